Source: an optimization exercise on an open RTL-to-GDS flow (aim: small area, a short achievable clock period and few clock cycles per item). Production flows keep margins and buffers that such runs may drop. RTL that was checked went through simulation tests only; none was proved equivalent to the original. Order is by start time. A run may have started before the one above it ended, and the first run may already hold edits. Not every run is shown, and edits may drop behaviour that the tests do not exercise. For runs 1 to 8, 21, 24, 31, 32, 34, 36, 37, 44, 45, 50, 51 and 54, only the layout was checked, not whether the RTL still works. Power and IR drop assume default switching activity.

<file path="design/flow/run.sh">
#!/bin/bash
# synth_recipe.tcl (not shown) runs the flow's synth.tcl, then flattens the netlist and writes it again
# the make line also repeats each setting of config.mk as NAME=value (left out here)
make -C /OpenROAD-flow-scripts/flow DESIGN_CONFIG=/design/flow/config.mk WORK_HOME=/design/flow/orfs CLKGATE_MAP_FILE= SYNTH_SCRIPT=/design/flow/synth_recipe.tcl finish
</file>
<file path="design/flow/config.mk">
export PLATFORM = sky130hd
export DESIGN_NAME = iterativeDivision
export DESIGN_NICKNAME = iterativeDivision
export VERILOG_FILES = /design/flow/design.v
export SDC_FILE = /design/flow/constraint.sdc
export NUM_CORES = 4
export LEC_CHECK = 0
export CAP_MARGIN = 20
export CORE_MARGIN = 2
export CORE_UTILIZATION = 40
export SLEW_MARGIN = 20
</file>
<file path="design/flow/constraint.sdc">
create_clock -name core_clock -period 8.0 [get_ports {i_clk}]
set_input_delay 1.6000 -clock core_clock [delete_from_list [all_inputs] [get_ports {i_clk}]]
set_output_delay 1.6000 -clock core_clock [all_outputs]
set_load 0.01 [all_outputs]
</file>
<file path="design/flow/design.v">
`default_nettype none
module iterativeDivision
  #(parameter int unsigned DATA_W = 32)
  ( input  var logic i_clk
  , input  var logic i_rst  
  , input  var logic [DATA_W-1:0] i_dividend
  , input  var logic [DATA_W-1:0] i_divisor
  , input  var logic i_start  
  , output var logic [DATA_W-1:0] o_quotient
  , output var logic [DATA_W-1:0] o_remainder
  , output var logic o_finish  
  );
  logic [5:0] counter_q;
  always_ff @(posedge i_clk)
    if (i_rst)
      counter_q <= 6'd63;
    else if (i_start)
      counter_q <= '0;
    else if (counter_q != 6'd63)
      counter_q <= counter_q + 1'b1;
    else
      counter_q <= counter_q;
  logic doProcess_d, doProcess_q;
  always_ff @(posedge i_clk)
    if (i_rst)
      doProcess_q <= '0;
    else
      doProcess_q <= doProcess_d;
  always_comb
    if (i_start)
      doProcess_d = '1;
    else if (counter_q == 6'd31)
      doProcess_d = '0;
    else
      doProcess_d = doProcess_q;
  logic finalShift;
  always_ff @(posedge i_clk)
    if (i_rst)
      finalShift <= '0;
    else
      finalShift <= doProcess_q;
  always_comb
    if (counter_q == 6'd33)
      o_finish = '1;
    else
      o_finish = '0;
  logic [DATA_W-1:0] divisor_q;
  always_ff @(posedge i_clk)
    if (i_start)
      divisor_q <= i_divisor;
    else
      divisor_q <= divisor_q;
  logic [(2*DATA_W):0] dividendRemainder_q, dividendRemainder_d;
  always_ff @(posedge i_clk)
    if (i_start)
      dividendRemainder_q <= {{(DATA_W+1){1'b0}}, i_dividend};
    else
      dividendRemainder_q <= dividendRemainder_d;
  logic [DATA_W:0] opA, opB;
  always_comb
    opA = dividendRemainder_q[(2*DATA_W):DATA_W];
  always_comb
    opB = {1'b0, divisor_q};
  logic shiftIn;
  always_comb
    if ((opA > opB) || (opA == opB))
      shiftIn = '1;
    else
      shiftIn = '0;
  logic [DATA_W:0] partialRemainder;
  always_comb
    partialRemainder = opA - opB;
  logic [DATA_W-1:0] quotient_d, quotient_q;
  always_ff @(posedge i_clk)
    if (i_start)
      quotient_q <= '0;
    else
      quotient_q <= quotient_d;
  always_comb
    if ((doProcess_q || finalShift) && shiftIn)
      quotient_d = {quotient_q[DATA_W-2:0], 1'b1};
    else if ((doProcess_q || finalShift) && !shiftIn)
      quotient_d = quotient_q << 1;
    else
      quotient_d = quotient_q;
  always_comb
    o_quotient = quotient_q;
  always_comb
    if (doProcess_q && !shiftIn)
      dividendRemainder_d = dividendRemainder_q << 1;
    else if (doProcess_q && shiftIn)
      dividendRemainder_d = {partialRemainder, dividendRemainder_q
                             [DATA_W-1:0]} << 1;
    else if (finalShift && shiftIn)
      dividendRemainder_d = {partialRemainder, dividendRemainder_q
                             [DATA_W-1:0]};
    else
      dividendRemainder_d = dividendRemainder_q;
  always_comb
    o_remainder = dividendRemainder_q[(2*DATA_W)-1:DATA_W];
endmodule
`resetall
</file>
==> flow_summary.ini, run 1 <==
[logic_synthesis]
avgSynthCellArea_um2 = 9.49
netlist_instances = 871
syn_area_um2 = 8260
ys_seq_area_frac = 0.409
yosys_warnings = 1
synth_ff_type = dfxtp_1
syn-num-nets = 973
yosys_register_bits = 137
synth.distinct_cells = 77
synth_edf_count = 64
synthArstFlopShare = 0

[sta]
fmax_mhz = 272
max_slew_margin = 0.328
hold_violations = 0
fin_crit_ns = 3.68
tightest_slew_ns = 1.01
layout_worst_path_cycle_share = 0.460
timing.final.ws_setup_ns = 4.32
holdWs_ns = 0.449
slew_viol_final = 0
finalSetupTns_ns = 0
rsz0062_at_grt = no
setup_viol = 0
skew_ns = 0.00886

[run_status]
outcome = timing/DRC/antenna clean

[critical_path]
worstSetupPathType = reg2reg
required_ns = 8.34
start_kind = register
cp.arrival_ns = 4.02
rr_worst_depth = 10
crit_fanout = 32
worstSetupEndpointType = register

[die]
core_um2 = 20200
row_count = 52
die_h_um = 148
fp.dieW_um = 148
die_area_um2 = 21800
ioPinCount = 132
initial_core_util = 0.408

[global_route]
grt_pass1_wl_um = 31500
grt_max_degree = 60
antenna_found_initial = 0
grt_pass1_vias = 6003
gr-total-overflow = 0
grt.total_usage = 0.181

[clock_network]
cts_buffers = 17
clk_pin_slew_ns = 0.07
clkLatencyLatePin_ns = 0.43
cts_hold_buf = 0
htreeDepth = 4
cts_setup_buffers = 0
cts_max_path_buffers = 2
root_buffer = clkbuf_16
cts_tree = yes
cts_resized = 0
clock-sinks = 137

[routing]
wl_per_cell_um = 16.2
drtAntennaViolNets = 0
routed_wl_um = 19500
vias = 6315
viasPerCell = 5.27
initialDrtViolationCount = 373
drc = 0
drt-pass1-iter-count = 5

[power]
leakage_nw = 3.70
ir_drop_v = 0.000129
powerDensity_nw_per_um2 = 210

[cells_and_area]
num-nets-final = 1018
antenna_cells = 0
syn2layout_area_growth_pct = 18.6
fillers = 1921
mostFrequentLayoutCells = 138 x nand2_1, 130 x clkdlybuf4s50_1, 72 x dfxtp_1
layout_commonest_cell = nand2_1
drive_above_1_share = 0.101

[min_path]
min_path_cells = 2
hp-class = reg2reg

[job]
maxCapViolations = 0

[placed_design]
gp_congestion = 0.864
port-buffer-count = 131
dpl.hpwl_um = 13300
post-place-ws_ns = 4.30
## Yosys cell counts (all sizes together) (25+ instances only)
master	n	area, µm²
xnor2	25	219
dfxtp	73	1460
a311oi	26	357
edfxtp	64	1920
nor2	38	158
a22o	32	280
a21oi	65	337
o21ai	32	164
inv	42	158
nand2	141	542
buf	87	648
ha	34	425
## worst paths after layout
check	slack, ns	end	from
hold reg to reg	0.45	quotient_q[31]	quotient_q[31]
setup / recovery	4.32	dividendRemainder_q[63]	dividendRemainder_q[42]
setup reg to reg	4.32	dividendRemainder_q[63]	dividendRemainder_q[42]
hold / removal	0.45	quotient_q[31]	quotient_q[31]
## where the power goes
group	internal, W	switching (W)	total [W]
Clock	0.000435	0.000357	0.000792
Sequential	0.000786	0.0000295	0.000815
Combinational	0.000197	0.000253	0.000449
## flip-flops by register name, summed over array words and instances, names as in the netlist
name / flops
quotient_q: 32
divisor_q: 32
finalShift: 1
doProcess_q: 1
counter_q: 6
dividendRemainder_q: 65
## metrics by stage
stage / utilization / cell area, µm² / std cells / total power (W)
after global routing: 0.484 / 9800 / 1199 / 0.00216
final: 0.484 / 9800 / 1199 / 0.00206
after floorplan: - / 8260 / 871 / 0.00116
after detailed placement: 0.454 / 9180 / 1166 / 0.00128
after global placement: 0.453 / 9170 / 1166 / 0.00128
after CTS: 0.483 / 9770 / 1198 / 0.00208
## area by class of cell
class                           count  area, µm²  area share
Inverter                           43        161      0.0165
Clock buffer                       18        450      0.0460
Multi-Input combinational cell    580       3950       0.403
Timing Repair Buffer              137       1370       0.140
Clock inverter                     14        143      0.0146
Sequential cell                   137       3380       0.345
Tap cell                          270        338      0.0345
## critical path, cell delays in order (launching register included)
cell      delay (ns)
dfxtp_1         0.34
ha_1            0.39
a21oi_2         0.21
o21ai_1         0.13
or3_1           0.40
o211ai_2        0.28
nand2_4         0.10
a21boi_4        0.81
nor2_2          0.28
a311o_1         0.41
a311oi_2        0.24
## per-layer routing
metal  up-vias  track usage  part of all wire
met1      3003        0.250              0.48
li1       3164            -                 -
met3        14       0.0367             0.041
met4         0       0.0514             0.011
met5         -            0                 0
met2       134        0.287              0.46
## kinds of logic (layout without fill, tap and decap cells)
| kind of cell | after synthesis | in the layout | share of synthesized area |
|---|---|---|---|
| AO/OA/AOI/OAI | 247 | 247 | 0.232 |
| XOR/XNOR | 31 | 31 | 0.0329 |
| adder cells (fa/ha/maj) | 35 | 35 | 0.0539 |
| buffers and inverters | 154 | 212 | 0.114 |
| flip-flops | 137 | 137 | 0.409 |
| multiplexers | 11 | 11 | 0.0142 |
| AND/OR/NAND/NOR | 256 | 256 | 0.144 |
==> run 2, diff against run 1 <==
==> design/flow/design.v (replaced) <==
`default_nettype none
module iterativeDivision
  #(parameter int unsigned DATA_W = 32)
  ( input  var logic i_clk
  , input  var logic i_rst  
  , input  var logic [DATA_W-1:0] i_dividend
  , input  var logic [DATA_W-1:0] i_divisor
  , input  var logic i_start  
  , output var logic [DATA_W-1:0] o_quotient
  , output var logic [DATA_W-1:0] o_remainder
  , output var logic o_finish  
  );
  function automatic logic [5:0] clz32(input logic [31:0] x);
    logic [5:0] n;
    n = 6'd32;
    for (int i = 0; i < 32; i++)
      if (x[i]) n = 31 - i;
    clz32 = n;
  endfunction
  logic [5:0] zA, zB;
  logic [5:0] shAmt;
  logic       divZero, quotZero;
  always_comb begin
    zA       = clz32(i_dividend);
    zB       = clz32(i_divisor);
    shAmt    = zB - zA;
    divZero  = (i_divisor == '0);
    quotZero = (zB < zA);  
  end
  logic       busy_q, iter_q;
  logic [3:0] count_q;
  always_ff @(posedge i_clk)
    if (i_rst) begin
      busy_q <= '0;
      iter_q <= '0;
    end else if (i_start) begin
      busy_q <= '1;
      iter_q <= !(divZero || quotZero);
    end else begin
      busy_q <= busy_q && iter_q;
      iter_q <= iter_q && (count_q != '0);
    end
  always_ff @(posedge i_clk)
    if (i_start)
      count_q <= shAmt[4:1];
    else
      count_q <= count_q - 1'b1;
  always_comb
    o_finish = busy_q && !iter_q;
  logic [DATA_W:0]   div_q;
  logic [DATA_W-1:0] rem_q, quo_q;
  logic [DATA_W:0]   t1, t2, div2;
  logic [DATA_W-1:0] rem1, rem2;
  logic              q1, q2;
  always_comb begin
    t1   = {1'b0, rem_q} - div_q;
    q1   = !t1[DATA_W] && !div_q[DATA_W];
    rem1 = q1 ? t1[DATA_W-1:0] : rem_q;
    div2 = div_q >> 1;
    t2   = {1'b0, rem1} - div2;
    q2   = !t2[DATA_W];
    rem2 = q2 ? t2[DATA_W-1:0] : rem1;
  end
  always_ff @(posedge i_clk)
    if (i_start) begin
      div_q <= {1'b0, i_divisor} << {shAmt[4:1], 1'b1};
      rem_q <= i_dividend;
      quo_q <= {DATA_W{divZero}};
    end else begin
      div_q <= div_q >> 2;
      rem_q <= rem2;
      quo_q <= {quo_q[DATA_W-3:0], q1, q2};
    end
  always_comb begin
    o_quotient  = quo_q;
    o_remainder = rem_q;
  end
endmodule
`resetall
==> flow_summary.ini, run 2 <==
[critical_path]
critPathSlowestCell = a41o_2
worstSetupPathType = reg2reg
start_kind = register
worstSetupEndpointType = register
crit_fanout = 39
required_ns = 8.24
cp.arrival_ns = 7.50
slowest_delay_ns = 0.87

[logic_synthesis]
ys_seq_area_frac = 0.229
yosys_register_bits = 103
yosys_warnings = 1
netlist_instances = 1141
syn_area_um2 = 9020
yosys.area.top_type = dfxtp_1
avgSynthCellArea_um2 = 7.91
synth_edf_count = 0
ys_top_cells_by_count = 109 x inv_1, 103 x dfxtp_1, 99 x o21ai_0
syn-num-nets = 1281
yosysMostFrequentCell = inv_1
synth_ff_type = dfxtp_1
yosys-top-cells-area = dfxtp_1 23%, ha_1 9.7%, o21ai_0 5.5%
synthArstFlopShare = 0
synth_top_area_frac = 0.229
synth.distinct_cells = 69

[cells_and_area]
top_register = div_q
antenna_cells = 0
seqCellArea_um2 = 2060
drive_above_1_share = 0.0789
fillers = 2091
syn2layout_area_growth_pct = 20.7
mostFrequentLayoutCells = 130 x clkdlybuf4s50_1, 109 x inv_1, 103 x dfxtp_1
largest_register_ffs = 33
multi_input_area_um2 = 6370
num-nets-final = 1390
instances_no_fill = 1535
layout_commonest_cell = clkdlybuf4s50_1
largestRegisters = div_q (33), quo_q (32), rem_q (32)

[run_status]
outcome = timing/DRC/antenna clean

[die]
die_area_um2 = 23800
core_um2 = 22000
ioPinCount = 132
fp.dieW_um = 154
die_h_um = 154
initial_core_util = 0.411
row_count = 54

[global_route]
grt_pass1_wl_um = 43800
antenna_found_initial = 0
grt_max_degree = 57
gr-total-overflow = 0
grt.total_usage = 0.229
grt_pass1_vias = 8314

[clock_network]
root_buffer = clkbuf_16
clkLatencyLatePin_ns = 0.36
cts_max_path_buffers = 2
clock-sinks = 103
clk_pin_slew_ns = 0.08
cts_setup_buffers = 0
cts_tree = yes
cts_resized = 0
cts_hold_buf = 0
htreeDepth = 3
cts_buffers = 9

[placed_design]
dpl.hpwl_um = 21500
place_inst = 1519
gp_congestion = 0.902
port-buffer-count = 131

[routing]
drtAntennaViolNets = 0
routed_wl_um = 27300
vias = 8692
wl_per_cell_um = 17.8
viasPerCell = 5.66
drt-pass1-iter-count = 5
drc = 0
initialDrtViolationCount = 573

[sta]
tightest_slew_ns = 1.00
holdWs_ns = 0.450
hold_violations = 0
finalSetupTns_ns = 0
skew_ns = 0.0131
setup_viol = 0
fmax_mhz = 138
max_slew_margin = 0.331
layout_worst_path_cycle_share = 0.907
fin_crit_ns = 7.26
rsz0062_at_grt = no
slew_viol_final = 0

[min_path]
hp-class = reg2reg

[job]
maxCapViolations = 0
[run 2: cell types whose count changed in the layout (fill, tap and decap cells not counted), sizes merged, moves of 25 or more]
cell    delta
nor2      +51
mux2      +27
dfxtp     +30
nand2     -59
edfxtp    -64
inv       +60
a22o      -32
mux2i     +43
o22ai     +25
ha        +36
a21oi     +35
o21ai     +75
[run 2: metrics by stage]
| step | instance area [µm²] | setup slack (ns) | utilization |
|---|---|---|---|
| 2_1_floorplan | 9020 | 2.46 | - |
| 3_3_place_gp | 10600 | 0.991 | 0.482 |
| 3_5_place_dp | 10600 | 0.862 | 0.482 |
| 4_1_cts | 10900 | 0.794 | 0.496 |
| 5_1_grt | 10900 | 0.120 | 0.496 |
| 6_report | 10900 | 0.743 | 0.496 |
[run 2: kinds of logic after synthesis]
family          after synthesis  synth area share
flops                       103             0.229
compound gates              372             0.263
simple gates                286             0.146
mux                          95             0.134
xor+xnor                     59            0.0573
buf+inv                     153            0.0677
fa+ha+maj                    73             0.104
[run 2: cell type report]
type                            count  area share
Tap cell                          280      0.0322
Inverter                          110      0.0379
Timing Repair Buffer              141       0.127
Clock inverter                      7     0.00839
Clock buffer                        9      0.0207
Sequential cell                   103       0.189
Multi-Input combinational cell    885       0.585
[run 2: worst paths after layout]
path              startpoint   endpoint  slack (ns)  depth (start not counted)
setup reg to reg    rem_q[0]  rem_q[11]        0.74                         28
setup / recovery    rem_q[0]  rem_q[11]        0.74                         28
hold / removal     quo_q[18]  quo_q[20]        0.45                          2
hold reg to reg    quo_q[18]  quo_q[20]        0.45                          2
[run 2: critical path: cells and delay by family, from the launching register on]
family                     cells  cell delay [ns]
AOI/OAI and AO/OA             17             4.54
adders and majority gates      4             1.07
buffers and inverters          5             0.76
DFF                            1             0.37
and+or+nand+nor                2             0.35
[run 2: routing by layer]
metal,global-route usage,share of wire,vias to the layer above
li1,-,-,4338
met1,0.322,0.48,4081
met2,0.372,0.45,251
met3,0.0325,0.054,22
met4,0.0547,0.015,0
met5,0,0,-
Power of run 2 is not shown: the default activity estimate is doubtful for this run.
==> run 3, diff against run 2 <==
--- a/design/flow/config.mk
+++ b/design/flow/config.mk
@@ -10,2 +10,3 @@
 export CORE_UTILIZATION = 40
+export SETUP_SLACK_MARGIN = 4.0
 export SLEW_MARGIN = 20
==> flow_summary.ini, run 3 <==
[run_status]
outcome = timing/DRC/antenna clean

[global_route]
grt_pass1_wl_um = 49800
grt_max_degree = 59
grt.total_usage = 0.265
grt_pass1_vias = 9117
gr-total-overflow = 0
antenna_found_initial = 0

[sta]
max_slew_margin = 0.480
slew_viol_final = 0
tightest_slew_ns = 0.780
fmax_mhz = 186
hold_violations = 0
fin_crit_ns = 5.38
finalSetupTns_ns = 0
layout_worst_path_cycle_share = 0.672
rsz0062_at_grt = yes
setup_viol = 0
skew_ns = 0.0113

[clock_network]
clkLatencyLatePin_ns = 0.37
cts_max_path_buffers = 2
clk_pin_slew_ns = 0.08
clock-sinks = 103
cts_hold_buf = 0
cts_tree = yes
htreeDepth = 3
root_buffer = clkbuf_16
cts_buffers = 9

[routing]
wl_met2_um = 14800
routed_wl_um = 33000
vias = 9480
drc = 0
initialDrtViolationCount = 689
drtAntennaViolNets = 0
wl_met3_um = 2360
drt-met1-wl_um = 14300
drt-pass1-iter-count = 5
wl_per_cell_um = 20.1
highest_layer = met4
viasPerCell = 5.79

[logic_synthesis]
synth_edf_count = 0
avgSynthCellArea_um2 = 7.91
synthArstFlopShare = 0
yosys-top-cells-area = dfxtp_1 23%, ha_1 9.7%, o21ai_0 5.5%
yosys.area.top_type = dfxtp_1
syn-num-nets = 1281
yosys_warnings = 1
ys_seq_area_frac = 0.229
synth_ff_type = dfxtp_1
synth_top_area_frac = 0.229
ys_top_cells_by_count = 109 x inv_1, 103 x dfxtp_1, 99 x o21ai_0
synth.distinct_cells = 69
netlist_instances = 1141
yosys_register_bits = 103
syn_area_um2 = 9020
yosysMostFrequentCell = inv_1

[critical_path]
worstSetupPathType = reg2reg
critPathMostFrequentCell = buf_12
worstSetupEndpointType = register
path_delay_family = compound AO/OA/AOI/OAI gates
slowest_delay_ns = 0.38
start_kind = register
crit_start = div_q[21]
path_buf_inv = 5
crit_fanout = 7
r2r_start = div_q[21]
cp.arrival_ns = 5.64
critPathSlowestCell = a2111oi_4
required_ns = 8.26

[die]
fp.dieW_um = 154
row_count = 54
die_area_um2 = 23800
initial_core_util = 0.411
ioPinCount = 132
core_um2 = 22000
die_h_um = 154

[cells_and_area]
antenna_cells = 0
fillers = 1833
layout_commonest_cell = dfxtp_1
largestRegisters = div_q (33), quo_q (32), rem_q (32)
syn2layout_area_growth_pct = 49.4
multi_input_area_um2 = 7970
seqCellArea_um2 = 2070
num-nets-final = 1492
top_register = div_q
largest_register_ffs = 33
mostFrequentLayoutCells = 100 x dfxtp_1, 99 x clkdlybuf4s50_1, 95 x inv_1
drive_above_1_share = 0.307

[min_path]
hp-class = reg2reg
min_from = quo_q[24]

[placed_design]
port-buffer-count = 131
dpl.hpwl_um = 21800
gp_congestion = 0.972

[job]
maxCapViolations = 0
run 3: worst paths after layout:
path | cells after the start | slack [ns] | end
worst min register to register | 2 | 0.45 | quo_q[26]
worst min-delay path | 2 | 0.45 | quo_q[26]
worst max-delay path | 25 | 2.62 | rem_q[18]
worst max register to register | 25 | 2.62 | rem_q[18]
run 3: final cells by class:
cell class,instances,area share
flip-flops and latches,103,0.153
inverters,110,0.0310
clock buffers,9,0.0167
clock inverters,7,0.00622
repair buffers,236,0.176
well taps,280,0.0260
multi-input cells,892,0.591
run 3: stage by stage:
stage / std cells / util / cell area [µm²] / hold WS (ns) / setup slack, ns
2_1_floorplan: 1141 / - / 9410 / 0.438 / 3.04
3_3_place_gp: 1516 / 0.493 / 10800 / 0.436 / 1.48
3_5_place_dp: 1516 / 0.493 / 10800 / 0.441 / 1.46
4_1_cts: 1615 / 0.576 / 12700 / 0.452 / 2.59
5_1_grt: 1637 / 0.614 / 13500 / 0.459 / 2.44
6_report: 1637 / 0.614 / 13500 / 0.450 / 2.62
run 3: cells by family after synthesis:
kind of cell | after synthesis | share of synthesized area
AOI/OAI and AO/OA | 372 | 0.263
DFF | 103 | 0.229
buffers and inverters | 153 | 0.0677
adders and majority gates | 73 | 0.104
xor gates and xnor gates | 59 | 0.0573
and+or+nand+nor | 286 | 0.146
muxes | 95 | 0.134
run 3: tightest hold or removal path, cell delays in order (launching register included):
cell and delay (ns):
dfxtp_1 0.31, inv_1 0.04, o21ai_0 0.05
run 3: per-layer routing:
layer	up-vias	GRT usage
met3	85	0.0488
li1	4569	-
met1	4480	0.352
met2	346	0.427
met4	0	0.107
met5	-	0
run 3: timing repair:
item	in CTS	in global routing
endpoints found under the setup margin	73	77
cloned	9	2
gates resized for setup	213	154
pin swaps	59	62
buffers inserted	74	20
hold endpoints to repair	0	0
Power of run 3 is left out: the tool's default activity adds up to more than one toggle a clock period on the data nets, which glitch-free logic cannot reach.
==> run 4, diff against run 3 <==
--- a/design/flow/design.v
+++ b/design/flow/design.v
@@ -50,14 +50,30 @@
   logic [DATA_W:0]   div_q;
-  logic [DATA_W-1:0] rem_q, quo_q;
-  logic [DATA_W:0]   t1, t2, div2;
-  logic [DATA_W-1:0] rem1, rem2;
-  logic              q1, q2;
+  logic [DATA_W-1:0] rem_q, quo_q, rem2;
+  localparam int unsigned W = DATA_W + 3;
+  logic [W-1:0] rX, dX, d2X, s3, c3;
+  logic [W:0]   t1, t2, t3;
+  logic         ge1, ge2, ge3, q1, q2;
   always_comb begin
-    t1   = {1'b0, rem_q} - div_q;
-    q1   = !t1[DATA_W] && !div_q[DATA_W];
-    rem1 = q1 ? t1[DATA_W-1:0] : rem_q;
-    div2 = div_q >> 1;
-    t2   = {1'b0, rem1} - div2;
-    q2   = !t2[DATA_W];
-    rem2 = q2 ? t2[DATA_W-1:0] : rem1;
+    rX  = W'(rem_q);
+    d2X = W'(div_q);
+    dX  = W'(div_q[DATA_W:1]);
+    s3  = rX ^ ~d2X ^ ~dX;
+    c3  = {(rX[W-2:0] & ~d2X[W-2:0]) | (rX[W-2:0] & ~dX[W-2:0])
+           | (~d2X[W-2:0] & ~dX[W-2:0]), 1'b1};
+    t1  = {rX, 1'b1} + {~dX, 1'b1};
+    t2  = {rX, 1'b1} + {~d2X, 1'b1};
+    t3  = {s3, 1'b1} + {c3, 1'b1};
+    ge1 = !t1[W];
+    ge2 = !t2[W];
+    ge3 = !t3[W];
+    q1  = ge2;
+    q2  = ge3 || (ge1 && !ge2);
+    if (ge3)
+      rem2 = t3[DATA_W:1];
+    else if (ge2)
+      rem2 = t2[DATA_W:1];
+    else if (ge1)
+      rem2 = t1[DATA_W:1];
+    else
+      rem2 = rem_q;
   end
--- a/design/flow/config.mk
+++ b/design/flow/config.mk
@@ -10,3 +10,2 @@
 export CORE_UTILIZATION = 40
-export SETUP_SLACK_MARGIN = 4.0
 export SLEW_MARGIN = 20
==> flow_summary.ini, run 4 <==
[run_status]
outcome = timing/DRC/antenna clean

[cells_and_area]
clock_cell_area_share = 0.0226
num-nets-final = 1709
clock_buffers = 9
dominant_cells = multi-input gates
fillers = 2858
mostFrequentLayoutCells = 130 x clkdlybuf4s50_1, 124 x o21ai_0, 116 x a21oi_1, 116 x nand2_1, 105 x inv_1
top_register = div_q
multi_input_comb_cells = 1142
buffers = 141
seq_cells = 103
layout_commonest_cell = clkdlybuf4s50_1
drive_above_1_share = 0.0417
multi_input_area_um2 = 8400
largestRegisters = div_q (33), quo_q (32), rem_q (32)
seqAreaFraction = 0.179
seqCellArea_um2 = 2380
largest_register_ffs = 33
antenna_cells = 0
area_share_nonclk_buffers = 0.104
syn2layout_area_growth_pct = 17.3
nNonClkInverters = 108
multi_input_area_share = 0.629

[critical_path]
path_delay_family = compound AO/OA/AOI/OAI gates
ff2ff_setup_slack_ns = 3.01
start_kind = primary input
worstSetupPathType = in2reg
crit_fanout = 14
rr_worst_depth = 13
worstSetupEndpointType = register
r2r-end = rem_q[4]
worstPathCellList = clkdlybuf4s50_1 > nor2_1 > o31ai_1 > a211oi_1 > nor3_1 > nor3_1 > o31a_1 > o31ai_1 > a211oi_1 > nor3_1 > o31ai_1 > fa_1 > a21o_1 > a21oi_1 > xnor2_1 > buf_4 > nor2_1 > buf_4 > nand2_1 > mux2_2 > o21ai_0
slowest_delay_ns = 0.55
cp.arrival_ns = 6.38
path_buf_inv = 3
critPathSlowestCell = nor2_1
required_ns = 8.29
r2r_start = rem_q[1]

[clock_network]
clk_pin_slew_ns = 0.08
root_buffer = clkbuf_16
cts_buffers = 9
cts_tree = yes
cts_hold_buf = 0
clkLatencyLatePin_ns = 0.38
cts_max_path_buffers = 2
clock-sinks = 103
htreeDepth = 3
cts_setup_buffers = 0
cts_resized = 0

[global_route]
grt.total_usage = 0.242
grt_pass1_vias = 10500
gr-total-overflow = 0
grt_max_degree = 88
antenna_found_initial = 0
grt_pass1_wl_um = 58100

[logic_synthesis]
synth.distinct_cells = 78
syn-num-nets = 1607
yosysMostFrequentCell = o21ai_0
yosys-top-cells-area = dfxtp_1 12%, ha_1 11%, edfxtp_1 8.4%
synth_ff_type = dfxtp_1
yosys_register_bits = 103
avgSynthCellArea_um2 = 8.11
yosys_warnings = 1
syn_area_um2 = 11400
synth_top_area_frac = 0.125
ys_top_cells_by_count = 124 x o21ai_0, 116 x a21oi_1, 116 x nand2_1
ys_seq_area_frac = 0.209
synth_edf_count = 32
netlist_instances = 1403
synthArstFlopShare = 0
yosys.area.top_type = dfxtp_1

[sta]
tightest_slew_ns = 1.01
fmax_mhz = 164
hold_violations = 0
layout_worst_path_cycle_share = 0.761
finalSetupTns_ns = 0
setup_viol = 0
fin_crit_ns = 6.09
max_slew_margin = 0.312
rsz0062_at_grt = no
slew_viol_final = 0
skew_ns = 0.0137

[min_path]
hp-class = reg2reg
min_from = quo_q[26]
hold_path_end = quo_q[28]
min_path_cells = 2

[die]
die_h_um = 173
initial_core_util = 0.407
row_count = 61
core_um2 = 27900
taps = 378
fp.dieW_um = 173
ioPinCount = 132
die_area_um2 = 29800

[routing]
vias = 11000
drtAntennaViolNets = 0
drc = 0
drt-pass1-iter-count = 5
viasPerCell = 5.84
initialDrtViolationCount = 769
routed_wl_um = 36400
wl_per_cell_um = 19.3

[placed_design]
gp_congestion = 0.955
dpl.hpwl_um = 28800
port-buffer-count = 131

[job]
maxCapViolations = 0
## run 4: changes by cell type in the layout (fill, tap and decap cells not counted), sizes merged, moves of 21 or more
cell / before / now
o21ai: 107 / 131
dfxtp: 103 / 71
ha: 70 / 101
clkdlybuf4s50: 99 / 130
a21o: 24 / 47
edfxtp: 0 / 32
mux2: 33 / 12
buf: 112 / 11
fa: 3 / 36
nand2: 83 / 116
## run 4: stage by stage
stage | hold slack [ns] | instances | utilization | area, µm² | worst slack, ns
floorplan | 0.430 | 1403 | - | 11400 | 2.66
global route | 0.473 | 1888 | 0.478 | 13300 | 1.52
finish | 0.453 | 1888 | 0.478 | 13300 | 1.91
detailed placement | 0.444 | 1872 | 0.467 | 13000 | 1.62
global placement | 0.438 | 1872 | 0.467 | 13000 | 1.66
CTS | 0.456 | 1888 | 0.478 | 13300 | 1.98
## run 4: cell families (layout without fill, tap and decap cells)
logic type,Yosys count,after routing,synth area share
XOR/XNOR,73,73,0.0569
AND/OR/NAND/NOR,356,356,0.146
buffers and inverters,158,265,0.0549
multiplexers,74,74,0.0704
AO/OA/AOI/OAI,502,502,0.288
adder cells (fa/ha/maj),137,137,0.174
flip-flops,103,103,0.209
## run 4: worst reg2reg max path, delay by kind of cell (launching register included)
| kind | cells | cell delay [ns] |
|---|---|---|
| buffers and inverters | 2 | 0.67 |
| and+or+nand+nor | 5 | 1.40 |
| AOI/OAI and AO/OA | 4 | 1.23 |
| DFF | 1 | 0.54 |
| adders and majority gates | 2 | 0.82 |
## run 4: worst max path at each step
stage	start	to	cells past startpoint	slack [ns]
floorplan	i_divisor[0]	div_q[27]	17	2.66
global placement	i_dividend[0]	div_q[28]	18	1.66
detailed placement	i_dividend[0]	div_q[28]	18	1.62
CTS	i_dividend[0]	div_q[28]	18	1.98
global route	i_dividend[0]	div_q[12]	21	1.52
finish	i_dividend[0]	div_q[20]	21	1.91
## run 4: metal layers
layer  wire (µm)  part of all wire  global-route usage  vias up
met3        2220             0.061              0.0451       46
met4         688             0.019              0.0583        0
met2       16000              0.44               0.377      358
li1            -                 -                   -     5375
met1       17500              0.48               0.345     5242
met5           0                 0                   0        -
Power of run 4 is not shown: the default activity estimate is doubtful for this run.
==> run 5, diff against run 4 <==
--- a/design/flow/design.v
+++ b/design/flow/design.v
@@ -13,10 +13,30 @@
   function automatic logic [5:0] clz32(input logic [31:0] x);
-    logic [5:0] n;
-    n = 6'd32;
-    for (int i = 0; i < 32; i++)
-      if (x[i]) n = 31 - i;
-    clz32 = n;
+    logic [15:0] z1; logic [15:0] c1;       
+    logic [7:0]  z2; logic [15:0] c2;       
+    logic [3:0]  z3; logic [11:0] c3;       
+    logic [1:0]  z4; logic [7:0]  c4;       
+    logic        z5; logic [4:0]  c5;
+    for (int i = 0; i < 16; i++) begin
+      z1[i] = !(x[2*i+1] || x[2*i]);
+      c1[i] = !x[2*i+1];
+    end
+    for (int i = 0; i < 8; i++) begin
+      z2[i]         = z1[2*i+1] && z1[2*i];
+      c2[2*i+:2]    = z1[2*i+1] ? {1'b1, c1[2*i]} : {1'b0, c1[2*i+1]};
+    end
+    for (int i = 0; i < 4; i++) begin
+      z3[i]         = z2[2*i+1] && z2[2*i];
+      c3[3*i+:3]    = z2[2*i+1] ? {1'b1, c2[4*i+:2]} : {1'b0, c2[4*i+2+:2]};
+    end
+    for (int i = 0; i < 2; i++) begin
+      z4[i]         = z3[2*i+1] && z3[2*i];
+      c4[4*i+:4]    = z3[2*i+1] ? {1'b1, c3[6*i+:3]} : {1'b0, c3[6*i+3+:3]};
+    end
+    z5 = z4[1] && z4[0];
+    c5 = z4[1] ? {1'b1, c4[3:0]} : {1'b0, c4[7:4]};
+    clz32 = {z5, z5 ? 5'd0 : c5};
   endfunction
   logic [5:0] zA, zB;
-  logic [5:0] shAmt;
+  logic [6:0] shDiff;
+  logic [4:0] shAmt;
   logic       divZero, quotZero;
@@ -25,5 +45,6 @@
     zB       = clz32(i_divisor);
-    shAmt    = zB - zA;
-    divZero  = (i_divisor == '0);
-    quotZero = (zB < zA);  
+    shDiff   = {1'b0, zB} - {1'b0, zA};
+    shAmt    = shDiff[4:0];
+    divZero  = zB[5];
+    quotZero = shDiff[6];  
   end
--- a/design/flow/config.mk
+++ b/design/flow/config.mk
@@ -10,2 +10,3 @@
 export CORE_UTILIZATION = 40
+export SETUP_SLACK_MARGIN = 4.0
 export SLEW_MARGIN = 20
==> flow_summary.ini, run 5 <==
[run_status]
outcome = timing/DRC/antenna clean

[logic_synthesis]
synth_edf_count = 32
ys_seq_area_frac = 0.198
synthArstFlopShare = 0
yosys_register_bits = 103
netlist_instances = 1517
yosys.area.top_type = dfxtp_1
synth_ff_type = dfxtp_1
ys_top_cells_by_count = 128 x a21oi_1, 123 x inv_1, 108 x nand2_1
syn-num-nets = 1721
syn_area_um2 = 12000
avgSynthCellArea_um2 = 7.93
yosys-top-cells-area = dfxtp_1 12%, ha_1 11%, edfxtp_1 8.0%
yosysMostFrequentCell = a21oi_1
yosys_warnings = 1
synth.distinct_cells = 82
synth_top_area_frac = 0.118

[routing]
drtAntennaViolNets = 0
highest_layer = met5
drt-pass1-iter-count = 5
initialDrtViolationCount = 962
drt-met1-wl_um = 20200
wl_met2_um = 20800
wl_met3_um = 2970
drc = 0
vias = 12800
wl_per_cell_um = 21.5
routed_wl_um = 45500
viasPerCell = 6.05

[clock_network]
cts_buffers = 9
cts_max_path_buffers = 2
clkLatencyLatePin_ns = 0.36
clk_pin_slew_ns = 0.09
htreeDepth = 3
clock-sinks = 103
root_buffer = clkbuf_16
cts_hold_buf = 0
cts_tree = yes

[critical_path]
r2r-end = rem_q[27]
worstSetupPathType = in2reg
critPathSlowestCell = fa_2
path_buf_inv = 4
path_delay_family = simple AND/OR/NAND/NOR gates
worstPathCellList = clkbuf_2 > nor4_4 > buf_4 > nand2_1 > nor3_2 > o221a_2 > o311ai_4 > or2_4 > fa_2 > xor2_4 > buf_12 > buf_4 > mux2i_4 > nand2_1 > nand2_2 > a31oi_2 > a41oi_2 > o22ai_1
required_ns = 8.21
worstSetupEndpointType = register
r2r_start = div_q[15]
crit_fanout = 7
ff2ff_setup_slack_ns = 3.98
rr_worst_depth = 12
cp.arrival_ns = 5.09
start_kind = primary input
slowest_delay_ns = 0.47

[cells_and_area]
antenna_cells = 0
largestRegisters = div_q (33), quo_q (32), rem_q (32)
num-nets-final = 1922
largest_register_ffs = 33
fin_area_um2 = 15700
top_register = div_q
layout_commonest_cell = a21oi_1
mostFrequentLayoutCells = 122 x a21oi_1, 108 x inv_1, 106 x buf_4
final_core_util = 0.531
syn2layout_area_growth_pct = 30.9
drive_above_1_share = 0.189

[sta]
finalSetupTns_ns = 0
fmax_mhz = 205
hold_violations = 0
tightest_slew_ns = 0.897
setup_viol = 0
max_slew_margin = 0.400
rsz0062_at_grt = yes
layout_worst_path_cycle_share = 0.609
timing.final.ws_setup_ns = 3.12
skew_ns = 0.0206
slew_viol_final = 0
fin_crit_ns = 4.88

[global_route]
antenna_found_initial = 1
grt.total_usage = 0.277
gr-total-overflow = 0
grt_pass1_vias = 11800
grt_pass1_wl_um = 67500
grt_max_degree = 61

[placed_design]
gp_congestion = 0.996
post-place-ws_ns = 1.66
dpl.hpwl_um = 33000
dpl-instance-area_um2 = 13700
port-buffer-count = 131

[min_path]
min_path_cells = 2
min_from = quo_q[27]
hp-class = reg2reg
hold_path_end = quo_q[29]

[die]
ioPinCount = 132
die_h_um = 177
initial_core_util = 0.406
core_um2 = 29600
row_count = 63
fp.dieW_um = 177
die_area_um2 = 31500

[job]
maxCapViolations = 0
## run 5: worst max-delay path by stage
stage,from,endpoint,slack (ns),cells after the start
after floorplan,i_dividend[18],div_q[29],3.16,15
after global placement,i_dividend[31],div_q[6],1.76,16
after CTS,i_dividend[20],div_q[29],3.14,16
after global routing,i_dividend[28],div_q[27],3.02,17
after detailed placement,i_dividend[31],div_q[5],1.66,16
final,i_dividend[28],div_q[16],3.12,18
## run 5: final cells by class
class	instances	area, µm²
fillers	2765	13900
multi-input cells	1230	9830
flip-flops and latches	103	2380
repair buffers	250	2240
well taps	390	488
inverters	124	482
clock buffers	9	225
clock inverters	7	86.3
## run 5: what timing repair did
action                                  in CTS  in global routing
setup buffers                               73                 31
endpoints found under the setup margin     133                123
pin swaps                                   45                 29
gates cloned                                 6                  2
gates resized for setup                    229                 71
## run 5: stage by stage
step                cells  hold slack [ns]
detailed placement   1985            0.442
global route         2113            0.483
floorplan            1517            0.436
global placement     1985            0.442
finish               2113            0.450
CTS                  2080            0.457
## run 5: kinds of logic after synthesis
family,after synthesis,synth area share
AO/OA/AOI/OAI,524,0.289
XOR/XNOR,64,0.0466
adder cells (fa/ha/maj),137,0.165
buffers and inverters,190,0.0615
flip-flops,103,0.198
multiplexers,76,0.0649
AND/OR/NAND/NOR,423,0.175
## run 5: per-layer routing
layer  vias up  global-route usage
met4         2              0.0960
met2       530               0.441
li1       6070                   -
met1      6110               0.388
met3        76              0.0306
met5         -                   0
## run 5: worst reg2reg max path: cells and delay by family (launching register included)
| kind | cells | cell delay (ns) |
|---|---|---|
| AND/OR/NAND/NOR | 3 | 0.92 |
| AO/OA/AOI/OAI | 5 | 1.21 |
| flip-flops | 1 | 0.31 |
| adder cells (fa/ha/maj) | 2 | 0.88 |
| buffers and inverters | 2 | 0.45 |
Power of run 5 is not shown: the default activity estimate is doubtful for this run.
==> run 6, diff against run 5 <==
--- a/design/flow/config.mk
+++ b/design/flow/config.mk
@@ -10,3 +10,2 @@
 export CORE_UTILIZATION = 40
-export SETUP_SLACK_MARGIN = 4.0
 export SLEW_MARGIN = 20
==> flow_summary.ini, run 6 <==
[run_status]
outcome = timing/DRC/antenna clean

[clock_network]
root_buffer = clkbuf_16
cts_resized = 0
cts_buffers = 9
cts_tree = yes
htreeDepth = 3
clkLatencyLatePin_ns = 0.36
clock-sinks = 103
cts_setup_buffers = 0
cts_hold_buf = 0
clk_pin_slew_ns = 0.08
cts_max_path_buffers = 2

[sta]
fmax_mhz = 159
setup_viol = 0
max_slew_margin = 0.281
finalSetupTns_ns = 0
hold_violations = 0
timing.final.ws_setup_ns = 1.72
holdWs_ns = 0.450
fin_crit_ns = 6.28
skew_ns = 0.0125
layout_worst_path_cycle_share = 0.785
slew_viol_final = 0
tightest_slew_ns = 1.08
rsz0062_at_grt = no

[routing]
viasPerCell = 6.00
initialDrtViolationCount = 944
vias = 12000
wl_per_cell_um = 20.7
drc = 0
routed_wl_um = 41500
drtAntennaViolNets = 0
drt-pass1-iter-count = 5

[die]
fp.dieW_um = 177
row_count = 63
core_um2 = 29600
ioPinCount = 132
die_h_um = 177
die_area_um2 = 31500
initial_core_util = 0.406

[logic_synthesis]
syn-num-nets = 1721
netlist_instances = 1517
synth_top_area_frac = 0.118
yosys_register_bits = 103
ys_seq_area_frac = 0.198
synth_ff_type = dfxtp_1
avgSynthCellArea_um2 = 7.93
yosys_warnings = 1
synth.distinct_cells = 82
synth_edf_count = 32
yosys.area.top_type = dfxtp_1
yosys-top-cells-area = dfxtp_1 12%, ha_1 11%, edfxtp_1 8.0%
syn_area_um2 = 12000
yosysMostFrequentCell = a21oi_1
synthArstFlopShare = 0
ys_top_cells_by_count = 128 x a21oi_1, 123 x inv_1, 108 x nand2_1

[critical_path]
cp.arrival_ns = 6.58
required_ns = 8.30
crit_fanout = 25
worstSetupPathType = in2reg
worstSetupEndpointType = register
start_kind = primary input

[cells_and_area]
largestRegisters = div_q (33), quo_q (32), rem_q (32)
drive_above_1_share = 0.0458
num-nets-final = 1813
largest_register_ffs = 33
syn2layout_area_growth_pct = 16.5
fillers = 2996
fin_area_um2 = 14000
top_register = div_q
mostFrequentLayoutCells = 130 x clkdlybuf4s50_1, 128 x a21oi_1, 123 x inv_1
layout_commonest_cell = clkdlybuf4s50_1

[min_path]
hp-class = reg2reg

[global_route]
grt_pass1_wl_um = 63500
grt.total_usage = 0.260
grt_pass1_vias = 11400
antenna_found_initial = 0
grt_max_degree = 51
gr-total-overflow = 0

[job]
maxCapViolations = 0

[placed_design]
dpl.hpwl_um = 33200
post-place-ws_ns = 1.35
gp_congestion = 0.969
dpl-instance-area_um2 = 13700
port-buffer-count = 131
## run 6: worst paths after layout
path | start | endpoint | slack, ns | cells after the start
max | i_dividend[27] | div_q[30] | 1.72 | 13
min | quo_q[28] | quo_q[30] | 0.45 | 2
max reg2reg | rem_q[7] | rem_q[3] | 3.02 | 11
min reg2reg | quo_q[28] | quo_q[30] | 0.45 | 2
## run 6: logic make-up (layout without fill, tap and decap cells)
logic type / count (synthesis) / after routing / synth area share
XOR/XNOR: 64 / 64 / 0.0466
buffers and inverters: 190 / 287 / 0.0615
AO/OA/AOI/OAI: 524 / 524 / 0.289
AND/OR/NAND/NOR: 423 / 423 / 0.175
adder cells (fa/ha/maj): 137 / 137 / 0.165
multiplexers: 76 / 76 / 0.0649
other: 0 / 1 / 0
flip-flops: 103 / 103 / 0.198
## run 6: layout make-up
type / instances / area [µm²] / area share
Multi-Input combinational cell: 1224 / 8930 / 0.638
Tap cell: 390 / 488 / 0.0348
Sequential cell: 103 / 2380 / 0.170
Inverter: 124 / 465 / 0.0332
Clock inverter: 6 / 58.8 / 0.00420
Antenna cell: 1 / 2.50 / 0.000179
Timing Repair Buffer: 147 / 1430 / 0.102
Clock buffer: 10 / 250 / 0.0179
## run 6: critical path, stage by stage
cell and delay, ns:
clkdlybuf4s50_1 0.46, nor4_1 0.76, and2_1 0.31, o211ai_4 0.11
a2111oi_4 0.31, o311ai_1 0.18, or2_2 0.33, fa_1 1.21
inv_2 0.41, mux2i_1 0.39, mux2i_1 0.13, or2_1 0.22
a31oi_1 0.15
## run 6: through the flow
| stage | std cells | utilization |
|---|---|---|
| floorplan | 1517 | - |
| global placement | 1988 | 0.462 |
| detailed placement | 1988 | 0.462 |
| CTS | 2004 | 0.472 |
| global route | 2004 | 0.472 |
| finish | 2005 | 0.473 |
## run 6: per-layer routing
layer	up-vias	track usage	routed length, µm
met1	5713	0.368	18700
met5	-	0	0
li1	5818	-	-
met4	0	0.0697	952
met3	55	0.0296	2910
met2	449	0.419	18900
Power of run 6 is not shown: the default activity estimate is doubtful for this run.
==> run 7, diff against run 6 <==
==> design/flow/design.v (replaced) <==
`default_nettype none
module iterativeDivision
  #(parameter int unsigned DATA_W = 32)
  ( input  var logic i_clk
  , input  var logic i_rst  
  , input  var logic [DATA_W-1:0] i_dividend
  , input  var logic [DATA_W-1:0] i_divisor
  , input  var logic i_start  
  , output var logic [DATA_W-1:0] o_quotient
  , output var logic [DATA_W-1:0] o_remainder
  , output var logic o_finish  
  );
  function automatic logic [5:0] clz32(input logic [31:0] x);
    logic [15:0] z1; logic [15:0] c1;       
    logic [7:0]  z2; logic [15:0] c2;       
    logic [3:0]  z3; logic [11:0] c3;       
    logic [1:0]  z4; logic [7:0]  c4;       
    logic        z5; logic [4:0]  c5;
    for (int i = 0; i < 16; i++) begin
      z1[i] = !(x[2*i+1] || x[2*i]);
      c1[i] = !x[2*i+1];
    end
    for (int i = 0; i < 8; i++) begin
      z2[i]         = z1[2*i+1] && z1[2*i];
      c2[2*i+:2]    = z1[2*i+1] ? {1'b1, c1[2*i]} : {1'b0, c1[2*i+1]};
    end
    for (int i = 0; i < 4; i++) begin
      z3[i]         = z2[2*i+1] && z2[2*i];
      c3[3*i+:3]    = z2[2*i+1] ? {1'b1, c2[4*i+:2]} : {1'b0, c2[4*i+2+:2]};
    end
    for (int i = 0; i < 2; i++) begin
      z4[i]         = z3[2*i+1] && z3[2*i];
      c4[4*i+:4]    = z3[2*i+1] ? {1'b1, c3[6*i+:3]} : {1'b0, c3[6*i+3+:3]};
    end
    z5 = z4[1] && z4[0];
    c5 = z4[1] ? {1'b1, c4[3:0]} : {1'b0, c4[7:4]};
    clz32 = {z5, z5 ? 5'd0 : c5};
  endfunction
  logic [5:0] zA_q, zB_q;
  always_ff @(posedge i_clk)
    if (i_start) begin
      zA_q <= clz32(i_dividend);
      zB_q <= clz32(i_divisor);
    end
  logic [6:0] shDiff;
  logic [4:0] shAmt;
  logic       quotZero;
  always_comb begin
    shDiff   = {1'b0, zB_q} - {1'b0, zA_q};
    shAmt    = shDiff[4:0];
    quotZero = shDiff[6] || zB_q[5];
  end
  logic       busy_q, align_q, step_q;
  logic [4:0] count_q;
  always_ff @(posedge i_clk)
    if (i_rst) begin
      busy_q  <= '0;
      align_q <= '0;
      step_q  <= '0;
    end else if (i_start) begin
      busy_q  <= '1;
      align_q <= '1;
      step_q  <= '0;
    end else if (align_q) begin
      busy_q  <= !quotZero;
      align_q <= '0;
      step_q  <= !quotZero;
    end else begin
      busy_q  <= busy_q && step_q;
      step_q  <= step_q && (count_q != '0);
    end
  always_ff @(posedge i_clk)
    if (align_q)
      count_q <= shAmt;
    else
      count_q <= count_q - 1'b1;
  always_comb
    o_finish = busy_q && (align_q ? quotZero : !step_q);
  logic [DATA_W-1:0] div_q, rem_q, quo_q;
  logic [DATA_W:0]   diff;
  logic              qBit;
  always_comb begin
    diff = {1'b0, rem_q} - {1'b0, div_q};
    qBit = !diff[DATA_W];
  end
  always_ff @(posedge i_clk)
    if (i_start)
      div_q <= i_divisor;
    else if (align_q)
      div_q <= div_q << shAmt;
    else
      div_q <= div_q >> 1;
  always_ff @(posedge i_clk)
    if (i_start)
      rem_q <= i_dividend;
    else if (step_q && qBit)
      rem_q <= diff[DATA_W-1:0];
  always_ff @(posedge i_clk)
    if (i_start)
      quo_q <= {DATA_W{i_divisor == '0}};
    else if (step_q)
      quo_q <= {quo_q[DATA_W-2:0], qBit};
  always_comb begin
    o_quotient  = quo_q;
    o_remainder = rem_q;
  end
endmodule
`resetall
--- a/design/flow/config.mk
+++ b/design/flow/config.mk
@@ -10,2 +10,3 @@
 export CORE_UTILIZATION = 40
+export SETUP_SLACK_MARGIN = 5.0
 export SLEW_MARGIN = 20
==> flow_summary.ini, run 7 <==
[cells_and_area]
final_core_util = 0.561
fin_area_um2 = 12200
syn2layout_area_growth_pct = 38.5
antenna_cells = 0
drive_above_1_share = 0.196
num-nets-final = 1268
mostFrequentLayoutCells = 108 x nand2_1, 98 x inv_1, 78 x edfxtp_1
layout_commonest_cell = nand2_1
largestRegisters = div_q (32), quo_q (32), rem_q (32)

[clock_network]
clk_pin_slew_ns = 0.06
htreeDepth = 4
root_buffer = clkbuf_16
clock-sinks = 116
cts_hold_buf = 0
cts_buffers = 17
clkLatencyLatePin_ns = 0.43
cts_max_path_buffers = 2
cts_tree = yes

[routing]
drc = 0
vias = 8520
drtAntennaViolNets = 0
initialDrtViolationCount = 967
wl_per_cell_um = 20.7
drt-pass1-iter-count = 5
viasPerCell = 5.87
routed_wl_um = 30100

[sta]
finalSetupTns_ns = 0
fmax_mhz = 250
holdWs_ns = 0.498
hold_violations = 0
slew_viol_final = 0
setup_viol = 0
rsz0062_at_grt = yes
layout_worst_path_cycle_share = 0.500
fin_crit_ns = 4.00
max_slew_margin = 0.388
tightest_slew_ns = 0.914
skew_ns = 0.0114

[placed_design]
gp_congestion = 0.977
dpl-instance-area_um2 = 10300
port-buffer-count = 131
dpl.hpwl_um = 21100

[logic_synthesis]
synth_ff_type = edfxtp_1
synth_edf_count = 78
synthArstFlopShare = 0
synth_top_family_by_area = compound AO/OA/AOI/OAI gates
synth-compound-area-share = 0.212
syn-num-nets = 1118
synth_adder_area_share = 0.0615
avgSynthCellArea_um2 = 8.71
netlist_instances = 1009
yosys_register_bits = 116
yosys.area.top_type = edfxtp_1
ys_top_cells_by_count = 114 x nand2_1, 99 x inv_1, 78 x edfxtp_1
yosys_warnings = 1
synth_top_area_frac = 0.267
synthMuxAreaShare = 0.126
synthSimpleGateAreaFrac = 0.144
yosys-top-cells-area = edfxtp_1 27%, dfxtp_1 8.7%, mux2i_1 6.6%
yosysMostFrequentCell = nand2_1
synth.distinct_cells = 65
syn_area_um2 = 8780
synth-xor-area-share = 0.0308
ys_seq_area_frac = 0.353

[die]
core_um2 = 21700
ioPinCount = 132
die_area_um2 = 23200
fp.dieW_um = 152
die_h_um = 152
row_count = 54
initial_core_util = 0.405

[global_route]
grt_pass1_vias = 8116
antenna_found_initial = 0
grt_pass1_wl_um = 46300
grt_max_degree = 95
gr-total-overflow = 0
grt.total_usage = 0.256

[power]
ir_drop_v = 0.000133
p_total_w = 0.00324
powerDensity_nw_per_um2 = 267
leakage_nw = 5.09

[critical_path]
cp.arrival_ns = 2.40
crit_fanout = 2
worstSetupPathType = reg2out
required_ns = 6.40
worstSetupEndpointType = primary output
start_kind = register

[job]
maxCapViolations = 0

[min_path]
hp-class = reg2reg

[run_status]
outcome = timing/DRC/antenna clean
run 7: cell count changes after synthesis, moves of 33 or more:
cell / previous run / this run
o21ai_0: 102 / 69
ha_1: 101 / 40
dfxtp_1: 71 / 38
a21oi_1: 128 / 75
edfxtp_1: 32 / 78
fa_1: 36 / 2
run 7: worst paths after layout:
| check | start | endpoint | slack (ns) | cells past startpoint |
|---|---|---|---|---|
| worst max-delay path | zA_q[0] | o_finish | 4.00 | 10 |
| worst min-delay path | count_q[0] | count_q[0] | 0.50 | 1 |
| worst max register to register | zA_q[0] | div_q[28] | 4.87 | 13 |
| worst min register to register | count_q[0] | count_q[0] | 0.50 | 1 |
run 7: area by class of cell:
| class | instances | area [µm²] |
|---|---|---|
| fillers | 1917 | 9520 |
| clock inverters | 13 | 206 |
| clock buffers | 19 | 433 |
| well taps | 280 | 350 |
| repair buffers | 182 | 1890 |
| inverters | 101 | 384 |
| multi-input cells | 741 | 5800 |
| flip-flops and latches | 116 | 3100 |
run 7: critical path, cell delays in order, from the launching register on:
cell      delay, ns
edfxtp_1       0.37
ha_1           0.21
inv_2          0.08
fa_2           0.21
a21o_1         0.13
a21oi_2        0.06
o21bai_1       0.15
a21oi_2        0.08
or3_4          0.37
and3b_1        0.19
buf_2          0.14
run 7: per-stage QoR:
step	cells	setup slack, ns
after floorplan	1009	4.59
after global placement	1372	3.51
after detailed placement	1372	3.44
after CTS	1443	4.00
after global routing	1452	3.88
final	1452	4.00
run 7: repair_timing:
item,CTS,global route
cloned,8,0
buffers inserted,31,9
resized for setup,154,85
pin swaps,33,34
setup endpoints to repair,136,130
run 7: where the power goes:
| group | leakage [nW] | switching [W] | total, W | internal (W) |
|---|---|---|---|---|
| registers | 1.09 | 0.0000898 | 0.000850 | 0.000760 |
| clock network | 0.307 | 0.000293 | 0.000845 | 0.000552 |
| logic | 3.69 | 0.000842 | 0.00155 | 0.000706 |
| total | 5.09 | 0.00123 | 0.00324 | 0.00202 |
run 7: metal layers:
metal  vias up  share of wire  track usage
met5         -              0            0
met4         0          0.030       0.0846
met3        64          0.067       0.0481
met2       333           0.46        0.400
met1      4119           0.44        0.359
li1       4004              -            -
==> run 8, diff against run 7 <==
--- a/design/flow/config.mk
+++ b/design/flow/config.mk
@@ -10,3 +10,2 @@
 export CORE_UTILIZATION = 40
-export SETUP_SLACK_MARGIN = 5.0
 export SLEW_MARGIN = 20
==> flow_summary.ini, run 8 <==
[sta]
rsz0062_at_grt = no
hold_violations = 0
setup_viol = 0
slew_viol_final = 0
finalSetupTns_ns = 0
fmax_mhz = 218
layout_worst_path_cycle_share = 0.574
skew_ns = 0.0106
holdWs_ns = 0.474
max_slew_margin = 0.305
tightest_slew_ns = 1.04
fin_crit_ns = 4.59

[power]
ir_drop_v = 0.000164
leakage_nw = 4.42
powerDensity_nw_per_um2 = 272
p_total_w = 0.00296

[clock_network]
cts_setup_buffers = 0
cts_buffers = 17
cts_hold_buf = 0
cts_tree = yes
htreeDepth = 4
cts_resized = 0
cts_max_path_buffers = 2
clock-sinks = 116
clkLatencyLatePin_ns = 0.43
root_buffer = clkbuf_16
clk_pin_slew_ns = 0.06

[global_route]
grt.total_usage = 0.237
grt_max_degree = 105
gr-total-overflow = 0
grt_pass1_wl_um = 43000
antenna_found_initial = 0
grt_pass1_vias = 7561

[cells_and_area]
num-nets-final = 1221
fillers = 2081
fin_area_um2 = 10900
syn2layout_area_growth_pct = 23.9
mostFrequentLayoutCells = 130 x clkdlybuf4s50_1, 114 x nand2_1, 99 x inv_1
antenna_cells = 0
layout_commonest_cell = clkdlybuf4s50_1
largestRegisters = div_q (32), quo_q (32), rem_q (32)
multi_input_area_um2 = 5070
drive_above_1_share = 0.0667
instances_no_fill = 1405
seqCellArea_um2 = 3100

[critical_path]
r2r_start = zB_q[0]
rr_worst_depth = 10
cp.arrival_ns = 2.99
crit_fanout = 3
required_ns = 6.40
worstSetupEndpointType = primary output
crit_start = zB_q[0]
start_kind = register
ff2ff_setup_slack_ns = 4.31
r2r-end = div_q[18]
worstSetupPathType = reg2out
endpoint = o_finish

[logic_synthesis]
ys_top_cells_by_count = 114 x nand2_1, 99 x inv_1, 78 x edfxtp_1
syn-num-nets = 1118
netlist_instances = 1009
synth_top_area_frac = 0.267
yosys-top-cells-area = edfxtp_1 27%, dfxtp_1 8.7%, mux2i_1 6.6%
yosysMostFrequentCell = nand2_1
yosys_warnings = 1
synth_edf_count = 78
avgSynthCellArea_um2 = 8.71
synth.distinct_cells = 65
yosys_register_bits = 116
yosys.area.top_type = edfxtp_1
syn_area_um2 = 8780
synth_ff_type = edfxtp_1
synthArstFlopShare = 0
ys_seq_area_frac = 0.353

[die]
core_um2 = 21700
initial_core_util = 0.405
fp.dieW_um = 152
ioPinCount = 132
die_area_um2 = 23200
die_h_um = 152
row_count = 54

[routing]
viasPerCell = 5.75
routed_wl_um = 27800
wl_per_cell_um = 19.8
drt-pass1-iter-count = 7
initialDrtViolationCount = 840
vias = 8081
drtAntennaViolNets = 0
drc = 0

[placed_design]
dpl-instance-area_um2 = 10300
dpl.hpwl_um = 21000
place_inst = 1373
gp_congestion = 0.920
port-buffer-count = 131

[run_status]
outcome = timing/DRC/antenna clean

[job]
maxCapViolations = 0

[min_path]
hp-class = reg2reg
==> run 8: cell counts after synthesis <==
Identical to the previous run, type by type.
==> run 8: stage by stage <==
step / util / worst slack, ns
after floorplan: - / 3.49
after global placement: 0.474 / 3.37
after detailed placement: 0.474 / 3.28
after CTS: 0.502 / 3.37
after global routing: 0.502 / 3.22
final: 0.502 / 3.41
==> run 8: layout make-up <==
class | count | share of cell area
multi-input combinational | 736 | 0.466
timing repair buffer | 140 | 0.126
sequential | 116 | 0.285
inverter | 101 | 0.0348
clock inverter | 15 | 0.0164
tap | 280 | 0.0322
clock buffer | 17 | 0.0391
==> run 8: logic make-up (layout without fill, tap and decap cells) <==
group | count (synthesis) | count (layout) | share of synthesized area
flops | 116 | 116 | 0.353
buf+inv | 157 | 273 | 0.0722
fa+ha+maj | 42 | 42 | 0.0615
simple gates | 278 | 278 | 0.144
xor+xnor | 30 | 30 | 0.0308
compound gates | 302 | 302 | 0.212
mux | 84 | 84 | 0.126
==> run 8: worst min-delay path by stage <==
stage	cells past startpoint	startpoint	end
final	1	count_q[0]	count_q[0]
after global routing	1	count_q[0]	count_q[0]
after CTS	1	count_q[0]	count_q[0]
after detailed placement	1	count_q[0]	count_q[0]
after global placement	1	count_q[0]	count_q[0]
after floorplan	1	count_q[0]	count_q[0]
==> run 8: routing by layer <==
layer / part of all wire / track usage / wire, µm
met5: 0 / 0 / 0
met4: 0.025 / 0.0859 / 684
met3: 0.063 / 0.0361 / 1740
met2: 0.45 / 0.354 / 12500
met1: 0.46 / 0.348 / 12900
==> run 8: where the power goes <==
group	leakage (nW)	switching, W	internal (W)
Sequential	1.09	0.0000842	0.000761
Clock	0.300	0.000307	0.000492
Combinational	3.03	0.000739	0.000577
==> run 8: worst max-delay path: stages (launching register included) <==
cell             delay, ns
edfxtp_1              0.36
inv_1                 0.06
ha_1                  0.13
inv_1                 0.06
fa_2                  0.39
a21o_1                0.19
a21oi_1               0.26
o21bai_1              0.12
a21oi_1               0.15
or3_1                 0.16
and3b_1               0.16
clkdlybuf4s50_1       0.53
==> run 9, diff against run 8 <==
--- a/design/flow/design.v
+++ b/design/flow/design.v
@@ -38,18 +38,20 @@
   endfunction
-  logic [5:0] zA_q, zB_q;
+  logic divZero_q;
+  logic [5:0] zA, zB;
+  logic [6:0] shDiff_q;
+  always_comb begin
+    zA = clz32(i_dividend);
+    zB = clz32(i_divisor);
+  end
   always_ff @(posedge i_clk)
-    if (i_start) begin
-      zA_q <= clz32(i_dividend);
-      zB_q <= clz32(i_divisor);
-    end
-  logic [6:0] shDiff;
-  logic [4:0] shAmt;
+    if (i_start)
+      shDiff_q <= {1'b0, zB} - {1'b0, zA};
+  logic [3:0] shAmt;
   logic       quotZero;
   always_comb begin
-    shDiff   = {1'b0, zB_q} - {1'b0, zA_q};
-    shAmt    = shDiff[4:0];
-    quotZero = shDiff[6] || zB_q[5];
+    shAmt    = shDiff_q[4:1];
+    quotZero = shDiff_q[6] || divZero_q;
   end
   logic       busy_q, align_q, step_q;
-  logic [4:0] count_q;
+  logic [3:0] count_q;
   always_ff @(posedge i_clk)
@@ -78,8 +80,31 @@
     o_finish = busy_q && (align_q ? quotZero : !step_q);
-  logic [DATA_W-1:0] div_q, rem_q, quo_q;
-  logic [DATA_W:0]   diff;
-  logic              qBit;
+  logic [DATA_W:0]   div_q;
+  logic [DATA_W-1:0] rem_q, quo_q, remNext;
+  localparam int unsigned W = DATA_W + 3;
+  logic [W-1:0] rX, dX, d2X, s3, c3;
+  logic [W:0]   t1, t2, t3;
+  logic         ge1, ge2, ge3, q1, q2;
   always_comb begin
-    diff = {1'b0, rem_q} - {1'b0, div_q};
-    qBit = !diff[DATA_W];
+    rX  = W'(rem_q);
+    d2X = W'(div_q);
+    dX  = W'(div_q[DATA_W:1]);
+    s3  = rX ^ ~d2X ^ ~dX;
+    c3  = {(rX[W-2:0] & ~d2X[W-2:0]) | (rX[W-2:0] & ~dX[W-2:0])
+           | (~d2X[W-2:0] & ~dX[W-2:0]), 1'b1};
+    t1  = {rX, 1'b1} + {~dX, 1'b1};
+    t2  = {rX, 1'b1} + {~d2X, 1'b1};
+    t3  = {s3, 1'b1} + {c3, 1'b1};
+    ge1 = !t1[W];
+    ge2 = !t2[W];
+    ge3 = !t3[W];
+    q1  = ge2;
+    q2  = ge3 || (ge1 && !ge2);
+    if (ge3)
+      remNext = t3[DATA_W:1];
+    else if (ge2)
+      remNext = t2[DATA_W:1];
+    else if (ge1)
+      remNext = t1[DATA_W:1];
+    else
+      remNext = rem_q;
   end
@@ -87,7 +112,10 @@
     if (i_start)
-      div_q <= i_divisor;
+      divZero_q <= (i_divisor == '0);
+  always_ff @(posedge i_clk)
+    if (i_start)
+      div_q <= {1'b0, i_divisor};
     else if (align_q)
-      div_q <= div_q << shAmt;
+      div_q <= {div_q[DATA_W-1:0], 1'b0} << {shAmt, 1'b0};
     else
-      div_q <= div_q >> 1;
+      div_q <= div_q >> 2;
   always_ff @(posedge i_clk)
@@ -95,4 +123,4 @@
       rem_q <= i_dividend;
-    else if (step_q && qBit)
-      rem_q <= diff[DATA_W-1:0];
+    else if (step_q)
+      rem_q <= remNext;
   always_ff @(posedge i_clk)
@@ -101,3 +129,3 @@
     else if (step_q)
-      quo_q <= {quo_q[DATA_W-2:0], qBit};
+      quo_q <= {quo_q[DATA_W-3:0], q1, q2};
   always_comb begin
--- a/design/flow/config.mk
+++ b/design/flow/config.mk
@@ -10,2 +10,3 @@
 export CORE_UTILIZATION = 40
+export SETUP_SLACK_MARGIN = 3.0
 export SLEW_MARGIN = 20
==> flow_summary.ini, run 9 <==
[logic_synthesis]
yosys_register_bits = 110
syn-num-nets = 1742
synth-compound-area-share = 0.273
yosys_warnings = 1
synth_adder_area_share = 0.160
synthArstFlopShare = 0
yosys-top-cells-area = edfxtp_1 17%, ha_1 10%, dfxtp_1 6.5%
synthMuxAreaShare = 0.0531
ys_top_cells_by_count = 152 x a21oi_1, 152 x nand2_1, 137 x o21ai_0
synthSimpleGateAreaFrac = 0.160
synth-xor-area-share = 0.0573
synth_top_area_frac = 0.170
yosys.area.top_type = edfxtp_1
netlist_instances = 1538
synth.distinct_cells = 77
ys_seq_area_frac = 0.235
synth_top_family_by_area = compound AO/OA/AOI/OAI gates
avgSynthCellArea_um2 = 8.05
syn_area_um2 = 12400
synth_edf_count = 70
synth_ff_type = edfxtp_1

[routing]
viasPerCell = 5.98
drt-pass1-iter-count = 7
vias = 12100
routed_wl_um = 42600
wl_per_cell_um = 21.1
drtAntennaViolNets = 0
drc = 0
initialDrtViolationCount = 1073

[sta]
tightest_slew_ns = 0.857
setup_viol = 0
fmax_mhz = 211
slew_viol_final = 0
fin_crit_ns = 4.74
rsz0062_at_grt = no
hold_violations = 0
max_slew_margin = 0.429
skew_ns = 0.0183
finalSetupTns_ns = 0
layout_worst_path_cycle_share = 0.592

[global_route]
grt_max_degree = 65
grt.total_usage = 0.258
antenna_found_initial = 0
grt_pass1_wl_um = 66400
gr-total-overflow = 0
grt_pass1_vias = 11700

[die]
core_um2 = 30500
fp.dieW_um = 180
initial_core_util = 0.406
die_area_um2 = 32400
die_h_um = 180
row_count = 64
ioPinCount = 132

[critical_path]
ff2ff_setup_slack_ns = 3.31
critPathSlowestCell = or4_1
crit_start = i_dividend[14]
worstSetupEndpointType = register
worstSetupPathType = in2reg
crit_fanout = 5
worstPathCellList = clkdlybuf4s50_1 > or4_1 > nand2b_1 > nor2_1 > nor2_1 > a22oi_1 > inv_1 > fa_1 > inv_1 > a21o_1 > a21oi_1 > o21bai_1 > a21oi_1
slowest_delay_ns = 0.57
cp.arrival_ns = 4.86
r2r_start = rem_q[1]
start_kind = primary input
required_ns = 8.12

[clock_network]
cts_tree = yes
cts_max_path_buffers = 2
cts_hold_buf = 0
root_buffer = clkbuf_16
clk_pin_slew_ns = 0.08
cts_buffers = 9
clock-sinks = 110
htreeDepth = 3
cts_setup_buffers = 0
clkLatencyLatePin_ns = 0.38

[cells_and_area]
top_register = div_q
largest_register_ffs = 33
num-nets-final = 1827
drive_above_1_share = 0.0381
largestRegisters = div_q (33), quo_q (32), rem_q (32)
syn2layout_area_growth_pct = 15.5
instances_no_fill = 2024
mostFrequentLayoutCells = 152 x a21oi_1, 152 x nand2_1, 137 x o21ai_0
antenna_cells = 0

[power]
powerDensity_nw_per_um2 = 447
p_total_w = 0.00638
leakage_nw = 5.90
ir_drop_v = 0.000283

[min_path]
hp-class = reg2reg
min_from = count_q[0]

[run_status]
outcome = timing/DRC/antenna clean

[job]
maxCapViolations = 0

[placed_design]
gp_congestion = 0.962
dpl.hpwl_um = 33500
place_inst = 2008
port-buffer-count = 131
[run 9: cell count changes after synthesis, sizes merged, moves of 13 or more]
cell / previous run / this run
xnor2: 12 / 45
a21o: 21 / 51
xor2: 18 / 36
a21oi: 75 / 152
mux2i: 58 / 33
inv: 99 / 125
nand2: 114 / 152
o211ai: 7 / 21
nand2b: 5 / 18
ha: 40 / 101
nor2: 65 / 111
fa: 2 / 36
clkbuf: 38 / 54
o21ai: 98 / 146
[run 9: area by class of cell]
class / count / area, µm²
timing repair buffer: 141 / 1390
sequential: 110 / 2900
multi-input combinational: 1233 / 8730
fill: 3109 / 16200
clock inverter: 7 / 66.3
clock buffer: 9 / 225
inverter: 128 / 480
tap: 396 / 495
[run 9: where the power goes]
group	leakage, nW	internal (W)	total, W	switching, W
logic	4.73	0.00206	0.00488	0.00283
clock network	0.143	0.000221	0.000479	0.000258
registers	1.03	0.000803	0.00102	0.000217
[run 9: cell families after synthesis]
family                     Yosys count
and+or+nand+nor                    428
xor gates and xnor gates            81
muxes                               52
adders and majority gates          137
DFF                                110
buffers and inverters              195
AOI/OAI and AO/OA                  535
[run 9: path summary, 6_finish.rpt]
check,to,cells after the start
worst max-delay path,shDiff_q[6],13
worst min-delay path,count_q[0],1
worst max register to register,rem_q[14],14
worst min register to register,count_q[0],1
[run 9: critical path: cells and delay by family]
family / cells / cell delay, ns
AO/OA/AOI/OAI: 5 / 0.74
AND/OR/NAND/NOR: 4 / 1.42
buffers and inverters: 3 / 0.65
adder cells (fa/ha/maj): 1 / 0.44
[run 9: stage by stage]
| stage | hold slack [ns] | util | setup WS (ns) | cell area [µm²] |
|---|---|---|---|---|
| floorplan | 0.439 | - | 3.53 | 12400 |
| global placement | 0.464 | 0.458 | 3.05 | 14000 |
| detailed placement | 0.469 | 0.458 | 2.97 | 14000 |
| CTS | 0.481 | 0.468 | 3.12 | 14300 |
| global route | 0.509 | 0.468 | 3.01 | 14300 |
| finish | 0.479 | 0.468 | 3.26 | 14300 |
[run 9: timing repair]
item | 4_1_cts | 5_1_grt
endpoints found under the setup margin | 2 | 33
pin swaps | 0 | 0
gates resized for setup | 1 | 3
[run 9: metal layers]
metal,wire (µm),GRT usage,vias to the layer above,share of wire
met2,20200,0.430,463,0.47
li1,-,-,5788,-
met3,2920,0.0432,50,0.068
met4,693,0.0556,0,0.016
met1,18800,0.352,5797,0.44
met5,0,0,-,0
Testbench counts for the RTL of run 9, summed over its fixed seeds: cycles 13,991, items 3,200.
==> run 10, diff against run 9 <==
--- a/design/flow/config.mk
+++ b/design/flow/config.mk
@@ -10,3 +10,3 @@
 export CORE_UTILIZATION = 40
-export SETUP_SLACK_MARGIN = 3.0
+export SETUP_SLACK_MARGIN = 4.5
 export SLEW_MARGIN = 20
==> flow_summary.ini, run 10 <==
[routing]
initialDrtViolationCount = 1221
viasPerCell = 6.07
drtAntennaViolNets = 0
drt-pass1-iter-count = 6
routed_wl_um = 48200
drc = 0
vias = 13100
wl_per_cell_um = 22.4

[die]
row_count = 64
die_h_um = 180
initial_core_util = 0.406
ioPinCount = 132
die_area_um2 = 32400
fp.dieW_um = 180
core_um2 = 30500

[critical_path]
worstSetupPathType = reg2reg
worstSetupEndpointType = register
required_ns = 8.08
start_kind = register
cp.arrival_ns = 3.97
crit_fanout = 16

[clock_network]
clock-sinks = 110
cts_hold_buf = 0
root_buffer = clkbuf_16
clkLatencyLatePin_ns = 0.37
cts_buffers = 9
cts_tree = yes
cts_max_path_buffers = 2
clk_pin_slew_ns = 0.09
htreeDepth = 3

[sta]
rsz0062_at_grt = yes
tightest_slew_ns = 0.891
finalSetupTns_ns = 0
max_slew_margin = 0.406
hold_violations = 0
setup_viol = 0
layout_worst_path_cycle_share = 0.486
fin_crit_ns = 3.89
skew_ns = 0.0132
holdWs_ns = 0.485
fmax_mhz = 257
slew_viol_final = 0

[placed_design]
gp_congestion = 0.962
port-buffer-count = 131
dpl.hpwl_um = 33600

[global_route]
grt_use_met1 = 0.382
grt_use_met3 = 0.0454
grt_pass1_vias = 12600
gr-total-overflow = 0
busiest_layer = met2
grt_max_degree = 72
grt.total_usage = 0.286
antenna_found_initial = 1
use_met2 = 0.469
grt_pass1_wl_um = 73100

[cells_and_area]
fillers = 2695
largestRegisters = div_q (33), quo_q (32), rem_q (32)
top_register = div_q
mostFrequentLayoutCells = 149 x nand2_1, 131 x a21oi_1, 108 x o21ai_0
layout_commonest_cell = nand2_1
syn2layout_area_growth_pct = 37.0
drive_above_1_share = 0.233
num-nets-final = 1957
antenna_cells = 0
largest_register_ffs = 33

[logic_synthesis]
yosys.area.top_type = edfxtp_1
synth_edf_count = 70
yosys_register_bits = 110
synth_ff_type = edfxtp_1
syn-num-nets = 1742
yosys_warnings = 1
ys_top_cells_by_count = 152 x a21oi_1, 152 x nand2_1, 137 x o21ai_0
netlist_instances = 1538
synth_top_area_frac = 0.170
ys_seq_area_frac = 0.235
syn_area_um2 = 12400
yosys-top-cells-area = edfxtp_1 17%, ha_1 10%, dfxtp_1 6.5%
avgSynthCellArea_um2 = 8.05
synth.distinct_cells = 77
synthArstFlopShare = 0

[min_path]
hp-class = reg2reg

[job]
maxCapViolations = 0

[run_status]
outcome = timing/DRC/antenna clean
[run 10: kinds of logic after synthesis]
family | Yosys count | share of synthesized area
and+or+nand+nor | 428 | 0.160
DFF | 110 | 0.235
xor gates and xnor gates | 81 | 0.0573
AOI/OAI and AO/OA | 535 | 0.273
muxes | 52 | 0.0531
adders and majority gates | 137 | 0.160
buffers and inverters | 195 | 0.0616
[run 10: cell type report]
cell class	count	area (µm²)	share of cell area
multi-input cells	1234	9980	0.589
flip-flops and latches	110	2930	0.173
repair buffers	270	2740	0.161
inverters	128	509	0.0300
well taps	396	495	0.0292
clock buffers	9	225	0.0133
clock inverters	7	83.8	0.00494
[run 10: layer usage]
metal / vias up / wire length [µm]
li1: 6071 / -
met1: 6314 / 20600
met2: 572 / 22500
met3: 109 / 3290
met4: 0 / 1840
met5: - / 0
[run 10: repair_timing]
action,in CTS,in global routing
endpoints found under the setup margin,106,79
pin swaps,81,52
cloned,12,0
resized for setup,299,110
setup buffers,92,25
[run 10: final timing paths]
kind | from | endpoint | slack [ns] | cells after the start
max reg2reg | div_q[9] | rem_q[20] | 4.11 | 15
min | count_q[0] | count_q[0] | 0.49 | 1
min reg2reg | count_q[0] | count_q[0] | 0.49 | 1
max | div_q[9] | rem_q[20] | 4.11 | 15
[run 10: per-stage QoR]
step / setup WS (ns) / area (µm²) / std cells / utilization
after floorplan: 4.17 / 12600 / 1538 / -
after global placement: 3.02 / 14200 / 2009 / 0.465
after detailed placement: 2.98 / 14200 / 2009 / 0.465
after CTS: 4.19 / 16500 / 2129 / 0.540
after global routing: 4.00 / 17000 / 2154 / 0.556
final: 4.11 / 17000 / 2154 / 0.556
[run 10: critical path: stages (launching register included)]
cell	delay (ns)
dfxtp_4	0.39
inv_8	0.05
fa_1	0.52
ha_4	0.32
o21ai_2	0.05
o21bai_1	0.21
o211ai_1	0.23
o31ai_2	0.34
nand3_1	0.18
o21ba_4	0.23
o32a_4	0.24
buf_12	0.14
and2_4	0.16
buf_4	0.14
a31oi_4	0.18
buf_12	0.19
Power of run 10 is not shown: the default activity estimate is doubtful for this run.
==> run 11, diff against run 10 <==
--- a/design/flow/config.mk
+++ b/design/flow/config.mk
@@ -7,2 +7,3 @@
 export LEC_CHECK = 0
+export ABC_AREA = 1
 export CAP_MARGIN = 20
==> flow_summary.ini, run 11 <==
[clock_network]
cts_buffers = 9
cts_tree = yes
root_buffer = clkbuf_16
clock-sinks = 110
htreeDepth = 3
cts_max_path_buffers = 2
clk_pin_slew_ns = 0.09
clkLatencyLatePin_ns = 0.38

[logic_synthesis]
ys_top_cells_by_count = 801 x nand2_1, 350 x inv_1, 218 x nor2_1
syn_area_um2 = 14100
yosys-top-cells-area = nand2_1 21%, edfxtp_1 15%, inv_1 9.3%
syn-num-nets = 2521
synthArstFlopShare = 0
avgSynthCellArea_um2 = 6.09
ys_seq_area_frac = 0.206
synth.distinct_cells = 54
yosys_register_bits = 110
synth_edf_count = 70
yosys_warnings = 1
synth_top_area_frac = 0.213
yosys.area.top_type = nand2_1
netlist_instances = 2317
synth_ff_type = edfxtp_1
yosysMostFrequentCell = nand2_1

[sta]
hold_violations = 0
finalSetupTns_ns = 0
fin_crit_ns = 3.57
timing.final.ws_setup_ns = 4.43
slew_viol_final = 0
layout_worst_path_cycle_share = 0.447
max_slew_margin = 0.281
fmax_mhz = 280
rsz0062_at_grt = yes
skew_ns = 0.0144
tightest_slew_ns = 1.08
setup_viol = 0

[min_path]
hp-class = reg2reg

[die]
row_count = 68
fp.dieW_um = 192
die_area_um2 = 36800
ioPinCount = 132
core_um2 = 34600
die_h_um = 192
initial_core_util = 0.407

[cells_and_area]
largest_register_ffs = 33
mostFrequentLayoutCells = 778 x nand2_1, 312 x inv_1, 188 x nor2_1
drive_above_1_share = 0.134
fillers = 3676
syn2layout_area_growth_pct = 26.5
fin_area_um2 = 17800
instances_no_fill = 2991
seqCellArea_um2 = 2910
num-nets-final = 2735
top_register = div_q
multi_input_area_um2 = 10400
antenna_cells = 0
layout_commonest_cell = nand2_1
largestRegisters = div_q (33), quo_q (32), rem_q (32)

[global_route]
grt_use_met3 = 0.0384
gr-total-overflow = 0
grt_pass1_vias = 15300
busiest_layer = met2
grt_max_degree = 74
use_met2 = 0.533
grt_use_met1 = 0.404
antenna_found_initial = 0
grt.total_usage = 0.319
grt_pass1_wl_um = 87400

[routing]
vias = 16300
drt-pass1-iter-count = 5
initialDrtViolationCount = 1415
viasPerCell = 5.46
drc = 0
drtAntennaViolNets = 0
wl_per_cell_um = 20.3
routed_wl_um = 60700

[critical_path]
critPathMostFrequentCell = nand2_1
path_delay_family = simple AND/OR/NAND/NOR gates
path_buf_inv = 3
cp.arrival_ns = 3.72
crit_fanout = 3
start_kind = primary input
critPathSlowestCell = dlygate4sd2_1
required_ns = 8.15
worstSetupEndpointType = register
slowest_delay_ns = 0.29
worstSetupPathType = in2reg
ff2ff_setup_slack_ns = 4.54
worstPathCellList = dlygate4sd2_1 > nor2_4 > buf_4 > o21ai_0 > a21oi_1 > o21ai_2 > or2_4 > buf_4 > ha_1 > nand2_1 > o21bai_4 > nand2_1 > nand2_1 > nand2_1

[placed_design]
gp_congestion = 0.966
port-buffer-count = 131
dpl.hpwl_um = 47600
place_inst = 2861
dpl-instance-area_um2 = 15800
post-place-ws_ns = 3.50

[run_status]
outcome = timing/DRC/antenna clean

[job]
maxCapViolations = 0
-- run 11: cells by family after synthesis --
| group | share of synthesized area |
|---|---|
| AND/OR/NAND/NOR | 0.368 |
| XOR/XNOR | 0.0298 |
| AO/OA/AOI/OAI | 0.140 |
| multiplexers | 0.00355 |
| flip-flops | 0.206 |
| adder cells (fa/ha/maj) | 0.141 |
| buffers and inverters | 0.113 |
-- run 11: final timing paths --
kind,startpoint,endpoint,cells after the start
hold reg to reg,count_q[0],count_q[0],1
hold / removal,count_q[0],count_q[0],1
setup / recovery,i_dividend[18],shDiff_q[3],14
setup reg to reg,div_q[11],rem_q[21],15
-- run 11: cell type report --
type	instances	share of cell area
Sequential cell	110	0.163
Tap cell	455	0.0319
Timing Repair Buffer	251	0.126
Inverter	354	0.0793
Clock inverter	7	0.00498
Clock buffer	9	0.0126
Multi-Input combinational cell	1805	0.582
-- run 11: what timing repair did --
action,in CTS,in global routing
pin swaps,60,32
hold buffers,0,0
gates cloned,1,6
resized for setup,145,136
buffers inserted,40,67
setup endpoints to repair,100,100
-- run 11: per-layer routing --
layer / part of all wire / up-vias
met4: 0.055 / 0
met2: 0.47 / 675
met3: 0.073 / 134
li1: - / 7917
met5: 0 / -
met1: 0.40 / 7606
-- run 11: stage by stage --
stage	hold WS, ns	utilization
2_1_floorplan	0.435	-
3_3_place_gp	0.462	0.457
3_5_place_dp	0.475	0.457
4_1_cts	0.487	0.481
5_1_grt	0.536	0.515
6_report	0.477	0.515
-- run 11: worst reg2reg max path, cell delays in order, from the launching register on --
cell	delay, ns
dfxtp_2	0.37
clkinvlp_4	0.16
buf_4	0.18
fa_1	0.49
ha_4	0.31
nand2_1	0.12
nor2_4	0.14
nand2_1	0.15
a21oi_2	0.20
o21ai_4	0.12
nand2_1	0.12
nor2_4	0.06
buf_4	0.16
a31oi_4	0.26
buf_12	0.18
clkbuf_16	0.18
Power of run 11 is not shown: the default activity estimate is doubtful for this run.
==> run 12, diff against run 11 <==
--- a/design/flow/design.v
+++ b/design/flow/design.v
@@ -49,3 +49,3 @@
   logic [3:0] shAmt;
-  logic       quotZero;
+  logic       quotZero, alignDone;
   always_comb begin
@@ -53,2 +53,3 @@
     quotZero = shDiff_q[6] || divZero_q;
+    alignDone = (shDiff_q[5:1] == '0);
   end
@@ -68,3 +69,3 @@
       align_q <= '0;
-      step_q  <= !quotZero;
+      step_q  <= !quotZero && !alignDone;
     end else begin
@@ -82,2 +83,5 @@
   logic [DATA_W-1:0] rem_q, quo_q, remNext;
+  logic              doStep;
+  always_comb
+    doStep = step_q || (align_q && alignDone && !quotZero);
   localparam int unsigned W = DATA_W + 3;
@@ -115,5 +119,5 @@
     if (i_start)
-      div_q <= {1'b0, i_divisor};
+      div_q <= {i_divisor, 1'b0};
     else if (align_q)
-      div_q <= {div_q[DATA_W-1:0], 1'b0} << {shAmt, 1'b0};
+      div_q <= div_q << {shAmt, 1'b0};
     else
@@ -123,3 +127,3 @@
       rem_q <= i_dividend;
-    else if (step_q)
+    else if (doStep)
       rem_q <= remNext;
@@ -128,3 +132,3 @@
       quo_q <= {DATA_W{i_divisor == '0}};
-    else if (step_q)
+    else if (doStep)
       quo_q <= {quo_q[DATA_W-3:0], q1, q2};
--- a/design/flow/config.mk
+++ b/design/flow/config.mk
@@ -11,3 +11,3 @@
 export CORE_UTILIZATION = 40
-export SETUP_SLACK_MARGIN = 4.5
+export SETUP_SLACK_MARGIN = 5.0
 export SLEW_MARGIN = 20
==> flow_summary.ini, run 12 <==
[sta]
skew_ns = 0.0169
rsz0062_at_grt = yes
timing.final.ws_setup_ns = 4.41
tightest_slew_ns = 0.825
slew_viol_final = 0
hold_violations = 0
fin_crit_ns = 3.59
layout_worst_path_cycle_share = 0.449
max_slew_margin = 0.444
setup_viol = 0
finalSetupTns_ns = 0
fmax_mhz = 278

[cells_and_area]
num-nets-final = 2833
syn2layout_area_growth_pct = 33.8
top_register = div_q
largest_register_ffs = 33
mostFrequentLayoutCells = 771 x nand2_1, 310 x inv_1, 171 x nor2_1
largestRegisters = div_q (33), quo_q (32), rem_q (32)
layout_commonest_cell = nand2_1
fillers = 3550
drive_above_1_share = 0.197
final_core_util = 0.543
antenna_cells = 0

[logic_synthesis]
synth_ff_type = edfxtp_1
yosys-top-cells-area = nand2_1 21%, edfxtp_1 16%, inv_1 9.3%
syn_area_um2 = 14400
synth_top_area_frac = 0.213
synthSimpleGateAreaFrac = 0.367
synth_adder_area_share = 0.138
netlist_instances = 2364
avgSynthCellArea_um2 = 6.09
yosys_register_bits = 111
synth.distinct_cells = 59
syn-num-nets = 2568
synth-compound-area-share = 0.138
yosysMostFrequentCell = nand2_1
ys_top_cells_by_count = 818 x nand2_1, 357 x inv_1, 203 x nor2_1
yosys.area.top_type = nand2_1
synthMuxAreaShare = 0.00417
synthArstFlopShare = 0
synth-xor-area-share = 0.0304
ys_seq_area_frac = 0.206
synth_edf_count = 75
synth_top_family_by_area = simple AND/OR/NAND/NOR gates
yosys_warnings = 1

[clock_network]
cts_hold_buf = 0
cts_setup_buffers = 128
cts_buffers = 9
root_buffer = clkbuf_16
cts_tree = yes
cts_max_path_buffers = 2
clk_pin_slew_ns = 0.09
cts_resized = 339
clkLatencyLatePin_ns = 0.38
htreeDepth = 3
clock-sinks = 111

[routing]
wl_per_cell_um = 20.5
viasPerCell = 5.52
initialDrtViolationCount = 1669
drtAntennaViolNets = 0
vias = 17100
drc = 0
drt-pass1-iter-count = 6
routed_wl_um = 63500

[min_path]
hold_path_end = count_q[0]
min_from = count_q[0]
hp-class = reg2reg
min_path_cells = 1

[power]
ir_drop_v = 0.000162
seqPwrFrac = 0.130
power_switching_w = 0.00367
netSwitchingFraction = 0.548
p_int_w = 0.00302
powerDensity_nw_per_um2 = 347
leakage_nw = 9.53
pwr-share-comb = 0.799
clkPwrFrac = 0.071

[die]
die_area_um2 = 37500
die_h_um = 194
row_count = 69
core_um2 = 35500
ioPinCount = 132
fp.dieW_um = 194
initial_core_util = 0.406

[job]
maxCapViolations = 0

[critical_path]
critPathSlowestCell = clkdlybuf4s50_1
cp.arrival_ns = 3.74
required_ns = 8.15
worstSetupPathType = in2reg
crit_fanout = 4
rr_worst_depth = 16
r2r-end = rem_q[28]
worstSetupEndpointType = register
critPathMostFrequentCell = nor2_1
start_kind = primary input
slowest_delay_ns = 0.46
r2r_start = div_q[26]
worstPathCellList = clkdlybuf4s50_1 > nor2_1 > nand3_1 > nor2_4 > inv_2 > nor2_4 > o211ai_1 > nand2_1 > inv_2 > fa_2 > o21ai_2 > a21oi_1 > nor2_1 > nor2_1
ff2ff_setup_slack_ns = 4.78

[run_status]
outcome = timing/DRC/antenna clean

[global_route]
gr-total-overflow = 0
grt_pass1_vias = 16600
grt_pass1_wl_um = 94900
antenna_found_initial = 0
grt_max_degree = 84
grt.total_usage = 0.328

[placed_design]
post-place-ws_ns = 3.53
dpl.hpwl_um = 47600
gp_congestion = 1.00
port-buffer-count = 131
==> run 12: per-stage QoR <==
| step | hold WS, ns | instances | power [W] | instance area (µm²) |
|---|---|---|---|---|
| 2_1_floorplan | 0.411 | 2364 | 0.00378 | 14500 |
| 3_3_place_gp | 0.430 | 2909 | 0.00495 | 16100 |
| 3_5_place_dp | 0.431 | 2909 | 0.00497 | 16100 |
| 4_1_cts | 0.447 | 3062 | 0.00626 | 18500 |
| 5_1_grt | 0.455 | 3095 | 0.00721 | 19300 |
| 6_report | 0.449 | 3095 | 0.00669 | 19300 |
==> run 12: power groups by stage <==
stage	sequential, W	clock (W)	combinational (W)
5_1_grt	0.000885	0.000497	0.00583
2_1_floorplan	0.000908	0	0.00287
3_5_place_dp	0.000952	0	0.00402
3_3_place_gp	0.000952	0	0.00400
4_1_cts	0.000866	0.000481	0.00491
6_report	0.000870	0.000477	0.00534
==> run 12: worst max-delay path by stage <==
| stage | from | end | slack, ns | cells after the start |
|---|---|---|---|---|
| after floorplan | i_divisor[27] | shDiff_q[6] | 4.30 | 16 |
| after global placement | i_divisor[27] | shDiff_q[5] | 3.52 | 17 |
| after detailed placement | i_dividend[31] | shDiff_q[5] | 3.53 | 15 |
| after CTS | i_divisor[26] | shDiff_q[6] | 4.37 | 17 |
| after global routing | i_divisor[26] | shDiff_q[6] | 4.28 | 17 |
| final | i_divisor[19] | shDiff_q[6] | 4.41 | 14 |
==> run 12: routing by layer <==
metal  wire (µm)  vias up  share of wire  global-route usage
met3        3910      152          0.062              0.0376
met5           0        -              0                   0
met1       26200     8090           0.41               0.413
met2       30200      669           0.48               0.553
li1            -     8179              -                   -
met4        3230        0          0.051               0.168
==> run 12: final cells by class <==
class	instances	area, µm²	share of cell area
Clock buffer	9	225	0.0117
Inverter	368	1460	0.0755
Timing Repair Buffer	299	2730	0.142
Multi-Input combinational cell	1838	11200	0.580
Clock inverter	7	75.1	0.00390
Sequential cell	111	3010	0.156
Timing Repair inverter	2	17.5	0.000909
Tap cell	461	577	0.0299
==> run 12: worst max-delay path, delay by kind of cell <==
family	cells	cell delay, ns
simple gates	7	0.87
fa+ha+maj	1	0.39
compound gates	3	0.31
buf+inv	3	0.60
Testbench counts for the RTL of run 12, summed over its fixed seeds: cycles 13,806, items 3,200.
==> run 13, diff against run 12 <==
==> design/flow/flow/run.sh (new file) <==
#!/bin/bash
# Standard layout, with the port buffers made from the smallest buffer cell
# (repair may still resize them). make's output goes to flow_make.log; each
# ORFS step writes its own log under orfs/logs/.
set -euo pipefail
export BUFFER_PORTS_ARGS="-buffer_cell sky130_fd_sc_hd__buf_1"
bash standard.sh finish > flow_make.log 2>&1
==> design/flow/standard.sh (new file) <==
#!/bin/bash
# synth_recipe.tcl (not shown) runs the flow's synth.tcl, then flattens the netlist and writes it again
# the make line also repeats each setting of config.mk as NAME=value (left out here)
make -C /OpenROAD-flow-scripts/flow DESIGN_CONFIG=/design/flow/config.mk WORK_HOME=/design/flow/orfs CLKGATE_MAP_FILE= SYNTH_SCRIPT=/design/flow/synth_recipe.tcl "${@:-finish}"
removed: design/flow/run.sh
==> flow_summary.ini, run 13 <==
[run_status]
outcome = timing/DRC/antenna clean

[logic_synthesis]
synth_edf_count = 75
syn-num-nets = 2568
ys_seq_area_frac = 0.206
yosysMostFrequentCell = nand2_1
ys_top_cells_by_count = 818 x nand2_1, 357 x inv_1, 203 x nor2_1
synthArstFlopShare = 0
synth_ff_type = edfxtp_1
syn_area_um2 = 14400
synth_top_area_frac = 0.213
yosys-top-cells-area = nand2_1 21%, edfxtp_1 16%, inv_1 9.3%
avgSynthCellArea_um2 = 6.09
netlist_instances = 2364
synth.distinct_cells = 59
yosys_warnings = 1
yosys.area.top_type = nand2_1
yosys_register_bits = 111

[sta]
setup_viol = 0
skew_ns = 0.0155
slew_viol_final = 0
max_slew_margin = 0.423
tightest_slew_ns = 0.857
layout_worst_path_cycle_share = 0.465
fin_crit_ns = 3.72
fmax_mhz = 269
holdWs_ns = 0.474
finalSetupTns_ns = 0
hold_violations = 0
rsz0062_at_grt = yes

[cells_and_area]
largest_register_ffs = 33
fin_area_um2 = 17800
antenna_cells = 0
syn2layout_area_growth_pct = 23.6
top_register = div_q
layout_commonest_cell = nand2_1
drive_above_1_share = 0.162
largestRegisters = div_q (33), quo_q (32), rem_q (32)
num-nets-final = 2779
mostFrequentLayoutCells = 781 x nand2_1, 315 x inv_1, 185 x nor2_1

[power]
ir_drop_v = 0.000182
leakage_nw = 8.71
powerDensity_nw_per_um2 = 369

[die]
die_h_um = 194
die_area_um2 = 37500
ioPinCount = 132
initial_core_util = 0.406
row_count = 69
core_um2 = 35500
fp.dieW_um = 194

[critical_path]
critPathSlowestCell = or2_2
path_buf_inv = 2
worstPathCellList = buf_1 > or2_2 > nor3_2 > nand2_2 > nor2_4 > buf_6 > o211ai_1 > a21oi_1 > ha_1 > a21oi_2 > nor2_1 > a211oi_2 > nand2_1 > nand2_1 > nand2_1
slowest_delay_ns = 0.34
crit_fanout = 4
cp.arrival_ns = 3.86
path_delay_family = simple AND/OR/NAND/NOR gates
worstSetupPathType = in2reg
required_ns = 8.14
critPathMostFrequentCell = nand2_1
worstSetupEndpointType = register
start_kind = primary input

[routing]
initialDrtViolationCount = 1772
drc = 0
vias = 16800
drtAntennaViolNets = 0
drt-pass1-iter-count = 6
wl_per_cell_um = 20.2
viasPerCell = 5.54
routed_wl_um = 61500

[clock_network]
htreeDepth = 3
root_buffer = clkbuf_16
cts_buffers = 9
clk_pin_slew_ns = 0.08
cts_hold_buf = 0
cts_tree = yes
cts_max_path_buffers = 2
clkLatencyLatePin_ns = 0.38
clock-sinks = 111

[global_route]
grt_max_degree = 84
gr-total-overflow = 0
grt_pass1_vias = 16000
grt.total_usage = 0.315
grt_pass1_wl_um = 91000
antenna_found_initial = 0

[min_path]
hp-class = reg2reg

[placed_design]
port-buffer-count = 131
dpl-instance-area_um2 = 15300
gp_congestion = 1.04
dpl.hpwl_um = 46700

[job]
maxCapViolations = 0
[run 13: changes by cell type in the layout (fill, tap and decap cells not counted), sizes merged]
cell	previous run	this run
buf	172	244
clkdlybuf4s50	59	0
dlygate4sd2	59	0
dlymetal6s2s	7	0
clkinv	8	4
clkbuf	11	14
bufinv	0	1
inv	365	366
nand2	832	831
nor2	216	215
[run 13: per-layer routing]
layer	track usage	up-vias	part of all wire
met3	0.0381	154	0.080
met5	0	-	0
li1	-	8036	-
met4	0.145	0	0.052
met2	0.519	824	0.46
met1	0.413	7824	0.41
[run 13: logic make-up after synthesis]
kind of cell / count (synthesis) / synth area share
simple gates: 1277 / 0.367
buf+inv: 424 / 0.116
compound gates: 359 / 0.138
fa+ha+maj: 137 / 0.138
flops: 111 / 0.206
xor+xnor: 50 / 0.0304
mux: 6 / 0.00417
[run 13: power breakdown]
group / switching (W) / leakage (nW) / internal [W]
Sequential: 0.000102 / 1.05 / 0.000765
Clock: 0.000242 / 0.146 / 0.000249
Combinational: 0.00329 / 7.51 / 0.00193
[run 13: stage by stage]
step / instances / setup WS, ns / power (W) / util
after global routing: 3041 / 4.11 / 0.00705 / 0.502
after CTS: 3007 / 4.20 / 0.00610 / 0.480
after global placement: 2907 / 3.74 / 0.00491 / 0.431
after floorplan: 2364 / 4.30 / 0.00378 / -
final: 3041 / 4.28 / 0.00658 / 0.502
after detailed placement: 2907 / 3.65 / 0.00491 / 0.431
[run 13: worst paths after layout]
path / from / end / slack (ns) / cells after the start
min reg2reg: count_q[0] / count_q[0] / 0.47 / 1
max reg2reg: div_q[10] / rem_q[5] / 4.91 / 14
max: i_divisor[23] / shDiff_q[5] / 4.28 / 15
min: count_q[0] / count_q[0] / 0.47 / 1
[run 13: layout make-up]
cell class                      count  area (µm²)
Timing Repair inverter              1        8.76
Fill cell                        3537       17700
Sequential cell                   111        3010
Clock buffer                       10         229
Inverter                          368        1460
Timing Repair Buffer              248        1570
Clock inverter                      6        75.1
Tap cell                          461         577
Multi-Input combinational cell   1836       10900
[run 13: repair_timing]
item / CTS / global route
cloned: 7 / 4
pin swaps: 36 / 67
buffers inserted: 77 / 30
gates resized for setup: 184 / 131
endpoints found under the setup margin: 103 / 111
==> run 14, diff against run 13 <==
==> design/flow/run.sh (new file) <==
#!/bin/bash
# synth_recipe.tcl (not shown) runs the flow's synth.tcl, then flattens the netlist and writes it again
# the make line also repeats each setting of config.mk as NAME=value (left out here)
make -C /OpenROAD-flow-scripts/flow DESIGN_CONFIG=/design/flow/config.mk WORK_HOME=/design/flow/orfs CLKGATE_MAP_FILE= SYNTH_SCRIPT=/design/flow/synth_recipe.tcl finish
--- a/design/flow/config.mk
+++ b/design/flow/config.mk
@@ -11,3 +11,3 @@
 export CORE_UTILIZATION = 40
-export SETUP_SLACK_MARGIN = 5.0
+export SETUP_SLACK_MARGIN = 4.5
 export SLEW_MARGIN = 20
removed: design/flow/flow/run.sh
removed: design/flow/standard.sh
==> flow_summary.ini, run 14 <==
[run_status]
outcome = timing/DRC/antenna clean

[clock_network]
cts_hold_buf = 0
clock-sinks = 111
cts_tree = yes
root_buffer = clkbuf_16
cts_buffers = 9
cts_max_path_buffers = 2
htreeDepth = 3
clk_pin_slew_ns = 0.08
clkLatencyLatePin_ns = 0.38

[global_route]
antenna_found_initial = 1
gr-total-overflow = 0
grt_use_met3 = 0.0344
grt_pass1_vias = 15700
use_met2 = 0.516
grt_use_met1 = 0.402
grt.total_usage = 0.311
grt_max_degree = 82
grt_pass1_wl_um = 89400
busiest_layer = met2

[sta]
hold_violations = 0
fmax_mhz = 274
skew_ns = 0.0127
max_slew_margin = 0.391
rsz0062_at_grt = yes
slew_viol_final = 0
fin_crit_ns = 3.65
tightest_slew_ns = 0.914
timing.final.ws_setup_ns = 4.35
finalSetupTns_ns = 0
setup_viol = 0
layout_worst_path_cycle_share = 0.457
holdWs_ns = 0.452

[min_path]
hp-class = reg2reg
hold_path_end = count_q[0]
min_path_cells = 1
min_from = count_q[0]

[cells_and_area]
multi_input_area_um2 = 10200
syn2layout_area_growth_pct = 20.9
num-nets-final = 2726
top_register = div_q
largestRegisters = div_q (33), quo_q (32), rem_q (32)
fillers = 3749
largest_register_ffs = 33
layout_commonest_cell = nand2_1
mostFrequentLayoutCells = 805 x nand2_1, 321 x inv_1, 183 x nor2_1
seqCellArea_um2 = 2980
drive_above_1_share = 0.0977

[critical_path]
worstSetupEndpointType = register
ff2ff_setup_slack_ns = 4.56
r2r_start = div_q[32]
start_kind = primary input
r2r-end = rem_q[12]
slowest_delay_ns = 0.44
worstPathCellList = clkdlybuf4s50_1 > nor2_2 > nand2_4 > nor2_4 > buf_6 > o22a_1 > o21ai_1 > nand2_2 > inv_1 > fa_2 > buf_4 > buf_6 > xnor2_1
rr_worst_depth = 13
crit_fanout = 4
crit_start = i_dividend[28]
required_ns = 8.13
worstSetupPathType = in2reg
cp.arrival_ns = 3.78
critPathSlowestCell = clkdlybuf4s50_1
critPathMostFrequentCell = buf_6

[logic_synthesis]
synthArstFlopShare = 0
syn_area_um2 = 14400
synth.distinct_cells = 59
yosys.area.top_type = nand2_1
yosys-top-cells-area = nand2_1 21%, edfxtp_1 16%, inv_1 9.3%
ys_seq_area_frac = 0.206
synth_top_area_frac = 0.213
yosys_warnings = 1
yosys_register_bits = 111
yosysMostFrequentCell = nand2_1
avgSynthCellArea_um2 = 6.09
netlist_instances = 2364
synth_edf_count = 75
synth_ff_type = edfxtp_1
syn-num-nets = 2568
ys_top_cells_by_count = 818 x nand2_1, 357 x inv_1, 203 x nor2_1

[power]
ir_drop_v = 0.000130
powerDensity_nw_per_um2 = 328
p_total_w = 0.00570
leakage_nw = 8.85

[routing]
drtAntennaViolNets = 0
initialDrtViolationCount = 1480
wl_per_cell_um = 19.9
drt-pass1-iter-count = 6
vias = 16200
drc = 0
viasPerCell = 5.43
routed_wl_um = 59600

[die]
core_um2 = 35500
row_count = 69
die_h_um = 194
initial_core_util = 0.406
fp.dieW_um = 194
ioPinCount = 132
die_area_um2 = 37500

[placed_design]
dpl.hpwl_um = 48400
port-buffer-count = 131
post-place-ws_ns = 3.50
gp_congestion = 1.03

[job]
maxCapViolations = 0
[run 14: cell counts after synthesis]
Identical to the previous run, type by type.
[run 14: timing repair]
| action | in CTS | in global routing |
|---|---|---|
| setup endpoints to repair | 101 | 87 |
| setup buffers | 36 | 23 |
| gates resized for setup | 89 | 107 |
| cloned | 2 | 0 |
| pin swaps | 33 | 40 |
[run 14: worst max path at each step]
stage / end / slack [ns] / cells after the start
after global routing: shDiff_q[5] / 4.22 / 15
after floorplan: shDiff_q[6] / 4.30 / 16
after detailed placement: shDiff_q[6] / 3.50 / 17
final: shDiff_q[2] / 4.35 / 13
after CTS: shDiff_q[6] / 4.30 / 17
after global placement: shDiff_q[5] / 3.58 / 15
[run 14: where the power goes]
part           internal [W]  switching (W)
Clock              0.000224       0.000249
Sequential         0.000764       0.000163
Combinational       0.00149        0.00281
Total               0.00248        0.00323
[run 14: layout make-up]
cell class / count / area share
well taps: 461 / 0.0331
clock inverters: 7 / 0.00417
inverters: 368 / 0.0818
flip-flops and latches: 111 / 0.171
repair buffers: 201 / 0.111
multi-input cells: 1831 / 0.586
clock buffers: 9 / 0.0129
diodes: 1 / 0.000144
[run 14: cells by family (layout without fill, tap and decap cells)]
kind of cell	after synthesis	count (layout)	synth area share
buf+inv	424	585	0.116
mux	6	6	0.00417
other cells	0	1	0
simple gates	1277	1278	0.367
xor+xnor	50	50	0.0304
fa+ha+maj	137	137	0.138
flops	111	111	0.206
compound gates	359	360	0.138
[run 14: stage by stage]
stage / utilization / cells / cell area (µm²)
after floorplan: - / 2364 / 14500
after global placement: 0.454 / 2910 / 16100
after detailed placement: 0.455 / 2911 / 16100
after CTS: 0.477 / 2965 / 16900
after global routing: 0.490 / 2988 / 17400
final: 0.490 / 2989 / 17400
[run 14: worst max-delay path, delay by kind of cell]
| kind | cells | cell delay (ns) |
|---|---|---|
| compound gates | 2 | 0.32 |
| buf+inv | 5 | 0.86 |
| xor+xnor | 1 | 0.13 |
| fa+ha+maj | 1 | 0.35 |
| simple gates | 4 | 0.51 |
[run 14: layer usage]
layer | vias up | share of wire | wire length (µm)
met4 | 0 | 0.052 | 3120
met2 | 587 | 0.46 | 27300
met5 | - | 0 | 0
li1 | 7925 | - | -
met1 | 7592 | 0.43 | 25800
met3 | 133 | 0.055 | 3270
==> run 15, diff against run 14 <==
--- a/design/flow/config.mk
+++ b/design/flow/config.mk
@@ -11,3 +11,3 @@
 export CORE_UTILIZATION = 40
-export SETUP_SLACK_MARGIN = 4.5
+export SETUP_SLACK_MARGIN = 4.0
 export SLEW_MARGIN = 20
==> flow_summary.ini, run 15 <==
[clock_network]
cts_tree = yes
htreeDepth = 3
clk_pin_slew_ns = 0.09
root_buffer = clkbuf_16
cts_buffers = 9
cts_max_path_buffers = 2
clkLatencyLatePin_ns = 0.39
clock-sinks = 111

[routing]
routed_wl_um = 59000
drc = 0
initialDrtViolationCount = 1314
wl_met2_um = 27700
viasPerCell = 5.42
drt-met1-wl_um = 25100
drt-pass1-iter-count = 6
wl_per_cell_um = 20.0
vias = 16000
highest_layer = met4
wl_met3_um = 3170
drtAntennaViolNets = 0

[logic_synthesis]
ys_seq_area_frac = 0.206
syn-num-nets = 2568
synth.distinct_cells = 59
yosysMostFrequentCell = nand2_1
ys_top_cells_by_count = 818 x nand2_1, 357 x inv_1, 203 x nor2_1
avgSynthCellArea_um2 = 6.09
yosys_warnings = 1
yosys.area.top_type = nand2_1
synth_edf_count = 75
yosys_register_bits = 111
synthArstFlopShare = 0
syn_area_um2 = 14400
synth_ff_type = edfxtp_1
synth_top_area_frac = 0.213
netlist_instances = 2364
yosys-top-cells-area = nand2_1 21%, edfxtp_1 16%, inv_1 9.3%

[cells_and_area]
layout_commonest_cell = nand2_1
top_register = div_q
fillers = 3859
mostFrequentLayoutCells = 815 x nand2_1, 355 x inv_1, 196 x nor2_1
largest_register_ffs = 33
antenna_cells = 0
num-nets-final = 2686
largestRegisters = div_q (33), quo_q (32), rem_q (32)
fin_area_um2 = 16800
syn2layout_area_growth_pct = 16.4
drive_above_1_share = 0.0503

[sta]
finalSetupTns_ns = 0
holdWs_ns = 0.451
skew_ns = 0.0170
setup_viol = 0
layout_worst_path_cycle_share = 0.484
fin_crit_ns = 3.88
slew_viol_final = 0
tightest_slew_ns = 0.892
hold_violations = 0
max_slew_margin = 0.405
fmax_mhz = 258
rsz0062_at_grt = yes

[die]
core_um2 = 35500
die_area_um2 = 37500
die_h_um = 194
initial_core_util = 0.406
row_count = 69
ioPinCount = 132
fp.dieW_um = 194

[critical_path]
worstSetupPathType = reg2reg
path_buf_inv = 3
start_kind = register
slowest_delay_ns = 0.51
worstPathCellList = inv_1 > fa_1 > ha_1 > a21oi_1 > o21ai_1 > a21oi_2 > nor2_1 > nor2_2 > nand3_4 > nand2_1 > inv_1 > nand2_1 > nand2_1 > inv_1 > nand2_1
critPathMostFrequentCell = nand2_1
crit_fanout = 16
worstSetupEndpointType = register
critPathSlowestCell = fa_1
path_delay_family = simple AND/OR/NAND/NOR gates
required_ns = 8.13
cp.arrival_ns = 4.01

[global_route]
grt.total_usage = 0.309
gr-total-overflow = 0
antenna_found_initial = 0
grt_max_degree = 74
grt_pass1_wl_um = 88300
grt_pass1_vias = 15600

[placed_design]
port-buffer-count = 131
gp_congestion = 1.02
dpl.hpwl_um = 48300
dpl-instance-area_um2 = 16100

[power]
ir_drop_v = 0.000141
clkPwrFrac = 0.086
netSwitchingFraction = 0.566
leakage_nw = 8.49
pwr-share-comb = 0.746
seqPwrFrac = 0.168
p_total_w = 0.00562
powerDensity_nw_per_um2 = 335
power_switching_w = 0.00318
p_int_w = 0.00244

[run_status]
outcome = timing/DRC/antenna clean

[min_path]
hp-class = reg2reg

[job]
maxCapViolations = 0
[run 15: cell counts after synthesis]
No cell type changed its count.
[run 15: worst paths after layout]
check | from | to | slack (ns) | cells after the start
max | div_q[22] | rem_q[18] | 4.12 | 15
min | count_q[0] | count_q[0] | 0.45 | 1
min reg2reg | count_q[0] | count_q[0] | 0.45 | 1
max reg2reg | div_q[22] | rem_q[18] | 4.12 | 15
[run 15: layout make-up]
class,count,area (µm²),share of cell area
multi-input cells,1832,9950,0.593
flip-flops and latches,111,2970,0.177
repair buffers,160,1580,0.0941
inverters,368,1380,0.0825
well taps,461,577,0.0344
clock buffers,9,225,0.0134
clock inverters,7,81.3,0.00485
[run 15: per-layer routing]
metal,vias up,GRT usage
li1,7849,-
met1,7433,0.393
met2,571,0.529
met3,116,0.0244
met4,0,0.150
met5,-,0
[run 15: power by group through the flow]
stage	logic, W	clock network (W)	registers (W)
finish	0.00419	0.000481	0.000945
CTS	0.00409	0.000490	0.000943
floorplan	0.00286	0	0.000908
global route	0.00466	0.000503	0.000961
global placement	0.00400	0	0.000953
detailed placement	0.00402	0	0.000956
[run 15: kinds of logic (layout without fill, tap and decap cells)]
family                   Yosys count  in the layout  share of synthesized area
multiplexers                       6              6                    0.00417
AND/OR/NAND/NOR                 1277           1279                      0.367
XOR/XNOR                          50             50                     0.0304
adder cells (fa/ha/maj)          137            137                      0.138
AO/OA/AOI/OAI                    359            360                      0.138
flip-flops                       111            111                      0.206
buffers and inverters            424            544                      0.116
[run 15: repair_timing]
| action | 4_1_cts | 5_1_grt |
|---|---|---|
| pin swaps | 5 | 17 |
| hold buffers | 0 | 0 |
| setup buffers | 12 | 8 |
| cloned | 2 | 1 |
| gates resized for setup | 8 | 38 |
| setup endpoints to repair | 42 | 80 |
[run 15: per-stage QoR]
stage / worst slack [ns] / std cells / util
final: 4.12 / 2948 / 0.473
after global routing: 3.96 / 2948 / 0.473
after CTS: 3.93 / 2939 / 0.466
after detailed placement: 3.22 / 2909 / 0.453
after global placement: 3.28 / 2909 / 0.453
after floorplan: 4.10 / 2364 / -
==> run 16, diff against run 15 <==
--- a/design/flow/config.mk
+++ b/design/flow/config.mk
@@ -10,4 +10,4 @@
 export CORE_MARGIN = 2
-export CORE_UTILIZATION = 40
-export SETUP_SLACK_MARGIN = 4.0
+export CORE_UTILIZATION = 55
+export SETUP_SLACK_MARGIN = 4.5
 export SLEW_MARGIN = 20
==> flow_summary.ini, run 16 <==
[die]
die_area_um2 = 27500
ioPinCount = 132
row_count = 59
die_h_um = 166
fp.dieW_um = 166
core_um2 = 25900
initial_core_util = 0.556

[logic_synthesis]
syn-num-nets = 2568
syn_area_um2 = 14400
netlist_instances = 2364
synth-compound-area-share = 0.138
yosys.area.top_type = nand2_1
synth_top_family_by_area = simple AND/OR/NAND/NOR gates
synthSimpleGateAreaFrac = 0.367
synth_edf_count = 75
yosys_register_bits = 111
synth_top_area_frac = 0.213
synth_ff_type = edfxtp_1
synthMuxAreaShare = 0.00417
avgSynthCellArea_um2 = 6.09
yosys_warnings = 1
yosysMostFrequentCell = nand2_1
synth-xor-area-share = 0.0304
ys_top_cells_by_count = 818 x nand2_1, 357 x inv_1, 203 x nor2_1
synthArstFlopShare = 0
ys_seq_area_frac = 0.206
yosys-top-cells-area = nand2_1 21%, edfxtp_1 16%, inv_1 9.3%
synth_adder_area_share = 0.138
synth.distinct_cells = 59

[sta]
rsz0062_at_grt = yes
setup_viol = 0
tightest_slew_ns = 0.974
layout_worst_path_cycle_share = 0.473
skew_ns = 0.0115
finalSetupTns_ns = 0
fmax_mhz = 264
fin_crit_ns = 3.79
max_slew_margin = 0.351
hold_violations = 0
slew_viol_final = 0

[clock_network]
cts_hold_buf = 0
htreeDepth = 3
clk_pin_slew_ns = 0.09
cts_max_path_buffers = 2
cts_buffers = 9
clkLatencyLatePin_ns = 0.38
cts_tree = yes
root_buffer = clkbuf_16
clock-sinks = 111

[cells_and_area]
drive_above_1_share = 0.119
largest_register_ffs = 33
fin_area_um2 = 17600
top_register = div_q
num-nets-final = 2743
syn2layout_area_growth_pct = 22.1
layout_commonest_cell = nand2_1
largestRegisters = div_q (33), quo_q (32), rem_q (32)
mostFrequentLayoutCells = 797 x nand2_1, 313 x inv_1, 180 x nor2_1
fillers = 2250

[global_route]
gr-total-overflow = 0
antenna_found_initial = 1
grt_pass1_wl_um = 86700
grt_pass1_vias = 16300
grt.total_usage = 0.404
grt_max_degree = 82

[routing]
vias = 17000
initialDrtViolationCount = 1897
drtAntennaViolNets = 0
wl_per_cell_um = 20.4
routed_wl_um = 58700
drt-pass1-iter-count = 6
viasPerCell = 5.91
drc = 0

[critical_path]
worstSetupEndpointType = register
worstSetupPathType = in2reg
start_kind = primary input
cp.arrival_ns = 3.93
required_ns = 8.14
crit_fanout = 4

[placed_design]
dpl-instance-area_um2 = 16000
dpl.hpwl_um = 45100
gp_congestion = 1.05
port-buffer-count = 131

[power]
p_total_w = 0.00595
leakage_nw = 8.88
powerDensity_nw_per_um2 = 338
ir_drop_v = 0.000187

[min_path]
hp-class = reg2reg

[job]
maxCapViolations = 0

[run_status]
outcome = timing/DRC/antenna clean
[run 16: changes by cell type in the layout (fill, tap and decap cells not counted), moves of 12 or more]
cell,previous run,this run
inv_1,355,313
nand2_1,815,797
dlygate4sd2_1,0,17
nand2_2,11,24
nor2_1,196,180
buf_4,26,76
inv_2,10,37
dlymetal6s2s_1,4,16
clkdlybuf4s50_1,126,92
[run 16: metal layers]
layer  vias to the layer above  track usage  routed length [µm]  part of all wire
li1                       7970            -                   -                 -
met1                      7788        0.479               21300              0.36
met2                      1008        0.700               27800              0.47
met3                       259       0.0596                5510             0.094
met4                         0        0.230                4090             0.070
met5                         -            0                   0                 0
[run 16: cell type report]
type	instances	area, µm²	area share
Antenna cell	1	2.50	0.000142
Clock buffer	9	225	0.0128
Clock inverter	7	87.6	0.00498
Inverter	368	1440	0.0818
Multi-Input combinational cell	1830	10300	0.588
Sequential cell	111	2990	0.170
Tap cell	335	419	0.0238
Timing Repair Buffer	219	2090	0.119
[run 16: timing repair]
action,CTS,global route
pin swaps,45,44
setup buffers,37,40
gates cloned,1,2
setup endpoints to repair,95,67
hold endpoints to repair,0,0
resized for setup,102,147
[run 16: worst max-delay path, stage by stage]
cell	delay [ns]
clkdlybuf4s50_1	0.46
nor2_1	0.20
nand2_2	0.10
inv_2	0.09
nand3_4	0.10
inv_4	0.09
o21ai_0	0.08
o211ai_1	0.10
nand2_1	0.10
nand3_2	0.12
inv_1	0.08
fa_2	0.37
o21ai_2	0.16
a21oi_1	0.10
nor2_1	0.12
nor2_1	0.06
[run 16: report_power, final]
part	internal, W	leakage, nW	total [W]	switching (W)
Clock	0.000231	0.155	0.000512	0.000282
Combinational	0.00158	7.67	0.00450	0.00292
Sequential	0.000765	1.05	0.000934	0.000169
[run 16: worst paths after layout]
check / startpoint / end / slack [ns] / cells past startpoint
setup / recovery: i_dividend[12] / shDiff_q[6] / 4.21 / 16
hold / removal: count_q[0] / count_q[0] / 0.48 / 1
setup reg to reg: div_q[19] / quo_q[0] / 4.56 / 13
hold reg to reg: count_q[0] / count_q[0] / 0.48 / 1
[run 16: per-stage QoR]
step,setup WS (ns),cells,util,hold WS (ns)
floorplan,4.30,2364,-,0.411
global placement,3.50,2783,0.616,0.429
detailed placement,3.46,2783,0.616,0.463
CTS,4.27,2837,0.648,0.475
global route,4.19,2880,0.679,0.506
finish,4.21,2880,0.679,0.480
==> run 17, diff against run 16 <==
==> design/flow/flow/run.sh (new file) <==
#!/bin/bash
# Standard layout, with the port buffers made from the smallest buffer cell
# (repair may still resize them). make's output goes to flow_make.log; each
# ORFS step writes its own log under orfs/logs/.
set -euo pipefail
export BUFFER_PORTS_ARGS="-buffer_cell sky130_fd_sc_hd__buf_1"
bash standard.sh finish > flow_make.log 2>&1
==> design/flow/standard.sh (new file) <==
#!/bin/bash
# synth_recipe.tcl (not shown) runs the flow's synth.tcl, then flattens the netlist and writes it again
# the make line also repeats each setting of config.mk as NAME=value (left out here)
make -C /OpenROAD-flow-scripts/flow DESIGN_CONFIG=/design/flow/config.mk WORK_HOME=/design/flow/orfs CLKGATE_MAP_FILE= SYNTH_SCRIPT=/design/flow/synth_recipe.tcl "${@:-finish}"
--- a/design/flow/config.mk
+++ b/design/flow/config.mk
@@ -7,6 +7,6 @@
 export LEC_CHECK = 0
-export ABC_AREA = 1
+export ABC_CLOCK_PERIOD_IN_PS = 3000
 export CAP_MARGIN = 20
 export CORE_MARGIN = 2
-export CORE_UTILIZATION = 55
+export CORE_UTILIZATION = 40
 export SETUP_SLACK_MARGIN = 4.5
removed: design/flow/run.sh
==> flow_summary.ini, run 17 <==
[global_route]
grt_pass1_vias = 12100
grt.total_usage = 0.269
gr-total-overflow = 0
grt_max_degree = 53
grt_pass1_wl_um = 69300
antenna_found_initial = 0

[logic_synthesis]
synth-xor-area-share = 0.0530
syn-num-nets = 1777
synth_top_area_frac = 0.179
ys_top_cells_by_count = 163 x o21ai_0, 146 x a21oi_1, 145 x nand2_1
yosys_warnings = 1
syn_area_um2 = 12600
yosys.area.top_type = edfxtp_1
netlist_instances = 1573
synth.distinct_cells = 80
synthArstFlopShare = 0
synth_adder_area_share = 0.158
synth_ff_type = edfxtp_1
synthSimpleGateAreaFrac = 0.159
avgSynthCellArea_um2 = 7.98
yosysMostFrequentCell = o21ai_0
synth-compound-area-share = 0.294
synth_top_family_by_area = compound AO/OA/AOI/OAI gates
synthMuxAreaShare = 0.0377
yosys_register_bits = 111
yosys-top-cells-area = edfxtp_1 18%, ha_1 10%, o21ai_0 6.5%
synth_edf_count = 75
ys_seq_area_frac = 0.237

[clock_network]
clk_pin_slew_ns = 0.08
htreeDepth = 3
clock-sinks = 111
cts_max_path_buffers = 2
cts_buffers = 9
cts_tree = yes
root_buffer = clkbuf_16
clkLatencyLatePin_ns = 0.39

[sta]
slew_viol_final = 0
rsz0062_at_grt = yes
tightest_slew_ns = 0.774
setup_viol = 0
fin_crit_ns = 3.73
finalSetupTns_ns = 0
skew_ns = 0.0144
hold_violations = 0
max_slew_margin = 0.482
layout_worst_path_cycle_share = 0.466
fmax_mhz = 268

[routing]
viasPerCell = 6.11
drt-pass1-iter-count = 6
routed_wl_um = 46500
initialDrtViolationCount = 1172
drc = 0
drtAntennaViolNets = 0
wl_per_cell_um = 21.6
vias = 13100

[critical_path]
worstSetupEndpointType = register
path_buf_inv = 1
worstSetupPathType = in2reg
path_delay_family = simple AND/OR/NAND/NOR gates
crit_fanout = 4
worstPathCellList = buf_1 > nor4_4 > nand3_2 > o41ai_4 > nand4_1 > ha_1 > o21ai_2 > a21oi_2 > mux2i_1 > nand2_1
ff2ff_setup_slack_ns = 4.28
slowest_delay_ns = 0.41
start_kind = primary input
critPathSlowestCell = o41ai_4
required_ns = 8.13
cp.arrival_ns = 3.86

[cells_and_area]
mostFrequentLayoutCells = 144 x o21ai_0, 133 x nand2_1, 126 x a21oi_1
largestRegisters = div_q (33), quo_q (32), rem_q (32)
top_register = div_q
drive_above_1_share = 0.199
largest_register_ffs = 33
layout_commonest_cell = o21ai_0
antenna_cells = 0
syn2layout_area_growth_pct = 26.7
num-nets-final = 1953

[run_status]
outcome = timing/DRC/antenna clean

[die]
row_count = 64
die_area_um2 = 32800
die_h_um = 181
core_um2 = 30700
ioPinCount = 132
initial_core_util = 0.408
fp.dieW_um = 181

[placed_design]
dpl.hpwl_um = 34000
port-buffer-count = 131
gp_congestion = 0.963

[min_path]
hp-class = reg2reg

[job]
maxCapViolations = 0
==> run 17: cell types whose count changed in the layout (fill, tap and decap cells not counted), moves of 18 or more <==
cell,delta
nand2_1,-664
clkdlybuf4s50_1,-92
inv_2,-18
buf_1,+123
a21oi_1,-21
o21ai_0,+40
xnor2_1,+28
inv_1,-208
mux2i_1,+30
nor2_1,-76
nand3_1,-123
nand2b_1,+18
a21o_1,+58
==> run 17: cells by family after synthesis <==
group / Yosys count
AO/OA/AOI/OAI: 577
flip-flops: 111
adder cells (fa/ha/maj): 137
XOR/XNOR: 76
buffers and inverters: 197
multiplexers: 46
AND/OR/NAND/NOR: 429
==> run 17: final cells by class <==
| type | count | area [µm²] |
|---|---|---|
| flip-flops and latches | 111 | 3000 |
| inverters | 128 | 494 |
| clock buffers | 9 | 225 |
| repair buffers | 232 | 1570 |
| fillers | 2979 | 14800 |
| well taps | 396 | 495 |
| clock inverters | 7 | 98.8 |
| multi-input cells | 1267 | 10000 |
==> run 17: worst paths after layout <==
check | endpoint | startpoint | cells past startpoint
setup / recovery | shDiff_q[5] | i_dividend[22] | 10
hold / removal | count_q[0] | count_q[0] | 1
setup reg to reg | rem_q[31] | div_q[4] | 15
hold reg to reg | count_q[0] | count_q[0] | 1
==> run 17: per-layer routing <==
layer	up-vias	track usage	wire, µm
met5	-	0	0
met1	6230	0.363	19700
met3	104	0.0456	3760
li1	6143	-	-
met2	652	0.438	21400
met4	0	0.0875	1620
==> run 17: stage by stage <==
step / hold slack [ns] / utilization / instances / cell area [µm²] / worst slack, ns
global placement: 0.462 / 0.437 / 2042 / 13400 / 3.01
floorplan: 0.439 / - / 1573 / 12700 / 4.09
finish: 0.476 / 0.517 / 2150 / 15900 / 4.27
global route: 0.505 / 0.517 / 2150 / 15900 / 4.12
detailed placement: 0.469 / 0.438 / 2043 / 13500 / 3.11
CTS: 0.482 / 0.490 / 2113 / 15100 / 4.13
==> run 17: what timing repair did <==
item | 4_1_cts | 5_1_grt
gates cloned | 5 | 0
hold buffers | 0 | 0
setup buffers | 49 | 37
setup endpoints to repair | 103 | 107
pin swaps | 63 | 65
resized for setup | 187 | 121
Power of run 17 is not shown: the default activity estimate is doubtful for this run.
==> run 18, diff against run 17 <==
--- a/design/flow/config.mk
+++ b/design/flow/config.mk
@@ -7,3 +7,3 @@
 export LEC_CHECK = 0
-export ABC_CLOCK_PERIOD_IN_PS = 3000
+export ABC_AREA = 1
 export CAP_MARGIN = 20
==> flow_summary.ini, run 18 <==
[run_status]
outcome = timing/DRC/antenna clean

[min_path]
hp-class = reg2reg

[cells_and_area]
num-nets-final = 2710
final_core_util = 0.459
mostFrequentLayoutCells = 810 x nand2_1, 323 x inv_1, 193 x nor2_1
largest_register_ffs = 33
multi_input_area_um2 = 10000
drive_above_1_share = 0.0812
syn2layout_area_growth_pct = 13.0
largestRegisters = div_q (33), quo_q (32), rem_q (32)
fillers = 3865
layout_commonest_cell = nand2_1
instances_no_fill = 2973
seqCellArea_um2 = 2980
fin_area_um2 = 16300
top_register = div_q

[clock_network]
clk_pin_slew_ns = 0.09
cts_max_path_buffers = 2
htreeDepth = 3
cts_hold_buf = 0
cts_buffers = 9
clkLatencyLatePin_ns = 0.38
clock-sinks = 111
root_buffer = clkbuf_16
cts_tree = yes

[critical_path]
path_delay_family = compound AO/OA/AOI/OAI gates
endpoint = shDiff_q[4]
worstPathCellList = buf_1 > nor2_1 > nand2_1 > o21ai_0 > o22a_1 > o21ai_1 > nand2_1 > inv_1 > fa_2 > o21ai_2 > buf_4 > xor2_1
worstSetupPathType = in2reg
crit_start = i_dividend[23]
cp.arrival_ns = 3.77
slowest_delay_ns = 0.41
required_ns = 8.22
rr_worst_depth = 15
critPathSlowestCell = fa_2
critPathMostFrequentCell = nand2_1
crit_fanout = 4
worstSetupEndpointType = register
path_buf_inv = 3
ff2ff_setup_slack_ns = 4.60
cp_num_cells = 12
start_kind = primary input
r2r-end = rem_q[29]
r2r_start = rem_q[8]

[global_route]
gr-total-overflow = 0
antenna_found_initial = 1
grt_max_degree = 82
grt_pass1_wl_um = 87600
grt.total_usage = 0.306
grt_pass1_vias = 15500

[sta]
fin_crit_ns = 3.55
setup_viol = 0
max_slew_margin = 0.340
layout_worst_path_cycle_share = 0.443
hold_violations = 0
fmax_mhz = 282
timing.final.ws_setup_ns = 4.45
slew_viol_final = 0
rsz0062_at_grt = yes
skew_ns = 0.0195
finalSetupTns_ns = 0
tightest_slew_ns = 0.983

[routing]
viasPerCell = 5.44
drc = 0
drt-pass1-iter-count = 8
vias = 16200
drtAntennaViolNets = 0
routed_wl_um = 58600
wl_per_cell_um = 19.7
initialDrtViolationCount = 1451

[die]
fp.dieW_um = 194
die_h_um = 194
ioPinCount = 132
initial_core_util = 0.406
row_count = 69
die_area_um2 = 37500
core_um2 = 35500

[power]
leakage_nw = 8.18
powerDensity_nw_per_um2 = 348
ir_drop_v = 0.000203

[logic_synthesis]
ys_top_cells_by_count = 818 x nand2_1, 357 x inv_1, 203 x nor2_1
syn-num-nets = 2568
netlist_instances = 2364
syn_area_um2 = 14400
yosysMostFrequentCell = nand2_1
yosys-top-cells-area = nand2_1 21%, edfxtp_1 16%, inv_1 9.3%
yosys_warnings = 1
yosys_register_bits = 111
yosys.area.top_type = nand2_1
synthArstFlopShare = 0
ys_seq_area_frac = 0.206
avgSynthCellArea_um2 = 6.09
synth_edf_count = 75
synth_top_area_frac = 0.213
synth.distinct_cells = 59
synth_ff_type = edfxtp_1

[job]
maxCapViolations = 0

[placed_design]
dpl.hpwl_um = 47600
gp_congestion = 1.08
port-buffer-count = 131
dpl-instance-area_um2 = 15300
place_inst = 2907
post-place-ws_ns = 3.75
run 18: cell families (layout without fill, tap and decap cells):
family,after synthesis,count (layout),synth area share
AND/OR/NAND/NOR,1277,1279,0.367
buffers and inverters,424,568,0.116
AO/OA/AOI/OAI,359,360,0.138
adder cells (fa/ha/maj),137,137,0.138
flip-flops,111,111,0.206
XOR/XNOR,50,50,0.0304
multiplexers,6,6,0.00417
other,0,1,0
run 18: how the worst min path moves through the flow:
stage                     cells past startpoint  startpoint         end  slack [ns]
after floorplan                               1  count_q[0]  count_q[0]        0.41
after global placement                        1  count_q[0]  count_q[0]        0.43
after detailed placement                      1  count_q[0]  count_q[0]        0.43
after CTS                                     1  count_q[0]  count_q[0]        0.45
after global routing                          1  count_q[0]  count_q[0]        0.46
final                                         1  count_q[0]  count_q[0]        0.44
run 18: what timing repair did:
item,4_1_cts,5_1_grt
gates cloned,3,0
resized for setup,37,65
hold endpoints to repair,0,0
pin swaps,20,13
buffers inserted,21,25
endpoints found under the setup margin,72,71
run 18: power breakdown:
part	switching, W	leakage [nW]	total (W)	internal (W)
combinational	0.00285	6.98	0.00428	0.00143
sequential	0.000148	1.05	0.000912	0.000764
clock	0.000246	0.147	0.000467	0.000221
total	0.00325	8.18	0.00566	0.00241
run 18: final cells by class:
class / count / area share
clock inverters: 7 / 0.00446
diodes: 1 / 0.000154
inverters: 368 / 0.0865
well taps: 461 / 0.0354
flip-flops and latches: 111 / 0.183
repair buffers: 184 / 0.0591
multi-input cells: 1832 / 0.617
clock buffers: 9 / 0.0138
run 18: through the flow:
| step | total power, W | hold WS (ns) |
|---|---|---|
| after floorplan | 0.00377 | 0.411 |
| after global placement | 0.00491 | 0.433 |
| after detailed placement | 0.00489 | 0.433 |
| after CTS | 0.00548 | 0.447 |
| after global routing | 0.00614 | 0.463 |
| final | 0.00566 | 0.445 |
run 18: per-layer routing:
layer	vias up	wire length [µm]	GRT usage
met4	0	2880	0.148
met2	657	26600	0.499
met3	122	4010	0.0407
met5	-	0	0
li1	7902	-	-
met1	7497	25100	0.400
==> run 19, diff against run 18 <==
==> design/flow/run.sh (new file) <==
#!/bin/bash
# synth_recipe.tcl (not shown) runs the flow's synth.tcl, then flattens the netlist and writes it again
# the make line also repeats each setting of config.mk as NAME=value (left out here)
make -C /OpenROAD-flow-scripts/flow DESIGN_CONFIG=/design/flow/config.mk WORK_HOME=/design/flow/orfs CLKGATE_MAP_FILE= SYNTH_SCRIPT=/design/flow/synth_recipe.tcl finish
--- a/design/flow/config.mk
+++ b/design/flow/config.mk
@@ -10,3 +10,4 @@
 export CORE_MARGIN = 2
-export CORE_UTILIZATION = 40
+export CORE_UTILIZATION = 55
+export PLACE_DENSITY = 0.7
 export SETUP_SLACK_MARGIN = 4.5
removed: design/flow/flow/run.sh
removed: design/flow/standard.sh
==> flow_summary.ini, run 19 <==
[cells_and_area]
largest_register_ffs = 33
syn2layout_area_growth_pct = 21.3
drive_above_1_share = 0.105
num-nets-final = 2744
fin_area_um2 = 17500
top_register = div_q
mostFrequentLayoutCells = 802 x nand2_1, 326 x inv_1, 184 x nor2_1
antenna_cells = 0
fillers = 2421
largestRegisters = div_q (33), quo_q (32), rem_q (32)
multi_input_area_um2 = 10300
seqCellArea_um2 = 2980
layout_commonest_cell = nand2_1

[critical_path]
required_ns = 8.14
cp.arrival_ns = 3.73
crit_fanout = 4
crit_start = i_dividend[27]
worstSetupEndpointType = register
start_kind = primary input
r2r_start = rem_q[17]
worstSetupPathType = in2reg

[sta]
tightest_slew_ns = 0.906
skew_ns = 0.0202
hold_violations = 0
fin_crit_ns = 3.59
max_slew_margin = 0.393
finalSetupTns_ns = 0
slew_viol_final = 0
fmax_mhz = 279
layout_worst_path_cycle_share = 0.448
setup_viol = 0
rsz0062_at_grt = yes

[clock_network]
cts_hold_buf = 0
cts_setup_buffers = 54
cts_max_path_buffers = 2
cts_buffers = 9
clk_pin_slew_ns = 0.08
clock-sinks = 111
htreeDepth = 3
root_buffer = clkbuf_16
cts_resized = 119
clkLatencyLatePin_ns = 0.38
cts_tree = yes

[routing]
routed_wl_um = 55800
drc = 0
drt-pass1-iter-count = 6
drtAntennaViolNets = 0
vias = 16800
viasPerCell = 5.85
initialDrtViolationCount = 1746
wl_per_cell_um = 19.4

[die]
ioPinCount = 132
row_count = 59
die_area_um2 = 27500
fp.dieW_um = 166
die_h_um = 166
initial_core_util = 0.556
core_um2 = 25900

[global_route]
grt.total_usage = 0.395
antenna_found_initial = 0
grt_pass1_vias = 16300
grt_max_degree = 60
grt_pass1_wl_um = 85000
gr-total-overflow = 0

[placed_design]
gp_congestion = 1.03
port-buffer-count = 131
dpl.hpwl_um = 43200
dpl-instance-area_um2 = 16000

[logic_synthesis]
ys_top_cells_by_count = 818 x nand2_1, 357 x inv_1, 203 x nor2_1
yosys_register_bits = 111
ys_seq_area_frac = 0.206
yosys-top-cells-area = nand2_1 21%, edfxtp_1 16%, inv_1 9.3%
synth_ff_type = edfxtp_1
syn-num-nets = 2568
syn_area_um2 = 14400
yosys.area.top_type = nand2_1
synth_edf_count = 75
synthArstFlopShare = 0
avgSynthCellArea_um2 = 6.09
synth.distinct_cells = 59
yosysMostFrequentCell = nand2_1
synth_top_area_frac = 0.213
netlist_instances = 2364
yosys_warnings = 1

[min_path]
hp-class = reg2reg
min_from = count_q[0]

[power]
leakage_nw = 8.91
ir_drop_v = 0.000165
powerDensity_nw_per_um2 = 332

[run_status]
outcome = timing/DRC/antenna clean

[job]
maxCapViolations = 0
## run 19: worst max-delay path, stage by stage
cell	delay (ns)
dlygate4sd2_1	0.27
nor2_2	0.19
nand2_2	0.09
nor2_4	0.21
inv_2	0.08
nor2_4	0.19
nand2_4	0.10
buf_12	0.14
ha_2	0.39
nand2_2	0.07
buf_4	0.13
nor2_1	0.08
nand2_1	0.07
nand3_1	0.07
nand2_1	0.05
## run 19: metrics by stage
| stage | worst slack, ns | utilization | power (W) | instances | hold WS [ns] |
|---|---|---|---|---|---|
| 2_1_floorplan | 4.30 | - | 0.00377 | 2364 | 0.411 |
| 3_5_place_dp | 3.38 | 0.616 | 0.00494 | 2782 | 0.439 |
| 5_1_grt | 4.28 | 0.674 | 0.00626 | 2880 | 0.468 |
| 3_3_place_gp | 3.42 | 0.616 | 0.00488 | 2782 | 0.430 |
| 6_report | 4.41 | 0.674 | 0.00580 | 2880 | 0.460 |
| 4_1_cts | 4.30 | 0.657 | 0.00554 | 2855 | 0.452 |
## run 19: per-layer routing
metal,part of all wire,track usage
met1,0.38,0.471
met2,0.47,0.683
met3,0.087,0.0565
met4,0.066,0.221
met5,0,0
## run 19: final cells by class
type | instances | area share
clock buffers | 9 | 0.0129
clock inverters | 7 | 0.00509
inverters | 368 | 0.0810
multi-input cells | 1832 | 0.589
flip-flops and latches | 111 | 0.170
well taps | 335 | 0.0240
repair buffers | 218 | 0.118
## run 19: logic make-up after synthesis
kind of cell / Yosys count / synth area share
fa+ha+maj: 137 / 0.138
buf+inv: 424 / 0.116
mux: 6 / 0.00417
flops: 111 / 0.206
xor+xnor: 50 / 0.0304
compound gates: 359 / 0.138
simple gates: 1277 / 0.367
## run 19: worst paths after layout
| check | end | slack [ns] | cells past startpoint |
|---|---|---|---|
| min | count_q[0] | 0.46 | 1 |
| min reg2reg | count_q[0] | 0.46 | 1 |
| max reg2reg | rem_q[25] | 4.60 | 13 |
| max | shDiff_q[5] | 4.41 | 15 |
## run 19: report_power, final
group / internal [W] / leakage (nW) / switching [W]
Clock: 0.000228 / 0.153 / 0.000262
Combinational: 0.00153 / 7.71 / 0.00285
Sequential: 0.000764 / 1.05 / 0.000166
Total: 0.00252 / 8.91 / 0.00327
==> run 20, diff against run 19 <==
==> design/flow/flow/run.sh (new file) <==
#!/bin/bash
# Standard layout, with the port buffers made from the smallest buffer cell
# (repair may still resize them). make's output goes to flow_make.log; each
# ORFS step writes its own log under orfs/logs/.
set -euo pipefail
export BUFFER_PORTS_ARGS="-buffer_cell sky130_fd_sc_hd__buf_1"
bash standard.sh finish > flow_make.log 2>&1
==> design/flow/standard.sh (new file) <==
#!/bin/bash
# synth_recipe.tcl (not shown) runs the flow's synth.tcl, then flattens the netlist and writes it again
# the make line also repeats each setting of config.mk as NAME=value (left out here)
make -C /OpenROAD-flow-scripts/flow DESIGN_CONFIG=/design/flow/config.mk WORK_HOME=/design/flow/orfs CLKGATE_MAP_FILE= SYNTH_SCRIPT=/design/flow/synth_recipe.tcl "${@:-finish}"
--- a/design/flow/config.mk
+++ b/design/flow/config.mk
@@ -7,7 +7,6 @@
 export LEC_CHECK = 0
-export ABC_AREA = 1
+export ABC_CLOCK_PERIOD_IN_PS = 2000
 export CAP_MARGIN = 20
 export CORE_MARGIN = 2
-export CORE_UTILIZATION = 55
-export PLACE_DENSITY = 0.7
+export CORE_UTILIZATION = 40
 export SETUP_SLACK_MARGIN = 4.5
removed: design/flow/run.sh
==> flow_summary.ini, run 20 <==
[run_status]
outcome = timing/DRC/antenna clean

[clock_network]
cts_max_path_buffers = 2
clkLatencyLatePin_ns = 0.39
cts_buffers = 9
cts_hold_buf = 0
clk_pin_slew_ns = 0.08
clock-sinks = 111
cts_resized = 187
root_buffer = clkbuf_16
cts_setup_buffers = 49
cts_tree = yes
htreeDepth = 3

[routing]
drt-pass1-iter-count = 6
drt-met1-wl_um = 19700
highest_layer = met4
routed_wl_um = 46500
wl_met3_um = 3760
vias = 13100
viasPerCell = 6.11
initialDrtViolationCount = 1172
wl_met2_um = 21400
drtAntennaViolNets = 0
wl_per_cell_um = 21.6
drc = 0

[logic_synthesis]
synth_ff_type = edfxtp_1
synthArstFlopShare = 0
syn-num-nets = 1777
yosys_register_bits = 111
yosysMostFrequentCell = o21ai_0
synth_edf_count = 75
netlist_instances = 1573
yosys_warnings = 1
synth_top_area_frac = 0.179
yosys-top-cells-area = edfxtp_1 18%, ha_1 10%, o21ai_0 6.5%
ys_top_cells_by_count = 163 x o21ai_0, 146 x a21oi_1, 145 x nand2_1
ys_seq_area_frac = 0.237
avgSynthCellArea_um2 = 7.98
syn_area_um2 = 12600
synth.distinct_cells = 80
yosys.area.top_type = edfxtp_1

[die]
fp.dieW_um = 181
core_um2 = 30700
die_area_um2 = 32800
die_h_um = 181
row_count = 64
ioPinCount = 132
initial_core_util = 0.408

[min_path]
min_from = count_q[0]
hold_path_end = count_q[0]
hp-class = reg2reg
min_path_cells = 1

[job]
maxCapViolations = 0

[critical_path]
cp.arrival_ns = 3.86
worstSetupEndpointType = register
crit_fanout = 4
required_ns = 8.13
r2r-end = rem_q[31]
r2r_start = div_q[4]
worstSetupPathType = in2reg
rr_worst_depth = 15
ff2ff_setup_slack_ns = 4.28
start_kind = primary input

[sta]
layout_worst_path_cycle_share = 0.466
skew_ns = 0.0144
slew_viol_final = 0
setup_viol = 0
fmax_mhz = 268
rsz0062_at_grt = yes
fin_crit_ns = 3.73
max_slew_margin = 0.482
holdWs_ns = 0.476
finalSetupTns_ns = 0
hold_violations = 0
tightest_slew_ns = 0.774

[cells_and_area]
top_register = div_q
fillers = 2979
largestRegisters = div_q (33), quo_q (32), rem_q (32)
antenna_cells = 0
largest_register_ffs = 33
syn2layout_area_growth_pct = 26.7
mostFrequentLayoutCells = 144 x o21ai_0, 133 x nand2_1, 126 x a21oi_1
num-nets-final = 1953
layout_commonest_cell = o21ai_0
final_core_util = 0.517
drive_above_1_share = 0.199

[global_route]
gr-total-overflow = 0
grt_max_degree = 53
antenna_found_initial = 0
grt.total_usage = 0.269
grt_pass1_vias = 12100
grt_pass1_wl_um = 69300

[placed_design]
dpl.hpwl_um = 34000
port-buffer-count = 131
gp_congestion = 0.963
run 20: changes by cell type after synthesis, moves of 30 or more:
| cell | before | now |
|---|---|---|
| mux2i_1 | 6 | 39 |
| a21o_1 | 3 | 61 |
| xnor2_1 | 15 | 45 |
| o21ai_0 | 116 | 163 |
| nand3_1 | 156 | 26 |
| inv_1 | 357 | 127 |
| nor2_1 | 203 | 116 |
| nand2_1 | 818 | 145 |
run 20: through the flow:
| stage | instances | setup WS [ns] | area, µm² |
|---|---|---|---|
| after global placement | 2042 | 3.01 | 13400 |
| after detailed placement | 2043 | 3.11 | 13500 |
| after CTS | 2113 | 4.13 | 15100 |
| after global routing | 2150 | 4.12 | 15900 |
| final | 2150 | 4.27 | 15900 |
| after floorplan | 1573 | 4.09 | 12700 |
run 20: area by class of cell:
class / count / area [µm²] / share of cell area
inverters: 128 / 494 / 0.0311
clock buffers: 9 / 225 / 0.0142
well taps: 396 / 495 / 0.0312
clock inverters: 7 / 98.8 / 0.00622
repair buffers: 232 / 1570 / 0.0989
multi-input cells: 1267 / 10000 / 0.630
flip-flops and latches: 111 / 3000 / 0.189
run 20: routing by layer:
metal / vias to the layer above / track usage
li1: 6143 / -
met1: 6230 / 0.363
met2: 652 / 0.438
met3: 104 / 0.0456
met4: 0 / 0.0875
met5: - / 0
run 20: cells by family (layout without fill, tap and decap cells):
logic type      after synthesis  after routing  synth area share
fa+ha+maj                   137            137             0.158
flops                       111            111             0.237
mux                          46             46            0.0377
compound gates              577            577             0.294
simple gates                429            431             0.159
xor+xnor                     76             76            0.0530
buf+inv                     197            376            0.0620
run 20: critical path, stage by stage:
cell and delay [ns]:
buf_1 0.16, nor4_4 0.30, nand3_2 0.22, o41ai_4 0.41
nand4_1 0.26, ha_1 0.38, o21ai_2 0.07, a21oi_2 0.19
mux2i_1 0.21, nand2_1 0.06
run 20: worst max path at each step:
stage | startpoint | end | depth (start not counted)
2_1_floorplan | i_divisor[15] | shDiff_q[5] | 11
3_3_place_gp | div_q[9] | rem_q[2] | 13
3_5_place_dp | div_q[3] | rem_q[1] | 14
4_1_cts | i_dividend[2] | shDiff_q[5] | 14
5_1_grt | rem_q[6] | rem_q[31] | 12
6_report | i_dividend[22] | shDiff_q[5] | 10
Power of run 20 is not shown: the default activity estimate is doubtful for this run.
==> run 21, diff against run 20 <==
--- a/design/flow/design.v
+++ b/design/flow/design.v
@@ -38,12 +38,17 @@
   endfunction
-  logic divZero_q;
-  logic [5:0] zA, zB;
-  logic [6:0] shDiff_q;
+  logic [5:0] zA_q, zB_q;
+  logic       quotZero_q;
+  logic [31:0] dividendSeen;
   always_comb begin
-    zA = clz32(i_dividend);
-    zB = clz32(i_divisor);
+    dividendSeen[31] = i_dividend[31];
+    for (int i = 30; i >= 0; i--)
+      dividendSeen[i] = dividendSeen[i+1] || i_dividend[i];
   end
   always_ff @(posedge i_clk)
-    if (i_start)
-      shDiff_q <= {1'b0, zB} - {1'b0, zA};
+    if (i_start) begin
+      zA_q       <= clz32(i_dividend);
+      zB_q       <= clz32(i_divisor);
+      quotZero_q <= (i_divisor == '0) || ((i_divisor & ~dividendSeen) != '0);
+    end
+  logic [5:0] shDiff;
   logic [3:0] shAmt;
@@ -51,5 +56,6 @@
   always_comb begin
-    shAmt    = shDiff_q[4:1];
-    quotZero = shDiff_q[6] || divZero_q;
-    alignDone = (shDiff_q[5:1] == '0);
+    shDiff   = zB_q - zA_q;  
+    shAmt    = shDiff[4:1];
+    quotZero = quotZero_q;
+    alignDone = (shDiff[5:1] == '0);
   end
@@ -116,5 +122,2 @@
     if (i_start)
-      divZero_q <= (i_divisor == '0);
-  always_ff @(posedge i_clk)
-    if (i_start)
       div_q <= {i_divisor, 1'b0};
--- a/design/flow/config.mk
+++ b/design/flow/config.mk
@@ -7,3 +7,3 @@
 export LEC_CHECK = 0
-export ABC_CLOCK_PERIOD_IN_PS = 2000
+export ABC_AREA = 1
 export CAP_MARGIN = 20
==> flow_summary.ini, run 21 <==
[logic_synthesis]
ys_top_cells_by_count = 860 x nand2_1, 405 x inv_1, 208 x nor2_1
yosys.area.top_type = nand2_1
yosys-top-cells-area = nand2_1 21%, edfxtp_1 16%, inv_1 10%
synth_ff_type = edfxtp_1
synth-compound-area-share = 0.142
synth_adder_area_share = 0.130
synthSimpleGateAreaFrac = 0.369
synth.distinct_cells = 56
synth_top_family_by_area = simple AND/OR/NAND/NOR gates
synth_edf_count = 81
yosys_register_bits = 117
netlist_instances = 2513
yosys_warnings = 1
avgSynthCellArea_um2 = 6.05
synthArstFlopShare = 0
synth-xor-area-share = 0.0282
ys_seq_area_frac = 0.207
synthMuxAreaShare = 0.00198
yosysMostFrequentCell = nand2_1
syn_area_um2 = 15200
syn-num-nets = 2716
synth_top_area_frac = 0.212

[die]
initial_core_util = 0.404
die_h_um = 199
fp.dieW_um = 199
ioPinCount = 132
row_count = 71
core_um2 = 37600
die_area_um2 = 39600

[sta]
holdWs_ns = 0.470
fmax_mhz = 287
skew_ns = 0.0159
hold_violations = 0
finalSetupTns_ns = 0
tightest_slew_ns = 0.730
max_slew_margin = 0.508
layout_worst_path_cycle_share = 0.436
setup_viol = 0
rsz0062_at_grt = yes
fin_crit_ns = 3.49
slew_viol_final = 0
timing.final.ws_setup_ns = 4.51

[routing]
drtAntennaViolNets = 0
drt-pass1-iter-count = 7
viasPerCell = 5.63
vias = 18100
routed_wl_um = 77700
initialDrtViolationCount = 2564
drc = 0
wl_per_cell_um = 24.2

[cells_and_area]
largestRegisters = div_q (33), quo_q (32), rem_q (32)
mostFrequentLayoutCells = 849 x nand2_1, 377 x inv_1, 198 x nor2_1
num-nets-final = 2885
layout_commonest_cell = nand2_1
seqCellArea_um2 = 3160
fillers = 4067
top_register = div_q
syn2layout_area_growth_pct = 17.1
drive_above_1_share = 0.0879
largest_register_ffs = 33
multi_input_area_um2 = 10600

[clock_network]
clock-sinks = 117
htreeDepth = 4
clk_pin_slew_ns = 0.07
root_buffer = clkbuf_16
cts_tree = yes
cts_hold_buf = 0
clkLatencyLatePin_ns = 0.45
cts_max_path_buffers = 2
cts_buffers = 17

[min_path]
hp-class = reg2reg

[global_route]
grt_pass1_wl_um = 109000
antenna_found_initial = 5
grt_max_degree = 54
grt.total_usage = 0.388
grt_pass1_vias = 16300
gr-total-overflow = 0

[critical_path]
critPathMostFrequentCell = nand2_1
path_buf_inv = 7
required_ns = 8.21
critPathSlowestCell = dfxtp_1
worstSetupEndpointType = register
cp.arrival_ns = 3.70
path_delay_family = simple AND/OR/NAND/NOR gates
worstSetupPathType = reg2reg
start_kind = register
worstPathCellList = clkinvlp_4 > buf_4 > ha_1 > nand2_1 > inv_1 > a21oi_2 > nand2_1 > inv_1 > nand2_1 > nand2_1 > nand3_4 > nor2_2 > a22oi_2 > buf_4 > buf_4 > buf_6
slowest_delay_ns = 0.37
crit_fanout = 8

[job]
maxCapViolations = 0

[placed_design]
post-place-ws_ns = 3.75
dpl.hpwl_um = 62500
port-buffer-count = 131
gp_congestion = 1.09

[run_status]
outcome = timing/DRC/antenna clean
## run 21: cell types whose count changed after synthesis, sizes merged, moves of 17 or more
cell,before,now
a31oi,23,2
o22ai,1,27
mux2i,39,3
nor2,117,216
nand3,26,185
a211oi,20,3
nand2,145,864
a21o,61,2
clkbuf,47,27
xnor2,45,15
nand2b,19,0
inv,128,413
o21ai,167,131
## run 21: per-layer routing
| layer | global-route usage | routed length, µm | part of all wire | vias to the layer above |
|---|---|---|---|---|
| met5 | 0 | 27 | 0.00035 | - |
| met4 | 0.120 | 2160 | 0.028 | 4 |
| met1 | 0.545 | 33300 | 0.43 | 8362 |
| met3 | 0.164 | 11400 | 0.15 | 136 |
| li1 | - | - | - | 8452 |
| met2 | 0.532 | 30900 | 0.40 | 1127 |
## run 21: worst paths after layout
check	cells after the start	from	end	slack, ns
setup / recovery	16	div_q[16]	rem_q[8]	4.51
hold reg to reg	1	count_q[0]	count_q[0]	0.47
hold / removal	1	count_q[0]	count_q[0]	0.47
setup reg to reg	16	div_q[16]	rem_q[8]	4.51
## run 21: area by class of cell
class,instances,area share
inverter,414,0.0932
clock buffer,17,0.0239
tap,511,0.0359
sequential,117,0.178
antenna,5,0.000703
clock inverter,15,0.00879
multi-input combinational,1926,0.594
timing repair buffer,204,0.0648
timing repair inverter,2,0.000984
## run 21: kinds of logic (layout without fill, tap and decap cells)
group	after synthesis	in the layout
other	0	5
AND/OR/NAND/NOR	1352	1353
XOR/XNOR	49	49
multiplexers	3	3
buffers and inverters	471	652
AO/OA/AOI/OAI	385	385
flip-flops	117	117
adder cells (fa/ha/maj)	136	136
## run 21: timing repair
action / in CTS / in global routing
resized for setup: 39 / 70
pin swaps: 3 / 5
endpoints found under the setup margin: 63 / 109
cloned: 4 / 3
buffers inserted: 21 / 37
## run 21: per-stage QoR
stage / cells / cell area [µm²] / util
3_5_place_dp: 3109 / 16300 / 0.433
5_1_grt: 3206 / 17800 / 0.473
6_report: 3211 / 17800 / 0.474
2_1_floorplan: 2513 / 15300 / -
3_3_place_gp: 3109 / 16300 / 0.433
4_1_cts: 3166 / 17200 / 0.459
Power of run 21 is not shown: the default activity estimate is doubtful for this run.
==> run 22, diff against run 21 <==
--- a/design/flow/design.v
+++ b/design/flow/design.v
@@ -38,17 +38,12 @@
   endfunction
-  logic [5:0] zA_q, zB_q;
-  logic       quotZero_q;
-  logic [31:0] dividendSeen;
+  logic divZero_q;
+  logic [5:0] zA, zB;
+  logic [6:0] shDiff_q;
   always_comb begin
-    dividendSeen[31] = i_dividend[31];
-    for (int i = 30; i >= 0; i--)
-      dividendSeen[i] = dividendSeen[i+1] || i_dividend[i];
+    zA = clz32(i_dividend);
+    zB = clz32(i_divisor);
   end
   always_ff @(posedge i_clk)
-    if (i_start) begin
-      zA_q       <= clz32(i_dividend);
-      zB_q       <= clz32(i_divisor);
-      quotZero_q <= (i_divisor == '0) || ((i_divisor & ~dividendSeen) != '0);
-    end
-  logic [5:0] shDiff;
+    if (i_start)
+      shDiff_q <= {1'b0, zB} - {1'b0, zA};
   logic [3:0] shAmt;
@@ -56,6 +51,5 @@
   always_comb begin
-    shDiff   = zB_q - zA_q;  
-    shAmt    = shDiff[4:1];
-    quotZero = quotZero_q;
-    alignDone = (shDiff[5:1] == '0);
+    shAmt    = shDiff_q[4:1];
+    quotZero = shDiff_q[6] || divZero_q;
+    alignDone = (shDiff_q[5:1] == '0);
   end
@@ -122,2 +116,5 @@
     if (i_start)
+      divZero_q <= (i_divisor == '0);
+  always_ff @(posedge i_clk)
+    if (i_start)
       div_q <= {i_divisor, 1'b0};
--- a/design/flow/config.mk
+++ b/design/flow/config.mk
@@ -11,3 +11,3 @@
 export CORE_UTILIZATION = 40
-export SETUP_SLACK_MARGIN = 4.5
+export SETUP_SLACK_MARGIN = 4.0
 export SLEW_MARGIN = 20
==> flow_summary.ini, run 22 <==
[routing]
wl_met2_um = 25500
drtAntennaViolNets = 0
wl_per_cell_um = 19.5
initialDrtViolationCount = 1467
drt-met1-wl_um = 24300
wl_met3_um = 4170
vias = 16000
drt-pass1-iter-count = 5
drc = 0
viasPerCell = 5.47
highest_layer = met4
routed_wl_um = 57100

[sta]
finalSetupTns_ns = 0
holdWs_ns = 0.478
skew_ns = 0.0164
hold_violations = 0
fin_crit_ns = 3.84
fmax_mhz = 260
max_slew_margin = 0.345
slew_viol_final = 0
tightest_slew_ns = 0.980
setup_viol = 0
rsz0062_at_grt = yes
layout_worst_path_cycle_share = 0.480

[global_route]
grt_pass1_wl_um = 87500
gr-total-overflow = 0
grt_pass1_vias = 15700
grt_max_degree = 82
grt.total_usage = 0.302
antenna_found_initial = 0

[clock_network]
clkLatencyLatePin_ns = 0.38
htreeDepth = 3
cts_hold_buf = 0
cts_buffers = 9
clock-sinks = 111
cts_tree = yes
root_buffer = clkbuf_16
clk_pin_slew_ns = 0.08
cts_max_path_buffers = 2

[critical_path]
crit_fanout = 5
cp.arrival_ns = 3.98
start_kind = primary input
worstSetupEndpointType = register
worstPathCellList = buf_1 > inv_1 > nand2_1 > nor3_1 > nand2_1 > nor2_1 > nand2_1 > inv_2 > a21oi_1 > ha_1 > a21oi_2 > nor2_1 > a211oi_2 > nand2_1 > nand2_1 > nand2_1
required_ns = 8.14
slowest_delay_ns = 0.37
critPathSlowestCell = nor3_1
rr_worst_depth = 17
critPathMostFrequentCell = nand2_1
worstSetupPathType = in2reg

[placed_design]
place_inst = 2907
port-buffer-count = 131
gp_congestion = 1.02
dpl.hpwl_um = 47000

[logic_synthesis]
ys_top_cells_by_count = 818 x nand2_1, 357 x inv_1, 203 x nor2_1
yosys-top-cells-area = nand2_1 21%, edfxtp_1 16%, inv_1 9.3%
avgSynthCellArea_um2 = 6.09
yosys_register_bits = 111
ys_seq_area_frac = 0.206
yosysMostFrequentCell = nand2_1
syn_area_um2 = 14400
synthArstFlopShare = 0
syn-num-nets = 2568
synth.distinct_cells = 59
yosys_warnings = 1
synth_ff_type = edfxtp_1
yosys.area.top_type = nand2_1
synth_top_area_frac = 0.213
netlist_instances = 2364
synth_edf_count = 75

[cells_and_area]
instances_no_fill = 2929
drive_above_1_share = 0.0340
antenna_cells = 0
largest_register_ffs = 33
top_register = div_q
largestRegisters = div_q (33), quo_q (32), rem_q (32)
fillers = 3846
final_core_util = 0.442
syn2layout_area_growth_pct = 8.86
num-nets-final = 2667
mostFrequentLayoutCells = 818 x nand2_1, 356 x inv_1, 202 x nor2_1
layout_commonest_cell = nand2_1

[die]
die_area_um2 = 37500
row_count = 69
ioPinCount = 132
core_um2 = 35500
die_h_um = 194
initial_core_util = 0.406
fp.dieW_um = 194

[job]
maxCapViolations = 0

[min_path]
hp-class = reg2reg
min_path_cells = 1

[run_status]
outcome = timing/DRC/antenna clean

[power]
powerDensity_nw_per_um2 = 351
ir_drop_v = 0.000126
leakage_nw = 7.96
-- run 22: changes by cell type in the layout (fill, tap and decap cells not counted), sizes merged, moves of 13 or more --
cell / before / now
buf: 200 / 141
clkinvlp: 23 / 2
inv: 406 / 368
nand2: 864 / 828
nand3: 186 / 158
o211ai: 22 / 9
o22ai: 27 / 4
-- run 22: cell families after synthesis --
logic type | count (synthesis) | share of synthesized area
simple gates | 1277 | 0.367
compound gates | 359 | 0.138
fa+ha+maj | 137 | 0.138
flops | 111 | 0.206
xor+xnor | 50 | 0.0304
buf+inv | 424 | 0.116
mux | 6 | 0.00417
-- run 22: final timing paths --
check / startpoint / to / slack [ns]
setup / recovery: i_divisor[7] / shDiff_q[5] / 4.16
setup reg to reg: rem_q[1] / rem_q[31] / 4.35
hold / removal: count_q[0] / count_q[0] / 0.48
hold reg to reg: count_q[0] / count_q[0] / 0.48
-- run 22: area by class of cell --
cell class | instances | area, µm² | area share
clock buffer | 10 | 229 | 0.0146
timing repair buffer | 142 | 616 | 0.0393
sequential | 111 | 2970 | 0.190
inverter | 368 | 1380 | 0.0882
tap | 461 | 577 | 0.0368
multi-input combinational | 1831 | 9840 | 0.628
clock inverter | 6 | 55.1 | 0.00351
-- run 22: metal layers --
metal  GRT usage  vias to the layer above
met4       0.156                        0
met2       0.492                      680
met5           0                        -
li1            -                     7809
met1       0.395                     7374
met3      0.0357                      144
-- run 22: what timing repair did --
item	4_1_cts	5_1_grt
endpoints found under the setup margin	34	46
pin swaps	1	5
gates resized for setup	3	10
gates cloned	2	0
buffers inserted	0	4
-- run 22: power by group --
part	internal, W	switching (W)
Combinational	0.00133	0.00280
Clock	0.000217	0.000238
Sequential	0.000764	0.000163
Total	0.00231	0.00320
-- run 22: through the flow --
step	total power (W)	setup slack [ns]	area [µm²]
6_report	0.00551	4.16	15700
5_1_grt	0.00602	3.94	15700
4_1_cts	0.00540	4.08	15600
3_5_place_dp	0.00491	3.59	15300
3_3_place_gp	0.00491	3.69	15300
2_1_floorplan	0.00377	4.10	14400
-- run 22: worst max-delay path, delay by kind of cell --
family          cells  cell delay, ns
compound gates      3            0.47
buf+inv             3            0.30
simple gates        9            1.23
fa+ha+maj           1            0.37
Testbench counts for the RTL of run 22, summed over its fixed seeds: cycles 13,806, items 3,200.
==> run 23, diff against run 22 <==
--- a/design/flow/config.mk
+++ b/design/flow/config.mk
@@ -11,3 +11,3 @@
 export CORE_UTILIZATION = 40
-export SETUP_SLACK_MARGIN = 4.0
+export SETUP_SLACK_MARGIN = 4.75
 export SLEW_MARGIN = 20
==> flow_summary.ini, run 23 <==
[run_status]
outcome = timing/DRC/antenna clean

[power]
leakage_nw = 8.40
clkPwrFrac = 0.075
power_switching_w = 0.00345
ir_drop_v = 0.000140
powerDensity_nw_per_um2 = 361
seqPwrFrac = 0.141
pwr-share-comb = 0.784
netSwitchingFraction = 0.561
p_int_w = 0.00270

[logic_synthesis]
netlist_instances = 2364
syn_area_um2 = 14400
synthArstFlopShare = 0
yosys_warnings = 1
yosys-top-cells-area = nand2_1 21%, edfxtp_1 16%, inv_1 9.3%
ys_seq_area_frac = 0.206
synth_edf_count = 75
synth_top_area_frac = 0.213
yosys_register_bits = 111
avgSynthCellArea_um2 = 6.09
yosys.area.top_type = nand2_1
synth.distinct_cells = 59
syn-num-nets = 2568
yosysMostFrequentCell = nand2_1
synth_ff_type = edfxtp_1
ys_top_cells_by_count = 818 x nand2_1, 357 x inv_1, 203 x nor2_1

[cells_and_area]
layout_commonest_cell = nand2_1
syn2layout_area_growth_pct = 18.3
final_core_util = 0.480
largest_register_ffs = 33
multi_input_area_um2 = 10500
drive_above_1_share = 0.126
top_register = div_q
antenna_cells = 0
seqCellArea_um2 = 2990
largestRegisters = div_q (33), quo_q (32), rem_q (32)
mostFrequentLayoutCells = 791 x nand2_1, 316 x inv_1, 189 x nor2_1
fillers = 3728
num-nets-final = 2743
fin_area_um2 = 17000

[sta]
fin_crit_ns = 3.63
layout_worst_path_cycle_share = 0.454
timing.final.ws_setup_ns = 4.37
skew_ns = 0.0129
rsz0062_at_grt = yes
setup_viol = 0
finalSetupTns_ns = 0
tightest_slew_ns = 0.912
hold_violations = 0
holdWs_ns = 0.448
fmax_mhz = 275
slew_viol_final = 0
max_slew_margin = 0.388

[clock_network]
root_buffer = clkbuf_16
cts_max_path_buffers = 2
cts_buffers = 9
cts_tree = yes
clkLatencyLatePin_ns = 0.39
clk_pin_slew_ns = 0.08
htreeDepth = 3
cts_hold_buf = 0
clock-sinks = 111

[placed_design]
dpl.hpwl_um = 46900
port-buffer-count = 131
dpl-instance-area_um2 = 15300
gp_congestion = 1.04
post-place-ws_ns = 3.73

[die]
core_um2 = 35500
row_count = 69
initial_core_util = 0.406
die_h_um = 194
fp.dieW_um = 194
ioPinCount = 132
die_area_um2 = 37500

[global_route]
antenna_found_initial = 0
gr-total-overflow = 0
grt_pass1_wl_um = 89900
grt.total_usage = 0.310
grt_pass1_vias = 15900
grt_max_degree = 84

[critical_path]
worstPathCellList = buf_1 > nor2_2 > nand2_1 > inv_1 > nand3_2 > o21ai_1 > nand2_1 > nand3_1 > ha_1 > a21oi_2 > nor2_1 > a211oi_2 > nand2_1 > nand2_1 > nand2_1
crit_start = i_dividend[15]
cp_num_cells = 15
rr_worst_depth = 12
path_delay_family = simple AND/OR/NAND/NOR gates
worstSetupPathType = in2reg
r2r_start = rem_q[18]
slowest_delay_ns = 0.31
critPathSlowestCell = o21ai_1
start_kind = primary input
path_buf_inv = 2
required_ns = 8.15
crit_fanout = 3
ff2ff_setup_slack_ns = 4.82
cp.arrival_ns = 3.78
endpoint = shDiff_q[5]
worstSetupEndpointType = register
critPathMostFrequentCell = nand2_1
r2r-end = rem_q[15]

[routing]
vias = 16400
initialDrtViolationCount = 1564
viasPerCell = 5.47
drc = 0
drtAntennaViolNets = 0
wl_per_cell_um = 19.7
drt-pass1-iter-count = 5
routed_wl_um = 59300

[min_path]
hp-class = reg2reg

[job]
maxCapViolations = 0
[run 23: cell counts after synthesis]
No cell type changed its count.
[run 23: logic make-up (layout without fill, tap and decap cells)]
| group | Yosys count | count (layout) | synth area share |
|---|---|---|---|
| simple gates | 1277 | 1280 | 0.367 |
| buf+inv | 424 | 600 | 0.116 |
| compound gates | 359 | 360 | 0.138 |
| fa+ha+maj | 137 | 137 | 0.138 |
| flops | 111 | 111 | 0.206 |
| xor+xnor | 50 | 50 | 0.0304 |
| mux | 6 | 6 | 0.00417 |
[run 23: what timing repair did]
item | CTS | global route
buffers inserted | 46 | 32
endpoints found under the setup margin | 102 | 102
pin swaps | 22 | 24
gates resized for setup | 106 | 115
cloned | 4 | 1
hold endpoints to repair | 0 | 0
[run 23: layout make-up]
type	instances	share of cell area
well taps	461	0.0339
flip-flops and latches	111	0.176
repair buffers	216	0.0718
clock buffers	9	0.0132
inverters	368	0.0842
clock inverters	7	0.00389
multi-input cells	1833	0.617
[run 23: per-layer routing]
layer	GRT usage	part of all wire
met1	0.412	0.43
met5	0	0
met3	0.0337	0.067
met4	0.120	0.041
met2	0.518	0.46
[run 23: how the worst min path moves through the flow]
stage	to	start	slack, ns	cells after the start
floorplan	count_q[0]	count_q[0]	0.41	1
global placement	count_q[0]	count_q[0]	0.43	1
detailed placement	count_q[0]	count_q[0]	0.44	1
CTS	count_q[0]	count_q[0]	0.45	1
global route	count_q[0]	count_q[0]	0.47	1
finish	count_q[0]	count_q[0]	0.45	1
[run 23: per-stage QoR]
stage / power, W / std cells
global route: 0.00665 / 3005
floorplan: 0.00377 / 2364
finish: 0.00616 / 3005
CTS: 0.00564 / 2972
global placement: 0.00489 / 2906
detailed placement: 0.00491 / 2906
[run 23: power groups by stage]
stage / clock [W] / sequential, W / combinational [W]
2_1_floorplan: 0 / 0.000908 / 0.00287
3_3_place_gp: 0 / 0.000934 / 0.00396
3_5_place_dp: 0 / 0.000937 / 0.00397
4_1_cts: 0.000468 / 0.000876 / 0.00430
5_1_grt: 0.000488 / 0.000884 / 0.00528
6_report: 0.000464 / 0.000869 / 0.00482
==> run 24, diff against run 23 <==
--- a/design/flow/design.v
+++ b/design/flow/design.v
@@ -38,12 +38,16 @@
   endfunction
-  logic divZero_q;
-  logic [5:0] zA, zB;
-  logic [6:0] shDiff_q;
+  logic [5:0] zA_q, zB_q;
+  logic       quotZero_q;
+  logic [31:0] dividendSeen;
   always_comb begin
-    zA = clz32(i_dividend);
-    zB = clz32(i_divisor);
+    dividendSeen[31] = i_dividend[31];
+    for (int i = 30; i >= 0; i--)
+      dividendSeen[i] = dividendSeen[i+1] || i_dividend[i];
   end
-  always_ff @(posedge i_clk)
-    if (i_start)
-      shDiff_q <= {1'b0, zB} - {1'b0, zA};
+  always_ff @(posedge i_clk) begin
+    zA_q       <= clz32(i_dividend);
+    zB_q       <= clz32(i_divisor);
+    quotZero_q <= (i_divisor == '0) || ((i_divisor & ~dividendSeen) != '0);
+  end
+  logic [5:0] shDiff;
   logic [3:0] shAmt;
@@ -51,5 +55,6 @@
   always_comb begin
-    shAmt    = shDiff_q[4:1];
-    quotZero = shDiff_q[6] || divZero_q;
-    alignDone = (shDiff_q[5:1] == '0);
+    shDiff   = zB_q - zA_q;  
+    shAmt    = shDiff[4:1];
+    quotZero = quotZero_q;
+    alignDone = (shDiff[5:1] == '0);
   end
@@ -116,5 +121,2 @@
     if (i_start)
-      divZero_q <= (i_divisor == '0);
-  always_ff @(posedge i_clk)
-    if (i_start)
       div_q <= {i_divisor, 1'b0};
@@ -132,3 +134,5 @@
       quo_q <= {DATA_W{i_divisor == '0}};
-    else if (doStep)
+    else if (align_q && !alignDone)
+      quo_q <= '0;
+    else
       quo_q <= {quo_q[DATA_W-3:0], q1, q2};
--- a/design/flow/config.mk
+++ b/design/flow/config.mk
@@ -11,3 +11,3 @@
 export CORE_UTILIZATION = 40
-export SETUP_SLACK_MARGIN = 4.75
+export SETUP_SLACK_MARGIN = 4.5
 export SLEW_MARGIN = 20
==> flow_summary.ini, run 24 <==
[run_status]
outcome = timing/DRC/antenna clean

[logic_synthesis]
yosys_warnings = 1
synth_ff_type = dfxtp_1
ys_seq_area_frac = 0.185
syn-num-nets = 2630
synth_edf_count = 36
yosys-top-cells-area = nand2_1 20%, dfxtp_1 11%, inv_1 9.1%
ys_top_cells_by_count = 784 x nand2_1, 355 x inv_1, 208 x nor2_1
synth_top_area_frac = 0.201
yosysMostFrequentCell = nand2_1
synth.distinct_cells = 56
yosys_register_bits = 117
synthArstFlopShare = 0
syn_area_um2 = 14600
netlist_instances = 2427
yosys.area.top_type = nand2_1
avgSynthCellArea_um2 = 6.03

[power]
p_int_w = 0.00299
clkPwrFrac = 0.104
power_switching_w = 0.00440
maxPowerGroup = combinational cells
p_comb_w = 0.00569
p_clk_w = 0.000767
powerDensity_nw_per_um2 = 443
seqPwrFrac = 0.127
leakage_nw = 8.09
p_seq_w = 0.000938
ir_drop_v = 0.000183
netSwitchingFraction = 0.595
pwr-share-comb = 0.769

[critical_path]
crit_start = div_q[27]
cp.arrival_ns = 3.66
start_kind = register
worstSetupPathType = reg2reg
worstSetupEndpointType = register
crit_fanout = 31
required_ns = 8.23
r2r_start = div_q[27]

[global_route]
busiest_layer = met1
grt_max_degree = 69
use_met2 = 0.505
grt_use_met1 = 0.523
grt.total_usage = 0.354
antenna_found_initial = 2
grt_pass1_vias = 15400
grt_pass1_wl_um = 99400
grt_use_met3 = 0.0915
gr-total-overflow = 0

[die]
core_um2 = 36300
die_area_um2 = 38100
die_h_um = 195
row_count = 70
ioPinCount = 132
initial_core_util = 0.403
fp.dieW_um = 195

[min_path]
min_from = quo_q[13]
hp-class = reg2reg

[placed_design]
dpl-instance-area_um2 = 15500
dpl.hpwl_um = 58000
port-buffer-count = 131
gp_congestion = 1.01

[cells_and_area]
final_core_util = 0.459
fillers = 3929
largestRegisters = div_q (33), quo_q (32), rem_q (32)
num-nets-final = 2768
drive_above_1_share = 0.0811
largest_register_ffs = 33
mostFrequentLayoutCells = 778 x nand2_1, 332 x inv_1, 205 x nor2_1
top_register = div_q
syn2layout_area_growth_pct = 14.1
fin_area_um2 = 16700
layout_commonest_cell = nand2_1

[clock_network]
cts_tree = yes
clkLatencyLatePin_ns = 0.44
cts_buffers = 17
cts_hold_buf = 0
clock-sinks = 117
root_buffer = clkbuf_16
htreeDepth = 4
clk_pin_slew_ns = 0.06
cts_max_path_buffers = 2

[routing]
viasPerCell = 5.59
initialDrtViolationCount = 1989
routed_wl_um = 69400
drt-pass1-iter-count = 6
wl_per_cell_um = 22.8
drtAntennaViolNets = 0
vias = 17000
drc = 0

[job]
maxCapViolations = 0

[sta]
rsz0062_at_grt = yes
hold_violations = 0
tightest_slew_ns = 0.856
setup_viol = 0
finalSetupTns_ns = 0
fin_crit_ns = 3.43
layout_worst_path_cycle_share = 0.429
skew_ns = 0.0113
max_slew_margin = 0.429
fmax_mhz = 291
slew_viol_final = 0
run 24: cell count changes after synthesis, sizes merged, moves of 18 or more:
cell	previous run	this run
edfxtp	75	36
o22ai	4	28
buf	23	42
o211ai	9	30
nand2	828	794
dfxtp	36	81
clkbuf	33	15
nand3	158	191
run 24: per-stage QoR:
stage / cells / power, W / setup WS (ns) / hold WS (ns)
floorplan: 2427 / 0.00449 / 4.61 / 0.435
global placement: 2975 / 0.00615 / 3.71 / 0.431
detailed placement: 2975 / 0.00613 / 3.71 / 0.427
CTS: 3022 / 0.00700 / 4.50 / 0.443
global route: 3046 / 0.00791 / 4.50 / 0.460
finish: 3047 / 0.00739 / 4.57 / 0.443
run 24: final cells by class:
cell class                 count  area, µm²  area share
tap                          468        586      0.0351
timing repair buffer         174        882      0.0528
antenna                        1       2.50    0.000150
clock buffer                  18        450      0.0270
timing repair inverter         1       5.00    0.000300
multi-input combinational   1889      10500       0.629
inverter                     365       1440      0.0860
clock inverter                14        129     0.00772
sequential                   117       2700       0.162
run 24: logic make-up after synthesis:
family / Yosys count / synth area share
buffers and inverters: 422 / 0.116
adders and majority gates: 136 / 0.135
muxes: 4 / 0.00274
xor gates and xnor gates: 51 / 0.0310
AOI/OAI and AO/OA: 416 / 0.159
and+or+nand+nor: 1281 / 0.372
DFF: 117 / 0.185
run 24: routing by layer:
| layer | up-vias | wire length, µm |
|---|---|---|
| met5 | - | 100 |
| met4 | 4 | 1580 |
| met3 | 88 | 7530 |
| met2 | 841 | 27900 |
| met1 | 7936 | 32400 |
| li1 | 8167 | - |
run 24: worst paths after layout:
path              depth (start not counted)        end  slack, ns
hold reg to reg                           2  quo_q[15]       0.44
setup / recovery                         12  rem_q[19]       4.57
hold / removal                            2  quo_q[15]       0.44
setup reg to reg                         12  rem_q[19]       4.57
run 24: critical path, cell delays in order, from the launching register on:
cell and delay, ns:
dfxtp_1 0.38, clkinvlp_4 0.18, fa_1 0.48, ha_1 0.39
nand2_1 0.11, a21oi_1 0.07, nor2_1 0.17, o22ai_1 0.13
a21oi_2 0.28, nand3_4 0.19, inv_8 0.27, nand3_1 0.21
a21oi_1 0.32
run 24: repair_timing:
item	4_1_cts	5_1_grt
buffers inserted	14	22
cloned	1	2
hold endpoints to repair	0	0
resized for setup	26	54
pin swaps	3	9
setup endpoints to repair	96	80
==> run 25, diff against run 24 <==
--- a/design/flow/design.v
+++ b/design/flow/design.v
@@ -38,16 +38,12 @@
   endfunction
-  logic [5:0] zA_q, zB_q;
-  logic       quotZero_q;
-  logic [31:0] dividendSeen;
+  logic divZero_q;
+  logic [5:0] zA, zB;
+  logic [6:0] shDiff_q;
   always_comb begin
-    dividendSeen[31] = i_dividend[31];
-    for (int i = 30; i >= 0; i--)
-      dividendSeen[i] = dividendSeen[i+1] || i_dividend[i];
+    zA = clz32(i_dividend);
+    zB = clz32(i_divisor);
   end
-  always_ff @(posedge i_clk) begin
-    zA_q       <= clz32(i_dividend);
-    zB_q       <= clz32(i_divisor);
-    quotZero_q <= (i_divisor == '0) || ((i_divisor & ~dividendSeen) != '0);
-  end
-  logic [5:0] shDiff;
+  always_ff @(posedge i_clk)
+    if (i_start)
+      shDiff_q <= {1'b0, zB} - {1'b0, zA};
   logic [3:0] shAmt;
@@ -55,6 +51,5 @@
   always_comb begin
-    shDiff   = zB_q - zA_q;  
-    shAmt    = shDiff[4:1];
-    quotZero = quotZero_q;
-    alignDone = (shDiff[5:1] == '0);
+    shAmt    = shDiff_q[4:1];
+    quotZero = shDiff_q[6] || divZero_q;
+    alignDone = (shDiff_q[5:1] == '0);
   end
@@ -121,2 +116,5 @@
     if (i_start)
+      divZero_q <= (i_divisor == '0);
+  always_ff @(posedge i_clk)
+    if (i_start)
       div_q <= {i_divisor, 1'b0};
@@ -134,5 +132,3 @@
       quo_q <= {DATA_W{i_divisor == '0}};
-    else if (align_q && !alignDone)
-      quo_q <= '0;
-    else
+    else if (doStep)
       quo_q <= {quo_q[DATA_W-3:0], q1, q2};
--- a/design/flow/config.mk
+++ b/design/flow/config.mk
@@ -11,3 +11,3 @@
 export CORE_UTILIZATION = 40
-export SETUP_SLACK_MARGIN = 4.5
+export SETUP_SLACK_MARGIN = 4.25
 export SLEW_MARGIN = 20
==> flow_summary.ini, run 25 <==
[sta]
skew_ns = 0.0202
layout_worst_path_cycle_share = 0.469
fmax_mhz = 267
finalSetupTns_ns = 0
fin_crit_ns = 3.75
hold_violations = 0
max_slew_margin = 0.364
slew_viol_final = 0
rsz0062_at_grt = yes
setup_viol = 0
tightest_slew_ns = 0.948

[cells_and_area]
largest_register_ffs = 33
fillers = 3904
mostFrequentLayoutCells = 814 x nand2_1, 351 x inv_1, 196 x nor2_1
seqCellArea_um2 = 2970
multi_input_area_um2 = 9930
instances_no_fill = 2936
top_register = div_q
layout_commonest_cell = nand2_1
fin_area_um2 = 15900
num-nets-final = 2674
largestRegisters = div_q (33), quo_q (32), rem_q (32)
antenna_cells = 0
final_core_util = 0.447
drive_above_1_share = 0.0481
syn2layout_area_growth_pct = 10.2

[clock_network]
cts_hold_buf = 0
cts_tree = yes
cts_buffers = 9
cts_max_path_buffers = 2
clock-sinks = 111
htreeDepth = 3
clkLatencyLatePin_ns = 0.39
clk_pin_slew_ns = 0.10
root_buffer = clkbuf_16

[critical_path]
worstPathCellList = buf_6 > or2_4 > nor3_4 > inv_1 > nor2_2 > nand2_2 > nor2_4 > nand2_1 > inv_2 > a21oi_1 > ha_1 > a21oi_2 > nor2_1 > a211oi_2 > nand2_1 > nand2_1 > nand2_1
cp.arrival_ns = 3.89
path_buf_inv = 3
critPathMostFrequentCell = nand2_1
worstSetupEndpointType = register
crit_fanout = 5
worstSetupPathType = in2reg
start_kind = primary input
required_ns = 8.14
path_delay_family = simple AND/OR/NAND/NOR gates
critPathSlowestCell = ha_1
slowest_delay_ns = 0.37
ff2ff_setup_slack_ns = 4.32

[placed_design]
port-buffer-count = 131
gp_congestion = 1.05
place_inst = 2907
dpl.hpwl_um = 48400
dpl-instance-area_um2 = 15300

[routing]
drc = 0
vias = 16100
viasPerCell = 5.47
initialDrtViolationCount = 1532
drtAntennaViolNets = 0
drt-pass1-iter-count = 6
routed_wl_um = 58900
wl_per_cell_um = 20.1

[logic_synthesis]
yosys_register_bits = 111
yosysMostFrequentCell = nand2_1
avgSynthCellArea_um2 = 6.09
synthArstFlopShare = 0
yosys.area.top_type = nand2_1
yosys-top-cells-area = nand2_1 21%, edfxtp_1 16%, inv_1 9.3%
syn-num-nets = 2568
yosys_warnings = 1
ys_top_cells_by_count = 818 x nand2_1, 357 x inv_1, 203 x nor2_1
synth_ff_type = edfxtp_1
synth.distinct_cells = 59
ys_seq_area_frac = 0.206
synth_edf_count = 75
synth_top_area_frac = 0.213
syn_area_um2 = 14400
netlist_instances = 2364

[run_status]
outcome = timing/DRC/antenna clean

[die]
row_count = 69
die_area_um2 = 37500
die_h_um = 194
ioPinCount = 132
core_um2 = 35500
fp.dieW_um = 194
initial_core_util = 0.406

[power]
p_total_w = 0.00558
ir_drop_v = 0.000142
leakage_nw = 8.03
powerDensity_nw_per_um2 = 352

[global_route]
grt_pass1_wl_um = 88800
grt_max_degree = 82
grt_pass1_vias = 15500
grt.total_usage = 0.310
gr-total-overflow = 0
antenna_found_initial = 0

[job]
maxCapViolations = 0

[min_path]
hp-class = reg2reg
-- run 25: cell count changes in the layout (fill, tap and decap cells not counted), moves of 23 or more --
cell,delta
buf_4,-23
edfxtp_1,+39
o22ai_1,-24
nand2_1,+36
dfxtp_1,-45
-- run 25: through the flow --
stage,hold WS [ns],setup slack [ns]
floorplan,0.411,4.26
global placement,0.429,3.75
detailed placement,0.444,3.67
CTS,0.458,4.23
global route,0.501,4.08
finish,0.457,4.25
-- run 25: cells by family (layout without fill, tap and decap cells) --
| family | after synthesis | after routing | synth area share |
|---|---|---|---|
| AND/OR/NAND/NOR | 1277 | 1278 | 0.367 |
| buffers and inverters | 424 | 533 | 0.116 |
| AO/OA/AOI/OAI | 359 | 360 | 0.138 |
| adder cells (fa/ha/maj) | 137 | 137 | 0.138 |
| flip-flops | 111 | 111 | 0.206 |
| XOR/XNOR | 50 | 50 | 0.0304 |
| multiplexers | 6 | 6 | 0.00417 |
-- run 25: report_power, final --
part	internal [W]	switching (W)	total [W]	leakage, nW
logic	0.00135	0.00282	0.00417	6.83
clock network	0.000226	0.000260	0.000485	0.150
registers	0.000764	0.000161	0.000925	1.05
-- run 25: metal layers --
metal | share of wire | up-vias | track usage
met5 | 0 | - | 0
met4 | 0.041 | 0 | 0.127
met3 | 0.064 | 111 | 0.0334
met2 | 0.47 | 621 | 0.520
met1 | 0.43 | 7514 | 0.407
li1 | - | 7817 | -
-- run 25: cell type report --
cell class / instances / share of cell area
Clock inverter: 7 / 0.00513
Multi-Input combinational cell: 1831 / 0.626
Timing Repair Buffer: 149 / 0.0438
Sequential cell: 111 / 0.187
Tap cell: 461 / 0.0364
Clock buffer: 9 / 0.0142
Inverter: 368 / 0.0874
-- run 25: worst register-to-register path: cells and delay by family, from the launching register on --
kind	cells	cell delay, ns
flops	1	0.39
simple gates	9	1.86
buf+inv	1	0.26
fa+ha+maj	2	0.93
-- run 25: worst paths after layout --
kind | startpoint | endpoint | cells after the start
worst max register to register | div_q[7] | rem_q[17] | 12
worst min-delay path | count_q[0] | count_q[0] | 1
worst min register to register | count_q[0] | count_q[0] | 1
worst max-delay path | i_divisor[26] | shDiff_q[5] | 17
-- run 25: what timing repair did --
action / in CTS / in global routing
gates resized for setup: 7 / 35
setup endpoints to repair: 43 / 56
gates cloned: 2 / 0
setup buffers: 6 / 5
pin swaps: 3 / 12
Testbench counts for the RTL of run 25, summed over its fixed seeds: cycles 13,806, items 3,200.
==> run 26, diff against run 25 <==
--- a/design/flow/config.mk
+++ b/design/flow/config.mk
@@ -10,4 +10,4 @@
 export CORE_MARGIN = 2
-export CORE_UTILIZATION = 40
-export SETUP_SLACK_MARGIN = 4.25
+export CORE_UTILIZATION = 50
+export SETUP_SLACK_MARGIN = 4.5
 export SLEW_MARGIN = 20
==> flow_summary.ini, run 26 <==
[run_status]
outcome = timing/DRC/antenna clean

[critical_path]
r2r-end = rem_q[24]
worstSetupEndpointType = register
start_kind = primary input
r2r_start = div_q[31]
worstSetupPathType = in2reg
crit_fanout = 5
rr_worst_depth = 14
required_ns = 8.14
ff2ff_setup_slack_ns = 4.58
cp.arrival_ns = 3.75

[global_route]
grt_pass1_wl_um = 84100
grt.total_usage = 0.363
grt_pass1_vias = 15600
grt_max_degree = 82
gr-total-overflow = 0
antenna_found_initial = 0

[sta]
max_slew_margin = 0.357
slew_viol_final = 0
rsz0062_at_grt = yes
skew_ns = 0.0139
hold_violations = 0
setup_viol = 0
tightest_slew_ns = 0.958
fin_crit_ns = 3.61
finalSetupTns_ns = 0
layout_worst_path_cycle_share = 0.451
fmax_mhz = 277

[logic_synthesis]
ys_top_cells_by_count = 818 x nand2_1, 357 x inv_1, 203 x nor2_1
synthMuxAreaShare = 0.00417
yosysMostFrequentCell = nand2_1
syn-num-nets = 2568
synth.distinct_cells = 59
synthSimpleGateAreaFrac = 0.367
synth_edf_count = 75
netlist_instances = 2364
synth-xor-area-share = 0.0304
syn_area_um2 = 14400
yosys_warnings = 1
yosys.area.top_type = nand2_1
synth_top_area_frac = 0.213
avgSynthCellArea_um2 = 6.09
yosys-top-cells-area = nand2_1 21%, edfxtp_1 16%, inv_1 9.3%
yosys_register_bits = 111
synth_top_family_by_area = simple AND/OR/NAND/NOR gates
ys_seq_area_frac = 0.206
synth-compound-area-share = 0.138
synth_ff_type = edfxtp_1
synthArstFlopShare = 0
synth_adder_area_share = 0.138

[placed_design]
gp_congestion = 1.04
port-buffer-count = 131
place_inst = 2832
dpl.hpwl_um = 44700

[min_path]
min_path_cells = 1
hold_path_end = count_q[0]
hp-class = reg2reg
min_from = count_q[0]

[routing]
drc = 0
initialDrtViolationCount = 1447
wl_per_cell_um = 19.3
vias = 16400
routed_wl_um = 56200
drtAntennaViolNets = 0
viasPerCell = 5.64
drt-pass1-iter-count = 5

[power]
leakage_nw = 8.21
clkPwrFrac = 0.087
netSwitchingFraction = 0.569
pwr-share-comb = 0.752
p_int_w = 0.00250
power_switching_w = 0.00330
ir_drop_v = 0.000141
seqPwrFrac = 0.161
powerDensity_nw_per_um2 = 352

[clock_network]
clock-sinks = 111
cts_tree = yes
cts_max_path_buffers = 2
clk_pin_slew_ns = 0.10
htreeDepth = 3
cts_buffers = 9
clkLatencyLatePin_ns = 0.39
root_buffer = clkbuf_16

[cells_and_area]
num-nets-final = 2722
drive_above_1_share = 0.0951
largest_register_ffs = 33
top_register = div_q
syn2layout_area_growth_pct = 14.5
seqCellArea_um2 = 2990
largestRegisters = div_q (33), quo_q (32), rem_q (32)
multi_input_area_um2 = 10200
final_core_util = 0.577
layout_commonest_cell = nand2_1
fillers = 3059
antenna_cells = 0
mostFrequentLayoutCells = 809 x nand2_1, 324 x inv_1, 192 x nor2_1
instances_no_fill = 2907

[die]
die_h_um = 174
core_um2 = 28500
row_count = 62
ioPinCount = 132
fp.dieW_um = 174
initial_core_util = 0.504
die_area_um2 = 30200

[job]
maxCapViolations = 0
## run 26: cell counts after synthesis
No cell type changed its count.
## run 26: final cells by class
type | count | area share
well taps | 384 | 0.0292
flip-flops and latches | 111 | 0.181
inverters | 368 | 0.0877
clock inverters | 7 | 0.00539
multi-input cells | 1830 | 0.616
repair buffers | 198 | 0.0669
clock buffers | 9 | 0.0137
## run 26: layer usage
metal | up-vias | GRT usage | routed length (µm)
li1 | 7915 | - | -
met1 | 7584 | 0.461 | 22600
met2 | 742 | 0.617 | 26400
met3 | 140 | 0.0351 | 4100
met4 | 0 | 0.185 | 3070
met5 | - | 0 | 0
## run 26: critical path: stages
cell and delay [ns]:
buf_1 0.11, nor2_1 0.21, nand2_1 0.14, nor2_4 0.21, inv_1 0.10, nor2_2 0.19, nand2_1 0.16, o21ai_1 0.28
nand2_2 0.11, inv_1 0.09, fa_2 0.22, o21ai_2 0.07, buf_4 0.13, xor2_1 0.13
## run 26: power groups by stage
stage                     Combinational (W)  Sequential (W)  Clock [W]
after floorplan                     0.00287        0.000908          0
after global placement              0.00389        0.000949          0
after detailed placement            0.00393        0.000949          0
after CTS                           0.00403        0.000931   0.000503
after global routing                0.00482        0.000944   0.000522
final                               0.00436        0.000932   0.000505
## run 26: repair_timing
item                                    in CTS  in global routing
buffers inserted                            22                 34
endpoints found under the setup margin      77                 67
gates resized for setup                     37                 92
gates cloned                                 1                  2
pin swaps                                   12                 19
hold buffers                                 0                  0
## run 26: through the flow
| stage | worst slack, ns | cell area (µm²) | total power [W] | hold WS, ns |
|---|---|---|---|---|
| CTS | 4.35 | 15800 | 0.00546 | 0.466 |
| finish | 4.39 | 16500 | 0.00580 | 0.471 |
| global route | 4.25 | 16500 | 0.00628 | 0.512 |
| floorplan | 4.30 | 14500 | 0.00377 | 0.411 |
| global placement | 3.88 | 15200 | 0.00484 | 0.426 |
| detailed placement | 3.80 | 15200 | 0.00488 | 0.451 |
## run 26: worst max-delay path by stage
stage / from / end / depth (start not counted)
finish: i_dividend[27] / shDiff_q[4] / 14
global route: i_divisor[27] / shDiff_q[5] / 16
CTS: i_divisor[27] / shDiff_q[5] / 16
detailed placement: i_dividend[30] / shDiff_q[5] / 15
global placement: i_divisor[6] / shDiff_q[5] / 16
floorplan: i_divisor[27] / shDiff_q[6] / 16
==> run 27, diff against run 26 <==
--- a/design/flow/config.mk
+++ b/design/flow/config.mk
@@ -10,3 +10,4 @@
 export CORE_MARGIN = 2
-export CORE_UTILIZATION = 50
+export CORE_UTILIZATION = 40
+export GPL_TIMING_DRIVEN = 0
 export SETUP_SLACK_MARGIN = 4.5
==> flow_summary.ini, run 27 <==
[critical_path]
critPathMostFrequentCell = nand2_1
start_kind = primary input
required_ns = 8.14
worstPathCellList = buf_1 > nor2_2 > nand2_1 > inv_1 > nand3_4 > o21ai_1 > nand2_1 > nand3_1 > ha_1 > a21oi_2 > nor2_2 > a211oi_2 > nand2_1 > nand2_1 > nand2_1
ff2ff_setup_slack_ns = 4.57
rr_worst_depth = 14
slowest_delay_ns = 0.38
r2r-end = rem_q[12]
crit_start = i_dividend[15]
crit_fanout = 3
critPathSlowestCell = o21ai_1
worstSetupPathType = in2reg
cp.arrival_ns = 3.85
r2r_start = rem_q[22]
worstSetupEndpointType = register
endpoint = shDiff_q[5]

[routing]
viasPerCell = 5.50
routed_wl_um = 63300
initialDrtViolationCount = 1487
wl_per_cell_um = 20.7
drt-pass1-iter-count = 9
vias = 16800
drtAntennaViolNets = 0
drc = 0

[sta]
timing.final.ws_setup_ns = 4.28
hold_violations = 0
max_slew_margin = 0.434
skew_ns = 0.0140
fin_crit_ns = 3.72
fmax_mhz = 269
setup_viol = 0
slew_viol_final = 0
finalSetupTns_ns = 0
tightest_slew_ns = 0.849
rsz0062_at_grt = yes
layout_worst_path_cycle_share = 0.465
holdWs_ns = 0.449

[power]
leakage_nw = 8.46
ir_drop_v = 0.000123
p_total_w = 0.00598
powerDensity_nw_per_um2 = 350

[clock_network]
clk_pin_slew_ns = 0.08
clkLatencyLatePin_ns = 0.38
root_buffer = clkbuf_16
cts_buffers = 9
cts_max_path_buffers = 2
clock-sinks = 111
cts_hold_buf = 0
htreeDepth = 3
cts_tree = yes

[die]
die_area_um2 = 37500
die_h_um = 194
fp.dieW_um = 194
initial_core_util = 0.406
core_um2 = 35500
ioPinCount = 132
row_count = 69

[cells_and_area]
multi_input_area_um2 = 10300
largestRegisters = div_q (33), quo_q (32), rem_q (32)
syn2layout_area_growth_pct = 18.8
drive_above_1_share = 0.116
layout_commonest_cell = nand2_1
fillers = 3812
largest_register_ffs = 33
antenna_cells = 0
fin_area_um2 = 17100
mostFrequentLayoutCells = 807 x nand2_1, 321 x inv_1, 190 x nor2_1
top_register = div_q
num-nets-final = 2798
seqCellArea_um2 = 3000

[logic_synthesis]
yosys.area.top_type = nand2_1
syn-num-nets = 2568
synth_top_area_frac = 0.213
syn_area_um2 = 14400
yosysMostFrequentCell = nand2_1
yosys-top-cells-area = nand2_1 21%, edfxtp_1 16%, inv_1 9.3%
synthArstFlopShare = 0
ys_seq_area_frac = 0.206
synth_ff_type = edfxtp_1
synth_edf_count = 75
yosys_warnings = 1
avgSynthCellArea_um2 = 6.09
yosys_register_bits = 111
netlist_instances = 2364
ys_top_cells_by_count = 818 x nand2_1, 357 x inv_1, 203 x nor2_1
synth.distinct_cells = 59

[placed_design]
port-buffer-count = 131
post-place-ws_ns = 3.57
gp_congestion = 1.03
dpl.hpwl_um = 52400
dpl-instance-area_um2 = 15500

[global_route]
antenna_found_initial = 0
grt_max_degree = 20
grt.total_usage = 0.326
gr-total-overflow = 0
grt_pass1_vias = 16000
grt_pass1_wl_um = 92400

[run_status]
outcome = timing/DRC/antenna clean

[job]
maxCapViolations = 0

[min_path]
hp-class = reg2reg
min_from = count_q[0]
==> run 27: cell counts after synthesis <==
No cell type changed its count.
==> run 27: timing repair <==
action / CTS / global route
cloned: 2 / 0
resized for setup: 60 / 105
buffers inserted: 42 / 43
endpoints found under the setup margin: 48 / 53
pin swaps: 20 / 35
==> run 27: worst max-delay path: cells and delay by family <==
family | cells | cell delay, ns
compound gates | 3 | 0.80
simple gates | 9 | 0.86
buf+inv | 2 | 0.29
fa+ha+maj | 1 | 0.28
==> run 27: area by class of cell <==
cell class / instances / share of cell area
flip-flops and latches: 111 / 0.175
multi-input cells: 1830 / 0.600
repair buffers: 218 / 0.0724
well taps: 461 / 0.0337
inverters: 368 / 0.0839
clock inverters: 7 / 0.00336
plain buffers: 56 / 0.0181
clock buffers: 9 / 0.0132
==> run 27: stage by stage <==
stage	std cells	util
final	3060	0.482
after global routing	3060	0.482
after CTS	3017	0.460
after detailed placement	2957	0.438
after global placement	2956	0.437
after floorplan	2364	-
==> run 27: logic make-up after synthesis <==
group,Yosys count,synth area share
AND/OR/NAND/NOR,1277,0.367
buffers and inverters,424,0.116
AO/OA/AOI/OAI,359,0.138
adder cells (fa/ha/maj),137,0.138
flip-flops,111,0.206
XOR/XNOR,50,0.0304
multiplexers,6,0.00417
==> run 27: worst min-delay path by stage <==
stage	endpoint	slack (ns)	cells past startpoint
detailed placement	count_q[0]	0.43	1
floorplan	count_q[0]	0.41	1
finish	count_q[0]	0.45	1
global placement	count_q[0]	0.43	1
global route	count_q[0]	0.50	1
CTS	count_q[0]	0.44	1
==> run 27: where the power goes <==
part	switching (W)	total [W]	internal, W
Clock	0.000240	0.000455	0.000215
Sequential	0.000134	0.000899	0.000765
Combinational	0.00300	0.00463	0.00163
Total	0.00337	0.00598	0.00261
==> run 27: routing by layer <==
metal	global-route usage	vias to the layer above	share of wire
met5	0	-	0
met4	0.172	0	0.057
met3	0.0310	187	0.064
met2	0.561	702	0.47
met1	0.405	7849	0.41
li1	-	8083	-
==> run 28, diff against run 27 <==
--- a/design/flow/config.mk
+++ b/design/flow/config.mk
@@ -10,4 +10,3 @@
 export CORE_MARGIN = 2
-export CORE_UTILIZATION = 40
-export GPL_TIMING_DRIVEN = 0
+export CORE_UTILIZATION = 30
 export SETUP_SLACK_MARGIN = 4.5
==> flow_summary.ini, run 28 <==
[sta]
hold_violations = 0
rsz0062_at_grt = yes
fin_crit_ns = 3.71
fmax_mhz = 270
tightest_slew_ns = 0.941
max_slew_margin = 0.369
slew_viol_final = 0
finalSetupTns_ns = 0
layout_worst_path_cycle_share = 0.463
setup_viol = 0
skew_ns = 0.0124
holdWs_ns = 0.441

[die]
core_um2 = 47500
row_count = 80
die_area_um2 = 49800
fp.dieW_um = 223
initial_core_util = 0.303
die_h_um = 223
ioPinCount = 132

[logic_synthesis]
netlist_instances = 2364
synth_ff_type = edfxtp_1
syn_area_um2 = 14400
ys_seq_area_frac = 0.206
yosys_warnings = 1
syn-num-nets = 2568
ys_top_cells_by_count = 818 x nand2_1, 357 x inv_1, 203 x nor2_1
avgSynthCellArea_um2 = 6.09
yosys.area.top_type = nand2_1
yosys-top-cells-area = nand2_1 21%, edfxtp_1 16%, inv_1 9.3%
synthArstFlopShare = 0
yosys_register_bits = 111
synth_top_area_frac = 0.213
yosysMostFrequentCell = nand2_1
synth_edf_count = 75
synth.distinct_cells = 59

[clock_network]
clk_pin_slew_ns = 0.08
clock-sinks = 111
cts_hold_buf = 0
clkLatencyLatePin_ns = 0.37
root_buffer = clkbuf_16
cts_buffers = 9
cts_tree = yes
htreeDepth = 3
cts_max_path_buffers = 2

[critical_path]
critPathSlowestCell = or2_1
critPathMostFrequentCell = nand2_1
worstPathCellList = buf_1 > or2_1 > nor3_2 > inv_1 > nor2_4 > buf_4 > buf_4 > buf_4 > nand2_1 > o2111ai_2 > nand2_1 > ha_2 > a21oi_4 > nor2_1 > a211oi_2 > nand2_1 > nand2_1 > nand2_1
start_kind = primary input
cp.arrival_ns = 3.84
required_ns = 8.13
slowest_delay_ns = 0.25
path_delay_family = simple AND/OR/NAND/NOR gates
worstSetupPathType = in2reg
worstSetupEndpointType = register
path_buf_inv = 5
crit_fanout = 3

[routing]
routed_wl_um = 57100
drt-pass1-iter-count = 5
drc = 0
vias = 16100
viasPerCell = 5.15
initialDrtViolationCount = 1475
wl_per_cell_um = 18.2
drtAntennaViolNets = 0

[cells_and_area]
drive_above_1_share = 0.0811
fillers = 5299
layout_commonest_cell = nand2_1
num-nets-final = 2715
seqCellArea_um2 = 2980
top_register = div_q
mostFrequentLayoutCells = 809 x nand2_1, 327 x inv_1, 194 x nor2_1
antenna_cells = 0
largestRegisters = div_q (33), quo_q (32), rem_q (32)
syn2layout_area_growth_pct = 14.5
multi_input_area_um2 = 10000
largest_register_ffs = 33

[job]
maxCapViolations = 0

[power]
leakage_nw = 8.19
powerDensity_nw_per_um2 = 343
ir_drop_v = 0.000118
p_total_w = 0.00565

[global_route]
busiest_layer = met2
grt_use_met1 = 0.303
grt_max_degree = 82
grt_use_met3 = 0.0187
gr-total-overflow = 0
grt_pass1_vias = 15200
grt_pass1_wl_um = 85700
use_met2 = 0.369
grt.total_usage = 0.224
antenna_found_initial = 0

[placed_design]
gp_congestion = 0.978
dpl.hpwl_um = 46500
port-buffer-count = 131

[min_path]
hp-class = reg2reg

[run_status]
outcome = timing/DRC/antenna clean
[run 28: cell types whose count changed in the layout (fill, tap and decap cells not counted), sizes merged]
cell / delta
buf: -52
clkbuf: -33
clkinvlp: -5
inv: +5
a31oi: +1
nor2: +1
[run 28: worst paths after layout]
kind              slack (ns)  depth (start not counted)           to     startpoint
setup / recovery        4.29                         18  shDiff_q[5]  i_divisor[26]
hold / removal          0.44                          1   count_q[0]     count_q[0]
setup reg to reg        4.53                         14     rem_q[1]      div_q[25]
hold reg to reg         0.44                          1   count_q[0]     count_q[0]
[run 28: cell families after synthesis]
kind of cell / count (synthesis) / synth area share
fa+ha+maj: 137 / 0.138
compound gates: 359 / 0.138
flops: 111 / 0.206
xor+xnor: 50 / 0.0304
buf+inv: 424 / 0.116
mux: 6 / 0.00417
simple gates: 1277 / 0.367
[run 28: report_power, final]
group / switching [W] / internal (W) / leakage (nW) / total (W)
Sequential: 0.000149 / 0.000764 / 1.05 / 0.000913
Combinational: 0.00284 / 0.00144 / 7.00 / 0.00428
Clock: 0.000244 / 0.000221 / 0.142 / 0.000465
Total: 0.00323 / 0.00242 / 8.19 / 0.00565
[run 28: through the flow]
stage,util,setup slack [ns],area [µm²],instances
6_report,0.347,4.29,16500,3131
5_1_grt,0.347,4.13,16500,3131
4_1_cts,0.338,4.35,16100,3104
2_1_floorplan,-,4.30,14500,2364
3_3_place_gp,0.326,3.71,15500,3063
3_5_place_dp,0.326,3.70,15500,3063
[run 28: per-layer routing]
layer / vias up / part of all wire
met5: - / 0
met4: 0 / 0.043
met3: 116 / 0.067
met2: 681 / 0.45
met1: 7429 / 0.44
li1: 7904 / -
[run 28: what timing repair did]
| action | CTS | global route |
|---|---|---|
| endpoints found under the setup margin | 69 | 67 |
| cloned | 2 | 1 |
| pin swaps | 8 | 14 |
| gates resized for setup | 28 | 65 |
| buffers inserted | 23 | 26 |
[run 28: final cells by class]
| type | instances | area share |
|---|---|---|
| multi-input combinational | 1832 | 0.609 |
| sequential | 111 | 0.181 |
| inverter | 368 | 0.0848 |
| timing repair buffer | 189 | 0.0602 |
| tap | 615 | 0.0467 |
| clock buffer | 9 | 0.0137 |
| clock inverter | 7 | 0.00455 |
==> run 29, diff against run 28 <==
--- a/design/flow/config.mk
+++ b/design/flow/config.mk
@@ -10,3 +10,4 @@
 export CORE_MARGIN = 2
-export CORE_UTILIZATION = 30
+export CORE_UTILIZATION = 40
+export GPL_ROUTABILITY_DRIVEN = 0
 export SETUP_SLACK_MARGIN = 4.5
==> flow_summary.ini, run 29 <==
[logic_synthesis]
syn-num-nets = 2568
synth.distinct_cells = 59
synthMuxAreaShare = 0.00417
synth-xor-area-share = 0.0304
yosys.area.top_type = nand2_1
yosys-top-cells-area = nand2_1 21%, edfxtp_1 16%, inv_1 9.3%
synth-compound-area-share = 0.138
synth_edf_count = 75
yosys_warnings = 1
synth_ff_type = edfxtp_1
ys_seq_area_frac = 0.206
synth_adder_area_share = 0.138
avgSynthCellArea_um2 = 6.09
yosys_register_bits = 111
syn_area_um2 = 14400
synthArstFlopShare = 0
netlist_instances = 2364
yosysMostFrequentCell = nand2_1
synth_top_family_by_area = simple AND/OR/NAND/NOR gates
ys_top_cells_by_count = 818 x nand2_1, 357 x inv_1, 203 x nor2_1
synthSimpleGateAreaFrac = 0.367
synth_top_area_frac = 0.213

[critical_path]
start_kind = primary input
required_ns = 8.14
crit_fanout = 4
worstSetupEndpointType = register
worstSetupPathType = in2reg
cp.arrival_ns = 3.94

[die]
fp.dieW_um = 194
row_count = 69
die_h_um = 194
die_area_um2 = 37500
initial_core_util = 0.406
ioPinCount = 132
core_um2 = 35500

[sta]
slew_viol_final = 0
rsz0062_at_grt = yes
hold_violations = 0
skew_ns = 0.0157
fin_crit_ns = 3.79
fmax_mhz = 264
layout_worst_path_cycle_share = 0.474
setup_viol = 0
max_slew_margin = 0.363
finalSetupTns_ns = 0
tightest_slew_ns = 0.955

[cells_and_area]
mostFrequentLayoutCells = 807 x nand2_1, 323 x inv_1, 193 x nor2_1
num-nets-final = 2708
largest_register_ffs = 33
instances_no_fill = 2971
drive_above_1_share = 0.0817
top_register = div_q
syn2layout_area_growth_pct = 13.3
largestRegisters = div_q (33), quo_q (32), rem_q (32)
fillers = 3720
layout_commonest_cell = nand2_1

[global_route]
grt_pass1_vias = 15200
gr-total-overflow = 0
antenna_found_initial = 1
grt_pass1_wl_um = 84800
grt.total_usage = 0.291
grt_max_degree = 82

[routing]
drt-pass1-iter-count = 9
drtAntennaViolNets = 0
routed_wl_um = 56300
viasPerCell = 5.45
initialDrtViolationCount = 1740
wl_per_cell_um = 18.9
drc = 0
vias = 16200

[clock_network]
clk_pin_slew_ns = 0.08
clkLatencyLatePin_ns = 0.38
cts_buffers = 9
htreeDepth = 3
cts_max_path_buffers = 2
cts_tree = yes
root_buffer = clkbuf_16
clock-sinks = 111

[placed_design]
place_inst = 2907
dpl.hpwl_um = 45100
port-buffer-count = 131

[job]
maxCapViolations = 0

[min_path]
hp-class = reg2reg

[power]
powerDensity_nw_per_um2 = 347
leakage_nw = 8.15
ir_drop_v = 0.000127

[run_status]
outcome = timing/DRC/antenna clean
-- run 29: cell counts after synthesis --
No cell type changed its count.
-- run 29: area by class of cell --
class                           count  area (µm²)  area share
Sequential cell                   111        2980       0.183
Multi-Input combinational cell   1832       10100       0.618
Clock buffer                        9         225      0.0138
Clock inverter                      7        83.8     0.00514
Timing Repair Buffer              182         947      0.0581
Inverter                          368        1410      0.0864
Antenna cell                        1        2.50    0.000153
Tap cell                          461         577      0.0354
-- run 29: cell families (layout without fill, tap and decap cells) --
logic type | count (synthesis) | after routing
and+or+nand+nor | 1277 | 1278
buffers and inverters | 424 | 566
AOI/OAI and AO/OA | 359 | 361
adders and majority gates | 137 | 137
DFF | 111 | 111
xor gates and xnor gates | 50 | 50
muxes | 6 | 6
other | 0 | 1
-- run 29: worst paths after layout --
path                  from           to  slack [ns]  depth (start not counted)
max          i_divisor[27]  shDiff_q[5]        4.21                         16
max reg2reg       div_q[7]     rem_q[8]        4.63                         14
min reg2reg     count_q[0]   count_q[0]        0.44                          1
min             count_q[0]   count_q[0]        0.44                          1
-- run 29: report_power, final --
part / internal (W) / switching, W
clock network: 0.000247 / 0.000233
registers: 0.000764 / 0.000158
logic: 0.00144 / 0.00281
-- run 29: layer usage --
metal / global-route usage / share of wire
met3: 0.0388 / 0.084
met2: 0.476 / 0.45
met5: 0 / 0
met1: 0.389 / 0.42
met4: 0.112 / 0.040
-- run 29: timing repair --
action,4_1_cts,5_1_grt
hold buffers,0,0
setup endpoints to repair,63,67
resized for setup,33,73
gates cloned,2,1
pin swaps,14,18
setup buffers,18,26
-- run 29: stage by stage --
step	setup WS [ns]	area (µm²)	hold WS (ns)	power, W	util
after floorplan	4.30	14500	0.411	0.00377	-
after global placement	3.90	15300	0.432	0.00481	0.431
after detailed placement	3.85	15300	0.436	0.00484	0.431
after CTS	4.43	15900	0.449	0.00541	0.447
after global routing	4.14	16300	0.497	0.00615	0.460
final	4.21	16300	0.444	0.00565	0.460
-- run 29: worst max-delay path, stage by stage --
cell and delay [ns]:
buf_6 0.09, or2_4 0.25, nor3_4 0.18, inv_1 0.07, nor2_2 0.11, nand2_2 0.08
nor2_4 0.14, o211ai_1 0.13, a21oi_1 0.22, ha_1 0.30, a21oi_2 0.21, nor2_2 0.07
a211oi_2 0.24, nand2_1 0.11, nand2_1 0.09, nand2_1 0.05
==> run 30, diff against run 29 <==
--- a/design/flow/design.v
+++ b/design/flow/design.v
@@ -38,21 +38,26 @@
   endfunction
-  logic divZero_q;
-  logic [5:0] zA, zB;
-  logic [6:0] shDiff_q;
+  logic [5:0] zA_q, zB_q;
+  logic       quotZero_q;
+  logic [31:0] dividendSeen;
   always_comb begin
-    zA = clz32(i_dividend);
-    zB = clz32(i_divisor);
+    dividendSeen[31] = i_dividend[31];
+    for (int i = 30; i >= 0; i--)
+      dividendSeen[i] = dividendSeen[i+1] || i_dividend[i];
   end
-  always_ff @(posedge i_clk)
-    if (i_start)
-      shDiff_q <= {1'b0, zB} - {1'b0, zA};
-  logic [3:0] shAmt;
+  always_ff @(posedge i_clk) begin
+    zA_q       <= clz32(i_dividend);
+    zB_q       <= clz32(i_divisor);
+    quotZero_q <= (i_divisor == '0) || ((i_divisor & ~dividendSeen) != '0);
+  end
+  logic [5:0] shDiff;
+  logic [4:0] shAmt;
   logic       quotZero, alignDone;
   always_comb begin
-    shAmt    = shDiff_q[4:1];
-    quotZero = shDiff_q[6] || divZero_q;
-    alignDone = (shDiff_q[5:1] == '0);
+    shDiff   = zB_q - zA_q;  
+    shAmt    = shDiff[4:0];
+    quotZero = quotZero_q;
+    alignDone = (shDiff[5:0] == '0);
   end
   logic       busy_q, align_q, step_q;
-  logic [3:0] count_q;
+  logic [4:0] count_q;
   always_ff @(posedge i_clk)
@@ -81,4 +86,3 @@
     o_finish = busy_q && (align_q ? quotZero : !step_q);
-  logic [DATA_W:0]   div_q;
-  logic [DATA_W-1:0] rem_q, quo_q, remNext;
+  logic [DATA_W-1:0] div_q, rem_q, quo_q, remNext;
   logic              doStep;
@@ -86,29 +90,8 @@
     doStep = step_q || (align_q && alignDone && !quotZero);
-  localparam int unsigned W = DATA_W + 3;
-  logic [W-1:0] rX, dX, d2X, s3, c3;
-  logic [W:0]   t1, t2, t3;
-  logic         ge1, ge2, ge3, q1, q2;
+  logic [DATA_W:0] diff;
+  logic            qBit;
   always_comb begin
-    rX  = W'(rem_q);
-    d2X = W'(div_q);
-    dX  = W'(div_q[DATA_W:1]);
-    s3  = rX ^ ~d2X ^ ~dX;
-    c3  = {(rX[W-2:0] & ~d2X[W-2:0]) | (rX[W-2:0] & ~dX[W-2:0])
-           | (~d2X[W-2:0] & ~dX[W-2:0]), 1'b1};
-    t1  = {rX, 1'b1} + {~dX, 1'b1};
-    t2  = {rX, 1'b1} + {~d2X, 1'b1};
-    t3  = {s3, 1'b1} + {c3, 1'b1};
-    ge1 = !t1[W];
-    ge2 = !t2[W];
-    ge3 = !t3[W];
-    q1  = ge2;
-    q2  = ge3 || (ge1 && !ge2);
-    if (ge3)
-      remNext = t3[DATA_W:1];
-    else if (ge2)
-      remNext = t2[DATA_W:1];
-    else if (ge1)
-      remNext = t1[DATA_W:1];
-    else
-      remNext = rem_q;
+    diff    = {1'b0, rem_q} - {1'b0, div_q};
+    qBit    = !diff[DATA_W];
+    remNext = qBit ? diff[DATA_W-1:0] : rem_q;
   end
@@ -116,10 +99,7 @@
     if (i_start)
-      divZero_q <= (i_divisor == '0);
-  always_ff @(posedge i_clk)
-    if (i_start)
-      div_q <= {i_divisor, 1'b0};
+      div_q <= i_divisor;
     else if (align_q)
-      div_q <= div_q << {shAmt, 1'b0};
+      div_q <= div_q << shAmt;
     else
-      div_q <= div_q >> 2;
+      div_q <= div_q >> 1;
   always_ff @(posedge i_clk)
@@ -132,4 +112,6 @@
       quo_q <= {DATA_W{i_divisor == '0}};
-    else if (doStep)
-      quo_q <= {quo_q[DATA_W-3:0], q1, q2};
+    else if (align_q && !alignDone)
+      quo_q <= '0;
+    else
+      quo_q <= {quo_q[DATA_W-2:0], qBit};
   always_comb begin
--- a/design/flow/config.mk
+++ b/design/flow/config.mk
@@ -7,3 +7,2 @@
 export LEC_CHECK = 0
-export ABC_AREA = 1
 export CAP_MARGIN = 20
@@ -11,4 +10,3 @@
 export CORE_UTILIZATION = 40
-export GPL_ROUTABILITY_DRIVEN = 0
-export SETUP_SLACK_MARGIN = 4.5
+export SETUP_SLACK_MARGIN = 5.0
 export SLEW_MARGIN = 20
==> flow_summary.ini, run 30 <==
[clock_network]
clk_pin_slew_ns = 0.07
cts_tree = yes
cts_hold_buf = 0
cts_buffers = 17
htreeDepth = 4
root_buffer = clkbuf_16
clkLatencyLatePin_ns = 0.42
cts_max_path_buffers = 2
clock-sinks = 117

[die]
initial_core_util = 0.403
core_um2 = 20800
row_count = 53
die_h_um = 149
die_area_um2 = 22200
ioPinCount = 132
fp.dieW_um = 149

[sta]
hold_violations = 0
rsz0062_at_grt = yes
fin_crit_ns = 3.25
layout_worst_path_cycle_share = 0.406
fmax_mhz = 308
skew_ns = 0.00934
tightest_slew_ns = 0.896
max_slew_margin = 0.397
setup_viol = 0
slew_viol_final = 0
finalSetupTns_ns = 0

[min_path]
hp-class = reg2reg

[routing]
initialDrtViolationCount = 636
highest_layer = met4
wl_per_cell_um = 19.8
drc = 0
viasPerCell = 5.80
wl_met2_um = 13400
vias = 8416
routed_wl_um = 28800
wl_met3_um = 2310
drt-met1-wl_um = 12100
drtAntennaViolNets = 0
drt-pass1-iter-count = 7

[global_route]
grt_pass1_wl_um = 44200
grt_max_degree = 90
antenna_found_initial = 0
gr-total-overflow = 0
grt_pass1_vias = 8043
grt.total_usage = 0.257

[logic_synthesis]
synth_adder_area_share = 0.0629
syn_area_um2 = 8400
synth-compound-area-share = 0.255
synth_ff_type = dfxtp_1
synthMuxAreaShare = 0.106
yosys-top-cells-area = dfxtp_1 20%, edfxtp_1 12%, ha_1 5.8%
netlist_instances = 997
synthSimpleGateAreaFrac = 0.164
yosys_warnings = 1
yosysMostFrequentCell = nand2_1
synthArstFlopShare = 0
yosys.area.top_type = dfxtp_1
syn-num-nets = 1105
synth.distinct_cells = 74
ys_seq_area_frac = 0.319
synth_top_area_frac = 0.198
synth-xor-area-share = 0.0344
avgSynthCellArea_um2 = 8.43
synth_edf_count = 34
ys_top_cells_by_count = 111 x nand2_1, 83 x dfxtp_1, 83 x o21ai_0
synth_top_family_by_area = compound AO/OA/AOI/OAI gates
yosys_register_bits = 117

[critical_path]
crit_fanout = 8
path_delay_family = simple AND/OR/NAND/NOR gates
slowest_delay_ns = 0.56
worstSetupPathType = in2reg
worstPathCellList = buf_6 > or4_4 > nor3_4 > nand4b_1 > or2_1 > or3_4 > buf_4 > a21oi_2 > nor2_1
cp.arrival_ns = 3.56
required_ns = 8.31
path_buf_inv = 2
start_kind = primary input
critPathSlowestCell = or4_4
worstSetupEndpointType = register

[cells_and_area]
mostFrequentLayoutCells = 127 x buf_1, 108 x nand2_1, 74 x o21ai_0
largestRegisters = div_q (32), quo_q (32), rem_q (32)
fillers = 1980
syn2layout_area_growth_pct = 31.2
drive_above_1_share = 0.202
num-nets-final = 1271
layout_commonest_cell = buf_1
antenna_cells = 0

[placed_design]
gp_congestion = 0.920
dpl.hpwl_um = 19800
port-buffer-count = 131

[run_status]
outcome = timing/DRC/antenna clean

[power]
leakage_nw = 4.62
ir_drop_v = 0.000158
p_total_w = 0.00293
powerDensity_nw_per_um2 = 265

[job]
maxCapViolations = 0
## run 30: cell count changes after synthesis, moves of 62 or more
cell and change:
a21oi_1 -89, nand2_1 -707, nor2_1 -128, inv_1 -286, ha_1 -62, nand3_1 -134
## run 30: through the flow
| stage | cell area, µm² | hold slack (ns) | setup slack, ns | std cells | util |
|---|---|---|---|---|---|
| floorplan | 8540 | 0.435 | 4.58 | 997 | - |
| global placement | 9240 | 0.431 | 4.01 | 1367 | 0.444 |
| detailed placement | 9240 | 0.441 | 4.03 | 1367 | 0.444 |
| CTS | 10600 | 0.455 | 4.80 | 1436 | 0.510 |
| global route | 11000 | 0.466 | 4.72 | 1451 | 0.529 |
| finish | 11000 | 0.448 | 4.75 | 1451 | 0.529 |
## run 30: final cells by class
cell class	count	area, µm²	area share
multi-input cells	759	5800	0.527
flip-flops and latches	117	2710	0.246
repair buffers	194	1280	0.117
clock buffers	17	425	0.0386
well taps	275	344	0.0312
inverters	74	297	0.0269
clock inverters	15	161	0.0146
## run 30: routing by layer
layer / GRT usage / up-vias
li1: - / 4010
met1: 0.344 / 3988
met2: 0.408 / 360
met3: 0.0584 / 58
met4: 0.0948 / 0
met5: 0 / -
## run 30: repair_timing
| item | in CTS | in global routing |
|---|---|---|
| gates resized for setup | 79 | 60 |
| pin swaps | 23 | 22 |
| setup buffers | 29 | 13 |
| cloned | 8 | 2 |
| setup endpoints to repair | 109 | 111 |
## run 30: power by group
part | total [W] | switching [W] | internal [W]
clock | 0.000757 | 0.000341 | 0.000416
sequential | 0.000796 | 0.0000764 | 0.000719
combinational | 0.00137 | 0.000749 | 0.000623
total | 0.00293 | 0.00117 | 0.00176
## run 30: final timing paths
kind	start	endpoint	slack (ns)	cells past startpoint
min	quo_q[17]	quo_q[18]	0.45	1
min reg2reg	quo_q[17]	quo_q[18]	0.45	1
max	i_dividend[29]	zA_q[3]	4.75	9
max reg2reg	rem_q[0]	rem_q[30]	4.89	14
## run 30: cells by family (layout without fill, tap and decap cells)
family	after synthesis	in the layout
muxes	62	62
and+or+nand+nor	297	298
AOI/OAI and AO/OA	325	325
buffers and inverters	122	300
adders and majority gates	41	41
xor gates and xnor gates	33	33
DFF	117	117
Testbench counts for the RTL of run 30, summed over its fixed seeds: cycles 22,318, items 3,200.
==> run 31, diff against run 30 <==
--- a/design/flow/design.v
+++ b/design/flow/design.v
@@ -52,3 +52,3 @@
   logic [5:0] shDiff;
-  logic [4:0] shAmt;
+  logic [3:0] shAmt;
   logic       quotZero, alignDone;
@@ -56,8 +56,8 @@
     shDiff   = zB_q - zA_q;  
-    shAmt    = shDiff[4:0];
+    shAmt    = shDiff[4:1];
     quotZero = quotZero_q;
-    alignDone = (shDiff[5:0] == '0);
+    alignDone = (shDiff[5:1] == '0);
   end
   logic       busy_q, align_q, step_q;
-  logic [4:0] count_q;
+  logic [3:0] count_q;
   always_ff @(posedge i_clk)
@@ -86,3 +86,4 @@
     o_finish = busy_q && (align_q ? quotZero : !step_q);
-  logic [DATA_W-1:0] div_q, rem_q, quo_q, remNext;
+  logic [DATA_W:0]   div_q;
+  logic [DATA_W-1:0] rem_q, quo_q, remNext;
   logic              doStep;
@@ -90,8 +91,29 @@
     doStep = step_q || (align_q && alignDone && !quotZero);
-  logic [DATA_W:0] diff;
-  logic            qBit;
+  localparam int unsigned W = DATA_W + 3;
+  logic [W-1:0] rX, dX, d2X, s3, c3;
+  logic [W:0]   t1, t2, t3;
+  logic         ge1, ge2, ge3, q1, q2;
   always_comb begin
-    diff    = {1'b0, rem_q} - {1'b0, div_q};
-    qBit    = !diff[DATA_W];
-    remNext = qBit ? diff[DATA_W-1:0] : rem_q;
+    rX  = W'(rem_q);
+    d2X = W'(div_q);
+    dX  = W'(div_q[DATA_W:1]);
+    s3  = rX ^ ~d2X ^ ~dX;
+    c3  = {(rX[W-2:0] & ~d2X[W-2:0]) | (rX[W-2:0] & ~dX[W-2:0])
+           | (~d2X[W-2:0] & ~dX[W-2:0]), 1'b1};
+    t1  = {rX, 1'b1} + {~dX, 1'b1};
+    t2  = {rX, 1'b1} + {~d2X, 1'b1};
+    t3  = {s3, 1'b1} + {c3, 1'b1};
+    ge1 = !t1[W];
+    ge2 = !t2[W];
+    ge3 = !t3[W];
+    q1  = ge2;
+    q2  = ge3 || (ge1 && !ge2);
+    if (ge3)
+      remNext = t3[DATA_W:1];
+    else if (ge2)
+      remNext = t2[DATA_W:1];
+    else if (ge1)
+      remNext = t1[DATA_W:1];
+    else
+      remNext = rem_q;
   end
@@ -99,7 +121,7 @@
     if (i_start)
-      div_q <= i_divisor;
+      div_q <= {i_divisor, 1'b0};
     else if (align_q)
-      div_q <= div_q << shAmt;
+      div_q <= div_q << {shAmt, 1'b0};
     else
-      div_q <= div_q >> 1;
+      div_q <= div_q >> 2;
   always_ff @(posedge i_clk)
@@ -115,3 +137,3 @@
     else
-      quo_q <= {quo_q[DATA_W-2:0], qBit};
+      quo_q <= {quo_q[DATA_W-3:0], q1, q2};
   always_comb begin
--- a/design/flow/config.mk
+++ b/design/flow/config.mk
@@ -7,2 +7,3 @@
 export LEC_CHECK = 0
+export ABC_AREA = 1
 export CAP_MARGIN = 20
@@ -10,3 +11,4 @@
 export CORE_UTILIZATION = 40
-export SETUP_SLACK_MARGIN = 5.0
+export CTS_BUF_LIST = sky130_fd_sc_hd__clkbuf_8 sky130_fd_sc_hd__clkbuf_16
+export SETUP_SLACK_MARGIN = 4.5
 export SLEW_MARGIN = 20
==> flow_summary.ini, run 31 <==
[critical_path]
start_kind = register
crit_start = div_q[27]
r2r_start = div_q[27]
path_delay_family = adder cells
critPathSlowestCell = fa_1
worstPathCellList = clkinvlp_4 > fa_1 > ha_1 > nand2_1 > a21oi_1 > nor2_1 > o22ai_1 > a21oi_2 > nand3_4 > inv_8 > nand3_1 > a21oi_1
crit_fanout = 31
endpoint = rem_q[19]
rr_worst_depth = 12
required_ns = 8.23
worstSetupPathType = reg2reg
cp.arrival_ns = 3.66
path_buf_inv = 2
cp_num_cells = 12
r2r-end = rem_q[19]
worstSetupEndpointType = register
slowest_delay_ns = 0.48
critPathMostFrequentCell = a21oi_1
ff2ff_setup_slack_ns = 4.57

[logic_synthesis]
yosys_register_bits = 117
syn-num-nets = 2630
avgSynthCellArea_um2 = 6.03
netlist_instances = 2427
synth_top_area_frac = 0.201
synth.distinct_cells = 56
synth_ff_type = dfxtp_1
ys_seq_area_frac = 0.185
synth_edf_count = 36
yosys-top-cells-area = nand2_1 20%, dfxtp_1 11%, inv_1 9.1%
synthArstFlopShare = 0
yosysMostFrequentCell = nand2_1
syn_area_um2 = 14600
yosys_warnings = 1
yosys.area.top_type = nand2_1
ys_top_cells_by_count = 784 x nand2_1, 355 x inv_1, 208 x nor2_1

[cells_and_area]
seqAreaFraction = 0.162
largestRegisters = div_q (33), quo_q (32), rem_q (32)
clock_cell_area_share = 0.0347
fin_area_um2 = 16700
clock_buffers = 18
seq_cells = 117
drive_above_1_share = 0.0811
largest_register_ffs = 33
fillers = 3929
syn2layout_area_growth_pct = 14.1
multi_input_area_share = 0.629
num-nets-final = 2768
instances_no_fill = 3047
final_core_util = 0.459
multi_input_area_um2 = 10500
layout_commonest_cell = nand2_1
antenna_cells = 1
top_register = div_q
multi_input_comb_cells = 1889
nNonClkInverters = 366
dominant_cells = multi-input gates
seqCellArea_um2 = 2700
buffers = 174
area_share_nonclk_buffers = 0.0528
mostFrequentLayoutCells = 778 x nand2_1, 332 x inv_1, 205 x nor2_1

[clock_network]
cts_tree = yes
clock-sinks = 117
clkLatencyLatePin_ns = 0.44
cts_max_path_buffers = 2
root_buffer = clkbuf_16
cts_hold_buf = 0
clk_pin_slew_ns = 0.06
htreeDepth = 4
cts_buffers = 17

[routing]
viasPerCell = 5.59
routed_wl_um = 69400
drc = 0
drtAntennaViolNets = 0
drt-pass1-iter-count = 6
vias = 17000
initialDrtViolationCount = 1989
wl_per_cell_um = 22.8

[sta]
slew_viol_final = 0
fmax_mhz = 291
hold_violations = 0
skew_ns = 0.0113
max_slew_margin = 0.429
finalSetupTns_ns = 0
fin_crit_ns = 3.43
setup_viol = 0
tightest_slew_ns = 0.856
rsz0062_at_grt = yes
layout_worst_path_cycle_share = 0.429

[global_route]
grt_pass1_wl_um = 99400
antenna_found_initial = 2
grt.total_usage = 0.354
grt_max_degree = 69
grt_pass1_vias = 15400
gr-total-overflow = 0

[power]
p_int_w = 0.00299
powerDensity_nw_per_um2 = 443
p_total_w = 0.00739
ir_drop_v = 0.000183
pwr-share-comb = 0.769
clkPwrFrac = 0.104
power_switching_w = 0.00440
netSwitchingFraction = 0.595
seqPwrFrac = 0.127
leakage_nw = 8.09

[min_path]
hold_path_end = quo_q[15]
hp-class = reg2reg
min_path_cells = 2
min_from = quo_q[13]

[die]
taps = 468
fp.dieW_um = 195
die_h_um = 195
ioPinCount = 132
core_um2 = 36300
initial_core_util = 0.403
row_count = 70
die_area_um2 = 38100

[placed_design]
dpl-instance-area_um2 = 15500
gp_congestion = 1.01
port-buffer-count = 131
place_inst = 2975
dpl.hpwl_um = 58000

[run_status]
outcome = timing/DRC/antenna clean

[job]
maxCapViolations = 0
## run 31: cell types whose count changed in the layout (fill, tap and decap cells not counted), sizes merged, moves of 60 or more
cell / change
nand2: +683
inv: +280
nand3: +169
nor2: +147
a21oi: +108
ha: +61
o21ai: +60
## run 31: what timing repair did
action	CTS	global route
cloned	1	2
buffers inserted	14	22
gates resized for setup	26	54
pin swaps	3	9
setup endpoints to repair	96	80
## run 31: power by group through the flow
stage | combinational (W) | sequential (W) | clock, W
after floorplan | 0.00357 | 0.000915 | 0
after global placement | 0.00519 | 0.000960 | 0
after detailed placement | 0.00517 | 0.000965 | 0
after CTS | 0.00529 | 0.000947 | 0.000770
after global routing | 0.00617 | 0.000949 | 0.000794
final | 0.00569 | 0.000938 | 0.000767
## run 31: worst register-to-register path: stages (launching register included)
cell and delay, ns:
dfxtp_1 0.38, clkinvlp_4 0.18, fa_1 0.48, ha_1 0.39, nand2_1 0.11, a21oi_1 0.07
nor2_1 0.17, o22ai_1 0.13, a21oi_2 0.28, nand3_4 0.19, inv_8 0.27, nand3_1 0.23
a21oi_1 0.32
## run 31: per-layer routing
metal / GRT usage / up-vias / share of wire
met5: 0.0179 / - / 0.0014
met4: 0.0902 / 4 / 0.023
met3: 0.0915 / 88 / 0.11
met2: 0.505 / 841 / 0.40
met1: 0.523 / 7936 / 0.47
li1: - / 8167 / -
## run 31: through the flow
stage / setup slack, ns / hold WS (ns)
2_1_floorplan: 4.61 / 0.435
3_3_place_gp: 3.71 / 0.431
3_5_place_dp: 3.71 / 0.427
4_1_cts: 4.50 / 0.443
5_1_grt: 4.50 / 0.460
6_report: 4.57 / 0.443
## run 31: cells by family (layout without fill, tap and decap cells)
| family | Yosys count | after routing | share of synthesized area |
|---|---|---|---|
| XOR/XNOR | 51 | 51 | 0.0310 |
| other | 0 | 1 | 0 |
| AO/OA/AOI/OAI | 416 | 417 | 0.159 |
| adder cells (fa/ha/maj) | 136 | 136 | 0.135 |
| AND/OR/NAND/NOR | 1281 | 1281 | 0.372 |
| multiplexers | 4 | 4 | 0.00274 |
| flip-flops | 117 | 117 | 0.185 |
| buffers and inverters | 422 | 572 | 0.116 |
==> run 32, diff against run 31 <==
--- a/design/flow/config.mk
+++ b/design/flow/config.mk
@@ -11,3 +11,4 @@
 export CORE_UTILIZATION = 40
-export CTS_BUF_LIST = sky130_fd_sc_hd__clkbuf_8 sky130_fd_sc_hd__clkbuf_16
+export CTS_BUF_LIST = sky130_fd_sc_hd__clkbuf_8
+export CTS_CLUSTER_SIZE = 12
 export SETUP_SLACK_MARGIN = 4.5
==> flow_summary.ini, run 32 <==
[die]
initial_core_util = 0.403
die_area_um2 = 38100
die_h_um = 195
row_count = 70
ioPinCount = 132
fp.dieW_um = 195
core_um2 = 36300

[logic_synthesis]
synth_edf_count = 36
yosysMostFrequentCell = nand2_1
synth_top_family_by_area = simple AND/OR/NAND/NOR gates
synth_ff_type = dfxtp_1
avgSynthCellArea_um2 = 6.03
ys_top_cells_by_count = 784 x nand2_1, 355 x inv_1, 208 x nor2_1
yosys_warnings = 1
synth_adder_area_share = 0.135
ys_seq_area_frac = 0.185
synthMuxAreaShare = 0.00274
syn-num-nets = 2630
synth.distinct_cells = 56
netlist_instances = 2427
yosys_register_bits = 117
synthArstFlopShare = 0
yosys.area.top_type = nand2_1
synth-xor-area-share = 0.0310
yosys-top-cells-area = nand2_1 20%, dfxtp_1 11%, inv_1 9.1%
syn_area_um2 = 14600
synthSimpleGateAreaFrac = 0.372
synth_top_area_frac = 0.201
synth-compound-area-share = 0.159

[global_route]
use_met2 = 0.509
grt_pass1_wl_um = 99800
grt_use_met3 = 0.0746
busiest_layer = met1
antenna_found_initial = 0
gr-total-overflow = 0
grt_pass1_vias = 15300
grt_max_degree = 69
grt_use_met1 = 0.537
grt.total_usage = 0.355

[critical_path]
cp.arrival_ns = 3.60
path_delay_family = simple AND/OR/NAND/NOR gates
worstPathCellList = clkinvlp_4 > fa_1 > ha_2 > nand2_1 > nor2_4 > nand2_2 > nor3_4 > nand3_1 > nand3_4 > buf_12 > nor3_4 > o21ai_4 > buf_12
start_kind = register
required_ns = 8.19
path_buf_inv = 3
worstSetupEndpointType = register
slowest_delay_ns = 0.45
worstSetupPathType = reg2reg
critPathSlowestCell = fa_1
crit_fanout = 18

[cells_and_area]
top_register = div_q
drive_above_1_share = 0.0788
final_core_util = 0.455
syn2layout_area_growth_pct = 12.9
mostFrequentLayoutCells = 780 x nand2_1, 333 x inv_1, 205 x nor2_1
largest_register_ffs = 33
largestRegisters = div_q (33), quo_q (32), rem_q (32)
antenna_cells = 0
layout_commonest_cell = nand2_1
num-nets-final = 2766

[sta]
fmax_mhz = 294
skew_ns = 0.0122
rsz0062_at_grt = yes
fin_crit_ns = 3.40
slew_viol_final = 0
setup_viol = 0
max_slew_margin = 0.432
finalSetupTns_ns = 0
hold_violations = 0
layout_worst_path_cycle_share = 0.426
tightest_slew_ns = 0.846

[power]
seqPwrFrac = 0.130
p_int_w = 0.00282
power_switching_w = 0.00437
pwr-share-comb = 0.790
netSwitchingFraction = 0.608
ir_drop_v = 0.000181
powerDensity_nw_per_um2 = 435
leakage_nw = 8.01
clkPwrFrac = 0.079

[clock_network]
cts_max_path_buffers = 2
cts_hold_buf = 0
root_buffer = clkbuf_8
cts_buffers = 17
clock-sinks = 117
clkLatencyLatePin_ns = 0.48
clk_pin_slew_ns = 0.09
cts_tree = yes
htreeDepth = 4

[routing]
vias = 17000
wl_met3_um = 7340
drt-pass1-iter-count = 8
initialDrtViolationCount = 2024
wl_met2_um = 27800
drc = 0
drtAntennaViolNets = 0
drt-met1-wl_um = 32800
viasPerCell = 5.58
routed_wl_um = 69500
highest_layer = met4
wl_per_cell_um = 22.8

[job]
maxCapViolations = 0

[placed_design]
dpl.hpwl_um = 58000
port-buffer-count = 131
gp_congestion = 1.01

[min_path]
hp-class = reg2reg

[run_status]
outcome = timing/DRC/antenna clean
-- run 32: cell count changes in the layout (fill, tap and decap cells not counted), sizes merged --
cell,delta
buf,-2
bufinv,+1
clkbuf,-1
clkinv,+1
diode,-1
inv,-1
-- run 32: logic make-up after synthesis --
family,count (synthesis)
AOI/OAI and AO/OA,416
xor gates and xnor gates,51
adders and majority gates,136
buffers and inverters,422
DFF,117
muxes,4
and+or+nand+nor,1281
-- run 32: worst register-to-register path, delay by kind of cell (launching register included) --
kind | cells | cell delay (ns)
compound gates | 1 | 0.18
fa+ha+maj | 2 | 0.85
buf+inv | 3 | 0.57
flops | 1 | 0.38
simple gates | 7 | 1.13
-- run 32: area by class of cell --
cell class	count	area (µm²)
fillers	3954	19800
clock inverters	15	159
inverters	365	1440
well taps	468	586
flip-flops and latches	117	2700
multi-input cells	1889	10500
repair buffers	172	885
repair inverters	1	5.00
clock buffers	17	234
-- run 32: through the flow --
step / total power, W / instances / instance area (µm²) / hold WS (ns) / setup WS [ns]
floorplan: 0.00449 / 2427 / 14600 / 0.435 / 4.61
global placement: 0.00615 / 2975 / 15500 / 0.431 / 3.71
detailed placement: 0.00613 / 2975 / 15500 / 0.427 / 3.71
global route: 0.00771 / 3044 / 16500 / 0.465 / 4.48
CTS: 0.00681 / 3021 / 16100 / 0.447 / 4.50
finish: 0.00718 / 3044 / 16500 / 0.448 / 4.60
-- run 32: repair_timing --
item	CTS	global route
cloned	1	2
setup buffers	13	21
endpoints found under the setup margin	96	84
pin swaps	3	6
resized for setup	25	56
-- run 32: power groups by stage --
| stage | clock network [W] | registers [W] | logic (W) |
|---|---|---|---|
| floorplan | 0 | 0.000915 | 0.00357 |
| global placement | 0 | 0.000960 | 0.00519 |
| detailed placement | 0 | 0.000965 | 0.00517 |
| CTS | 0.000573 | 0.000941 | 0.00529 |
| global route | 0.000597 | 0.000948 | 0.00617 |
| finish | 0.000570 | 0.000936 | 0.00568 |
-- run 32: path summary, 6_finish.rpt --
path / slack, ns / startpoint / end / cells after the start
worst max-delay path: 4.60 / div_q[23] / rem_q[24] / 13
worst min-delay path: 0.45 / quo_q[19] / quo_q[21] / 2
worst max register to register: 4.60 / div_q[23] / rem_q[24] / 13
worst min register to register: 0.45 / quo_q[19] / quo_q[21] / 2
==> run 33, diff against run 32 <==
--- a/design/flow/design.v
+++ b/design/flow/design.v
@@ -52,3 +52,3 @@
   logic [5:0] shDiff;
-  logic [3:0] shAmt;
+  logic [4:0] shAmt;
   logic       quotZero, alignDone;
@@ -56,8 +56,8 @@
     shDiff   = zB_q - zA_q;  
-    shAmt    = shDiff[4:1];
+    shAmt    = shDiff[4:0];
     quotZero = quotZero_q;
-    alignDone = (shDiff[5:1] == '0);
+    alignDone = (shDiff[5:0] == '0);
   end
   logic       busy_q, align_q, step_q;
-  logic [3:0] count_q;
+  logic [4:0] count_q;
   always_ff @(posedge i_clk)
@@ -86,4 +86,3 @@
     o_finish = busy_q && (align_q ? quotZero : !step_q);
-  logic [DATA_W:0]   div_q;
-  logic [DATA_W-1:0] rem_q, quo_q, remNext;
+  logic [DATA_W-1:0] div_q, rem_q, quo_q, remNext;
   logic              doStep;
@@ -91,29 +90,8 @@
     doStep = step_q || (align_q && alignDone && !quotZero);
-  localparam int unsigned W = DATA_W + 3;
-  logic [W-1:0] rX, dX, d2X, s3, c3;
-  logic [W:0]   t1, t2, t3;
-  logic         ge1, ge2, ge3, q1, q2;
+  logic [DATA_W:0] diff;
+  logic            qBit;
   always_comb begin
-    rX  = W'(rem_q);
-    d2X = W'(div_q);
-    dX  = W'(div_q[DATA_W:1]);
-    s3  = rX ^ ~d2X ^ ~dX;
-    c3  = {(rX[W-2:0] & ~d2X[W-2:0]) | (rX[W-2:0] & ~dX[W-2:0])
-           | (~d2X[W-2:0] & ~dX[W-2:0]), 1'b1};
-    t1  = {rX, 1'b1} + {~dX, 1'b1};
-    t2  = {rX, 1'b1} + {~d2X, 1'b1};
-    t3  = {s3, 1'b1} + {c3, 1'b1};
-    ge1 = !t1[W];
-    ge2 = !t2[W];
-    ge3 = !t3[W];
-    q1  = ge2;
-    q2  = ge3 || (ge1 && !ge2);
-    if (ge3)
-      remNext = t3[DATA_W:1];
-    else if (ge2)
-      remNext = t2[DATA_W:1];
-    else if (ge1)
-      remNext = t1[DATA_W:1];
-    else
-      remNext = rem_q;
+    diff    = {1'b0, rem_q} - {1'b0, div_q};
+    qBit    = !diff[DATA_W];
+    remNext = qBit ? diff[DATA_W-1:0] : rem_q;
   end
@@ -121,7 +99,7 @@
     if (i_start)
-      div_q <= {i_divisor, 1'b0};
+      div_q <= i_divisor;
     else if (align_q)
-      div_q <= div_q << {shAmt, 1'b0};
+      div_q <= div_q << shAmt;
     else
-      div_q <= div_q >> 2;
+      div_q <= div_q >> 1;
   always_ff @(posedge i_clk)
@@ -137,3 +115,3 @@
     else
-      quo_q <= {quo_q[DATA_W-3:0], q1, q2};
+      quo_q <= {quo_q[DATA_W-2:0], qBit};
   always_comb begin
==> design/flow/flow/run.sh (replaced) <==
#!/bin/bash
# Standard layout, with the port buffers made from the smallest buffer cell
# (repair may still resize them), and timing repair aimed at a 5.3 ns setup
# margin. make's output goes to flow_make.log; each ORFS step writes its own
# log under orfs/logs/.
set -euo pipefail
export BUFFER_PORTS_ARGS="-buffer_cell sky130_fd_sc_hd__buf_1"
bash standard.sh finish SETUP_SLACK_MARGIN=5.3 > flow_make.log 2>&1
--- a/design/flow/config.mk
+++ b/design/flow/config.mk
@@ -11,5 +11,3 @@
 export CORE_UTILIZATION = 40
-export CTS_BUF_LIST = sky130_fd_sc_hd__clkbuf_8
-export CTS_CLUSTER_SIZE = 12
-export SETUP_SLACK_MARGIN = 4.5
+export SETUP_SLACK_MARGIN = 5.0
 export SLEW_MARGIN = 20
==> flow_summary.ini, run 33 <==
[run_status]
outcome = timing/DRC/antenna clean

[min_path]
min_from = count_q[0]
hold_path_end = count_q[0]
min_path_cells = 1
hp-class = reg2reg

[clock_network]
cts_hold_buf = 0
cts_max_path_buffers = 2
root_buffer = clkbuf_16
clkLatencyLatePin_ns = 0.44
cts_buffers = 17
cts_tree = yes
cts_setup_buffers = 11
clk_pin_slew_ns = 0.06
cts_resized = 38
htreeDepth = 4
clock-sinks = 117

[logic_synthesis]
synth-xor-area-share = 0.00550
synth_top_family_by_area = simple AND/OR/NAND/NOR gates
synth_edf_count = 34
synthArstFlopShare = 0
yosys_warnings = 1
synthMuxAreaShare = 0
yosys_register_bits = 117
yosys-top-cells-area = nand2_1 22%, dfxtp_1 18%, edfxtp_1 11%
syn_area_um2 = 9330
syn-num-nets = 1660
synth-compound-area-share = 0.137
yosysMostFrequentCell = nand2_1
yosys.area.top_type = nand2_1
ys_seq_area_frac = 0.288
synth_adder_area_share = 0.0566
avgSynthCellArea_um2 = 6.01
netlist_instances = 1552
ys_top_cells_by_count = 542 x nand2_1, 203 x inv_1, 191 x nand3_1
synth_ff_type = dfxtp_1
synthSimpleGateAreaFrac = 0.400
synth.distinct_cells = 45
synth_top_area_frac = 0.218

[critical_path]
critPathSlowestCell = dfxtp_4
worstPathCellList = clkinvlp_4 > nor2_4 > nor3b_2 > buf_2
ff2ff_setup_slack_ns = 5.31
r2r_start = zB_q[0]
cp.arrival_ns = 1.21
slowest_delay_ns = 0.38
r2r-end = rem_q[25]
rr_worst_depth = 13
crit_fanout = 4
worstSetupPathType = reg2out
start_kind = register
required_ns = 6.40
worstSetupEndpointType = primary output

[sta]
fmax_mhz = 355
skew_ns = 0.0173
rsz0062_at_grt = yes
layout_worst_path_cycle_share = 0.352
tightest_slew_ns = 0.612
max_slew_margin = 0.590
slew_viol_final = 0
fin_crit_ns = 2.81
setup_viol = 0
holdWs_ns = 0.457
hold_violations = 0
finalSetupTns_ns = 0

[die]
ioPinCount = 132
initial_core_util = 0.410
core_um2 = 22800
fp.dieW_um = 157
die_area_um2 = 24600
die_h_um = 157
row_count = 55

[placed_design]
port-buffer-count = 131
gp_congestion = 1.05
dpl.hpwl_um = 26900

[global_route]
grt.total_usage = 0.286
grt_pass1_wl_um = 53400
gr-total-overflow = 0
grt_pass1_vias = 9610
grt_max_degree = 78
antenna_found_initial = 1

[cells_and_area]
largestRegisters = div_q (32), quo_q (32), rem_q (32)
fillers = 2408
num-nets-final = 1806
mostFrequentLayoutCells = 516 x nand2_1, 191 x inv_1, 186 x nand3_1
layout_commonest_cell = nand2_1
drive_above_1_share = 0.108
final_core_util = 0.502
syn2layout_area_growth_pct = 22.6

[power]
ir_drop_v = 0.000151
leakage_nw = 5.60
powerDensity_nw_per_um2 = 232

[routing]
wl_per_cell_um = 18.0
drtAntennaViolNets = 0
viasPerCell = 5.37
routed_wl_um = 36500
drc = 0
drt-pass1-iter-count = 6
initialDrtViolationCount = 1175
vias = 10900

[job]
maxCapViolations = 0
-- run 33: changes by cell type after synthesis, moves of 23 or more --
cell and change:
o21ai_0 -23, nor2_1 -113, nand3_2 -25, o22ai_1 -27
nand2_1 -242, xor2_1 -37, fa_1 -34, ha_1 -61
inv_1 -152, nand3_1 +25, a21oi_1 -83
-- run 33: layout make-up --
class	instances	area (µm²)	share of cell area
Clock inverter	15	183	0.0160
Clock buffer	17	425	0.0372
Antenna cell	1	2.50	0.000219
Timing Repair inverter	3	20.0	0.00175
Sequential cell	117	2690	0.235
Multi-Input combinational cell	1177	6010	0.526
Timing Repair Buffer	175	927	0.0810
Tap cell	313	392	0.0342
Inverter	207	792	0.0692
-- run 33: worst max-delay path, delay by kind of cell, from the launching register on --
kind / cells / cell delay, ns
buf+inv: 2 / 0.25
flops: 1 / 0.38
simple gates: 2 / 0.16
-- run 33: power breakdown --
| part | switching (W) | internal [W] | total [W] | leakage, nW |
|---|---|---|---|---|
| sequential | 0.0000483 | 0.000687 | 0.000736 | 1.02 |
| clock | 0.000350 | 0.000474 | 0.000825 | 0.298 |
| combinational | 0.000734 | 0.000358 | 0.00109 | 4.28 |
| total | 0.00113 | 0.00152 | 0.00265 | 5.60 |
-- run 33: stage by stage --
step	instance area [µm²]	cells	worst slack, ns	total power [W]
floorplan	9390	1552	5.30	0.00145
global placement	10000	1947	4.41	0.00173
detailed placement	10000	1947	4.33	0.00173
CTS	10900	1996	5.16	0.00258
global route	11400	2024	5.13	0.00281
finish	11400	2025	5.19	0.00265
-- run 33: routing by layer --
layer  part of all wire  vias to the layer above  wire length, µm  global-route usage
li1                   -                     5337                -                   -
met4              0.032                        0             1170              0.0948
met2               0.43                      574            15500               0.434
met5                  0                        -                0                   0
met3              0.095                       70             3470              0.0695
met1               0.45                     4899            16300               0.397
-- run 33: logic make-up after synthesis --
logic type	after synthesis
AO/OA/AOI/OAI	236
XOR/XNOR	5
adder cells (fa/ha/maj)	41
buffers and inverters	263
flip-flops	117
AND/OR/NAND/NOR	890
-- run 33: worst max path at each step --
stage	start	endpoint	slack, ns	cells after the start
finish	align_q	o_finish	5.19	4
global route	align_q	o_finish	5.13	4
CTS	align_q	o_finish	5.16	4
detailed placement	align_q	o_finish	4.33	4
global placement	align_q	o_finish	4.41	4
floorplan	i_dividend[30]	zA_q[1]	5.30	12
Testbench counts for the RTL of run 33, summed over its fixed seeds: cycles 22,318, items 3,200.
==> run 34, diff against run 33 <==
--- a/design/flow/design.v
+++ b/design/flow/design.v
@@ -39,3 +39,3 @@
   logic [5:0] zA_q, zB_q;
-  logic       quotZero_q;
+  logic       quotZero_q, divZero_q;
   logic [31:0] dividendSeen;
@@ -50,2 +50,3 @@
     quotZero_q <= (i_divisor == '0) || ((i_divisor & ~dividendSeen) != '0);
+    divZero_q  <= (i_divisor == '0);
   end
@@ -110,5 +111,3 @@
   always_ff @(posedge i_clk)
-    if (i_start)
-      quo_q <= {DATA_W{i_divisor == '0}};
-    else if (align_q && !alignDone)
+    if (i_start || (align_q && !alignDone))
       quo_q <= '0;
@@ -117,3 +116,3 @@
   always_comb begin
-    o_quotient  = quo_q;
+    o_quotient  = quo_q | {DATA_W{align_q && divZero_q}};
     o_remainder = rem_q;
==> design/flow/flow/run.sh (replaced) <==
#!/bin/bash
# Standard layout, with the port buffers made from the smallest buffer cell
# (repair may still resize them). make's output goes to flow_make.log; each
# ORFS step writes its own log under orfs/logs/.
set -euo pipefail
export BUFFER_PORTS_ARGS="-buffer_cell sky130_fd_sc_hd__buf_1"
bash standard.sh finish > flow_make.log 2>&1
==> flow_summary.ini, run 34 <==
[power]
powerDensity_nw_per_um2 = 240
maxPowerGroup = combinational cells
power_switching_w = 0.00107
p_seq_w = 0.000735
p_comb_w = 0.00103
clkPwrFrac = 0.310
seqPwrFrac = 0.287
p_int_w = 0.00149
p_clk_w = 0.000793
ir_drop_v = 0.000110
pwr-share-comb = 0.403
netSwitchingFraction = 0.419
leakage_nw = 4.97

[cells_and_area]
layout_commonest_cell = nand2_1
seqCellArea_um2 = 2690
num-nets-final = 1713
syn2layout_area_growth_pct = 15.9
multi_input_area_um2 = 5550
largestRegisters = div_q (32), quo_q (32), rem_q (32)
mostFrequentLayoutCells = 430 x nand2_1, 203 x inv_1, 148 x nand3_1
drive_above_1_share = 0.0575
fin_area_um2 = 10700
antenna_cells = 0
fillers = 2480

[sta]
layout_worst_path_cycle_share = 0.369
setup_viol = 0
hold_violations = 0
slew_viol_final = 0
max_slew_margin = 0.519
rsz0062_at_grt = yes
tightest_slew_ns = 0.719
fmax_mhz = 339
skew_ns = 0.0103
finalSetupTns_ns = 0
fin_crit_ns = 2.95

[die]
row_count = 55
die_h_um = 156
initial_core_util = 0.407
ioPinCount = 132
core_um2 = 22600
die_area_um2 = 24200
fp.dieW_um = 156

[logic_synthesis]
synthMuxAreaShare = 0.00653
synth_top_area_frac = 0.181
avgSynthCellArea_um2 = 6.17
yosys_register_bits = 117
synth_ff_type = dfxtp_1
synthSimpleGateAreaFrac = 0.357
synth_edf_count = 34
netlist_instances = 1489
ys_seq_area_frac = 0.292
synth-compound-area-share = 0.162
ys_top_cells_by_count = 432 x nand2_1, 205 x inv_1, 148 x nand3_1
syn_area_um2 = 9190
synth.distinct_cells = 48
yosysMostFrequentCell = nand2_1
yosys.area.top_type = dfxtp_1
synth-xor-area-share = 0.0103
syn-num-nets = 1597
synthArstFlopShare = 0
yosys-top-cells-area = dfxtp_1 18%, nand2_1 18%, edfxtp_1 11%
yosys_warnings = 1
synth_top_family_by_area = simple AND/OR/NAND/NOR gates
synth_adder_area_share = 0.0574

[clock_network]
root_buffer = clkbuf_16
cts_tree = yes
htreeDepth = 4
cts_max_path_buffers = 2
cts_buffers = 17
clkLatencyLatePin_ns = 0.43
cts_hold_buf = 0
clk_pin_slew_ns = 0.06
clock-sinks = 117

[routing]
drc = 0
viasPerCell = 5.46
routed_wl_um = 35900
drt-pass1-iter-count = 6
wl_per_cell_um = 18.8
drtAntennaViolNets = 0
vias = 10400
initialDrtViolationCount = 1053

[min_path]
min_from = quo_q[10]
hp-class = reg2reg

[critical_path]
worstSetupPathType = reg2reg
cp.arrival_ns = 3.05
rr_worst_depth = 13
worstSetupEndpointType = register
start_kind = register
r2r_start = div_q[0]
crit_fanout = 32
endpoint = rem_q[28]
required_ns = 8.10
r2r-end = rem_q[28]
crit_start = div_q[0]
ff2ff_setup_slack_ns = 5.05

[run_status]
outcome = timing/DRC/antenna clean

[placed_design]
dpl-instance-area_um2 = 9830
gp_congestion = 0.976
dpl.hpwl_um = 27800
port-buffer-count = 131

[global_route]
gr-total-overflow = 0
antenna_found_initial = 0
grt_pass1_vias = 9506
grt_max_degree = 72
grt_pass1_wl_um = 54200
grt.total_usage = 0.295

[job]
maxCapViolations = 0
[run 34: cell types whose count changed after synthesis, moves of 4 or more]
cell | previous run | this run
a21oi_1 | 86 | 79
buf_1 | 7 | 3
mux2i_1 | 0 | 6
nand2_1 | 542 | 432
nand3_1 | 191 | 148
nor2_1 | 95 | 142
nor2_2 | 6 | 1
nor3_1 | 16 | 20
o211ai_1 | 9 | 18
o21a_1 | 1 | 5
o21ai_0 | 107 | 124
o22ai_1 | 1 | 7
xnor2_1 | 2 | 6
[run 34: per-stage QoR]
| stage | std cells | total power (W) | utilization | setup slack, ns | hold WS (ns) |
|---|---|---|---|---|---|
| global route | 1903 | 0.00272 | 0.472 | 4.87 | 0.454 |
| global placement | 1858 | 0.00172 | 0.436 | 4.11 | 0.423 |
| finish | 1903 | 0.00256 | 0.472 | 5.05 | 0.433 |
| floorplan | 1489 | 0.00144 | - | 5.02 | 0.416 |
| CTS | 1896 | 0.00253 | 0.467 | 4.99 | 0.436 |
| detailed placement | 1858 | 0.00172 | 0.436 | 4.04 | 0.427 |
[run 34: final cells by class]
class                   count  area share
repair buffers            147      0.0606
clock inverters            11      0.0104
flip-flops and latches    117       0.252
clock buffers              21      0.0461
inverters                 209      0.0746
well taps                 285      0.0335
multi-input cells        1111       0.521
repair inverters            2     0.00117
[run 34: worst max-delay path, stage by stage, from the launching register on]
cell and delay (ns):
dfxtp_1 0.38, ha_1 0.24, fa_1 0.37, inv_1 0.13, nand3_1 0.08, nand2_1 0.17, nand2_1 0.08, nand2_1 0.19
nand2_1 0.07, nand2_1 0.15, nand3_1 0.11, nand3_1 0.16, nand2_1 0.16, nand2_8 0.27
[run 34: per-layer routing]
layer,share of wire,track usage,up-vias
li1,-,-,5113
met1,0.45,0.408,4748
met2,0.43,0.449,465
met3,0.079,0.0550,68
met4,0.043,0.131,0
met5,0,0,-
[run 34: worst min path at each step]
stage                           end  slack [ns]  depth (start not counted)
after floorplan           quo_q[10]        0.42                          2
after detailed placement  quo_q[11]        0.43                          2
after global routing      quo_q[22]        0.45                          2
after CTS                 quo_q[11]        0.44                          2
after global placement    quo_q[27]        0.42                          2
final                     quo_q[11]        0.43                          2
[run 34: timing repair]
action	CTS	global route
buffers inserted	3	7
endpoints found under the setup margin	137	122
cloned	3	0
resized for setup	20	18
hold endpoints to repair	0	0
pin swaps	0	1
==> run 35, diff against run 34 <==
--- a/design/flow/design.v
+++ b/design/flow/design.v
@@ -39,3 +39,3 @@
   logic [5:0] zA_q, zB_q;
-  logic       quotZero_q, divZero_q;
+  logic       quotZero_q;
   logic [31:0] dividendSeen;
@@ -50,3 +50,2 @@
     quotZero_q <= (i_divisor == '0) || ((i_divisor & ~dividendSeen) != '0);
-    divZero_q  <= (i_divisor == '0);
   end
@@ -111,3 +110,5 @@
   always_ff @(posedge i_clk)
-    if (i_start || (align_q && !alignDone))
+    if (i_start)
+      quo_q <= {DATA_W{i_divisor == '0}};
+    else if (align_q && !alignDone)
       quo_q <= '0;
@@ -116,3 +117,3 @@
   always_comb begin
-    o_quotient  = quo_q | {DATA_W{align_q && divZero_q}};
+    o_quotient  = quo_q;
     o_remainder = rem_q;
==> design/flow/flow/run.sh (replaced) <==
#!/bin/bash
# Standard layout, with the port buffers made from the smallest buffer cell
# (repair may still resize them), and timing repair aimed at a 5.6 ns setup
# margin. make's output goes to flow_make.log; each ORFS step writes its own
# log under orfs/logs/.
set -euo pipefail
export BUFFER_PORTS_ARGS="-buffer_cell sky130_fd_sc_hd__buf_1"
bash standard.sh finish SETUP_SLACK_MARGIN=5.6 > flow_make.log 2>&1
==> flow_summary.ini, run 35 <==
[power]
power_switching_w = 0.00130
pwr-share-comb = 0.479
powerDensity_nw_per_um2 = 208
p_total_w = 0.00291
clkPwrFrac = 0.268
leakage_nw = 6.71
ir_drop_v = 0.000152
p_int_w = 0.00161
seqPwrFrac = 0.253
netSwitchingFraction = 0.446

[logic_synthesis]
syn_area_um2 = 9330
yosys.area.top_type = nand2_1
yosys-top-cells-area = nand2_1 22%, dfxtp_1 18%, edfxtp_1 11%
ys_seq_area_frac = 0.288
syn-num-nets = 1660
synth_edf_count = 34
synth.distinct_cells = 45
synthArstFlopShare = 0
yosys_warnings = 1
ys_top_cells_by_count = 542 x nand2_1, 203 x inv_1, 191 x nand3_1
yosysMostFrequentCell = nand2_1
synth_top_area_frac = 0.218
synth_ff_type = dfxtp_1
avgSynthCellArea_um2 = 6.01
yosys_register_bits = 117
netlist_instances = 1552

[clock_network]
clkLatencyLatePin_ns = 0.43
clk_pin_slew_ns = 0.07
cts_buffers = 17
htreeDepth = 4
root_buffer = clkbuf_16
clock-sinks = 117
cts_tree = yes
cts_max_path_buffers = 2

[cells_and_area]
antenna_cells = 0
drive_above_1_share = 0.332
fin_area_um2 = 14000
num-nets-final = 1897
largestRegisters = div_q (32), quo_q (32), rem_q (32)
instances_no_fill = 2115
mostFrequentLayoutCells = 441 x nand2_1, 179 x inv_1, 143 x nand3_1
fillers = 2090
layout_commonest_cell = nand2_1
syn2layout_area_growth_pct = 49.8

[critical_path]
worstPathCellList = nor2_4 > nor3b_2 > buf_2
ff2ff_setup_slack_ns = 5.24
required_ns = 6.40
crit_fanout = 4
critPathSlowestCell = dfxtp_4
cp.arrival_ns = 1.21
r2r_start = zB_q[0]
rr_worst_depth = 13
worstSetupEndpointType = primary output
r2r-end = rem_q[14]
start_kind = register
worstSetupPathType = reg2out
slowest_delay_ns = 0.43

[global_route]
grt_pass1_vias = 10600
grt.total_usage = 0.322
grt_pass1_wl_um = 59500
grt_max_degree = 92
gr-total-overflow = 0
antenna_found_initial = 0

[die]
row_count = 55
die_area_um2 = 24600
core_um2 = 22800
fp.dieW_um = 157
die_h_um = 157
initial_core_util = 0.410
ioPinCount = 132

[routing]
vias = 11800
drc = 0
wl_per_cell_um = 19.9
drtAntennaViolNets = 0
drt-pass1-iter-count = 6
routed_wl_um = 42000
viasPerCell = 5.58
initialDrtViolationCount = 1359

[sta]
fmax_mhz = 355
hold_violations = 0
holdWs_ns = 0.452
fin_crit_ns = 2.81
finalSetupTns_ns = 0
rsz0062_at_grt = yes
tightest_slew_ns = 0.597
slew_viol_final = 0
max_slew_margin = 0.598
layout_worst_path_cycle_share = 0.352
setup_viol = 0
skew_ns = 0.0142

[min_path]
hold_path_end = count_q[0]
min_path_cells = 1
min_from = count_q[0]
hp-class = reg2reg

[placed_design]
gp_congestion = 0.986
place_inst = 1945
port-buffer-count = 131
dpl-instance-area_um2 = 10200
dpl.hpwl_um = 27600

[job]
maxCapViolations = 0

[run_status]
outcome = timing/DRC/antenna clean
[run 35: changes by cell type in the layout (fill, tap and decap cells not counted), sizes merged, moves of 4 or more]
cell	delta
clkbuf	+26
nand3	+43
nor2	-42
o211ai	-9
nand2	+118
xnor2	-4
mux2i	-6
o21ai	-16
o21a	-4
a21oi	+7
buf	+83
o22ai	-6
[run 35: repair_timing]
item | CTS | global route
resized for setup | 292 | 309
hold buffers | 0 | 0
buffers inserted | 78 | 44
pin swaps | 85 | 95
cloned | 12 | 4
endpoints found under the setup margin | 204 | 194
[run 35: cell type report]
class                   count  area (µm²)  share of cell area
clock buffers              17         425              0.0304
multi-input cells        1180        7120               0.509
well taps                 313         392              0.0280
repair inverters            4        35.0             0.00251
inverters                 207         905              0.0647
repair buffers            262        2220               0.159
clock inverters            15         153              0.0109
flip-flops and latches    117        2730               0.195
[run 35: power groups by stage]
stage                     sequential (W)  clock [W]  combinational [W]
after floorplan                 0.000742          0           0.000728
after global placement          0.000748          0           0.000994
after detailed placement        0.000749          0           0.000994
after CTS                       0.000732   0.000781            0.00116
after global routing            0.000739   0.000809            0.00151
final                           0.000735   0.000780            0.00139
[run 35: per-stage QoR]
stage / utilization / setup slack (ns)
2_1_floorplan: - / 5.39
3_3_place_gp: 0.449 / 4.63
3_5_place_dp: 0.449 / 4.65
4_1_cts: 0.553 / 5.17
5_1_grt: 0.614 / 5.12
6_report: 0.614 / 5.19
[run 35: kinds of logic after synthesis]
logic type      after synthesis  synth area share
simple gates                890             0.400
flops                       117             0.288
buf+inv                     263             0.113
fa+ha+maj                    41            0.0566
xor+xnor                      5           0.00550
compound gates              236             0.137
[run 35: worst max-delay path: cells and delay by family, from the launching register on]
family | cells | cell delay, ns
buffers and inverters | 1 | 0.14
DFF | 1 | 0.43
and+or+nand+nor | 2 | 0.21
[run 35: worst max-delay path by stage]
stage                        start        end  slack (ns)
floorplan           i_dividend[29]    zA_q[1]        5.39
global placement           zB_q[0]  div_q[30]        4.63
detailed placement         zB_q[0]  div_q[30]        4.65
CTS                        align_q   o_finish        5.17
global route               align_q   o_finish        5.12
finish                     align_q   o_finish        5.19
[run 35: layer usage]
metal,part of all wire,up-vias,global-route usage,wire [µm]
met2,0.44,742,0.496,18500
met3,0.11,147,0.0834,4480
li1,-,5537,-,-
met4,0.052,0,0.149,2190
met5,0,-,0,0
met1,0.40,5369,0.420,16800
Testbench counts for the RTL of run 35, summed over its fixed seeds: cycles 22,318, items 3,200.
==> run 36, diff against run 35 <==
--- a/design/flow/design.v
+++ b/design/flow/design.v
@@ -39,3 +39,3 @@
   logic [5:0] zA_q, zB_q;
-  logic       quotZero_q;
+  logic       quotZero_q, divZero_q;
   logic [31:0] dividendSeen;
@@ -50,2 +50,3 @@
     quotZero_q <= (i_divisor == '0) || ((i_divisor & ~dividendSeen) != '0);
+    divZero_q  <= (i_divisor == '0);
   end
@@ -110,5 +111,3 @@
   always_ff @(posedge i_clk)
-    if (i_start)
-      quo_q <= {DATA_W{i_divisor == '0}};
-    else if (align_q && !alignDone)
+    if (i_start || (align_q && !alignDone))
       quo_q <= '0;
@@ -117,3 +116,3 @@
   always_comb begin
-    o_quotient  = quo_q;
+    o_quotient  = quo_q | {DATA_W{align_q && divZero_q}};
     o_remainder = rem_q;
==> design/flow/flow/run.sh (replaced) <==
#!/bin/bash
# Standard layout, with the port buffers made from the smallest buffer cell
# (repair may still resize them), and timing repair aimed at a 5.3 ns setup
# margin. make's output goes to flow_make.log; each ORFS step writes its own
# log under orfs/logs/.
set -euo pipefail
export BUFFER_PORTS_ARGS="-buffer_cell sky130_fd_sc_hd__buf_1"
bash standard.sh finish SETUP_SLACK_MARGIN=5.3 > flow_make.log 2>&1
==> flow_summary.ini, run 36 <==
[cells_and_area]
multi_input_area_um2 = 5800
instances_no_fill = 1920
mostFrequentLayoutCells = 423 x nand2_1, 201 x inv_1, 142 x nand3_1
syn2layout_area_growth_pct = 20.2
final_core_util = 0.489
drive_above_1_share = 0.0997
antenna_cells = 0
seqCellArea_um2 = 2690
num-nets-final = 1730
largestRegisters = div_q (32), quo_q (32), rem_q (32)
layout_commonest_cell = nand2_1
fillers = 2433

[run_status]
outcome = timing/DRC/antenna clean

[global_route]
grt.total_usage = 0.286
gr-total-overflow = 0
grt_max_degree = 74
antenna_found_initial = 0
grt_pass1_wl_um = 52100
grt_pass1_vias = 9097

[critical_path]
critPathSlowestCell = dfxtp_4
worstPathCellList = buf_6 > nor2_4 > nor3b_2 > buf_2
cp.arrival_ns = 1.34
slowest_delay_ns = 0.37
crit_fanout = 5
worstSetupEndpointType = primary output
required_ns = 6.40
worstSetupPathType = reg2out
start_kind = register

[logic_synthesis]
synth_top_area_frac = 0.181
ys_top_cells_by_count = 432 x nand2_1, 205 x inv_1, 148 x nand3_1
yosys.area.top_type = dfxtp_1
syn_area_um2 = 9190
synth_edf_count = 34
yosys_register_bits = 117
syn-num-nets = 1597
avgSynthCellArea_um2 = 6.17
synth.distinct_cells = 48
yosys_warnings = 1
yosys-top-cells-area = dfxtp_1 18%, nand2_1 18%, edfxtp_1 11%
ys_seq_area_frac = 0.292
synthArstFlopShare = 0
yosysMostFrequentCell = nand2_1
netlist_instances = 1489
synth_ff_type = dfxtp_1

[die]
ioPinCount = 132
fp.dieW_um = 156
row_count = 55
die_h_um = 156
initial_core_util = 0.407
die_area_um2 = 24200
core_um2 = 22600

[power]
powerDensity_nw_per_um2 = 229
leakage_nw = 5.14
ir_drop_v = 0.000139

[routing]
initialDrtViolationCount = 1065
viasPerCell = 5.42
drc = 0
drtAntennaViolNets = 0
vias = 10400
routed_wl_um = 35000
drt-pass1-iter-count = 6
wl_per_cell_um = 18.2

[sta]
finalSetupTns_ns = 0
setup_viol = 0
tightest_slew_ns = 0.609
max_slew_margin = 0.594
timing.final.ws_setup_ns = 5.06
fin_crit_ns = 2.94
layout_worst_path_cycle_share = 0.368
rsz0062_at_grt = yes
fmax_mhz = 340
slew_viol_final = 0
hold_violations = 0
skew_ns = 0.00844

[clock_network]
cts_max_path_buffers = 2
cts_tree = yes
root_buffer = clkbuf_16
cts_buffers = 17
clock-sinks = 117
clk_pin_slew_ns = 0.06
clkLatencyLatePin_ns = 0.43
htreeDepth = 4

[placed_design]
place_inst = 1858
post-place-ws_ns = 4.31
gp_congestion = 0.978
port-buffer-count = 131
dpl.hpwl_um = 26300

[min_path]
hp-class = reg2reg

[job]
maxCapViolations = 0
## run 36: path summary, 6_finish.rpt
| kind | start | to | slack [ns] | cells past startpoint |
|---|---|---|---|---|
| max reg2reg | zB_q[0] | div_q[31] | 5.37 | 12 |
| max | align_q | o_finish | 5.06 | 4 |
| min reg2reg | quo_q[6] | quo_q[7] | 0.43 | 2 |
| min | quo_q[6] | quo_q[7] | 0.43 | 2 |
## run 36: cells by family after synthesis
group / after synthesis / synth area share
fa+ha+maj: 41 / 0.0574
simple gates: 785 / 0.357
compound gates: 268 / 0.162
xor+xnor: 10 / 0.0103
buf+inv: 262 / 0.115
mux: 6 / 0.00653
flops: 117 / 0.292
## run 36: layer usage
| layer | GRT usage | share of wire |
|---|---|---|
| met4 | 0.119 | 0.036 |
| met1 | 0.395 | 0.45 |
| met3 | 0.0492 | 0.080 |
| met2 | 0.443 | 0.43 |
| met5 | 0 | 0 |
## run 36: power breakdown
part | switching [W] | leakage [nW] | internal (W) | total [W]
sequential | 0.0000430 | 1.02 | 0.000688 | 0.000731
combinational | 0.000713 | 3.84 | 0.000357 | 0.00107
clock | 0.000329 | 0.273 | 0.000403 | 0.000733
total | 0.00109 | 5.14 | 0.00145 | 0.00253
## run 36: per-stage QoR
step           instance area (µm²)  total power [W]  hold slack (ns)
6_report                     11000          0.00253            0.433
3_3_place_gp                  9840          0.00170            0.420
2_1_floorplan                 9210          0.00144            0.416
4_1_cts                      10800          0.00248            0.435
3_5_place_dp                  9840          0.00171            0.426
5_1_grt                      11000          0.00269            0.460
## run 36: layout make-up
type | instances | share of cell area
clock buffer | 17 | 0.0385
clock inverter | 15 | 0.0108
inverter | 209 | 0.0728
multi-input combinational | 1115 | 0.525
sequential | 117 | 0.243
tap | 285 | 0.0323
timing repair buffer | 160 | 0.0758
timing repair inverter | 2 | 0.00113
## run 36: critical path, delay by kind of cell (launching register included)
| kind | cells | cell delay (ns) |
|---|---|---|
| flops | 1 | 0.37 |
| buf+inv | 2 | 0.30 |
| simple gates | 2 | 0.23 |
## run 36: timing repair
action                     in CTS  in global routing
setup buffers                  12                 10
pin swaps                       5                 10
gates cloned                    7                  1
gates resized for setup        62                 58
hold buffers                    0                  0
setup endpoints to repair     163                145
==> run 37, diff against run 36 <==
--- a/design/flow/config.mk
+++ b/design/flow/config.mk
@@ -11,2 +11,4 @@
 export CORE_UTILIZATION = 40
+export CTS_BUF_LIST = sky130_fd_sc_hd__clkbuf_8
+export CTS_CLUSTER_SIZE = 12
 export SETUP_SLACK_MARGIN = 5.0
==> flow_summary.ini, run 37 <==
[job]
maxCapViolations = 0

[logic_synthesis]
yosysMostFrequentCell = nand2_1
synthArstFlopShare = 0
ys_seq_area_frac = 0.292
synth_top_area_frac = 0.181
yosys_register_bits = 117
yosys_warnings = 1
synth_edf_count = 34
synth_ff_type = dfxtp_1
avgSynthCellArea_um2 = 6.17
netlist_instances = 1489
syn-num-nets = 1597
ys_top_cells_by_count = 432 x nand2_1, 205 x inv_1, 148 x nand3_1
yosys.area.top_type = dfxtp_1
yosys-top-cells-area = dfxtp_1 18%, nand2_1 18%, edfxtp_1 11%
synth.distinct_cells = 48
syn_area_um2 = 9190

[global_route]
grt_pass1_wl_um = 52000
grt_max_degree = 74
gr-total-overflow = 0
antenna_found_initial = 0
grt_pass1_vias = 9128
grt.total_usage = 0.286

[cells_and_area]
final_core_util = 0.483
layout_commonest_cell = nand2_1
fin_area_um2 = 10900
syn2layout_area_growth_pct = 18.7
seqCellArea_um2 = 2690
drive_above_1_share = 0.103
largestRegisters = div_q (32), quo_q (32), rem_q (32)
multi_input_area_um2 = 5810
mostFrequentLayoutCells = 424 x nand2_1, 201 x inv_1, 141 x nand3_1
antenna_cells = 0
fillers = 2477
num-nets-final = 1735

[sta]
max_slew_margin = 0.596
setup_viol = 0
fmax_mhz = 334
fin_crit_ns = 2.99
finalSetupTns_ns = 0
holdWs_ns = 0.435
slew_viol_final = 0
tightest_slew_ns = 0.607
hold_violations = 0
layout_worst_path_cycle_share = 0.374
skew_ns = 0.0127
rsz0062_at_grt = yes

[clock_network]
cts_max_path_buffers = 2
cts_buffers = 17
cts_hold_buf = 0
htreeDepth = 4
clk_pin_slew_ns = 0.09
cts_tree = yes
clkLatencyLatePin_ns = 0.47
clock-sinks = 117
root_buffer = clkbuf_8

[critical_path]
start_kind = register
worstSetupEndpointType = primary output
crit_fanout = 5
critPathSlowestCell = dfxtp_4
required_ns = 6.40
cp.arrival_ns = 1.39
path_buf_inv = 2
worstPathCellList = buf_6 > nor2_4 > nor3b_2 > buf_2
path_delay_family = flip-flops
worstSetupPathType = reg2out
slowest_delay_ns = 0.38

[die]
row_count = 55
die_h_um = 156
core_um2 = 22600
die_area_um2 = 24200
ioPinCount = 132
initial_core_util = 0.407
fp.dieW_um = 156

[routing]
drc = 0
drt-pass1-iter-count = 7
vias = 10400
initialDrtViolationCount = 1090
drtAntennaViolNets = 0
wl_per_cell_um = 18.2
routed_wl_um = 35000
viasPerCell = 5.42

[placed_design]
dpl-instance-area_um2 = 9840
dpl.hpwl_um = 26300
port-buffer-count = 131
gp_congestion = 0.978

[power]
powerDensity_nw_per_um2 = 214
power_switching_w = 0.00106
p_total_w = 0.00233
pwr-share-comb = 0.461
ir_drop_v = 0.000102
p_int_w = 0.00127
leakage_nw = 5.10
netSwitchingFraction = 0.455
clkPwrFrac = 0.225
seqPwrFrac = 0.313

[run_status]
outcome = timing/DRC/antenna clean

[min_path]
hp-class = reg2reg
-- run 37: cell counts after synthesis --
No cell type changed its count.
-- run 37: kinds of logic (layout without fill, tap and decap cells) --
family,count (synthesis),in the layout,share of synthesized area
mux,6,6,0.00653
compound gates,268,268,0.162
fa+ha+maj,41,41,0.0574
buf+inv,262,408,0.115
flops,117,117,0.292
xor+xnor,10,10,0.0103
simple gates,785,790,0.357
-- run 37: cell type report --
| class | count | area share |
|---|---|---|
| multi-input combinational | 1115 | 0.533 |
| sequential | 117 | 0.246 |
| timing repair buffer | 165 | 0.0807 |
| inverter | 209 | 0.0740 |
| tap | 285 | 0.0327 |
| clock buffer | 17 | 0.0214 |
| clock inverter | 15 | 0.0109 |
| timing repair inverter | 2 | 0.00115 |
-- run 37: worst paths after layout --
check	startpoint	to	slack, ns	cells past startpoint
setup reg to reg	zB_q[0]	div_q[31]	5.38	12
hold / removal	quo_q[30]	quo_q[31]	0.43	2
setup / recovery	align_q	o_finish	5.01	4
hold reg to reg	quo_q[30]	quo_q[31]	0.43	2
-- run 37: layer usage --
layer,share of wire,GRT usage
met3,0.086,0.0506
met1,0.44,0.394
met4,0.043,0.131
met5,0,0
met2,0.43,0.436
-- run 37: per-stage QoR --
stage               cells  worst slack [ns]
floorplan            1489              5.30
global placement     1858              4.38
detailed placement   1858              4.31
CTS                  1911              5.00
global route         1925              4.94
finish               1925              5.01
-- run 37: worst register-to-register path, stage by stage, from the launching register on --
cell       delay, ns
dfxtp_1         0.31
inv_1           0.05
ha_4            0.17
inv_2           0.08
fa_2            0.47
buf_4           0.16
bufbuf_16       0.28
o21ai_0         0.28
nand2_1         0.12
nand3_1         0.14
nand3_1         0.10
nand4_1         0.15
nand2_1         0.06
-- run 37: power groups by stage --
stage | clock network [W] | registers, W | logic, W
CTS | 0.000530 | 0.000730 | 0.00102
detailed placement | 0 | 0.000744 | 0.000962
global route | 0.000560 | 0.000738 | 0.00120
finish | 0.000525 | 0.000730 | 0.00108
floorplan | 0 | 0.000743 | 0.000698
global placement | 0 | 0.000744 | 0.000960
-- run 37: what timing repair did --
action | 4_1_cts | 5_1_grt
gates resized for setup | 63 | 57
pin swaps | 6 | 10
setup buffers | 14 | 13
setup endpoints to repair | 162 | 151
gates cloned | 7 | 1
==> run 38, diff against run 37 <==
--- a/design/flow/design.v
+++ b/design/flow/design.v
@@ -39,3 +39,3 @@
   logic [5:0] zA_q, zB_q;
-  logic       quotZero_q, divZero_q;
+  logic       quotZero_q;
   logic [31:0] dividendSeen;
@@ -50,3 +50,2 @@
     quotZero_q <= (i_divisor == '0) || ((i_divisor & ~dividendSeen) != '0);
-    divZero_q  <= (i_divisor == '0);
   end
@@ -111,3 +110,5 @@
   always_ff @(posedge i_clk)
-    if (i_start || (align_q && !alignDone))
+    if (i_start)
+      quo_q <= {DATA_W{i_divisor == '0}};
+    else if (align_q && !alignDone)
       quo_q <= '0;
@@ -116,3 +117,3 @@
   always_comb begin
-    o_quotient  = quo_q | {DATA_W{align_q && divZero_q}};
+    o_quotient  = quo_q;
     o_remainder = rem_q;
==> design/flow/flow/run.sh (replaced) <==
#!/bin/bash
# Standard layout, with the port buffers made from the smallest buffer cell
# (repair may still resize them). make's output goes to flow_make.log; each
# ORFS step writes its own log under orfs/logs/.
set -euo pipefail
export BUFFER_PORTS_ARGS="-buffer_cell sky130_fd_sc_hd__buf_1"
bash standard.sh finish > flow_make.log 2>&1
--- a/design/flow/config.mk
+++ b/design/flow/config.mk
@@ -11,4 +11,2 @@
 export CORE_UTILIZATION = 40
-export CTS_BUF_LIST = sky130_fd_sc_hd__clkbuf_8
-export CTS_CLUSTER_SIZE = 12
 export SETUP_SLACK_MARGIN = 5.0
==> flow_summary.ini, run 38 <==
[run_status]
outcome = timing/DRC/antenna clean

[power]
powerDensity_nw_per_um2 = 238
netSwitchingFraction = 0.423
pwr-share-comb = 0.394
leakage_nw = 5.37
ir_drop_v = 0.000149
power_switching_w = 0.00109
clkPwrFrac = 0.321
p_int_w = 0.00149
seqPwrFrac = 0.285

[die]
die_h_um = 157
die_area_um2 = 24600
core_um2 = 22800
row_count = 55
ioPinCount = 132
initial_core_util = 0.410
fp.dieW_um = 157

[clock_network]
clock-sinks = 117
root_buffer = clkbuf_16
cts_max_path_buffers = 2
htreeDepth = 4
clkLatencyLatePin_ns = 0.43
clk_pin_slew_ns = 0.06
cts_hold_buf = 0
cts_tree = yes
cts_buffers = 17

[sta]
hold_violations = 0
max_slew_margin = 0.455
layout_worst_path_cycle_share = 0.367
fmax_mhz = 340
skew_ns = 0.0174
tightest_slew_ns = 0.816
finalSetupTns_ns = 0
fin_crit_ns = 2.94
rsz0062_at_grt = yes
setup_viol = 0
holdWs_ns = 0.456
slew_viol_final = 0

[min_path]
hold_path_end = count_q[0]
min_path_cells = 1
hp-class = reg2reg
min_from = count_q[0]

[global_route]
grt_max_degree = 90
grt_pass1_wl_um = 51900
grt.total_usage = 0.279
antenna_found_initial = 0
gr-total-overflow = 0
grt_pass1_vias = 9336

[routing]
initialDrtViolationCount = 992
drt-pass1-iter-count = 8
wl_per_cell_um = 17.3
viasPerCell = 5.26
drc = 0
routed_wl_um = 34600
vias = 10500
drtAntennaViolNets = 0

[cells_and_area]
num-nets-final = 1776
drive_above_1_share = 0.0601
antenna_cells = 0
fillers = 2461
mostFrequentLayoutCells = 537 x nand2_1, 200 x inv_1, 191 x nand3_1
layout_commonest_cell = nand2_1
syn2layout_area_growth_pct = 16.3
largestRegisters = div_q (32), quo_q (32), rem_q (32)

[critical_path]
crit_start = align_q
r2r_start = zA_q[0]
ff2ff_setup_slack_ns = 5.16
required_ns = 6.40
worstSetupPathType = reg2out
worstSetupEndpointType = primary output
r2r-end = div_q[28]
start_kind = register
crit_fanout = 8
rr_worst_depth = 15
cp.arrival_ns = 1.34

[logic_synthesis]
avgSynthCellArea_um2 = 6.01
syn-num-nets = 1660
yosys-top-cells-area = nand2_1 22%, dfxtp_1 18%, edfxtp_1 11%
synth_ff_type = dfxtp_1
synth_edf_count = 34
netlist_instances = 1552
yosys_warnings = 1
yosysMostFrequentCell = nand2_1
synthArstFlopShare = 0
ys_seq_area_frac = 0.288
yosys.area.top_type = nand2_1
syn_area_um2 = 9330
ys_top_cells_by_count = 542 x nand2_1, 203 x inv_1, 191 x nand3_1
yosys_register_bits = 117
synth_top_area_frac = 0.218
synth.distinct_cells = 45

[placed_design]
port-buffer-count = 131
gp_congestion = 0.984
dpl.hpwl_um = 26300

[job]
maxCapViolations = 0
run 38: how the worst max path moves through the flow:
stage	endpoint	slack (ns)
2_1_floorplan	rem_q[0]	5.01
3_3_place_gp	rem_q[0]	4.05
3_5_place_dp	rem_q[0]	4.03
4_1_cts	o_finish	4.84
5_1_grt	div_q[30]	4.98
6_report	o_finish	5.06
run 38: cells by family after synthesis:
group / count (synthesis) / share of synthesized area
fa+ha+maj: 41 / 0.0566
xor+xnor: 5 / 0.00550
simple gates: 890 / 0.400
buf+inv: 263 / 0.113
flops: 117 / 0.288
compound gates: 236 / 0.137
run 38: layout make-up:
cell class / count / area, µm² / share of cell area
repair inverters: 3 / 20.0 / 0.00185
multi-input cells: 1174 / 5700 / 0.525
clock inverters: 15 / 206 / 0.0190
repair buffers: 148 / 633 / 0.0584
flip-flops and latches: 117 / 2690 / 0.248
clock buffers: 17 / 425 / 0.0392
inverters: 207 / 788 / 0.0727
well taps: 313 / 392 / 0.0361
run 38: per-stage QoR:
step,instance area [µm²],util,setup slack (ns),power (W),instances
floorplan,9340,-,5.01,0.00145,1552
global placement,10000,0.439,4.05,0.00172,1947
detailed placement,10000,0.439,4.03,0.00172,1947
CTS,10700,0.470,4.84,0.00256,1984
global route,10800,0.476,4.98,0.00275,1994
finish,10800,0.476,5.06,0.00258,1994
run 38: power groups by stage:
stage	logic, W	clock network [W]	registers (W)
2_1_floorplan	0.000709	0	0.000742
3_3_place_gp	0.000968	0	0.000748
3_5_place_dp	0.000972	0	0.000748
4_1_cts	0.000987	0.000836	0.000735
5_1_grt	0.00115	0.000862	0.000742
6_report	0.00102	0.000829	0.000736
run 38: timing repair:
action,in CTS,in global routing
endpoints found under the setup margin,84,85
buffers inserted,2,8
gates cloned,3,2
resized for setup,12,16
run 38: per-layer routing:
layer,share of wire,routed length (µm),up-vias,track usage
met2,0.42,14400,486,0.416
met3,0.092,3190,65,0.0676
met4,0.035,1200,0,0.114
li1,-,-,5253,-
met1,0.46,15800,4678,0.385
met5,0,0,-,0
run 38: critical path: stages (launching register included):
cell and delay [ns]:
dfxtp_4 0.39, clkinvlp_4 0.11, nor2_4 0.05, nor3b_2 0.19, clkbuf_2 0.16
Testbench counts for the RTL of run 38, summed over its fixed seeds: cycles 22,318, items 3,200.
==> run 39, diff against run 38 <==
--- a/design/flow/config.mk
+++ b/design/flow/config.mk
@@ -10,3 +10,3 @@
 export CORE_MARGIN = 2
-export CORE_UTILIZATION = 40
+export CORE_UTILIZATION = 50
 export SETUP_SLACK_MARGIN = 5.0
==> flow_summary.ini, run 39 <==
[critical_path]
r2r-end = rem_q[16]
required_ns = 8.12
worstPathCellList = inv_1 > ha_1 > inv_1 > fa_1 > buf_8 > nor3_1 > nand2_1 > nor2_2 > nand3_1 > nand2_1 > nand2_4 > nand2_4
path_delay_family = simple AND/OR/NAND/NOR gates
worstSetupEndpointType = register
start_kind = register
crit_fanout = 32
path_buf_inv = 3
r2r_start = zB_q[0]
slowest_delay_ns = 0.49
cp.arrival_ns = 3.05
worstSetupPathType = reg2reg
critPathSlowestCell = fa_1
rr_worst_depth = 12
ff2ff_setup_slack_ns = 5.07

[routing]
drt-pass1-iter-count = 6
initialDrtViolationCount = 1372
drtAntennaViolNets = 0
viasPerCell = 5.59
drc = 0
routed_wl_um = 35100
vias = 10700
wl_per_cell_um = 18.4

[sta]
finalSetupTns_ns = 0
max_slew_margin = 0.482
skew_ns = 0.0163
rsz0062_at_grt = no
timing.final.ws_setup_ns = 5.07
setup_viol = 0
slew_viol_final = 0
hold_violations = 0
fmax_mhz = 341
layout_worst_path_cycle_share = 0.366
fin_crit_ns = 2.93
tightest_slew_ns = 0.769
holdWs_ns = 0.462

[power]
p_total_w = 0.00251
leakage_nw = 5.35
powerDensity_nw_per_um2 = 235
ir_drop_v = 0.000154

[placed_design]
place_inst = 1861
dpl-instance-area_um2 = 9880
dpl.hpwl_um = 26400
port-buffer-count = 131
post-place-ws_ns = 3.80
gp_congestion = 1.01

[min_path]
hold_path_end = quo_q[24]
hp-class = reg2reg
min_from = quo_q[23]
min_path_cells = 2

[cells_and_area]
mostFrequentLayoutCells = 537 x nand2_1, 200 x inv_1, 191 x nand3_1
final_core_util = 0.591
syn2layout_area_growth_pct = 14.9
largestRegisters = div_q (32), quo_q (32), rem_q (32)
num-nets-final = 1775
instances_no_fill = 1909
fin_area_um2 = 10700
layout_commonest_cell = nand2_1
drive_above_1_share = 0.0595
antenna_cells = 0

[clock_network]
cts_buffers = 17
htreeDepth = 4
cts_tree = yes
clkLatencyLatePin_ns = 0.43
clk_pin_slew_ns = 0.06
cts_hold_buf = 0
clock-sinks = 117
root_buffer = clkbuf_16
cts_max_path_buffers = 2

[die]
initial_core_util = 0.514
row_count = 49
fp.dieW_um = 141
ioPinCount = 132
die_area_um2 = 19800
core_um2 = 18100
die_h_um = 141

[global_route]
grt.total_usage = 0.344
antenna_found_initial = 1
grt_pass1_vias = 9540
grt_pass1_wl_um = 52200
gr-total-overflow = 0
grt_max_degree = 79

[logic_synthesis]
synth_edf_count = 34
yosysMostFrequentCell = nand2_1
synth_top_area_frac = 0.218
ys_seq_area_frac = 0.288
synthArstFlopShare = 0
avgSynthCellArea_um2 = 6.01
yosys-top-cells-area = nand2_1 22%, dfxtp_1 18%, edfxtp_1 11%
yosys_register_bits = 117
ys_top_cells_by_count = 542 x nand2_1, 203 x inv_1, 191 x nand3_1
syn-num-nets = 1660
syn_area_um2 = 9330
synth_ff_type = dfxtp_1
synth.distinct_cells = 45
netlist_instances = 1552
yosys_warnings = 1
yosys.area.top_type = nand2_1

[run_status]
outcome = timing/DRC/antenna clean

[job]
maxCapViolations = 0
[run 39: repair_timing]
action / in CTS / in global routing
setup endpoints to repair: 120 / 84
pin swaps: 0 / 3
buffers inserted: 4 / 6
resized for setup: 16 / 26
gates cloned: 3 / 3
[run 39: final cells by class]
class	count	area, µm²
inverters	207	796
repair inverters	3	17.5
repair buffers	146	628
clock buffers	18	439
fillers	1922	7430
flip-flops and latches	117	2690
well taps	229	287
multi-input cells	1175	5750
clock inverters	14	113
[run 39: tightest hold or removal path, cell delays in order (launching register included)]
cell     delay [ns]
dfxtp_1        0.31
nand3_1        0.07
nand2_1        0.04
[run 39: worst max path at each step]
| stage | startpoint | end | slack, ns | depth (start not counted) |
|---|---|---|---|---|
| 2_1_floorplan | i_start | rem_q[0] | 5.01 | 5 |
| 3_3_place_gp | i_start | rem_q[8] | 3.82 | 5 |
| 3_5_place_dp | i_start | rem_q[8] | 3.80 | 5 |
| 4_1_cts | align_q | o_finish | 4.92 | 4 |
| 5_1_grt | zA_q[2] | rem_q[16] | 5.00 | 11 |
| 6_report | zB_q[0] | rem_q[16] | 5.07 | 12 |
[run 39: report_power, final]
group	switching, W	leakage [nW]	total (W)	internal, W
sequential	0.0000463	1.02	0.000734	0.000687
combinational	0.000713	4.05	0.00104	0.000324
clock	0.000332	0.271	0.000744	0.000412
total	0.00109	5.35	0.00251	0.00142
[run 39: kinds of logic after synthesis]
family | share of synthesized area
AND/OR/NAND/NOR | 0.400
flip-flops | 0.288
adder cells (fa/ha/maj) | 0.0566
buffers and inverters | 0.113
XOR/XNOR | 0.00550
AO/OA/AOI/OAI | 0.137
[run 39: routing by layer]
| metal | share of wire | track usage | wire, µm |
|---|---|---|---|
| met1 | 0.43 | 0.462 | 15000 |
| met3 | 0.11 | 0.0941 | 3850 |
| met5 | 0.00020 | 0 | 7 |
| met4 | 0.038 | 0.141 | 1340 |
| met2 | 0.42 | 0.525 | 14900 |
==> run 40, diff against run 39 <==
--- a/design/flow/config.mk
+++ b/design/flow/config.mk
@@ -10,3 +10,5 @@
 export CORE_MARGIN = 2
-export CORE_UTILIZATION = 50
+export CORE_UTILIZATION = 40
+export CTS_BUF_LIST = sky130_fd_sc_hd__clkbuf_8
+export CTS_CLUSTER_SIZE = 12
 export SETUP_SLACK_MARGIN = 5.0
==> flow_summary.ini, run 40 <==
[logic_synthesis]
yosysMostFrequentCell = nand2_1
ys_top_cells_by_count = 542 x nand2_1, 203 x inv_1, 191 x nand3_1
yosys-top-cells-area = nand2_1 22%, dfxtp_1 18%, edfxtp_1 11%
syn_area_um2 = 9330
synth-xor-area-share = 0.00550
yosys_warnings = 1
avgSynthCellArea_um2 = 6.01
synthArstFlopShare = 0
synth_ff_type = dfxtp_1
synth-compound-area-share = 0.137
synth_adder_area_share = 0.0566
ys_seq_area_frac = 0.288
yosys_register_bits = 117
yosys.area.top_type = nand2_1
synthMuxAreaShare = 0
synth_top_area_frac = 0.218
syn-num-nets = 1660
synth.distinct_cells = 45
synthSimpleGateAreaFrac = 0.400
synth_edf_count = 34
synth_top_family_by_area = simple AND/OR/NAND/NOR gates
netlist_instances = 1552

[global_route]
gr-total-overflow = 0
grt_pass1_wl_um = 51900
grt.total_usage = 0.279
grt_max_degree = 90
antenna_found_initial = 0
grt_pass1_vias = 9317

[critical_path]
path_buf_inv = 2
required_ns = 6.40
worstPathCellList = clkinvlp_4 > nor2_4 > nor3b_2 > clkbuf_2
path_delay_family = flip-flops
start_kind = register
worstSetupPathType = reg2out
slowest_delay_ns = 0.38
crit_fanout = 4
worstSetupEndpointType = primary output
cp.arrival_ns = 1.34
critPathSlowestCell = dfxtp_4

[cells_and_area]
fin_area_um2 = 10700
antenna_cells = 0
fillers = 2487
largestRegisters = div_q (32), quo_q (32), rem_q (32)
drive_above_1_share = 0.0606
layout_commonest_cell = nand2_1
instances_no_fill = 1995
num-nets-final = 1777
mostFrequentLayoutCells = 537 x nand2_1, 200 x inv_1, 191 x nand3_1
final_core_util = 0.468
syn2layout_area_growth_pct = 14.3

[sta]
skew_ns = 0.0233
holdWs_ns = 0.457
tightest_slew_ns = 0.856
slew_viol_final = 0
rsz0062_at_grt = yes
setup_viol = 0
fin_crit_ns = 2.94
hold_violations = 0
fmax_mhz = 340
layout_worst_path_cycle_share = 0.368
max_slew_margin = 0.430
finalSetupTns_ns = 0

[routing]
drt-pass1-iter-count = 6
drc = 0
routed_wl_um = 34600
drtAntennaViolNets = 0
initialDrtViolationCount = 1081
viasPerCell = 5.23
wl_per_cell_um = 17.3
vias = 10400

[placed_design]
place_inst = 1947
gp_congestion = 0.984
port-buffer-count = 131
dpl.hpwl_um = 26300
dpl-instance-area_um2 = 10000

[clock_network]
htreeDepth = 4
clock-sinks = 117
root_buffer = clkbuf_8
clk_pin_slew_ns = 0.09
cts_max_path_buffers = 2
clkLatencyLatePin_ns = 0.48
cts_tree = yes
cts_buffers = 17
cts_hold_buf = 0

[die]
die_area_um2 = 24600
ioPinCount = 132
row_count = 55
fp.dieW_um = 157
die_h_um = 157
initial_core_util = 0.410
core_um2 = 22800

[power]
leakage_nw = 5.29
ir_drop_v = 0.000106
powerDensity_nw_per_um2 = 222

[job]
maxCapViolations = 0

[run_status]
outcome = timing/DRC/antenna clean

[min_path]
hp-class = reg2reg
run 40: cell counts after synthesis:
No cell type changed its count.
run 40: kinds of logic after synthesis:
kind of cell | Yosys count
compound gates | 236
xor+xnor | 5
flops | 117
fa+ha+maj | 41
simple gates | 890
buf+inv | 263
run 40: what timing repair did:
item                       4_1_cts  5_1_grt
cloned                           3        2
setup buffers                    2        9
gates resized for setup         12       17
setup endpoints to repair       67       87
run 40: final timing paths:
path / endpoint / cells past startpoint / slack, ns / startpoint
max: o_finish / 4 / 5.06 / align_q
min: count_q[0] / 1 / 0.46 / count_q[0]
max reg2reg: div_q[31] / 12 / 5.15 / zA_q[0]
min reg2reg: count_q[0] / 1 / 0.46 / count_q[0]
run 40: metal layers:
| metal | up-vias | GRT usage | part of all wire |
|---|---|---|---|
| met3 | 71 | 0.0748 | 0.10 |
| met5 | - | 0 | 0 |
| li1 | 5251 | - | - |
| met1 | 4638 | 0.384 | 0.45 |
| met4 | 0 | 0.102 | 0.034 |
| met2 | 474 | 0.416 | 0.41 |
run 40: through the flow:
step / setup WS (ns) / total power (W)
final: 5.06 / 0.00237
after global routing: 4.99 / 0.00254
after CTS: 4.87 / 0.00235
after detailed placement: 4.03 / 0.00172
after global placement: 4.05 / 0.00172
after floorplan: 5.01 / 0.00145
run 40: power by group:
| group | leakage (nW) | internal [W] | total (W) | switching (W) |
|---|---|---|---|---|
| sequential | 1.02 | 0.000687 | 0.000735 | 0.0000480 |
| clock | 0.222 | 0.000297 | 0.000618 | 0.000321 |
| combinational | 4.04 | 0.000325 | 0.00102 | 0.000694 |
run 40: final cells by class:
cell class                      instances  area [µm²]  share of cell area
Timing Repair Buffer                  149         634              0.0595
Clock buffer                           17         234              0.0219
Inverter                              207         791              0.0742
Timing Repair inverter                  3        20.0             0.00188
Tap cell                              313         392              0.0367
Sequential cell                       117        2690               0.252
Multi-Input combinational cell       1174        5700               0.534
Clock inverter                         15         206              0.0194
==> run 41, diff against run 40 <==
==> design/flow/flow/run.sh (replaced) <==
#!/bin/bash
# Standard layout, with the port buffers made from the smallest buffer cell
# (repair may still resize them), and timing repair aimed at a 5.15 ns setup
# margin. make's output goes to flow_make.log; each ORFS step writes its own
# log under orfs/logs/.
set -euo pipefail
export BUFFER_PORTS_ARGS="-buffer_cell sky130_fd_sc_hd__buf_1"
bash standard.sh finish SETUP_SLACK_MARGIN=5.15 > flow_make.log 2>&1
--- a/design/flow/config.mk
+++ b/design/flow/config.mk
@@ -11,4 +11,2 @@
 export CORE_UTILIZATION = 40
-export CTS_BUF_LIST = sky130_fd_sc_hd__clkbuf_8
-export CTS_CLUSTER_SIZE = 12
 export SETUP_SLACK_MARGIN = 5.0
==> flow_summary.ini, run 41 <==
[placed_design]
port-buffer-count = 131
dpl.hpwl_um = 26500
dpl-instance-area_um2 = 10000
gp_congestion = 0.969

[logic_synthesis]
synthArstFlopShare = 0
synth_edf_count = 34
yosys.area.top_type = nand2_1
synth_top_area_frac = 0.218
ys_top_cells_by_count = 542 x nand2_1, 203 x inv_1, 191 x nand3_1
syn_area_um2 = 9330
yosys_register_bits = 117
syn-num-nets = 1660
synth.distinct_cells = 45
avgSynthCellArea_um2 = 6.01
ys_seq_area_frac = 0.288
yosys_warnings = 1
yosysMostFrequentCell = nand2_1
netlist_instances = 1552
yosys-top-cells-area = nand2_1 22%, dfxtp_1 18%, edfxtp_1 11%
synth_ff_type = dfxtp_1

[sta]
setup_viol = 0
slew_viol_final = 0
max_slew_margin = 0.568
skew_ns = 0.0149
fin_crit_ns = 2.85
fmax_mhz = 351
hold_violations = 0
tightest_slew_ns = 0.641
rsz0062_at_grt = yes
finalSetupTns_ns = 0
layout_worst_path_cycle_share = 0.356

[clock_network]
cts_resized = 22
root_buffer = clkbuf_16
clock-sinks = 117
cts_max_path_buffers = 2
htreeDepth = 4
cts_buffers = 17
clk_pin_slew_ns = 0.06
clkLatencyLatePin_ns = 0.43
cts_hold_buf = 0
cts_setup_buffers = 6
cts_tree = yes

[routing]
wl_per_cell_um = 17.6
vias = 10600
initialDrtViolationCount = 1172
routed_wl_um = 35100
drt-pass1-iter-count = 6
drtAntennaViolNets = 0
viasPerCell = 5.32
drc = 0

[power]
ir_drop_v = 0.000146
p_total_w = 0.00262
leakage_nw = 5.43
powerDensity_nw_per_um2 = 237

[critical_path]
worstSetupEndpointType = primary output
r2r-end = rem_q[29]
required_ns = 6.40
crit_fanout = 4
start_kind = register
worstSetupPathType = reg2out
ff2ff_setup_slack_ns = 5.28
cp.arrival_ns = 1.25
r2r_start = rem_q[0]
rr_worst_depth = 13

[die]
initial_core_util = 0.410
die_h_um = 157
die_area_um2 = 24600
fp.dieW_um = 157
ioPinCount = 132
core_um2 = 22800
row_count = 55

[run_status]
outcome = timing/DRC/antenna clean

[cells_and_area]
mostFrequentLayoutCells = 534 x nand2_1, 200 x inv_1, 187 x nand3_1
layout_commonest_cell = nand2_1
syn2layout_area_growth_pct = 18.5
drive_above_1_share = 0.0717
largestRegisters = div_q (32), quo_q (32), rem_q (32)
fin_area_um2 = 11100
num-nets-final = 1783

[global_route]
grt_pass1_vias = 9587
grt_pass1_wl_um = 52900
gr-total-overflow = 0
antenna_found_initial = 1
grt_max_degree = 79
grt.total_usage = 0.283

[job]
maxCapViolations = 0

[min_path]
hp-class = reg2reg
min_path_cells = 1
hold_path_end = count_q[0]
min_from = count_q[0]
==> run 41: through the flow <==
| stage | setup slack, ns | utilization | hold WS [ns] | instances |
|---|---|---|---|---|
| global placement | 3.76 | 0.439 | 0.447 | 1947 |
| CTS | 5.09 | 0.475 | 0.455 | 1991 |
| finish | 5.15 | 0.485 | 0.452 | 2002 |
| floorplan | 5.16 | - | 0.427 | 1552 |
| detailed placement | 3.76 | 0.439 | 0.449 | 1947 |
| global route | 5.09 | 0.485 | 0.473 | 2001 |
==> run 41: kinds of logic (layout without fill, tap and decap cells) <==
| logic type | after synthesis | count (layout) | share of synthesized area |
|---|---|---|---|
| flops | 117 | 117 | 0.288 |
| buf+inv | 263 | 396 | 0.113 |
| xor+xnor | 5 | 5 | 0.00550 |
| simple gates | 890 | 893 | 0.400 |
| other cells | 0 | 1 | 0 |
| fa+ha+maj | 41 | 41 | 0.0566 |
| compound gates | 236 | 236 | 0.137 |
==> run 41: critical path: stages, from the launching register on <==
cell and delay, ns:
dfxtp_4 0.37, clkinvlp_4 0.12, nor2_4 0.14, nor3b_2 0.06, buf_2 0.14
==> run 41: worst max path at each step <==
stage | from | endpoint | slack (ns) | cells past startpoint
finish | align_q | o_finish | 5.15 | 4
global route | align_q | o_finish | 5.09 | 4
CTS | i_dividend[31] | zA_q[1] | 5.09 | 13
global placement | i_start | rem_q[8] | 3.76 | 5
floorplan | i_start | rem_q[0] | 5.16 | 5
detailed placement | i_start | rem_q[7] | 3.76 | 5
==> run 41: routing by layer <==
layer | vias to the layer above | wire length (µm) | part of all wire | track usage
met5 | - | 0 | 0 | 0
met4 | 0 | 1010 | 0.029 | 0.107
met3 | 53 | 3330 | 0.095 | 0.0720
met2 | 491 | 14900 | 0.42 | 0.422
met1 | 4801 | 15900 | 0.45 | 0.392
li1 | 5301 | - | - | -
==> run 41: layout make-up <==
cell class	count	area [µm²]
fill	2478	11700
clock buffer	17	425
tap	313	392
timing repair inverter	3	20.0
clock inverter	15	190
sequential	117	2690
inverter	207	803
multi-input combinational	1175	5820
antenna	1	2.50
timing repair buffer	154	721
==> run 41: report_power, final <==
part | leakage, nW | switching, W | internal (W)
combinational | 4.11 | 0.000714 | 0.000342
clock | 0.297 | 0.000331 | 0.000498
sequential | 1.02 | 0.0000461 | 0.000688
==> run 42, diff against run 41 <==
==> design/flow/flow/run.sh (replaced) <==
#!/bin/bash
# Standard layout, with the port buffers made from the smallest buffer cell
# (repair may still resize them). make's output goes to flow_make.log; each
# ORFS step writes its own log under orfs/logs/.
set -euo pipefail
export BUFFER_PORTS_ARGS="-buffer_cell sky130_fd_sc_hd__buf_1"
bash standard.sh finish > flow_make.log 2>&1
--- a/design/flow/config.mk
+++ b/design/flow/config.mk
@@ -10,3 +10,3 @@
 export CORE_MARGIN = 2
-export CORE_UTILIZATION = 40
+export CORE_UTILIZATION = 30
 export SETUP_SLACK_MARGIN = 5.0
==> flow_summary.ini, run 42 <==
[power]
ir_drop_v = 0.000125
powerDensity_nw_per_um2 = 233
leakage_nw = 5.35

[cells_and_area]
fillers = 3439
syn2layout_area_growth_pct = 17.2
layout_commonest_cell = nand2_1
mostFrequentLayoutCells = 538 x nand2_1, 200 x inv_1, 191 x nand3_1
largestRegisters = div_q (32), quo_q (32), rem_q (32)
multi_input_area_um2 = 5680
num-nets-final = 1776
seqCellArea_um2 = 2690
drive_above_1_share = 0.0607

[sta]
slew_viol_final = 0
holdWs_ns = 0.457
max_slew_margin = 0.428
fin_crit_ns = 3.01
fmax_mhz = 332
finalSetupTns_ns = 0
rsz0062_at_grt = yes
skew_ns = 0.0167
tightest_slew_ns = 0.850
layout_worst_path_cycle_share = 0.376
hold_violations = 0
setup_viol = 0

[logic_synthesis]
netlist_instances = 1552
syn-num-nets = 1660
yosys-top-cells-area = nand2_1 22%, dfxtp_1 18%, edfxtp_1 11%
ys_seq_area_frac = 0.288
ys_top_cells_by_count = 542 x nand2_1, 203 x inv_1, 191 x nand3_1
synthArstFlopShare = 0
yosys_register_bits = 117
synth_edf_count = 34
yosysMostFrequentCell = nand2_1
syn_area_um2 = 9330
synth_ff_type = dfxtp_1
synth.distinct_cells = 45
yosys_warnings = 1
synth_top_area_frac = 0.218
yosys.area.top_type = nand2_1
avgSynthCellArea_um2 = 6.01

[global_route]
grt_pass1_vias = 9696
gr-total-overflow = 0
grt_pass1_wl_um = 55300
grt.total_usage = 0.217
grt_max_degree = 63
antenna_found_initial = 1

[clock_network]
htreeDepth = 4
cts_max_path_buffers = 2
cts_setup_buffers = 4
clk_pin_slew_ns = 0.07
cts_tree = yes
clock-sinks = 117
cts_buffers = 17
cts_resized = 15
clkLatencyLatePin_ns = 0.44
cts_hold_buf = 0
root_buffer = clkbuf_16

[job]
maxCapViolations = 0

[die]
die_area_um2 = 32500
ioPinCount = 132
initial_core_util = 0.305
fp.dieW_um = 180
core_um2 = 30600
die_h_um = 180
row_count = 64

[critical_path]
critPathSlowestCell = nor2_1
worstSetupPathType = in2reg
start_kind = primary input
path_buf_inv = 1
slowest_delay_ns = 0.29
critPathMostFrequentCell = nand2_1
required_ns = 8.37
path_delay_family = simple AND/OR/NAND/NOR gates
cp.arrival_ns = 3.38
crit_fanout = 32
worstSetupEndpointType = register
worstPathCellList = buf_1 > nor2_1 > nand2_1 > nor3_1 > nand3_1 > nor2_4 > nand2_4 > nand2_1

[placed_design]
dpl.hpwl_um = 28700
gp_congestion = 0.966
port-buffer-count = 131

[routing]
routed_wl_um = 37100
viasPerCell = 5.18
drt-pass1-iter-count = 5
wl_per_cell_um = 17.9
vias = 10800
drc = 0
initialDrtViolationCount = 1193
drtAntennaViolNets = 0

[min_path]
hp-class = reg2reg

[run_status]
outcome = timing/DRC/antenna clean
-- run 42: cell counts after synthesis --
No cell type changed its count.
-- run 42: cells by family (layout without fill, tap and decap cells) --
group	after synthesis	after routing	synth area share
and+or+nand+nor	890	891	0.400
buffers and inverters	263	391	0.113
AOI/OAI and AO/OA	236	236	0.137
DFF	117	117	0.288
adders and majority gates	41	41	0.0566
xor gates and xnor gates	5	5	0.00550
other	0	1	0
-- run 42: power breakdown --
part / switching, W / internal (W) / total [W]
logic: 0.000714 / 0.000328 / 0.00104
clock network: 0.000344 / 0.000420 / 0.000764
registers: 0.0000519 / 0.000688 / 0.000739
total: 0.00111 / 0.00144 / 0.00255
-- run 42: per-layer routing --
| layer | vias up | GRT usage | share of wire |
|---|---|---|---|
| li1 | 5274 | - | - |
| met1 | 4849 | 0.302 | 0.44 |
| met2 | 589 | 0.326 | 0.42 |
| met3 | 56 | 0.0584 | 0.11 |
| met4 | 0 | 0.0661 | 0.027 |
| met5 | - | 0 | 0 |
-- run 42: worst paths after layout --
kind                                     from  slack (ns)  cells past startpoint          to
worst max-delay path            i_divisor[23]        4.99                      8   quo_q[21]
worst min-delay path               count_q[0]        0.46                      1  count_q[0]
worst max register to register        zB_q[0]        5.04                     13   rem_q[29]
worst min register to register     count_q[0]        0.46                      1  count_q[0]
-- run 42: metrics by stage --
| step | worst slack [ns] | util | power [W] | std cells | cell area (µm²) |
|---|---|---|---|---|---|
| final | 4.99 | 0.357 | 0.00255 | 2078 | 10900 |
| after floorplan | 5.01 | - | 0.00145 | 1552 | 9340 |
| after global placement | 4.05 | 0.330 | 0.00173 | 2030 | 10100 |
| after detailed placement | 4.03 | 0.330 | 0.00174 | 2030 | 10100 |
| after global routing | 4.91 | 0.357 | 0.00271 | 2078 | 10900 |
| after CTS | 4.92 | 0.352 | 0.00251 | 2068 | 10800 |
-- run 42: cell type report --
| cell class | instances | share of cell area |
|---|---|---|
| sequential | 117 | 0.246 |
| antenna | 1 | 0.000229 |
| clock buffer | 18 | 0.0402 |
| clock inverter | 14 | 0.0122 |
| tap | 396 | 0.0453 |
| inverter | 207 | 0.0726 |
| timing repair inverter | 3 | 0.00160 |
| multi-input combinational | 1173 | 0.520 |
| timing repair buffer | 149 | 0.0624 |
==> run 43, diff against run 42 <==
--- a/design/flow/config.mk
+++ b/design/flow/config.mk
@@ -10,3 +10,5 @@
 export CORE_MARGIN = 2
-export CORE_UTILIZATION = 30
+export CORE_UTILIZATION = 40
+export CTS_BUF_LIST = sky130_fd_sc_hd__clkbuf_8
+export CTS_CLUSTER_SIZE = 18
 export SETUP_SLACK_MARGIN = 5.0
==> flow_summary.ini, run 43 <==
[min_path]
hp-class = reg2reg

[die]
initial_core_util = 0.410
die_area_um2 = 24600
core_um2 = 22800
fp.dieW_um = 157
row_count = 55
ioPinCount = 132
die_h_um = 157

[sta]
rsz0062_at_grt = yes
skew_ns = 0.0233
fin_crit_ns = 2.94
holdWs_ns = 0.457
timing.final.ws_setup_ns = 5.06
layout_worst_path_cycle_share = 0.368
slew_viol_final = 0
finalSetupTns_ns = 0
tightest_slew_ns = 0.856
fmax_mhz = 340
max_slew_margin = 0.430
setup_viol = 0
hold_violations = 0

[logic_synthesis]
syn_area_um2 = 9330
yosysMostFrequentCell = nand2_1
ys_top_cells_by_count = 542 x nand2_1, 203 x inv_1, 191 x nand3_1
ys_seq_area_frac = 0.288
synthArstFlopShare = 0
synth_top_area_frac = 0.218
avgSynthCellArea_um2 = 6.01
yosys_warnings = 1
synthMuxAreaShare = 0
netlist_instances = 1552
syn-num-nets = 1660
yosys_register_bits = 117
yosys-top-cells-area = nand2_1 22%, dfxtp_1 18%, edfxtp_1 11%
yosys.area.top_type = nand2_1
synth.distinct_cells = 45
synth-compound-area-share = 0.137
synth_adder_area_share = 0.0566
synth_edf_count = 34
synth_ff_type = dfxtp_1
synth_top_family_by_area = simple AND/OR/NAND/NOR gates
synth-xor-area-share = 0.00550
synthSimpleGateAreaFrac = 0.400

[clock_network]
cts_hold_buf = 0
clock-sinks = 117
cts_buffers = 17
cts_max_path_buffers = 2
htreeDepth = 4
root_buffer = clkbuf_8
cts_tree = yes
clk_pin_slew_ns = 0.09
clkLatencyLatePin_ns = 0.48

[job]
maxCapViolations = 0

[routing]
drt-pass1-iter-count = 6
routed_wl_um = 34600
initialDrtViolationCount = 1081
drc = 0
viasPerCell = 5.23
vias = 10400
wl_per_cell_um = 17.3
drtAntennaViolNets = 0

[cells_and_area]
final_core_util = 0.468
instances_no_fill = 1995
antenna_cells = 0
layout_commonest_cell = nand2_1
drive_above_1_share = 0.0606
multi_input_area_um2 = 5700
num-nets-final = 1777
syn2layout_area_growth_pct = 14.3
fin_area_um2 = 10700
fillers = 2487
largestRegisters = div_q (32), quo_q (32), rem_q (32)
mostFrequentLayoutCells = 537 x nand2_1, 200 x inv_1, 191 x nand3_1
seqCellArea_um2 = 2690

[global_route]
grt_pass1_vias = 9317
grt_max_degree = 90
gr-total-overflow = 0
grt_pass1_wl_um = 51900
grt.total_usage = 0.279
antenna_found_initial = 0

[critical_path]
crit_start = align_q
endpoint = o_finish
start_kind = register
r2r_start = zA_q[0]
cp.arrival_ns = 1.34
worstSetupEndpointType = primary output
rr_worst_depth = 12
crit_fanout = 4
worstSetupPathType = reg2out
r2r-end = div_q[31]
required_ns = 6.40
ff2ff_setup_slack_ns = 5.15

[power]
powerDensity_nw_per_um2 = 222
p_total_w = 0.00237
ir_drop_v = 0.000106
leakage_nw = 5.29

[placed_design]
gp_congestion = 0.984
dpl.hpwl_um = 26300
post-place-ws_ns = 4.03
port-buffer-count = 131
dpl-instance-area_um2 = 10000
place_inst = 1947

[run_status]
outcome = timing/DRC/antenna clean
## run 43: logic make-up (layout without fill, tap and decap cells)
logic type,count (synthesis),in the layout
xor+xnor,5,5
buf+inv,263,391
fa+ha+maj,41,41
compound gates,236,236
simple gates,890,892
flops,117,117
## run 43: metal layers
| metal | GRT usage | share of wire | vias up | wire length (µm) |
|---|---|---|---|---|
| met5 | 0 | 0 | - | 0 |
| met2 | 0.416 | 0.41 | 474 | 14300 |
| met3 | 0.0748 | 0.10 | 71 | 3440 |
| met4 | 0.102 | 0.034 | 0 | 1170 |
| met1 | 0.384 | 0.45 | 4638 | 15600 |
| li1 | - | - | 5251 | - |
## run 43: worst max-delay path: stages (launching register included)
cell        delay [ns]
dfxtp_4           0.38
clkinvlp_4        0.10
nor2_4            0.05
nor3b_2           0.19
clkbuf_2          0.16
## run 43: repair_timing
item | in CTS | in global routing
gates resized for setup | 12 | 17
endpoints found under the setup margin | 67 | 87
buffers inserted | 2 | 9
cloned | 3 | 2
pin swaps | 0 | 0
## run 43: report_power, final
group	internal [W]	switching (W)	total [W]
Combinational	0.000325	0.000694	0.00102
Clock	0.000297	0.000321	0.000618
Sequential	0.000687	0.0000480	0.000735
Total	0.00131	0.00106	0.00237
## run 43: final cells by class
class | count | share of cell area
clock buffer | 17 | 0.0219
tap | 313 | 0.0367
sequential | 117 | 0.252
timing repair inverter | 3 | 0.00188
clock inverter | 15 | 0.0194
multi-input combinational | 1174 | 0.534
timing repair buffer | 149 | 0.0595
inverter | 207 | 0.0742
## run 43: how the worst min path moves through the flow
stage / endpoint / slack [ns] / cells past startpoint / from
6_report: count_q[0] / 0.46 / 1 / count_q[0]
5_1_grt: quo_q[13] / 0.48 / 2 / quo_q[12]
4_1_cts: quo_q[29] / 0.46 / 2 / quo_q[28]
3_5_place_dp: count_q[0] / 0.45 / 1 / count_q[0]
3_3_place_gp: count_q[0] / 0.45 / 1 / count_q[0]
2_1_floorplan: count_q[0] / 0.43 / 1 / count_q[0]
==> run 44, diff against run 43 <==
--- a/design/flow/design.v
+++ b/design/flow/design.v
@@ -39,3 +39,3 @@
   logic [5:0] zA_q, zB_q;
-  logic       quotZero_q;
+  logic       quotZero_q, divZero_q;
   logic [31:0] dividendSeen;
@@ -50,2 +50,3 @@
     quotZero_q <= (i_divisor == '0) || ((i_divisor & ~dividendSeen) != '0);
+    divZero_q  <= (i_divisor == '0);
   end
@@ -60,3 +61,3 @@
   end
-  logic       busy_q, align_q, step_q;
+  logic       align_q, step_q, done_q;
   logic [4:0] count_q;
@@ -64,16 +65,16 @@
     if (i_rst) begin
-      busy_q  <= '0;
       align_q <= '0;
       step_q  <= '0;
+      done_q  <= '0;
     end else if (i_start) begin
-      busy_q  <= '1;
       align_q <= '1;
       step_q  <= '0;
+      done_q  <= '0;
     end else if (align_q) begin
-      busy_q  <= !quotZero;
       align_q <= '0;
       step_q  <= !quotZero && !alignDone;
+      done_q  <= !quotZero && alignDone;
     end else begin
-      busy_q  <= busy_q && step_q;
       step_q  <= step_q && (count_q != '0);
+      done_q  <= step_q && (count_q == '0);
     end
@@ -85,3 +86,3 @@
   always_comb
-    o_finish = busy_q && (align_q ? quotZero : !step_q);
+    o_finish = done_q || (align_q && quotZero);
   logic [DATA_W-1:0] div_q, rem_q, quo_q, remNext;
@@ -110,6 +111,4 @@
   always_ff @(posedge i_clk)
-    if (i_start)
-      quo_q <= {DATA_W{i_divisor == '0}};
-    else if (align_q && !alignDone)
-      quo_q <= '0;
+    if (align_q)
+      quo_q <= {{(DATA_W-1){1'b0}}, alignDone && qBit};
     else
@@ -117,3 +116,3 @@
   always_comb begin
-    o_quotient  = quo_q;
+    o_quotient  = align_q ? {DATA_W{divZero_q}} : quo_q;
     o_remainder = rem_q;
==> design/flow/flow/run.sh (replaced) <==
#!/bin/bash
# Standard layout, with the port buffers made from the smallest buffer cell
# (repair may still resize them), and timing repair aimed at a 5.15 ns setup
# margin. make's output goes to flow_make.log; each ORFS step writes its own
# log under orfs/logs/.
set -euo pipefail
export BUFFER_PORTS_ARGS="-buffer_cell sky130_fd_sc_hd__buf_1"
bash standard.sh finish SETUP_SLACK_MARGIN=5.15 > flow_make.log 2>&1
--- a/design/flow/config.mk
+++ b/design/flow/config.mk
@@ -12,3 +12,3 @@
 export CTS_BUF_LIST = sky130_fd_sc_hd__clkbuf_8
-export CTS_CLUSTER_SIZE = 18
+export CTS_CLUSTER_SIZE = 12
 export SETUP_SLACK_MARGIN = 5.0
==> flow_summary.ini, run 44 <==
[clock_network]
cts_tree = yes
htreeDepth = 4
cts_hold_buf = 0
clock-sinks = 117
clkLatencyLatePin_ns = 0.46
cts_max_path_buffers = 2
cts_buffers = 17
clk_pin_slew_ns = 0.08
root_buffer = clkbuf_8

[logic_synthesis]
netlist_instances = 1641
synth_top_area_frac = 0.218
ys_seq_area_frac = 0.278
avgSynthCellArea_um2 = 5.88
yosys-top-cells-area = nand2_1 22%, dfxtp_1 17%, edfxtp_1 11%
yosys.area.top_type = nand2_1
synth_edf_count = 34
synthArstFlopShare = 0
synth_ff_type = dfxtp_1
syn_area_um2 = 9640
yosysMostFrequentCell = nand2_1
synth.distinct_cells = 43
syn-num-nets = 1749
ys_top_cells_by_count = 561 x nand2_1, 247 x inv_1, 181 x nand3_1
yosys_warnings = 1
yosys_register_bits = 117

[power]
clkPwrFrac = 0.236
pwr-share-comb = 0.463
maxPowerGroup = combinational cells
power_switching_w = 0.00110
p_int_w = 0.00135
leakage_nw = 5.75
p_total_w = 0.00246
ir_drop_v = 0.0000979
netSwitchingFraction = 0.449
p_clk_w = 0.000580
seqPwrFrac = 0.301
p_comb_w = 0.00114
powerDensity_nw_per_um2 = 216
p_seq_w = 0.000740

[critical_path]
rr_worst_depth = 14
required_ns = 6.40
path_buf_inv = 3
slowest_delay_ns = 0.36
ff2ff_setup_slack_ns = 5.29
r2r_start = rem_q[0]
worstSetupEndpointType = primary output
critPathSlowestCell = dfxtp_4
r2r-end = rem_q[14]
start_kind = register
crit_fanout = 8
worstPathCellList = buf_12 > buf_4 > nand2_4 > o21ai_0 > buf_2
worstSetupPathType = reg2out
cp.arrival_ns = 1.51
path_delay_family = buffers and inverters

[global_route]
gr-total-overflow = 0
antenna_found_initial = 0
grt_pass1_wl_um = 55800
grt_max_degree = 81
grt_pass1_vias = 10000
grt.total_usage = 0.284

[cells_and_area]
num-nets-final = 1873
drive_above_1_share = 0.0832
mostFrequentLayoutCells = 557 x nand2_1, 246 x inv_1, 180 x nand3_1
layout_commonest_cell = nand2_1
largestRegisters = div_q (32), quo_q (32), rem_q (32)
final_core_util = 0.483
syn2layout_area_growth_pct = 17.8
antenna_cells = 0
fillers = 2574
multi_input_area_um2 = 5980
seqCellArea_um2 = 2690

[sta]
fmax_mhz = 321
layout_worst_path_cycle_share = 0.389
tightest_slew_ns = 0.719
rsz0062_at_grt = yes
finalSetupTns_ns = 0
slew_viol_final = 0
max_slew_margin = 0.520
setup_viol = 0
fin_crit_ns = 3.11
hold_violations = 0
skew_ns = 0.0196

[placed_design]
port-buffer-count = 131
dpl.hpwl_um = 28000
gp_congestion = 0.940

[die]
row_count = 56
core_um2 = 23500
fp.dieW_um = 159
die_h_um = 159
ioPinCount = 132
die_area_um2 = 25400
initial_core_util = 0.410

[routing]
vias = 11200
wl_per_cell_um = 17.7
routed_wl_um = 37200
initialDrtViolationCount = 1179
drtAntennaViolNets = 0
viasPerCell = 5.36
drc = 0
drt-pass1-iter-count = 6

[min_path]
min_from = quo_q[6]
hold_path_end = quo_q[7]
hp-class = reg2reg
min_path_cells = 2

[job]
maxCapViolations = 0

[run_status]
outcome = timing/DRC/antenna clean
run 44: how the worst max path moves through the flow:
stage | start | endpoint | slack, ns | depth (start not counted)
finish | align_q | o_quotient[15] | 4.89 | 5
global route | align_q | o_quotient[15] | 4.82 | 5
CTS | align_q | o_finish | 4.89 | 5
detailed placement | i_start | rem_q[17] | 4.25 | 5
global placement | i_start | rem_q[17] | 4.27 | 5
floorplan | align_q | o_quotient[31] | 5.18 | 5
run 44: stage by stage:
| stage | worst slack, ns | area (µm²) | hold slack [ns] | instances |
|---|---|---|---|---|
| after floorplan | 5.18 | 9650 | 0.405 | 1641 |
| after global placement | 4.27 | 10300 | 0.413 | 2041 |
| after detailed placement | 4.25 | 10300 | 0.414 | 2041 |
| after CTS | 4.89 | 11100 | 0.423 | 2090 |
| after global routing | 4.82 | 11400 | 0.444 | 2097 |
| final | 4.89 | 11400 | 0.428 | 2097 |
run 44: timing repair:
action	in CTS	in global routing
pin swaps	10	3
endpoints found under the setup margin	96	89
gates cloned	10	3
setup buffers	7	4
gates resized for setup	61	50
run 44: logic make-up after synthesis:
logic type / count (synthesis) / synth area share
AOI/OAI and AO/OA: 228 / 0.127
xor gates and xnor gates: 6 / 0.00623
adders and majority gates: 41 / 0.0548
buffers and inverters: 309 / 0.126
DFF: 117 / 0.278
and+or+nand+nor: 940 / 0.408
run 44: layer usage:
layer,up-vias,track usage,share of wire
met5,-,0,0
met4,0,0.0760,0.021
met3,50,0.0651,0.099
met2,515,0.435,0.43
met1,5171,0.402,0.44
li1,5494,-,-
run 44: layout make-up:
cell class | count | share of cell area
Sequential cell | 117 | 0.237
Clock buffer | 19 | 0.0230
Timing Repair inverter | 1 | 0.000661
Multi-Input combinational cell | 1221 | 0.527
Timing Repair Buffer | 156 | 0.0812
Tap cell | 319 | 0.0351
Inverter | 251 | 0.0838
Clock inverter | 13 | 0.0127
run 44: worst reg2reg max path, stage by stage, from the launching register on:
cell	delay, ns
edfxtp_1	0.36
inv_1	0.05
ha_1	0.22
fa_1	0.37
inv_1	0.16
nand3_1	0.11
nand3_2	0.15
nand2_1	0.07
nand2_1	0.14
nand3_1	0.11
nand2_1	0.13
nand2_1	0.11
nand2_4	0.14
nand2_8	0.14
nand2_8	0.16
==> run 45, diff against run 44 <==
==> design/flow/flow/run.sh (replaced) <==
#!/bin/bash
# Standard layout, with the port buffers made from the smallest buffer cell
# (repair may still resize them). make's output goes to flow_make.log; each
# ORFS step writes its own log under orfs/logs/.
set -euo pipefail
export BUFFER_PORTS_ARGS="-buffer_cell sky130_fd_sc_hd__buf_1"
bash standard.sh finish > flow_make.log 2>&1
==> flow_summary.ini, run 45 <==
[logic_synthesis]
synthArstFlopShare = 0
syn-num-nets = 1749
yosys_warnings = 1
netlist_instances = 1641
yosys.area.top_type = nand2_1
ys_seq_area_frac = 0.278
yosysMostFrequentCell = nand2_1
synth_edf_count = 34
yosys-top-cells-area = nand2_1 22%, dfxtp_1 17%, edfxtp_1 11%
syn_area_um2 = 9640
synth.distinct_cells = 43
synth_ff_type = dfxtp_1
avgSynthCellArea_um2 = 5.88
ys_top_cells_by_count = 561 x nand2_1, 247 x inv_1, 181 x nand3_1
yosys_register_bits = 117
synth_top_area_frac = 0.218

[routing]
routed_wl_um = 35500
drt-met1-wl_um = 16400
vias = 11000
drc = 0
drt-pass1-iter-count = 8
wl_met3_um = 3080
wl_met2_um = 15300
initialDrtViolationCount = 1078
wl_per_cell_um = 17.0
highest_layer = met4
drtAntennaViolNets = 0
viasPerCell = 5.28

[cells_and_area]
antenna_cells = 0
num-nets-final = 1866
fin_area_um2 = 11100
layout_commonest_cell = nand2_1
largestRegisters = div_q (32), quo_q (32), rem_q (32)
mostFrequentLayoutCells = 557 x nand2_1, 245 x inv_1, 181 x nand3_1
syn2layout_area_growth_pct = 15.1
drive_above_1_share = 0.0728

[critical_path]
crit_start = align_q
worstSetupEndpointType = primary output
r2r-end = rem_q[7]
worstPathCellList = buf_16 > buf_4 > nand2_8 > o21ai_0 > buf_1
start_kind = register
worstSetupPathType = reg2out
endpoint = o_quotient[15]
ff2ff_setup_slack_ns = 5.06
slowest_delay_ns = 0.38
r2r_start = rem_q[0]
rr_worst_depth = 14
crit_fanout = 16
cp.arrival_ns = 1.54
critPathSlowestCell = dfxtp_4
required_ns = 6.40

[min_path]
hp-class = reg2reg

[die]
core_um2 = 23500
die_area_um2 = 25400
initial_core_util = 0.410
die_h_um = 159
ioPinCount = 132
fp.dieW_um = 159
row_count = 56

[sta]
skew_ns = 0.0182
slew_viol_final = 0
max_slew_margin = 0.522
fin_crit_ns = 3.14
setup_viol = 0
layout_worst_path_cycle_share = 0.393
fmax_mhz = 318
hold_violations = 0
tightest_slew_ns = 0.716
finalSetupTns_ns = 0
rsz0062_at_grt = yes

[clock_network]
htreeDepth = 4
clkLatencyLatePin_ns = 0.46
clk_pin_slew_ns = 0.08
cts_tree = yes
cts_max_path_buffers = 2
root_buffer = clkbuf_8
cts_hold_buf = 0
cts_buffers = 17
clock-sinks = 117

[global_route]
antenna_found_initial = 1
grt_pass1_vias = 9807
grt.total_usage = 0.274
gr-total-overflow = 0
grt_max_degree = 81
grt_pass1_wl_um = 53700

[power]
ir_drop_v = 0.0000853
powerDensity_nw_per_um2 = 218
leakage_nw = 5.61

[placed_design]
gp_congestion = 1.02
dpl-instance-area_um2 = 10300
port-buffer-count = 131
dpl.hpwl_um = 27600

[run_status]
outcome = timing/DRC/antenna clean

[job]
maxCapViolations = 0
-- run 45: cell counts after synthesis --
No cell type changed its count.
-- run 45: how the worst min path moves through the flow --
stage | from | to | slack [ns] | cells past startpoint
after CTS | quo_q[24] | quo_q[25] | 0.43 | 2
after global routing | quo_q[21] | quo_q[22] | 0.43 | 2
after detailed placement | quo_q[24] | quo_q[25] | 0.42 | 2
final | quo_q[24] | quo_q[25] | 0.43 | 2
after global placement | quo_q[10] | quo_q[11] | 0.41 | 2
after floorplan | quo_q[9] | quo_q[10] | 0.40 | 2
-- run 45: where the power goes --
part	internal (W)	leakage (nW)	switching (W)	total [W]
Combinational	0.000349	4.38	0.000756	0.00110
Clock	0.000284	0.205	0.000286	0.000570
Sequential	0.000694	1.03	0.0000457	0.000740
-- run 45: kinds of logic (layout without fill, tap and decap cells) --
family,count (synthesis),count (layout),synth area share
adders and majority gates,41,41,0.0548
buffers and inverters,309,438,0.126
and+or+nand+nor,940,941,0.408
DFF,117,117,0.278
AOI/OAI and AO/OA,228,228,0.127
xor gates and xnor gates,6,6,0.00623
-- run 45: area by class of cell --
class	instances	area (µm²)
clock buffers	21	289
well taps	319	399
fillers	2597	12400
repair buffers	154	815
flip-flops and latches	117	2690
clock inverters	11	110
repair inverters	1	7.51
multi-input cells	1216	5840
inverters	251	950
-- run 45: layer usage --
layer / up-vias / GRT usage
met3: 46 / 0.0576
li1: 5481 / -
met2: 462 / 0.421
met4: 0 / 0.0756
met1: 5042 / 0.388
met5: - / 0
-- run 45: critical path, delay by kind of cell (launching register included) --
family	cells	cell delay, ns
compound gates	1	0.11
flops	1	0.38
simple gates	1	0.09
buf+inv	3	0.49
-- run 45: through the flow --
stage,setup slack [ns],hold slack (ns),std cells,util,total power (W)
final,4.86,0.426,2090,0.471,0.00241
after global routing,4.79,0.432,2090,0.471,0.00258
after CTS,4.87,0.427,2082,0.465,0.00238
after detailed placement,4.13,0.416,2040,0.438,0.00180
after global placement,4.20,0.413,2040,0.438,0.00180
after floorplan,5.03,0.405,1641,-,0.00151
-- run 45: what timing repair did --
action | CTS | global route
pin swaps | 1 | 1
gates cloned | 4 | 1
setup buffers | 6 | 7
resized for setup | 49 | 41
endpoints found under the setup margin | 80 | 112
==> run 46, diff against run 45 <==
--- a/design/flow/design.v
+++ b/design/flow/design.v
@@ -39,3 +39,3 @@
   logic [5:0] zA_q, zB_q;
-  logic       quotZero_q, divZero_q;
+  logic       quotZero_q;
   logic [31:0] dividendSeen;
@@ -50,3 +50,2 @@
     quotZero_q <= (i_divisor == '0) || ((i_divisor & ~dividendSeen) != '0);
-    divZero_q  <= (i_divisor == '0);
   end
@@ -61,3 +60,3 @@
   end
-  logic       align_q, step_q, done_q;
+  logic       busy_q, align_q, step_q;
   logic [4:0] count_q;
@@ -65,16 +64,16 @@
     if (i_rst) begin
+      busy_q  <= '0;
       align_q <= '0;
       step_q  <= '0;
-      done_q  <= '0;
     end else if (i_start) begin
+      busy_q  <= '1;
       align_q <= '1;
       step_q  <= '0;
-      done_q  <= '0;
     end else if (align_q) begin
+      busy_q  <= !quotZero;
       align_q <= '0;
       step_q  <= !quotZero && !alignDone;
-      done_q  <= !quotZero && alignDone;
     end else begin
+      busy_q  <= busy_q && step_q;
       step_q  <= step_q && (count_q != '0);
-      done_q  <= step_q && (count_q == '0);
     end
@@ -86,3 +85,3 @@
   always_comb
-    o_finish = done_q || (align_q && quotZero);
+    o_finish = busy_q && (align_q ? quotZero : !step_q);
   logic [DATA_W-1:0] div_q, rem_q, quo_q, remNext;
@@ -111,4 +110,6 @@
   always_ff @(posedge i_clk)
-    if (align_q)
-      quo_q <= {{(DATA_W-1){1'b0}}, alignDone && qBit};
+    if (i_start)
+      quo_q <= {DATA_W{i_divisor == '0}};
+    else if (align_q && !alignDone)
+      quo_q <= '0;
     else
@@ -116,3 +117,3 @@
   always_comb begin
-    o_quotient  = align_q ? {DATA_W{divZero_q}} : quo_q;
+    o_quotient  = quo_q;
     o_remainder = rem_q;
==> design/flow/flow/run.sh (replaced) <==
#!/bin/bash
# Standard layout, with the port buffers made from the smallest buffer cell
# (repair may still resize them), and timing repair aimed at a 5.15 ns setup
# margin. make's output goes to flow_make.log; each ORFS step writes its own
# log under orfs/logs/.
set -euo pipefail
export BUFFER_PORTS_ARGS="-buffer_cell sky130_fd_sc_hd__buf_1"
bash standard.sh finish SETUP_SLACK_MARGIN=5.15 > flow_make.log 2>&1
==> flow_summary.ini, run 46 <==
[critical_path]
slowest_delay_ns = 0.38
worstSetupEndpointType = primary output
start_kind = register
crit_fanout = 4
worstPathCellList = clkinvlp_4 > nor2_4 > nor3b_2 > buf_2
worstSetupPathType = reg2out
critPathSlowestCell = dfxtp_4
cp.arrival_ns = 1.27
required_ns = 6.40

[placed_design]
dpl.hpwl_um = 26500
gp_congestion = 0.969
port-buffer-count = 131
dpl-instance-area_um2 = 10000

[global_route]
grt_use_met3 = 0.0593
grt_pass1_vias = 9522
use_met2 = 0.433
grt_max_degree = 79
grt_pass1_wl_um = 52600
grt_use_met1 = 0.390
gr-total-overflow = 0
busiest_layer = met2
grt.total_usage = 0.280
antenna_found_initial = 1

[sta]
rsz0062_at_grt = yes
holdWs_ns = 0.454
hold_violations = 0
max_slew_margin = 0.562
finalSetupTns_ns = 0
fmax_mhz = 348
layout_worst_path_cycle_share = 0.359
skew_ns = 0.0187
tightest_slew_ns = 0.654
setup_viol = 0
slew_viol_final = 0
fin_crit_ns = 2.87

[routing]
drtAntennaViolNets = 0
vias = 10600
drt-pass1-iter-count = 5
initialDrtViolationCount = 1101
routed_wl_um = 34300
drc = 0
wl_per_cell_um = 17.2
viasPerCell = 5.29

[cells_and_area]
layout_commonest_cell = nand2_1
final_core_util = 0.473
fillers = 2520
multi_input_area_um2 = 5740
seqCellArea_um2 = 2690
antenna_cells = 0
syn2layout_area_growth_pct = 15.5
mostFrequentLayoutCells = 534 x nand2_1, 200 x inv_1, 190 x nand3_1
largestRegisters = div_q (32), quo_q (32), rem_q (32)
fin_area_um2 = 10800
drive_above_1_share = 0.0665
num-nets-final = 1778

[clock_network]
clkLatencyLatePin_ns = 0.46
root_buffer = clkbuf_8
cts_buffers = 17
cts_max_path_buffers = 2
clk_pin_slew_ns = 0.08
cts_hold_buf = 0
htreeDepth = 4
clock-sinks = 117
cts_tree = yes

[logic_synthesis]
synthMuxAreaShare = 0
synth_top_area_frac = 0.218
yosysMostFrequentCell = nand2_1
synth-xor-area-share = 0.00550
avgSynthCellArea_um2 = 6.01
syn-num-nets = 1660
yosys_warnings = 1
yosys-top-cells-area = nand2_1 22%, dfxtp_1 18%, edfxtp_1 11%
ys_top_cells_by_count = 542 x nand2_1, 203 x inv_1, 191 x nand3_1
synth_edf_count = 34
synthSimpleGateAreaFrac = 0.400
synthArstFlopShare = 0
syn_area_um2 = 9330
ys_seq_area_frac = 0.288
yosys.area.top_type = nand2_1
synth-compound-area-share = 0.137
netlist_instances = 1552
synth_adder_area_share = 0.0566
synth_ff_type = dfxtp_1
synth.distinct_cells = 45
yosys_register_bits = 117
synth_top_family_by_area = simple AND/OR/NAND/NOR gates

[die]
die_area_um2 = 24600
die_h_um = 157
initial_core_util = 0.410
fp.dieW_um = 157
row_count = 55
core_um2 = 22800
ioPinCount = 132

[power]
ir_drop_v = 0.000125
seqPwrFrac = 0.307
clkPwrFrac = 0.260
p_total_w = 0.00239
p_int_w = 0.00134
netSwitchingFraction = 0.440
power_switching_w = 0.00105
pwr-share-comb = 0.433
powerDensity_nw_per_um2 = 222
leakage_nw = 5.32

[run_status]
outcome = timing/DRC/antenna clean

[min_path]
hp-class = reg2reg

[job]
maxCapViolations = 0
[run 46: repair_timing]
| item | 4_1_cts | 5_1_grt |
|---|---|---|
| pin swaps | 1 | 3 |
| endpoints found under the hold margin | 0 | 0 |
| resized for setup | 22 | 30 |
| setup buffers | 7 | 6 |
| cloned | 4 | 0 |
| endpoints found under the setup margin | 128 | 97 |
[run 46: path summary, 6_finish.rpt]
path | startpoint | endpoint | slack (ns) | cells after the start
min | count_q[0] | count_q[0] | 0.45 | 1
max | align_q | o_finish | 5.13 | 4
max reg2reg | rem_q[0] | rem_q[29] | 5.25 | 14
min reg2reg | count_q[0] | count_q[0] | 0.45 | 1
[run 46: per-stage QoR]
stage,instances,setup WS (ns)
6_report,1996,5.13
4_1_cts,1990,5.06
5_1_grt,1996,5.06
3_3_place_gp,1947,3.76
2_1_floorplan,1552,5.16
3_5_place_dp,1947,3.76
[run 46: metal layers]
layer | vias to the layer above | wire (µm)
li1 | 5279 | -
met1 | 4766 | 15800
met2 | 468 | 14700
met3 | 46 | 2940
met4 | 2 | 784
met5 | - | 10
[run 46: logic make-up after synthesis]
group,after synthesis
xor+xnor,5
compound gates,236
buf+inv,263
simple gates,890
fa+ha+maj,41
flops,117
[run 46: worst max-delay path, delay by kind of cell, from the launching register on]
family	cells	cell delay, ns
buffers and inverters	2	0.26
DFF	1	0.38
and+or+nand+nor	2	0.19
[run 46: cell type report]
class                   instances  area share
well taps                     313      0.0363
clock buffers                  17      0.0217
multi-input cells            1173       0.533
inverters                     207      0.0746
clock inverters                15      0.0177
repair inverters                3     0.00186
flip-flops and latches        117       0.249
repair buffers                151      0.0655
[run 46: power by group through the flow]
stage               clock, W  sequential (W)  combinational, W
floorplan                  0        0.000742          0.000710
detailed placement         0        0.000747          0.000974
global route        0.000652        0.000739           0.00117
finish              0.000621        0.000733           0.00104
CTS                 0.000625        0.000732           0.00100
global placement           0        0.000746          0.000970
Testbench counts for the RTL of run 46, summed over its fixed seeds: cycles 22,318, items 3,200.
==> run 47, diff against run 46 <==
--- a/design/flow/design.v
+++ b/design/flow/design.v
@@ -60,3 +60,3 @@
   end
-  logic       busy_q, align_q, step_q;
+  logic       align_q, step_q, done_q;
   logic [4:0] count_q;
@@ -64,16 +64,16 @@
     if (i_rst) begin
-      busy_q  <= '0;
       align_q <= '0;
       step_q  <= '0;
+      done_q  <= '0;
     end else if (i_start) begin
-      busy_q  <= '1;
       align_q <= '1;
       step_q  <= '0;
+      done_q  <= '0;
     end else if (align_q) begin
-      busy_q  <= !quotZero;
       align_q <= '0;
       step_q  <= !quotZero && !alignDone;
+      done_q  <= !quotZero && alignDone;
     end else begin
-      busy_q  <= busy_q && step_q;
       step_q  <= step_q && (count_q != '0);
+      done_q  <= step_q && (count_q == '0);
     end
@@ -85,3 +85,3 @@
   always_comb
-    o_finish = busy_q && (align_q ? quotZero : !step_q);
+    o_finish = done_q || (align_q && quotZero);
   logic [DATA_W-1:0] div_q, rem_q, quo_q, remNext;
==> design/flow/flow/run.sh (replaced) <==
#!/bin/bash
# Standard layout, with the port buffers made from the smallest buffer cell
# (repair may still resize them). make's output goes to flow_make.log; each
# ORFS step writes its own log under orfs/logs/.
set -euo pipefail
export BUFFER_PORTS_ARGS="-buffer_cell sky130_fd_sc_hd__buf_1"
bash standard.sh finish > flow_make.log 2>&1
==> flow_summary.ini, run 47 <==
[logic_synthesis]
netlist_instances = 1421
syn-num-nets = 1529
yosys.area.top_type = dfxtp_1
yosys_warnings = 1
synth_top_area_frac = 0.185
yosys-top-cells-area = dfxtp_1 19%, nand2_1 18%, edfxtp_1 11%
synth_ff_type = dfxtp_1
yosysMostFrequentCell = nand2_1
syn_area_um2 = 8960
avgSynthCellArea_um2 = 6.31
synth_edf_count = 34
synthArstFlopShare = 0
yosys_register_bits = 117
ys_seq_area_frac = 0.299
ys_top_cells_by_count = 424 x nand2_1, 172 x inv_1, 162 x nand3_1
synth.distinct_cells = 45

[cells_and_area]
drive_above_1_share = 0.0588
layout_commonest_cell = nand2_1
mostFrequentLayoutCells = 419 x nand2_1, 168 x inv_1, 161 x nand3_1
syn2layout_area_growth_pct = 14.3
num-nets-final = 1642
largestRegisters = div_q (32), quo_q (32), rem_q (32)
antenna_cells = 0

[critical_path]
rr_worst_depth = 15
worstSetupPathType = in2reg
crit_fanout = 58
crit_start = i_start
ff2ff_setup_slack_ns = 5.13
r2r_start = zB_q[0]
worstSetupEndpointType = register
cp.arrival_ns = 3.03
r2r-end = div_q[30]
required_ns = 8.15
endpoint = rem_q[3]
start_kind = primary input

[die]
core_um2 = 21900
initial_core_util = 0.409
die_h_um = 154
row_count = 54
die_area_um2 = 23600
fp.dieW_um = 154
ioPinCount = 132

[power]
clkPwrFrac = 0.260
ir_drop_v = 0.000109
seqPwrFrac = 0.313
pwr-share-comb = 0.427
netSwitchingFraction = 0.431
p_total_w = 0.00232
leakage_nw = 4.76
powerDensity_nw_per_um2 = 227
power_switching_w = 0.00100
p_int_w = 0.00132

[sta]
slew_viol_final = 0
max_slew_margin = 0.574
rsz0062_at_grt = no
hold_violations = 0
setup_viol = 0
fin_crit_ns = 2.88
skew_ns = 0.00970
finalSetupTns_ns = 0
layout_worst_path_cycle_share = 0.361
fmax_mhz = 347
tightest_slew_ns = 0.639

[routing]
viasPerCell = 5.47
vias = 9995
wl_met2_um = 14000
drc = 0
drt-pass1-iter-count = 6
initialDrtViolationCount = 906
drt-met1-wl_um = 15500
wl_met3_um = 2950
wl_per_cell_um = 18.3
drtAntennaViolNets = 0
highest_layer = met4
routed_wl_um = 33400

[run_status]
outcome = timing/DRC/antenna clean

[clock_network]
clk_pin_slew_ns = 0.08
htreeDepth = 4
cts_hold_buf = 0
cts_tree = yes
cts_max_path_buffers = 2
root_buffer = clkbuf_8
clock-sinks = 117
cts_buffers = 17
clkLatencyLatePin_ns = 0.45

[min_path]
hp-class = reg2reg
hold_path_end = quo_q[19]
min_from = quo_q[18]
min_path_cells = 2

[global_route]
grt.total_usage = 0.273
grt_max_degree = 63
grt_pass1_vias = 8910
antenna_found_initial = 0
gr-total-overflow = 0
grt_pass1_wl_um = 50000

[job]
maxCapViolations = 0

[placed_design]
port-buffer-count = 131
dpl.hpwl_um = 25600
gp_congestion = 0.957
==> run 47: changes by cell type after synthesis, moves of 9 or more <==
cell,previous run,this run
a21oi_1,86,77
o22ai_1,1,11
mux2i_1,0,13
nand2_1,542,424
nor2_1,95,108
inv_1,203,172
o21ai_0,107,120
nand3_1,191,162
==> run 47: layout make-up <==
type                            instances  area [µm²]
Timing Repair Buffer                  144         609
Clock buffer                           18         248
Tap cell                              280         350
Timing Repair inverter                  3        21.3
Sequential cell                       117        2680
Inverter                              173         686
Multi-Input combinational cell       1078        5470
Clock inverter                         14         175
Fill cell                            2343       11600
==> run 47: power groups by stage <==
stage | registers, W | logic, W | clock network [W]
2_1_floorplan | 0.000740 | 0.000675 | 0
5_1_grt | 0.000733 | 0.00110 | 0.000634
3_5_place_dp | 0.000740 | 0.000936 | 0
6_report | 0.000727 | 0.000991 | 0.000603
4_1_cts | 0.000727 | 0.000954 | 0.000607
3_3_place_gp | 0.000739 | 0.000933 | 0
==> run 47: critical path, stage by stage <==
cell      delay, ns
clkbuf_2       0.08
buf_6          0.38
clkinv_8       0.31
buf_6          0.36
nand2_8        0.24
==> run 47: stage by stage <==
step	setup slack, ns	util	instance area, µm²	hold slack (ns)	instances
CTS	4.99	0.463	10100	0.473	1821
detailed placement	3.53	0.438	9590	0.457	1783
global route	5.01	0.468	10200	0.491	1827
global placement	3.57	0.438	9590	0.448	1783
floorplan	5.13	-	8970	0.427	1421
finish	5.12	0.468	10200	0.472	1827
==> run 47: cells by family after synthesis <==
family	share of synthesized area
muxes	0.0145
xor gates and xnor gates	0.00656
AOI/OAI and AO/OA	0.165
adders and majority gates	0.0589
buffers and inverters	0.102
DFF	0.299
and+or+nand+nor	0.353
==> run 47: repair_timing <==
| item | in CTS | in global routing |
|---|---|---|
| gates cloned | 3 | 2 |
| pin swaps | 1 | 2 |
| resized for setup | 17 | 19 |
| buffers inserted | 3 | 4 |
| setup endpoints to repair | 129 | 87 |
==> run 47: layer usage <==
| metal | track usage | vias up |
|---|---|---|
| li1 | - | 4928 |
| met1 | 0.393 | 4535 |
| met2 | 0.411 | 482 |
| met3 | 0.0513 | 50 |
| met4 | 0.0891 | 0 |
| met5 | 0 | - |
Testbench counts for the RTL of run 47, summed over its fixed seeds: cycles 22,318, items 3,200.
==> run 48, diff against run 47 <==
==> design/flow/flow/run.sh (replaced) <==
#!/bin/bash
# Standard layout, with the port buffers made from the smallest buffer cell
# (repair may still resize them), and timing repair aimed at a 5.15 ns setup
# margin. make's output goes to flow_make.log; each ORFS step writes its own
# log under orfs/logs/.
set -euo pipefail
export BUFFER_PORTS_ARGS="-buffer_cell sky130_fd_sc_hd__buf_1"
bash standard.sh finish SETUP_SLACK_MARGIN=5.15 > flow_make.log 2>&1
==> flow_summary.ini, run 48 <==
[global_route]
use_met2 = 0.416
grt.total_usage = 0.280
grt_pass1_vias = 9003
grt_use_met1 = 0.404
gr-total-overflow = 0
antenna_found_initial = 0
grt_max_degree = 72
busiest_layer = met2
grt_use_met3 = 0.0578
grt_pass1_wl_um = 51400

[clock_network]
clk_pin_slew_ns = 0.09
clkLatencyLatePin_ns = 0.47
clock-sinks = 117
cts_max_path_buffers = 2
cts_hold_buf = 0
cts_tree = yes
htreeDepth = 4
cts_buffers = 17
root_buffer = clkbuf_8

[sta]
setup_viol = 0
max_slew_margin = 0.547
hold_violations = 0
skew_ns = 0.0158
rsz0062_at_grt = yes
holdWs_ns = 0.463
layout_worst_path_cycle_share = 0.351
tightest_slew_ns = 0.670
fmax_mhz = 356
fin_crit_ns = 2.81
slew_viol_final = 0
finalSetupTns_ns = 0

[run_status]
outcome = timing/DRC/antenna clean

[logic_synthesis]
yosys.area.top_type = dfxtp_1
synth_edf_count = 34
avgSynthCellArea_um2 = 6.31
yosys-top-cells-area = dfxtp_1 19%, nand2_1 18%, edfxtp_1 11%
synth_top_area_frac = 0.185
synth_ff_type = dfxtp_1
synth.distinct_cells = 45
syn-num-nets = 1529
ys_seq_area_frac = 0.299
ys_top_cells_by_count = 424 x nand2_1, 172 x inv_1, 162 x nand3_1
netlist_instances = 1421
syn_area_um2 = 8960
yosys_register_bits = 117
yosys_warnings = 1
synthArstFlopShare = 0
yosysMostFrequentCell = nand2_1

[placed_design]
port-buffer-count = 131
dpl.hpwl_um = 26000
gp_congestion = 0.966

[power]
ir_drop_v = 0.000115
leakage_nw = 4.86
powerDensity_nw_per_um2 = 222

[job]
maxCapViolations = 0

[routing]
drc = 0
viasPerCell = 5.46
routed_wl_um = 34300
drt-pass1-iter-count = 6
initialDrtViolationCount = 969
wl_per_cell_um = 18.6
drtAntennaViolNets = 0
vias = 10100

[cells_and_area]
final_core_util = 0.479
layout_commonest_cell = nand2_1
mostFrequentLayoutCells = 417 x nand2_1, 168 x inv_1, 158 x nand3_1
syn2layout_area_growth_pct = 17.0
num-nets-final = 1658
drive_above_1_share = 0.0774
largestRegisters = div_q (32), quo_q (32), rem_q (32)
antenna_cells = 0

[die]
initial_core_util = 0.409
die_area_um2 = 23600
ioPinCount = 132
die_h_um = 154
core_um2 = 21900
row_count = 54
fp.dieW_um = 154

[critical_path]
worstSetupPathType = reg2out
required_ns = 6.40
cp.arrival_ns = 1.21
worstSetupEndpointType = primary output
start_kind = register
crit_fanout = 3
r2r_start = zB_q[0]
crit_start = align_q

[min_path]
hp-class = reg2reg
min_from = count_q[0]
==> run 48: cell counts after synthesis <==
Identical to the previous run, type by type.
==> run 48: final cells by class <==
| cell class | instances | area (µm²) |
|---|---|---|
| timing repair inverter | 3 | 21.3 |
| multi-input combinational | 1079 | 5550 |
| sequential | 117 | 2690 |
| inverter | 173 | 689 |
| timing repair buffer | 159 | 806 |
| clock buffer | 18 | 248 |
| fill | 2335 | 11400 |
| tap | 280 | 350 |
| clock inverter | 14 | 138 |
==> run 48: path summary, 6_finish.rpt <==
path	end	depth (start not counted)	slack, ns
max	o_finish	3	5.19
min	count_q[0]	1	0.46
max reg2reg	div_q[30]	15	5.25
min reg2reg	count_q[0]	1	0.46
==> run 48: metal layers <==
metal  routed length (µm)  share of wire
met1                15800           0.46
met3                 3080          0.090
met4                 1090          0.032
met5                    0              0
met2                14300           0.42
==> run 48: kinds of logic after synthesis <==
group / synth area share
AOI/OAI and AO/OA: 0.165
xor gates and xnor gates: 0.00656
adders and majority gates: 0.0589
buffers and inverters: 0.102
DFF: 0.299
muxes: 0.0145
and+or+nand+nor: 0.353
==> run 48: what timing repair did <==
item	in CTS	in global routing
resized for setup	32	31
pin swaps	3	8
buffers inserted	7	12
setup endpoints to repair	139	84
gates cloned	5	3
==> run 48: metrics by stage <==
step | cell area, µm² | total power (W) | setup slack (ns) | instances
after global routing | 10500 | 0.00248 | 5.11 | 1843
final | 10500 | 0.00233 | 5.19 | 1843
after CTS | 10200 | 0.00227 | 5.03 | 1828
after floorplan | 8980 | 0.00142 | 5.21 | 1421
after global placement | 9610 | 0.00168 | 3.77 | 1784
after detailed placement | 9610 | 0.00168 | 3.73 | 1784
==> run 48: report_power, final <==
part,internal [W],switching (W)
Combinational,0.000349,0.000694
Clock,0.000262,0.000301
Sequential,0.000685,0.0000410
==> run 48: critical path, cell delays in order, from the launching register on <==
cell and delay (ns):
dfxtp_4 0.37, clkinvlp_4 0.10, o21bai_1 0.13, buf_2 0.14
==> run 49, diff against run 48 <==
==> design/flow/flow/run.sh (replaced) <==
#!/bin/bash
# Standard layout, with the port buffers made from the smallest buffer cell
# (repair may still resize them), and timing repair aimed at a 5.25 ns setup
# margin. make's output goes to flow_make.log; each ORFS step writes its own
# log under orfs/logs/.
set -euo pipefail
export BUFFER_PORTS_ARGS="-buffer_cell sky130_fd_sc_hd__buf_1"
bash standard.sh finish SETUP_SLACK_MARGIN=5.25 > flow_make.log 2>&1
==> flow_summary.ini, run 49 <==
[run_status]
outcome = timing/DRC/antenna clean

[sta]
hold_violations = 0
holdWs_ns = 0.459
finalSetupTns_ns = 0
rsz0062_at_grt = yes
fmax_mhz = 348
fin_crit_ns = 2.87
skew_ns = 0.0263
layout_worst_path_cycle_share = 0.359
slew_viol_final = 0
setup_viol = 0
tightest_slew_ns = 0.607
max_slew_margin = 0.590

[routing]
viasPerCell = 5.50
vias = 10200
wl_per_cell_um = 18.7
drtAntennaViolNets = 0
wl_met3_um = 3340
initialDrtViolationCount = 1209
highest_layer = met4
drc = 0
routed_wl_um = 34600
drt-met1-wl_um = 15300
drt-pass1-iter-count = 6
wl_met2_um = 14600

[clock_network]
cts_hold_buf = 0
root_buffer = clkbuf_8
cts_buffers = 17
clk_pin_slew_ns = 0.09
clkLatencyLatePin_ns = 0.46
clock-sinks = 117
cts_max_path_buffers = 2
htreeDepth = 4
cts_tree = yes

[logic_synthesis]
avgSynthCellArea_um2 = 6.31
yosys-top-cells-area = dfxtp_1 19%, nand2_1 18%, edfxtp_1 11%
ys_seq_area_frac = 0.299
synthSimpleGateAreaFrac = 0.353
synth_adder_area_share = 0.0589
yosysMostFrequentCell = nand2_1
yosys_register_bits = 117
synthMuxAreaShare = 0.0145
synth-compound-area-share = 0.165
ys_top_cells_by_count = 424 x nand2_1, 172 x inv_1, 162 x nand3_1
synth-xor-area-share = 0.00656
synth_top_family_by_area = simple AND/OR/NAND/NOR gates
syn-num-nets = 1529
syn_area_um2 = 8960
yosys.area.top_type = dfxtp_1
synth.distinct_cells = 45
synth_edf_count = 34
synth_top_area_frac = 0.185
synthArstFlopShare = 0
netlist_instances = 1421
synth_ff_type = dfxtp_1
yosys_warnings = 1

[critical_path]
slowest_delay_ns = 0.36
worstSetupPathType = reg2out
rr_worst_depth = 15
worstSetupEndpointType = primary output
required_ns = 6.40
critPathSlowestCell = dfxtp_4
ff2ff_setup_slack_ns = 5.23
cp.arrival_ns = 1.27
start_kind = register
path_delay_family = flip-flops
crit_fanout = 2
path_buf_inv = 3
r2r-end = div_q[30]
worstPathCellList = buf_12 > clkinvlp_4 > o21bai_1 > buf_2
r2r_start = zB_q[0]

[global_route]
grt_pass1_wl_um = 52800
grt_max_degree = 63
gr-total-overflow = 0
grt_pass1_vias = 9415
grt.total_usage = 0.288
antenna_found_initial = 0

[die]
fp.dieW_um = 154
core_um2 = 21900
initial_core_util = 0.409
die_area_um2 = 23600
ioPinCount = 132
die_h_um = 154
row_count = 54

[min_path]
min_path_cells = 2
hold_path_end = quo_q[25]
min_from = quo_q[24]
hp-class = reg2reg

[cells_and_area]
antenna_cells = 0
mostFrequentLayoutCells = 415 x nand2_1, 168 x inv_1, 159 x nand3_1
syn2layout_area_growth_pct = 17.9
largestRegisters = div_q (32), quo_q (32), rem_q (32)
drive_above_1_share = 0.0863
final_core_util = 0.483
fillers = 2338
layout_commonest_cell = nand2_1
num-nets-final = 1660

[placed_design]
dpl.hpwl_um = 26000
gp_congestion = 0.994
port-buffer-count = 131

[power]
p_total_w = 0.00234
ir_drop_v = 0.0000971
leakage_nw = 4.87
powerDensity_nw_per_um2 = 221

[job]
maxCapViolations = 0
-- run 49: cell counts after synthesis --
No cell type changed its count.
-- run 49: layout make-up --
type / count / area [µm²] / area share
inverters: 173 / 678 / 0.0642
clock inverters: 13 / 134 / 0.0127
repair inverters: 4 / 26.3 / 0.00249
multi-input cells: 1079 / 5620 / 0.532
well taps: 280 / 350 / 0.0332
repair buffers: 160 / 807 / 0.0764
clock buffers: 19 / 262 / 0.0248
flip-flops and latches: 117 / 2690 / 0.254
-- run 49: cells by family (layout without fill, tap and decap cells) --
family / Yosys count / after routing
adder cells (fa/ha/maj): 41 / 41
AO/OA/AOI/OAI: 266 / 266
multiplexers: 13 / 13
buffers and inverters: 228 / 369
flip-flops: 117 / 117
XOR/XNOR: 5 / 5
AND/OR/NAND/NOR: 751 / 754
-- run 49: through the flow --
step	cell area (µm²)	worst slack, ns	instances
after floorplan	8980	5.23	1421
after global placement	9620	4.20	1785
after detailed placement	9620	4.18	1785
after CTS	10300	5.10	1833
after global routing	10600	5.01	1845
final	10600	5.13	1845
-- run 49: routing by layer --
metal,global-route usage,vias up
li1,-,4977
met1,0.396,4588
met2,0.438,528
met3,0.0660,62
met4,0.116,0
met5,0,-
-- run 49: how the worst max path moves through the flow --
stage	start	endpoint	cells past startpoint	slack, ns
6_report	align_q	o_finish	4	5.13
5_1_grt	zB_q[0]	div_q[30]	15	5.01
4_1_cts	align_q	o_finish	4	5.10
3_5_place_dp	i_start	rem_q[26]	5	4.18
3_3_place_gp	i_start	rem_q[26]	5	4.20
2_1_floorplan	i_dividend[23]	quotZero_q	11	5.23
-- run 49: timing repair --
| action | in CTS | in global routing |
|---|---|---|
| pin swaps | 6 | 8 |
| buffers inserted | 9 | 11 |
| gates resized for setup | 45 | 38 |
| gates cloned | 7 | 1 |
| endpoints found under the setup margin | 136 | 90 |
-- run 49: worst min-delay path, cell delays in order, from the launching register on --
cell and delay [ns]:
dfxtp_1 0.32, nand3_1 0.08, nand2_1 0.04
-- run 49: where the power goes --
group / leakage (nW) / internal [W] / switching [W]
Clock: 0.205 / 0.000292 / 0.000285
Sequential: 1.02 / 0.000685 / 0.0000446
Combinational: 3.65 / 0.000339 / 0.000691
Total: 4.87 / 0.00132 / 0.00102
==> run 50, diff against run 49 <==
--- a/design/flow/design.v
+++ b/design/flow/design.v
@@ -39,3 +39,3 @@
   logic [5:0] zA_q, zB_q;
-  logic       quotZero_q;
+  logic       quotZeroIn, quotZero_q;
   logic [31:0] dividendSeen;
@@ -45,2 +45,3 @@
       dividendSeen[i] = dividendSeen[i+1] || i_dividend[i];
+    quotZeroIn = (i_divisor == '0) || ((i_divisor & ~dividendSeen) != '0);
   end
@@ -49,3 +50,3 @@
     zB_q       <= clz32(i_divisor);
-    quotZero_q <= (i_divisor == '0) || ((i_divisor & ~dividendSeen) != '0);
+    quotZero_q <= quotZeroIn;
   end
@@ -60,3 +61,3 @@
   end
-  logic       align_q, step_q, done_q;
+  logic       align_q, step_q, finish_q;
   logic [4:0] count_q;
@@ -64,16 +65,16 @@
     if (i_rst) begin
-      align_q <= '0;
-      step_q  <= '0;
-      done_q  <= '0;
+      align_q  <= '0;
+      step_q   <= '0;
+      finish_q <= '0;
     end else if (i_start) begin
-      align_q <= '1;
-      step_q  <= '0;
-      done_q  <= '0;
+      align_q  <= '1;
+      step_q   <= '0;
+      finish_q <= quotZeroIn;
     end else if (align_q) begin
-      align_q <= '0;
-      step_q  <= !quotZero && !alignDone;
-      done_q  <= !quotZero && alignDone;
+      align_q  <= '0;
+      step_q   <= !quotZero && !alignDone;
+      finish_q <= !quotZero && alignDone;
     end else begin
-      step_q  <= step_q && (count_q != '0);
-      done_q  <= step_q && (count_q == '0);
+      step_q   <= step_q && (count_q != '0);
+      finish_q <= step_q && (count_q == '0);
     end
@@ -85,3 +86,3 @@
   always_comb
-    o_finish = done_q || (align_q && quotZero);
+    o_finish = finish_q;
   logic [DATA_W-1:0] div_q, rem_q, quo_q, remNext;
==> design/flow/flow/run.sh (replaced) <==
#!/bin/bash
# Standard layout, with the port buffers made from the smallest buffer cell
# (repair may still resize them), and timing repair aimed at a 5.15 ns setup
# margin. make's output goes to flow_make.log; each ORFS step writes its own
# log under orfs/logs/.
set -euo pipefail
export BUFFER_PORTS_ARGS="-buffer_cell sky130_fd_sc_hd__buf_1"
bash standard.sh finish SETUP_SLACK_MARGIN=5.15 > flow_make.log 2>&1
==> flow_summary.ini, run 50 <==
[sta]
finalSetupTns_ns = 0
tightest_slew_ns = 0.866
hold_violations = 0
skew_ns = 0.0218
layout_worst_path_cycle_share = 0.348
fin_crit_ns = 2.79
rsz0062_at_grt = yes
setup_viol = 0
slew_viol_final = 0
max_slew_margin = 0.415
holdWs_ns = 0.470
fmax_mhz = 359

[clock_network]
root_buffer = clkbuf_8
cts_hold_buf = 0
htreeDepth = 4
cts_buffers = 17
clkLatencyLatePin_ns = 0.49
cts_tree = yes
clk_pin_slew_ns = 0.09
cts_max_path_buffers = 2
clock-sinks = 117

[logic_synthesis]
synth_ff_type = dfxtp_1
synthArstFlopShare = 0
synth.distinct_cells = 53
ys_top_cells_by_count = 483 x nand2_1, 178 x nand3_1, 165 x inv_1
ys_seq_area_frac = 0.289
yosys_register_bits = 117
yosys_warnings = 1
yosysMostFrequentCell = nand2_1
synth_edf_count = 34
syn_area_um2 = 9280
avgSynthCellArea_um2 = 6.26
syn-num-nets = 1589
synth_top_area_frac = 0.195
yosys.area.top_type = nand2_1
yosys-top-cells-area = nand2_1 20%, dfxtp_1 18%, edfxtp_1 11%
netlist_instances = 1481

[power]
leakage_nw = 4.93
powerDensity_nw_per_um2 = 223
ir_drop_v = 0.0000965

[global_route]
use_met2 = 0.427
grt_pass1_wl_um = 52300
busiest_layer = met2
gr-total-overflow = 0
grt.total_usage = 0.282
grt_use_met3 = 0.0670
grt_max_degree = 62
grt_pass1_vias = 9237
grt_use_met1 = 0.391
antenna_found_initial = 0

[cells_and_area]
antenna_cells = 0
mostFrequentLayoutCells = 477 x nand2_1, 177 x nand3_1, 163 x inv_1
layout_commonest_cell = nand2_1
seqCellArea_um2 = 2680
syn2layout_area_growth_pct = 12.5
fillers = 2461
num-nets-final = 1696
drive_above_1_share = 0.0643
largestRegisters = div_q (32), quo_q (32), rem_q (32)
multi_input_area_um2 = 5740

[placed_design]
dpl.hpwl_um = 26300
port-buffer-count = 131
gp_congestion = 0.944

[die]
initial_core_util = 0.408
die_area_um2 = 24400
ioPinCount = 132
die_h_um = 156
row_count = 55
core_um2 = 22700
fp.dieW_um = 156

[critical_path]
worstSetupPathType = in2reg
crit_fanout = 55
ff2ff_setup_slack_ns = 5.23
worstSetupEndpointType = register
required_ns = 8.21
start_kind = primary input
cp.arrival_ns = 2.99

[routing]
highest_layer = met4
wl_met3_um = 3580
routed_wl_um = 34700
initialDrtViolationCount = 1048
wl_per_cell_um = 18.4
drtAntennaViolNets = 0
viasPerCell = 5.42
vias = 10200
drc = 0
drt-pass1-iter-count = 8
drt-met1-wl_um = 15400
wl_met2_um = 14600

[job]
maxCapViolations = 0

[min_path]
hp-class = reg2reg

[run_status]
outcome = timing/DRC/antenna clean
## run 50: changes by cell type after synthesis, moves of 8 or more
| cell | previous run | this run |
|---|---|---|
| mux2i_1 | 13 | 1 |
| clkbuf_1 | 29 | 17 |
| nand3_1 | 162 | 178 |
| o21ai_0 | 120 | 112 |
| nor2_1 | 108 | 100 |
| nand2_1 | 424 | 483 |
| a21oi_1 | 77 | 85 |
## run 50: worst max-delay path: stages
cell      delay, ns
clkbuf_2       0.08
buf_4          0.24
inv_6          0.35
buf_8          0.40
nand2_8        0.22
## run 50: final cells by class
cell class              count  area share
clock buffers              17      0.0224
clock inverters            15      0.0148
inverters                 171      0.0627
multi-input cells        1139       0.550
flip-flops and latches    117       0.257
well taps                 285      0.0342
repair buffers            141      0.0578
repair inverters            1    0.000720
## run 50: path summary, 6_finish.rpt
path / to / start / cells after the start
worst max-delay path: rem_q[4] / i_start / 5
worst min-delay path: quo_q[30] / quo_q[29] / 2
worst max register to register: rem_q[4] / zA_q[2] / 11
worst min register to register: quo_q[30] / quo_q[29] / 2
## run 50: kinds of logic after synthesis
group | Yosys count | synth area share
XOR/XNOR | 7 | 0.00742
AO/OA/AOI/OAI | 262 | 0.156
AND/OR/NAND/NOR | 826 | 0.384
multiplexers | 1 | 0.00108
flip-flops | 117 | 0.289
adder cells (fa/ha/maj) | 41 | 0.0569
buffers and inverters | 227 | 0.105
## run 50: power breakdown
group          leakage, nW  internal [W]  total (W)  switching, W
sequential            1.02      0.000687   0.000732     0.0000443
combinational         3.70      0.000323    0.00102      0.000697
clock                0.202      0.000234   0.000570      0.000335
total                 4.93       0.00124    0.00232       0.00108
## run 50: what timing repair did
action,in CTS,in global routing
resized for setup,12,21
pin swaps,1,2
setup buffers,0,2
cloned,2,1
endpoints found under the setup margin,99,79
hold endpoints to repair,0,0
## run 50: through the flow
step,instances,power [W],instance area [µm²],setup slack (ns),util
6_report,1886,0.00232,10400,5.21,0.459
5_1_grt,1886,0.00249,10400,5.08,0.459
4_1_cts,1883,0.00230,10300,5.16,0.454
3_5_place_dp,1849,0.00172,9860,3.95,0.434
3_3_place_gp,1849,0.00172,9860,3.96,0.434
2_1_floorplan,1481,0.00147,9290,5.21,-
==> run 51, diff against run 50 <==
==> design/flow/flow/run.sh (replaced) <==
#!/bin/bash
# Standard layout, with the port buffers made from the smallest buffer cell
# (repair may still resize them), and timing repair aimed at a 5.25 ns setup
# margin. make's output goes to flow_make.log; each ORFS step writes its own
# log under orfs/logs/.
set -euo pipefail
export BUFFER_PORTS_ARGS="-buffer_cell sky130_fd_sc_hd__buf_1"
bash standard.sh finish SETUP_SLACK_MARGIN=5.25 > flow_make.log 2>&1
==> flow_summary.ini, run 51 <==
[logic_synthesis]
netlist_instances = 1481
avgSynthCellArea_um2 = 6.26
yosys_warnings = 1
synth_top_area_frac = 0.195
ys_top_cells_by_count = 483 x nand2_1, 178 x nand3_1, 165 x inv_1
synthArstFlopShare = 0
syn_area_um2 = 9280
ys_seq_area_frac = 0.289
syn-num-nets = 1589
yosys.area.top_type = nand2_1
synth.distinct_cells = 53
synth_edf_count = 34
yosys_register_bits = 117
yosysMostFrequentCell = nand2_1
synth_ff_type = dfxtp_1
yosys-top-cells-area = nand2_1 20%, dfxtp_1 18%, edfxtp_1 11%

[clock_network]
clk_pin_slew_ns = 0.11
root_buffer = clkbuf_8
htreeDepth = 4
cts_hold_buf = 0
clkLatencyLatePin_ns = 0.49
cts_tree = yes
cts_buffers = 17
cts_max_path_buffers = 2
clock-sinks = 117

[routing]
routed_wl_um = 35300
vias = 10400
drt-pass1-iter-count = 5
drtAntennaViolNets = 0
initialDrtViolationCount = 1092
drt-met1-wl_um = 15700
wl_met3_um = 3470
drc = 0
wl_met2_um = 14800
wl_per_cell_um = 18.6
highest_layer = met4
viasPerCell = 5.49

[global_route]
grt_pass1_wl_um = 51700
grt.total_usage = 0.279
gr-total-overflow = 0
antenna_found_initial = 0
grt_pass1_vias = 9214
grt_max_degree = 69

[sta]
rsz0062_at_grt = yes
finalSetupTns_ns = 0
slew_viol_final = 0
layout_worst_path_cycle_share = 0.342
fin_crit_ns = 2.74
setup_viol = 0
max_slew_margin = 0.505
holdWs_ns = 0.444
tightest_slew_ns = 0.733
hold_violations = 0
skew_ns = 0.0375
fmax_mhz = 365

[power]
powerDensity_nw_per_um2 = 220
p_total_w = 0.00233
leakage_nw = 4.99
ir_drop_v = 0.000107

[cells_and_area]
drive_above_1_share = 0.0806
fillers = 2462
antenna_cells = 0
multi_input_area_um2 = 5830
seqCellArea_um2 = 2680
num-nets-final = 1708
mostFrequentLayoutCells = 471 x nand2_1, 175 x nand3_1, 161 x inv_1
fin_area_um2 = 10600
layout_commonest_cell = nand2_1
syn2layout_area_growth_pct = 14.6
largestRegisters = div_q (32), quo_q (32), rem_q (32)

[placed_design]
dpl-instance-area_um2 = 9860
dpl.hpwl_um = 26600
gp_congestion = 0.948
port-buffer-count = 131

[critical_path]
worstPathCellList = buf_1 > nor2_2 > nand2_2 > nor3_4 > buf_4 > buf_4 > inv_1 > nand2_1 > nand3_1 > a22o_1
rr_worst_depth = 15
r2r_start = zB_q[0]
ff2ff_setup_slack_ns = 5.34
r2r-end = div_q[30]
worstSetupPathType = in2reg
start_kind = primary input
slowest_delay_ns = 0.30
critPathSlowestCell = a22o_1
crit_fanout = 6
cp.arrival_ns = 3.07
worstSetupEndpointType = register
required_ns = 8.34
critPathMostFrequentCell = buf_4

[min_path]
min_from = quo_q[5]
min_path_cells = 2
hold_path_end = quo_q[6]
hp-class = reg2reg

[die]
ioPinCount = 132
die_h_um = 156
initial_core_util = 0.408
core_um2 = 22700
die_area_um2 = 24400
row_count = 55
fp.dieW_um = 156

[job]
maxCapViolations = 0

[run_status]
outcome = timing/DRC/antenna clean
==> run 51: cell counts after synthesis <==
Identical to the previous run, type by type.
==> run 51: per-layer routing <==
layer,vias to the layer above,global-route usage
li1,5123,-
met1,4680,0.380
met2,536,0.424
met3,75,0.0695
met4,0,0.111
met5,-,0
==> run 51: where the power goes <==
group / switching, W / total (W) / internal [W]
Sequential: 0.0000445 / 0.000732 / 0.000687
Combinational: 0.000715 / 0.00107 / 0.000350
Clock: 0.000305 / 0.000536 / 0.000231
==> run 51: repair_timing <==
action / in CTS / in global routing
resized for setup: 18 / 41
pin swaps: 1 / 13
endpoints found under the setup margin: 115 / 94
buffers inserted: 0 / 11
gates cloned: 2 / 5
==> run 51: critical path, delay by kind of cell <==
family,cells,cell delay [ns]
simple gates,5,0.67
buf+inv,4,0.51
compound gates,1,0.30
==> run 51: worst max path at each step <==
stage	cells past startpoint	slack, ns	start	to
finish	10	5.26	i_dividend[31]	zA_q[1]
global route	14	5.18	rem_q[0]	rem_q[18]
CTS	14	5.16	zB_q[0]	div_q[30]
detailed placement	4	4.16	i_start	rem_q[3]
global placement	4	4.19	i_start	rem_q[9]
floorplan	5	5.28	i_start	rem_q[0]
==> run 51: kinds of logic after synthesis <==
| group | count (synthesis) | synth area share |
|---|---|---|
| simple gates | 826 | 0.384 |
| compound gates | 262 | 0.156 |
| fa+ha+maj | 41 | 0.0569 |
| xor+xnor | 7 | 0.00742 |
| flops | 117 | 0.289 |
| buf+inv | 227 | 0.105 |
| mux | 1 | 0.00108 |
==> run 51: final cells by class <==
class	count	share of cell area
well taps	285	0.0336
clock buffers	18	0.0233
multi-input cells	1141	0.548
repair inverters	1	0.000706
flip-flops and latches	117	0.252
inverters	171	0.0622
clock inverters	14	0.0107
repair buffers	151	0.0688
==> run 51: through the flow <==
| stage | utilization | instances | setup WS (ns) |
|---|---|---|---|
| final | 0.468 | 1898 | 5.26 |
| after global routing | 0.468 | 1898 | 5.18 |
| after CTS | 0.454 | 1882 | 5.16 |
| after detailed placement | 0.434 | 1848 | 4.16 |
| after global placement | 0.434 | 1848 | 4.19 |
| after floorplan | - | 1481 | 5.28 |
==> run 52, diff against run 51 <==
--- a/design/flow/design.v
+++ b/design/flow/design.v
@@ -39,3 +39,3 @@
   logic [5:0] zA_q, zB_q;
-  logic       quotZeroIn, quotZero_q;
+  logic       quotZero_q;
   logic [31:0] dividendSeen;
@@ -45,3 +45,2 @@
       dividendSeen[i] = dividendSeen[i+1] || i_dividend[i];
-    quotZeroIn = (i_divisor == '0) || ((i_divisor & ~dividendSeen) != '0);
   end
@@ -50,3 +49,3 @@
     zB_q       <= clz32(i_divisor);
-    quotZero_q <= quotZeroIn;
+    quotZero_q <= (i_divisor == '0) || ((i_divisor & ~dividendSeen) != '0);
   end
@@ -61,3 +60,3 @@
   end
-  logic       align_q, step_q, finish_q;
+  logic       align_q, step_q, done_q;
   logic [4:0] count_q;
@@ -65,16 +64,16 @@
     if (i_rst) begin
-      align_q  <= '0;
-      step_q   <= '0;
-      finish_q <= '0;
+      align_q <= '0;
+      step_q  <= '0;
+      done_q  <= '0;
     end else if (i_start) begin
-      align_q  <= '1;
-      step_q   <= '0;
-      finish_q <= quotZeroIn;
+      align_q <= '1;
+      step_q  <= '0;
+      done_q  <= '0;
     end else if (align_q) begin
-      align_q  <= '0;
-      step_q   <= !quotZero && !alignDone;
-      finish_q <= !quotZero && alignDone;
+      align_q <= '0;
+      step_q  <= !quotZero && !alignDone;
+      done_q  <= !quotZero && alignDone;
     end else begin
-      step_q   <= step_q && (count_q != '0);
-      finish_q <= step_q && (count_q == '0);
+      step_q  <= step_q && (count_q != '0);
+      done_q  <= step_q && (count_q == '0);
     end
@@ -86,3 +85,3 @@
   always_comb
-    o_finish = finish_q;
+    o_finish = done_q || (align_q && quotZero);
   logic [DATA_W-1:0] div_q, rem_q, quo_q, remNext;
==> design/flow/flow/run.sh (replaced) <==
#!/bin/bash
# Standard layout, with the port buffers made from the smallest buffer cell
# (repair may still resize them), and timing repair aimed at a 5.1 ns setup
# margin. make's output goes to flow_make.log; each ORFS step writes its own
# log under orfs/logs/.
set -euo pipefail
export BUFFER_PORTS_ARGS="-buffer_cell sky130_fd_sc_hd__buf_1"
bash standard.sh finish SETUP_SLACK_MARGIN=5.1 > flow_make.log 2>&1
==> flow_summary.ini, run 52 <==
[logic_synthesis]
synth_ff_type = dfxtp_1
ys_top_cells_by_count = 424 x nand2_1, 172 x inv_1, 162 x nand3_1
yosys_warnings = 1
ys_seq_area_frac = 0.299
synthArstFlopShare = 0
avgSynthCellArea_um2 = 6.31
synth.distinct_cells = 45
yosys.area.top_type = dfxtp_1
yosysMostFrequentCell = nand2_1
yosys-top-cells-area = dfxtp_1 19%, nand2_1 18%, edfxtp_1 11%
synth_edf_count = 34
syn_area_um2 = 8960
synth_top_area_frac = 0.185
syn-num-nets = 1529
yosys_register_bits = 117
netlist_instances = 1421

[global_route]
grt_pass1_vias = 8945
grt_pass1_wl_um = 50000
use_met2 = 0.409
antenna_found_initial = 0
grt_use_met3 = 0.0513
gr-total-overflow = 0
grt_max_degree = 63
busiest_layer = met2
grt_use_met1 = 0.392
grt.total_usage = 0.273

[sta]
rsz0062_at_grt = yes
tightest_slew_ns = 0.649
fin_crit_ns = 2.81
max_slew_margin = 0.563
skew_ns = 0.0103
finalSetupTns_ns = 0
fmax_mhz = 356
slew_viol_final = 0
setup_viol = 0
hold_violations = 0
layout_worst_path_cycle_share = 0.352

[clock_network]
cts_tree = yes
cts_buffers = 17
clock-sinks = 117
cts_max_path_buffers = 2
clkLatencyLatePin_ns = 0.45
htreeDepth = 4
root_buffer = clkbuf_8
clk_pin_slew_ns = 0.08

[routing]
drt-pass1-iter-count = 5
drt-met1-wl_um = 15500
highest_layer = met4
initialDrtViolationCount = 961
drtAntennaViolNets = 0
vias = 10000
drc = 0
wl_per_cell_um = 18.4
viasPerCell = 5.49
wl_met3_um = 2990
routed_wl_um = 33600
wl_met2_um = 14100

[min_path]
hold_path_end = quo_q[23]
min_from = quo_q[22]
min_path_cells = 2
hp-class = reg2reg

[cells_and_area]
num-nets-final = 1645
layout_commonest_cell = nand2_1
syn2layout_area_growth_pct = 15.2
fillers = 2329
mostFrequentLayoutCells = 419 x nand2_1, 168 x inv_1, 160 x nand3_1
drive_above_1_share = 0.0626
largestRegisters = div_q (32), quo_q (32), rem_q (32)
antenna_cells = 0

[critical_path]
start_kind = register
path_buf_inv = 2
path_delay_family = flip-flops
cp_num_cells = 3
ff2ff_setup_slack_ns = 5.22
rr_worst_depth = 14
crit_fanout = 2
slowest_delay_ns = 0.41
worstSetupEndpointType = primary output
worstSetupPathType = reg2out
cp.arrival_ns = 1.21
worstPathCellList = inv_1 > o21bai_1 > buf_2
r2r-end = div_q[30]
required_ns = 6.40
critPathSlowestCell = dfxtp_1
r2r_start = zA_q[0]
crit_start = quotZero_q

[die]
die_area_um2 = 23600
fp.dieW_um = 154
initial_core_util = 0.409
row_count = 54
ioPinCount = 132
die_h_um = 154
core_um2 = 21900

[job]
maxCapViolations = 0

[power]
p_total_w = 0.00233
powerDensity_nw_per_um2 = 226
leakage_nw = 4.78
ir_drop_v = 0.000109

[placed_design]
gp_congestion = 0.957
dpl.hpwl_um = 25600
port-buffer-count = 131

[run_status]
outcome = timing/DRC/antenna clean
==> run 52: cell count changes in the layout (fill, tap and decap cells not counted), moves of 9 or more <==
| cell | previous run | this run |
|---|---|---|
| nor2_1 | 95 | 104 |
| nand2_1 | 471 | 419 |
| mux2i_1 | 0 | 13 |
| nand2_2 | 11 | 2 |
| nand3_1 | 175 | 160 |
==> run 52: repair_timing <==
item / CTS / global route
pin swaps: 1 / 5
cloned: 4 / 3
resized for setup: 26 / 23
endpoints found under the setup margin: 137 / 93
hold buffers: 0 / 0
buffers inserted: 4 / 4
==> run 52: worst max-delay path by stage <==
| stage | to | slack, ns |
|---|---|---|
| after global routing | quo_q[31] | 5.09 |
| after global placement | rem_q[12] | 3.57 |
| final | o_finish | 5.19 |
| after detailed placement | rem_q[10] | 3.53 |
| after CTS | rem_q[2] | 5.11 |
| after floorplan | rem_q[0] | 5.13 |
==> run 52: cells by family after synthesis <==
group / count (synthesis) / share of synthesized area
buf+inv: 228 / 0.102
xor+xnor: 5 / 0.00656
mux: 13 / 0.0145
flops: 117 / 0.299
simple gates: 751 / 0.353
fa+ha+maj: 41 / 0.0589
compound gates: 266 / 0.165
==> run 52: per-stage QoR <==
stage / hold WS, ns / util / area (µm²) / worst slack, ns / instances
2_1_floorplan: 0.427 / - / 8970 / 5.13 / 1421
3_3_place_gp: 0.448 / 0.438 / 9590 / 3.57 / 1783
3_5_place_dp: 0.457 / 0.438 / 9590 / 3.53 / 1783
4_1_cts: 0.473 / 0.465 / 10200 / 5.11 / 1823
5_1_grt: 0.491 / 0.472 / 10300 / 5.09 / 1830
6_report: 0.472 / 0.472 / 10300 / 5.19 / 1830
==> run 52: report_power, final <==
part	total [W]	switching, W	internal (W)
Sequential	0.000727	0.0000424	0.000685
Clock	0.000604	0.000284	0.000320
Combinational	0.00100	0.000680	0.000321
Total	0.00233	0.00101	0.00133
==> run 52: final cells by class <==
cell class                      instances  area (µm²)  area share
Multi-Input combinational cell       1079        5520       0.535
Sequential cell                       117        2690       0.260
Inverter                              173         686      0.0664
Timing Repair Buffer                  145         633      0.0613
Tap cell                              280         350      0.0339
Clock buffer                           18         248      0.0240
Clock inverter                         14         175      0.0170
Timing Repair inverter                  4        26.3     0.00254
Testbench counts for the RTL of run 52, summed over its fixed seeds: cycles 22,318, items 3,200.
==> run 53, diff against run 52 <==
==> design/flow/flow/run.sh (replaced) <==
#!/bin/bash
# Standard layout, with the port buffers made from the smallest buffer cell
# (repair may still resize them), and timing repair aimed at a 5.2 ns setup
# margin. make's output goes to flow_make.log; each ORFS step writes its own
# log under orfs/logs/.
set -euo pipefail
export BUFFER_PORTS_ARGS="-buffer_cell sky130_fd_sc_hd__buf_1"
bash standard.sh finish SETUP_SLACK_MARGIN=5.2 > flow_make.log 2>&1
==> flow_summary.ini, run 53 <==
[sta]
tightest_slew_ns = 0.694
holdWs_ns = 0.464
skew_ns = 0.0168
max_slew_margin = 0.531
fmax_mhz = 360
layout_worst_path_cycle_share = 0.347
rsz0062_at_grt = yes
slew_viol_final = 0
timing.final.ws_setup_ns = 5.23
fin_crit_ns = 2.77
finalSetupTns_ns = 0
hold_violations = 0
setup_viol = 0

[critical_path]
required_ns = 6.40
crit_fanout = 2
worstSetupEndpointType = primary output
start_kind = register
ff2ff_setup_slack_ns = 5.29
worstSetupPathType = reg2out
rr_worst_depth = 13
r2r_start = zA_q[0]
cp.arrival_ns = 1.17
r2r-end = rem_q[4]

[global_route]
grt_max_degree = 71
grt_pass1_vias = 9023
gr-total-overflow = 0
grt.total_usage = 0.281
antenna_found_initial = 0
grt_pass1_wl_um = 51500

[power]
p_total_w = 0.00233
p_int_w = 0.00130
pwr-share-comb = 0.449
seqPwrFrac = 0.311
leakage_nw = 4.88
powerDensity_nw_per_um2 = 222
ir_drop_v = 0.000116
clkPwrFrac = 0.241
netSwitchingFraction = 0.442
power_switching_w = 0.00103

[logic_synthesis]
yosys_warnings = 1
yosys-top-cells-area = dfxtp_1 19%, nand2_1 18%, edfxtp_1 11%
netlist_instances = 1421
avgSynthCellArea_um2 = 6.31
synth_ff_type = dfxtp_1
ys_top_cells_by_count = 424 x nand2_1, 172 x inv_1, 162 x nand3_1
ys_seq_area_frac = 0.299
synth.distinct_cells = 45
syn-num-nets = 1529
yosys_register_bits = 117
synthArstFlopShare = 0
yosys.area.top_type = dfxtp_1
syn_area_um2 = 8960
synth_top_area_frac = 0.185
yosysMostFrequentCell = nand2_1
synth_edf_count = 34

[clock_network]
htreeDepth = 4
cts_tree = yes
clock-sinks = 117
clkLatencyLatePin_ns = 0.46
cts_max_path_buffers = 2
root_buffer = clkbuf_8
cts_buffers = 17
clk_pin_slew_ns = 0.09
cts_hold_buf = 0

[placed_design]
dpl.hpwl_um = 26000
port-buffer-count = 131
post-place-ws_ns = 3.73
place_inst = 1784
gp_congestion = 0.966

[min_path]
min_path_cells = 1
min_from = count_q[0]
hp-class = reg2reg
hold_path_end = count_q[0]

[die]
fp.dieW_um = 154
ioPinCount = 132
initial_core_util = 0.409
die_area_um2 = 23600
core_um2 = 21900
row_count = 54
die_h_um = 154

[cells_and_area]
syn2layout_area_growth_pct = 17.5
instances_no_fill = 1847
num-nets-final = 1662
layout_commonest_cell = nand2_1
drive_above_1_share = 0.0817
antenna_cells = 0
largestRegisters = div_q (32), quo_q (32), rem_q (32)
mostFrequentLayoutCells = 417 x nand2_1, 168 x inv_1, 158 x nand3_1

[routing]
drt-met1-wl_um = 15500
drtAntennaViolNets = 0
wl_met3_um = 3350
wl_met2_um = 14400
drc = 0
drt-pass1-iter-count = 8
viasPerCell = 5.47
vias = 10100
routed_wl_um = 34300
initialDrtViolationCount = 1027
highest_layer = met4
wl_per_cell_um = 18.6

[job]
maxCapViolations = 0

[run_status]
outcome = timing/DRC/antenna clean
-- run 53: stage by stage --
step,util,instance area (µm²)
floorplan,-,8980
global placement,0.439,9610
detailed placement,0.439,9610
CTS,0.469,10300
global route,0.481,10500
finish,0.481,10500
-- run 53: logic make-up after synthesis --
family / Yosys count / share of synthesized area
and+or+nand+nor: 751 / 0.353
AOI/OAI and AO/OA: 266 / 0.165
buffers and inverters: 228 / 0.102
DFF: 117 / 0.299
adders and majority gates: 41 / 0.0589
muxes: 13 / 0.0145
xor gates and xnor gates: 5 / 0.00656
-- run 53: how the worst max path moves through the flow --
stage | start | end | slack [ns] | cells past startpoint
2_1_floorplan | i_start | rem_q[0] | 5.21 | 5
3_3_place_gp | i_start | rem_q[27] | 3.77 | 5
3_5_place_dp | i_start | rem_q[19] | 3.73 | 5
4_1_cts | i_start | rem_q[4] | 5.18 | 6
5_1_grt | align_q | o_finish | 5.15 | 3
6_report | align_q | o_finish | 5.23 | 3
-- run 53: metal layers --
metal,global-route usage,vias to the layer above
met4,0.0957,0
met3,0.0581,54
li1,-,4972
met2,0.420,500
met5,0,-
met1,0.402,4573
-- run 53: final cells by class --
type | instances | area (µm²)
inverters | 173 | 689
clock buffers | 18 | 248
multi-input cells | 1078 | 5540
well taps | 280 | 350
repair inverters | 3 | 21.3
fillers | 2327 | 11400
repair buffers | 164 | 851
clock inverters | 14 | 138
flip-flops and latches | 117 | 2690
-- run 53: power groups by stage --
stage | logic (W) | clock network (W) | registers, W
6_report | 0.00105 | 0.000562 | 0.000726
2_1_floorplan | 0.000676 | 0 | 0.000740
5_1_grt | 0.00116 | 0.000592 | 0.000732
3_5_place_dp | 0.000942 | 0 | 0.000739
3_3_place_gp | 0.000941 | 0 | 0.000738
4_1_cts | 0.000985 | 0.000566 | 0.000726
-- run 53: repair_timing --
item	CTS	global route
setup endpoints to repair	139	93
pin swaps	4	6
gates resized for setup	36	30
gates cloned	5	2
setup buffers	8	16
-- run 53: worst max-delay path, stage by stage, from the launching register on --
cell,delay (ns)
dfxtp_4,0.37
clkinvlp_4,0.09
o21bai_1,0.12
buf_2,0.14
==> run 54, diff against run 53 <==
--- a/design/flow/design.v
+++ b/design/flow/design.v
@@ -39,3 +39,3 @@
   logic [5:0] zA_q, zB_q;
-  logic       quotZero_q;
+  logic       quotZeroIn, quotZero_q;
   logic [31:0] dividendSeen;
@@ -45,2 +45,3 @@
       dividendSeen[i] = dividendSeen[i+1] || i_dividend[i];
+    quotZeroIn = (i_divisor == '0) || ((i_divisor & ~dividendSeen) != '0);
   end
@@ -49,3 +50,3 @@
     zB_q       <= clz32(i_divisor);
-    quotZero_q <= (i_divisor == '0) || ((i_divisor & ~dividendSeen) != '0);
+    quotZero_q <= quotZeroIn;
   end
@@ -60,3 +61,3 @@
   end
-  logic       align_q, step_q, done_q;
+  logic       align_q, step_q, finish_q;
   logic [4:0] count_q;
@@ -64,16 +65,16 @@
     if (i_rst) begin
-      align_q <= '0;
-      step_q  <= '0;
-      done_q  <= '0;
+      align_q  <= '0;
+      step_q   <= '0;
+      finish_q <= '0;
     end else if (i_start) begin
-      align_q <= '1;
-      step_q  <= '0;
-      done_q  <= '0;
+      align_q  <= '1;
+      step_q   <= '0;
+      finish_q <= quotZeroIn;
     end else if (align_q) begin
-      align_q <= '0;
-      step_q  <= !quotZero && !alignDone;
-      done_q  <= !quotZero && alignDone;
+      align_q  <= '0;
+      step_q   <= !quotZero && !alignDone;
+      finish_q <= !quotZero && alignDone;
     end else begin
-      step_q  <= step_q && (count_q != '0);
-      done_q  <= step_q && (count_q == '0);
+      step_q   <= step_q && (count_q != '0);
+      finish_q <= step_q && (count_q == '0);
     end
@@ -85,3 +86,3 @@
   always_comb
-    o_finish = done_q || (align_q && quotZero);
+    o_finish = finish_q;
   logic [DATA_W-1:0] div_q, rem_q, quo_q, remNext;
==> design/flow/flow/run.sh (replaced) <==
#!/bin/bash
# Standard layout, with the port buffers made from the smallest buffer cell
# (repair may still resize them), and timing repair aimed at a 5.15 ns setup
# margin. make's output goes to flow_make.log; each ORFS step writes its own
# log under orfs/logs/.
set -euo pipefail
export BUFFER_PORTS_ARGS="-buffer_cell sky130_fd_sc_hd__buf_1"
bash standard.sh finish SETUP_SLACK_MARGIN=5.15 > flow_make.log 2>&1
--- a/design/flow/config.mk
+++ b/design/flow/config.mk
@@ -13,2 +13,3 @@
 export CTS_CLUSTER_SIZE = 12
+export PLACE_DENSITY = 0.7
 export SETUP_SLACK_MARGIN = 5.0
==> flow_summary.ini, run 54 <==
[cells_and_area]
antenna_cells = 0
layout_commonest_cell = nand2_1
syn2layout_area_growth_pct = 13.2
num-nets-final = 1700
drive_above_1_share = 0.0685
mostFrequentLayoutCells = 474 x nand2_1, 177 x nand3_1, 162 x inv_1
fillers = 2423
largestRegisters = div_q (32), quo_q (32), rem_q (32)

[clock_network]
clkLatencyLatePin_ns = 0.48
clock-sinks = 117
cts_max_path_buffers = 2
cts_tree = yes
cts_hold_buf = 0
cts_buffers = 17
root_buffer = clkbuf_8
htreeDepth = 4
clk_pin_slew_ns = 0.08

[critical_path]
cp_num_cells = 10
worstSetupEndpointType = register
crit_start = i_dividend[29]
worstPathCellList = buf_1 > nor2_1 > nand2_2 > nor3_4 > nand3_2 > nor2_1 > nand2_1 > nand2_1 > nand2_1 > nand2_1
ff2ff_setup_slack_ns = 5.26
path_delay_family = simple AND/OR/NAND/NOR gates
required_ns = 8.42
path_buf_inv = 1
slowest_delay_ns = 0.34
start_kind = primary input
cp.arrival_ns = 3.24
crit_fanout = 5
worstSetupPathType = in2reg
critPathSlowestCell = nor3_4
rr_worst_depth = 13
critPathMostFrequentCell = nand2_1
r2r-end = rem_q[0]
endpoint = finish_q
r2r_start = zB_q[0]

[routing]
highest_layer = met4
vias = 10500
wl_met3_um = 3630
wl_met2_um = 14500
drt-pass1-iter-count = 6
routed_wl_um = 34100
initialDrtViolationCount = 1291
drc = 0
viasPerCell = 5.58
drtAntennaViolNets = 0
drt-met1-wl_um = 14900
wl_per_cell_um = 18.1

[logic_synthesis]
avgSynthCellArea_um2 = 6.26
synth_edf_count = 34
synth-compound-area-share = 0.156
synthSimpleGateAreaFrac = 0.384
synthArstFlopShare = 0
netlist_instances = 1481
yosys_register_bits = 117
yosysMostFrequentCell = nand2_1
synth_ff_type = dfxtp_1
ys_top_cells_by_count = 483 x nand2_1, 178 x nand3_1, 165 x inv_1
synth_top_area_frac = 0.195
syn_area_um2 = 9280
ys_seq_area_frac = 0.289
yosys.area.top_type = nand2_1
syn-num-nets = 1589
synth-xor-area-share = 0.00742
synth_adder_area_share = 0.0569
synthMuxAreaShare = 0.00108
synth_top_family_by_area = simple AND/OR/NAND/NOR gates
yosys_warnings = 1
yosys-top-cells-area = nand2_1 20%, dfxtp_1 18%, edfxtp_1 11%
synth.distinct_cells = 53

[power]
power_switching_w = 0.00106
p_int_w = 0.00130
powerDensity_nw_per_um2 = 225
ir_drop_v = 0.000100
leakage_nw = 4.94
seqPwrFrac = 0.311
netSwitchingFraction = 0.447
pwr-share-comb = 0.439
clkPwrFrac = 0.250

[die]
fp.dieW_um = 156
die_area_um2 = 24400
row_count = 55
initial_core_util = 0.408
core_um2 = 22700
die_h_um = 156
ioPinCount = 132

[sta]
rsz0062_at_grt = no
timing.final.ws_setup_ns = 5.18
max_slew_margin = 0.425
skew_ns = 0.0177
fin_crit_ns = 2.82
setup_viol = 0
layout_worst_path_cycle_share = 0.353
fmax_mhz = 355
tightest_slew_ns = 0.851
slew_viol_final = 0
finalSetupTns_ns = 0
hold_violations = 0

[global_route]
grt_max_degree = 79
antenna_found_initial = 0
grt_pass1_wl_um = 51100
gr-total-overflow = 0
grt_pass1_vias = 9236
grt.total_usage = 0.272

[min_path]
hp-class = reg2reg

[job]
maxCapViolations = 0

[run_status]
outcome = timing/DRC/antenna clean

[placed_design]
post-place-ws_ns = 3.95
port-buffer-count = 131
dpl.hpwl_um = 26000
gp_congestion = 1.00
==> run 54: through the flow <==
step / hold WS, ns / util / std cells / instance area, µm² / power, W
2_1_floorplan: 0.427 / - / 1481 / 9290 / 0.00147
3_5_place_dp: 0.455 / 0.433 / 1847 / 9840 / 0.00172
4_1_cts: 0.468 / 0.455 / 1884 / 10300 / 0.00232
5_1_grt: 0.487 / 0.462 / 1890 / 10500 / 0.00251
6_report: 0.470 / 0.462 / 1890 / 10500 / 0.00236
3_3_place_gp: 0.451 / 0.433 / 1847 / 9840 / 0.00171
==> run 54: timing repair <==
item,CTS,global route
pin swaps,0,6
buffers inserted,3,3
gates resized for setup,11,30
gates cloned,2,3
setup endpoints to repair,110,96
==> run 54: worst min path at each step <==
stage	startpoint	endpoint	slack [ns]	depth (start not counted)
floorplan	count_q[0]	count_q[0]	0.43	1
global placement	count_q[0]	count_q[0]	0.45	1
detailed placement	quo_q[20]	quo_q[21]	0.46	2
CTS	quo_q[20]	quo_q[21]	0.47	2
global route	quo_q[27]	quo_q[28]	0.49	2
finish	quo_q[24]	quo_q[25]	0.47	2
==> run 54: cell type report <==
type,count,area [µm²],area share
repair buffers,143,627,0.0597
repair inverters,2,15.0,0.00143
inverters,171,653,0.0622
multi-input cells,1140,5760,0.549
clock buffers,17,234,0.0223
well taps,285,357,0.0340
flip-flops and latches,117,2680,0.255
clock inverters,15,168,0.0160
==> run 54: power by group through the flow <==
stage / registers, W / logic, W / clock network [W]
2_1_floorplan: 0.000744 / 0.000723 / 0
3_3_place_gp: 0.000745 / 0.000968 / 0
3_5_place_dp: 0.000746 / 0.000975 / 0
4_1_cts: 0.000733 / 0.000991 / 0.000593
5_1_grt: 0.000739 / 0.00116 / 0.000616
6_report: 0.000734 / 0.00104 / 0.000590
==> run 54: routing by layer <==
layer,vias up,track usage
li1,5105,-
met1,4753,0.374
met2,611,0.417
met3,73,0.0670
met4,0,0.0931
met5,-,0
==> run 54: worst reg2reg max path: stages, from the launching register on <==
cell,delay [ns]
dfxtp_1,0.30
inv_1,0.04
ha_1,0.14
inv_1,0.08
fa_1,0.43
xor2_2,0.17
buf_6,0.20
nor3_1,0.21
nand2_2,0.09
nor2_4,0.14
nand3_1,0.10
nand2_1,0.21
nand2_8,0.17
nand2_8,0.17
==> run 55, diff against run 54 <==
--- a/design/flow/design.v
+++ b/design/flow/design.v
@@ -39,3 +39,3 @@
   logic [5:0] zA_q, zB_q;
-  logic       quotZeroIn, quotZero_q;
+  logic       quotZero_q;
   logic [31:0] dividendSeen;
@@ -45,3 +45,2 @@
       dividendSeen[i] = dividendSeen[i+1] || i_dividend[i];
-    quotZeroIn = (i_divisor == '0) || ((i_divisor & ~dividendSeen) != '0);
   end
@@ -50,3 +49,3 @@
     zB_q       <= clz32(i_divisor);
-    quotZero_q <= quotZeroIn;
+    quotZero_q <= (i_divisor == '0) || ((i_divisor & ~dividendSeen) != '0);
   end
@@ -61,3 +60,3 @@
   end
-  logic       align_q, step_q, finish_q;
+  logic       align_q, step_q, done_q;
   logic [4:0] count_q;
@@ -65,16 +64,16 @@
     if (i_rst) begin
-      align_q  <= '0;
-      step_q   <= '0;
-      finish_q <= '0;
+      align_q <= '0;
+      step_q  <= '0;
+      done_q  <= '0;
     end else if (i_start) begin
-      align_q  <= '1;
-      step_q   <= '0;
-      finish_q <= quotZeroIn;
+      align_q <= '1;
+      step_q  <= '0;
+      done_q  <= '0;
     end else if (align_q) begin
-      align_q  <= '0;
-      step_q   <= !quotZero && !alignDone;
-      finish_q <= !quotZero && alignDone;
+      align_q <= '0;
+      step_q  <= !quotZero && !alignDone;
+      done_q  <= !quotZero && alignDone;
     end else begin
-      step_q   <= step_q && (count_q != '0);
-      finish_q <= step_q && (count_q == '0);
+      step_q  <= step_q && (count_q != '0);
+      done_q  <= step_q && (count_q == '0);
     end
@@ -86,3 +85,3 @@
   always_comb
-    o_finish = finish_q;
+    o_finish = done_q || (align_q && quotZero);
   logic [DATA_W-1:0] div_q, rem_q, quo_q, remNext;
--- a/design/flow/config.mk
+++ b/design/flow/config.mk
@@ -10,6 +10,5 @@
 export CORE_MARGIN = 2
-export CORE_UTILIZATION = 40
+export CORE_UTILIZATION = 45
 export CTS_BUF_LIST = sky130_fd_sc_hd__clkbuf_8
 export CTS_CLUSTER_SIZE = 12
-export PLACE_DENSITY = 0.7
 export SETUP_SLACK_MARGIN = 5.0
==> flow_summary.ini, run 55 <==
[routing]
vias = 10200
drtAntennaViolNets = 0
initialDrtViolationCount = 1233
drt-pass1-iter-count = 6
routed_wl_um = 34700
drc = 0
wl_per_cell_um = 19.0
viasPerCell = 5.58

[logic_synthesis]
avgSynthCellArea_um2 = 6.31
yosys_register_bits = 117
yosys-top-cells-area = dfxtp_1 19%, nand2_1 18%, edfxtp_1 11%
synth_edf_count = 34
syn-num-nets = 1529
yosysMostFrequentCell = nand2_1
netlist_instances = 1421
synth.distinct_cells = 45
synthArstFlopShare = 0
synth_ff_type = dfxtp_1
ys_seq_area_frac = 0.299
yosys.area.top_type = dfxtp_1
ys_top_cells_by_count = 424 x nand2_1, 172 x inv_1, 162 x nand3_1
synth_top_area_frac = 0.185
syn_area_um2 = 8960
yosys_warnings = 1

[critical_path]
path_delay_family = flip-flops
cp_num_cells = 3
rr_worst_depth = 13
cp.arrival_ns = 1.21
slowest_delay_ns = 0.36
start_kind = register
required_ns = 6.40
crit_fanout = 2
worstPathCellList = clkinvlp_4 > o21bai_1 > buf_2
worstSetupEndpointType = primary output
worstSetupPathType = reg2out
critPathSlowestCell = dfxtp_4
path_buf_inv = 2

[min_path]
min_path_cells = 2
hp-class = reg2reg

[die]
initial_core_util = 0.459
row_count = 51
fp.dieW_um = 145
ioPinCount = 132
die_area_um2 = 21100
die_h_um = 145
core_um2 = 19500

[sta]
rsz0062_at_grt = yes
layout_worst_path_cycle_share = 0.352
fin_crit_ns = 2.81
fmax_mhz = 355
finalSetupTns_ns = 0
tightest_slew_ns = 0.732
hold_violations = 0
slew_viol_final = 0
max_slew_margin = 0.507
setup_viol = 0
holdWs_ns = 0.467
skew_ns = 0.0184

[clock_network]
cts_buffers = 17
cts_max_path_buffers = 2
clkLatencyLatePin_ns = 0.47
cts_setup_buffers = 5
clock-sinks = 117
clk_pin_slew_ns = 0.09
root_buffer = clkbuf_8
cts_tree = yes
cts_resized = 27
htreeDepth = 4
cts_hold_buf = 0

[placed_design]
gp_congestion = 0.945
dpl.hpwl_um = 26100
place_inst = 1769
port-buffer-count = 131
dpl-instance-area_um2 = 9590

[run_status]
outcome = timing/DRC/antenna clean

[cells_and_area]
drive_above_1_share = 0.0725
fin_area_um2 = 10400
instances_no_fill = 1823
antenna_cells = 0
mostFrequentLayoutCells = 418 x nand2_1, 168 x inv_1, 159 x nand3_1
layout_commonest_cell = nand2_1
largestRegisters = div_q (32), quo_q (32), rem_q (32)
syn2layout_area_growth_pct = 15.7
fillers = 2124
num-nets-final = 1653

[global_route]
grt.total_usage = 0.321
grt_pass1_vias = 9148
antenna_found_initial = 1
grt_max_degree = 64
gr-total-overflow = 0
grt_pass1_wl_um = 52200

[power]
ir_drop_v = 0.0000985
leakage_nw = 4.81
powerDensity_nw_per_um2 = 223
p_total_w = 0.00231

[job]
maxCapViolations = 0
## run 55: cell count changes in the layout (fill, tap and decap cells not counted), moves of 6 or more
cell,before,now
a21oi_1,85,77
o21a_1,0,6
mux2i_1,1,12
o22ai_1,4,11
nand3_1,177,159
buf_4,6,15
nand2_2,8,2
inv_1,162,168
nand2_1,474,418
## run 55: cell families (layout without fill, tap and decap cells)
| kind of cell | after synthesis | after routing | synth area share |
|---|---|---|---|
| AND/OR/NAND/NOR | 751 | 755 | 0.353 |
| AO/OA/AOI/OAI | 266 | 266 | 0.165 |
| buffers and inverters | 228 | 361 | 0.102 |
| flip-flops | 117 | 117 | 0.299 |
| adder cells (fa/ha/maj) | 41 | 41 | 0.0589 |
| multiplexers | 13 | 13 | 0.0145 |
| XOR/XNOR | 5 | 5 | 0.00656 |
## run 55: final timing paths
path	start	endpoint	slack (ns)
worst max-delay path	align_q	o_finish	5.19
worst min-delay path	quo_q[10]	quo_q[11]	0.47
worst max register to register	zB_q[0]	rem_q[30]	5.28
worst min register to register	quo_q[10]	quo_q[11]	0.47
## run 55: metrics by stage
| step | utilization | worst slack (ns) |
|---|---|---|
| after global routing | 0.531 | 5.11 |
| after detailed placement | 0.491 | 4.26 |
| after CTS | 0.521 | 5.15 |
| after global placement | 0.491 | 4.32 |
| final | 0.531 | 5.19 |
| after floorplan | - | 5.21 |
## run 55: where the power goes
group | internal (W) | switching (W)
Sequential | 0.000685 | 0.0000429
Combinational | 0.000333 | 0.000691
Clock | 0.000254 | 0.000308
## run 55: per-layer routing
layer / up-vias / GRT usage / share of wire
met4: 2 / 0.134 / 0.041
li1: 4966 / - / -
met2: 554 / 0.474 / 0.42
met5: - / 0 / 0.00026
met3: 73 / 0.0588 / 0.095
met1: 4579 / 0.460 / 0.45
## run 55: tightest hold or removal path: cells and delay by family (launching register included)
| family | cells | cell delay (ns) |
|---|---|---|
| simple gates | 2 | 0.11 |
| flops | 1 | 0.32 |
## run 55: final cells by class
type | count | area, µm² | area share
clock buffers | 17 | 234 | 0.0226
clock inverters | 15 | 145 | 0.0140
inverters | 173 | 674 | 0.0651
multi-input cells | 1080 | 5560 | 0.536
flip-flops and latches | 117 | 2690 | 0.259
well taps | 265 | 332 | 0.0320
repair buffers | 152 | 708 | 0.0683
repair inverters | 4 | 26.3 | 0.00254
Testbench counts for the RTL of run 55, summed over its fixed seeds: cycles 22,318, items 3,200.

## afterwards: timing with drivers on the ports
How much do the figures lean on ideal ports? The routed layouts below were timed once more, with nothing changed but the port constraints.
Step 1 (the two cells are an assumption about what drives the block):
set clk [get_ports {i_clk}]
set_driving_cell -lib_cell sky130_fd_sc_hd__clkbuf_16 $clk
set_driving_cell -lib_cell sky130_fd_sc_hd__buf_2 [delete_from_list [all_inputs] $clk]
Step 2, shift: input delay + t, output delay - t, t = (earliest + latest rising clock arrival at the registers) / 2. This alone moves slack from input paths to output paths.
Slacks: ideal / step 1 / step 2; pairs: ideal / step 1.
| run | t (ns) | setup slack, ns | clock arrival spread, ns | worst slew at a driven data input, ns |
|---|---|---|---|---|
| run 1 | 0.474 | 4.319 / 4.319 / 4.319 | 0.010 / 0.011 | 0.05 |
| run 2 | 0.400 | 0.743 / 0.743 / 0.743 | 0.014 / 0.013 | 0.04 |
| run 3 | 0.408 | 2.623 / 2.623 / 2.385 | 0.011 / 0.011 | 0.05 |
| run 4 | 0.413 | 1.911 / 1.933 / 1.520 | 0.015 / 0.014 | 0.04 |
| run 5 | 0.396 | 3.125 / 3.137 / 2.742 | 0.020 / 0.021 | 0.07 |
| run 6 | 0.401 | 1.719 / 1.743 / 1.342 | 0.013 / 0.012 | 0.08 |
| run 7 | 0.468 | 4.004 / 3.960 / 4.428 | 0.011 / 0.012 | 0.06 |
| run 8 | 0.470 | 3.406 / 3.358 / 3.297 | 0.011 / 0.011 | 0.06 |
| run 9 | 0.418 | 3.261 / 3.284 / 2.866 | 0.019 / 0.018 | 0.05 |
| run 10 | 0.415 | 4.112 / 4.112 / 3.753 | 0.015 / 0.014 | 0.05 |
| run 11 | 0.431 | 4.427 / 4.455 / 4.023 | 0.015 / 0.015 | 0.04 |
| run 12 | 0.427 | 4.407 / 4.434 / 4.007 | 0.017 / 0.017 | 0.04 |
| run 13 | 0.420 | 4.282 / 4.308 / 3.888 | 0.016 / 0.016 | 0.05 |
| run 14 | 0.428 | 4.348 / 4.379 / 3.951 | 0.013 / 0.013 | 0.07 |
| run 15 | 0.430 | 4.125 / 4.125 / 3.724 | 0.017 / 0.017 | 0.06 |
| run 16 | 0.421 | 4.213 / 4.233 / 3.811 | 0.011 / 0.011 | 0.06 |
| run 17 | 0.425 | 4.270 / 4.279 / 3.866 | 0.014 / 0.014 | 0.08 |
| run 18 | 0.423 | 4.453 / 4.465 / 4.042 | 0.020 / 0.020 | 0.07 |
| run 19 | 0.421 | 4.414 / 4.422 / 4.001 | 0.020 / 0.020 | 0.05 |
| run 20 | 0.425 | 4.270 / 4.279 / 3.866 | 0.014 / 0.014 | 0.08 |
| run 21 | 0.497 | 4.515 / 4.515 / 4.254 | 0.016 / 0.016 | 0.08 |
| run 22 | 0.426 | 4.156 / 4.189 / 3.763 | 0.020 / 0.020 | 0.04 |
| run 23 | 0.428 | 4.370 / 4.379 / 3.951 | 0.014 / 0.013 | 0.05 |
| run 24 | 0.483 | 4.566 / 4.566 / 4.162 | 0.012 / 0.011 | 0.05 |
| run 25 | 0.432 | 4.251 / 4.265 / 3.833 | 0.020 / 0.020 | 0.05 |
| run 26 | 0.430 | 4.394 / 4.412 / 3.982 | 0.014 / 0.014 | 0.05 |
| run 27 | 0.427 | 4.282 / 4.312 / 3.885 | 0.014 / 0.014 | 0.05 |
| run 28 | 0.411 | 4.292 / 4.312 / 3.901 | 0.012 / 0.013 | 0.04 |
| run 29 | 0.420 | 4.206 / 4.222 / 3.801 | 0.016 / 0.015 | 0.08 |
| run 30 | 0.465 | 4.752 / 4.763 / 4.299 | 0.010 / 0.011 | 0.05 |
| run 31 | 0.483 | 4.566 / 4.566 / 4.162 | 0.012 / 0.011 | 0.05 |
| run 32 | 0.517 | 4.596 / 4.596 / 4.169 | 0.012 / 0.012 | 0.05 |
| run 33 | 0.479 | 5.186 / 5.138 / 4.831 | 0.017 / 0.017 | 0.04 |
| run 34 | 0.474 | 5.048 / 5.004 / 4.662 | 0.010 / 0.010 | 0.04 |
| run 35 | 0.477 | 5.186 / 5.135 / 4.966 | 0.015 / 0.015 | 0.07 |
| run 36 | 0.478 | 5.060 / 5.011 / 4.882 | 0.008 / 0.008 | 0.07 |
| run 37 | 0.499 | 5.009 / 4.969 / 4.892 | 0.013 / 0.013 | 0.07 |
| run 38 | 0.474 | 5.061 / 5.013 / 4.739 | 0.018 / 0.018 | 0.04 |
| run 39 | 0.472 | 5.070 / 5.053 / 4.623 | 0.016 / 0.016 | 0.05 |
| run 40 | 0.506 | 5.055 / 5.013 / 4.601 | 0.024 / 0.024 | 0.04 |
| run 41 | 0.475 | 5.149 / 5.102 / 4.771 | 0.015 / 0.015 | 0.05 |
| run 42 | 0.473 | 4.990 / 4.978 / 4.542 | 0.017 / 0.016 | 0.12 |
| run 43 | 0.506 | 5.055 / 5.013 / 4.601 | 0.024 / 0.024 | 0.04 |
| run 44 | 0.495 | 4.886 / 4.840 / 4.744 | 0.020 / 0.020 | 0.04 |
| run 45 | 0.499 | 4.857 / 4.811 / 4.629 | 0.018 / 0.018 | 0.04 |
| run 46 | 0.497 | 5.126 / 5.083 / 4.730 | 0.018 / 0.019 | 0.06 |
| run 47 | 0.483 | 5.115 / 5.118 / 4.650 | 0.010 / 0.010 | 0.05 |
| run 48 | 0.504 | 5.194 / 5.149 / 4.763 | 0.016 / 0.016 | 0.05 |
| run 49 | 0.492 | 5.129 / 5.088 / 4.783 | 0.026 / 0.026 | 0.05 |
| run 50 | 0.526 | 5.213 / 5.229 / 4.708 | 0.021 / 0.022 | 0.06 |
| run 51 | 0.509 | 5.263 / 5.269 / 4.775 | 0.037 / 0.038 | 0.05 |
| run 52 | 0.485 | 5.187 / 5.146 / 4.750 | 0.010 / 0.010 | 0.05 |
| run 53 | 0.496 | 5.225 / 5.182 / 4.753 | 0.017 / 0.017 | 0.05 |
| run 54 | 0.510 | 5.180 / 5.193 / 4.683 | 0.017 / 0.018 | 0.06 |
| run 55 | 0.502 | 5.186 / 5.141 / 4.736 | 0.019 / 0.019 | 0.04 |
After both steps every run listed still meets setup and hold. For run 50, which loses most, drivers alone change the setup slack by +0.016 ns; drivers and shift together by -0.505 ns.
